This design comes from an exercise in tuning for small area and a short achievable clock period on the open sky130 flow, not from production work.
Where RTL was checked, it was by simulation tests only, not by an equivalence proof against the original.
The runs stand in the order in which they began. Some may have run side by side, so a run need not build on the results above it, and the first need not be the original design.
Not every run is shown, and edits may drop behaviour that the tests do not exercise.
Only the layout flow was run in runs 3 to 8 and 17 to 19; the RTL was not checked for function there.
The clock port is modelled as an ideal driver, which makes a skipped or thinned clock tree look cheaper than it is; a real chip needs a root buffer or a tree.
Power figures rest on the tool's default switching activity, not on a simulated workload.

$ cat flow/config.mk
export PLATFORM = sky130hd
export DESIGN_NAME = MBF
export DESIGN_NICKNAME = MBF
export VERILOG_FILES = /design/flow/design.v
export SDC_FILE = /design/flow/constraint.sdc
export NUM_CORES = 4
export LEC_CHECK = 0
export CAP_MARGIN = 20
export CORE_MARGIN = 2
export CORE_UTILIZATION = 40
export SLEW_MARGIN = 20
$ cat flow/constraint.sdc
create_clock -name core_clock -period 12.0 [get_ports {clk}]
set_input_delay 2.4000 -clock core_clock [delete_from_list [all_inputs] [get_ports {clk}]]
set_output_delay 2.4000 -clock core_clock [all_outputs]
set_load 0.01 [all_outputs]
$ cat flow/design.v
`timescale 1ns/10ps
module MBF(clk, reset, x_valid, x_in, y_valid, z_valid, y, z);
input          clk;
input          reset;
input          x_valid;
input   [7:0]  x_in;
output         y_valid;
output         z_valid;
output  [7:0]  y;
output  [7:0]  z;
reg  [7:0] d [0:15];    
integer i;
always @(posedge clk) begin
    if (reset) begin
        for (i = 0; i < 16; i = i + 1) d[i] <= 8'd0;
    end else if (x_valid) begin
        d[0] <= x_in;
        for (i = 1; i < 16; i = i + 1) d[i] <= d[i-1];
    end
end
function [16:0] sx;
    input [7:0] v;
    sx = {{9{v[7]}}, v};
endfunction
wire [16:0] e = - sx(d[0])        + (sx(d[2])  << 2) - sx(d[4])*17'd24  + sx(d[6])*17'd80
                + (sx(d[8]) << 8) - sx(d[10])*17'd40 + sx(d[12])*17'd12 - (sx(d[14]) << 1);
wire [16:0] o = - (sx(d[1]) << 1) + sx(d[3])*17'd12  - sx(d[5])*17'd40  + (sx(d[7]) << 8)
                + sx(d[9])*17'd80 - sx(d[11])*17'd24 + (sx(d[13]) << 2) - sx(d[15]);
reg [16:0] e_r, o_r;
reg        v1, v2, v3;
reg  [7:0] y_r, z_r;
wire [16:0] sl = e_r + o_r + 17'd256;
wire [16:0] sh = e_r - o_r + 17'd256;
always @(posedge clk) begin
    e_r <= e;
    o_r <= o;
    y_r <= sl[16:9];
    z_r <= sh[16:9];
    if (reset) begin
        v1 <= 1'b0;
        v2 <= 1'b0;
        v3 <= 1'b0;
    end else begin
        v1 <= x_valid;
        v2 <= v1;
        v3 <= v2;
    end
end
assign y = y_r;
assign z = z_r;
assign y_valid = v3;
assign z_valid = v3;
endmodule
$ cat flow/run.sh
#!/bin/bash
# synth_recipe.tcl (not shown) runs the flow's synth.tcl, then flattens the netlist and writes it again
# the make line also repeats each setting of config.mk as NAME=value (left out here)
make -C /OpenROAD-flow-scripts/flow DESIGN_CONFIG=/design/flow/config.mk WORK_HOME=/design/flow/orfs CLKGATE_MAP_FILE= SYNTH_SCRIPT=/design/flow/synth_recipe.tcl finish
==> results_dict.tcl, run 1 <==
set metrics [dict create \
    drt-wirelength-per-cell_um 16.15 \
    startpoint "d[4][1]$_SDFFE_PP0P_" \
    cp.required_ps 12340 \
    slowest_delay_ps 540 \
    dp_hpwl_mm 24.50 \
    hp-start "d[15][0]$_SDFFE_PP0P_" \
    ios 29 \
    antenna_cells 0 \
    cpMostUsedCell "fa_1" \
    synth_area_um2 14240 \
    final_common_cell "inv_1" \
    report.final.slew_viol_count 0 \
    yosys.cell_types.count 50 \
    finalHoldViolations 0 \
    tns_ps 0 \
    grt_setup_unrepaired "false" \
    post_cts_resized 0 \
    syn_to_final_growth_pct 9.316 \
    clockBufferDepth 2 \
    fmax_mhz 175.4 \
    worst_pin_slew_ps 1026 \
    grt_pass1_vias 9411 \
    dr.pass1.iters 4 \
    path_clk_slew_ps 80 \
    switching_power_uw 818.9 \
    seq_power_share_pct 32.8 \
    p_comb_share_pct 42.3 \
    antenna_found_initial 1 \
    cts_tree "done" \
    ys_warn_count 2 \
    synth_edf_count 0 \
    async_flop_share_pct 0 \
    post-cts-setup-buffers 0 \
    grt_overflow 0 \
    hold_path.class "reg -> reg" \
    drcViolationCount 0 \
    power_density_nw_per_um2 144.7 \
    hold_buffers 0 \
    drv_cap 0 \
    synth_seq_cells 181 \
    max_slew_margin_pct 31.60 \
    final_cell_area_um2 15560 \
    final_cell_mix "inv_1 (226), ha_1 (188), dfxtp_1 (181)" \
    crit_type "reg -> reg" \
    grt_max_degree 92 \
    status "timing/DRC/antenna clean" \
    ys_seq_area_share_pct 25.45 \
    switching_share_pct 36.36 \
    port_buffers 28 \
    syn-instance-count 1395 \
    power.internal_uw 1434 \
    grt_pass1_wl_mm 49.36 \
    drive_above_1_share_pct 3.018 \
    worst_ep_arrival_time_ps 6040 \
    grt_usage_pct 17.45 \
    avgSynthCellArea_um2 10.21 \
    drt-vias-per-instance 4.838 \
    drtIter0Drc 401 \
    die_x_um 192.7 \
    setup_violations 0 \
    core_area_um2 35310 \
    fin_crit_ps 5702 \
    ir_worst_vdd_v 0.0001391 \
    start_kind "flop" \
    wirelength_mm 30.45 \
    rr_startpoint "d[4][1]$_SDFFE_PP0P_" \
    htree_levels 4 \
    cp_max_fo 5 \
    vias 9124 \
    start_util_pct 40.32 \
    fin_crit_sh_pct 47.51 \
    die_h_um 192.7 \
    postRouteAntennaNets 0 \
    leakagePower_uw 0.007706 \
    clock-sinks 181 \
    root_buffer "clkbuf_16" \
    worstSkewPairLatency_ps 460 \
    placed_area_um2 14980 \
    hold_ws_ps 371.1 \
    end_kind "flop" \
    layout.nets 1763 \
    rows 69 \
    cp_cell_sequence "ha_1 > inv_1 > fa_1 > inv_1 > a21oi_1 > o21bai_1 > a21o_1 > a21oi_1 > xnor2_1 > fa_1 > fa_1 > fa_1 > fa_1 > inv_1 > ha_1 > a21o_1 > nand2_1 > o31ai_1 > o41ai_1 > o21ai_1 > xor2_1" \
    finClkSkew_ps 15.75 \
    numCtsBuffers 17 \
    power_frac_clock_pct 25.0 \
    fillCellCount 3393 \
    gp_congestion 0.8157 \
    die_area_um2 37120 \
    slowest_stage "fa_1" \
    ys.flop_type "dfxtp_1" \
]
==> kinds of logic after synthesis <==
kind of cell / after synthesis / share of synthesized area, %
AO/OA/AOI/OAI: 162 / 7.506
XOR/XNOR: 107 / 6.680
adder cells (fa/ha/maj): 340 / 37.90
buffers and inverters: 259 / 6.873
flip-flops: 181 / 25.45
multiplexers: 128 / 9.000
AND/OR/NAND/NOR: 218 / 6.592
==> final timing paths <==
path	slack, ps	to	depth (start not counted)
min reg2reg	370	o_r[0]$_DFF_P_	0
min	370	o_r[0]$_DFF_P_	0
max reg2reg	6300	e_r[16]$_DFF_P_	21
max	6300	e_r[16]$_DFF_P_	21
==> state kept, by name, summed over array words and instances (netlist names) <==
signal and flops:
e_r 17, v1 1, o_r 17, v3 1
d 128, z_r 8, v2 1, y_r 8
==> cells in the mapped netlist (2+ instances only) <==
master,count,area share (%)
o31ai_1,3,0.16
o21ai_0,18,0.63
ha_1,188,17
inv_1,226,6.0
buf_2,2,0.070
nor2_1,152,4.0
nand3_1,3,0.11
a21o_1,25,1.3
o21ai_1,10,0.35
and2_1,2,0.088
o41ai_1,2,0.12
xnor2_1,83,5.1
nor2b_1,20,0.88
o21a_1,12,0.63
clkbuf_1,14,0.37
xor2_1,23,1.4
dfxtp_1,181,25
and3_1,2,0.088
nor3_1,7,0.25
fa_1,152,21
nand2b_1,10,0.44
a21oi_1,52,1.8
a21oi_2,2,0.12
o41ai_2,2,0.23
nand2_1,17,0.45
a211oi_1,3,0.16
o21bai_1,19,1.0
a41o_1,2,0.14
buf_1,15,0.40
mux2i_1,128,9.0
==> per-layer routing <==
layer  track usage, %  vias up  share of wire, %
li1                 -     4537                 -
met1            22.69     4486                47
met2            30.08       74                49
met3            3.019       27               2.2
met4            4.228        0               1.2
met5                0        -                 0
==> area by class of cell <==
cell class                      count  area, um^2  share of cell area (%)
Sequential cell                   181        3623                   23.28
Inverter                          227       852.1                   5.475
Clock inverter                     15       156.4                   1.005
Clock buffer                       17       425.4                   2.734
Multi-Input combinational cell    955        9634                   61.91
Timing Repair Buffer               30       294.0                   1.889
Tap cell                          461       576.8                   3.706
==> stage by stage <==
stage          utilization [%]  worst slack (ps)  cells  total power (uW)
2_1_floorplan                -              6797   1395              1461
3_3_place_gp             42.43              6367   1854              1697
3_5_place_dp             42.43              6323   1854              1711
4_1_cts                  44.07              6296   1886              2289
5_1_grt                  44.07              5959   1886              2429
6_report                 44.07              6298   1886              2252
==> power groups by stage <==
stage	Combinational, uW	Sequential [uW]	Clock [uW]
after global placement	945	752	0
after floorplan	707	754	0
after CTS	969	740	579
final	952	739	562
after detailed placement	957	754	0
after global routing	1080	748	602
==> worst max-delay path, delay by kind of cell, from the launching register on <==
family	cells	cell delay [ps]
buffers and inverters	3	180
AND/OR/NAND/NOR	1	60
AO/OA/AOI/OAI	8	1540
XOR/XNOR	2	390
adder cells (fa/ha/maj)	7	2990
flip-flops	1	420
==> run 2: changes to the inputs <==
==> flow/design.v (replaced) <==
`timescale 1ns/10ps
module MBF(clk, reset, x_valid, x_in, y_valid, z_valid, y, z);
input          clk;
input          reset;
input          x_valid;
input   [7:0]  x_in;
output         y_valid;
output         z_valid;
output  [7:0]  y;
output  [7:0]  z;
reg  [7:0] x0;           
reg        sh, nsh;      
reg        hd, nhd;      
always @(posedge clk) begin
    x0  <= x_in ^ 8'h7f;
    sh  <= x_valid & ~reset;
    nsh <= ~(x_valid & ~reset);
    hd  <= ~x_valid & ~reset;
    nhd <= ~(~x_valid & ~reset);
end
reg  [7:0] d0;
wire [7:0] d0_n;
reg  [7:0] d1;
wire [7:0] d1_n;
reg  [7:0] d2;
wire [7:0] d2_n;
reg  [7:0] d3;
wire [7:0] d3_n;
reg  [7:0] d4;
wire [7:0] d4_n;
reg  [7:0] d5;
wire [7:0] d5_n;
reg  [7:0] d6;
wire [7:0] d6_n;
reg  [7:0] d7;
wire [7:0] d7_n;
reg  [7:0] d8;
wire [7:0] d8_n;
reg  [7:0] d9;
wire [7:0] d9_n;
reg  [7:0] d10;
wire [7:0] d10_n;
reg  [7:0] d11;
wire [7:0] d11_n;
reg  [7:0] d12;
wire [7:0] d12_n;
reg  [7:0] d13;
wire [7:0] d13_n;
reg  [7:0] d14;
wire [7:0] d14_n;
MBF_dl_o22a u_d0_0 (x0[0], d0[0], nsh, nhd, d0_n[0]);
MBF_dl_o22a u_d0_1 (x0[1], d0[1], nsh, nhd, d0_n[1]);
MBF_dl_o22a u_d0_2 (x0[2], d0[2], nsh, nhd, d0_n[2]);
MBF_dl_o22a u_d0_3 (x0[3], d0[3], nsh, nhd, d0_n[3]);
MBF_dl_o22a u_d0_4 (x0[4], d0[4], nsh, nhd, d0_n[4]);
MBF_dl_o22a u_d0_5 (x0[5], d0[5], nsh, nhd, d0_n[5]);
MBF_dl_o22a u_d0_6 (x0[6], d0[6], nsh, nhd, d0_n[6]);
MBF_dl_a22o u_d0_7 (x0[7], d0[7], sh, hd, d0_n[7]);
MBF_dl_a2bb2o u_d1_0 (d0[0], d1[0], nsh, hd, d1_n[0]);
MBF_dl_a2bb2o u_d1_1 (d0[1], d1[1], nsh, hd, d1_n[1]);
MBF_dl_a2bb2o u_d1_2 (d0[2], d1[2], nsh, hd, d1_n[2]);
MBF_dl_a2bb2o u_d1_3 (d0[3], d1[3], nsh, hd, d1_n[3]);
MBF_dl_a2bb2o u_d1_4 (d0[4], d1[4], nsh, hd, d1_n[4]);
MBF_dl_a2bb2o u_d1_5 (d0[5], d1[5], nsh, hd, d1_n[5]);
MBF_dl_a2bb2o u_d1_6 (d0[6], d1[6], nsh, hd, d1_n[6]);
MBF_dl_o2bb2a u_d1_7 (d0[7], d1[7], sh, nhd, d1_n[7]);
MBF_dl_a22o u_d2_0 (d1[0], d2[0], sh, hd, d2_n[0]);
MBF_dl_a22o u_d2_1 (d1[1], d2[1], sh, hd, d2_n[1]);
MBF_dl_a22o u_d2_2 (d1[2], d2[2], sh, hd, d2_n[2]);
MBF_dl_a22o u_d2_3 (d1[3], d2[3], sh, hd, d2_n[3]);
MBF_dl_a22o u_d2_4 (d1[4], d2[4], sh, hd, d2_n[4]);
MBF_dl_a22o u_d2_5 (d1[5], d2[5], sh, hd, d2_n[5]);
MBF_dl_a22o u_d2_6 (d1[6], d2[6], sh, hd, d2_n[6]);
MBF_dl_o22a u_d2_7 (d1[7], d2[7], nsh, nhd, d2_n[7]);
MBF_dl_o2bb2a u_d3_0 (d2[0], d3[0], sh, nhd, d3_n[0]);
MBF_dl_o2bb2a u_d3_1 (d2[1], d3[1], sh, nhd, d3_n[1]);
MBF_dl_o2bb2a u_d3_2 (d2[2], d3[2], sh, nhd, d3_n[2]);
MBF_dl_o2bb2a u_d3_3 (d2[3], d3[3], sh, nhd, d3_n[3]);
MBF_dl_o2bb2a u_d3_4 (d2[4], d3[4], sh, nhd, d3_n[4]);
MBF_dl_o2bb2a u_d3_5 (d2[5], d3[5], sh, nhd, d3_n[5]);
MBF_dl_o2bb2a u_d3_6 (d2[6], d3[6], sh, nhd, d3_n[6]);
MBF_dl_a2bb2o u_d3_7 (d2[7], d3[7], nsh, hd, d3_n[7]);
MBF_dl_o22a u_d4_0 (d3[0], d4[0], nsh, nhd, d4_n[0]);
MBF_dl_o22a u_d4_1 (d3[1], d4[1], nsh, nhd, d4_n[1]);
MBF_dl_o22a u_d4_2 (d3[2], d4[2], nsh, nhd, d4_n[2]);
MBF_dl_o22a u_d4_3 (d3[3], d4[3], nsh, nhd, d4_n[3]);
MBF_dl_o22a u_d4_4 (d3[4], d4[4], nsh, nhd, d4_n[4]);
MBF_dl_o22a u_d4_5 (d3[5], d4[5], nsh, nhd, d4_n[5]);
MBF_dl_o22a u_d4_6 (d3[6], d4[6], nsh, nhd, d4_n[6]);
MBF_dl_a22o u_d4_7 (d3[7], d4[7], sh, hd, d4_n[7]);
MBF_dl_a2bb2o u_d5_0 (d4[0], d5[0], nsh, hd, d5_n[0]);
MBF_dl_a2bb2o u_d5_1 (d4[1], d5[1], nsh, hd, d5_n[1]);
MBF_dl_a2bb2o u_d5_2 (d4[2], d5[2], nsh, hd, d5_n[2]);
MBF_dl_a2bb2o u_d5_3 (d4[3], d5[3], nsh, hd, d5_n[3]);
MBF_dl_a2bb2o u_d5_4 (d4[4], d5[4], nsh, hd, d5_n[4]);
MBF_dl_a2bb2o u_d5_5 (d4[5], d5[5], nsh, hd, d5_n[5]);
MBF_dl_a2bb2o u_d5_6 (d4[6], d5[6], nsh, hd, d5_n[6]);
MBF_dl_o2bb2a u_d5_7 (d4[7], d5[7], sh, nhd, d5_n[7]);
MBF_dl_a22o u_d6_0 (d5[0], d6[0], sh, hd, d6_n[0]);
MBF_dl_a22o u_d6_1 (d5[1], d6[1], sh, hd, d6_n[1]);
MBF_dl_a22o u_d6_2 (d5[2], d6[2], sh, hd, d6_n[2]);
MBF_dl_a22o u_d6_3 (d5[3], d6[3], sh, hd, d6_n[3]);
MBF_dl_a22o u_d6_4 (d5[4], d6[4], sh, hd, d6_n[4]);
MBF_dl_a22o u_d6_5 (d5[5], d6[5], sh, hd, d6_n[5]);
MBF_dl_a22o u_d6_6 (d5[6], d6[6], sh, hd, d6_n[6]);
MBF_dl_o22a u_d6_7 (d5[7], d6[7], nsh, nhd, d6_n[7]);
MBF_dl_a22o u_d7_0 (d6[0], d7[0], sh, hd, d7_n[0]);
MBF_dl_a22o u_d7_1 (d6[1], d7[1], sh, hd, d7_n[1]);
MBF_dl_a22o u_d7_2 (d6[2], d7[2], sh, hd, d7_n[2]);
MBF_dl_a22o u_d7_3 (d6[3], d7[3], sh, hd, d7_n[3]);
MBF_dl_a22o u_d7_4 (d6[4], d7[4], sh, hd, d7_n[4]);
MBF_dl_a22o u_d7_5 (d6[5], d7[5], sh, hd, d7_n[5]);
MBF_dl_a22o u_d7_6 (d6[6], d7[6], sh, hd, d7_n[6]);
MBF_dl_o22a u_d7_7 (d6[7], d7[7], nsh, nhd, d7_n[7]);
MBF_dl_a22o u_d8_0 (d7[0], d8[0], sh, hd, d8_n[0]);
MBF_dl_a22o u_d8_1 (d7[1], d8[1], sh, hd, d8_n[1]);
MBF_dl_a22o u_d8_2 (d7[2], d8[2], sh, hd, d8_n[2]);
MBF_dl_a22o u_d8_3 (d7[3], d8[3], sh, hd, d8_n[3]);
MBF_dl_a22o u_d8_4 (d7[4], d8[4], sh, hd, d8_n[4]);
MBF_dl_a22o u_d8_5 (d7[5], d8[5], sh, hd, d8_n[5]);
MBF_dl_a22o u_d8_6 (d7[6], d8[6], sh, hd, d8_n[6]);
MBF_dl_o22a u_d8_7 (d7[7], d8[7], nsh, nhd, d8_n[7]);
MBF_dl_o2bb2a u_d9_0 (d8[0], d9[0], sh, nhd, d9_n[0]);
MBF_dl_o2bb2a u_d9_1 (d8[1], d9[1], sh, nhd, d9_n[1]);
MBF_dl_o2bb2a u_d9_2 (d8[2], d9[2], sh, nhd, d9_n[2]);
MBF_dl_o2bb2a u_d9_3 (d8[3], d9[3], sh, nhd, d9_n[3]);
MBF_dl_o2bb2a u_d9_4 (d8[4], d9[4], sh, nhd, d9_n[4]);
MBF_dl_o2bb2a u_d9_5 (d8[5], d9[5], sh, nhd, d9_n[5]);
MBF_dl_o2bb2a u_d9_6 (d8[6], d9[6], sh, nhd, d9_n[6]);
MBF_dl_a2bb2o u_d9_7 (d8[7], d9[7], nsh, hd, d9_n[7]);
MBF_dl_o22a u_d10_0 (d9[0], d10[0], nsh, nhd, d10_n[0]);
MBF_dl_o22a u_d10_1 (d9[1], d10[1], nsh, nhd, d10_n[1]);
MBF_dl_o22a u_d10_2 (d9[2], d10[2], nsh, nhd, d10_n[2]);
MBF_dl_o22a u_d10_3 (d9[3], d10[3], nsh, nhd, d10_n[3]);
MBF_dl_o22a u_d10_4 (d9[4], d10[4], nsh, nhd, d10_n[4]);
MBF_dl_o22a u_d10_5 (d9[5], d10[5], nsh, nhd, d10_n[5]);
MBF_dl_o22a u_d10_6 (d9[6], d10[6], nsh, nhd, d10_n[6]);
MBF_dl_a22o u_d10_7 (d9[7], d10[7], sh, hd, d10_n[7]);
MBF_dl_a2bb2o u_d11_0 (d10[0], d11[0], nsh, hd, d11_n[0]);
MBF_dl_a2bb2o u_d11_1 (d10[1], d11[1], nsh, hd, d11_n[1]);
MBF_dl_a2bb2o u_d11_2 (d10[2], d11[2], nsh, hd, d11_n[2]);
MBF_dl_a2bb2o u_d11_3 (d10[3], d11[3], nsh, hd, d11_n[3]);
MBF_dl_a2bb2o u_d11_4 (d10[4], d11[4], nsh, hd, d11_n[4]);
MBF_dl_a2bb2o u_d11_5 (d10[5], d11[5], nsh, hd, d11_n[5]);
MBF_dl_a2bb2o u_d11_6 (d10[6], d11[6], nsh, hd, d11_n[6]);
MBF_dl_o2bb2a u_d11_7 (d10[7], d11[7], sh, nhd, d11_n[7]);
MBF_dl_a22o u_d12_0 (d11[0], d12[0], sh, hd, d12_n[0]);
MBF_dl_a22o u_d12_1 (d11[1], d12[1], sh, hd, d12_n[1]);
MBF_dl_a22o u_d12_2 (d11[2], d12[2], sh, hd, d12_n[2]);
MBF_dl_a22o u_d12_3 (d11[3], d12[3], sh, hd, d12_n[3]);
MBF_dl_a22o u_d12_4 (d11[4], d12[4], sh, hd, d12_n[4]);
MBF_dl_a22o u_d12_5 (d11[5], d12[5], sh, hd, d12_n[5]);
MBF_dl_a22o u_d12_6 (d11[6], d12[6], sh, hd, d12_n[6]);
MBF_dl_o22a u_d12_7 (d11[7], d12[7], nsh, nhd, d12_n[7]);
MBF_dl_o2bb2a u_d13_0 (d12[0], d13[0], sh, nhd, d13_n[0]);
MBF_dl_o2bb2a u_d13_1 (d12[1], d13[1], sh, nhd, d13_n[1]);
MBF_dl_o2bb2a u_d13_2 (d12[2], d13[2], sh, nhd, d13_n[2]);
MBF_dl_o2bb2a u_d13_3 (d12[3], d13[3], sh, nhd, d13_n[3]);
MBF_dl_o2bb2a u_d13_4 (d12[4], d13[4], sh, nhd, d13_n[4]);
MBF_dl_o2bb2a u_d13_5 (d12[5], d13[5], sh, nhd, d13_n[5]);
MBF_dl_o2bb2a u_d13_6 (d12[6], d13[6], sh, nhd, d13_n[6]);
MBF_dl_a2bb2o u_d13_7 (d12[7], d13[7], nsh, hd, d13_n[7]);
MBF_dl_o22a u_d14_0 (d13[0], d14[0], nsh, nhd, d14_n[0]);
MBF_dl_o22a u_d14_1 (d13[1], d14[1], nsh, nhd, d14_n[1]);
MBF_dl_o22a u_d14_2 (d13[2], d14[2], nsh, nhd, d14_n[2]);
MBF_dl_o22a u_d14_3 (d13[3], d14[3], nsh, nhd, d14_n[3]);
MBF_dl_o22a u_d14_4 (d13[4], d14[4], nsh, nhd, d14_n[4]);
MBF_dl_o22a u_d14_5 (d13[5], d14[5], nsh, nhd, d14_n[5]);
MBF_dl_o22a u_d14_6 (d13[6], d14[6], nsh, nhd, d14_n[6]);
MBF_dl_a22o u_d14_7 (d13[7], d14[7], sh, hd, d14_n[7]);
always @(posedge clk) begin
    d0 <= d0_n;
    d1 <= d1_n;
    d2 <= d2_n;
    d3 <= d3_n;
    d4 <= d4_n;
    d5 <= d5_n;
    d6 <= d6_n;
    d7 <= d7_n;
    d8 <= d8_n;
    d9 <= d9_n;
    d10 <= d10_n;
    d11 <= d11_n;
    d12 <= d12_n;
    d13 <= d13_n;
    d14 <= d14_n;
end
reg pe0_0;
reg pe1_0;
reg pe1_1;
reg pe2_0;
reg pe2_1;
reg pe3_0;
reg pe3_1;
reg pe4_0;
reg pe4_1;
reg pe5_0;
reg pe5_1;
reg pe6_0;
reg pe6_1;
reg pe7_0;
reg pe7_1;
reg pe8_0;
reg pe8_1;
reg pe9_0;
reg pe9_1;
reg pe10_0;
reg pe10_1;
reg pe11_0;
reg pe11_1;
reg pe12_0;
reg pe12_1;
reg pe13_0;
reg pe13_1;
reg pe14_0;
reg pe14_1;
reg pe15_0;
reg pe15_1;
reg po0_0;
reg po1_0;
reg po1_1;
reg po2_0;
reg po2_1;
reg po3_0;
reg po3_1;
reg po4_0;
reg po4_1;
reg po5_0;
reg po5_1;
reg po6_0;
reg po6_1;
reg po7_0;
reg po7_1;
reg po8_0;
reg po8_1;
reg po9_0;
reg po9_1;
reg po10_0;
reg po10_1;
reg po11_0;
reg po11_1;
reg po12_0;
reg po12_1;
reg po13_0;
reg po13_1;
reg po14_0;
reg po14_1;
reg po15_0;
reg po15_1;
wire npo0_0 = ~po0_0;
wire npo1_0 = ~po1_0;
wire npo1_1 = ~po1_1;
wire npo2_0 = ~po2_0;
wire npo2_1 = ~po2_1;
wire npo3_0 = ~po3_0;
wire npo3_1 = ~po3_1;
wire npo4_0 = ~po4_0;
wire npo4_1 = ~po4_1;
wire npo5_0 = ~po5_0;
wire npo5_1 = ~po5_1;
wire npo6_0 = ~po6_0;
wire npo6_1 = ~po6_1;
wire npo7_0 = ~po7_0;
wire npo7_1 = ~po7_1;
wire npo8_0 = ~po8_0;
wire npo8_1 = ~po8_1;
wire npo9_0 = ~po9_0;
wire npo9_1 = ~po9_1;
wire npo10_0 = ~po10_0;
wire npo10_1 = ~po10_1;
wire npo11_0 = ~po11_0;
wire npo11_1 = ~po11_1;
wire npo12_0 = ~po12_0;
wire npo12_1 = ~po12_1;
wire npo13_0 = ~po13_0;
wire npo13_1 = ~po13_1;
wire npo14_0 = ~po14_0;
wire npo14_1 = ~po14_1;
wire npo15_0 = ~po15_0;
wire npo15_1 = ~po15_1;
wire es1, ec2;
MBF_ha u_es1 (.a(x0[5]), .b(d1[3]), .s(es1), .co(ec2));
wire es3, ec4;
MBF_fa u_es3 (.a(x0[6]), .b(d1[4]), .c(d3[3]), .s(es3), .co(ec4));
wire es5, ec6;
MBF_ha u_es5 (.a(d3[2]), .b(d5[2]), .s(es5), .co(ec6));
wire es7, ec8;
MBF_fa u_es7 (.a(x0[7]), .b(d1[5]), .c(d3[4]), .s(es7), .co(ec8));
wire es9, ec10;
MBF_fa u_es9 (.a(d3[3]), .b(d5[3]), .c(d5[1]), .s(es9), .co(ec10));
wire es11, ec12;
MBF_fa u_es11 (.a(d1[6]), .b(d3[5]), .c(d3[4]), .s(es11), .co(ec12));
wire es13, ec14;
MBF_fa u_es13 (.a(d5[4]), .b(d5[2]), .c(d7[0]), .s(es13), .co(ec14));
wire es15, ec16;
MBF_fa u_es15 (.a(d1[7]), .b(d3[6]), .c(d3[5]), .s(es15), .co(ec16));
wire es17, ec18;
MBF_ha u_es17 (.a(d5[5]), .b(d5[3]), .s(es17), .co(ec18));
wire es19, ec20;
MBF_ha u_es19 (.a(d3[7]), .b(d3[6]), .s(es19), .co(ec20));
wire es21, ec22;
MBF_ha u_es21 (.a(x0[3]), .b(d1[1]), .s(es21), .co(ec22));
wire es23, ec24;
MBF_fa u_es23 (.a(x0[4]), .b(d1[2]), .c(d3[1]), .s(es23), .co(ec24));
wire es25, ec26;
MBF_fa u_es25 (.a(d3[0]), .b(d5[0]), .c(d9[1]), .s(es25), .co(ec26));
wire es27, ec28;
MBF_fa u_es27 (.a(es1), .b(d3[2]), .c(d3[1]), .s(es27), .co(ec28));
wire es29, ec30;
MBF_fa u_es29 (.a(d5[1]), .b(d9[2]), .c(d9[0]), .s(es29), .co(ec30));
wire es31, ec32;
MBF_ha u_es31 (.a(d11[3]), .b(d11[2]), .s(es31), .co(ec32));
wire es33, ec34;
MBF_fa u_es33 (.a(ec2), .b(es3), .c(es5), .s(es33), .co(ec34));
wire es35, ec36;
MBF_fa u_es35 (.a(d5[0]), .b(d9[3]), .c(d9[1]), .s(es35), .co(ec36));
wire es37, ec38;
MBF_fa u_es37 (.a(d11[4]), .b(d11[3]), .c(d13[5]), .s(es37), .co(ec38));
wire es39, ec40;
MBF_fa u_es39 (.a(ec4), .b(ec6), .c(es7), .s(es39), .co(ec40));
wire es41, ec42;
MBF_fa u_es41 (.a(es9), .b(d9[4]), .c(d9[2]), .s(es41), .co(ec42));
wire es43, ec44;
MBF_fa u_es43 (.a(d11[5]), .b(d11[4]), .c(d13[6]), .s(es43), .co(ec44));
wire es45, ec46;
MBF_fa u_es45 (.a(ec8), .b(ec10), .c(es11), .s(es45), .co(ec46));
wire es47, ec48;
MBF_fa u_es47 (.a(es13), .b(d9[5]), .c(d9[3]), .s(es47), .co(ec48));
wire es49, ec50;
MBF_fa u_es49 (.a(d11[6]), .b(d11[5]), .c(d13[7]), .s(es49), .co(ec50));
wire es51, ec52;
MBF_fa u_es51 (.a(ec12), .b(ec14), .c(es15), .s(es51), .co(ec52));
wire es53, ec54;
MBF_fa u_es53 (.a(es17), .b(d7[1]), .c(d9[6]), .s(es53), .co(ec54));
wire es55, ec56;
MBF_fa u_es55 (.a(d9[4]), .b(d11[7]), .c(d11[6]), .s(es55), .co(ec56));
wire es57, ec58;
MBF_fa u_es57 (.a(ec16), .b(ec18), .c(es19), .s(es57), .co(ec58));
wire es59, ec60;
MBF_fa u_es59 (.a(d5[6]), .b(d5[4]), .c(d7[2]), .s(es59), .co(ec60));
wire es61, ec62;
MBF_fa u_es61 (.a(d9[7]), .b(d9[5]), .c(d11[7]), .s(es61), .co(ec62));
wire es63, ec64;
MBF_fa u_es63 (.a(ec20), .b(d3[7]), .c(d5[7]), .s(es63), .co(ec64));
wire es65, ec66;
MBF_ha u_es65 (.a(d5[5]), .b(d7[3]), .s(es65), .co(ec66));
wire es67, ec68;
MBF_fa u_es67 (.a(es21), .b(d3[0]), .c(d9[0]), .s(es67), .co(ec68));
wire es69, ec70;
MBF_fa u_es69 (.a(ec22), .b(es23), .c(es25), .s(es69), .co(ec70));
wire es71, ec72;
MBF_ha u_es71 (.a(d11[2]), .b(d11[1]), .s(es71), .co(ec72));
wire es73, ec74;
MBF_fa u_es73 (.a(ec24), .b(ec26), .c(es27), .s(es73), .co(ec74));
wire es75, ec76;
MBF_fa u_es75 (.a(es29), .b(es31), .c(d13[4]), .s(es75), .co(ec76));
wire es77, ec78;
MBF_fa u_es77 (.a(ec28), .b(ec30), .c(ec32), .s(es77), .co(ec78));
wire es79, ec80;
MBF_fa u_es79 (.a(es33), .b(es35), .c(es37), .s(es79), .co(ec80));
wire es81, ec82;
MBF_fa u_es81 (.a(ec34), .b(ec36), .c(ec38), .s(es81), .co(ec82));
wire es83, ec84;
MBF_fa u_es83 (.a(es39), .b(es41), .c(es43), .s(es83), .co(ec84));
wire es85, ec86;
MBF_fa u_es85 (.a(ec40), .b(ec42), .c(ec44), .s(es85), .co(ec86));
wire es87, ec88;
MBF_fa u_es87 (.a(es45), .b(es47), .c(es49), .s(es87), .co(ec88));
wire es89, ec90;
MBF_fa u_es89 (.a(ec46), .b(ec48), .c(ec50), .s(es89), .co(ec90));
wire es91, ec92;
MBF_fa u_es91 (.a(es51), .b(es53), .c(es55), .s(es91), .co(ec92));
wire es93, ec94;
MBF_fa u_es93 (.a(ec52), .b(ec54), .c(ec56), .s(es93), .co(ec94));
wire es95, ec96;
MBF_fa u_es95 (.a(es57), .b(es59), .c(es61), .s(es95), .co(ec96));
wire es97, ec98;
MBF_fa u_es97 (.a(ec58), .b(ec60), .c(ec62), .s(es97), .co(ec98));
wire es99, ec100;
MBF_fa u_es99 (.a(es63), .b(es65), .c(d9[6]), .s(es99), .co(ec100));
wire es101, ec102;
MBF_fa u_es101 (.a(ec64), .b(ec66), .c(d5[6]), .s(es101), .co(ec102));
wire es103, ec104;
MBF_ha u_es103 (.a(d7[4]), .b(d9[7]), .s(es103), .co(ec104));
wire es105, ec106;
MBF_ha u_es105 (.a(x0[2]), .b(d1[0]), .s(es105), .co(ec106));
wire es107, ec108;
MBF_fa u_es107 (.a(es67), .b(d11[1]), .c(d11[0]), .s(es107), .co(ec108));
wire es109, ec110;
MBF_fa u_es109 (.a(ec68), .b(es69), .c(es71), .s(es109), .co(ec110));
wire es111, ec112;
MBF_fa u_es111 (.a(ec70), .b(ec72), .c(es73), .s(es111), .co(ec112));
wire es113, ec114;
MBF_fa u_es113 (.a(ec74), .b(ec76), .c(es77), .s(es113), .co(ec114));
wire es115, ec116;
MBF_fa u_es115 (.a(ec78), .b(ec80), .c(es81), .s(es115), .co(ec116));
wire es117, ec118;
MBF_fa u_es117 (.a(ec82), .b(ec84), .c(es85), .s(es117), .co(ec118));
wire es119, ec120;
MBF_fa u_es119 (.a(ec86), .b(ec88), .c(es89), .s(es119), .co(ec120));
wire es121, ec122;
MBF_fa u_es121 (.a(ec90), .b(ec92), .c(es93), .s(es121), .co(ec122));
wire es123, ec124;
MBF_fa u_es123 (.a(ec94), .b(ec96), .c(es97), .s(es123), .co(ec124));
wire es125, ec126;
MBF_fa u_es125 (.a(ec98), .b(ec100), .c(es101), .s(es125), .co(ec126));
wire es127, ec128;
MBF_fa u_es127 (.a(ec102), .b(ec104), .c(d5[7]), .s(es127), .co(ec128));
wire es129, ec130;
MBF_ha u_es129 (.a(es105), .b(d11[0]), .s(es129), .co(ec130));
wire es131, ec132;
MBF_fa u_es131 (.a(ec106), .b(es107), .c(d13[2]), .s(es131), .co(ec132));
wire es133, ec134;
MBF_fa u_es133 (.a(ec108), .b(es109), .c(d13[3]), .s(es133), .co(ec134));
wire es135, ec136;
MBF_fa u_es135 (.a(ec110), .b(es111), .c(es75), .s(es135), .co(ec136));
wire es137, ec138;
MBF_fa u_es137 (.a(ec112), .b(es113), .c(es79), .s(es137), .co(ec138));
wire es139, ec140;
MBF_fa u_es139 (.a(ec114), .b(es115), .c(es83), .s(es139), .co(ec140));
wire es141, ec142;
MBF_fa u_es141 (.a(ec116), .b(es117), .c(es87), .s(es141), .co(ec142));
wire es143, ec144;
MBF_fa u_es143 (.a(ec118), .b(es119), .c(es91), .s(es143), .co(ec144));
wire es145, ec146;
MBF_fa u_es145 (.a(ec120), .b(es121), .c(es95), .s(es145), .co(ec146));
wire es147, ec148;
MBF_fa u_es147 (.a(ec122), .b(es123), .c(es99), .s(es147), .co(ec148));
wire es149, ec150;
MBF_fa u_es149 (.a(ec124), .b(es125), .c(es103), .s(es149), .co(ec150));
wire es151, ec152;
MBF_fa u_es151 (.a(ec126), .b(es127), .c(d7[5]), .s(es151), .co(ec152));
wire es153, ec154;
MBF_ha u_es153 (.a(ec128), .b(d7[6]), .s(es153), .co(ec154));
wire os155, oc156;
MBF_ha u_os155 (.a(d0[4]), .b(d2[3]), .s(os155), .co(oc156));
wire os157, oc158;
MBF_fa u_os157 (.a(d0[5]), .b(d2[4]), .c(d2[3]), .s(os157), .co(oc158));
wire os159, oc160;
MBF_ha u_os159 (.a(d4[3]), .b(d4[1]), .s(os159), .co(oc160));
wire os161, oc162;
MBF_fa u_os161 (.a(d0[6]), .b(d2[5]), .c(d2[4]), .s(os161), .co(oc162));
wire os163, oc164;
MBF_fa u_os163 (.a(d4[4]), .b(d4[2]), .c(d8[3]), .s(os163), .co(oc164));
wire os165, oc166;
MBF_fa u_os165 (.a(d0[7]), .b(d2[6]), .c(d2[5]), .s(os165), .co(oc166));
wire os167, oc168;
MBF_fa u_os167 (.a(d4[5]), .b(d4[3]), .c(d6[0]), .s(os167), .co(oc168));
wire os169, oc170;
MBF_fa u_os169 (.a(d2[7]), .b(d2[6]), .c(d4[6]), .s(os169), .co(oc170));
wire os171, oc172;
MBF_ha u_os171 (.a(d4[4]), .b(d6[1]), .s(os171), .co(oc172));
wire os173, oc174;
MBF_ha u_os173 (.a(d2[7]), .b(d4[7]), .s(os173), .co(oc174));
wire os175, oc176;
MBF_ha u_os175 (.a(d0[2]), .b(d2[1]), .s(os175), .co(oc176));
wire os177, oc178;
MBF_fa u_os177 (.a(d0[3]), .b(d2[2]), .c(d2[1]), .s(os177), .co(oc178));
wire os179, oc180;
MBF_fa u_os179 (.a(d4[1]), .b(d8[0]), .c(d10[1]), .s(os179), .co(oc180));
wire os181, oc182;
MBF_fa u_os181 (.a(os155), .b(d2[2]), .c(d4[2]), .s(os181), .co(oc182));
wire os183, oc184;
MBF_fa u_os183 (.a(d4[0]), .b(d8[1]), .c(d10[2]), .s(os183), .co(oc184));
wire os185, oc186;
MBF_ha u_os185 (.a(d10[1]), .b(d12[3]), .s(os185), .co(oc186));
wire os187, oc188;
MBF_fa u_os187 (.a(oc156), .b(os157), .c(os159), .s(os187), .co(oc188));
wire os189, oc190;
MBF_fa u_os189 (.a(d8[2]), .b(d8[0]), .c(d10[3]), .s(os189), .co(oc190));
wire os191, oc192;
MBF_fa u_os191 (.a(d10[2]), .b(d12[4]), .c(d14[6]), .s(os191), .co(oc192));
wire os193, oc194;
MBF_fa u_os193 (.a(oc158), .b(oc160), .c(os161), .s(os193), .co(oc194));
wire os195, oc196;
MBF_fa u_os195 (.a(os163), .b(d8[1]), .c(d10[4]), .s(os195), .co(oc196));
wire os197, oc198;
MBF_fa u_os197 (.a(d10[3]), .b(d12[5]), .c(d14[7]), .s(os197), .co(oc198));
wire os199, oc200;
MBF_fa u_os199 (.a(oc162), .b(oc164), .c(os165), .s(os199), .co(oc200));
wire os201, oc202;
MBF_fa u_os201 (.a(os167), .b(d8[4]), .c(d8[2]), .s(os201), .co(oc202));
wire os203, oc204;
MBF_fa u_os203 (.a(d10[5]), .b(d10[4]), .c(d12[6]), .s(os203), .co(oc204));
wire os205, oc206;
MBF_fa u_os205 (.a(oc166), .b(oc168), .c(os169), .s(os205), .co(oc206));
wire os207, oc208;
MBF_fa u_os207 (.a(os171), .b(d8[5]), .c(d8[3]), .s(os207), .co(oc208));
wire os209, oc210;
MBF_fa u_os209 (.a(d10[6]), .b(d10[5]), .c(d12[7]), .s(os209), .co(oc210));
wire os211, oc212;
MBF_fa u_os211 (.a(oc170), .b(oc172), .c(os173), .s(os211), .co(oc212));
wire os213, oc214;
MBF_fa u_os213 (.a(d4[5]), .b(d6[2]), .c(d8[6]), .s(os213), .co(oc214));
wire os215, oc216;
MBF_fa u_os215 (.a(d8[4]), .b(d10[7]), .c(d10[6]), .s(os215), .co(oc216));
wire os217, oc218;
MBF_fa u_os217 (.a(oc174), .b(d4[6]), .c(d6[3]), .s(os217), .co(oc218));
wire os219, oc220;
MBF_ha u_os219 (.a(d8[7]), .b(d8[5]), .s(os219), .co(oc220));
wire os221, oc222;
MBF_fa u_os221 (.a(os175), .b(d2[0]), .c(d4[0]), .s(os221), .co(oc222));
wire os223, oc224;
MBF_fa u_os223 (.a(oc176), .b(os177), .c(os179), .s(os223), .co(oc224));
wire os225, oc226;
MBF_ha u_os225 (.a(d10[0]), .b(d12[2]), .s(os225), .co(oc226));
wire os227, oc228;
MBF_fa u_os227 (.a(oc178), .b(oc180), .c(os181), .s(os227), .co(oc228));
wire os229, oc230;
MBF_fa u_os229 (.a(os183), .b(os185), .c(d14[5]), .s(os229), .co(oc230));
wire os231, oc232;
MBF_fa u_os231 (.a(oc182), .b(oc184), .c(oc186), .s(os231), .co(oc232));
wire os233, oc234;
MBF_fa u_os233 (.a(os187), .b(os189), .c(os191), .s(os233), .co(oc234));
wire os235, oc236;
MBF_fa u_os235 (.a(oc188), .b(oc190), .c(oc192), .s(os235), .co(oc236));
wire os237, oc238;
MBF_fa u_os237 (.a(os193), .b(os195), .c(os197), .s(os237), .co(oc238));
wire os239, oc240;
MBF_fa u_os239 (.a(oc194), .b(oc196), .c(oc198), .s(os239), .co(oc240));
wire os241, oc242;
MBF_fa u_os241 (.a(os199), .b(os201), .c(os203), .s(os241), .co(oc242));
wire os243, oc244;
MBF_fa u_os243 (.a(oc200), .b(oc202), .c(oc204), .s(os243), .co(oc244));
wire os245, oc246;
MBF_fa u_os245 (.a(os205), .b(os207), .c(os209), .s(os245), .co(oc246));
wire os247, oc248;
MBF_fa u_os247 (.a(oc206), .b(oc208), .c(oc210), .s(os247), .co(oc248));
wire os249, oc250;
MBF_fa u_os249 (.a(os211), .b(os213), .c(os215), .s(os249), .co(oc250));
wire os251, oc252;
MBF_fa u_os251 (.a(oc212), .b(oc214), .c(oc216), .s(os251), .co(oc252));
wire os253, oc254;
MBF_fa u_os253 (.a(os217), .b(os219), .c(d10[7]), .s(os253), .co(oc254));
wire os255, oc256;
MBF_fa u_os255 (.a(oc218), .b(oc220), .c(d4[7]), .s(os255), .co(oc256));
wire os257, oc258;
MBF_ha u_os257 (.a(d6[4]), .b(d8[6]), .s(os257), .co(oc258));
wire os259, oc260;
MBF_ha u_os259 (.a(d0[1]), .b(d2[0]), .s(os259), .co(oc260));
wire os261, oc262;
MBF_fa u_os261 (.a(os221), .b(d10[0]), .c(d12[1]), .s(os261), .co(oc262));
wire os263, oc264;
MBF_fa u_os263 (.a(oc222), .b(os223), .c(os225), .s(os263), .co(oc264));
wire os265, oc266;
MBF_fa u_os265 (.a(oc224), .b(oc226), .c(os227), .s(os265), .co(oc266));
wire os267, oc268;
MBF_fa u_os267 (.a(oc228), .b(oc230), .c(os231), .s(os267), .co(oc268));
wire os269, oc270;
MBF_fa u_os269 (.a(oc232), .b(oc234), .c(os235), .s(os269), .co(oc270));
wire os271, oc272;
MBF_fa u_os271 (.a(oc236), .b(oc238), .c(os239), .s(os271), .co(oc272));
wire os273, oc274;
MBF_fa u_os273 (.a(oc240), .b(oc242), .c(os243), .s(os273), .co(oc274));
wire os275, oc276;
MBF_fa u_os275 (.a(oc244), .b(oc246), .c(os247), .s(os275), .co(oc276));
wire os277, oc278;
MBF_fa u_os277 (.a(oc248), .b(oc250), .c(os251), .s(os277), .co(oc278));
wire os279, oc280;
MBF_fa u_os279 (.a(oc252), .b(oc254), .c(os255), .s(os279), .co(oc280));
wire os281, oc282;
MBF_fa u_os281 (.a(oc256), .b(oc258), .c(d6[5]), .s(os281), .co(oc282));
wire os283, oc284;
MBF_ha u_os283 (.a(os259), .b(d12[0]), .s(os283), .co(oc284));
wire os285, oc286;
MBF_fa u_os285 (.a(oc260), .b(os261), .c(d14[3]), .s(os285), .co(oc286));
wire os287, oc288;
MBF_fa u_os287 (.a(oc262), .b(os263), .c(d14[4]), .s(os287), .co(oc288));
wire os289, oc290;
MBF_fa u_os289 (.a(oc264), .b(os265), .c(os229), .s(os289), .co(oc290));
wire os291, oc292;
MBF_fa u_os291 (.a(oc266), .b(os267), .c(os233), .s(os291), .co(oc292));
wire os293, oc294;
MBF_fa u_os293 (.a(oc268), .b(os269), .c(os237), .s(os293), .co(oc294));
wire os295, oc296;
MBF_fa u_os295 (.a(oc270), .b(os271), .c(os241), .s(os295), .co(oc296));
wire os297, oc298;
MBF_fa u_os297 (.a(oc272), .b(os273), .c(os245), .s(os297), .co(oc298));
wire os299, oc300;
MBF_fa u_os299 (.a(oc274), .b(os275), .c(os249), .s(os299), .co(oc300));
wire os301, oc302;
MBF_fa u_os301 (.a(oc276), .b(os277), .c(os253), .s(os301), .co(oc302));
wire os303, oc304;
MBF_fa u_os303 (.a(oc278), .b(os279), .c(os257), .s(os303), .co(oc304));
wire os305, oc306;
MBF_fa u_os305 (.a(oc280), .b(os281), .c(d8[7]), .s(os305), .co(oc306));
wire os307, oc308;
MBF_ha u_os307 (.a(oc282), .b(d6[6]), .s(os307), .co(oc308));
wire ls309, lc310;
assign ls309 = pe2_0 ^ pe2_1;
assign lc310 = pe2_0 | pe2_1;
wire ls311, lc312;
MBF_ha u_ls311 (.a(pe3_0), .b(pe3_1), .s(ls311), .co(lc312));
wire ls313, lc314;
MBF_ha u_ls313 (.a(pe4_0), .b(pe4_1), .s(ls313), .co(lc314));
wire ls315, lc316;
MBF_ha u_ls315 (.a(pe5_0), .b(pe5_1), .s(ls315), .co(lc316));
wire ls317, lc318;
MBF_ha u_ls317 (.a(pe6_0), .b(pe6_1), .s(ls317), .co(lc318));
wire ls319, lc320;
assign ls319 = pe7_0 ^ pe7_1;
assign lc320 = pe7_0 | pe7_1;
wire ls321, lc322;
MBF_ha u_ls321 (.a(pe8_0), .b(pe8_1), .s(ls321), .co(lc322));
wire ls323, lc324;
assign ls323 = pe9_0 ^ pe9_1;
assign lc324 = pe9_0 | pe9_1;
wire ls325, lc326;
assign ls325 = pe10_0 ^ pe10_1;
assign lc326 = pe10_0 | pe10_1;
wire ls327, lc328;
assign ls327 = pe11_0 ^ pe11_1;
assign lc328 = pe11_0 | pe11_1;
wire ls329, lc330;
assign ls329 = pe12_0 ^ pe12_1;
assign lc330 = pe12_0 | pe12_1;
wire ls331, lc332;
MBF_ha u_ls331 (.a(pe13_0), .b(pe13_1), .s(ls331), .co(lc332));
wire ls333, lc334;
assign ls333 = pe14_0 ^ pe14_1;
assign lc334 = pe14_0 | pe14_1;
wire ls335, lc336;
MBF_ha u_ls335 (.a(pe15_0), .b(pe15_1), .s(ls335), .co(lc336));
wire ls337, lc338;
MBF_ha u_ls337 (.a(pe1_1), .b(po1_0), .s(ls337), .co(lc338));
wire ls339, lc340;
MBF_fa u_ls339 (.a(pe1_0), .b(po2_0), .c(po2_1), .s(ls339), .co(lc340));
wire ls341, lc342;
MBF_fa u_ls341 (.a(lc310), .b(ls311), .c(po3_0), .s(ls341), .co(lc342));
wire ls343, lc344;
MBF_fa u_ls343 (.a(lc312), .b(ls313), .c(po4_0), .s(ls343), .co(lc344));
wire ls345, lc346;
MBF_fa u_ls345 (.a(lc314), .b(ls315), .c(po5_0), .s(ls345), .co(lc346));
wire ls347, lc348;
MBF_fa u_ls347 (.a(lc316), .b(ls317), .c(po6_0), .s(ls347), .co(lc348));
wire ls349, lc350;
MBF_fa u_ls349 (.a(lc318), .b(po7_0), .c(po7_1), .s(ls349), .co(lc350));
wire ls351, lc352;
MBF_fa u_ls351 (.a(lc320), .b(ls321), .c(po8_0), .s(ls351), .co(lc352));
wire ls353, lc354;
MBF_fa u_ls353 (.a(lc322), .b(po9_0), .c(po9_1), .s(ls353), .co(lc354));
wire ls355, lc356;
MBF_fa u_ls355 (.a(lc324), .b(po10_0), .c(po10_1), .s(ls355), .co(lc356));
wire ls357, lc358;
MBF_fa u_ls357 (.a(lc326), .b(po11_0), .c(po11_1), .s(ls357), .co(lc358));
wire ls359, lc360;
MBF_fa u_ls359 (.a(lc328), .b(po12_0), .c(po12_1), .s(ls359), .co(lc360));
wire ls361, lc362;
MBF_fa u_ls361 (.a(lc330), .b(ls331), .c(po13_0), .s(ls361), .co(lc362));
wire ls363, lc364;
MBF_fa u_ls363 (.a(lc332), .b(po14_0), .c(po14_1), .s(ls363), .co(lc364));
wire ls365, lc366;
MBF_fa u_ls365 (.a(lc334), .b(ls335), .c(po15_0), .s(ls365), .co(lc366));
wire ls367, lc368;
MBF_ha u_ls367 (.a(ls337), .b(po1_1), .s(ls367), .co(lc368));
wire ls369, lc370;
MBF_fa u_ls369 (.a(lc338), .b(ls339), .c(~ls309), .s(ls369), .co(lc370));
wire ls371, lc372;
MBF_fa u_ls371 (.a(lc340), .b(ls341), .c(po3_1), .s(ls371), .co(lc372));
wire ls373, lc374;
MBF_fa u_ls373 (.a(lc342), .b(ls343), .c(po4_1), .s(ls373), .co(lc374));
wire ls375, lc376;
MBF_fa u_ls375 (.a(lc344), .b(ls345), .c(po5_1), .s(ls375), .co(lc376));
wire ls377, lc378;
MBF_fa u_ls377 (.a(lc346), .b(ls347), .c(po6_1), .s(ls377), .co(lc378));
wire ls379, lc380;
MBF_fa u_ls379 (.a(lc348), .b(ls349), .c(~ls319), .s(ls379), .co(lc380));
wire ls381, lc382;
MBF_fa u_ls381 (.a(lc350), .b(ls351), .c(po8_1), .s(ls381), .co(lc382));
wire ls383, lc384;
MBF_fa u_ls383 (.a(lc352), .b(ls353), .c(~ls323), .s(ls383), .co(lc384));
wire ls385, lc386;
MBF_fa u_ls385 (.a(lc354), .b(ls355), .c(~ls325), .s(ls385), .co(lc386));
wire ls387, lc388;
MBF_fa u_ls387 (.a(lc356), .b(ls357), .c(~ls327), .s(ls387), .co(lc388));
wire ls389, lc390;
MBF_fa u_ls389 (.a(lc358), .b(ls359), .c(~ls329), .s(ls389), .co(lc390));
wire ls391, lc392;
MBF_fa u_ls391 (.a(lc360), .b(ls361), .c(po13_1), .s(ls391), .co(lc392));
wire ls393, lc394;
MBF_fa u_ls393 (.a(lc362), .b(ls363), .c(~ls333), .s(ls393), .co(lc394));
wire ls395, lc396;
MBF_fa u_ls395 (.a(lc364), .b(ls365), .c(po15_1), .s(ls395), .co(lc396));
wire ls397, lc398;
MBF_ha u_ls397 (.a(lc366), .b(lc336), .s(ls397), .co(lc398));
wire hs399, hc400;
MBF_ha u_hs399 (.a(pe2_0), .b(pe2_1), .s(hs399), .co(hc400));
wire hs401, hc402;
MBF_ha u_hs401 (.a(pe3_0), .b(pe3_1), .s(hs401), .co(hc402));
wire hs403, hc404;
MBF_ha u_hs403 (.a(pe4_0), .b(pe4_1), .s(hs403), .co(hc404));
wire hs405, hc406;
MBF_ha u_hs405 (.a(pe5_0), .b(pe5_1), .s(hs405), .co(hc406));
wire hs407, hc408;
MBF_ha u_hs407 (.a(pe6_0), .b(pe6_1), .s(hs407), .co(hc408));
wire hs409, hc410;
MBF_ha u_hs409 (.a(pe7_0), .b(pe7_1), .s(hs409), .co(hc410));
wire hs411, hc412;
assign hs411 = pe8_0 ^ pe8_1;
assign hc412 = pe8_0 | pe8_1;
wire hs413, hc414;
MBF_ha u_hs413 (.a(pe9_0), .b(pe9_1), .s(hs413), .co(hc414));
wire hs415, hc416;
MBF_ha u_hs415 (.a(pe10_0), .b(pe10_1), .s(hs415), .co(hc416));
wire hs417, hc418;
MBF_ha u_hs417 (.a(pe11_0), .b(pe11_1), .s(hs417), .co(hc418));
wire hs419, hc420;
MBF_ha u_hs419 (.a(pe12_0), .b(pe12_1), .s(hs419), .co(hc420));
wire hs421, hc422;
MBF_ha u_hs421 (.a(pe13_0), .b(pe13_1), .s(hs421), .co(hc422));
wire hs423, hc424;
MBF_ha u_hs423 (.a(pe14_0), .b(pe14_1), .s(hs423), .co(hc424));
wire hs425, hc426;
MBF_ha u_hs425 (.a(pe15_0), .b(pe15_1), .s(hs425), .co(hc426));
wire hs427, hc428;
MBF_ha u_hs427 (.a(pe1_1), .b(npo1_0), .s(hs427), .co(hc428));
wire hs429, hc430;
MBF_fa u_hs429 (.a(pe1_0), .b(hs399), .c(npo2_0), .s(hs429), .co(hc430));
wire hs431, hc432;
MBF_fa u_hs431 (.a(hc400), .b(hs401), .c(npo3_0), .s(hs431), .co(hc432));
wire hs433, hc434;
MBF_fa u_hs433 (.a(hc402), .b(hs403), .c(npo4_0), .s(hs433), .co(hc434));
wire hs435, hc436;
MBF_fa u_hs435 (.a(hc404), .b(hs405), .c(npo5_0), .s(hs435), .co(hc436));
wire hs437, hc438;
MBF_fa u_hs437 (.a(hc406), .b(hs407), .c(npo6_0), .s(hs437), .co(hc438));
wire hs439, hc440;
MBF_fa u_hs439 (.a(hc408), .b(hs409), .c(npo7_0), .s(hs439), .co(hc440));
wire hs441, hc442;
MBF_fa u_hs441 (.a(hc410), .b(npo8_0), .c(npo8_1), .s(hs441), .co(hc442));
wire hs443, hc444;
MBF_fa u_hs443 (.a(hc412), .b(hs413), .c(npo9_0), .s(hs443), .co(hc444));
wire hs445, hc446;
MBF_fa u_hs445 (.a(hc414), .b(hs415), .c(npo10_0), .s(hs445), .co(hc446));
wire hs447, hc448;
MBF_fa u_hs447 (.a(hc416), .b(hs417), .c(npo11_0), .s(hs447), .co(hc448));
wire hs449, hc450;
MBF_fa u_hs449 (.a(hc418), .b(hs419), .c(npo12_0), .s(hs449), .co(hc450));
wire hs451, hc452;
MBF_fa u_hs451 (.a(hc420), .b(hs421), .c(npo13_0), .s(hs451), .co(hc452));
wire hs453, hc454;
MBF_fa u_hs453 (.a(hc422), .b(hs423), .c(npo14_0), .s(hs453), .co(hc454));
wire hs455, hc456;
MBF_fa u_hs455 (.a(hc424), .b(hs425), .c(npo15_0), .s(hs455), .co(hc456));
wire hs457, hc458;
MBF_fa u_hs457 (.a(hs427), .b(npo1_1), .c(~pe1_0), .s(hs457), .co(hc458));
wire hs459, hc460;
MBF_fa u_hs459 (.a(hc428), .b(hs429), .c(npo2_1), .s(hs459), .co(hc460));
wire hs461, hc462;
MBF_fa u_hs461 (.a(hc430), .b(hs431), .c(npo3_1), .s(hs461), .co(hc462));
wire hs463, hc464;
MBF_fa u_hs463 (.a(hc432), .b(hs433), .c(npo4_1), .s(hs463), .co(hc464));
wire hs465, hc466;
MBF_fa u_hs465 (.a(hc434), .b(hs435), .c(npo5_1), .s(hs465), .co(hc466));
wire hs467, hc468;
MBF_fa u_hs467 (.a(hc436), .b(hs437), .c(npo6_1), .s(hs467), .co(hc468));
wire hs469, hc470;
MBF_fa u_hs469 (.a(hc438), .b(hs439), .c(npo7_1), .s(hs469), .co(hc470));
wire hs471, hc472;
MBF_fa u_hs471 (.a(hc440), .b(hs441), .c(~hs411), .s(hs471), .co(hc472));
wire hs473, hc474;
MBF_fa u_hs473 (.a(hc442), .b(hs443), .c(npo9_1), .s(hs473), .co(hc474));
wire hs475, hc476;
MBF_fa u_hs475 (.a(hc444), .b(hs445), .c(npo10_1), .s(hs475), .co(hc476));
wire hs477, hc478;
MBF_fa u_hs477 (.a(hc446), .b(hs447), .c(npo11_1), .s(hs477), .co(hc478));
wire hs479, hc480;
MBF_fa u_hs479 (.a(hc448), .b(hs449), .c(npo12_1), .s(hs479), .co(hc480));
wire hs481, hc482;
MBF_fa u_hs481 (.a(hc450), .b(hs451), .c(npo13_1), .s(hs481), .co(hc482));
wire hs483, hc484;
MBF_fa u_hs483 (.a(hc452), .b(hs453), .c(npo14_1), .s(hs483), .co(hc484));
wire hs485, hc486;
MBF_fa u_hs485 (.a(hc454), .b(hs455), .c(npo15_1), .s(hs485), .co(hc486));
wire hs487, hc488;
MBF_ha u_hs487 (.a(hc456), .b(hc426), .s(hs487), .co(hc488));
always @(posedge clk) begin
    pe0_0 <= x0[0];
    pe1_0 <= x0[1];
    pe1_1 <= d13[0];
    pe2_0 <= es129;
    pe2_1 <= d13[1];
    pe3_0 <= ec130;
    pe3_1 <= es131;
    pe4_0 <= ec132;
    pe4_1 <= es133;
    pe5_0 <= ec134;
    pe5_1 <= es135;
    pe6_0 <= ec136;
    pe6_1 <= es137;
    pe7_0 <= ec138;
    pe7_1 <= es139;
    pe8_0 <= ec140;
    pe8_1 <= es141;
    pe9_0 <= ec142;
    pe9_1 <= es143;
    pe10_0 <= ec144;
    pe10_1 <= es145;
    pe11_0 <= ec146;
    pe11_1 <= es147;
    pe12_0 <= ec148;
    pe12_1 <= es149;
    pe13_0 <= ec150;
    pe13_1 <= es151;
    pe14_0 <= ec152;
    pe14_1 <= es153;
    pe15_0 <= ec154;
    pe15_1 <= d7[7];
    po0_0 <= d14[0];
    po1_0 <= d0[0];
    po1_1 <= d14[1];
    po2_0 <= os283;
    po2_1 <= d14[2];
    po3_0 <= oc284;
    po3_1 <= os285;
    po4_0 <= oc286;
    po4_1 <= os287;
    po5_0 <= oc288;
    po5_1 <= os289;
    po6_0 <= oc290;
    po6_1 <= os291;
    po7_0 <= oc292;
    po7_1 <= os293;
    po8_0 <= oc294;
    po8_1 <= os295;
    po9_0 <= oc296;
    po9_1 <= os297;
    po10_0 <= oc298;
    po10_1 <= os299;
    po11_0 <= oc300;
    po11_1 <= os301;
    po12_0 <= oc302;
    po12_1 <= os303;
    po13_0 <= oc304;
    po13_1 <= os305;
    po14_0 <= oc306;
    po14_1 <= os307;
    po15_0 <= oc308;
    po15_1 <= d6[7];
end
wire [16:0] sl = {lc396, lc394, lc392, lc390, lc388, lc386, lc384, lc382, lc380, lc378, lc376, lc374, lc372, lc370, lc368, ls367, pe0_0}
                + {ls397, ls395, ls393, ls391, ls389, ls387, ls385, ls383, ls381, ls379, ls377, ls375, ls373, ls371, ls369, ~pe1_0, po0_0};
wire [16:0] sh2 = {hc486, hc484, hc482, hc480, hc478, hc476, hc474, hc472, hc470, hc468, hc466, hc464, hc462, hc460, hc458, pe0_0, ~pe0_0}
                + {hs487, hs485, hs483, hs481, hs479, hs477, hs475, hs473, hs471, hs469, hs467, hs465, hs463, hs461, hs459, hs457, npo0_0};
reg  [7:0] y_r, z_r;
reg        v2, v3;
always @(posedge clk) begin
    y_r <= sl[16:9];
    z_r <= sh2[16:9];
    v2 <= sh & ~reset;
    v3 <= v2 & ~reset;
end
assign y = y_r;
assign z = z_r;
assign y_valid = v3;
assign z_valid = v3;
endmodule
module MBF_fa(a, b, c, s, co);
input  a, b, c;
output s, co;
assign s  = a ^ b ^ c;
assign co = (a & b) | (a & c) | (b & c);
endmodule
module MBF_dl_a22o(p, q, sh, hd, n);
input  p, q, sh, hd;
output n;
assign n = (sh & p) | (hd & q);
endmodule
module MBF_dl_o22a(p, q, nsh, nhd, n);
input  p, q, nsh, nhd;
output n;
assign n = (p | nsh) & (q | nhd);
endmodule
module MBF_dl_a2bb2o(p, q, nsh, hd, n);
input  p, q, nsh, hd;
output n;
assign n = (~nsh & ~p) | (hd & q);
endmodule
module MBF_dl_o2bb2a(p, q, sh, nhd, n);
input  p, q, sh, nhd;
output n;
assign n = (~p | ~sh) & (q | nhd);
endmodule
module MBF_ha(a, b, s, co);
input  a, b;
output s, co;
assign s  = a ^ b;
assign co = a & b;
endmodule
--- a/flow/config.mk
+++ b/flow/config.mk
@@ -9,3 +9,4 @@
 export CORE_MARGIN = 2
 export CORE_UTILIZATION = 40
 export SLEW_MARGIN = 20
+export SYNTH_HIERARCHICAL = 1
==> run 2 against run 1 <==
  * Final area is 16% lower
  * Combinational power is 24% higher
  * Still clean
  * Worst setup slack better by 1900 ps
  * Largest cell class unchanged
  * Largest power group unchanged
==> results_dict.tcl, run 2 <==
set metrics [dict create \
    ys_top_cells_by_count "dfxtp_1 (212), fa_1 (187), ha_1 (87)" \
    layout.nets 1141 \
    numCtsBuffers 25 \
    post-cts-setup-buffers 0 \
    synth_most_common_cell "dfxtp_1" \
    end_kind "output pin" \
    vias 6218 \
    drt-wirelength-per-cell_um 17.87 \
    drtIter0Drc 310 \
    rows 61 \
    slowest_delay_ps 540 \
    ys_seq_area_share_pct 37.00 \
    finalHoldViolations 0 \
    postRouteAntennaNets 0 \
    grt_max_degree 64 \
    gp_congestion 0.7918 \
    clock-sinks 212 \
    root_buffer "clkbuf_16" \
    setup_violations 0 \
    place_ws_ps 8588 \
    start_kind "flop" \
    worst_pin_slew_ps 912.5 \
    r2r_setup_slack_ps 8620 \
    grt_pass1_vias 6885 \
    crit_family "buffers and inverters" \
    antenna_found_initial 0 \
    die_area_um2 30050 \
    dp_hpwl_mm 17.13 \
    layout_setup_ws_ps 8186 \
    ys_warn_count 7 \
    clockBufferDepth 3 \
    dp.cells 1207 \
    status "timing/DRC/antenna clean" \
    syn-instance-count 798 \
    dr.pass1.iters 4 \
    power_density_nw_per_um2 209.5 \
    drv_cap 0 \
    final_cell_mix "dfxtp_1 (208), fa_1 (187), ha_1 (87)" \
    finish.utilization_pct 46.60 \
    cp_cell_sequence "clkdlybuf4s50_1" \
    ir_worst_vdd_v 0.0001212 \
    ios 29 \
    slowest_stage "clkdlybuf4s50_1" \
    hold_buffers 0 \
    synth_seq_cells 212 \
    yosys.cell_types.count 45 \
    wirelength_mm 22.31 \
    path_clk_slew_ps 60 \
    core_area_um2 28010 \
    ys.flop_type "dfxtp_1" \
    drcViolationCount 0 \
    drt-vias-per-instance 4.978 \
    post_cts_resized 0 \
    die_h_um 173.3 \
    worstSkewPairLatency_ps 530 \
    crit_type "reg -> out" \
    fin_cells 1249 \
    cts_tree "done" \
    synth_top_area_cell "dfxtp_1" \
    fin_crit_ps 3814 \
    path_buf_inv 1 \
    htree_levels 1 \
    fmax_mhz 262.2 \
    finClkSkew_ps 22.49 \
    synth_area_um2 11470 \
    start_util_pct 40.95 \
    final_common_cell "dfxtp_1" \
    grt_overflow 0 \
    hold_ws_ps 349.0 \
    die_x_um 173.3 \
    synth_edf_count 0 \
    antenna_cells 0 \
    grt_setup_unrepaired "false" \
    syn_to_final_growth_pct 13.80 \
    synth_area_leaders "dfxtp_1 (37%), fa_1 (33%), ha_1 (9.5%)" \
    fin_crit_sh_pct 31.78 \
    report.final.slew_viol_count 0 \
    grt_usage_pct 15.49 \
    max_slew_margin_pct 39.17 \
    grt_pass1_wl_mm 37.43 \
    hold_path.class "reg -> reg" \
    port_buffers 28 \
    avgSynthCellArea_um2 14.37 \
    tns_ps 0 \
    leakagePower_uw 0.005318 \
    netlist.area_leader.share_pct 37.00 \
    worst_ep_arrival_time_ps 1410 \
    cp_max_fo 1 \
    async_flop_share_pct 0 \
    cp.required_ps 9600 \
    drive_above_1_share_pct 12.06 \
]
==> run 2: routing by layer <==
metal,global-route usage (%),share of wire [%]
met1,22.18,50
met2,24.98,45
met3,2.039,3.2
met4,3.884,2.0
met5,0,0
==> run 2: per-stage QoR <==
step / area [um^2] / total power, uW
3_5_place_dp: 12250 / 2022
6_report: 13050 / 2735
5_1_grt: 13050 / 2978
2_1_floorplan: 11470 / 1713
3_3_place_gp: 12250 / 1989
4_1_cts: 13050 / 2770
==> run 2: final timing paths <==
kind / to / from / cells past startpoint
min reg2reg: pe0_0$_DFF_P_ / x0[0]$_DFF_P_ / 0
max: y[5] / y_r[5]$_DFF_P_ / 1
max reg2reg: y_r[7]$_DFF_P_ / pe4_0$_DFF_P_ / 9
min: pe0_0$_DFF_P_ / x0[0]$_DFF_P_ / 0
==> run 2: cell families after synthesis <==
| kind of cell | Yosys count | synth area share [%] |
|---|---|---|
| flip-flops | 212 | 37.00 |
| adder cells (fa/ha/maj) | 274 | 42.12 |
| AO/OA/AOI/OAI | 177 | 15.09 |
| buffers and inverters | 77 | 2.552 |
| AND/OR/NAND/NOR | 43 | 2.094 |
| XOR/XNOR | 15 | 1.145 |
==> run 2: cell type report <==
cell class	instances	area, um^2
well taps	378	473.0
clock buffers	30	674.4
multi-input cells	509	6934
flip-flops and latches	212	4249
fillers	2525	14960
clock inverters	12	127.6
inverters	76	285.3
repair buffers	32	310.3
==> run 2: Yosys stat by module (local to each module, per instance) <==
module / flip-flops and latches / area (um^2) / copies in the design
MBF_ha: 0 / 12.51 / 49
MBF_dl_a2bb2o: 0 / 15.01 / 24
MBF: 212 / 5763 / 1
MBF_dl_o22a: 0 / 8.758 / 33
MBF_fa: 0 / 20.02 / 187
MBF_dl_a22o: 0 / 8.758 / 39
MBF_dl_o2bb2a: 0 / 15.01 / 24
==> run 2: power by group <==
group          switching [uW]  total (uW)  internal (uW)
sequential               31.8         813            782
combinational             638        1180            546
clock                     296         737            442
==> run 3: changes to the inputs <==
==> flow/design.v (replaced) <==
`timescale 1ns/10ps
module MBF(clk, reset, x_valid, x_in, y_valid, z_valid, y, z);
input          clk;
input          reset;
input          x_valid;
input   [7:0]  x_in;
output         y_valid;
output         z_valid;
output  [7:0]  y;
output  [7:0]  z;
reg  [7:0] x0;           
reg        sh, nsh;      
reg        hd, nhd;      
always @(posedge clk) begin
    x0  <= x_in ^ 8'h7f;
    sh  <= x_valid & ~reset;
    nsh <= ~(x_valid & ~reset);
    hd  <= ~x_valid & ~reset;
    nhd <= ~(~x_valid & ~reset);
end
reg  [7:0] d0;
wire [7:0] d0_n;
reg  [7:0] d1;
wire [7:0] d1_n;
reg  [7:0] d2;
wire [7:0] d2_n;
reg  [7:0] d3;
wire [7:0] d3_n;
reg  [7:0] d4;
wire [7:0] d4_n;
reg  [7:0] d5;
wire [7:0] d5_n;
reg  [7:0] d6;
wire [7:0] d6_n;
reg  [7:0] d7;
wire [7:0] d7_n;
reg  [7:0] d8;
wire [7:0] d8_n;
reg  [7:0] d9;
wire [7:0] d9_n;
reg  [7:0] d10;
wire [7:0] d10_n;
reg  [7:0] d11;
wire [7:0] d11_n;
reg  [7:0] d12;
wire [7:0] d12_n;
reg  [7:0] d13;
wire [7:0] d13_n;
reg  [7:0] d14;
wire [7:0] d14_n;
MBF_dl_o22a u_d0_0 (x0[0], d0[0], nsh, nhd, d0_n[0]);
MBF_dl_o22a u_d0_1 (x0[1], d0[1], nsh, nhd, d0_n[1]);
MBF_dl_o22a u_d0_2 (x0[2], d0[2], nsh, nhd, d0_n[2]);
MBF_dl_o22a u_d0_3 (x0[3], d0[3], nsh, nhd, d0_n[3]);
MBF_dl_o22a u_d0_4 (x0[4], d0[4], nsh, nhd, d0_n[4]);
MBF_dl_o22a u_d0_5 (x0[5], d0[5], nsh, nhd, d0_n[5]);
MBF_dl_o22a u_d0_6 (x0[6], d0[6], nsh, nhd, d0_n[6]);
MBF_dl_a22o u_d0_7 (x0[7], d0[7], sh, hd, d0_n[7]);
MBF_dl_a2bb2o u_d1_0 (d0[0], d1[0], nsh, hd, d1_n[0]);
MBF_dl_a2bb2o u_d1_1 (d0[1], d1[1], nsh, hd, d1_n[1]);
MBF_dl_a2bb2o u_d1_2 (d0[2], d1[2], nsh, hd, d1_n[2]);
MBF_dl_a2bb2o u_d1_3 (d0[3], d1[3], nsh, hd, d1_n[3]);
MBF_dl_a2bb2o u_d1_4 (d0[4], d1[4], nsh, hd, d1_n[4]);
MBF_dl_a2bb2o u_d1_5 (d0[5], d1[5], nsh, hd, d1_n[5]);
MBF_dl_a2bb2o u_d1_6 (d0[6], d1[6], nsh, hd, d1_n[6]);
MBF_dl_o2bb2a u_d1_7 (d0[7], d1[7], sh, nhd, d1_n[7]);
MBF_dl_a22o u_d2_0 (d1[0], d2[0], sh, hd, d2_n[0]);
MBF_dl_a22o u_d2_1 (d1[1], d2[1], sh, hd, d2_n[1]);
MBF_dl_a22o u_d2_2 (d1[2], d2[2], sh, hd, d2_n[2]);
MBF_dl_a22o u_d2_3 (d1[3], d2[3], sh, hd, d2_n[3]);
MBF_dl_a22o u_d2_4 (d1[4], d2[4], sh, hd, d2_n[4]);
MBF_dl_a22o u_d2_5 (d1[5], d2[5], sh, hd, d2_n[5]);
MBF_dl_a22o u_d2_6 (d1[6], d2[6], sh, hd, d2_n[6]);
MBF_dl_o22a u_d2_7 (d1[7], d2[7], nsh, nhd, d2_n[7]);
MBF_dl_o2bb2a u_d3_0 (d2[0], d3[0], sh, nhd, d3_n[0]);
MBF_dl_o2bb2a u_d3_1 (d2[1], d3[1], sh, nhd, d3_n[1]);
MBF_dl_o2bb2a u_d3_2 (d2[2], d3[2], sh, nhd, d3_n[2]);
MBF_dl_o2bb2a u_d3_3 (d2[3], d3[3], sh, nhd, d3_n[3]);
MBF_dl_o2bb2a u_d3_4 (d2[4], d3[4], sh, nhd, d3_n[4]);
MBF_dl_o2bb2a u_d3_5 (d2[5], d3[5], sh, nhd, d3_n[5]);
MBF_dl_o2bb2a u_d3_6 (d2[6], d3[6], sh, nhd, d3_n[6]);
MBF_dl_a2bb2o u_d3_7 (d2[7], d3[7], nsh, hd, d3_n[7]);
MBF_dl_o22a u_d4_0 (d3[0], d4[0], nsh, nhd, d4_n[0]);
MBF_dl_o22a u_d4_1 (d3[1], d4[1], nsh, nhd, d4_n[1]);
MBF_dl_o22a u_d4_2 (d3[2], d4[2], nsh, nhd, d4_n[2]);
MBF_dl_o22a u_d4_3 (d3[3], d4[3], nsh, nhd, d4_n[3]);
MBF_dl_o22a u_d4_4 (d3[4], d4[4], nsh, nhd, d4_n[4]);
MBF_dl_o22a u_d4_5 (d3[5], d4[5], nsh, nhd, d4_n[5]);
MBF_dl_o22a u_d4_6 (d3[6], d4[6], nsh, nhd, d4_n[6]);
MBF_dl_a22o u_d4_7 (d3[7], d4[7], sh, hd, d4_n[7]);
MBF_dl_a2bb2o u_d5_0 (d4[0], d5[0], nsh, hd, d5_n[0]);
MBF_dl_a2bb2o u_d5_1 (d4[1], d5[1], nsh, hd, d5_n[1]);
MBF_dl_a2bb2o u_d5_2 (d4[2], d5[2], nsh, hd, d5_n[2]);
MBF_dl_a2bb2o u_d5_3 (d4[3], d5[3], nsh, hd, d5_n[3]);
MBF_dl_a2bb2o u_d5_4 (d4[4], d5[4], nsh, hd, d5_n[4]);
MBF_dl_a2bb2o u_d5_5 (d4[5], d5[5], nsh, hd, d5_n[5]);
MBF_dl_a2bb2o u_d5_6 (d4[6], d5[6], nsh, hd, d5_n[6]);
MBF_dl_o2bb2a u_d5_7 (d4[7], d5[7], sh, nhd, d5_n[7]);
MBF_dl_a22o u_d6_0 (d5[0], d6[0], sh, hd, d6_n[0]);
MBF_dl_a22o u_d6_1 (d5[1], d6[1], sh, hd, d6_n[1]);
MBF_dl_a22o u_d6_2 (d5[2], d6[2], sh, hd, d6_n[2]);
MBF_dl_a22o u_d6_3 (d5[3], d6[3], sh, hd, d6_n[3]);
MBF_dl_a22o u_d6_4 (d5[4], d6[4], sh, hd, d6_n[4]);
MBF_dl_a22o u_d6_5 (d5[5], d6[5], sh, hd, d6_n[5]);
MBF_dl_a22o u_d6_6 (d5[6], d6[6], sh, hd, d6_n[6]);
MBF_dl_o22a u_d6_7 (d5[7], d6[7], nsh, nhd, d6_n[7]);
MBF_dl_a22o u_d7_0 (d6[0], d7[0], sh, hd, d7_n[0]);
MBF_dl_a22o u_d7_1 (d6[1], d7[1], sh, hd, d7_n[1]);
MBF_dl_a22o u_d7_2 (d6[2], d7[2], sh, hd, d7_n[2]);
MBF_dl_a22o u_d7_3 (d6[3], d7[3], sh, hd, d7_n[3]);
MBF_dl_a22o u_d7_4 (d6[4], d7[4], sh, hd, d7_n[4]);
MBF_dl_a22o u_d7_5 (d6[5], d7[5], sh, hd, d7_n[5]);
MBF_dl_a22o u_d7_6 (d6[6], d7[6], sh, hd, d7_n[6]);
MBF_dl_o22a u_d7_7 (d6[7], d7[7], nsh, nhd, d7_n[7]);
MBF_dl_a22o u_d8_0 (d7[0], d8[0], sh, hd, d8_n[0]);
MBF_dl_a22o u_d8_1 (d7[1], d8[1], sh, hd, d8_n[1]);
MBF_dl_a22o u_d8_2 (d7[2], d8[2], sh, hd, d8_n[2]);
MBF_dl_a22o u_d8_3 (d7[3], d8[3], sh, hd, d8_n[3]);
MBF_dl_a22o u_d8_4 (d7[4], d8[4], sh, hd, d8_n[4]);
MBF_dl_a22o u_d8_5 (d7[5], d8[5], sh, hd, d8_n[5]);
MBF_dl_a22o u_d8_6 (d7[6], d8[6], sh, hd, d8_n[6]);
MBF_dl_o22a u_d8_7 (d7[7], d8[7], nsh, nhd, d8_n[7]);
MBF_dl_o2bb2a u_d9_0 (d8[0], d9[0], sh, nhd, d9_n[0]);
MBF_dl_o2bb2a u_d9_1 (d8[1], d9[1], sh, nhd, d9_n[1]);
MBF_dl_o2bb2a u_d9_2 (d8[2], d9[2], sh, nhd, d9_n[2]);
MBF_dl_o2bb2a u_d9_3 (d8[3], d9[3], sh, nhd, d9_n[3]);
MBF_dl_o2bb2a u_d9_4 (d8[4], d9[4], sh, nhd, d9_n[4]);
MBF_dl_o2bb2a u_d9_5 (d8[5], d9[5], sh, nhd, d9_n[5]);
MBF_dl_o2bb2a u_d9_6 (d8[6], d9[6], sh, nhd, d9_n[6]);
MBF_dl_a2bb2o u_d9_7 (d8[7], d9[7], nsh, hd, d9_n[7]);
MBF_dl_o22a u_d10_0 (d9[0], d10[0], nsh, nhd, d10_n[0]);
MBF_dl_o22a u_d10_1 (d9[1], d10[1], nsh, nhd, d10_n[1]);
MBF_dl_o22a u_d10_2 (d9[2], d10[2], nsh, nhd, d10_n[2]);
MBF_dl_o22a u_d10_3 (d9[3], d10[3], nsh, nhd, d10_n[3]);
MBF_dl_o22a u_d10_4 (d9[4], d10[4], nsh, nhd, d10_n[4]);
MBF_dl_o22a u_d10_5 (d9[5], d10[5], nsh, nhd, d10_n[5]);
MBF_dl_o22a u_d10_6 (d9[6], d10[6], nsh, nhd, d10_n[6]);
MBF_dl_a22o u_d10_7 (d9[7], d10[7], sh, hd, d10_n[7]);
MBF_dl_a2bb2o u_d11_0 (d10[0], d11[0], nsh, hd, d11_n[0]);
MBF_dl_a2bb2o u_d11_1 (d10[1], d11[1], nsh, hd, d11_n[1]);
MBF_dl_a2bb2o u_d11_2 (d10[2], d11[2], nsh, hd, d11_n[2]);
MBF_dl_a2bb2o u_d11_3 (d10[3], d11[3], nsh, hd, d11_n[3]);
MBF_dl_a2bb2o u_d11_4 (d10[4], d11[4], nsh, hd, d11_n[4]);
MBF_dl_a2bb2o u_d11_5 (d10[5], d11[5], nsh, hd, d11_n[5]);
MBF_dl_a2bb2o u_d11_6 (d10[6], d11[6], nsh, hd, d11_n[6]);
MBF_dl_o2bb2a u_d11_7 (d10[7], d11[7], sh, nhd, d11_n[7]);
MBF_dl_a22o u_d12_0 (d11[0], d12[0], sh, hd, d12_n[0]);
MBF_dl_a22o u_d12_1 (d11[1], d12[1], sh, hd, d12_n[1]);
MBF_dl_a22o u_d12_2 (d11[2], d12[2], sh, hd, d12_n[2]);
MBF_dl_a22o u_d12_3 (d11[3], d12[3], sh, hd, d12_n[3]);
MBF_dl_a22o u_d12_4 (d11[4], d12[4], sh, hd, d12_n[4]);
MBF_dl_a22o u_d12_5 (d11[5], d12[5], sh, hd, d12_n[5]);
MBF_dl_a22o u_d12_6 (d11[6], d12[6], sh, hd, d12_n[6]);
MBF_dl_o22a u_d12_7 (d11[7], d12[7], nsh, nhd, d12_n[7]);
MBF_dl_o2bb2a u_d13_0 (d12[0], d13[0], sh, nhd, d13_n[0]);
MBF_dl_o2bb2a u_d13_1 (d12[1], d13[1], sh, nhd, d13_n[1]);
MBF_dl_o2bb2a u_d13_2 (d12[2], d13[2], sh, nhd, d13_n[2]);
MBF_dl_o2bb2a u_d13_3 (d12[3], d13[3], sh, nhd, d13_n[3]);
MBF_dl_o2bb2a u_d13_4 (d12[4], d13[4], sh, nhd, d13_n[4]);
MBF_dl_o2bb2a u_d13_5 (d12[5], d13[5], sh, nhd, d13_n[5]);
MBF_dl_o2bb2a u_d13_6 (d12[6], d13[6], sh, nhd, d13_n[6]);
MBF_dl_a2bb2o u_d13_7 (d12[7], d13[7], nsh, hd, d13_n[7]);
MBF_dl_o22a u_d14_0 (d13[0], d14[0], nsh, nhd, d14_n[0]);
MBF_dl_o22a u_d14_1 (d13[1], d14[1], nsh, nhd, d14_n[1]);
MBF_dl_o22a u_d14_2 (d13[2], d14[2], nsh, nhd, d14_n[2]);
MBF_dl_o22a u_d14_3 (d13[3], d14[3], nsh, nhd, d14_n[3]);
MBF_dl_o22a u_d14_4 (d13[4], d14[4], nsh, nhd, d14_n[4]);
MBF_dl_o22a u_d14_5 (d13[5], d14[5], nsh, nhd, d14_n[5]);
MBF_dl_o22a u_d14_6 (d13[6], d14[6], nsh, nhd, d14_n[6]);
MBF_dl_a22o u_d14_7 (d13[7], d14[7], sh, hd, d14_n[7]);
always @(posedge clk) begin
    d0 <= d0_n;
    d1 <= d1_n;
    d2 <= d2_n;
    d3 <= d3_n;
    d4 <= d4_n;
    d5 <= d5_n;
    d6 <= d6_n;
    d7 <= d7_n;
    d8 <= d8_n;
    d9 <= d9_n;
    d10 <= d10_n;
    d11 <= d11_n;
    d12 <= d12_n;
    d13 <= d13_n;
    d14 <= d14_n;
end
reg pe0_0;
reg pe1_0;
reg pe1_1;
reg pe2_0;
reg pe2_1;
reg pe3_0;
reg pe3_1;
reg pe4_0;
reg pe4_1;
reg pe5_0;
reg pe5_1;
reg pe6_0;
reg pe6_1;
reg pe7_0;
reg pe7_1;
reg pe8_0;
reg pe8_1;
reg pe9_0;
reg pe9_1;
reg pe10_0;
reg pe10_1;
reg pe11_0;
reg pe11_1;
reg pe12_0;
reg pe12_1;
reg pe13_0;
reg pe13_1;
reg pe14_0;
reg pe14_1;
reg pe15_0;
reg pe15_1;
reg po0_0;
reg po1_0;
reg po1_1;
reg po2_0;
reg po2_1;
reg po3_0;
reg po3_1;
reg po4_0;
reg po4_1;
reg po5_0;
reg po5_1;
reg po6_0;
reg po6_1;
reg po7_0;
reg po7_1;
reg po8_0;
reg po8_1;
reg po9_0;
reg po9_1;
reg po10_0;
reg po10_1;
reg po11_0;
reg po11_1;
reg po12_0;
reg po12_1;
reg po13_0;
reg po13_1;
reg po14_0;
reg po14_1;
reg po15_0;
reg po15_1;
wire npo0_0 = ~po0_0;
wire npo1_0 = ~po1_0;
wire npo1_1 = ~po1_1;
wire npo2_0 = ~po2_0;
wire npo2_1 = ~po2_1;
wire npo3_0 = ~po3_0;
wire npo3_1 = ~po3_1;
wire npo4_0 = ~po4_0;
wire npo4_1 = ~po4_1;
wire npo5_0 = ~po5_0;
wire npo5_1 = ~po5_1;
wire npo6_0 = ~po6_0;
wire npo6_1 = ~po6_1;
wire npo7_0 = ~po7_0;
wire npo7_1 = ~po7_1;
wire npo8_0 = ~po8_0;
wire npo8_1 = ~po8_1;
wire npo9_0 = ~po9_0;
wire npo9_1 = ~po9_1;
wire npo10_0 = ~po10_0;
wire npo10_1 = ~po10_1;
wire npo11_0 = ~po11_0;
wire npo11_1 = ~po11_1;
wire npo12_0 = ~po12_0;
wire npo12_1 = ~po12_1;
wire npo13_0 = ~po13_0;
wire npo13_1 = ~po13_1;
wire npo14_0 = ~po14_0;
wire npo14_1 = ~po14_1;
wire npo15_0 = ~po15_0;
wire npo15_1 = ~po15_1;
wire es1, ec2;
MBF_ha u_es1 (.a(x0[5]), .b(d1[3]), .s(es1), .co(ec2));
wire es3, ec4;
assign es3 = x0[6] ^ d1[4];
assign ec4 = x0[6] | d1[4];
wire es5, ec6;
MBF_fa u_es5 (.a(d3[3]), .b(d3[2]), .c(d5[2]), .s(es5), .co(ec6));
wire es7, ec8;
assign es7 = x0[7] ^ d1[5];
assign ec8 = x0[7] | d1[5];
wire es9, ec10;
MBF_fa u_es9 (.a(d3[4]), .b(d3[3]), .c(d5[3]), .s(es9), .co(ec10));
wire es11, ec12;
MBF_ha u_es11 (.a(d5[1]), .b(d9[4]), .s(es11), .co(ec12));
wire es13, ec14;
assign es13 = d1[6] ^ d3[5];
assign ec14 = d1[6] | d3[5];
wire es15, ec16;
MBF_fa u_es15 (.a(d3[4]), .b(d5[4]), .c(d5[2]), .s(es15), .co(ec16));
wire es17, ec18;
MBF_fa u_es17 (.a(d7[0]), .b(d9[5]), .c(d9[3]), .s(es17), .co(ec18));
wire es19, ec20;
assign es19 = d1[7] ^ d3[6];
assign ec20 = d1[7] | d3[6];
wire es21, ec22;
MBF_fa u_es21 (.a(d3[5]), .b(d5[5]), .c(d5[3]), .s(es21), .co(ec22));
wire es23, ec24;
MBF_ha u_es23 (.a(d7[1]), .b(d9[6]), .s(es23), .co(ec24));
wire es25, ec26;
assign es25 = d3[7] ^ d3[6];
assign ec26 = d3[7] | d3[6];
wire es27, ec28;
MBF_ha u_es27 (.a(d5[6]), .b(d5[4]), .s(es27), .co(ec28));
wire es29, ec30;
MBF_ha u_es29 (.a(x0[3]), .b(d1[1]), .s(es29), .co(ec30));
wire es31, ec32;
MBF_fa u_es31 (.a(x0[4]), .b(d1[2]), .c(d3[1]), .s(es31), .co(ec32));
wire es33, ec34;
MBF_fa u_es33 (.a(d3[0]), .b(d5[0]), .c(d9[1]), .s(es33), .co(ec34));
wire es35, ec36;
MBF_fa u_es35 (.a(es1), .b(d3[2]), .c(d3[1]), .s(es35), .co(ec36));
wire es37, ec38;
MBF_fa u_es37 (.a(d5[1]), .b(d9[2]), .c(d9[0]), .s(es37), .co(ec38));
wire es39, ec40;
MBF_ha u_es39 (.a(d11[3]), .b(d11[2]), .s(es39), .co(ec40));
wire es41, ec42;
MBF_fa u_es41 (.a(ec2), .b(es5), .c(d5[0]), .s(es41), .co(ec42));
wire es43, ec44;
MBF_fa u_es43 (.a(d9[3]), .b(d9[1]), .c(d11[4]), .s(es43), .co(ec44));
wire es45, ec46;
MBF_fa u_es45 (.a(d11[3]), .b(d13[5]), .c(~es3), .s(es45), .co(ec46));
wire es47, ec48;
MBF_fa u_es47 (.a(ec4), .b(ec6), .c(es9), .s(es47), .co(ec48));
wire es49, ec50;
MBF_fa u_es49 (.a(es11), .b(d9[2]), .c(d11[5]), .s(es49), .co(ec50));
wire es51, ec52;
MBF_fa u_es51 (.a(d11[4]), .b(d13[6]), .c(~es7), .s(es51), .co(ec52));
wire es53, ec54;
MBF_fa u_es53 (.a(ec8), .b(ec10), .c(ec12), .s(es53), .co(ec54));
wire es55, ec56;
MBF_fa u_es55 (.a(es15), .b(es17), .c(d11[6]), .s(es55), .co(ec56));
wire es57, ec58;
MBF_fa u_es57 (.a(d11[5]), .b(d13[7]), .c(~es13), .s(es57), .co(ec58));
wire es59, ec60;
MBF_fa u_es59 (.a(ec14), .b(ec16), .c(ec18), .s(es59), .co(ec60));
wire es61, ec62;
MBF_fa u_es61 (.a(es21), .b(es23), .c(d9[4]), .s(es61), .co(ec62));
wire es63, ec64;
MBF_fa u_es63 (.a(d11[7]), .b(d11[6]), .c(~es19), .s(es63), .co(ec64));
wire es65, ec66;
MBF_fa u_es65 (.a(ec20), .b(ec22), .c(ec24), .s(es65), .co(ec66));
wire es67, ec68;
MBF_fa u_es67 (.a(es27), .b(d7[2]), .c(d9[7]), .s(es67), .co(ec68));
wire es69, ec70;
MBF_fa u_es69 (.a(d9[5]), .b(d11[7]), .c(~es25), .s(es69), .co(ec70));
wire es71, ec72;
assign es71 = ec26 ^ ec28;
assign ec72 = ec26 | ec28;
wire es73, ec74;
MBF_fa u_es73 (.a(d3[7]), .b(d5[7]), .c(d5[5]), .s(es73), .co(ec74));
wire es75, ec76;
MBF_ha u_es75 (.a(d7[3]), .b(d9[6]), .s(es75), .co(ec76));
wire es77, ec78;
MBF_fa u_es77 (.a(es29), .b(d3[0]), .c(d9[0]), .s(es77), .co(ec78));
wire es79, ec80;
MBF_ha u_es79 (.a(d11[1]), .b(d11[0]), .s(es79), .co(ec80));
wire es81, ec82;
MBF_fa u_es81 (.a(ec30), .b(es31), .c(es33), .s(es81), .co(ec82));
wire es83, ec84;
MBF_fa u_es83 (.a(d11[2]), .b(d11[1]), .c(d13[3]), .s(es83), .co(ec84));
wire es85, ec86;
MBF_fa u_es85 (.a(ec32), .b(ec34), .c(es35), .s(es85), .co(ec86));
wire es87, ec88;
MBF_fa u_es87 (.a(es37), .b(es39), .c(d13[4]), .s(es87), .co(ec88));
wire es89, ec90;
MBF_fa u_es89 (.a(ec36), .b(ec38), .c(ec40), .s(es89), .co(ec90));
wire es91, ec92;
MBF_fa u_es91 (.a(es41), .b(es43), .c(es45), .s(es91), .co(ec92));
wire es93, ec94;
MBF_fa u_es93 (.a(ec42), .b(ec44), .c(ec46), .s(es93), .co(ec94));
wire es95, ec96;
MBF_fa u_es95 (.a(es47), .b(es49), .c(es51), .s(es95), .co(ec96));
wire es97, ec98;
MBF_fa u_es97 (.a(ec48), .b(ec50), .c(ec52), .s(es97), .co(ec98));
wire es99, ec100;
MBF_fa u_es99 (.a(es53), .b(es55), .c(es57), .s(es99), .co(ec100));
wire es101, ec102;
MBF_fa u_es101 (.a(ec54), .b(ec56), .c(ec58), .s(es101), .co(ec102));
wire es103, ec104;
MBF_fa u_es103 (.a(es59), .b(es61), .c(es63), .s(es103), .co(ec104));
wire es105, ec106;
MBF_fa u_es105 (.a(ec60), .b(ec62), .c(ec64), .s(es105), .co(ec106));
wire es107, ec108;
MBF_fa u_es107 (.a(es65), .b(es67), .c(es69), .s(es107), .co(ec108));
wire es109, ec110;
MBF_fa u_es109 (.a(ec66), .b(ec68), .c(ec70), .s(es109), .co(ec110));
wire es111, ec112;
MBF_fa u_es111 (.a(es73), .b(es75), .c(~es71), .s(es111), .co(ec112));
wire es113, ec114;
MBF_fa u_es113 (.a(ec72), .b(ec74), .c(ec76), .s(es113), .co(ec114));
wire es115, ec116;
MBF_fa u_es115 (.a(d5[6]), .b(d7[4]), .c(d9[7]), .s(es115), .co(ec116));
wire es117, ec118;
MBF_ha u_es117 (.a(d1[0]), .b(d11[0]), .s(es117), .co(ec118));
wire es119, ec120;
MBF_fa u_es119 (.a(x0[2]), .b(es77), .c(es79), .s(es119), .co(ec120));
wire es121, ec122;
MBF_fa u_es121 (.a(ec78), .b(ec80), .c(es81), .s(es121), .co(ec122));
wire es123, ec124;
MBF_fa u_es123 (.a(ec82), .b(ec84), .c(es85), .s(es123), .co(ec124));
wire es125, ec126;
MBF_fa u_es125 (.a(ec86), .b(ec88), .c(es89), .s(es125), .co(ec126));
wire es127, ec128;
MBF_fa u_es127 (.a(ec90), .b(ec92), .c(es93), .s(es127), .co(ec128));
wire es129, ec130;
MBF_fa u_es129 (.a(ec94), .b(ec96), .c(es97), .s(es129), .co(ec130));
wire es131, ec132;
MBF_fa u_es131 (.a(ec98), .b(ec100), .c(es101), .s(es131), .co(ec132));
wire es133, ec134;
MBF_fa u_es133 (.a(ec102), .b(ec104), .c(es105), .s(es133), .co(ec134));
wire es135, ec136;
MBF_fa u_es135 (.a(ec106), .b(ec108), .c(es109), .s(es135), .co(ec136));
wire es137, ec138;
MBF_fa u_es137 (.a(ec110), .b(ec112), .c(es113), .s(es137), .co(ec138));
wire es139, ec140;
MBF_fa u_es139 (.a(ec114), .b(ec116), .c(d7[5]), .s(es139), .co(ec140));
wire es141, ec142;
MBF_ha u_es141 (.a(es117), .b(d13[1]), .s(es141), .co(ec142));
wire es143, ec144;
MBF_fa u_es143 (.a(ec118), .b(es119), .c(d13[2]), .s(es143), .co(ec144));
wire es145, ec146;
MBF_fa u_es145 (.a(ec120), .b(es121), .c(es83), .s(es145), .co(ec146));
wire es147, ec148;
MBF_fa u_es147 (.a(ec122), .b(es123), .c(es87), .s(es147), .co(ec148));
wire es149, ec150;
MBF_fa u_es149 (.a(ec124), .b(es125), .c(es91), .s(es149), .co(ec150));
wire es151, ec152;
MBF_fa u_es151 (.a(ec126), .b(es127), .c(es95), .s(es151), .co(ec152));
wire es153, ec154;
MBF_fa u_es153 (.a(ec128), .b(es129), .c(es99), .s(es153), .co(ec154));
wire es155, ec156;
MBF_fa u_es155 (.a(ec130), .b(es131), .c(es103), .s(es155), .co(ec156));
wire es157, ec158;
MBF_fa u_es157 (.a(ec132), .b(es133), .c(es107), .s(es157), .co(ec158));
wire es159, ec160;
MBF_fa u_es159 (.a(ec134), .b(es135), .c(es111), .s(es159), .co(ec160));
wire es161, ec162;
MBF_fa u_es161 (.a(ec136), .b(es137), .c(es115), .s(es161), .co(ec162));
wire es163, ec164;
MBF_fa u_es163 (.a(ec138), .b(es139), .c(~d5[7]), .s(es163), .co(ec164));
wire es165, ec166;
MBF_fa u_es165 (.a(ec140), .b(d5[7]), .c(d7[6]), .s(es165), .co(ec166));
wire os167, oc168;
MBF_ha u_os167 (.a(d0[4]), .b(d2[3]), .s(os167), .co(oc168));
wire os169, oc170;
assign os169 = d0[5] ^ d2[4];
assign oc170 = d0[5] | d2[4];
wire os171, oc172;
MBF_fa u_os171 (.a(d2[3]), .b(d4[3]), .c(d4[1]), .s(os171), .co(oc172));
wire os173, oc174;
assign os173 = d0[6] ^ d2[5];
assign oc174 = d0[6] | d2[5];
wire os175, oc176;
MBF_fa u_os175 (.a(d2[4]), .b(d4[4]), .c(d4[2]), .s(os175), .co(oc176));
wire os177, oc178;
MBF_ha u_os177 (.a(d8[3]), .b(d8[1]), .s(os177), .co(oc178));
wire os179, oc180;
MBF_fa u_os179 (.a(d0[7]), .b(d2[6]), .c(d2[5]), .s(os179), .co(oc180));
wire os181, oc182;
MBF_fa u_os181 (.a(d4[5]), .b(d4[3]), .c(d6[0]), .s(os181), .co(oc182));
wire os183, oc184;
MBF_ha u_os183 (.a(d8[4]), .b(d8[2]), .s(os183), .co(oc184));
wire os185, oc186;
assign os185 = d2[7] ^ d2[6];
assign oc186 = d2[7] | d2[6];
wire os187, oc188;
MBF_fa u_os187 (.a(d4[6]), .b(d4[4]), .c(d6[1]), .s(os187), .co(oc188));
wire os189, oc190;
MBF_ha u_os189 (.a(d8[5]), .b(d8[3]), .s(os189), .co(oc190));
wire os191, oc192;
assign os191 = d2[7] ^ d4[7];
assign oc192 = d2[7] | d4[7];
wire os193, oc194;
MBF_ha u_os193 (.a(d4[5]), .b(d6[2]), .s(os193), .co(oc194));
wire os195, oc196;
MBF_ha u_os195 (.a(d0[2]), .b(d2[1]), .s(os195), .co(oc196));
wire os197, oc198;
MBF_fa u_os197 (.a(d0[3]), .b(d2[2]), .c(d2[1]), .s(os197), .co(oc198));
wire os199, oc200;
MBF_fa u_os199 (.a(d4[1]), .b(d8[0]), .c(d10[1]), .s(os199), .co(oc200));
wire os201, oc202;
MBF_fa u_os201 (.a(os167), .b(d2[2]), .c(d4[2]), .s(os201), .co(oc202));
wire os203, oc204;
MBF_fa u_os203 (.a(d4[0]), .b(d8[1]), .c(d10[2]), .s(os203), .co(oc204));
wire os205, oc206;
MBF_ha u_os205 (.a(d10[1]), .b(d12[3]), .s(os205), .co(oc206));
wire os207, oc208;
MBF_fa u_os207 (.a(oc168), .b(os171), .c(d8[2]), .s(os207), .co(oc208));
wire os209, oc210;
MBF_fa u_os209 (.a(d8[0]), .b(d10[3]), .c(d10[2]), .s(os209), .co(oc210));
wire os211, oc212;
MBF_fa u_os211 (.a(d12[4]), .b(d14[6]), .c(~os169), .s(os211), .co(oc212));
wire os213, oc214;
MBF_fa u_os213 (.a(oc170), .b(oc172), .c(os175), .s(os213), .co(oc214));
wire os215, oc216;
MBF_fa u_os215 (.a(os177), .b(d10[4]), .c(d10[3]), .s(os215), .co(oc216));
wire os217, oc218;
MBF_fa u_os217 (.a(d12[5]), .b(d14[7]), .c(~os173), .s(os217), .co(oc218));
wire os219, oc220;
MBF_fa u_os219 (.a(oc174), .b(oc176), .c(oc178), .s(os219), .co(oc220));
wire os221, oc222;
MBF_fa u_os221 (.a(os179), .b(os181), .c(os183), .s(os221), .co(oc222));
wire os223, oc224;
MBF_fa u_os223 (.a(d10[5]), .b(d10[4]), .c(d12[6]), .s(os223), .co(oc224));
wire os225, oc226;
MBF_fa u_os225 (.a(oc180), .b(oc182), .c(oc184), .s(os225), .co(oc226));
wire os227, oc228;
MBF_fa u_os227 (.a(os187), .b(os189), .c(d10[6]), .s(os227), .co(oc228));
wire os229, oc230;
MBF_fa u_os229 (.a(d10[5]), .b(d12[7]), .c(~os185), .s(os229), .co(oc230));
wire os231, oc232;
MBF_fa u_os231 (.a(oc186), .b(oc188), .c(oc190), .s(os231), .co(oc232));
wire os233, oc234;
MBF_fa u_os233 (.a(os193), .b(d8[6]), .c(d8[4]), .s(os233), .co(oc234));
wire os235, oc236;
MBF_fa u_os235 (.a(d10[7]), .b(d10[6]), .c(~os191), .s(os235), .co(oc236));
wire os237, oc238;
assign os237 = oc192 ^ oc194;
assign oc238 = oc192 | oc194;
wire os239, oc240;
MBF_fa u_os239 (.a(d4[6]), .b(d6[3]), .c(d8[7]), .s(os239), .co(oc240));
wire os241, oc242;
MBF_ha u_os241 (.a(d8[5]), .b(d10[7]), .s(os241), .co(oc242));
wire os243, oc244;
MBF_fa u_os243 (.a(os195), .b(d2[0]), .c(d4[0]), .s(os243), .co(oc244));
wire os245, oc246;
MBF_fa u_os245 (.a(oc196), .b(os197), .c(os199), .s(os245), .co(oc246));
wire os247, oc248;
MBF_ha u_os247 (.a(d10[0]), .b(d12[2]), .s(os247), .co(oc248));
wire os249, oc250;
MBF_fa u_os249 (.a(oc198), .b(oc200), .c(os201), .s(os249), .co(oc250));
wire os251, oc252;
MBF_fa u_os251 (.a(os203), .b(os205), .c(d14[5]), .s(os251), .co(oc252));
wire os253, oc254;
MBF_fa u_os253 (.a(oc202), .b(oc204), .c(oc206), .s(os253), .co(oc254));
wire os255, oc256;
MBF_fa u_os255 (.a(os207), .b(os209), .c(os211), .s(os255), .co(oc256));
wire os257, oc258;
MBF_fa u_os257 (.a(oc208), .b(oc210), .c(oc212), .s(os257), .co(oc258));
wire os259, oc260;
MBF_fa u_os259 (.a(os213), .b(os215), .c(os217), .s(os259), .co(oc260));
wire os261, oc262;
MBF_fa u_os261 (.a(oc214), .b(oc216), .c(oc218), .s(os261), .co(oc262));
wire os263, oc264;
MBF_fa u_os263 (.a(os219), .b(os221), .c(os223), .s(os263), .co(oc264));
wire os265, oc266;
MBF_fa u_os265 (.a(oc220), .b(oc222), .c(oc224), .s(os265), .co(oc266));
wire os267, oc268;
MBF_fa u_os267 (.a(os225), .b(os227), .c(os229), .s(os267), .co(oc268));
wire os269, oc270;
MBF_fa u_os269 (.a(oc226), .b(oc228), .c(oc230), .s(os269), .co(oc270));
wire os271, oc272;
MBF_fa u_os271 (.a(os231), .b(os233), .c(os235), .s(os271), .co(oc272));
wire os273, oc274;
MBF_fa u_os273 (.a(oc232), .b(oc234), .c(oc236), .s(os273), .co(oc274));
wire os275, oc276;
MBF_fa u_os275 (.a(os239), .b(os241), .c(~os237), .s(os275), .co(oc276));
wire os277, oc278;
MBF_fa u_os277 (.a(oc238), .b(oc240), .c(oc242), .s(os277), .co(oc278));
wire os279, oc280;
MBF_fa u_os279 (.a(d4[7]), .b(d6[4]), .c(d8[6]), .s(os279), .co(oc280));
wire os281, oc282;
MBF_ha u_os281 (.a(d0[1]), .b(d2[0]), .s(os281), .co(oc282));
wire os283, oc284;
MBF_fa u_os283 (.a(os243), .b(d10[0]), .c(d12[1]), .s(os283), .co(oc284));
wire os285, oc286;
MBF_fa u_os285 (.a(oc244), .b(os245), .c(os247), .s(os285), .co(oc286));
wire os287, oc288;
MBF_fa u_os287 (.a(oc246), .b(oc248), .c(os249), .s(os287), .co(oc288));
wire os289, oc290;
MBF_fa u_os289 (.a(oc250), .b(oc252), .c(os253), .s(os289), .co(oc290));
wire os291, oc292;
MBF_fa u_os291 (.a(oc254), .b(oc256), .c(os257), .s(os291), .co(oc292));
wire os293, oc294;
MBF_fa u_os293 (.a(oc258), .b(oc260), .c(os261), .s(os293), .co(oc294));
wire os295, oc296;
MBF_fa u_os295 (.a(oc262), .b(oc264), .c(os265), .s(os295), .co(oc296));
wire os297, oc298;
MBF_fa u_os297 (.a(oc266), .b(oc268), .c(os269), .s(os297), .co(oc298));
wire os299, oc300;
MBF_fa u_os299 (.a(oc270), .b(oc272), .c(os273), .s(os299), .co(oc300));
wire os301, oc302;
MBF_fa u_os301 (.a(oc274), .b(oc276), .c(os277), .s(os301), .co(oc302));
wire os303, oc304;
MBF_fa u_os303 (.a(oc278), .b(oc280), .c(d8[7]), .s(os303), .co(oc304));
wire os305, oc306;
MBF_fa u_os305 (.a(os281), .b(d12[0]), .c(d14[2]), .s(os305), .co(oc306));
wire os307, oc308;
MBF_fa u_os307 (.a(oc282), .b(os283), .c(d14[3]), .s(os307), .co(oc308));
wire os309, oc310;
MBF_fa u_os309 (.a(oc284), .b(os285), .c(d14[4]), .s(os309), .co(oc310));
wire os311, oc312;
MBF_fa u_os311 (.a(oc286), .b(os287), .c(os251), .s(os311), .co(oc312));
wire os313, oc314;
MBF_fa u_os313 (.a(oc288), .b(os289), .c(os255), .s(os313), .co(oc314));
wire os315, oc316;
MBF_fa u_os315 (.a(oc290), .b(os291), .c(os259), .s(os315), .co(oc316));
wire os317, oc318;
MBF_fa u_os317 (.a(oc292), .b(os293), .c(os263), .s(os317), .co(oc318));
wire os319, oc320;
MBF_fa u_os319 (.a(oc294), .b(os295), .c(os267), .s(os319), .co(oc320));
wire os321, oc322;
MBF_fa u_os321 (.a(oc296), .b(os297), .c(os271), .s(os321), .co(oc322));
wire os323, oc324;
MBF_fa u_os323 (.a(oc298), .b(os299), .c(os275), .s(os323), .co(oc324));
wire os325, oc326;
MBF_fa u_os325 (.a(oc300), .b(os301), .c(os279), .s(os325), .co(oc326));
wire os327, oc328;
MBF_fa u_os327 (.a(oc302), .b(os303), .c(~d6[5]), .s(os327), .co(oc328));
wire os329, oc330;
MBF_fa u_os329 (.a(oc304), .b(d6[5]), .c(d6[6]), .s(os329), .co(oc330));
wire ls331, lc332;
MBF_ha u_ls331 (.a(pe1_0), .b(pe1_1), .s(ls331), .co(lc332));
wire ls333, lc334;
MBF_fa u_ls333 (.a(pe2_0), .b(po2_0), .c(po2_1), .s(ls333), .co(lc334));
wire ls335, lc336;
MBF_fa u_ls335 (.a(pe3_0), .b(pe3_1), .c(po3_0), .s(ls335), .co(lc336));
wire ls337, lc338;
MBF_fa u_ls337 (.a(pe4_0), .b(pe4_1), .c(po4_0), .s(ls337), .co(lc338));
wire ls339, lc340;
MBF_fa u_ls339 (.a(pe5_0), .b(pe5_1), .c(po5_0), .s(ls339), .co(lc340));
wire ls341, lc342;
MBF_fa u_ls341 (.a(pe6_0), .b(pe6_1), .c(po6_0), .s(ls341), .co(lc342));
wire ls343, lc344;
MBF_fa u_ls343 (.a(pe7_0), .b(pe7_1), .c(po7_0), .s(ls343), .co(lc344));
wire ls345, lc346;
MBF_fa u_ls345 (.a(pe8_0), .b(pe8_1), .c(po8_0), .s(ls345), .co(lc346));
wire ls347, lc348;
MBF_fa u_ls347 (.a(pe9_0), .b(pe9_1), .c(po9_0), .s(ls347), .co(lc348));
wire ls349, lc350;
MBF_fa u_ls349 (.a(pe10_0), .b(pe10_1), .c(po10_0), .s(ls349), .co(lc350));
wire ls351, lc352;
MBF_fa u_ls351 (.a(pe11_0), .b(pe11_1), .c(po11_0), .s(ls351), .co(lc352));
wire ls353, lc354;
MBF_fa u_ls353 (.a(pe12_0), .b(pe12_1), .c(po12_0), .s(ls353), .co(lc354));
wire ls355, lc356;
MBF_fa u_ls355 (.a(pe13_0), .b(pe13_1), .c(po13_0), .s(ls355), .co(lc356));
wire ls357, lc358;
MBF_fa u_ls357 (.a(pe14_0), .b(pe14_1), .c(po14_0), .s(ls357), .co(lc358));
wire ls359, lc360;
MBF_fa u_ls359 (.a(pe15_0), .b(pe15_1), .c(po15_0), .s(ls359), .co(lc360));
wire ls361, lc362;
MBF_ha u_ls361 (.a(ls331), .b(po1_1), .s(ls361), .co(lc362));
wire ls363, lc364;
MBF_fa u_ls363 (.a(lc332), .b(ls333), .c(~pe2_1), .s(ls363), .co(lc364));
wire ls365, lc366;
MBF_fa u_ls365 (.a(lc334), .b(ls335), .c(po3_1), .s(ls365), .co(lc366));
wire ls367, lc368;
MBF_fa u_ls367 (.a(lc336), .b(ls337), .c(po4_1), .s(ls367), .co(lc368));
wire ls369, lc370;
MBF_fa u_ls369 (.a(lc338), .b(ls339), .c(po5_1), .s(ls369), .co(lc370));
wire ls371, lc372;
MBF_fa u_ls371 (.a(lc340), .b(ls341), .c(po6_1), .s(ls371), .co(lc372));
wire ls373, lc374;
MBF_fa u_ls373 (.a(lc342), .b(ls343), .c(po7_1), .s(ls373), .co(lc374));
wire ls375, lc376;
MBF_fa u_ls375 (.a(lc344), .b(ls345), .c(po8_1), .s(ls375), .co(lc376));
wire ls377, lc378;
MBF_fa u_ls377 (.a(lc346), .b(ls347), .c(po9_1), .s(ls377), .co(lc378));
wire ls379, lc380;
MBF_fa u_ls379 (.a(lc348), .b(ls349), .c(po10_1), .s(ls379), .co(lc380));
wire ls381, lc382;
MBF_fa u_ls381 (.a(lc350), .b(ls351), .c(po11_1), .s(ls381), .co(lc382));
wire ls383, lc384;
MBF_fa u_ls383 (.a(lc352), .b(ls353), .c(po12_1), .s(ls383), .co(lc384));
wire ls385, lc386;
MBF_fa u_ls385 (.a(lc354), .b(ls355), .c(po13_1), .s(ls385), .co(lc386));
wire ls387, lc388;
MBF_fa u_ls387 (.a(lc356), .b(ls357), .c(po14_1), .s(ls387), .co(lc388));
wire ls389, lc390;
MBF_fa u_ls389 (.a(lc358), .b(ls359), .c(po15_1), .s(ls389), .co(lc390));
wire hs391, hc392;
MBF_ha u_hs391 (.a(pe1_0), .b(pe1_1), .s(hs391), .co(hc392));
wire hs393, hc394;
MBF_fa u_hs393 (.a(pe2_0), .b(npo2_0), .c(npo2_1), .s(hs393), .co(hc394));
wire hs395, hc396;
MBF_fa u_hs395 (.a(pe3_0), .b(pe3_1), .c(npo3_0), .s(hs395), .co(hc396));
wire hs397, hc398;
MBF_fa u_hs397 (.a(pe4_0), .b(pe4_1), .c(npo4_0), .s(hs397), .co(hc398));
wire hs399, hc400;
MBF_fa u_hs399 (.a(pe5_0), .b(pe5_1), .c(npo5_0), .s(hs399), .co(hc400));
wire hs401, hc402;
MBF_fa u_hs401 (.a(pe6_0), .b(pe6_1), .c(npo6_0), .s(hs401), .co(hc402));
wire hs403, hc404;
MBF_fa u_hs403 (.a(pe7_0), .b(pe7_1), .c(npo7_0), .s(hs403), .co(hc404));
wire hs405, hc406;
MBF_fa u_hs405 (.a(pe8_0), .b(pe8_1), .c(npo8_0), .s(hs405), .co(hc406));
wire hs407, hc408;
MBF_fa u_hs407 (.a(pe9_0), .b(pe9_1), .c(npo9_0), .s(hs407), .co(hc408));
wire hs409, hc410;
MBF_fa u_hs409 (.a(pe10_0), .b(pe10_1), .c(npo10_0), .s(hs409), .co(hc410));
wire hs411, hc412;
MBF_fa u_hs411 (.a(pe11_0), .b(pe11_1), .c(npo11_0), .s(hs411), .co(hc412));
wire hs413, hc414;
MBF_fa u_hs413 (.a(pe12_0), .b(pe12_1), .c(npo12_0), .s(hs413), .co(hc414));
wire hs415, hc416;
MBF_fa u_hs415 (.a(pe13_0), .b(pe13_1), .c(npo13_0), .s(hs415), .co(hc416));
wire hs417, hc418;
MBF_fa u_hs417 (.a(pe14_0), .b(pe14_1), .c(npo14_0), .s(hs417), .co(hc418));
wire hs419, hc420;
MBF_fa u_hs419 (.a(pe15_0), .b(pe15_1), .c(npo15_0), .s(hs419), .co(hc420));
wire hs421, hc422;
MBF_fa u_hs421 (.a(hs391), .b(npo1_1), .c(~npo1_0), .s(hs421), .co(hc422));
wire hs423, hc424;
MBF_fa u_hs423 (.a(hc392), .b(hs393), .c(~pe2_1), .s(hs423), .co(hc424));
wire hs425, hc426;
MBF_fa u_hs425 (.a(hc394), .b(hs395), .c(npo3_1), .s(hs425), .co(hc426));
wire hs427, hc428;
MBF_fa u_hs427 (.a(hc396), .b(hs397), .c(npo4_1), .s(hs427), .co(hc428));
wire hs429, hc430;
MBF_fa u_hs429 (.a(hc398), .b(hs399), .c(npo5_1), .s(hs429), .co(hc430));
wire hs431, hc432;
MBF_fa u_hs431 (.a(hc400), .b(hs401), .c(npo6_1), .s(hs431), .co(hc432));
wire hs433, hc434;
MBF_fa u_hs433 (.a(hc402), .b(hs403), .c(npo7_1), .s(hs433), .co(hc434));
wire hs435, hc436;
MBF_fa u_hs435 (.a(hc404), .b(hs405), .c(npo8_1), .s(hs435), .co(hc436));
wire hs437, hc438;
MBF_fa u_hs437 (.a(hc406), .b(hs407), .c(npo9_1), .s(hs437), .co(hc438));
wire hs439, hc440;
MBF_fa u_hs439 (.a(hc408), .b(hs409), .c(npo10_1), .s(hs439), .co(hc440));
wire hs441, hc442;
MBF_fa u_hs441 (.a(hc410), .b(hs411), .c(npo11_1), .s(hs441), .co(hc442));
wire hs443, hc444;
MBF_fa u_hs443 (.a(hc412), .b(hs413), .c(npo12_1), .s(hs443), .co(hc444));
wire hs445, hc446;
MBF_fa u_hs445 (.a(hc414), .b(hs415), .c(npo13_1), .s(hs445), .co(hc446));
wire hs447, hc448;
MBF_fa u_hs447 (.a(hc416), .b(hs417), .c(npo14_1), .s(hs447), .co(hc448));
wire hs449, hc450;
MBF_fa u_hs449 (.a(hc418), .b(hs419), .c(npo15_1), .s(hs449), .co(hc450));
always @(posedge clk) begin
    pe0_0 <= x0[0];
    pe1_0 <= x0[1];
    pe1_1 <= d13[0];
    pe2_0 <= es141;
    pe2_1 <= x0[2];
    pe3_0 <= ec142;
    pe3_1 <= es143;
    pe4_0 <= ec144;
    pe4_1 <= es145;
    pe5_0 <= ec146;
    pe5_1 <= es147;
    pe6_0 <= ec148;
    pe6_1 <= es149;
    pe7_0 <= ec150;
    pe7_1 <= es151;
    pe8_0 <= ec152;
    pe8_1 <= es153;
    pe9_0 <= ec154;
    pe9_1 <= es155;
    pe10_0 <= ec156;
    pe10_1 <= es157;
    pe11_0 <= ec158;
    pe11_1 <= es159;
    pe12_0 <= ec160;
    pe12_1 <= es161;
    pe13_0 <= ec162;
    pe13_1 <= es163;
    pe14_0 <= ec164;
    pe14_1 <= es165;
    pe15_0 <= ec166;
    pe15_1 <= d7[7];
    po0_0 <= d14[0];
    po1_0 <= d0[0];
    po1_1 <= d14[1];
    po2_0 <= d0[0];
    po2_1 <= os305;
    po3_0 <= oc306;
    po3_1 <= os307;
    po4_0 <= oc308;
    po4_1 <= os309;
    po5_0 <= oc310;
    po5_1 <= os311;
    po6_0 <= oc312;
    po6_1 <= os313;
    po7_0 <= oc314;
    po7_1 <= os315;
    po8_0 <= oc316;
    po8_1 <= os317;
    po9_0 <= oc318;
    po9_1 <= os319;
    po10_0 <= oc320;
    po10_1 <= os321;
    po11_0 <= oc322;
    po11_1 <= os323;
    po12_0 <= oc324;
    po12_1 <= os325;
    po13_0 <= oc326;
    po13_1 <= os327;
    po14_0 <= oc328;
    po14_1 <= os329;
    po15_0 <= oc330;
    po15_1 <= d6[7];
end
wire [16:0] sl = {lc390, lc388, lc386, lc384, lc382, lc380, lc378, lc376, lc374, lc372, lc370, lc368, lc366, lc364, lc362, ls361, pe0_0}
                + {lc360, ls389, ls387, ls385, ls383, ls381, ls379, ls377, ls375, ls373, ls371, ls369, ls367, ls365, ls363, ~po1_0, po0_0};
wire [16:0] sh2 = {hc450, hc448, hc446, hc444, hc442, hc440, hc438, hc436, hc434, hc432, hc430, hc428, hc426, hc424, hc422, pe0_0, ~pe0_0}
                + {hc420, hs449, hs447, hs445, hs443, hs441, hs439, hs437, hs435, hs433, hs431, hs429, hs427, hs425, hs423, hs421, npo0_0};
reg  [7:0] y_r, z_r;
reg        v2, v3;
always @(posedge clk) begin
    y_r <= sl[16:9];
    z_r <= sh2[16:9];
    v2 <= sh & ~reset;
    v3 <= v2 & ~reset;
end
assign y = y_r;
assign z = z_r;
assign y_valid = v3;
assign z_valid = v3;
endmodule
module MBF_fa(a, b, c, s, co);
input  a, b, c;
output s, co;
assign s  = a ^ b ^ c;
assign co = (a & b) | (a & c) | (b & c);
endmodule
module MBF_dl_a22o(p, q, sh, hd, n);
input  p, q, sh, hd;
output n;
assign n = (sh & p) | (hd & q);
endmodule
module MBF_dl_o22a(p, q, nsh, nhd, n);
input  p, q, nsh, nhd;
output n;
assign n = (p | nsh) & (q | nhd);
endmodule
module MBF_dl_a2bb2o(p, q, nsh, hd, n);
input  p, q, nsh, hd;
output n;
assign n = (~nsh & ~p) | (hd & q);
endmodule
module MBF_dl_o2bb2a(p, q, sh, nhd, n);
input  p, q, sh, nhd;
output n;
assign n = (~p | ~sh) & (q | nhd);
endmodule
module MBF_ha(a, b, s, co);
input  a, b;
output s, co;
assign s  = a ^ b;
assign co = a & b;
endmodule
==> flow/flow/run.sh (new file) <==
#!/bin/bash
set -e
export BUFFER_PORTS_ARGS="-buffer_cell sky130_fd_sc_hd__buf_2"
bash standard.sh > standard.log 2>&1
==> flow/standard.sh (new file) <==
#!/bin/bash
# synth_recipe.tcl (not shown) runs the flow's synth.tcl, then flattens the netlist and writes it again
# the make line also repeats each setting of config.mk as NAME=value (left out here)
make -C /OpenROAD-flow-scripts/flow DESIGN_CONFIG=/design/flow/config.mk WORK_HOME=/design/flow/orfs CLKGATE_MAP_FILE= SYNTH_SCRIPT=/design/flow/synth_recipe.tcl "${@:-finish}"
removed: flow/run.sh
==> run 3 against run 2 <==
  * Clock skew down 8.0 ps
  * Largest power group unchanged
  * Final cell count fell by 1.6%
  * Critical path type unchanged
  * Sequential share of layout area is 0.77 points higher
  * Area after synthesis is 1.5% lower
  * Largest cell class unchanged
==> results_dict.tcl, run 3 <==
set metrics [dict create \
    status "timing/DRC/antenna clean" \
    ios 29 \
    hold_path.class "reg -> reg" \
    start_util_pct 40.65 \
    post_cts_resized 0 \
    htree_levels 1 \
    clockBufferDepth 3 \
    ir_worst_vdd_v 0.0001138 \
    placed_area_um2 11920 \
    synth_top_area_cell "dfxtp_1" \
    slowest_delay_ps 320 \
    ys.flop_type "dfxtp_1" \
    postRouteAntennaNets 0 \
    drt-wirelength-per-cell_um 18.50 \
    report.final.slew_viol_count 0 \
    root_buffer "clkbuf_16" \
    worst_pin_slew_ps 911.8 \
    cts_tree "done" \
    finalHoldViolations 0 \
    async_flop_share_pct 0 \
    synth_edf_count 0 \
    clock-sinks 211 \
    drcViolationCount 0 \
    grt_pass1_vias 6956 \
    netlist.area_leader.share_pct 37.40 \
    final_common_cell "dfxtp_1" \
    drv_cap 0 \
    synth_seq_cells 211 \
    cp_max_fo 2 \
    antenna_found_initial 0 \
    syn-instance-count 781 \
    start_kind "flop" \
    ys_seq_area_share_pct 37.40 \
    layout.nets 1101 \
    final_cell_area_um2 12690 \
    post-cts-setup-buffers 0 \
    wirelength_mm 22.73 \
    crit_type "reg -> out" \
    ys_warn_count 7 \
    setup_violations 0 \
    fmax_mhz 297.2 \
    avgSynthCellArea_um2 14.46 \
    cp_cell_sequence "buf_2" \
    grt_usage_pct 16.93 \
    port_buffers 28 \
    numCtsBuffers 23 \
    grt_overflow 0 \
    worstSkewPairLatency_ps 510 \
    end_kind "output pin" \
    final_cell_mix "dfxtp_1 (207), fa_1 (191), inv_1 (84)" \
    synth_area_leaders "dfxtp_1 (37%), fa_1 (34%), ha_1 (7.1%)" \
    hold_buffers 0 \
    grt_setup_unrepaired "false" \
    max_slew_margin_pct 39.22 \
    gp_congestion 0.8499 \
    synth_most_common_cell "dfxtp_1" \
    ys_top_cells_by_count "dfxtp_1 (211), fa_1 (191), inv_1 (84)" \
    finish.utilization_pct 45.69 \
    grt_pass1_wl_mm 38.29 \
    die_x_um 172.0 \
    die_h_um 172.0 \
    path_clk_slew_ps 60 \
    path_buf_inv 1 \
    fin_crit_sh_pct 28.04 \
    drtIter0Drc 301 \
    crit_family "flip-flops" \
    vias 6129 \
    die_area_um2 29600 \
    fin_crit_ps 3365 \
    slowest_stage "dfxtp_1" \
    total_power_uw 2632 \
    core_area_um2 27780 \
    leakagePower_uw 0.005250 \
    cp.required_ps 9600 \
    dr.pass1.iters 4 \
    finClkSkew_ps 14.45 \
    antenna_cells 0 \
    yosys.cell_types.count 50 \
    tns_ps 0 \
    drive_above_1_share_pct 14.57 \
    worst_ep_arrival_time_ps 960 \
    syn_to_final_growth_pct 12.37 \
    power_density_nw_per_um2 207.4 \
    drt-vias-per-instance 4.987 \
    dp_hpwl_mm 17.27 \
    synth_area_um2 11290 \
    rows 61 \
    grt_max_degree 64 \
]
[run 3: changes by cell type in the layout (fill, tap and decap cells not counted), sizes merged, moves of 5 or more]
cell,change
o21a,+6
ha,-23
inv,+8
o21ai,-6
a21o,+5
a21oi,-8
buf,+28
clkdlybuf4s50,-28
[run 3: area by class of cell]
type | instances | area (um^2)
Clock buffer | 33 | 653.1
Clock inverter | 8 | 118.9
Fill cell | 2563 | 15090
Inverter | 84 | 315.3
Multi-Input combinational cell | 483 | 6733
Sequential cell | 211 | 4229
Tap cell | 378 | 473.0
Timing Repair Buffer | 32 | 170.2
[run 3: path summary, 6_finish.rpt]
check / from / endpoint / slack (ps) / cells after the start
worst max register to register: po2_0$_DFF_P_ / z_r[5]$_DFF_P_ / 8860 / 9
worst max-delay path: v3$_DFF_P_ / y_valid / 8640 / 1
worst min-delay path: d14[0]$_DFF_P_ / po0_0$_DFF_P_ / 350 / 0
worst min register to register: d14[0]$_DFF_P_ / po0_0$_DFF_P_ / 350 / 0
[run 3: per-layer routing]
metal | part of all wire, % | GRT usage [%]
met5 | 0 | 0
met4 | 3.2 | 5.005
met3 | 2.4 | 2.060
met2 | 50 | 29.14
met1 | 45 | 22.52
[run 3: logic make-up (layout without fill, tap and decap cells)]
group | after synthesis | after routing | share of synthesized area, %
AND/OR/NAND/NOR | 37 | 37 | 1.916
multiplexers | 1 | 1 | 0.08863
XOR/XNOR | 16 | 16 | 1.241
flip-flops | 211 | 211 | 37.40
buffers and inverters | 87 | 157 | 2.991
AO/OA/AOI/OAI | 174 | 174 | 15.42
adder cells (fa/ha/maj) | 255 | 255 | 40.94
[run 3: modules after synthesis (local to each module, per instance)]
module	area, um^2	cells	copies in the design
MBF	5832	447	1
MBF_dl_a22o	8.758	1	39
MBF_dl_a2bb2o	15.01	1	24
MBF_dl_o22a	8.758	1	33
MBF_dl_o2bb2a	15.01	1	24
MBF_fa	20.02	1	191
MBF_ha	12.51	1	23
[run 3: per-stage QoR]
stage          setup WS [ps]  hold WS (ps)  std cells
3_5_place_dp            8884         345.9       1188
3_3_place_gp            8873         335.3       1188
2_1_floorplan           9115         331.6        781
5_1_grt                 8560         367.6       1229
4_1_cts                 8597         355.9       1229
6_report                8635         352.1       1229
[run 3: power by group]
| part | total [uW] | internal [uW] | switching (uW) |
|---|---|---|---|
| clock network | 720 | 442 | 278 |
| logic | 1090 | 500 | 587 |
| registers | 825 | 781 | 44.2 |
| total | 2630 | 1720 | 909 |
==> run 4: changes to the inputs <==
--- a/flow/config.mk
+++ b/flow/config.mk
@@ -7,6 +7,7 @@
 export LEC_CHECK = 0
 export CAP_MARGIN = 20
 export CORE_MARGIN = 2
-export CORE_UTILIZATION = 40
+export CORE_UTILIZATION = 65
+export CTS_CLUSTER_SIZE = 30
 export SLEW_MARGIN = 20
 export SYNTH_HIERARCHICAL = 1
==> run 4 against run 3 <==
  * Utilization increased by 27 points
  * Critical path depth is the same
  * Non-clock buffer count is the same
==> results_dict.tcl, run 4 <==
set metrics [dict create \
    avgSynthCellArea_um2 14.46 \
    drcViolationCount 0 \
    grt_setup_unrepaired "false" \
    ys_top_cells_by_count "dfxtp_1 (211), fa_1 (191), inv_1 (84)" \
    start_kind "flop" \
    worst_pin_slew_ps 867.4 \
    grt_pass1_wl_mm 37.43 \
    ys_warn_count 7 \
    power_density_nw_per_um2 206.9 \
    grt_overflow 0 \
    layout_setup_ws_ps 8654 \
    setup_violations 0 \
    grt_usage_pct 26.56 \
    antenna_found_initial 0 \
    place_ws_ps 8927 \
    leakagePower_uw 0.005192 \
    clockBufferDepth 3 \
    syn-instance-count 781 \
    die_h_um 135.8 \
    layout.nets 1100 \
    hold_path.class "reg -> reg" \
    syn_to_final_growth_pct 9.837 \
    startpoint "v3$_DFF_P_" \
    report.final.slew_viol_count 0 \
    synth_top_area_cell "dfxtp_1" \
    path_buf_inv 1 \
    htree_levels 1 \
    netlist.area_leader.share_pct 37.40 \
    crit_family "flip-flops" \
    die_x_um 135.8 \
    fin_crit_ps 3346 \
    post_cts_resized 0 \
    worstSkewPairLatency_ps 500 \
    path_clk_slew_ps 60 \
    postRouteAntennaNets 0 \
    final_common_cell "dfxtp_1" \
    crit_type "reg -> out" \
    drtIter0Drc 320 \
    slowest_stage "dfxtp_1" \
    synth_area_um2 11290 \
    placed_area_um2 11730 \
    ys.flop_type "dfxtp_1" \
    ys_seq_area_share_pct 37.40 \
    fin_crit_sh_pct 27.88 \
    rows 48 \
    start_util_pct 65.99 \
    cts_tree "done" \
    cp_cell_sequence "buf_2" \
    drive_above_1_share_pct 14.17 \
    dr.pass1.iters 5 \
    total_power_uw 2567 \
    synth_edf_count 0 \
    die_area_um2 18450 \
    grt_pass1_vias 7085 \
    synth_most_common_cell "dfxtp_1" \
    numCtsBuffers 22 \
    port_buffers 28 \
    post-cts-setup-buffers 0 \
    final_cell_mix "dfxtp_1 (207), fa_1 (191), inv_1 (84)" \
    ir_worst_vdd_v 0.0001763 \
    gp_congestion 0.8830 \
    final_cell_area_um2 12410 \
    drt-vias-per-instance 5.920 \
    core_area_um2 17120 \
    fmax_mhz 298.9 \
    finalHoldViolations 0 \
    finish.utilization_pct 72.48 \
    drv_cap 0 \
    root_buffer "clkbuf_16" \
    ios 29 \
    antenna_cells 0 \
    worst_ep_arrival_time_ps 950 \
    cp.required_ps 9600 \
    grt_max_degree 64 \
    synth_seq_cells 211 \
    finClkSkew_ps 11.20 \
    hold_buffers 0 \
    drt-wirelength-per-cell_um 21.42 \
    vias 6346 \
    clock-sinks 211 \
    hp-start "d14[1]$_DFF_P_" \
    wirelength_mm 22.96 \
    slowest_delay_ps 320 \
    async_flop_share_pct 0 \
    synth_area_leaders "dfxtp_1 (37%), fa_1 (34%), ha_1 (7.1%)" \
    status "timing/DRC/antenna clean" \
    tns_ps 0 \
    end_kind "output pin" \
    yosys.cell_types.count 50 \
    cp_max_fo 2 \
    dp_hpwl_mm 17.51 \
    max_slew_margin_pct 42.17 \
    rr_startpoint "pe9_0$_DFF_P_" \
]
## run 4: cell counts after synthesis
No cell type changed its count.
## run 4: logic make-up after synthesis
family	count (synthesis)	share of synthesized area (%)
adder cells (fa/ha/maj)	255	40.94
flip-flops	211	37.40
AO/OA/AOI/OAI	174	15.42
buffers and inverters	87	2.991
AND/OR/NAND/NOR	37	1.916
XOR/XNOR	16	1.241
multiplexers	1	0.08863
## run 4: where the power goes
| group | internal, uW | switching [uW] | total [uW] |
|---|---|---|---|
| clock network | 369 | 271 | 640 |
| logic | 502 | 602 | 1100 |
| registers | 781 | 41.8 | 823 |
## run 4: layer usage
metal / GRT usage [%] / vias up / share of wire (%)
li1: - / 2816 / -
met1: 37.54 / 3312 / 45
met2: 43.32 / 181 / 47
met3: 4.474 / 37 / 5.5
met4: 7.118 / 0 / 2.1
met5: 0 / - / 0
## run 4: metrics by stage
step                      cells  hold WS (ps)
after global placement     1035         339.0
after floorplan             781         331.6
after global routing       1072         368.7
after CTS                  1072         364.7
after detailed placement   1035         357.3
final                      1072         363.7
## run 4: layout make-up
cell class | instances | area [um^2]
tap | 225 | 281.5
clock inverter | 5 | 37.54
multi-input combinational | 483 | 6733
inverter | 84 | 315.3
fill | 1186 | 4711
timing repair buffer | 32 | 170.2
clock buffer | 32 | 639.4
sequential | 211 | 4229
## run 4: worst paths after layout
check / end / slack [ps] / cells past startpoint
max reg2reg: y_r[6]$_DFF_P_ / 8870 / 8
min reg2reg: po1_1$_DFF_P_ / 360 / 0
min: po1_1$_DFF_P_ / 360 / 0
max: z_valid / 8650 / 1
## run 4: per-module statistics from Yosys, one instance, submodules excluded
module         flip-flops and latches  area (um^2)
MBF                               211         5832
MBF_dl_a22o                         0        8.758
MBF_dl_a2bb2o                       0        15.01
MBF_dl_o22a                         0        8.758
MBF_dl_o2bb2a                       0        15.01
MBF_fa                              0        20.02
MBF_ha                              0        12.51
==> run 5: changes to the inputs <==
--- a/flow/config.mk
+++ b/flow/config.mk
@@ -8,6 +8,7 @@
 export CAP_MARGIN = 20
 export CORE_MARGIN = 2
 export CORE_UTILIZATION = 65
-export CTS_CLUSTER_SIZE = 30
+export CTS_BUF_LIST = sky130_fd_sc_hd__clkbuf_8
+export CTS_CLUSTER_SIZE = 24
 export SLEW_MARGIN = 20
 export SYNTH_HIERARCHICAL = 1
==> run 5 against run 4 <==
  * Utilization rose by 0.066 points
  * Clock skew rose by 14 ps
  * Sequential power barely moved
  * Sequential cell count did not move
  * Routed wire length rose by 0.20%
  * Final area barely moved
  * Area after synthesis did not move
  * Global-route usage rose by 0.34 points
  * Register-to-register slack got worse by 60 ps
  * Combinational power barely moved
  * Power fell by 0.82%
==> results_dict.tcl, run 5 <==
set metrics [dict create \
    start_kind "flop" \
    htree_levels 2 \
    drive_above_1_share_pct 16.03 \
    drt-vias-per-instance 5.819 \
    die_h_um 135.8 \
    numCtsBuffers 35 \
    synth_seq_cells 211 \
    netlist.area_leader.share_pct 37.40 \
    ir_worst_vdd_v 0.0001618 \
    worst_pin_slew_ps 887.0 \
    syn-instance-count 781 \
    total_power_uw 2546 \
    syn_to_final_growth_pct 9.937 \
    placed_area_um2 11730 \
    die_area_um2 18450 \
    route.met2.wl_mm 10.81 \
    die_x_um 135.8 \
    drv_cap 0 \
    synth_top_family_by_area "adder cells" \
    antenna_found_initial 0 \
    vias 6354 \
    gp_congestion 0.8830 \
    drcViolationCount 0 \
    ys.flop_type "dfxtp_1" \
    synth_fa_ha_area_share_pct 40.94 \
    hold_path.class "reg -> reg" \
    synth_top_area_cell "dfxtp_1" \
    top_layer "met4" \
    wl_met1_mm 10.38 \
    grt_max_degree 64 \
    ys_warn_count 7 \
    cts_tree "done" \
    r2r_cells 8 \
    path_clk_slew_ps 60 \
    finClkSkew_ps 25.68 \
    synth_xor_area_share_pct 1.241 \
    final_cell_mix "dfxtp_1 (207), fa_1 (191), inv_1 (91)" \
    final_common_cell "dfxtp_1" \
    drt-wirelength-per-cell_um 21.07 \
    yosys.cell_types.count 50 \
    dr.pass1.iters 4 \
    status "timing/DRC/antenna clean" \
    hold_buffers 0 \
    rows 48 \
    antenna_cells 0 \
    grt_overflow 0 \
    setup_violations 0 \
    ys_seq_area_share_pct 37.40 \
    root_buffer "clkbuf_8" \
    power_density_nw_per_um2 205.1 \
    grt_usage_pct 26.91 \
    end_kind "output pin" \
    cp_cell_sequence "buf_2" \
    crit_type "reg -> out" \
    finish.utilization_pct 72.54 \
    drtIter0Drc 309 \
    core_area_um2 17120 \
    grt_pass1_vias 7115 \
    cp.required_ps 9600 \
    dp_hpwl_mm 17.51 \
    leakagePower_uw 0.005255 \
    start_util_pct 65.99 \
    port_buffers 28 \
    clock-sinks 211 \
    max_slew_margin_pct 40.87 \
    tns_ps 0 \
    synth_most_common_cell "dfxtp_1" \
    cp_max_fo 2 \
    ys_top_cells_by_count "dfxtp_1 (211), fa_1 (191), inv_1 (84)" \
    slowest_stage "dfxtp_1" \
    avgSynthCellArea_um2 14.46 \
    finalHoldViolations 0 \
    synth_mux_area_share_pct 0.08862 \
    synth_area_leaders "dfxtp_1 (37%), fa_1 (34%), ha_1 (7.1%)" \
    layout.nets 1113 \
    post-cts-setup-buffers 0 \
    slowest_delay_ps 320 \
    report.final.slew_viol_count 0 \
    cp.depth 1 \
    fin_crit_sh_pct 28.07 \
    wirelength_mm 23.01 \
    fin_crit_ps 3368 \
    grt_setup_unrepaired "false" \
    grt_pass1_wl_mm 37.63 \
    final_cell_area_um2 12420 \
    synth-simple-area-share_pct 1.916 \
    postRouteAntennaNets 0 \
    clockBufferDepth 3 \
    crit_family "flip-flops" \
    fmax_mhz 296.9 \
    post_cts_resized 0 \
    path_buf_inv 1 \
    synth-compound-area-share_pct 15.42 \
    ios 29 \
    worst_ep_arrival_time_ps 970 \
    worstSkewPairLatency_ps 520 \
    async_flop_share_pct 0 \
    whs_path_depth 0 \
    synth_edf_count 0 \
    synth_area_um2 11290 \
    wl_met3_mm 1.297 \
]
run 5: cell counts after synthesis:
No cell type changed its count.
run 5: worst reg2reg max path: cells and delay by family, from the launching register on:
kind,cells,cell delay (ps)
xor+xnor,1,120
fa+ha+maj,3,1370
flops,1,340
compound gates,4,1230
run 5: through the flow:
step	setup slack (ps)	std cells	hold slack (ps)
global route	8567	1092	368.2
global placement	8964	1035	339.0
detailed placement	8927	1035	357.3
floorplan	9115	781	331.6
finish	8632	1092	362.5
CTS	8600	1092	364.1
run 5: final timing paths:
path                       start        endpoint  slack (ps)
hold / removal    d14[1]$_DFF_P_   po1_1$_DFF_P_         360
setup reg to reg   pe9_0$_DFF_P_  y_r[6]$_DFF_P_        8810
hold reg to reg   d14[1]$_DFF_P_   po1_1$_DFF_P_         360
setup / recovery      v3$_DFF_P_         z_valid        8630
run 5: logic make-up after synthesis:
| group | after synthesis |
|---|---|
| and+or+nand+nor | 37 |
| muxes | 1 |
| DFF | 211 |
| AOI/OAI and AO/OA | 174 |
| adders and majority gates | 255 |
| xor gates and xnor gates | 16 |
| buffers and inverters | 87 |
run 5: layout make-up:
type,instances,area (um^2)
timing repair buffer,32,170.2
tap,225,281.5
sequential,211,4229
clock buffer,47,646.9
multi-input combinational,483,6733
inverter,84,315.3
fill,1189,4700
clock inverter,10,41.29
run 5: metal layers:
layer / global-route usage [%] / vias to the layer above
met1: 37.47 / 3286
li1: - / 2854
met3: 6.115 / 43
met5: 0 / -
met2: 43.21 / 171
met4: 7.407 / 0
run 5: modules after synthesis, one instance, submodules excluded:
module	cells	copies in the design
MBF_dl_a2bb2o	1	24
MBF_dl_o22a	1	33
MBF_fa	1	191
MBF_ha	1	23
MBF_dl_a22o	1	39
MBF_dl_o2bb2a	1	24
MBF	447	1
run 5: report_power, final:
| part | total, uW | switching, uW | internal, uW |
|---|---|---|---|
| sequential | 823 | 41.5 | 781 |
| combinational | 1110 | 605 | 502 |
| clock | 617 | 271 | 346 |
| total | 2550 | 917 | 1630 |
==> run 6: changes to the inputs <==
==> flow/flow/run.sh (replaced) <==
#!/bin/bash
set -e
here=$(cd "$(dirname "$0")" && pwd)
export BUFFER_PORTS_ARGS="-buffer_cell sky130_fd_sc_hd__buf_2"
export POST_SYNTH_TCL="$here/post_synth.tcl"
export CTS_ARGS="-sink_clustering_enable -repair_clock_nets -dont_use_dummy_load"
bash standard.sh > standard.log 2>&1
==> flow/flow/post_synth.tcl (new file) <==
# The delay line's polarity-flipping next-state cells come out of ABC at drive
# strength 2; they drive one flip-flop each and are far from critical.
foreach inst [get_cells *] {
  set m [get_property $inst ref_name]
  if {$m eq "sky130_fd_sc_hd__o2bb2ai_2"} {
    replace_cell $inst sky130_fd_sc_hd__o2bb2ai_1
  } elseif {$m eq "sky130_fd_sc_hd__a2bb2oi_2"} {
    replace_cell $inst sky130_fd_sc_hd__a2bb2oi_1
  }
}
--- a/flow/config.mk
+++ b/flow/config.mk
@@ -8,7 +8,5 @@
 export CAP_MARGIN = 20
 export CORE_MARGIN = 2
 export CORE_UTILIZATION = 65
-export CTS_BUF_LIST = sky130_fd_sc_hd__clkbuf_8
-export CTS_CLUSTER_SIZE = 24
 export SLEW_MARGIN = 20
 export SYNTH_HIERARCHICAL = 1
==> run 6 against run 5 <==
  * Sequential share of layout area grew 1.3 points
  * Die area is 2.6% lower
  * Highest routed layer unchanged
  * Still clean
  * Critical path depth unchanged
  * Largest cell class unchanged
  * Clock-buffer cell count is 25 lower
  * Combinational power is essentially flat
  * Via count decreased by 2.3%
  * Sequential power about the same
  * First-iteration DRC count fell by 17%
  * Area after synthesis down 2.7%
  * Non-clock buffer count unchanged
==> results_dict.tcl, run 6 <==
set metrics [dict create \
    status "timing/DRC/antenna clean" \
    ir_worst_vdd_v 0.0001636 \
    hold_buffers 0 \
    drive_above_1_share_pct 7.572 \
    synth_area_um2 10990 \
    leakagePower_uw 0.005065 \
    drtIter0Drc 255 \
    syn_to_final_growth_pct 8.899 \
    cp.required_ps 9600 \
    path_clk_slew_ps 60 \
    cp_max_fo 2 \
    hold_ws_ps 357.0 \
    dp.cells 1030 \
    syn-instance-count 781 \
    drv_cap 0 \
    fin_crit_ps 3336 \
    post-cts-setup-buffers 0 \
    die_area_um2 17970 \
    ys_warn_count 7 \
    setup_violations 0 \
    fin_cells 1052 \
    vias 6209 \
    fmax_mhz 299.7 \
    clockBufferDepth 3 \
    fin_crit_sh_pct 27.80 \
    grt_pass1_vias 6778 \
    grt_pass1_wl_mm 35.58 \
    crit_type "reg -> out" \
    path_buf_inv 1 \
    drcViolationCount 0 \
    start_util_pct 66.30 \
    slowest_stage "dfxtp_1" \
    worstSkewPairLatency_ps 500 \
    finClkSkew_ps 23.89 \
    rows 47 \
    antenna_found_initial 0 \
    core_area_um2 16580 \
    clock-sinks 211 \
    numCtsBuffers 22 \
    final_cell_mix "dfxtp_1 (207), fa_1 (191), inv_1 (84)" \
    grt_setup_unrepaired "false" \
    post_cts_resized 0 \
    die_h_um 134.1 \
    fillCellCount 1146 \
    end_kind "output pin" \
    grt_usage_pct 25.49 \
    postRouteAntennaNets 0 \
    root_buffer "clkbuf_16" \
    gp_congestion 0.8788 \
    htree_levels 1 \
    dp_hpwl_mm 16.64 \
    cts_tree "done" \
    tns_ps 0 \
    start_kind "flop" \
    wirelength_mm 21.67 \
    worst_pin_slew_ps 737.5 \
    avgSynthCellArea_um2 14.08 \
    die_x_um 134.1 \
    finalHoldViolations 0 \
    grt_overflow 0 \
    hold_path.class "reg -> reg" \
    antenna_cells 0 \
    drt-vias-per-instance 5.902 \
    worst_ep_arrival_time_ps 940 \
    ios 29 \
    port_buffers 28 \
    crit_family "flip-flops" \
    grt_max_degree 64 \
    report.final.slew_viol_count 0 \
    max_slew_margin_pct 50.84 \
    slowest_delay_ps 310 \
    placed_area_um2 11420 \
    dr.pass1.iters 4 \
    final_cell_area_um2 11970 \
    power_density_nw_per_um2 206.1 \
    final_common_cell "dfxtp_1" \
    cp_cell_sequence "buf_2" \
    layout.nets 1100 \
    drt-wirelength-per-cell_um 20.59 \
]
## run 6: where the power goes
group          leakage, uW  switching [uW]  internal (uW)
combinational      0.00307             581            498
clock             0.000271             245            321
sequential         0.00173            40.1            781
total              0.00507             867           1600
## run 6: worst paths after layout
path / endpoint / cells past startpoint / slack, ps / start
min reg2reg: pe1_0$_DFF_P_ / 0 / 360 / x0[1]$_DFF_P_
max reg2reg: po8_1$_DFF_P_ / 5 / 8890 / d4[3]$_DFF_P_
min: pe1_0$_DFF_P_ / 0 / 360 / x0[1]$_DFF_P_
max: z_valid / 1 / 8660 / v3$_DFF_P_
## run 6: final cells by class
type / count / area, um^2 / share of cell area [%]
multi-input combinational: 483 / 6432 / 53.73
sequential: 211 / 4229 / 35.32
clock buffer: 22 / 550.5 / 4.598
inverter: 84 / 315.3 / 2.634
tap: 220 / 275.3 / 2.299
timing repair buffer: 32 / 170.2 / 1.421
## run 6: per-layer routing
layer  vias to the layer above  part of all wire, %  track usage, %
li1                       2803                    -               -
met1                      3219                   46           37.11
met2                       154                   46           39.77
met3                        33                  5.4           5.745
met4                         0                  2.4           6.316
met5                         -                    0               0
## run 6: metrics by stage
stage / utilization (%) / worst slack (ps) / power [uW]
after detailed placement: 68.88 / 8907 / 1908
final: 72.20 / 8664 / 2467
after global placement: 68.88 / 8963 / 1887
after CTS: 72.20 / 8652 / 2483
after floorplan: - / 9115 / 1667
after global routing: 72.20 / 8635 / 2650
==> run 7: changes to the inputs <==
==> flow/flow/run.sh (replaced) <==
#!/bin/bash
set -e
here=$(cd "$(dirname "$0")" && pwd)
export BUFFER_PORTS_ARGS="-buffer_cell sky130_fd_sc_hd__buf_2"
export POST_SYNTH_TCL="$here/post_synth.tcl"
export CTS_ARGS="-sink_clustering_enable -repair_clock_nets -dont_use_dummy_load -sink_clustering_size 24 -sink_clustering_buffer sky130_fd_sc_hd__clkbuf_8"
bash standard.sh > standard.log 2>&1
==> run 7 against run 6 <==
  * Utilization fell by 0.076 points
  * Worst setup slack improved by 47 ps
  * Synthesized cell count did not move
  * Die area did not move
  * Sequential power barely moved
  * Critical path depth did not move
  * Combinational power barely moved
  * Sequential share of layout area barely moved
  * Largest power group unchanged
  * Highest routed layer unchanged
==> results_dict.tcl, run 7 <==
set metrics [dict create \
    status "timing/DRC/antenna clean" \
    r2r_end "z_r[5]$_DFF_P_" \
    drt-wirelength-per-cell_um 20.33 \
    grt_overflow 0 \
    synth_area_um2 10990 \
    drv_cap 0 \
    cp_max_fo 2 \
    cts_tree "done" \
    post_cts_resized 0 \
    finalHoldViolations 0 \
    r2r_cells 9 \
    layout.nets 1113 \
    port_buffers 28 \
    drive_above_1_share_pct 8.994 \
    worst_hold_path.endpoint "pe1_0$_DFF_P_" \
    antenna_cells 0 \
    antenna_found_initial 0 \
    die_area_um2 17970 \
    whs_path_depth 0 \
    grt_max_degree 64 \
    dr.pass1.iters 4 \
    crit_type "reg -> out" \
    avgSynthCellArea_um2 14.08 \
    syn_to_final_growth_pct 8.786 \
    total_power_uw 2450 \
    worstSkewPairLatency_ps 460 \
    drtIter0Drc 323 \
    drt-vias-per-instance 5.914 \
    setup_violations 0 \
    path_buf_inv 1 \
    final_cell_mix "dfxtp_1 (207), fa_1 (191), inv_1 (84)" \
    end_kind "output pin" \
    cp_cell_sequence "buf_2" \
    numCtsBuffers 35 \
    hold_path.class "reg -> reg" \
    rows 47 \
    path_clk_slew_ps 50 \
    drcViolationCount 0 \
    hp-start "x0[1]$_DFF_P_" \
    start_kind "flop" \
    post-cts-setup-buffers 0 \
    die_x_um 134.1 \
    finish.utilization_pct 72.12 \
    slowest_stage "dfxtp_1" \
    grt_pass1_wl_mm 35.76 \
    grt_setup_unrepaired "false" \
    report.final.slew_viol_count 0 \
    hold_buffers 0 \
    worst_ep_arrival_time_ps 890 \
    final_common_cell "dfxtp_1" \
    grt_usage_pct 25.89 \
    vias 6298 \
    root_buffer "clkbuf_16" \
    finClkSkew_ps 31.23 \
    rr_startpoint "po2_0$_DFF_P_" \
    power_density_nw_per_um2 204.9 \
    slowest_delay_ps 310 \
    r2r_setup_slack_ps 8870 \
    fin_crit_sh_pct 27.41 \
    dp_hpwl_mm 16.64 \
    cp.required_ps 9600 \
    postRouteAntennaNets 0 \
    start_util_pct 66.30 \
    crit_family "flip-flops" \
    wirelength_mm 21.65 \
    die_h_um 134.1 \
    ir_worst_vdd_v 0.0001602 \
    fin_crit_ps 3290 \
    gp_congestion 0.8788 \
    tns_ps 0 \
    clock-sinks 211 \
    grt_pass1_vias 6878 \
    max_slew_margin_pct 50.05 \
    htree_levels 2 \
    core_area_um2 16580 \
    ios 29 \
    ys_warn_count 7 \
    syn-instance-count 781 \
    clockBufferDepth 3 \
    worst_pin_slew_ps 749.2 \
    leakagePower_uw 0.005072 \
    fmax_mhz 304.0 \
]
run 7: per-stage QoR:
stage               hold slack (ps)  setup WS [ps]  cell area, um^2  std cells
floorplan                     331.6           9115            10990        781
global placement              338.8           8963            11420       1030
detailed placement            346.7           8907            11420       1030
CTS                           355.2           8688            11960       1065
global route                  359.0           8670            11960       1065
finish                        353.3           8710            11960       1065
run 7: final cells by class:
cell class                 instances  area (um^2)
multi-input combinational        483         6432
fill                            1173         4623
sequential                       211         4229
clock buffer                      35        538.0
inverter                          84        315.3
tap                              220        275.3
timing repair buffer              32        170.2
run 7: worst max path at each step:
stage	start	to	slack (ps)	cells past startpoint
global placement	d4[3]$_DFF_P_	po7_1$_DFF_P_	8960	5
finish	v3$_DFF_P_	z_valid	8710	1
CTS	v3$_DFF_P_	z_valid	8690	1
global route	v3$_DFF_P_	z_valid	8670	1
floorplan	v3$_DFF_P_	z_valid	9110	1
detailed placement	d4[3]$_DFF_P_	po7_1$_DFF_P_	8910	5
run 7: layer usage:
| layer | vias to the layer above | wire [um] | global-route usage [%] |
|---|---|---|---|
| met1 | 3219 | 9962 | 37.51 |
| met4 | 0 | 575 | 8.363 |
| met5 | - | 0 | 0 |
| met3 | 50 | 1246 | 6.274 |
| li1 | 2836 | - | - |
| met2 | 193 | 9866 | 39.32 |
run 7: power by group:
part           leakage [uW]  internal [uW]  switching (uW)
Combinational       0.00307            499             586
Sequential          0.00173            782            40.3
Clock              0.000277            295             248
Total               0.00507           1580             875
==> run 8: changes to the inputs <==
==> flow/flow/run.sh (replaced) <==
#!/bin/bash
set -e
here=$(cd "$(dirname "$0")" && pwd)
export BUFFER_PORTS_ARGS="-buffer_cell sky130_fd_sc_hd__buf_2"
export POST_SYNTH_TCL="$here/post_synth.tcl"
export CTS_ARGS="-sink_clustering_enable -repair_clock_nets -dont_use_dummy_load -sink_clustering_size 32 -sink_clustering_max_diameter 100 -sink_clustering_buffer sky130_fd_sc_hd__clkbuf_16"
bash standard.sh > standard.log 2>&1
==> run 8 against run 7 <==
  * Power decreased by 7.6%
  * Combinational power about the same
  * Via count decreased by 2.3%
  * First-iteration DRC count increased by 0.93%
  * Final cell count decreased by 2.3%
  * Critical path type unchanged
==> results_dict.tcl, run 8 <==
set metrics [dict create \
    hold_ws_ps 361.9 \
    path_clk_slew_ps 110 \
    cp.required_ps 9600 \
    postRouteAntennaNets 0 \
    post_cts_resized 0 \
    final_cell_mix "dfxtp_1 (207), fa_1 (191), inv_1 (84)" \
    die_x_um 134.1 \
    slowest_stage "dfxtp_1" \
    finalHoldViolations 0 \
    start_util_pct 66.30 \
    ios 29 \
    drt-wirelength-per-cell_um 20.29 \
    ir_worst_vdd_v 0.0001597 \
    crit_type "reg -> out" \
    finClkSkew_ps 55.30 \
    status "timing/DRC/antenna clean" \
    hold_buffers 0 \
    drv_cap 0 \
    grt_pass1_wl_mm 34.87 \
    route.met2.wl_mm 9.759 \
    path_buf_inv 1 \
    synth_area_um2 10990 \
    hp-start "x0[1]$_DFF_P_" \
    hold_path.class "reg -> reg" \
    root_buffer "clkbuf_16" \
    die_area_um2 17970 \
    drtIter0Drc 326 \
    wl_met1_mm 9.955 \
    cp_cell_sequence "buf_2" \
    seq_area_um2 4229 \
    slowest_delay_ps 330 \
    syn-instance-count 781 \
    clock-sinks 211 \
    grt_usage_pct 25.01 \
    multiInputGateArea_um2 6432 \
    dr.pass1.iters 7 \
    r2r_setup_slack_ps 8870 \
    rr_startpoint "pe10_0$_DFF_P_" \
    worst_hold_path.endpoint "pe1_0$_DFF_P_" \
    grt_max_degree 64 \
    htree_levels 1 \
    whs_path_depth 0 \
    worst_pin_slew_ps 730.0 \
    antenna_found_initial 0 \
    start_kind "flop" \
    final_common_cell "dfxtp_1" \
    port_buffers 28 \
    numCtsBuffers 10 \
    dp_hpwl_mm 16.64 \
    total_power_uw 2263 \
    r2r_end "y_r[4]$_DFF_P_" \
    wirelength_mm 21.10 \
    ys_warn_count 7 \
    fin_crit_ps 3325 \
    die_h_um 134.1 \
    avgSynthCellArea_um2 14.08 \
    cts_tree "done" \
    tns_ps 0 \
    drt-vias-per-instance 5.916 \
    worstSkewPairLatency_ps 480 \
    worst_ep_arrival_time_ps 930 \
    grt_pass1_vias 6650 \
    drcViolationCount 0 \
    top_layer "met4" \
    grt_setup_unrepaired "false" \
    syn_to_final_growth_pct 6.168 \
    post-cts-setup-buffers 0 \
    wl_met3_um 923 \
    antenna_cells 0 \
    core_area_um2 16580 \
    drive_above_1_share_pct 6.220 \
    max_slew_margin_pct 51.33 \
    cp_max_fo 2 \
    r2r_cells 8 \
    grt_overflow 0 \
    report.final.slew_viol_count 0 \
    power_density_nw_per_um2 193.9 \
    fin_crit_sh_pct 27.71 \
    end_kind "output pin" \
    rows 47 \
    crit_family "flip-flops" \
    gp_congestion 0.8788 \
    setup_violations 0 \
    vias 6153 \
    layout.nets 1088 \
    leakagePower_uw 0.004918 \
    clockBufferDepth 3 \
    fillCellCount 1197 \
    fmax_mhz 300.7 \
]
run 8: cell type report:
cell class | count | area share [%]
Clock buffer | 10 | 2.144
Inverter | 84 | 2.701
Multi-Input combinational cell | 483 | 55.11
Sequential cell | 211 | 36.23
Tap cell | 220 | 2.358
Timing Repair Buffer | 32 | 1.458
run 8: worst max-delay path by stage:
stage	slack (ps)	depth (start not counted)	to	from
2_1_floorplan	9110	1	z_valid	v3$_DFF_P_
3_3_place_gp	8960	5	po7_1$_DFF_P_	d4[3]$_DFF_P_
3_5_place_dp	8910	5	po7_1$_DFF_P_	d4[3]$_DFF_P_
4_1_cts	8660	1	z_valid	v3$_DFF_P_
5_1_grt	8640	1	z_valid	v3$_DFF_P_
6_report	8670	1	z_valid	v3$_DFF_P_
run 8: per-layer routing:
layer  up-vias  track usage (%)
met3        28            4.082
met4         0            5.731
met5         -                0
met2       151            39.12
met1      3189            37.61
li1       2785                -
run 8: metrics by stage:
step / util, % / instances / instance area, um^2 / setup WS (ps)
CTS: 70.39 / 1040 / 11670 / 8656
detailed placement: 68.88 / 1030 / 11420 / 8907
floorplan: - / 781 / 10990 / 9115
finish: 70.39 / 1040 / 11670 / 8675
global placement: 68.88 / 1030 / 11420 / 8963
global route: 70.39 / 1040 / 11670 / 8638
run 8: where the power goes:
| group | total [uW] | internal [uW] | switching [uW] | leakage (uW) |
|---|---|---|---|---|
| clock network | 358 | 151 | 207 | 0.000123 |
| logic | 1090 | 499 | 586 | 0.00307 |
| registers | 820 | 780 | 39.9 | 0.00173 |
| total | 2260 | 1430 | 833 | 0.00492 |
==> run 9: changes to the inputs <==
--- a/flow/design.v
+++ b/flow/design.v
@@ -803,15 +803,181 @@
     po15_0 <= oc330;
     po15_1 <= d6[7];
 end
-wire [16:0] sl = {lc390, lc388, lc386, lc384, lc382, lc380, lc378, lc376, lc374, lc372, lc370, lc368, lc366, lc364, lc362, ls361, pe0_0}
-                + {lc360, ls389, ls387, ls385, ls383, ls381, ls379, ls377, ls375, ls373, ls371, ls369, ls367, ls365, ls363, ~po1_0, po0_0};
-wire [16:0] sh2 = {hc450, hc448, hc446, hc444, hc442, hc440, hc438, hc436, hc434, hc432, hc430, hc428, hc426, hc424, hc422, pe0_0, ~pe0_0}
-                + {hc420, hs449, hs447, hs445, hs443, hs441, hs439, hs437, hs435, hs433, hs431, hs429, hs427, hs425, hs423, hs421, npo0_0};
+wire sl_g0_0 = pe0_0 & po0_0;
+wire sl_p0_0 = pe0_0 | po0_0;
+wire sl_g1_1 = ls361 & ~po1_0;
+wire sl_p1_1 = ls361 | ~po1_0;
+wire sl_g2_2 = lc362 & ls363;
+wire sl_p2_2 = lc362 | ls363;
+wire sl_g3_3 = lc364 & ls365;
+wire sl_p3_3 = lc364 | ls365;
+wire sl_g4_4 = lc366 & ls367;
+wire sl_p4_4 = lc366 | ls367;
+wire sl_g5_5 = lc368 & ls369;
+wire sl_p5_5 = lc368 | ls369;
+wire sl_g6_6 = lc370 & ls371;
+wire sl_p6_6 = lc370 | ls371;
+wire sl_g7_7 = lc372 & ls373;
+wire sl_p7_7 = lc372 | ls373;
+wire sl_g8_8 = lc374 & ls375;
+wire sl_p8_8 = lc374 | ls375;
+wire sl_g9_9 = lc376 & ls377;
+wire sl_p9_9 = lc376 ^ ls377;
+wire sl_g10_10 = lc378 & ls379;
+wire sl_p10_10 = lc378 ^ ls379;
+wire sl_g11_11 = lc380 & ls381;
+wire sl_p11_11 = lc380 ^ ls381;
+wire sl_g12_12 = lc382 & ls383;
+wire sl_p12_12 = lc382 ^ ls383;
+wire sl_g13_13 = lc384 & ls385;
+wire sl_p13_13 = lc384 ^ ls385;
+wire sl_g14_14 = lc386 & ls387;
+wire sl_p14_14 = lc386 ^ ls387;
+wire sl_g15_15 = lc388 & ls389;
+wire sl_p15_15 = lc388 ^ ls389;
+wire sl_g16_16 = lc390 & lc360;
+wire sl_p16_16 = lc390 ^ lc360;
+wire sl_g1_0 = sl_g1_1 | (sl_p1_1 & sl_g0_0);
+wire sl_g3_2 = sl_g3_3 | (sl_p3_3 & sl_g2_2);
+wire sl_p3_2 = sl_p3_3 & sl_p2_2;
+wire sl_g5_4 = sl_g5_5 | (sl_p5_5 & sl_g4_4);
+wire sl_p5_4 = sl_p5_5 & sl_p4_4;
+wire sl_g7_6 = sl_g7_7 | (sl_p7_7 & sl_g6_6);
+wire sl_p7_6 = sl_p7_7 & sl_p6_6;
+wire sl_g9_8 = sl_g9_9 | (sl_p9_9 & sl_g8_8);
+wire sl_p9_8 = sl_p9_9 & sl_p8_8;
+wire sl_g11_10 = sl_g11_11 | (sl_p11_11 & sl_g10_10);
+wire sl_p11_10 = sl_p11_11 & sl_p10_10;
+wire sl_g13_12 = sl_g13_13 | (sl_p13_13 & sl_g12_12);
+wire sl_p13_12 = sl_p13_13 & sl_p12_12;
+wire sl_g15_14 = sl_g15_15 | (sl_p15_15 & sl_g14_14);
+wire sl_p15_14 = sl_p15_15 & sl_p14_14;
+wire sl_g2_0 = sl_g2_2 | (sl_p2_2 & sl_g1_0);
+wire sl_g3_0 = sl_g3_2 | (sl_p3_2 & sl_g1_0);
+wire sl_g6_4 = sl_g6_6 | (sl_p6_6 & sl_g5_4);
+wire sl_p6_4 = sl_p6_6 & sl_p5_4;
+wire sl_g7_4 = sl_g7_6 | (sl_p7_6 & sl_g5_4);
+wire sl_p7_4 = sl_p7_6 & sl_p5_4;
+wire sl_g10_8 = sl_g10_10 | (sl_p10_10 & sl_g9_8);
+wire sl_p10_8 = sl_p10_10 & sl_p9_8;
+wire sl_g11_8 = sl_g11_10 | (sl_p11_10 & sl_g9_8);
+wire sl_p11_8 = sl_p11_10 & sl_p9_8;
+wire sl_g14_12 = sl_g14_14 | (sl_p14_14 & sl_g13_12);
+wire sl_p14_12 = sl_p14_14 & sl_p13_12;
+wire sl_g15_12 = sl_g15_14 | (sl_p15_14 & sl_g13_12);
+wire sl_p15_12 = sl_p15_14 & sl_p13_12;
+wire sl_g4_0 = sl_g4_4 | (sl_p4_4 & sl_g3_0);
+wire sl_g5_0 = sl_g5_4 | (sl_p5_4 & sl_g3_0);
+wire sl_g6_0 = sl_g6_4 | (sl_p6_4 & sl_g3_0);
+wire sl_g7_0 = sl_g7_4 | (sl_p7_4 & sl_g3_0);
+wire sl_g12_8 = sl_g12_12 | (sl_p12_12 & sl_g11_8);
+wire sl_p12_8 = sl_p12_12 & sl_p11_8;
+wire sl_g13_8 = sl_g13_12 | (sl_p13_12 & sl_g11_8);
+wire sl_p13_8 = sl_p13_12 & sl_p11_8;
+wire sl_g14_8 = sl_g14_12 | (sl_p14_12 & sl_g11_8);
+wire sl_p14_8 = sl_p14_12 & sl_p11_8;
+wire sl_g15_8 = sl_g15_12 | (sl_p15_12 & sl_g11_8);
+wire sl_p15_8 = sl_p15_12 & sl_p11_8;
+wire sl_g8_0 = sl_g8_8 | (sl_p8_8 & sl_g7_0);
+wire sl_g9_0 = sl_g9_8 | (sl_p9_8 & sl_g7_0);
+wire sl_g10_0 = sl_g10_8 | (sl_p10_8 & sl_g7_0);
+wire sl_g11_0 = sl_g11_8 | (sl_p11_8 & sl_g7_0);
+wire sl_g12_0 = sl_g12_8 | (sl_p12_8 & sl_g7_0);
+wire sl_g13_0 = sl_g13_8 | (sl_p13_8 & sl_g7_0);
+wire sl_g14_0 = sl_g14_8 | (sl_p14_8 & sl_g7_0);
+wire sl_g15_0 = sl_g15_8 | (sl_p15_8 & sl_g7_0);
+wire sl_g16_0 = sl_g16_16 | (sl_p16_16 & sl_g15_0);
+wire [7:0] sl = {sl_p16_16 ^ sl_g15_0, sl_p15_15 ^ sl_g14_0, sl_p14_14 ^ sl_g13_0, sl_p13_13 ^ sl_g12_0, sl_p12_12 ^ sl_g11_0, sl_p11_11 ^ sl_g10_0, sl_p10_10 ^ sl_g9_0, sl_p9_9 ^ sl_g8_0};
+wire sh2_g0_0 = ~pe0_0 & npo0_0;
+wire sh2_p0_0 = ~pe0_0 | npo0_0;
+wire sh2_g1_1 = pe0_0 & hs421;
+wire sh2_p1_1 = pe0_0 | hs421;
+wire sh2_g2_2 = hc422 & hs423;
+wire sh2_p2_2 = hc422 | hs423;
+wire sh2_g3_3 = hc424 & hs425;
+wire sh2_p3_3 = hc424 | hs425;
+wire sh2_g4_4 = hc426 & hs427;
+wire sh2_p4_4 = hc426 | hs427;
+wire sh2_g5_5 = hc428 & hs429;
+wire sh2_p5_5 = hc428 | hs429;
+wire sh2_g6_6 = hc430 & hs431;
+wire sh2_p6_6 = hc430 | hs431;
+wire sh2_g7_7 = hc432 & hs433;
+wire sh2_p7_7 = hc432 | hs433;
+wire sh2_g8_8 = hc434 & hs435;
+wire sh2_p8_8 = hc434 | hs435;
+wire sh2_g9_9 = hc436 & hs437;
+wire sh2_p9_9 = hc436 ^ hs437;
+wire sh2_g10_10 = hc438 & hs439;
+wire sh2_p10_10 = hc438 ^ hs439;
+wire sh2_g11_11 = hc440 & hs441;
+wire sh2_p11_11 = hc440 ^ hs441;
+wire sh2_g12_12 = hc442 & hs443;
+wire sh2_p12_12 = hc442 ^ hs443;
+wire sh2_g13_13 = hc444 & hs445;
+wire sh2_p13_13 = hc444 ^ hs445;
+wire sh2_g14_14 = hc446 & hs447;
+wire sh2_p14_14 = hc446 ^ hs447;
+wire sh2_g15_15 = hc448 & hs449;
+wire sh2_p15_15 = hc448 ^ hs449;
+wire sh2_g16_16 = hc450 & hc420;
+wire sh2_p16_16 = hc450 ^ hc420;
+wire sh2_g1_0 = sh2_g1_1 | (sh2_p1_1 & sh2_g0_0);
+wire sh2_g3_2 = sh2_g3_3 | (sh2_p3_3 & sh2_g2_2);
+wire sh2_p3_2 = sh2_p3_3 & sh2_p2_2;
+wire sh2_g5_4 = sh2_g5_5 | (sh2_p5_5 & sh2_g4_4);
+wire sh2_p5_4 = sh2_p5_5 & sh2_p4_4;
+wire sh2_g7_6 = sh2_g7_7 | (sh2_p7_7 & sh2_g6_6);
+wire sh2_p7_6 = sh2_p7_7 & sh2_p6_6;
+wire sh2_g9_8 = sh2_g9_9 | (sh2_p9_9 & sh2_g8_8);
+wire sh2_p9_8 = sh2_p9_9 & sh2_p8_8;
+wire sh2_g11_10 = sh2_g11_11 | (sh2_p11_11 & sh2_g10_10);
+wire sh2_p11_10 = sh2_p11_11 & sh2_p10_10;
+wire sh2_g13_12 = sh2_g13_13 | (sh2_p13_13 & sh2_g12_12);
+wire sh2_p13_12 = sh2_p13_13 & sh2_p12_12;
+wire sh2_g15_14 = sh2_g15_15 | (sh2_p15_15 & sh2_g14_14);
+wire sh2_p15_14 = sh2_p15_15 & sh2_p14_14;
+wire sh2_g2_0 = sh2_g2_2 | (sh2_p2_2 & sh2_g1_0);
+wire sh2_g3_0 = sh2_g3_2 | (sh2_p3_2 & sh2_g1_0);
+wire sh2_g6_4 = sh2_g6_6 | (sh2_p6_6 & sh2_g5_4);
+wire sh2_p6_4 = sh2_p6_6 & sh2_p5_4;
+wire sh2_g7_4 = sh2_g7_6 | (sh2_p7_6 & sh2_g5_4);
+wire sh2_p7_4 = sh2_p7_6 & sh2_p5_4;
+wire sh2_g10_8 = sh2_g10_10 | (sh2_p10_10 & sh2_g9_8);
+wire sh2_p10_8 = sh2_p10_10 & sh2_p9_8;
+wire sh2_g11_8 = sh2_g11_10 | (sh2_p11_10 & sh2_g9_8);
+wire sh2_p11_8 = sh2_p11_10 & sh2_p9_8;
+wire sh2_g14_12 = sh2_g14_14 | (sh2_p14_14 & sh2_g13_12);
+wire sh2_p14_12 = sh2_p14_14 & sh2_p13_12;
+wire sh2_g15_12 = sh2_g15_14 | (sh2_p15_14 & sh2_g13_12);
+wire sh2_p15_12 = sh2_p15_14 & sh2_p13_12;
+wire sh2_g4_0 = sh2_g4_4 | (sh2_p4_4 & sh2_g3_0);
+wire sh2_g5_0 = sh2_g5_4 | (sh2_p5_4 & sh2_g3_0);
+wire sh2_g6_0 = sh2_g6_4 | (sh2_p6_4 & sh2_g3_0);
+wire sh2_g7_0 = sh2_g7_4 | (sh2_p7_4 & sh2_g3_0);
+wire sh2_g12_8 = sh2_g12_12 | (sh2_p12_12 & sh2_g11_8);
+wire sh2_p12_8 = sh2_p12_12 & sh2_p11_8;
+wire sh2_g13_8 = sh2_g13_12 | (sh2_p13_12 & sh2_g11_8);
+wire sh2_p13_8 = sh2_p13_12 & sh2_p11_8;
+wire sh2_g14_8 = sh2_g14_12 | (sh2_p14_12 & sh2_g11_8);
+wire sh2_p14_8 = sh2_p14_12 & sh2_p11_8;
+wire sh2_g15_8 = sh2_g15_12 | (sh2_p15_12 & sh2_g11_8);
+wire sh2_p15_8 = sh2_p15_12 & sh2_p11_8;
+wire sh2_g8_0 = sh2_g8_8 | (sh2_p8_8 & sh2_g7_0);
+wire sh2_g9_0 = sh2_g9_8 | (sh2_p9_8 & sh2_g7_0);
+wire sh2_g10_0 = sh2_g10_8 | (sh2_p10_8 & sh2_g7_0);
+wire sh2_g11_0 = sh2_g11_8 | (sh2_p11_8 & sh2_g7_0);
+wire sh2_g12_0 = sh2_g12_8 | (sh2_p12_8 & sh2_g7_0);
+wire sh2_g13_0 = sh2_g13_8 | (sh2_p13_8 & sh2_g7_0);
+wire sh2_g14_0 = sh2_g14_8 | (sh2_p14_8 & sh2_g7_0);
+wire sh2_g15_0 = sh2_g15_8 | (sh2_p15_8 & sh2_g7_0);
+wire sh2_g16_0 = sh2_g16_16 | (sh2_p16_16 & sh2_g15_0);
+wire [7:0] sh2 = {sh2_p16_16 ^ sh2_g15_0, sh2_p15_15 ^ sh2_g14_0, sh2_p14_14 ^ sh2_g13_0, sh2_p13_13 ^ sh2_g12_0, sh2_p12_12 ^ sh2_g11_0, sh2_p11_11 ^ sh2_g10_0, sh2_p10_10 ^ sh2_g9_0, sh2_p9_9 ^ sh2_g8_0};
 reg  [7:0] y_r, z_r;
 reg        v2, v3;
 always @(posedge clk) begin
-    y_r <= sl[16:9];
-    z_r <= sh2[16:9];
+    y_r <= sl;
+    z_r <= sh2;
     v2 <= sh & ~reset;
     v3 <= v2 & ~reset;
 end
==> run 9 against run 8 <==
  * Still clean on timing, DRC and antenna
  * Final area decreased by 2.4%
  * First-iteration DRC count decreased by 5.2%
  * Sequential power about the same
  * Die area decreased by 2.7%
  * Highest routed layer unchanged
==> results_dict.tcl, run 9 <==
set metrics [dict create \
    grt_pass1_vias 6473 \
    slowest_delay_ps 340 \
    switching_power_uw 734.6 \
    drtIter0Drc 309 \
    start_kind "flop" \
    post_cts_resized 0 \
    finalHoldViolations 0 \
    port_buffers 28 \
    power.internal_uw 1354 \
    finClkSkew_ps 60.33 \
    max_slew_margin_pct 51.82 \
    power_frac_clock_pct 18.1 \
    end_kind "output pin" \
    antenna_cells 0 \
    layout.nets 1045 \
    worst_ep_arrival_time_ps 930 \
    crit_family "flip-flops" \
    ys_warn_count 7 \
    clockBufferDepth 3 \
    core_area_um2 16000 \
    ios 29 \
    r2r_end "z_r[7]$_DFF_P_" \
    switching_share_pct 35.17 \
    antenna_found_initial 0 \
    final_common_cell "dfxtp_1" \
    dp_hpwl_mm 15.93 \
    vias 5893 \
    gp_congestion 0.8676 \
    crit_type "reg -> out" \
    worstSkewPairLatency_ps 490 \
    total_power_uw 2089 \
    drcViolationCount 0 \
    fin_crit_ps 3329 \
    die_area_um2 17480 \
    post-cts-setup-buffers 0 \
    htree_levels 1 \
    drt-vias-per-instance 5.840 \
    die_h_um 132.2 \
    r2r_cells 9 \
    report.final.slew_viol_count 0 \
    leakagePower_uw 0.004719 \
    slowest_stage "dfxtp_1" \
    grt_overflow 0 \
    tns_ps 0 \
    clock-sinks 211 \
    fmax_mhz 300.4 \
    hold_buffers 0 \
    r2r_setup_slack_ps 8820 \
    rows 46 \
    avgSynthCellArea_um2 14.21 \
    wirelength_mm 20.47 \
    root_buffer "clkbuf_16" \
    grt_setup_unrepaired "false" \
    postRouteAntennaNets 0 \
    hold_path.class "reg -> reg" \
    power_density_nw_per_um2 183.3 \
    dr.pass1.iters 5 \
    fillCellCount 1143 \
    whs_path_depth 0 \
    cp_cell_sequence "buf_2" \
    grt_usage_pct 24.78 \
    grt_pass1_wl_mm 34.20 \
    fin_crit_sh_pct 27.74 \
    drt-wirelength-per-cell_um 20.29 \
    path_buf_inv 1 \
    worst_pin_slew_ps 722.7 \
    numCtsBuffers 11 \
    grt_max_degree 64 \
    final_cell_mix "dfxtp_1 (207), fa_1 (191), inv_1 (84)" \
    cp_max_fo 1 \
    start_util_pct 66.78 \
    cp.required_ps 9600 \
    ir_worst_vdd_v 0.0001659 \
    setup_violations 0 \
    syn-instance-count 752 \
    cts_tree "done" \
    synth_area_um2 10690 \
    drive_above_1_share_pct 6.810 \
    die_x_um 132.2 \
    rr_startpoint "pe9_0$_DFF_P_" \
    seq_power_share_pct 39.4 \
    p_comb_share_pct 42.4 \
    syn_to_final_growth_pct 6.627 \
    status "timing/DRC/antenna clean" \
    path_clk_slew_ps 110 \
    hp-start "d14[1]$_DFF_P_" \
    worst_hold_path.endpoint "po1_1$_DFF_P_" \
    drv_cap 0 \
]
-- run 9: cell count changes in the layout (fill, tap and decap cells not counted), sizes merged, moves of 4 or more --
cell and delta:
and3 -4, nor2 +5, nand3 -4, a21o -7, ha -16, o21ai +4
-- run 9: area by class of cell --
class	count	area (um^2)	share of cell area, %
clock buffers	11	275.3	2.416
well taps	216	270.3	2.372
multi-input cells	456	6138	53.88
inverters	84	315.3	2.767
repair buffers	31	162.7	1.428
flip-flops and latches	211	4232	37.14
-- run 9: through the flow --
step	instance area, um^2	worst slack, ps	cells	hold WS (ps)	utilization, %
4_1_cts	11390	8655	1009	354.5	71.21
3_3_place_gp	11120	8921	998	343.9	69.47
2_1_floorplan	10690	9035	752	331.6	-
3_5_place_dp	11120	8850	998	340.8	69.49
5_1_grt	11390	8626	1009	374.4	71.21
6_report	11390	8671	1009	355.9	71.21
-- run 9: how the worst max path moves through the flow --
stage | startpoint | end | slack [ps] | cells after the start
finish | y_r[4]$_DFF_P_ | y[4] | 8670 | 1
floorplan | pe9_0$_DFF_P_ | z_r[7]$_DFF_P_ | 9030 | 9
global placement | pe9_0$_DFF_P_ | y_r[7]$_DFF_P_ | 8920 | 9
CTS | y_r[4]$_DFF_P_ | y[4] | 8660 | 1
global route | y_r[3]$_DFF_P_ | y[3] | 8630 | 1
detailed placement | pe9_0$_DFF_P_ | z_r[7]$_DFF_P_ | 8850 | 9
-- run 9: per-layer routing --
| layer | share of wire [%] | GRT usage, % | up-vias | routed length, um |
|---|---|---|---|---|
| met2 | 46 | 39.15 | 141 | 9315 |
| met1 | 48 | 37.89 | 3062 | 9840 |
| li1 | - | - | 2668 | - |
| met3 | 4.7 | 3.076 | 22 | 962 |
| met5 | 0 | 0 | - | 0 |
| met4 | 1.7 | 4.719 | 0 | 352 |
-- run 9: power by group through the flow --
stage | combinational, uW | clock, uW | sequential [uW]
floorplan | 663 | 0 | 851
global placement | 854 | 0 | 837
detailed placement | 884 | 0 | 841
CTS | 888 | 388 | 824
global route | 1000 | 410 | 833
finish | 886 | 379 | 823
==> run 10: changes to the inputs <==
==> flow/flow/run.sh (replaced) <==
#!/bin/bash
set -e
here=$(cd "$(dirname "$0")" && pwd)
export BUFFER_PORTS_ARGS="-buffer_cell sky130_fd_sc_hd__buf_2"
export POST_SYNTH_TCL="$here/post_synth.tcl"
export CTS_ARGS="-sink_clustering_enable -repair_clock_nets -dont_use_dummy_load -sink_clustering_size 32 -sink_clustering_max_diameter 100 -sink_clustering_buffer sky130_fd_sc_hd__clkbuf_16"
export POST_CTS_TCL="$here/post_cts.tcl"
bash standard.sh > standard.log 2>&1
==> flow/flow/post_cts.tcl (new file) <==
set block [ord::get_db_block]
foreach inst [$block getInsts] {
  if {[$inst getName] ne "clkbuf_0_clk"} { continue }
  set in_net [[$inst findITerm A] getNet]
  set out_net [[$inst findITerm X] getNet]
  set loads {}
  foreach it [$out_net getITerms] {
    if {[$it getInst] ne $inst} { lappend loads $it }
  }
  if {[llength $loads] > 4} {
    puts "post_cts: root buffer drives [llength $loads] loads, kept"
    break
  }
  foreach it $loads {
    $it disconnect
    $it connect $in_net
  }
  [$inst findITerm A] disconnect
  [$inst findITerm X] disconnect
  odb::dbInst_destroy $inst
  odb::dbNet_destroy $out_net
  puts "post_cts: removed root buffer, clock port drives [llength $loads] buffers"
}
estimate_parasitics -placement
report_clock_min_period
==> run 10 against run 9 <==
  * Largest power group unchanged
  * Area after synthesis unchanged
  * Global-route usage down 0.13 points
  * Routed wire length is 0.26% higher
  * Worst setup slack gained 130 ps
  * Highest routed layer unchanged
  * Power is 1.0% lower
  * Largest cell class unchanged
  * Clock power down 5.8%
  * Still clean
==> results_dict.tcl, run 10 <==
set metrics [dict create \
    syn_to_final_growth_pct 6.393 \
    drv_cap 0 \
    die_x_um 132.2 \
    finClkSkew_ps 52.83 \
    fmax_mhz 313.0 \
    leakagePower_uw 0.004707 \
    gp_congestion 0.8676 \
    die_area_um2 17480 \
    final_cell_area_um2 11370 \
    report.final.slew_viol_count 0 \
    tns_ps 0 \
    grt_max_degree 64 \
    rows 46 \
    hold_path.class "reg -> reg" \
    drive_above_1_share_pct 6.692 \
    drtIter0Drc 313 \
    core_area_um2 16000 \
    slowest_delay_ps 340 \
    worst_ep_arrival_time_ps 800 \
    final_cell_mix "dfxtp_1 (207), fa_1 (191), inv_1 (84)" \
    power_density_nw_per_um2 181.8 \
    grt_pass1_wl_mm 34.15 \
    grt_overflow 0 \
    antenna_found_initial 0 \
    start_kind "flop" \
    dp_hpwl_mm 15.93 \
    fin_crit_sh_pct 26.63 \
    grt_setup_unrepaired "false" \
    final_common_cell "dfxtp_1" \
    drt-wirelength-per-cell_um 20.36 \
    avgSynthCellArea_um2 14.21 \
    layout.nets 1044 \
    crit_family "flip-flops" \
    cp_cell_sequence "buf_2" \
    cp.required_ps 9600 \
    ios 29 \
    path_clk_slew_ps 110 \
    r2r_setup_slack_ps 8820 \
    finalHoldViolations 0 \
    drt-vias-per-instance 5.855 \
    worst_pin_slew_ps 735.7 \
    vias 5902 \
    setup_violations 0 \
    worstSkewPairLatency_ps 350 \
    postRouteAntennaNets 0 \
    max_slew_margin_pct 50.95 \
    antenna_cells 0 \
    ir_worst_vdd_v 0.0001619 \
    status "timing/DRC/antenna clean" \
    die_h_um 132.2 \
    port_buffers 28 \
    synth_area_um2 10690 \
    clock-sinks 211 \
    placed_area_um2 11120 \
    syn-instance-count 752 \
    wirelength_mm 20.53 \
    cp_max_fo 1 \
    grt_usage_pct 24.66 \
    path_buf_inv 1 \
    grt_pass1_vias 6473 \
    fillCellCount 1146 \
    slowest_stage "dfxtp_1" \
    fin_crit_ps 3195 \
    drcViolationCount 0 \
    dr.pass1.iters 5 \
    end_kind "output pin" \
    ys_warn_count 7 \
    start_util_pct 66.78 \
    crit_type "reg -> out" \
]
-- run 10: metrics by stage --
stage          std cells  util, %  power (uW)  hold slack, ps  worst slack (ps)
3_3_place_gp         998    69.47        1691           343.9              8921
2_1_floorplan        752        -        1513           331.6              9035
3_5_place_dp         998    69.49        1725           340.8              8850
6_report            1008    71.05        2067           354.2              8805
5_1_grt             1008    71.05        2221           374.4              8698
-- run 10: path summary, 6_finish.rpt --
kind | from | to | depth (start not counted)
max | y_r[4]$_DFF_P_ | y[4] | 1
min | d14[1]$_DFF_P_ | po1_1$_DFF_P_ | 0
max reg2reg | pe9_0$_DFF_P_ | z_r[7]$_DFF_P_ | 9
min reg2reg | d14[1]$_DFF_P_ | po1_1$_DFF_P_ | 0
-- run 10: worst register-to-register path: stages (launching register included) --
cell and delay, ps:
dfxtp_1 360, fa_1 560, fa_1 430, ha_1 360, a311oi_1 280, o21ai_0 140, a21oi_2 210, o21ai_2 120
or4_1 470, and3_1 150
-- run 10: area by class of cell --
| cell class | count | area (um^2) | area share (%) |
|---|---|---|---|
| tap | 216 | 270.3 | 2.377 |
| inverter | 84 | 315.3 | 2.773 |
| timing repair buffer | 31 | 162.7 | 1.431 |
| multi-input combinational | 456 | 6138 | 54.00 |
| clock buffer | 10 | 250.2 | 2.201 |
| sequential | 211 | 4232 | 37.22 |
-- run 10: routing by layer --
metal  share of wire, %  vias to the layer above  GRT usage, %
li1                   -                     2666             -
met1                 48                     3066         37.89
met2                 45                      148         39.12
met3                4.8                       22         2.730
met4                1.7                        0         4.421
met5                  0                        -             0
-- run 10: where the power goes --
part	leakage, uW	internal [uW]	switching [uW]	total (uW)
clock	0.000123	151	205	357
combinational	0.00286	410	477	887
sequential	0.00173	779	44.6	823
==> run 11: changes to the inputs <==
==> flow/flow/run.sh (replaced) <==
#!/bin/bash
set -e
here=$(cd "$(dirname "$0")" && pwd)
export BUFFER_PORTS_ARGS="-buffer_cell sky130_fd_sc_hd__buf_2"
export POST_SYNTH_TCL="$here/post_synth.tcl"
export CTS_ARGS="-sink_clustering_enable -repair_clock_nets -dont_use_dummy_load -sink_clustering_size 24 -sink_clustering_max_diameter 80 -sink_clustering_buffer sky130_fd_sc_hd__clkbuf_16"
export POST_CTS_TCL="$here/post_cts.tcl"
bash standard.sh > standard.log 2>&1
==> run 11 against run 10 <==
  * Clock power is 9.2% higher
  * Register-to-register slack worse by 20 ps
  * Clock skew fell by 17 ps
  * Critical path depth increased by 8
  * Sequential cell count stayed put
  * Power grew 1.5%
  * Hold slack better by 1.8 ps
  * Utilization increased by 0.31 points
  * Clock-buffer cell count is 2 higher
  * Die area unchanged
  * Area after synthesis unchanged
==> results_dict.tcl, run 11 <==
set metrics [dict create \
    grt_pass1_wl_mm 34.78 \
    fmax_mhz 312.8 \
    postRouteAntennaNets 0 \
    crit_family "adder cells" \
    rows 46 \
    fillCellCount 1142 \
    wirelength_mm 20.76 \
    cp_cell_sequence "fa_1 > fa_1 > ha_1 > a311oi_1 > o21ai_0 > a21oi_2 > o21ai_2 > or4_1 > and3_1" \
    hold_path.class "reg -> reg" \
    grt_max_degree 64 \
    final_common_cell "dfxtp_1" \
    worst_ep_arrival_time_ps 3400 \
    place_ws_ps 8850 \
    ir_worst_vdd_v 0.0001590 \
    fin_crit_ps 3197 \
    worst_pin_slew_ps 727.5 \
    end_kind "flop" \
    syn_to_final_growth_pct 6.862 \
    finish.utilization_pct 71.36 \
    path_clk_slew_ps 90 \
    layout_setup_ws_ps 8803 \
    drv_cap 0 \
    antenna_cells 0 \
    slowest_stage "fa_1" \
    hold_ws_ps 356.0 \
    core_area_um2 16000 \
    vias 5929 \
    die_area_um2 17480 \
    leakagePower_uw 0.004732 \
    drive_above_1_share_pct 6.927 \
    final_cell_mix "dfxtp_1 (207), fa_1 (191), inv_1 (84)" \
    clock-sinks 211 \
    dr.pass1.iters 5 \
    power_density_nw_per_um2 183.8 \
    grt_setup_unrepaired "false" \
    cpMostUsedCell "fa_1" \
    fin_crit_sh_pct 26.64 \
    finClkSkew_ps 35.76 \
    path_buf_inv 0 \
    report.final.slew_viol_count 0 \
    start_kind "flop" \
    max_slew_margin_pct 51.50 \
    seq_area_um2 4232 \
    ios 29 \
    drtIter0Drc 332 \
    antenna_found_initial 0 \
    setup_violations 0 \
    worstSkewPairLatency_ps 340 \
    gp_congestion 0.8676 \
    finalHoldViolations 0 \
    tns_ps 0 \
    syn-instance-count 752 \
    dp_hpwl_mm 15.93 \
    cp_max_fo 4 \
    layout.nets 1046 \
    crit_type "reg -> reg" \
    cp.required_ps 12200 \
    synth_area_um2 10690 \
    drt-wirelength-per-cell_um 20.56 \
    grt_overflow 0 \
    grt_pass1_vias 6533 \
    avgSynthCellArea_um2 14.21 \
    drt-vias-per-instance 5.870 \
    status "timing/DRC/antenna clean" \
    die_h_um 132.2 \
    slowest_delay_ps 500 \
    ys_warn_count 7 \
    start_util_pct 66.78 \
    port_buffers 28 \
    grt_usage_pct 25.22 \
    multiInputGateArea_um2 6138 \
    die_x_um 132.2 \
    drcViolationCount 0 \
]
-- run 11: per-stage QoR --
| stage | cell area (um^2) | std cells | total power [uW] |
|---|---|---|---|
| finish | 11420 | 1010 | 2099 |
| global route | 11420 | 1010 | 2262 |
| global placement | 11120 | 998 | 1691 |
| detailed placement | 11120 | 998 | 1725 |
| floorplan | 10690 | 752 | 1513 |
-- run 11: per-layer routing --
layer	routed length (um)	track usage (%)	up-vias	share of wire, %
li1	-	-	2665	-
met1	9852	38.68	3083	47
met2	9531	39.84	158	46
met3	988	2.884	23	4.8
met4	390	4.898	0	1.9
met5	0	0	-	0
-- run 11: power breakdown --
| group | switching, uW | internal, uW | total (uW) | leakage (uW) |
|---|---|---|---|---|
| sequential | 44.6 | 779 | 823 | 0.00173 |
| clock | 210 | 180 | 390 | 0.000148 |
| combinational | 476 | 410 | 885 | 0.00286 |
-- run 11: worst paths after layout --
kind                                     start              to  slack, ps  cells after the start
worst max register to register   pe8_0$_DFF_P_  z_r[7]$_DFF_P_       8800                      9
worst min register to register  d14[1]$_DFF_P_   po1_1$_DFF_P_        360                      0
worst max-delay path             pe8_0$_DFF_P_  z_r[7]$_DFF_P_       8800                      9
worst min-delay path            d14[1]$_DFF_P_   po1_1$_DFF_P_        360                      0
-- run 11: worst register-to-register path, delay by kind of cell (launching register included) --
family / cells / cell delay, ps
compound gates: 4 / 750
fa+ha+maj: 3 / 1330
simple gates: 2 / 620
flops: 1 / 360
-- run 11: layout make-up --
cell class	instances	share of cell area, %
clock buffer	12	2.630
inverter	84	2.761
tap	216	2.367
timing repair buffer	31	1.424
multi-input combinational	456	53.76
sequential	211	37.06
==> run 12: changes to the inputs <==
==> flow/flow/run.sh (replaced) <==
#!/bin/bash
set -e
here=$(cd "$(dirname "$0")" && pwd)
export BUFFER_PORTS_ARGS="-buffer_cell sky130_fd_sc_hd__buf_2"
export POST_SYNTH_TCL="$here/post_synth.tcl"
export CTS_ARGS="-sink_clustering_enable -repair_clock_nets -dont_use_dummy_load -sink_clustering_size 32 -sink_clustering_max_diameter 100 -sink_clustering_buffer sky130_fd_sc_hd__clkbuf_16"
export POST_CTS_TCL="$here/post_cts.tcl"
bash standard.sh > standard.log 2>&1
--- a/flow/config.mk
+++ b/flow/config.mk
@@ -7,6 +7,6 @@
 export LEC_CHECK = 0
 export CAP_MARGIN = 20
 export CORE_MARGIN = 2
-export CORE_UTILIZATION = 65
+export CORE_UTILIZATION = 75
 export SLEW_MARGIN = 20
 export SYNTH_HIERARCHICAL = 1
==> run 12 against run 11 <==
  * Still clean
  * Non-clock buffer count shrank 1
  * Die area down 13%
  * Sequential cell count unchanged
  * Clock skew up 24 ps
  * Area after synthesis unchanged
  * Routed wire length fell by 0.33%
  * Sequential share of layout area increased by 0.35 points
  * Hold slack better by 18 ps
  * Highest routed layer unchanged
  * Utilization increased by 10 points
==> results_dict.tcl, run 12 <==
set metrics [dict create \
    grt_overflow 0 \
    syn-instance-count 752 \
    gp_congestion 0.8762 \
    path_clk_slew_ps 110 \
    die_area_um2 15220 \
    crit_family "adder cells" \
    drv_cap 0 \
    setup_violations 0 \
    wirelength_mm 20.70 \
    power.internal_uw 1341 \
    whs_path_depth 0 \
    die_h_um 123.4 \
    antenna_cells 0 \
    start_util_pct 76.98 \
    layout_setup_ws_ps 8801 \
    cp.required_ps 12230 \
    final_cell_mix "dfxtp_1 (207), fa_1 (191), inv_1 (84)" \
    clock-sinks 211 \
    ys_warn_count 7 \
    dp_hpwl_mm 15.69 \
    vias 5973 \
    avgSynthCellArea_um2 14.21 \
    grt_max_degree 64 \
    leakagePower_uw 0.004703 \
    grt_usage_pct 29.19 \
    die_x_um 123.4 \
    postRouteAntennaNets 0 \
    start_kind "flop" \
    max_slew_margin_pct 50.72 \
    worstSkewPairLatency_ps 350 \
    dr.pass1.iters 5 \
    ios 29 \
    fin_crit_sh_pct 26.66 \
    drt-wirelength-per-cell_um 21.31 \
    antenna_found_initial 0 \
    rr_startpoint "pe9_0$_DFF_P_" \
    r2r_end "z_r[7]$_DFF_P_" \
    power_density_nw_per_um2 183.0 \
    rows 43 \
    cpMostUsedCell "fa_1" \
    fillCellCount 792 \
    grt_setup_unrepaired "false" \
    worst_hold_path.endpoint "po1_1$_DFF_P_" \
    fin_crit_ps 3199 \
    fmax_mhz 312.6 \
    grt_pass1_wl_mm 33.56 \
    crit_type "reg -> reg" \
    r2r_cells 9 \
    worst_ep_arrival_time_ps 3430 \
    placed_area_um2 11070 \
    port_buffers 28 \
    cp_max_fo 4 \
    syn_to_final_growth_pct 5.925 \
    switching_share_pct 35.24 \
    drcViolationCount 0 \
    path_buf_inv 0 \
    p_comb_share_pct 43.0 \
    report.final.slew_viol_count 0 \
    hold_path.class "reg -> reg" \
    final_cell_area_um2 11320 \
    r2r_setup_slack_ps 8800 \
    hp-start "d14[1]$_DFF_P_" \
    end_kind "flop" \
    drive_above_1_share_pct 6.574 \
    slowest_stage "fa_1" \
    status "timing/DRC/antenna clean" \
    power_frac_clock_pct 17.2 \
    finClkSkew_ps 60.16 \
    final_common_cell "dfxtp_1" \
    finalHoldViolations 0 \
    switching_power_uw 729.8 \
    worst_pin_slew_ps 739.3 \
    grt_pass1_vias 6409 \
    synth_area_um2 10690 \
    slowest_delay_ps 590 \
    seq_power_share_pct 39.8 \
    drtIter0Drc 561 \
    drt-vias-per-instance 6.151 \
    cp_cell_sequence "fa_1 > fa_1 > ha_1 > a311oi_1 > o21ai_0 > a21oi_2 > o21ai_2 > or4_1 > and3_1" \
    layout.nets 1043 \
    tns_ps 0 \
    place_ws_ps 8801 \
    core_area_um2 13880 \
    ir_worst_vdd_v 0.0001558 \
]
==> run 12: how the worst max path moves through the flow <==
stage,startpoint,end,cells past startpoint,slack (ps)
floorplan,pe9_0$_DFF_P_,z_r[7]$_DFF_P_,9,9030
global placement,pe9_0$_DFF_P_,z_r[7]$_DFF_P_,9,8930
detailed placement,pe9_0$_DFF_P_,z_r[7]$_DFF_P_,9,8800
global route,po9_0$_DFF_P_,z_r[7]$_DFF_P_,10,8560
finish,pe9_0$_DFF_P_,z_r[7]$_DFF_P_,9,8800
==> run 12: final cells by class <==
class / count / area [um^2] / area share (%)
sequential: 211 / 4234 / 37.41
tap: 180 / 225.2 / 1.990
timing repair buffer: 30 / 155.1 / 1.371
clock buffer: 10 / 250.2 / 2.211
multi-input combinational: 456 / 6138 / 54.23
inverter: 84 / 315.3 / 2.786
==> run 12: per-layer routing <==
layer | track usage, % | share of wire [%]
met3 | 3.644 | 5.6
met1 | 43.89 | 45
met4 | 5.682 | 2.0
met2 | 47.01 | 47
met5 | 0 | 0
==> run 12: per-stage QoR <==
step	hold WS (ps)	utilization (%)	total power (uW)	cells
final	373.9	81.54	2071	971
after global placement	343.3	79.70	1682	961
after detailed placement	354.4	79.72	1712	961
after global routing	380.4	81.54	2214	971
after floorplan	331.6	-	1513	752
==> run 12: power by group through the flow <==
stage                     combinational, uW  sequential [uW]  clock [uW]
after floorplan                         663              851           0
after global placement                  842              839           0
after detailed placement                871              841           0
after global routing                    993              836         386
final                                   890              824         357
==> run 13: changes to the inputs <==
--- a/flow/flow/post_cts.tcl
+++ b/flow/flow/post_cts.tcl
@@ -23,3 +23,18 @@
 }
 estimate_parasitics -placement
 report_clock_min_period
+
+# Output-side drive: the flip-flops that drive output ports get drive
+# strength 2 and the output port buffers buf_4.
+foreach inst [$block getInsts] {
+  set name [$inst getName]
+  set m [[$inst getMaster] getName]
+  if {$m eq "sky130_fd_sc_hd__dfxtp_1" && [regexp {^(y_r|z_r|v3)} $name]} {
+    $inst swapMaster [[ord::get_db] findMaster sky130_fd_sc_hd__dfxtp_2]
+  }
+  if {$m eq "sky130_fd_sc_hd__buf_2" && [regexp {^output} $name]} {
+    $inst swapMaster [[ord::get_db] findMaster sky130_fd_sc_hd__buf_4]
+  }
+}
+detailed_placement
+estimate_parasitics -placement
--- a/flow/config.mk
+++ b/flow/config.mk
@@ -7,6 +7,6 @@
 export LEC_CHECK = 0
 export CAP_MARGIN = 20
 export CORE_MARGIN = 2
-export CORE_UTILIZATION = 75
+export CORE_UTILIZATION = 65
 export SLEW_MARGIN = 20
 export SYNTH_HIERARCHICAL = 1
==> run 13 against run 12 <==
  * Critical path depth is 8 lower
  * Worst setup slack gained 1.3 ps
  * Power is 0.75% higher
  * Highest routed layer unchanged
  * Routed wire length is 1.2% lower
==> results_dict.tcl, run 13 <==
set metrics [dict create \
    finalHoldViolations 0 \
    fin_crit_ps 3198 \
    syn-instance-count 752 \
    ir_worst_vdd_v 0.0001633 \
    core_area_um2 16000 \
    wl_met3_um 826 \
    clock-sinks 211 \
    die_area_um2 17480 \
    grt_usage_pct 24.69 \
    slowest_delay_ps 330 \
    finClkSkew_ps 50.73 \
    grt_pass1_wl_mm 34.21 \
    cp_cell_sequence "buf_4" \
    seq_power_share_pct 39.8 \
    switching_power_uw 727.0 \
    power_density_nw_per_um2 182.5 \
    path_clk_slew_ps 110 \
    gp_congestion 0.8676 \
    report.final.slew_viol_count 0 \
    fin_crit_sh_pct 26.65 \
    wl_met1_mm 9.910 \
    switching_share_pct 34.84 \
    drtIter0Drc 303 \
    worst_pin_slew_ps 734.4 \
    drt-vias-per-instance 5.843 \
    drcViolationCount 0 \
    grt_max_degree 64 \
    fmax_mhz 312.7 \
    worstSkewPairLatency_ps 350 \
    synth_area_um2 10690 \
    grt_setup_unrepaired "false" \
    slowest_stage "dfxtp_2" \
    syn_to_final_growth_pct 7.014 \
    antenna_found_initial 0 \
    die_x_um 132.2 \
    crit_type "reg -> out" \
    p_comb_share_pct 43.2 \
    cp.required_ps 9600 \
    end_kind "output pin" \
    route.met2.wl_mm 9.367 \
    postRouteAntennaNets 0 \
    dp_hpwl_mm 15.93 \
    setup_violations 0 \
    path_buf_inv 1 \
    max_slew_margin_pct 51.04 \
    start_kind "flop" \
    start_util_pct 66.78 \
    leakagePower_uw 0.004722 \
    final_cell_mix "fa_1 (191), dfxtp_1 (190), inv_1 (84)" \
    antenna_cells 0 \
    drv_cap 0 \
    worst_ep_arrival_time_ps 800 \
    cp_max_fo 1 \
    hold_path.class "reg -> reg" \
    avgSynthCellArea_um2 14.21 \
    power.internal_uw 1360 \
    drt-wirelength-per-cell_um 20.29 \
    port_buffers 28 \
    tns_ps 0 \
    top_layer "met4" \
    ios 29 \
    status "timing/DRC/antenna clean" \
    die_h_um 132.2 \
    finish.utilization_pct 71.47 \
    power_frac_clock_pct 17.0 \
    grt_overflow 0 \
    ys_warn_count 7 \
    crit_family "flip-flops" \
    dr.pass1.iters 5 \
    grt_pass1_vias 6496 \
    vias 5890 \
    layout.nets 1044 \
    drive_above_1_share_pct 8.838 \
    rows 46 \
    wirelength_mm 20.45 \
    final_common_cell "fa_1" \
]
## run 13: changes by cell type in the layout (fill, tap and decap cells not counted)
cell and change:
dfxtp_2 +18, buf_4 +19, dfxtp_4 -1, dfxtp_1 -17, buf_2 -18
## run 13: power groups by stage
stage                     combinational, uW  clock, uW  sequential [uW]
after global routing                   1020        388              840
after floorplan                         663          0              851
final                                   901        355              831
after global placement                  854          0              837
after detailed placement                884          0              841
## run 13: metal layers
layer	up-vias	track usage [%]
li1	2659	-
met1	3084	37.91
met2	127	39.21
met3	20	2.730
met4	0	4.421
met5	-	0
## run 13: cell type report
cell class / instances / area [um^2]
clock buffers: 10 / 250.2
flip-flops and latches: 211 / 4253
inverters: 84 / 315.3
multi-input cells: 456 / 6138
well taps: 216 / 270.3
repair buffers: 31 / 207.7
fillers: 1138 / 4566
## run 13: worst reg2reg max path, stage by stage (launching register included)
cell	delay [ps]
dfxtp_1	360
fa_1	560
fa_1	430
ha_1	360
a311oi_1	280
o21ai_0	140
a21oi_2	210
o21ai_2	130
or4_1	470
and3_1	150
## run 13: path summary, 6_finish.rpt
kind,slack [ps],startpoint,to,cells after the start
worst max-delay path,8800,y_r[4]$_DFF_P_,y[4],1
worst min-delay path,360,d14[1]$_DFF_P_,po1_1$_DFF_P_,0
worst max register to register,8810,pe9_0$_DFF_P_,z_r[7]$_DFF_P_,9
worst min register to register,360,d14[1]$_DFF_P_,po1_1$_DFF_P_,0
## run 13: stage by stage
step	cell area [um^2]	instances	setup slack [ps]	hold slack [ps]	total power, uW
2_1_floorplan	10690	752	9035	331.6	1513
3_3_place_gp	11120	998	8921	343.9	1691
3_5_place_dp	11120	998	8850	340.8	1725
5_1_grt	11430	1008	8695	374.4	2243
6_report	11430	1008	8802	355.9	2087
==> run 14: changes to the inputs <==
--- a/flow/design.v
+++ b/flow/design.v
@@ -318,138 +318,138 @@
 wire es33, ec34;
 MBF_fa u_es33 (.a(d3[0]), .b(d5[0]), .c(d9[1]), .s(es33), .co(ec34));
 wire es35, ec36;
-MBF_fa u_es35 (.a(es1), .b(d3[2]), .c(d3[1]), .s(es35), .co(ec36));
+MBF_fa u_es35 (.a(d3[2]), .b(d3[1]), .c(d5[1]), .s(es35), .co(ec36));
 wire es37, ec38;
-MBF_fa u_es37 (.a(d5[1]), .b(d9[2]), .c(d9[0]), .s(es37), .co(ec38));
+MBF_fa u_es37 (.a(d9[2]), .b(d9[0]), .c(d11[3]), .s(es37), .co(ec38));
 wire es39, ec40;
-MBF_ha u_es39 (.a(d11[3]), .b(d11[2]), .s(es39), .co(ec40));
+MBF_ha u_es39 (.a(d11[2]), .b(d13[4]), .s(es39), .co(ec40));
 wire es41, ec42;
-MBF_fa u_es41 (.a(ec2), .b(es5), .c(d5[0]), .s(es41), .co(ec42));
+MBF_fa u_es41 (.a(d5[0]), .b(d9[3]), .c(d9[1]), .s(es41), .co(ec42));
 wire es43, ec44;
-MBF_fa u_es43 (.a(d9[3]), .b(d9[1]), .c(d11[4]), .s(es43), .co(ec44));
+MBF_fa u_es43 (.a(d11[4]), .b(d11[3]), .c(d13[5]), .s(es43), .co(ec44));
 wire es45, ec46;
-MBF_fa u_es45 (.a(d11[3]), .b(d13[5]), .c(~es3), .s(es45), .co(ec46));
+MBF_fa u_es45 (.a(ec2), .b(es5), .c(~es3), .s(es45), .co(ec46));
 wire es47, ec48;
-MBF_fa u_es47 (.a(ec4), .b(ec6), .c(es9), .s(es47), .co(ec48));
+MBF_fa u_es47 (.a(d9[2]), .b(d11[5]), .c(d11[4]), .s(es47), .co(ec48));
 wire es49, ec50;
-MBF_fa u_es49 (.a(es11), .b(d9[2]), .c(d11[5]), .s(es49), .co(ec50));
+MBF_fa u_es49 (.a(d13[6]), .b(ec4), .c(es11), .s(es49), .co(ec50));
 wire es51, ec52;
-MBF_fa u_es51 (.a(d11[4]), .b(d13[6]), .c(~es7), .s(es51), .co(ec52));
+MBF_fa u_es51 (.a(ec6), .b(es9), .c(~es7), .s(es51), .co(ec52));
 wire es53, ec54;
-MBF_fa u_es53 (.a(ec8), .b(ec10), .c(ec12), .s(es53), .co(ec54));
+MBF_fa u_es53 (.a(d11[6]), .b(d11[5]), .c(d13[7]), .s(es53), .co(ec54));
 wire es55, ec56;
-MBF_fa u_es55 (.a(es15), .b(es17), .c(d11[6]), .s(es55), .co(ec56));
+MBF_fa u_es55 (.a(ec8), .b(ec12), .c(ec10), .s(es55), .co(ec56));
 wire es57, ec58;
-MBF_fa u_es57 (.a(d11[5]), .b(d13[7]), .c(~es13), .s(es57), .co(ec58));
+MBF_fa u_es57 (.a(es15), .b(es17), .c(~es13), .s(es57), .co(ec58));
 wire es59, ec60;
-MBF_fa u_es59 (.a(ec14), .b(ec16), .c(ec18), .s(es59), .co(ec60));
+MBF_fa u_es59 (.a(d9[4]), .b(d11[7]), .c(d11[6]), .s(es59), .co(ec60));
 wire es61, ec62;
-MBF_fa u_es61 (.a(es21), .b(es23), .c(d9[4]), .s(es61), .co(ec62));
+MBF_fa u_es61 (.a(ec14), .b(es23), .c(ec16), .s(es61), .co(ec62));
 wire es63, ec64;
-MBF_fa u_es63 (.a(d11[7]), .b(d11[6]), .c(~es19), .s(es63), .co(ec64));
+MBF_fa u_es63 (.a(ec18), .b(es21), .c(~es19), .s(es63), .co(ec64));
 wire es65, ec66;
-MBF_fa u_es65 (.a(ec20), .b(ec22), .c(ec24), .s(es65), .co(ec66));
+MBF_fa u_es65 (.a(d7[2]), .b(d9[7]), .c(d9[5]), .s(es65), .co(ec66));
 wire es67, ec68;
-MBF_fa u_es67 (.a(es27), .b(d7[2]), .c(d9[7]), .s(es67), .co(ec68));
+MBF_fa u_es67 (.a(d11[7]), .b(ec20), .c(ec24), .s(es67), .co(ec68));
 wire es69, ec70;
-MBF_fa u_es69 (.a(d9[5]), .b(d11[7]), .c(~es25), .s(es69), .co(ec70));
+MBF_fa u_es69 (.a(es27), .b(ec22), .c(~es25), .s(es69), .co(ec70));
 wire es71, ec72;
-assign es71 = ec26 ^ ec28;
-assign ec72 = ec26 | ec28;
+assign es71 = d3[7] ^ d5[7];
+assign ec72 = d3[7] | d5[7];
 wire es73, ec74;
-MBF_fa u_es73 (.a(d3[7]), .b(d5[7]), .c(d5[5]), .s(es73), .co(ec74));
+MBF_fa u_es73 (.a(d5[5]), .b(d7[3]), .c(d9[6]), .s(es73), .co(ec74));
 wire es75, ec76;
-MBF_ha u_es75 (.a(d7[3]), .b(d9[6]), .s(es75), .co(ec76));
+MBF_ha u_es75 (.a(ec26), .b(ec28), .s(es75), .co(ec76));
 wire es77, ec78;
-MBF_fa u_es77 (.a(es29), .b(d3[0]), .c(d9[0]), .s(es77), .co(ec78));
+MBF_fa u_es77 (.a(d3[0]), .b(d9[0]), .c(d11[1]), .s(es77), .co(ec78));
 wire es79, ec80;
-MBF_ha u_es79 (.a(d11[1]), .b(d11[0]), .s(es79), .co(ec80));
+MBF_ha u_es79 (.a(d11[0]), .b(d13[2]), .s(es79), .co(ec80));
 wire es81, ec82;
-MBF_fa u_es81 (.a(ec30), .b(es31), .c(es33), .s(es81), .co(ec82));
+MBF_fa u_es81 (.a(d11[2]), .b(d11[1]), .c(d13[3]), .s(es81), .co(ec82));
 wire es83, ec84;
-MBF_fa u_es83 (.a(d11[2]), .b(d11[1]), .c(d13[3]), .s(es83), .co(ec84));
+MBF_fa u_es83 (.a(ec30), .b(es31), .c(es33), .s(es83), .co(ec84));
 wire es85, ec86;
-MBF_fa u_es85 (.a(ec32), .b(ec34), .c(es35), .s(es85), .co(ec86));
+MBF_fa u_es85 (.a(es39), .b(es1), .c(ec32), .s(es85), .co(ec86));
 wire es87, ec88;
-MBF_fa u_es87 (.a(es37), .b(es39), .c(d13[4]), .s(es87), .co(ec88));
+MBF_fa u_es87 (.a(ec34), .b(es35), .c(es37), .s(es87), .co(ec88));
 wire es89, ec90;
-MBF_fa u_es89 (.a(ec36), .b(ec38), .c(ec40), .s(es89), .co(ec90));
+MBF_fa u_es89 (.a(ec40), .b(ec36), .c(ec38), .s(es89), .co(ec90));
 wire es91, ec92;
 MBF_fa u_es91 (.a(es41), .b(es43), .c(es45), .s(es91), .co(ec92));
 wire es93, ec94;
-MBF_fa u_es93 (.a(ec42), .b(ec44), .c(ec46), .s(es93), .co(ec94));
+MBF_fa u_es93 (.a(ec42), .b(ec44), .c(es47), .s(es93), .co(ec94));
 wire es95, ec96;
-MBF_fa u_es95 (.a(es47), .b(es49), .c(es51), .s(es95), .co(ec96));
+MBF_fa u_es95 (.a(es49), .b(ec46), .c(es51), .s(es95), .co(ec96));
 wire es97, ec98;
-MBF_fa u_es97 (.a(ec48), .b(ec50), .c(ec52), .s(es97), .co(ec98));
+MBF_fa u_es97 (.a(ec48), .b(es53), .c(ec50), .s(es97), .co(ec98));
 wire es99, ec100;
-MBF_fa u_es99 (.a(es53), .b(es55), .c(es57), .s(es99), .co(ec100));
+MBF_fa u_es99 (.a(ec52), .b(es55), .c(es57), .s(es99), .co(ec100));
 wire es101, ec102;
-MBF_fa u_es101 (.a(ec54), .b(ec56), .c(ec58), .s(es101), .co(ec102));
+MBF_fa u_es101 (.a(ec54), .b(es59), .c(ec56), .s(es101), .co(ec102));
 wire es103, ec104;
-MBF_fa u_es103 (.a(es59), .b(es61), .c(es63), .s(es103), .co(ec104));
+MBF_fa u_es103 (.a(ec58), .b(es61), .c(es63), .s(es103), .co(ec104));
 wire es105, ec106;
-MBF_fa u_es105 (.a(ec60), .b(ec62), .c(ec64), .s(es105), .co(ec106));
+MBF_fa u_es105 (.a(ec60), .b(es65), .c(es67), .s(es105), .co(ec106));
 wire es107, ec108;
-MBF_fa u_es107 (.a(es65), .b(es67), .c(es69), .s(es107), .co(ec108));
+MBF_fa u_es107 (.a(ec62), .b(ec64), .c(es69), .s(es107), .co(ec108));
 wire es109, ec110;
-MBF_fa u_es109 (.a(ec66), .b(ec68), .c(ec70), .s(es109), .co(ec110));
+MBF_fa u_es109 (.a(ec66), .b(es73), .c(es75), .s(es109), .co(ec110));
 wire es111, ec112;
-MBF_fa u_es111 (.a(es73), .b(es75), .c(~es71), .s(es111), .co(ec112));
+MBF_fa u_es111 (.a(ec68), .b(ec70), .c(~es71), .s(es111), .co(ec112));
 wire es113, ec114;
-MBF_fa u_es113 (.a(ec72), .b(ec74), .c(ec76), .s(es113), .co(ec114));
+MBF_fa u_es113 (.a(d5[6]), .b(d7[4]), .c(d9[7]), .s(es113), .co(ec114));
 wire es115, ec116;
-MBF_fa u_es115 (.a(d5[6]), .b(d7[4]), .c(d9[7]), .s(es115), .co(ec116));
+MBF_fa u_es115 (.a(ec72), .b(ec74), .c(ec76), .s(es115), .co(ec116));
 wire es117, ec118;
 MBF_ha u_es117 (.a(d1[0]), .b(d11[0]), .s(es117), .co(ec118));
 wire es119, ec120;
-MBF_fa u_es119 (.a(x0[2]), .b(es77), .c(es79), .s(es119), .co(ec120));
+MBF_fa u_es119 (.a(x0[2]), .b(es79), .c(es29), .s(es119), .co(ec120));
 wire es121, ec122;
-MBF_fa u_es121 (.a(ec78), .b(ec80), .c(es81), .s(es121), .co(ec122));
+MBF_fa u_es121 (.a(ec80), .b(ec78), .c(es81), .s(es121), .co(ec122));
 wire es123, ec124;
 MBF_fa u_es123 (.a(ec82), .b(ec84), .c(es85), .s(es123), .co(ec124));
 wire es125, ec126;
 MBF_fa u_es125 (.a(ec86), .b(ec88), .c(es89), .s(es125), .co(ec126));
 wire es127, ec128;
-MBF_fa u_es127 (.a(ec90), .b(ec92), .c(es93), .s(es127), .co(ec128));
+MBF_fa u_es127 (.a(ec90), .b(es93), .c(ec92), .s(es127), .co(ec128));
 wire es129, ec130;
-MBF_fa u_es129 (.a(ec94), .b(ec96), .c(es97), .s(es129), .co(ec130));
+MBF_fa u_es129 (.a(ec94), .b(es97), .c(ec96), .s(es129), .co(ec130));
 wire es131, ec132;
-MBF_fa u_es131 (.a(ec98), .b(ec100), .c(es101), .s(es131), .co(ec132));
+MBF_fa u_es131 (.a(ec98), .b(es101), .c(ec100), .s(es131), .co(ec132));
 wire es133, ec134;
-MBF_fa u_es133 (.a(ec102), .b(ec104), .c(es105), .s(es133), .co(ec134));
+MBF_fa u_es133 (.a(ec102), .b(es105), .c(ec104), .s(es133), .co(ec134));
 wire es135, ec136;
-MBF_fa u_es135 (.a(ec106), .b(ec108), .c(es109), .s(es135), .co(ec136));
+MBF_fa u_es135 (.a(es109), .b(ec106), .c(ec108), .s(es135), .co(ec136));
 wire es137, ec138;
-MBF_fa u_es137 (.a(ec110), .b(ec112), .c(es113), .s(es137), .co(ec138));
+MBF_fa u_es137 (.a(es113), .b(ec110), .c(es115), .s(es137), .co(ec138));
 wire es139, ec140;
-MBF_fa u_es139 (.a(ec114), .b(ec116), .c(d7[5]), .s(es139), .co(ec140));
+MBF_fa u_es139 (.a(d7[5]), .b(ec114), .c(ec116), .s(es139), .co(ec140));
 wire es141, ec142;
-MBF_ha u_es141 (.a(es117), .b(d13[1]), .s(es141), .co(ec142));
+MBF_ha u_es141 (.a(d13[1]), .b(es117), .s(es141), .co(ec142));
 wire es143, ec144;
-MBF_fa u_es143 (.a(ec118), .b(es119), .c(d13[2]), .s(es143), .co(ec144));
+MBF_fa u_es143 (.a(ec118), .b(es77), .c(es119), .s(es143), .co(ec144));
 wire es145, ec146;
 MBF_fa u_es145 (.a(ec120), .b(es121), .c(es83), .s(es145), .co(ec146));
 wire es147, ec148;
-MBF_fa u_es147 (.a(ec122), .b(es123), .c(es87), .s(es147), .co(ec148));
+MBF_fa u_es147 (.a(ec122), .b(es87), .c(es123), .s(es147), .co(ec148));
 wire es149, ec150;
 MBF_fa u_es149 (.a(ec124), .b(es125), .c(es91), .s(es149), .co(ec150));
 wire es151, ec152;
-MBF_fa u_es151 (.a(ec126), .b(es127), .c(es95), .s(es151), .co(ec152));
+MBF_fa u_es151 (.a(ec126), .b(es95), .c(es127), .s(es151), .co(ec152));
 wire es153, ec154;
-MBF_fa u_es153 (.a(ec128), .b(es129), .c(es99), .s(es153), .co(ec154));
+MBF_fa u_es153 (.a(es99), .b(ec128), .c(es129), .s(es153), .co(ec154));
 wire es155, ec156;
-MBF_fa u_es155 (.a(ec130), .b(es131), .c(es103), .s(es155), .co(ec156));
+MBF_fa u_es155 (.a(es103), .b(ec130), .c(es131), .s(es155), .co(ec156));
 wire es157, ec158;
-MBF_fa u_es157 (.a(ec132), .b(es133), .c(es107), .s(es157), .co(ec158));
+MBF_fa u_es157 (.a(es107), .b(ec132), .c(es133), .s(es157), .co(ec158));
 wire es159, ec160;
-MBF_fa u_es159 (.a(ec134), .b(es135), .c(es111), .s(es159), .co(ec160));
+MBF_fa u_es159 (.a(es111), .b(ec134), .c(es135), .s(es159), .co(ec160));
 wire es161, ec162;
-MBF_fa u_es161 (.a(ec136), .b(es137), .c(es115), .s(es161), .co(ec162));
+MBF_fa u_es161 (.a(ec112), .b(es137), .c(ec136), .s(es161), .co(ec162));
 wire es163, ec164;
 MBF_fa u_es163 (.a(ec138), .b(es139), .c(~d5[7]), .s(es163), .co(ec164));
 wire es165, ec166;
-MBF_fa u_es165 (.a(ec140), .b(d5[7]), .c(d7[6]), .s(es165), .co(ec166));
+MBF_fa u_es165 (.a(d5[7]), .b(d7[6]), .c(ec140), .s(es165), .co(ec166));
 wire os167, oc168;
 MBF_ha u_os167 (.a(d0[4]), .b(d2[3]), .s(os167), .co(oc168));
 wire os169, oc170;
@@ -489,136 +489,136 @@
 wire os199, oc200;
 MBF_fa u_os199 (.a(d4[1]), .b(d8[0]), .c(d10[1]), .s(os199), .co(oc200));
 wire os201, oc202;
-MBF_fa u_os201 (.a(os167), .b(d2[2]), .c(d4[2]), .s(os201), .co(oc202));
+MBF_fa u_os201 (.a(d2[2]), .b(d4[2]), .c(d4[0]), .s(os201), .co(oc202));
 wire os203, oc204;
-MBF_fa u_os203 (.a(d4[0]), .b(d8[1]), .c(d10[2]), .s(os203), .co(oc204));
+MBF_fa u_os203 (.a(d8[1]), .b(d10[2]), .c(d10[1]), .s(os203), .co(oc204));
 wire os205, oc206;
-MBF_ha u_os205 (.a(d10[1]), .b(d12[3]), .s(os205), .co(oc206));
+MBF_ha u_os205 (.a(d12[3]), .b(d14[5]), .s(os205), .co(oc206));
 wire os207, oc208;
-MBF_fa u_os207 (.a(oc168), .b(os171), .c(d8[2]), .s(os207), .co(oc208));
+MBF_fa u_os207 (.a(d8[2]), .b(d8[0]), .c(d10[3]), .s(os207), .co(oc208));
 wire os209, oc210;
-MBF_fa u_os209 (.a(d8[0]), .b(d10[3]), .c(d10[2]), .s(os209), .co(oc210));
+MBF_fa u_os209 (.a(d10[2]), .b(d12[4]), .c(d14[6]), .s(os209), .co(oc210));
 wire os211, oc212;
-MBF_fa u_os211 (.a(d12[4]), .b(d14[6]), .c(~os169), .s(os211), .co(oc212));
+MBF_fa u_os211 (.a(oc168), .b(os171), .c(~os169), .s(os211), .co(oc212));
 wire os213, oc214;
-MBF_fa u_os213 (.a(oc170), .b(oc172), .c(os175), .s(os213), .co(oc214));
+MBF_fa u_os213 (.a(d10[4]), .b(d10[3]), .c(d12[5]), .s(os213), .co(oc214));
 wire os215, oc216;
-MBF_fa u_os215 (.a(os177), .b(d10[4]), .c(d10[3]), .s(os215), .co(oc216));
+MBF_fa u_os215 (.a(d14[7]), .b(oc170), .c(os177), .s(os215), .co(oc216));
 wire os217, oc218;
-MBF_fa u_os217 (.a(d12[5]), .b(d14[7]), .c(~os173), .s(os217), .co(oc218));
+MBF_fa u_os217 (.a(oc172), .b(os175), .c(~os173), .s(os217), .co(oc218));
 wire os219, oc220;
-MBF_fa u_os219 (.a(oc174), .b(oc176), .c(oc178), .s(os219), .co(oc220));
+MBF_fa u_os219 (.a(d10[5]), .b(d10[4]), .c(d12[6]), .s(os219), .co(oc220));
 wire os221, oc222;
-MBF_fa u_os221 (.a(os179), .b(os181), .c(os183), .s(os221), .co(oc222));
+MBF_fa u_os221 (.a(oc174), .b(oc178), .c(os183), .s(os221), .co(oc222));
 wire os223, oc224;
-MBF_fa u_os223 (.a(d10[5]), .b(d10[4]), .c(d12[6]), .s(os223), .co(oc224));
+MBF_fa u_os223 (.a(oc176), .b(os179), .c(os181), .s(os223), .co(oc224));
 wire os225, oc226;
-MBF_fa u_os225 (.a(oc180), .b(oc182), .c(oc184), .s(os225), .co(oc226));
+MBF_fa u_os225 (.a(d10[6]), .b(d10[5]), .c(d12[7]), .s(os225), .co(oc226));
 wire os227, oc228;
-MBF_fa u_os227 (.a(os187), .b(os189), .c(d10[6]), .s(os227), .co(oc228));
+MBF_fa u_os227 (.a(oc184), .b(os189), .c(oc180), .s(os227), .co(oc228));
 wire os229, oc230;
-MBF_fa u_os229 (.a(d10[5]), .b(d12[7]), .c(~os185), .s(os229), .co(oc230));
+MBF_fa u_os229 (.a(oc182), .b(os187), .c(~os185), .s(os229), .co(oc230));
 wire os231, oc232;
-MBF_fa u_os231 (.a(oc186), .b(oc188), .c(oc190), .s(os231), .co(oc232));
+MBF_fa u_os231 (.a(d8[6]), .b(d8[4]), .c(d10[7]), .s(os231), .co(oc232));
 wire os233, oc234;
-MBF_fa u_os233 (.a(os193), .b(d8[6]), .c(d8[4]), .s(os233), .co(oc234));
+MBF_fa u_os233 (.a(d10[6]), .b(oc186), .c(oc190), .s(os233), .co(oc234));
 wire os235, oc236;
-MBF_fa u_os235 (.a(d10[7]), .b(d10[6]), .c(~os191), .s(os235), .co(oc236));
+MBF_fa u_os235 (.a(os193), .b(oc188), .c(~os191), .s(os235), .co(oc236));
 wire os237, oc238;
-assign os237 = oc192 ^ oc194;
-assign oc238 = oc192 | oc194;
+assign os237 = d4[6] ^ d6[3];
+assign oc238 = d4[6] | d6[3];
 wire os239, oc240;
-MBF_fa u_os239 (.a(d4[6]), .b(d6[3]), .c(d8[7]), .s(os239), .co(oc240));
+MBF_fa u_os239 (.a(d8[7]), .b(d8[5]), .c(d10[7]), .s(os239), .co(oc240));
 wire os241, oc242;
-MBF_ha u_os241 (.a(d8[5]), .b(d10[7]), .s(os241), .co(oc242));
+MBF_ha u_os241 (.a(oc192), .b(oc194), .s(os241), .co(oc242));
 wire os243, oc244;
-MBF_fa u_os243 (.a(os195), .b(d2[0]), .c(d4[0]), .s(os243), .co(oc244));
+MBF_fa u_os243 (.a(d2[0]), .b(d4[0]), .c(d10[0]), .s(os243), .co(oc244));
 wire os245, oc246;
-MBF_fa u_os245 (.a(oc196), .b(os197), .c(os199), .s(os245), .co(oc246));
+MBF_fa u_os245 (.a(d10[0]), .b(d12[2]), .c(d14[4]), .s(os245), .co(oc246));
 wire os247, oc248;
-MBF_ha u_os247 (.a(d10[0]), .b(d12[2]), .s(os247), .co(oc248));
+MBF_ha u_os247 (.a(oc196), .b(os197), .s(os247), .co(oc248));
 wire os249, oc250;
-MBF_fa u_os249 (.a(oc198), .b(oc200), .c(os201), .s(os249), .co(oc250));
+MBF_fa u_os249 (.a(os205), .b(os167), .c(oc198), .s(os249), .co(oc250));
 wire os251, oc252;
-MBF_fa u_os251 (.a(os203), .b(os205), .c(d14[5]), .s(os251), .co(oc252));
+MBF_fa u_os251 (.a(oc200), .b(os201), .c(os203), .s(os251), .co(oc252));
 wire os253, oc254;
-MBF_fa u_os253 (.a(oc202), .b(oc204), .c(oc206), .s(os253), .co(oc254));
+MBF_fa u_os253 (.a(oc206), .b(oc202), .c(oc204), .s(os253), .co(oc254));
 wire os255, oc256;
 MBF_fa u_os255 (.a(os207), .b(os209), .c(os211), .s(os255), .co(oc256));
 wire os257, oc258;
-MBF_fa u_os257 (.a(oc208), .b(oc210), .c(oc212), .s(os257), .co(oc258));
+MBF_fa u_os257 (.a(oc208), .b(oc210), .c(os213), .s(os257), .co(oc258));
 wire os259, oc260;
-MBF_fa u_os259 (.a(os213), .b(os215), .c(os217), .s(os259), .co(oc260));
+MBF_fa u_os259 (.a(os215), .b(oc212), .c(os217), .s(os259), .co(oc260));
 wire os261, oc262;
-MBF_fa u_os261 (.a(oc214), .b(oc216), .c(oc218), .s(os261), .co(oc262));
+MBF_fa u_os261 (.a(oc214), .b(os219), .c(oc216), .s(os261), .co(oc262));
 wire os263, oc264;
-MBF_fa u_os263 (.a(os219), .b(os221), .c(os223), .s(os263), .co(oc264));
+MBF_fa u_os263 (.a(os221), .b(oc218), .c(os223), .s(os263), .co(oc264));
 wire os265, oc266;
-MBF_fa u_os265 (.a(oc220), .b(oc222), .c(oc224), .s(os265), .co(oc266));
+MBF_fa u_os265 (.a(oc220), .b(os225), .c(oc222), .s(os265), .co(oc266));
 wire os267, oc268;
-MBF_fa u_os267 (.a(os225), .b(os227), .c(os229), .s(os267), .co(oc268));
+MBF_fa u_os267 (.a(oc224), .b(os227), .c(os229), .s(os267), .co(oc268));
 wire os269, oc270;
-MBF_fa u_os269 (.a(oc226), .b(oc228), .c(oc230), .s(os269), .co(oc270));
+MBF_fa u_os269 (.a(oc226), .b(os231), .c(os233), .s(os269), .co(oc270));
 wire os271, oc272;
-MBF_fa u_os271 (.a(os231), .b(os233), .c(os235), .s(os271), .co(oc272));
+MBF_fa u_os271 (.a(oc228), .b(oc230), .c(os235), .s(os271), .co(oc272));
 wire os273, oc274;
-MBF_fa u_os273 (.a(oc232), .b(oc234), .c(oc236), .s(os273), .co(oc274));
+MBF_fa u_os273 (.a(oc232), .b(os239), .c(os241), .s(os273), .co(oc274));
 wire os275, oc276;
-MBF_fa u_os275 (.a(os239), .b(os241), .c(~os237), .s(os275), .co(oc276));
+MBF_fa u_os275 (.a(oc234), .b(oc236), .c(~os237), .s(os275), .co(oc276));
 wire os277, oc278;
-MBF_fa u_os277 (.a(oc238), .b(oc240), .c(oc242), .s(os277), .co(oc278));
+MBF_fa u_os277 (.a(d4[7]), .b(d6[4]), .c(d8[6]), .s(os277), .co(oc278));
 wire os279, oc280;
-MBF_fa u_os279 (.a(d4[7]), .b(d6[4]), .c(d8[6]), .s(os279), .co(oc280));
+MBF_fa u_os279 (.a(oc238), .b(oc240), .c(oc242), .s(os279), .co(oc280));
 wire os281, oc282;
 MBF_ha u_os281 (.a(d0[1]), .b(d2[0]), .s(os281), .co(oc282));
 wire os283, oc284;
-MBF_fa u_os283 (.a(os243), .b(d10[0]), .c(d12[1]), .s(os283), .co(oc284));
+MBF_fa u_os283 (.a(d12[1]), .b(d14[3]), .c(os195), .s(os283), .co(oc284));
 wire os285, oc286;
-MBF_fa u_os285 (.a(oc244), .b(os245), .c(os247), .s(os285), .co(oc286));
+MBF_fa u_os285 (.a(oc244), .b(os245), .c(os199), .s(os285), .co(oc286));
 wire os287, oc288;
 MBF_fa u_os287 (.a(oc246), .b(oc248), .c(os249), .s(os287), .co(oc288));
 wire os289, oc290;
 MBF_fa u_os289 (.a(oc250), .b(oc252), .c(os253), .s(os289), .co(oc290));
 wire os291, oc292;
-MBF_fa u_os291 (.a(oc254), .b(oc256), .c(os257), .s(os291), .co(oc292));
+MBF_fa u_os291 (.a(oc254), .b(os257), .c(oc256), .s(os291), .co(oc292));
 wire os293, oc294;
-MBF_fa u_os293 (.a(oc258), .b(oc260), .c(os261), .s(os293), .co(oc294));
+MBF_fa u_os293 (.a(oc258), .b(os261), .c(oc260), .s(os293), .co(oc294));
 wire os295, oc296;
-MBF_fa u_os295 (.a(oc262), .b(oc264), .c(os265), .s(os295), .co(oc296));
+MBF_fa u_os295 (.a(oc262), .b(os265), .c(oc264), .s(os295), .co(oc296));
 wire os297, oc298;
-MBF_fa u_os297 (.a(oc266), .b(oc268), .c(os269), .s(os297), .co(oc298));
+MBF_fa u_os297 (.a(oc266), .b(os269), .c(oc268), .s(os297), .co(oc298));
 wire os299, oc300;
-MBF_fa u_os299 (.a(oc270), .b(oc272), .c(os273), .s(os299), .co(oc300));
+MBF_fa u_os299 (.a(os273), .b(oc270), .c(oc272), .s(os299), .co(oc300));
 wire os301, oc302;
-MBF_fa u_os301 (.a(oc274), .b(oc276), .c(os277), .s(os301), .co(oc302));
+MBF_fa u_os301 (.a(os277), .b(oc274), .c(os279), .s(os301), .co(oc302));
 wire os303, oc304;
-MBF_fa u_os303 (.a(oc278), .b(oc280), .c(d8[7]), .s(os303), .co(oc304));
+MBF_fa u_os303 (.a(d8[7]), .b(oc278), .c(oc280), .s(os303), .co(oc304));
 wire os305, oc306;
-MBF_fa u_os305 (.a(os281), .b(d12[0]), .c(d14[2]), .s(os305), .co(oc306));
+MBF_fa u_os305 (.a(d12[0]), .b(d14[2]), .c(os281), .s(os305), .co(oc306));
 wire os307, oc308;
-MBF_fa u_os307 (.a(oc282), .b(os283), .c(d14[3]), .s(os307), .co(oc308));
+MBF_fa u_os307 (.a(oc282), .b(os243), .c(os283), .s(os307), .co(oc308));
 wire os309, oc310;
-MBF_fa u_os309 (.a(oc284), .b(os285), .c(d14[4]), .s(os309), .co(oc310));
+MBF_fa u_os309 (.a(oc284), .b(os247), .c(os285), .s(os309), .co(oc310));
 wire os311, oc312;
-MBF_fa u_os311 (.a(oc286), .b(os287), .c(os251), .s(os311), .co(oc312));
+MBF_fa u_os311 (.a(oc286), .b(os251), .c(os287), .s(os311), .co(oc312));
 wire os313, oc314;
 MBF_fa u_os313 (.a(oc288), .b(os289), .c(os255), .s(os313), .co(oc314));
 wire os315, oc316;
-MBF_fa u_os315 (.a(oc290), .b(os291), .c(os259), .s(os315), .co(oc316));
+MBF_fa u_os315 (.a(oc290), .b(os259), .c(os291), .s(os315), .co(oc316));
 wire os317, oc318;
-MBF_fa u_os317 (.a(oc292), .b(os293), .c(os263), .s(os317), .co(oc318));
+MBF_fa u_os317 (.a(os263), .b(oc292), .c(os293), .s(os317), .co(oc318));
 wire os319, oc320;
-MBF_fa u_os319 (.a(oc294), .b(os295), .c(os267), .s(os319), .co(oc320));
+MBF_fa u_os319 (.a(os267), .b(oc294), .c(os295), .s(os319), .co(oc320));
 wire os321, oc322;
-MBF_fa u_os321 (.a(oc296), .b(os297), .c(os271), .s(os321), .co(oc322));
+MBF_fa u_os321 (.a(os271), .b(oc296), .c(os297), .s(os321), .co(oc322));
 wire os323, oc324;
-MBF_fa u_os323 (.a(oc298), .b(os299), .c(os275), .s(os323), .co(oc324));
+MBF_fa u_os323 (.a(os275), .b(oc298), .c(os299), .s(os323), .co(oc324));
 wire os325, oc326;
-MBF_fa u_os325 (.a(oc300), .b(os301), .c(os279), .s(os325), .co(oc326));
+MBF_fa u_os325 (.a(oc276), .b(os301), .c(oc300), .s(os325), .co(oc326));
 wire os327, oc328;
 MBF_fa u_os327 (.a(oc302), .b(os303), .c(~d6[5]), .s(os327), .co(oc328));
 wire os329, oc330;
-MBF_fa u_os329 (.a(oc304), .b(d6[5]), .c(d6[6]), .s(os329), .co(oc330));
+MBF_fa u_os329 (.a(d6[5]), .b(d6[6]), .c(oc304), .s(os329), .co(oc330));
 wire ls331, lc332;
 MBF_ha u_ls331 (.a(pe1_0), .b(pe1_1), .s(ls331), .co(lc332));
 wire ls333, lc334;
@@ -650,35 +650,35 @@
 wire ls359, lc360;
 MBF_fa u_ls359 (.a(pe15_0), .b(pe15_1), .c(po15_0), .s(ls359), .co(lc360));
 wire ls361, lc362;
-MBF_ha u_ls361 (.a(ls331), .b(po1_1), .s(ls361), .co(lc362));
+MBF_ha u_ls361 (.a(po1_1), .b(ls331), .s(ls361), .co(lc362));
 wire ls363, lc364;
 MBF_fa u_ls363 (.a(lc332), .b(ls333), .c(~pe2_1), .s(ls363), .co(lc364));
 wire ls365, lc366;
-MBF_fa u_ls365 (.a(lc334), .b(ls335), .c(po3_1), .s(ls365), .co(lc366));
+MBF_fa u_ls365 (.a(po3_1), .b(lc334), .c(ls335), .s(ls365), .co(lc366));
 wire ls367, lc368;
-MBF_fa u_ls367 (.a(lc336), .b(ls337), .c(po4_1), .s(ls367), .co(lc368));
+MBF_fa u_ls367 (.a(po4_1), .b(lc336), .c(ls337), .s(ls367), .co(lc368));
 wire ls369, lc370;
-MBF_fa u_ls369 (.a(lc338), .b(ls339), .c(po5_1), .s(ls369), .co(lc370));
+MBF_fa u_ls369 (.a(po5_1), .b(lc338), .c(ls339), .s(ls369), .co(lc370));
 wire ls371, lc372;
-MBF_fa u_ls371 (.a(lc340), .b(ls341), .c(po6_1), .s(ls371), .co(lc372));
+MBF_fa u_ls371 (.a(po6_1), .b(lc340), .c(ls341), .s(ls371), .co(lc372));
 wire ls373, lc374;
-MBF_fa u_ls373 (.a(lc342), .b(ls343), .c(po7_1), .s(ls373), .co(lc374));
+MBF_fa u_ls373 (.a(po7_1), .b(lc342), .c(ls343), .s(ls373), .co(lc374));
 wire ls375, lc376;
-MBF_fa u_ls375 (.a(lc344), .b(ls345), .c(po8_1), .s(ls375), .co(lc376));
+MBF_fa u_ls375 (.a(po8_1), .b(lc344), .c(ls345), .s(ls375), .co(lc376));
 wire ls377, lc378;
-MBF_fa u_ls377 (.a(lc346), .b(ls347), .c(po9_1), .s(ls377), .co(lc378));
+MBF_fa u_ls377 (.a(po9_1), .b(lc346), .c(ls347), .s(ls377), .co(lc378));
 wire ls379, lc380;
-MBF_fa u_ls379 (.a(lc348), .b(ls349), .c(po10_1), .s(ls379), .co(lc380));
+MBF_fa u_ls379 (.a(po10_1), .b(lc348), .c(ls349), .s(ls379), .co(lc380));
 wire ls381, lc382;
-MBF_fa u_ls381 (.a(lc350), .b(ls351), .c(po11_1), .s(ls381), .co(lc382));
+MBF_fa u_ls381 (.a(po11_1), .b(lc350), .c(ls351), .s(ls381), .co(lc382));
 wire ls383, lc384;
-MBF_fa u_ls383 (.a(lc352), .b(ls353), .c(po12_1), .s(ls383), .co(lc384));
+MBF_fa u_ls383 (.a(po12_1), .b(lc352), .c(ls353), .s(ls383), .co(lc384));
 wire ls385, lc386;
-MBF_fa u_ls385 (.a(lc354), .b(ls355), .c(po13_1), .s(ls385), .co(lc386));
+MBF_fa u_ls385 (.a(po13_1), .b(lc354), .c(ls355), .s(ls385), .co(lc386));
 wire ls387, lc388;
-MBF_fa u_ls387 (.a(lc356), .b(ls357), .c(po14_1), .s(ls387), .co(lc388));
+MBF_fa u_ls387 (.a(po14_1), .b(lc356), .c(ls357), .s(ls387), .co(lc388));
 wire ls389, lc390;
-MBF_fa u_ls389 (.a(lc358), .b(ls359), .c(po15_1), .s(ls389), .co(lc390));
+MBF_fa u_ls389 (.a(po15_1), .b(lc358), .c(ls359), .s(ls389), .co(lc390));
 wire hs391, hc392;
 MBF_ha u_hs391 (.a(pe1_0), .b(pe1_1), .s(hs391), .co(hc392));
 wire hs393, hc394;
@@ -710,35 +710,35 @@
 wire hs419, hc420;
 MBF_fa u_hs419 (.a(pe15_0), .b(pe15_1), .c(npo15_0), .s(hs419), .co(hc420));
 wire hs421, hc422;
-MBF_fa u_hs421 (.a(hs391), .b(npo1_1), .c(~npo1_0), .s(hs421), .co(hc422));
+MBF_fa u_hs421 (.a(npo1_1), .b(hs391), .c(~npo1_0), .s(hs421), .co(hc422));
 wire hs423, hc424;
 MBF_fa u_hs423 (.a(hc392), .b(hs393), .c(~pe2_1), .s(hs423), .co(hc424));
 wire hs425, hc426;
-MBF_fa u_hs425 (.a(hc394), .b(hs395), .c(npo3_1), .s(hs425), .co(hc426));
+MBF_fa u_hs425 (.a(npo3_1), .b(hc394), .c(hs395), .s(hs425), .co(hc426));
 wire hs427, hc428;
-MBF_fa u_hs427 (.a(hc396), .b(hs397), .c(npo4_1), .s(hs427), .co(hc428));
+MBF_fa u_hs427 (.a(npo4_1), .b(hc396), .c(hs397), .s(hs427), .co(hc428));
 wire hs429, hc430;
-MBF_fa u_hs429 (.a(hc398), .b(hs399), .c(npo5_1), .s(hs429), .co(hc430));
+MBF_fa u_hs429 (.a(npo5_1), .b(hc398), .c(hs399), .s(hs429), .co(hc430));
 wire hs431, hc432;
-MBF_fa u_hs431 (.a(hc400), .b(hs401), .c(npo6_1), .s(hs431), .co(hc432));
+MBF_fa u_hs431 (.a(npo6_1), .b(hc400), .c(hs401), .s(hs431), .co(hc432));
 wire hs433, hc434;
-MBF_fa u_hs433 (.a(hc402), .b(hs403), .c(npo7_1), .s(hs433), .co(hc434));
+MBF_fa u_hs433 (.a(npo7_1), .b(hc402), .c(hs403), .s(hs433), .co(hc434));
 wire hs435, hc436;
-MBF_fa u_hs435 (.a(hc404), .b(hs405), .c(npo8_1), .s(hs435), .co(hc436));
+MBF_fa u_hs435 (.a(npo8_1), .b(hc404), .c(hs405), .s(hs435), .co(hc436));
 wire hs437, hc438;
-MBF_fa u_hs437 (.a(hc406), .b(hs407), .c(npo9_1), .s(hs437), .co(hc438));
+MBF_fa u_hs437 (.a(npo9_1), .b(hc406), .c(hs407), .s(hs437), .co(hc438));
 wire hs439, hc440;
-MBF_fa u_hs439 (.a(hc408), .b(hs409), .c(npo10_1), .s(hs439), .co(hc440));
+MBF_fa u_hs439 (.a(npo10_1), .b(hc408), .c(hs409), .s(hs439), .co(hc440));
 wire hs441, hc442;
-MBF_fa u_hs441 (.a(hc410), .b(hs411), .c(npo11_1), .s(hs441), .co(hc442));
+MBF_fa u_hs441 (.a(npo11_1), .b(hc410), .c(hs411), .s(hs441), .co(hc442));
 wire hs443, hc444;
-MBF_fa u_hs443 (.a(hc412), .b(hs413), .c(npo12_1), .s(hs443), .co(hc444));
+MBF_fa u_hs443 (.a(npo12_1), .b(hc412), .c(hs413), .s(hs443), .co(hc444));
 wire hs445, hc446;
-MBF_fa u_hs445 (.a(hc414), .b(hs415), .c(npo13_1), .s(hs445), .co(hc446));
+MBF_fa u_hs445 (.a(npo13_1), .b(hc414), .c(hs415), .s(hs445), .co(hc446));
 wire hs447, hc448;
-MBF_fa u_hs447 (.a(hc416), .b(hs417), .c(npo14_1), .s(hs447), .co(hc448));
+MBF_fa u_hs447 (.a(npo14_1), .b(hc416), .c(hs417), .s(hs447), .co(hc448));
 wire hs449, hc450;
-MBF_fa u_hs449 (.a(hc418), .b(hs419), .c(npo15_1), .s(hs449), .co(hc450));
+MBF_fa u_hs449 (.a(npo15_1), .b(hc418), .c(hs419), .s(hs449), .co(hc450));
 always @(posedge clk) begin
     pe0_0 <= x0[0];
     pe1_0 <= x0[1];
--- a/flow/flow/post_cts.tcl
+++ b/flow/flow/post_cts.tcl
@@ -23,18 +23,3 @@
 }
 estimate_parasitics -placement
 report_clock_min_period
-
-# Output-side drive: the flip-flops that drive output ports get drive
-# strength 2 and the output port buffers buf_4.
-foreach inst [$block getInsts] {
-  set name [$inst getName]
-  set m [[$inst getMaster] getName]
-  if {$m eq "sky130_fd_sc_hd__dfxtp_1" && [regexp {^(y_r|z_r|v3)} $name]} {
-    $inst swapMaster [[ord::get_db] findMaster sky130_fd_sc_hd__dfxtp_2]
-  }
-  if {$m eq "sky130_fd_sc_hd__buf_2" && [regexp {^output} $name]} {
-    $inst swapMaster [[ord::get_db] findMaster sky130_fd_sc_hd__buf_4]
-  }
-}
-detailed_placement
-estimate_parasitics -placement
==> run 14 against run 13 <==
  * Synthesized cell count up 1.9%
  * Fmax up 0.52%
  * Worst setup slack better by 16 ps
  * Clock-buffer cell count unchanged
  * Global-route usage up 1.0 points
  * Non-clock buffer count down 1
  * First-iteration DRC count up 5.0%
  * Area after synthesis up 0.55%
  * Power down 7.3%
  * Clock skew down 4.9 ps
  * Combinational power down 15%
  * Sequential cell count unchanged
  * Critical endpoint is now y[7]
  * Highest routed layer unchanged
==> results_dict.tcl, run 14 <==
set metrics [dict create \
    fin_crit_ps 3182 \
    grt_max_degree 64 \
    postRouteAntennaNets 0 \
    drive_above_1_share_pct 6.584 \
    die_h_um 132.6 \
    grt_pass1_vias 6594 \
    start_util_pct 65.72 \
    path_buf_inv 1 \
    finalHoldViolations 0 \
    avgSynthCellArea_um2 14.03 \
    grt_setup_unrepaired "false" \
    path_clk_slew_ps 110 \
    clock-sinks 211 \
    worstSkewPairLatency_ps 340 \
    total_power_uw 1934 \
    antenna_found_initial 0 \
    end_kind "output pin" \
    grt_overflow 0 \
    syn-instance-count 766 \
    drcViolationCount 0 \
    setup_violations 0 \
    dr.pass1.iters 5 \
    drv_cap 0 \
    leakagePower_uw 0.004716 \
    slowest_stage "dfxtp_1" \
    port_buffers 28 \
    layout_setup_ws_ps 8818 \
    ir_worst_vdd_v 0.0001559 \
    tns_ps 0 \
    r2r_setup_slack_ps 8930 \
    layout.nets 1057 \
    place_ws_ps 8935 \
    synth_area_um2 10740 \
    worst_pin_slew_ps 755.1 \
    dp_hpwl_mm 16.64 \
    hold_path.class "reg -> reg" \
    finClkSkew_ps 45.87 \
    core_area_um2 16350 \
    fin_crit_sh_pct 26.51 \
    cp_cell_sequence "buf_2" \
    gp_congestion 0.8950 \
    drt-vias-per-instance 5.866 \
    drtIter0Drc 318 \
    grt_usage_pct 25.72 \
    ys_warn_count 7 \
    die_area_um2 17570 \
    cp_max_fo 1 \
    slowest_delay_ps 330 \
    ios 29 \
    max_slew_margin_pct 49.66 \
    antenna_cells 0 \
    finish.utilization_pct 69.90 \
    drt-wirelength-per-cell_um 20.73 \
    final_cell_mix "dfxtp_1 (207), fa_1 (191), inv_1 (84)" \
    status "timing/DRC/antenna clean" \
    report.final.slew_viol_count 0 \
    worst_ep_arrival_time_ps 780 \
    die_x_um 132.6 \
    start_kind "flop" \
    syn_to_final_growth_pct 6.358 \
    cp.required_ps 9600 \
    crit_type "reg -> out" \
    crit_family "flip-flops" \
    vias 6013 \
    rows 47 \
    final_common_cell "dfxtp_1" \
    wirelength_mm 21.25 \
    power_density_nw_per_um2 169.3 \
    fmax_mhz 314.3 \
    grt_pass1_wl_mm 35.31 \
]
-- run 14: cell types whose count changed in the layout (fill, tap and decap cells not counted), moves of 2 or more --
| cell | before | now |
|---|---|---|
| a21o_1 | 2 | 4 |
| nand3_1 | 0 | 5 |
| dfxtp_2 | 20 | 2 |
| buf_2 | 10 | 28 |
| nor3_1 | 2 | 4 |
| a211oi_1 | 3 | 5 |
| o21ai_1 | 4 | 0 |
| nand2b_1 | 4 | 1 |
| nor2_1 | 11 | 18 |
| xor2_1 | 6 | 11 |
| buf_4 | 21 | 2 |
| or2_2 | 1 | 3 |
| o211ai_1 | 1 | 3 |
| dfxtp_1 | 190 | 207 |
-- run 14: final cells by class --
class	instances	area [um^2]
Multi-Input combinational cell	470	6197
Sequential cell	211	4234
Tap cell	220	275.3
Inverter	84	315.3
Timing Repair Buffer	30	155.1
Fill cell	1224	4921
Clock buffer	10	250.2
-- run 14: worst reg2reg max path, stage by stage (launching register included) --
cell      delay [ps]
dfxtp_1          360
fa_1             560
fa_1             410
ha_1             360
o211ai_1         110
a211oi_1         220
nor2_1            70
nor2_1           210
nand4_1          210
a311oi_2         310
xnor2_1          160
-- run 14: per-layer routing --
layer / GRT usage, % / share of wire [%]
met4: 4.421 / 1.8
met3: 4.215 / 5.0
met2: 41.08 / 47
met5: 0 / 0
met1: 38.46 / 46
-- run 14: path summary, 6_finish.rpt --
| kind | startpoint | end | cells after the start |
|---|---|---|---|
| max | y_r[7]$_DFF_P_ | y[7] | 1 |
| min | x0[1]$_DFF_P_ | pe1_0$_DFF_P_ | 0 |
| min reg2reg | x0[1]$_DFF_P_ | pe1_0$_DFF_P_ | 0 |
| max reg2reg | pe10_0$_DFF_P_ | y_r[7]$_DFF_P_ | 10 |
-- run 14: metrics by stage --
step	hold WS [ps]	area (um^2)	std cells
after floorplan	331.6	10740	766
after global placement	343.4	11170	1015
after detailed placement	353.1	11180	1015
after global routing	332.2	11430	1025
final	328.2	11430	1025
-- run 14: where the power goes --
group / switching [uW] / leakage, uW / internal [uW]
sequential: 40.7 / 0.00173 / 771
combinational: 414 / 0.00287 / 353
clock: 204 / 0.000123 / 151
==> run 15: changes to the inputs <==
==> flow/design.v (replaced) <==
`timescale 1ns/10ps
module MBF(clk, reset, x_valid, x_in, y_valid, z_valid, y, z);
input          clk;
input          reset;
input          x_valid;
input   [7:0]  x_in;
output         y_valid;
output         z_valid;
output  [7:0]  y;
output  [7:0]  z;
reg  [7:0] x0;           
reg        sh, nsh;      
reg        hd, nhd;      
always @(posedge clk) begin
    x0  <= x_in ^ 8'h7f;
    sh  <= x_valid & ~reset;
    nsh <= ~(x_valid & ~reset);
    hd  <= ~x_valid & ~reset;
    nhd <= ~(~x_valid & ~reset);
end
reg  [7:0] d0;
wire [7:0] d0_n;
reg  [7:0] d1;
wire [7:0] d1_n;
reg  [7:0] d2;
wire [7:0] d2_n;
reg  [7:0] d3;
wire [7:0] d3_n;
reg  [7:0] d4;
wire [7:0] d4_n;
reg  [7:0] d5;
wire [7:0] d5_n;
reg  [7:0] d6;
wire [7:0] d6_n;
reg  [7:0] d7;
wire [7:0] d7_n;
reg  [7:0] d8;
wire [7:0] d8_n;
reg  [7:0] d9;
wire [7:0] d9_n;
reg  [7:0] d10;
wire [7:0] d10_n;
reg  [7:0] d11;
wire [7:0] d11_n;
reg  [7:0] d12;
wire [7:0] d12_n;
reg  [7:0] d13;
wire [7:0] d13_n;
reg  [7:0] d14;
wire [7:0] d14_n;
MBF_dl_o22a u_d0_0 (x0[0], d0[0], nsh, nhd, d0_n[0]);
MBF_dl_o22a u_d0_1 (x0[1], d0[1], nsh, nhd, d0_n[1]);
MBF_dl_o22a u_d0_2 (x0[2], d0[2], nsh, nhd, d0_n[2]);
MBF_dl_o22a u_d0_3 (x0[3], d0[3], nsh, nhd, d0_n[3]);
MBF_dl_o22a u_d0_4 (x0[4], d0[4], nsh, nhd, d0_n[4]);
MBF_dl_o22a u_d0_5 (x0[5], d0[5], nsh, nhd, d0_n[5]);
MBF_dl_o22a u_d0_6 (x0[6], d0[6], nsh, nhd, d0_n[6]);
MBF_dl_a22o u_d0_7 (x0[7], d0[7], sh, hd, d0_n[7]);
MBF_dl_a2bb2o u_d1_0 (d0[0], d1[0], nsh, hd, d1_n[0]);
MBF_dl_a2bb2o u_d1_1 (d0[1], d1[1], nsh, hd, d1_n[1]);
MBF_dl_a2bb2o u_d1_2 (d0[2], d1[2], nsh, hd, d1_n[2]);
MBF_dl_a2bb2o u_d1_3 (d0[3], d1[3], nsh, hd, d1_n[3]);
MBF_dl_a2bb2o u_d1_4 (d0[4], d1[4], nsh, hd, d1_n[4]);
MBF_dl_a2bb2o u_d1_5 (d0[5], d1[5], nsh, hd, d1_n[5]);
MBF_dl_a2bb2o u_d1_6 (d0[6], d1[6], nsh, hd, d1_n[6]);
MBF_dl_o2bb2a u_d1_7 (d0[7], d1[7], sh, nhd, d1_n[7]);
MBF_dl_a22o u_d2_0 (d1[0], d2[0], sh, hd, d2_n[0]);
MBF_dl_a22o u_d2_1 (d1[1], d2[1], sh, hd, d2_n[1]);
MBF_dl_a22o u_d2_2 (d1[2], d2[2], sh, hd, d2_n[2]);
MBF_dl_a22o u_d2_3 (d1[3], d2[3], sh, hd, d2_n[3]);
MBF_dl_a22o u_d2_4 (d1[4], d2[4], sh, hd, d2_n[4]);
MBF_dl_a22o u_d2_5 (d1[5], d2[5], sh, hd, d2_n[5]);
MBF_dl_a22o u_d2_6 (d1[6], d2[6], sh, hd, d2_n[6]);
MBF_dl_o22a u_d2_7 (d1[7], d2[7], nsh, nhd, d2_n[7]);
MBF_dl_o2bb2a u_d3_0 (d2[0], d3[0], sh, nhd, d3_n[0]);
MBF_dl_o2bb2a u_d3_1 (d2[1], d3[1], sh, nhd, d3_n[1]);
MBF_dl_o2bb2a u_d3_2 (d2[2], d3[2], sh, nhd, d3_n[2]);
MBF_dl_o2bb2a u_d3_3 (d2[3], d3[3], sh, nhd, d3_n[3]);
MBF_dl_o2bb2a u_d3_4 (d2[4], d3[4], sh, nhd, d3_n[4]);
MBF_dl_o2bb2a u_d3_5 (d2[5], d3[5], sh, nhd, d3_n[5]);
MBF_dl_o2bb2a u_d3_6 (d2[6], d3[6], sh, nhd, d3_n[6]);
MBF_dl_a2bb2o u_d3_7 (d2[7], d3[7], nsh, hd, d3_n[7]);
MBF_dl_o22a u_d4_0 (d3[0], d4[0], nsh, nhd, d4_n[0]);
MBF_dl_o22a u_d4_1 (d3[1], d4[1], nsh, nhd, d4_n[1]);
MBF_dl_o22a u_d4_2 (d3[2], d4[2], nsh, nhd, d4_n[2]);
MBF_dl_o22a u_d4_3 (d3[3], d4[3], nsh, nhd, d4_n[3]);
MBF_dl_o22a u_d4_4 (d3[4], d4[4], nsh, nhd, d4_n[4]);
MBF_dl_o22a u_d4_5 (d3[5], d4[5], nsh, nhd, d4_n[5]);
MBF_dl_o22a u_d4_6 (d3[6], d4[6], nsh, nhd, d4_n[6]);
MBF_dl_a22o u_d4_7 (d3[7], d4[7], sh, hd, d4_n[7]);
MBF_dl_a2bb2o u_d5_0 (d4[0], d5[0], nsh, hd, d5_n[0]);
MBF_dl_a2bb2o u_d5_1 (d4[1], d5[1], nsh, hd, d5_n[1]);
MBF_dl_a2bb2o u_d5_2 (d4[2], d5[2], nsh, hd, d5_n[2]);
MBF_dl_a2bb2o u_d5_3 (d4[3], d5[3], nsh, hd, d5_n[3]);
MBF_dl_a2bb2o u_d5_4 (d4[4], d5[4], nsh, hd, d5_n[4]);
MBF_dl_a2bb2o u_d5_5 (d4[5], d5[5], nsh, hd, d5_n[5]);
MBF_dl_a2bb2o u_d5_6 (d4[6], d5[6], nsh, hd, d5_n[6]);
MBF_dl_o2bb2a u_d5_7 (d4[7], d5[7], sh, nhd, d5_n[7]);
MBF_dl_a22o u_d6_0 (d5[0], d6[0], sh, hd, d6_n[0]);
MBF_dl_a22o u_d6_1 (d5[1], d6[1], sh, hd, d6_n[1]);
MBF_dl_a22o u_d6_2 (d5[2], d6[2], sh, hd, d6_n[2]);
MBF_dl_a22o u_d6_3 (d5[3], d6[3], sh, hd, d6_n[3]);
MBF_dl_a22o u_d6_4 (d5[4], d6[4], sh, hd, d6_n[4]);
MBF_dl_a22o u_d6_5 (d5[5], d6[5], sh, hd, d6_n[5]);
MBF_dl_a22o u_d6_6 (d5[6], d6[6], sh, hd, d6_n[6]);
MBF_dl_o22a u_d6_7 (d5[7], d6[7], nsh, nhd, d6_n[7]);
MBF_dl_a22o u_d7_0 (d6[0], d7[0], sh, hd, d7_n[0]);
MBF_dl_a22o u_d7_1 (d6[1], d7[1], sh, hd, d7_n[1]);
MBF_dl_a22o u_d7_2 (d6[2], d7[2], sh, hd, d7_n[2]);
MBF_dl_a22o u_d7_3 (d6[3], d7[3], sh, hd, d7_n[3]);
MBF_dl_a22o u_d7_4 (d6[4], d7[4], sh, hd, d7_n[4]);
MBF_dl_a22o u_d7_5 (d6[5], d7[5], sh, hd, d7_n[5]);
MBF_dl_a22o u_d7_6 (d6[6], d7[6], sh, hd, d7_n[6]);
MBF_dl_o22a u_d7_7 (d6[7], d7[7], nsh, nhd, d7_n[7]);
MBF_dl_a22o u_d8_0 (d7[0], d8[0], sh, hd, d8_n[0]);
MBF_dl_a22o u_d8_1 (d7[1], d8[1], sh, hd, d8_n[1]);
MBF_dl_a22o u_d8_2 (d7[2], d8[2], sh, hd, d8_n[2]);
MBF_dl_a22o u_d8_3 (d7[3], d8[3], sh, hd, d8_n[3]);
MBF_dl_a22o u_d8_4 (d7[4], d8[4], sh, hd, d8_n[4]);
MBF_dl_a22o u_d8_5 (d7[5], d8[5], sh, hd, d8_n[5]);
MBF_dl_a22o u_d8_6 (d7[6], d8[6], sh, hd, d8_n[6]);
MBF_dl_o22a u_d8_7 (d7[7], d8[7], nsh, nhd, d8_n[7]);
MBF_dl_o2bb2a u_d9_0 (d8[0], d9[0], sh, nhd, d9_n[0]);
MBF_dl_o2bb2a u_d9_1 (d8[1], d9[1], sh, nhd, d9_n[1]);
MBF_dl_o2bb2a u_d9_2 (d8[2], d9[2], sh, nhd, d9_n[2]);
MBF_dl_o2bb2a u_d9_3 (d8[3], d9[3], sh, nhd, d9_n[3]);
MBF_dl_o2bb2a u_d9_4 (d8[4], d9[4], sh, nhd, d9_n[4]);
MBF_dl_o2bb2a u_d9_5 (d8[5], d9[5], sh, nhd, d9_n[5]);
MBF_dl_o2bb2a u_d9_6 (d8[6], d9[6], sh, nhd, d9_n[6]);
MBF_dl_a2bb2o u_d9_7 (d8[7], d9[7], nsh, hd, d9_n[7]);
MBF_dl_o22a u_d10_0 (d9[0], d10[0], nsh, nhd, d10_n[0]);
MBF_dl_o22a u_d10_1 (d9[1], d10[1], nsh, nhd, d10_n[1]);
MBF_dl_o22a u_d10_2 (d9[2], d10[2], nsh, nhd, d10_n[2]);
MBF_dl_o22a u_d10_3 (d9[3], d10[3], nsh, nhd, d10_n[3]);
MBF_dl_o22a u_d10_4 (d9[4], d10[4], nsh, nhd, d10_n[4]);
MBF_dl_o22a u_d10_5 (d9[5], d10[5], nsh, nhd, d10_n[5]);
MBF_dl_o22a u_d10_6 (d9[6], d10[6], nsh, nhd, d10_n[6]);
MBF_dl_a22o u_d10_7 (d9[7], d10[7], sh, hd, d10_n[7]);
MBF_dl_a2bb2o u_d11_0 (d10[0], d11[0], nsh, hd, d11_n[0]);
MBF_dl_a2bb2o u_d11_1 (d10[1], d11[1], nsh, hd, d11_n[1]);
MBF_dl_a2bb2o u_d11_2 (d10[2], d11[2], nsh, hd, d11_n[2]);
MBF_dl_a2bb2o u_d11_3 (d10[3], d11[3], nsh, hd, d11_n[3]);
MBF_dl_a2bb2o u_d11_4 (d10[4], d11[4], nsh, hd, d11_n[4]);
MBF_dl_a2bb2o u_d11_5 (d10[5], d11[5], nsh, hd, d11_n[5]);
MBF_dl_a2bb2o u_d11_6 (d10[6], d11[6], nsh, hd, d11_n[6]);
MBF_dl_o2bb2a u_d11_7 (d10[7], d11[7], sh, nhd, d11_n[7]);
MBF_dl_a22o u_d12_0 (d11[0], d12[0], sh, hd, d12_n[0]);
MBF_dl_a22o u_d12_1 (d11[1], d12[1], sh, hd, d12_n[1]);
MBF_dl_a22o u_d12_2 (d11[2], d12[2], sh, hd, d12_n[2]);
MBF_dl_a22o u_d12_3 (d11[3], d12[3], sh, hd, d12_n[3]);
MBF_dl_a22o u_d12_4 (d11[4], d12[4], sh, hd, d12_n[4]);
MBF_dl_a22o u_d12_5 (d11[5], d12[5], sh, hd, d12_n[5]);
MBF_dl_a22o u_d12_6 (d11[6], d12[6], sh, hd, d12_n[6]);
MBF_dl_o22a u_d12_7 (d11[7], d12[7], nsh, nhd, d12_n[7]);
MBF_dl_o2bb2a u_d13_0 (d12[0], d13[0], sh, nhd, d13_n[0]);
MBF_dl_o2bb2a u_d13_1 (d12[1], d13[1], sh, nhd, d13_n[1]);
MBF_dl_o2bb2a u_d13_2 (d12[2], d13[2], sh, nhd, d13_n[2]);
MBF_dl_o2bb2a u_d13_3 (d12[3], d13[3], sh, nhd, d13_n[3]);
MBF_dl_o2bb2a u_d13_4 (d12[4], d13[4], sh, nhd, d13_n[4]);
MBF_dl_o2bb2a u_d13_5 (d12[5], d13[5], sh, nhd, d13_n[5]);
MBF_dl_o2bb2a u_d13_6 (d12[6], d13[6], sh, nhd, d13_n[6]);
MBF_dl_a2bb2o u_d13_7 (d12[7], d13[7], nsh, hd, d13_n[7]);
MBF_dl_o22a u_d14_0 (d13[0], d14[0], nsh, nhd, d14_n[0]);
MBF_dl_o22a u_d14_1 (d13[1], d14[1], nsh, nhd, d14_n[1]);
MBF_dl_o22a u_d14_2 (d13[2], d14[2], nsh, nhd, d14_n[2]);
MBF_dl_o22a u_d14_3 (d13[3], d14[3], nsh, nhd, d14_n[3]);
MBF_dl_o22a u_d14_4 (d13[4], d14[4], nsh, nhd, d14_n[4]);
MBF_dl_o22a u_d14_5 (d13[5], d14[5], nsh, nhd, d14_n[5]);
MBF_dl_o22a u_d14_6 (d13[6], d14[6], nsh, nhd, d14_n[6]);
MBF_dl_a22o u_d14_7 (d13[7], d14[7], sh, hd, d14_n[7]);
always @(posedge clk) begin
    d0 <= d0_n;
    d1 <= d1_n;
    d2 <= d2_n;
    d3 <= d3_n;
    d4 <= d4_n;
    d5 <= d5_n;
    d6 <= d6_n;
    d7 <= d7_n;
    d8 <= d8_n;
    d9 <= d9_n;
    d10 <= d10_n;
    d11 <= d11_n;
    d12 <= d12_n;
    d13 <= d13_n;
    d14 <= d14_n;
end
reg pe0_0;
reg pe1_0;
reg pe1_1;
reg pe2_0;
reg pe3_0;
reg pe3_1;
reg pe4_0;
reg pe4_1;
reg pe5_0;
reg pe5_1;
reg pe6_0;
reg pe6_1;
reg pe7_0;
reg pe7_1;
reg pe8_0;
reg pe8_1;
reg pe9_0;
reg pe9_1;
reg pe10_0;
reg pe10_1;
reg pe11_0;
reg pe11_1;
reg pe12_0;
reg pe12_1;
reg pe13_0;
reg pe13_1;
reg pe14_0;
reg pe14_1;
reg pe15_0;
reg pe15_1;
reg po0_0;
reg po1_0;
reg po2_0;
reg po2_1;
reg po3_0;
reg po3_1;
reg po4_0;
reg po4_1;
reg po5_0;
reg po5_1;
reg po6_0;
reg po6_1;
reg po7_0;
reg po7_1;
reg po8_0;
reg po8_1;
reg po9_0;
reg po9_1;
reg po10_0;
reg po10_1;
reg po11_0;
reg po11_1;
reg po12_0;
reg po12_1;
reg po13_0;
reg po13_1;
reg po14_0;
reg po14_1;
reg po15_0;
reg po15_1;
wire npo0_0 = ~po0_0;
wire npo1_0 = ~po1_0;
wire npo2_0 = ~po2_0;
wire npo2_1 = ~po2_1;
wire npo3_0 = ~po3_0;
wire npo3_1 = ~po3_1;
wire npo4_0 = ~po4_0;
wire npo4_1 = ~po4_1;
wire npo5_0 = ~po5_0;
wire npo5_1 = ~po5_1;
wire npo6_0 = ~po6_0;
wire npo6_1 = ~po6_1;
wire npo7_0 = ~po7_0;
wire npo7_1 = ~po7_1;
wire npo8_0 = ~po8_0;
wire npo8_1 = ~po8_1;
wire npo9_0 = ~po9_0;
wire npo9_1 = ~po9_1;
wire npo10_0 = ~po10_0;
wire npo10_1 = ~po10_1;
wire npo11_0 = ~po11_0;
wire npo11_1 = ~po11_1;
wire npo12_0 = ~po12_0;
wire npo12_1 = ~po12_1;
wire npo13_0 = ~po13_0;
wire npo13_1 = ~po13_1;
wire npo14_0 = ~po14_0;
wire npo14_1 = ~po14_1;
wire npo15_0 = ~po15_0;
wire npo15_1 = ~po15_1;
wire es1, ec2;
MBF_ha u_es1 (.a(x0[5]), .b(d1[3]), .s(es1), .co(ec2));
wire es3, ec4;
MBF_fa u_es3 (.a(x0[6]), .b(d1[4]), .c(1'b1), .s(es3), .co(ec4));
wire es5, ec6;
MBF_fa u_es5 (.a(d3[3]), .b(d3[2]), .c(d5[2]), .s(es5), .co(ec6));
wire es7, ec8;
MBF_fa u_es7 (.a(x0[7]), .b(d1[5]), .c(1'b1), .s(es7), .co(ec8));
wire es9, ec10;
MBF_fa u_es9 (.a(d3[4]), .b(d3[3]), .c(d5[3]), .s(es9), .co(ec10));
wire es11, ec12;
MBF_ha u_es11 (.a(d5[1]), .b(d9[4]), .s(es11), .co(ec12));
wire es13, ec14;
MBF_fa u_es13 (.a(d1[6]), .b(d3[5]), .c(1'b1), .s(es13), .co(ec14));
wire es15, ec16;
MBF_fa u_es15 (.a(d3[4]), .b(d5[4]), .c(d5[2]), .s(es15), .co(ec16));
wire es17, ec18;
MBF_fa u_es17 (.a(d7[0]), .b(d9[5]), .c(d9[3]), .s(es17), .co(ec18));
wire es19, ec20;
MBF_fa u_es19 (.a(d1[7]), .b(d3[6]), .c(1'b1), .s(es19), .co(ec20));
wire es21, ec22;
MBF_fa u_es21 (.a(d3[5]), .b(d5[5]), .c(d5[3]), .s(es21), .co(ec22));
wire es23, ec24;
MBF_ha u_es23 (.a(d7[1]), .b(d9[6]), .s(es23), .co(ec24));
wire es25, ec26;
MBF_fa u_es25 (.a(d3[7]), .b(d3[6]), .c(1'b1), .s(es25), .co(ec26));
wire es27, ec28;
MBF_ha u_es27 (.a(d5[6]), .b(d5[4]), .s(es27), .co(ec28));
wire es29, ec30;
MBF_ha u_es29 (.a(x0[3]), .b(d1[1]), .s(es29), .co(ec30));
wire es31, ec32;
MBF_fa u_es31 (.a(x0[4]), .b(d1[2]), .c(d3[1]), .s(es31), .co(ec32));
wire es33, ec34;
MBF_fa u_es33 (.a(d3[0]), .b(d5[0]), .c(d9[1]), .s(es33), .co(ec34));
wire es35, ec36;
MBF_fa u_es35 (.a(d3[2]), .b(d3[1]), .c(d5[1]), .s(es35), .co(ec36));
wire es37, ec38;
MBF_fa u_es37 (.a(d9[2]), .b(d9[0]), .c(d11[3]), .s(es37), .co(ec38));
wire es39, ec40;
MBF_ha u_es39 (.a(d11[2]), .b(d13[4]), .s(es39), .co(ec40));
wire es41, ec42;
MBF_fa u_es41 (.a(d5[0]), .b(d9[3]), .c(d9[1]), .s(es41), .co(ec42));
wire es43, ec44;
MBF_fa u_es43 (.a(d11[4]), .b(d11[3]), .c(d13[5]), .s(es43), .co(ec44));
wire es45, ec46;
MBF_fa u_es45 (.a(ec2), .b(es3), .c(es5), .s(es45), .co(ec46));
wire es47, ec48;
MBF_fa u_es47 (.a(d9[2]), .b(d11[5]), .c(d11[4]), .s(es47), .co(ec48));
wire es49, ec50;
MBF_fa u_es49 (.a(d13[6]), .b(ec4), .c(es7), .s(es49), .co(ec50));
wire es51, ec52;
MBF_fa u_es51 (.a(es11), .b(ec6), .c(es9), .s(es51), .co(ec52));
wire es53, ec54;
MBF_fa u_es53 (.a(d11[6]), .b(d11[5]), .c(d13[7]), .s(es53), .co(ec54));
wire es55, ec56;
MBF_fa u_es55 (.a(ec8), .b(ec12), .c(es13), .s(es55), .co(ec56));
wire es57, ec58;
MBF_fa u_es57 (.a(ec10), .b(es15), .c(es17), .s(es57), .co(ec58));
wire es59, ec60;
MBF_fa u_es59 (.a(d9[4]), .b(d11[7]), .c(d11[6]), .s(es59), .co(ec60));
wire es61, ec62;
MBF_fa u_es61 (.a(ec14), .b(es19), .c(es23), .s(es61), .co(ec62));
wire es63, ec64;
MBF_fa u_es63 (.a(ec16), .b(ec18), .c(es21), .s(es63), .co(ec64));
wire es65, ec66;
MBF_fa u_es65 (.a(d7[2]), .b(d9[7]), .c(d9[5]), .s(es65), .co(ec66));
wire es67, ec68;
MBF_fa u_es67 (.a(d11[7]), .b(ec20), .c(ec24), .s(es67), .co(ec68));
wire es69, ec70;
MBF_fa u_es69 (.a(es25), .b(es27), .c(ec22), .s(es69), .co(ec70));
wire es71, ec72;
MBF_fa u_es71 (.a(d3[7]), .b(d5[7]), .c(1'b1), .s(es71), .co(ec72));
wire es73, ec74;
MBF_fa u_es73 (.a(d5[5]), .b(d7[3]), .c(d9[6]), .s(es73), .co(ec74));
wire es75, ec76;
MBF_ha u_es75 (.a(ec26), .b(ec28), .s(es75), .co(ec76));
wire es77, ec78;
MBF_ha u_es77 (.a(x0[2]), .b(d1[0]), .s(es77), .co(ec78));
wire es79, ec80;
MBF_fa u_es79 (.a(d3[0]), .b(d9[0]), .c(d11[1]), .s(es79), .co(ec80));
wire es81, ec82;
MBF_ha u_es81 (.a(d11[0]), .b(d13[2]), .s(es81), .co(ec82));
wire es83, ec84;
MBF_fa u_es83 (.a(d11[2]), .b(d11[1]), .c(d13[3]), .s(es83), .co(ec84));
wire es85, ec86;
MBF_fa u_es85 (.a(ec30), .b(es31), .c(es33), .s(es85), .co(ec86));
wire es87, ec88;
MBF_fa u_es87 (.a(es39), .b(es1), .c(ec32), .s(es87), .co(ec88));
wire es89, ec90;
MBF_fa u_es89 (.a(ec34), .b(es35), .c(es37), .s(es89), .co(ec90));
wire es91, ec92;
MBF_fa u_es91 (.a(ec40), .b(ec36), .c(ec38), .s(es91), .co(ec92));
wire es93, ec94;
MBF_fa u_es93 (.a(es41), .b(es43), .c(es45), .s(es93), .co(ec94));
wire es95, ec96;
MBF_fa u_es95 (.a(ec42), .b(ec44), .c(es47), .s(es95), .co(ec96));
wire es97, ec98;
MBF_fa u_es97 (.a(es49), .b(ec46), .c(es51), .s(es97), .co(ec98));
wire es99, ec100;
MBF_fa u_es99 (.a(ec48), .b(es53), .c(ec50), .s(es99), .co(ec100));
wire es101, ec102;
MBF_fa u_es101 (.a(es55), .b(ec52), .c(es57), .s(es101), .co(ec102));
wire es103, ec104;
MBF_fa u_es103 (.a(ec54), .b(es59), .c(ec56), .s(es103), .co(ec104));
wire es105, ec106;
MBF_fa u_es105 (.a(es61), .b(ec58), .c(es63), .s(es105), .co(ec106));
wire es107, ec108;
MBF_fa u_es107 (.a(ec60), .b(es65), .c(ec62), .s(es107), .co(ec108));
wire es109, ec110;
MBF_fa u_es109 (.a(es67), .b(ec64), .c(es69), .s(es109), .co(ec110));
wire es111, ec112;
MBF_fa u_es111 (.a(es71), .b(ec66), .c(es73), .s(es111), .co(ec112));
wire es113, ec114;
MBF_fa u_es113 (.a(es75), .b(ec68), .c(ec70), .s(es113), .co(ec114));
wire es115, ec116;
MBF_fa u_es115 (.a(d5[6]), .b(d7[4]), .c(d9[7]), .s(es115), .co(ec116));
wire es117, ec118;
MBF_fa u_es117 (.a(ec72), .b(ec74), .c(ec76), .s(es117), .co(ec118));
wire es119, ec120;
MBF_ha u_es119 (.a(d5[7]), .b(d7[5]), .s(es119), .co(ec120));
wire es121, ec122;
MBF_ha u_es121 (.a(d11[0]), .b(d13[1]), .s(es121), .co(ec122));
wire es123, ec124;
MBF_fa u_es123 (.a(ec78), .b(es81), .c(es29), .s(es123), .co(ec124));
wire es125, ec126;
MBF_fa u_es125 (.a(ec82), .b(ec80), .c(es83), .s(es125), .co(ec126));
wire es127, ec128;
MBF_fa u_es127 (.a(ec84), .b(ec86), .c(es87), .s(es127), .co(ec128));
wire es129, ec130;
MBF_fa u_es129 (.a(ec88), .b(ec90), .c(es91), .s(es129), .co(ec130));
wire es131, ec132;
MBF_fa u_es131 (.a(ec92), .b(es95), .c(ec94), .s(es131), .co(ec132));
wire es133, ec134;
MBF_fa u_es133 (.a(ec96), .b(es99), .c(ec98), .s(es133), .co(ec134));
wire es135, ec136;
MBF_fa u_es135 (.a(ec100), .b(es103), .c(ec102), .s(es135), .co(ec136));
wire es137, ec138;
MBF_fa u_es137 (.a(ec104), .b(es107), .c(ec106), .s(es137), .co(ec138));
wire es139, ec140;
MBF_fa u_es139 (.a(es111), .b(ec108), .c(ec110), .s(es139), .co(ec140));
wire es141, ec142;
MBF_fa u_es141 (.a(es115), .b(ec112), .c(es117), .s(es141), .co(ec142));
wire es143, ec144;
MBF_fa u_es143 (.a(es119), .b(ec116), .c(1'b1), .s(es143), .co(ec144));
wire es145, ec146;
MBF_ha u_es145 (.a(es121), .b(es77), .s(es145), .co(ec146));
wire es147, ec148;
MBF_fa u_es147 (.a(ec122), .b(es79), .c(es123), .s(es147), .co(ec148));
wire es149, ec150;
MBF_fa u_es149 (.a(ec124), .b(es125), .c(es85), .s(es149), .co(ec150));
wire es151, ec152;
MBF_fa u_es151 (.a(ec126), .b(es89), .c(es127), .s(es151), .co(ec152));
wire es153, ec154;
MBF_fa u_es153 (.a(ec128), .b(es129), .c(es93), .s(es153), .co(ec154));
wire es155, ec156;
MBF_fa u_es155 (.a(ec130), .b(es97), .c(es131), .s(es155), .co(ec156));
wire es157, ec158;
MBF_fa u_es157 (.a(es101), .b(ec132), .c(es133), .s(es157), .co(ec158));
wire es159, ec160;
MBF_fa u_es159 (.a(es105), .b(ec134), .c(es135), .s(es159), .co(ec160));
wire es161, ec162;
MBF_fa u_es161 (.a(es109), .b(ec136), .c(es137), .s(es161), .co(ec162));
wire es163, ec164;
MBF_fa u_es163 (.a(es113), .b(ec138), .c(es139), .s(es163), .co(ec164));
wire es165, ec166;
MBF_fa u_es165 (.a(ec114), .b(es141), .c(ec140), .s(es165), .co(ec166));
wire es167, ec168;
MBF_fa u_es167 (.a(es143), .b(ec118), .c(ec142), .s(es167), .co(ec168));
wire es169, ec170;
MBF_fa u_es169 (.a(d7[6]), .b(ec120), .c(ec144), .s(es169), .co(ec170));
wire os171, oc172;
MBF_ha u_os171 (.a(d0[4]), .b(d2[3]), .s(os171), .co(oc172));
wire os173, oc174;
MBF_fa u_os173 (.a(d0[5]), .b(d2[4]), .c(1'b1), .s(os173), .co(oc174));
wire os175, oc176;
MBF_fa u_os175 (.a(d2[3]), .b(d4[3]), .c(d4[1]), .s(os175), .co(oc176));
wire os177, oc178;
MBF_fa u_os177 (.a(d0[6]), .b(d2[5]), .c(1'b1), .s(os177), .co(oc178));
wire os179, oc180;
MBF_fa u_os179 (.a(d2[4]), .b(d4[4]), .c(d4[2]), .s(os179), .co(oc180));
wire os181, oc182;
MBF_ha u_os181 (.a(d8[3]), .b(d8[1]), .s(os181), .co(oc182));
wire os183, oc184;
MBF_fa u_os183 (.a(d0[7]), .b(d2[6]), .c(d2[5]), .s(os183), .co(oc184));
wire os185, oc186;
MBF_fa u_os185 (.a(d4[5]), .b(d4[3]), .c(d6[0]), .s(os185), .co(oc186));
wire os187, oc188;
MBF_ha u_os187 (.a(d8[4]), .b(d8[2]), .s(os187), .co(oc188));
wire os189, oc190;
MBF_fa u_os189 (.a(d2[7]), .b(d2[6]), .c(1'b1), .s(os189), .co(oc190));
wire os191, oc192;
MBF_fa u_os191 (.a(d4[6]), .b(d4[4]), .c(d6[1]), .s(os191), .co(oc192));
wire os193, oc194;
MBF_ha u_os193 (.a(d8[5]), .b(d8[3]), .s(os193), .co(oc194));
wire os195, oc196;
MBF_fa u_os195 (.a(d2[7]), .b(d4[7]), .c(1'b1), .s(os195), .co(oc196));
wire os197, oc198;
MBF_ha u_os197 (.a(d4[5]), .b(d6[2]), .s(os197), .co(oc198));
wire os199, oc200;
MBF_ha u_os199 (.a(d0[2]), .b(d2[1]), .s(os199), .co(oc200));
wire os201, oc202;
MBF_fa u_os201 (.a(d0[3]), .b(d2[2]), .c(d2[1]), .s(os201), .co(oc202));
wire os203, oc204;
MBF_fa u_os203 (.a(d4[1]), .b(d8[0]), .c(d10[1]), .s(os203), .co(oc204));
wire os205, oc206;
MBF_fa u_os205 (.a(d2[2]), .b(d4[2]), .c(d4[0]), .s(os205), .co(oc206));
wire os207, oc208;
MBF_fa u_os207 (.a(d8[1]), .b(d10[2]), .c(d10[1]), .s(os207), .co(oc208));
wire os209, oc210;
MBF_ha u_os209 (.a(d12[3]), .b(d14[5]), .s(os209), .co(oc210));
wire os211, oc212;
MBF_fa u_os211 (.a(d8[2]), .b(d8[0]), .c(d10[3]), .s(os211), .co(oc212));
wire os213, oc214;
MBF_fa u_os213 (.a(d10[2]), .b(d12[4]), .c(d14[6]), .s(os213), .co(oc214));
wire os215, oc216;
MBF_fa u_os215 (.a(oc172), .b(os173), .c(os175), .s(os215), .co(oc216));
wire os217, oc218;
MBF_fa u_os217 (.a(d10[4]), .b(d10[3]), .c(d12[5]), .s(os217), .co(oc218));
wire os219, oc220;
MBF_fa u_os219 (.a(d14[7]), .b(oc174), .c(os177), .s(os219), .co(oc220));
wire os221, oc222;
MBF_fa u_os221 (.a(os181), .b(oc176), .c(os179), .s(os221), .co(oc222));
wire os223, oc224;
MBF_fa u_os223 (.a(d10[5]), .b(d10[4]), .c(d12[6]), .s(os223), .co(oc224));
wire os225, oc226;
MBF_fa u_os225 (.a(oc178), .b(oc182), .c(os187), .s(os225), .co(oc226));
wire os227, oc228;
MBF_fa u_os227 (.a(oc180), .b(os183), .c(os185), .s(os227), .co(oc228));
wire os229, oc230;
MBF_fa u_os229 (.a(d10[6]), .b(d10[5]), .c(d12[7]), .s(os229), .co(oc230));
wire os231, oc232;
MBF_fa u_os231 (.a(oc188), .b(os189), .c(os193), .s(os231), .co(oc232));
wire os233, oc234;
MBF_fa u_os233 (.a(oc184), .b(oc186), .c(os191), .s(os233), .co(oc234));
wire os235, oc236;
MBF_fa u_os235 (.a(d8[6]), .b(d8[4]), .c(d10[7]), .s(os235), .co(oc236));
wire os237, oc238;
MBF_fa u_os237 (.a(d10[6]), .b(oc190), .c(oc194), .s(os237), .co(oc238));
wire os239, oc240;
MBF_fa u_os239 (.a(os195), .b(os197), .c(oc192), .s(os239), .co(oc240));
wire os241, oc242;
MBF_fa u_os241 (.a(d4[6]), .b(d6[3]), .c(1'b1), .s(os241), .co(oc242));
wire os243, oc244;
MBF_fa u_os243 (.a(d8[7]), .b(d8[5]), .c(d10[7]), .s(os243), .co(oc244));
wire os245, oc246;
MBF_ha u_os245 (.a(oc196), .b(oc198), .s(os245), .co(oc246));
wire os247, oc248;
MBF_fa u_os247 (.a(d2[0]), .b(d4[0]), .c(d10[0]), .s(os247), .co(oc248));
wire os249, oc250;
MBF_fa u_os249 (.a(d10[0]), .b(d12[2]), .c(d14[4]), .s(os249), .co(oc250));
wire os251, oc252;
MBF_ha u_os251 (.a(oc200), .b(os201), .s(os251), .co(oc252));
wire os253, oc254;
MBF_fa u_os253 (.a(os209), .b(os171), .c(oc202), .s(os253), .co(oc254));
wire os255, oc256;
MBF_fa u_os255 (.a(oc204), .b(os205), .c(os207), .s(os255), .co(oc256));
wire os257, oc258;
MBF_fa u_os257 (.a(oc210), .b(oc206), .c(oc208), .s(os257), .co(oc258));
wire os259, oc260;
MBF_fa u_os259 (.a(os211), .b(os213), .c(os215), .s(os259), .co(oc260));
wire os261, oc262;
MBF_fa u_os261 (.a(oc212), .b(oc214), .c(os217), .s(os261), .co(oc262));
wire os263, oc264;
MBF_fa u_os263 (.a(os219), .b(oc216), .c(os221), .s(os263), .co(oc264));
wire os265, oc266;
MBF_fa u_os265 (.a(oc218), .b(os223), .c(oc220), .s(os265), .co(oc266));
wire os267, oc268;
MBF_fa u_os267 (.a(os225), .b(oc222), .c(os227), .s(os267), .co(oc268));
wire os269, oc270;
MBF_fa u_os269 (.a(oc224), .b(os229), .c(oc226), .s(os269), .co(oc270));
wire os271, oc272;
MBF_fa u_os271 (.a(os231), .b(oc228), .c(os233), .s(os271), .co(oc272));
wire os273, oc274;
MBF_fa u_os273 (.a(oc230), .b(os235), .c(oc232), .s(os273), .co(oc274));
wire os275, oc276;
MBF_fa u_os275 (.a(os237), .b(oc234), .c(os239), .s(os275), .co(oc276));
wire os277, oc278;
MBF_fa u_os277 (.a(os241), .b(oc236), .c(os243), .s(os277), .co(oc278));
wire os279, oc280;
MBF_fa u_os279 (.a(os245), .b(oc238), .c(oc240), .s(os279), .co(oc280));
wire os281, oc282;
MBF_fa u_os281 (.a(d4[7]), .b(d6[4]), .c(d8[6]), .s(os281), .co(oc282));
wire os283, oc284;
MBF_fa u_os283 (.a(oc242), .b(oc244), .c(oc246), .s(os283), .co(oc284));
wire os285, oc286;
MBF_ha u_os285 (.a(d6[5]), .b(d8[7]), .s(os285), .co(oc286));
wire os287, oc288;
MBF_ha u_os287 (.a(d0[1]), .b(d2[0]), .s(os287), .co(oc288));
wire os289, oc290;
MBF_fa u_os289 (.a(d12[1]), .b(d14[3]), .c(os199), .s(os289), .co(oc290));
wire os291, oc292;
MBF_fa u_os291 (.a(oc248), .b(os249), .c(os203), .s(os291), .co(oc292));
wire os293, oc294;
MBF_fa u_os293 (.a(oc250), .b(oc252), .c(os253), .s(os293), .co(oc294));
wire os295, oc296;
MBF_fa u_os295 (.a(oc254), .b(oc256), .c(os257), .s(os295), .co(oc296));
wire os297, oc298;
MBF_fa u_os297 (.a(oc258), .b(os261), .c(oc260), .s(os297), .co(oc298));
wire os299, oc300;
MBF_fa u_os299 (.a(oc262), .b(os265), .c(oc264), .s(os299), .co(oc300));
wire os301, oc302;
MBF_fa u_os301 (.a(oc266), .b(os269), .c(oc268), .s(os301), .co(oc302));
wire os303, oc304;
MBF_fa u_os303 (.a(oc270), .b(os273), .c(oc272), .s(os303), .co(oc304));
wire os305, oc306;
MBF_fa u_os305 (.a(os277), .b(oc274), .c(oc276), .s(os305), .co(oc306));
wire os307, oc308;
MBF_fa u_os307 (.a(os281), .b(oc278), .c(os283), .s(os307), .co(oc308));
wire os309, oc310;
MBF_fa u_os309 (.a(os285), .b(oc282), .c(1'b1), .s(os309), .co(oc310));
wire os311, oc312;
MBF_ha u_os311 (.a(d0[0]), .b(d14[1]), .s(os311), .co(oc312));
wire os313, oc314;
MBF_fa u_os313 (.a(d12[0]), .b(d14[2]), .c(os287), .s(os313), .co(oc314));
wire os315, oc316;
MBF_fa u_os315 (.a(oc288), .b(os247), .c(os289), .s(os315), .co(oc316));
wire os317, oc318;
MBF_fa u_os317 (.a(oc290), .b(os251), .c(os291), .s(os317), .co(oc318));
wire os319, oc320;
MBF_fa u_os319 (.a(oc292), .b(os255), .c(os293), .s(os319), .co(oc320));
wire os321, oc322;
MBF_fa u_os321 (.a(oc294), .b(os295), .c(os259), .s(os321), .co(oc322));
wire os323, oc324;
MBF_fa u_os323 (.a(oc296), .b(os263), .c(os297), .s(os323), .co(oc324));
wire os325, oc326;
MBF_fa u_os325 (.a(os267), .b(oc298), .c(os299), .s(os325), .co(oc326));
wire os327, oc328;
MBF_fa u_os327 (.a(os271), .b(oc300), .c(os301), .s(os327), .co(oc328));
wire os329, oc330;
MBF_fa u_os329 (.a(os275), .b(oc302), .c(os303), .s(os329), .co(oc330));
wire os331, oc332;
MBF_fa u_os331 (.a(os279), .b(oc304), .c(os305), .s(os331), .co(oc332));
wire os333, oc334;
MBF_fa u_os333 (.a(oc280), .b(os307), .c(oc306), .s(os333), .co(oc334));
wire os335, oc336;
MBF_fa u_os335 (.a(os309), .b(oc284), .c(oc308), .s(os335), .co(oc336));
wire os337, oc338;
MBF_fa u_os337 (.a(d6[6]), .b(oc286), .c(oc310), .s(os337), .co(oc338));
wire ls339, lc340;
MBF_ha u_ls339 (.a(pe1_0), .b(pe1_1), .s(ls339), .co(lc340));
wire ls341, lc342;
MBF_fa u_ls341 (.a(pe2_0), .b(po2_0), .c(1'b1), .s(ls341), .co(lc342));
wire ls343, lc344;
MBF_fa u_ls343 (.a(pe3_0), .b(pe3_1), .c(po3_0), .s(ls343), .co(lc344));
wire ls345, lc346;
MBF_fa u_ls345 (.a(pe4_0), .b(pe4_1), .c(po4_0), .s(ls345), .co(lc346));
wire ls347, lc348;
MBF_fa u_ls347 (.a(pe5_0), .b(pe5_1), .c(po5_0), .s(ls347), .co(lc348));
wire ls349, lc350;
MBF_fa u_ls349 (.a(pe6_0), .b(pe6_1), .c(po6_0), .s(ls349), .co(lc350));
wire ls351, lc352;
MBF_fa u_ls351 (.a(pe7_0), .b(pe7_1), .c(po7_0), .s(ls351), .co(lc352));
wire ls353, lc354;
MBF_fa u_ls353 (.a(pe8_0), .b(pe8_1), .c(po8_0), .s(ls353), .co(lc354));
wire ls355, lc356;
MBF_fa u_ls355 (.a(pe9_0), .b(pe9_1), .c(po9_0), .s(ls355), .co(lc356));
wire ls357, lc358;
MBF_fa u_ls357 (.a(pe10_0), .b(pe10_1), .c(po10_0), .s(ls357), .co(lc358));
wire ls359, lc360;
MBF_fa u_ls359 (.a(pe11_0), .b(pe11_1), .c(po11_0), .s(ls359), .co(lc360));
wire ls361, lc362;
MBF_fa u_ls361 (.a(pe12_0), .b(pe12_1), .c(po12_0), .s(ls361), .co(lc362));
wire ls363, lc364;
MBF_fa u_ls363 (.a(pe13_0), .b(pe13_1), .c(po13_0), .s(ls363), .co(lc364));
wire ls365, lc366;
MBF_fa u_ls365 (.a(pe14_0), .b(pe14_1), .c(po14_0), .s(ls365), .co(lc366));
wire ls367, lc368;
MBF_fa u_ls367 (.a(pe15_0), .b(pe15_1), .c(po15_0), .s(ls367), .co(lc368));
wire ls369, lc370;
MBF_ha u_ls369 (.a(po1_0), .b(ls339), .s(ls369), .co(lc370));
wire ls371, lc372;
MBF_fa u_ls371 (.a(po2_1), .b(lc340), .c(ls341), .s(ls371), .co(lc372));
wire ls373, lc374;
MBF_fa u_ls373 (.a(po3_1), .b(lc342), .c(ls343), .s(ls373), .co(lc374));
wire ls375, lc376;
MBF_fa u_ls375 (.a(po4_1), .b(lc344), .c(ls345), .s(ls375), .co(lc376));
wire ls377, lc378;
MBF_fa u_ls377 (.a(po5_1), .b(lc346), .c(ls347), .s(ls377), .co(lc378));
wire ls379, lc380;
MBF_fa u_ls379 (.a(po6_1), .b(lc348), .c(ls349), .s(ls379), .co(lc380));
wire ls381, lc382;
MBF_fa u_ls381 (.a(po7_1), .b(lc350), .c(ls351), .s(ls381), .co(lc382));
wire ls383, lc384;
MBF_fa u_ls383 (.a(po8_1), .b(lc352), .c(ls353), .s(ls383), .co(lc384));
wire ls385, lc386;
MBF_fa u_ls385 (.a(po9_1), .b(lc354), .c(ls355), .s(ls385), .co(lc386));
wire ls387, lc388;
MBF_fa u_ls387 (.a(po10_1), .b(lc356), .c(ls357), .s(ls387), .co(lc388));
wire ls389, lc390;
MBF_fa u_ls389 (.a(po11_1), .b(lc358), .c(ls359), .s(ls389), .co(lc390));
wire ls391, lc392;
MBF_fa u_ls391 (.a(po12_1), .b(lc360), .c(ls361), .s(ls391), .co(lc392));
wire ls393, lc394;
MBF_fa u_ls393 (.a(po13_1), .b(lc362), .c(ls363), .s(ls393), .co(lc394));
wire ls395, lc396;
MBF_fa u_ls395 (.a(po14_1), .b(lc364), .c(ls365), .s(ls395), .co(lc396));
wire ls397, lc398;
MBF_fa u_ls397 (.a(po15_1), .b(lc366), .c(ls367), .s(ls397), .co(lc398));
wire hs399, hc400;
MBF_ha u_hs399 (.a(pe2_0), .b(npo2_0), .s(hs399), .co(hc400));
wire hs401, hc402;
MBF_fa u_hs401 (.a(pe3_0), .b(pe3_1), .c(npo3_0), .s(hs401), .co(hc402));
wire hs403, hc404;
MBF_fa u_hs403 (.a(pe4_0), .b(pe4_1), .c(npo4_0), .s(hs403), .co(hc404));
wire hs405, hc406;
MBF_fa u_hs405 (.a(pe5_0), .b(pe5_1), .c(npo5_0), .s(hs405), .co(hc406));
wire hs407, hc408;
MBF_fa u_hs407 (.a(pe6_0), .b(pe6_1), .c(npo6_0), .s(hs407), .co(hc408));
wire hs409, hc410;
MBF_fa u_hs409 (.a(pe7_0), .b(pe7_1), .c(npo7_0), .s(hs409), .co(hc410));
wire hs411, hc412;
MBF_fa u_hs411 (.a(pe8_0), .b(pe8_1), .c(npo8_0), .s(hs411), .co(hc412));
wire hs413, hc414;
MBF_fa u_hs413 (.a(pe9_0), .b(pe9_1), .c(npo9_0), .s(hs413), .co(hc414));
wire hs415, hc416;
MBF_fa u_hs415 (.a(pe10_0), .b(pe10_1), .c(npo10_0), .s(hs415), .co(hc416));
wire hs417, hc418;
MBF_fa u_hs417 (.a(pe11_0), .b(pe11_1), .c(npo11_0), .s(hs417), .co(hc418));
wire hs419, hc420;
MBF_fa u_hs419 (.a(pe12_0), .b(pe12_1), .c(npo12_0), .s(hs419), .co(hc420));
wire hs421, hc422;
MBF_fa u_hs421 (.a(pe13_0), .b(pe13_1), .c(npo13_0), .s(hs421), .co(hc422));
wire hs423, hc424;
MBF_fa u_hs423 (.a(pe14_0), .b(pe14_1), .c(npo14_0), .s(hs423), .co(hc424));
wire hs425, hc426;
MBF_fa u_hs425 (.a(pe15_0), .b(pe15_1), .c(npo15_0), .s(hs425), .co(hc426));
wire hs427, hc428;
MBF_ha u_hs427 (.a(pe0_0), .b(npo0_0), .s(hs427), .co(hc428));
wire hs429, hc430;
MBF_fa u_hs429 (.a(pe1_0), .b(pe1_1), .c(npo1_0), .s(hs429), .co(hc430));
wire hs431, hc432;
MBF_fa u_hs431 (.a(npo2_1), .b(hs399), .c(1'b1), .s(hs431), .co(hc432));
wire hs433, hc434;
MBF_fa u_hs433 (.a(npo3_1), .b(hc400), .c(hs401), .s(hs433), .co(hc434));
wire hs435, hc436;
MBF_fa u_hs435 (.a(npo4_1), .b(hc402), .c(hs403), .s(hs435), .co(hc436));
wire hs437, hc438;
MBF_fa u_hs437 (.a(npo5_1), .b(hc404), .c(hs405), .s(hs437), .co(hc438));
wire hs439, hc440;
MBF_fa u_hs439 (.a(npo6_1), .b(hc406), .c(hs407), .s(hs439), .co(hc440));
wire hs441, hc442;
MBF_fa u_hs441 (.a(npo7_1), .b(hc408), .c(hs409), .s(hs441), .co(hc442));
wire hs443, hc444;
MBF_fa u_hs443 (.a(npo8_1), .b(hc410), .c(hs411), .s(hs443), .co(hc444));
wire hs445, hc446;
MBF_fa u_hs445 (.a(npo9_1), .b(hc412), .c(hs413), .s(hs445), .co(hc446));
wire hs447, hc448;
MBF_fa u_hs447 (.a(npo10_1), .b(hc414), .c(hs415), .s(hs447), .co(hc448));
wire hs449, hc450;
MBF_fa u_hs449 (.a(npo11_1), .b(hc416), .c(hs417), .s(hs449), .co(hc450));
wire hs451, hc452;
MBF_fa u_hs451 (.a(npo12_1), .b(hc418), .c(hs419), .s(hs451), .co(hc452));
wire hs453, hc454;
MBF_fa u_hs453 (.a(npo13_1), .b(hc420), .c(hs421), .s(hs453), .co(hc454));
wire hs455, hc456;
MBF_fa u_hs455 (.a(npo14_1), .b(hc422), .c(hs423), .s(hs455), .co(hc456));
wire hs457, hc458;
MBF_fa u_hs457 (.a(npo15_1), .b(hc424), .c(hs425), .s(hs457), .co(hc458));
always @(posedge clk) begin
    pe0_0 <= x0[0];
    pe1_0 <= x0[1];
    pe1_1 <= d13[0];
    pe2_0 <= es145;
    pe3_0 <= ec146;
    pe3_1 <= es147;
    pe4_0 <= ec148;
    pe4_1 <= es149;
    pe5_0 <= ec150;
    pe5_1 <= es151;
    pe6_0 <= ec152;
    pe6_1 <= es153;
    pe7_0 <= ec154;
    pe7_1 <= es155;
    pe8_0 <= ec156;
    pe8_1 <= es157;
    pe9_0 <= ec158;
    pe9_1 <= es159;
    pe10_0 <= ec160;
    pe10_1 <= es161;
    pe11_0 <= ec162;
    pe11_1 <= es163;
    pe12_0 <= ec164;
    pe12_1 <= es165;
    pe13_0 <= ec166;
    pe13_1 <= es167;
    pe14_0 <= ec168;
    pe14_1 <= es169;
    pe15_0 <= ec170;
    pe15_1 <= d7[7];
    po0_0 <= d14[0];
    po1_0 <= os311;
    po2_0 <= oc312;
    po2_1 <= os313;
    po3_0 <= oc314;
    po3_1 <= os315;
    po4_0 <= oc316;
    po4_1 <= os317;
    po5_0 <= oc318;
    po5_1 <= os319;
    po6_0 <= oc320;
    po6_1 <= os321;
    po7_0 <= oc322;
    po7_1 <= os323;
    po8_0 <= oc324;
    po8_1 <= os325;
    po9_0 <= oc326;
    po9_1 <= os327;
    po10_0 <= oc328;
    po10_1 <= os329;
    po11_0 <= oc330;
    po11_1 <= os331;
    po12_0 <= oc332;
    po12_1 <= os333;
    po13_0 <= oc334;
    po13_1 <= os335;
    po14_0 <= oc336;
    po14_1 <= os337;
    po15_0 <= oc338;
    po15_1 <= d6[7];
end
wire sl_g0_0 = pe0_0 & po0_0;
wire sl_p0_0 = pe0_0 | po0_0;
wire sl_g1_1 = ls369 & 1'b1;
wire sl_p1_1 = ls369 | 1'b1;
wire sl_g2_2 = lc370 & ls371;
wire sl_p2_2 = lc370 | ls371;
wire sl_g3_3 = lc372 & ls373;
wire sl_p3_3 = lc372 | ls373;
wire sl_g4_4 = lc374 & ls375;
wire sl_p4_4 = lc374 | ls375;
wire sl_g5_5 = lc376 & ls377;
wire sl_p5_5 = lc376 | ls377;
wire sl_g6_6 = lc378 & ls379;
wire sl_p6_6 = lc378 | ls379;
wire sl_g7_7 = lc380 & ls381;
wire sl_p7_7 = lc380 | ls381;
wire sl_g8_8 = lc382 & ls383;
wire sl_p8_8 = lc382 | ls383;
wire sl_g9_9 = lc384 & ls385;
wire sl_p9_9 = lc384 ^ ls385;
wire sl_g10_10 = lc386 & ls387;
wire sl_p10_10 = lc386 ^ ls387;
wire sl_g11_11 = lc388 & ls389;
wire sl_p11_11 = lc388 ^ ls389;
wire sl_g12_12 = lc390 & ls391;
wire sl_p12_12 = lc390 ^ ls391;
wire sl_g13_13 = lc392 & ls393;
wire sl_p13_13 = lc392 ^ ls393;
wire sl_g14_14 = lc394 & ls395;
wire sl_p14_14 = lc394 ^ ls395;
wire sl_g15_15 = lc396 & ls397;
wire sl_p15_15 = lc396 ^ ls397;
wire sl_g16_16 = lc398 & lc368;
wire sl_p16_16 = lc398 ^ lc368;
wire sl_g1_0 = sl_g1_1 | (sl_p1_1 & sl_g0_0);
wire sl_g3_2 = sl_g3_3 | (sl_p3_3 & sl_g2_2);
wire sl_p3_2 = sl_p3_3 & sl_p2_2;
wire sl_g5_4 = sl_g5_5 | (sl_p5_5 & sl_g4_4);
wire sl_p5_4 = sl_p5_5 & sl_p4_4;
wire sl_g7_6 = sl_g7_7 | (sl_p7_7 & sl_g6_6);
wire sl_p7_6 = sl_p7_7 & sl_p6_6;
wire sl_g9_8 = sl_g9_9 | (sl_p9_9 & sl_g8_8);
wire sl_p9_8 = sl_p9_9 & sl_p8_8;
wire sl_g11_10 = sl_g11_11 | (sl_p11_11 & sl_g10_10);
wire sl_p11_10 = sl_p11_11 & sl_p10_10;
wire sl_g13_12 = sl_g13_13 | (sl_p13_13 & sl_g12_12);
wire sl_p13_12 = sl_p13_13 & sl_p12_12;
wire sl_g15_14 = sl_g15_15 | (sl_p15_15 & sl_g14_14);
wire sl_p15_14 = sl_p15_15 & sl_p14_14;
wire sl_g2_0 = sl_g2_2 | (sl_p2_2 & sl_g1_0);
wire sl_g3_0 = sl_g3_2 | (sl_p3_2 & sl_g1_0);
wire sl_g6_4 = sl_g6_6 | (sl_p6_6 & sl_g5_4);
wire sl_p6_4 = sl_p6_6 & sl_p5_4;
wire sl_g7_4 = sl_g7_6 | (sl_p7_6 & sl_g5_4);
wire sl_p7_4 = sl_p7_6 & sl_p5_4;
wire sl_g10_8 = sl_g10_10 | (sl_p10_10 & sl_g9_8);
wire sl_p10_8 = sl_p10_10 & sl_p9_8;
wire sl_g11_8 = sl_g11_10 | (sl_p11_10 & sl_g9_8);
wire sl_p11_8 = sl_p11_10 & sl_p9_8;
wire sl_g14_12 = sl_g14_14 | (sl_p14_14 & sl_g13_12);
wire sl_p14_12 = sl_p14_14 & sl_p13_12;
wire sl_g15_12 = sl_g15_14 | (sl_p15_14 & sl_g13_12);
wire sl_p15_12 = sl_p15_14 & sl_p13_12;
wire sl_g4_0 = sl_g4_4 | (sl_p4_4 & sl_g3_0);
wire sl_g5_0 = sl_g5_4 | (sl_p5_4 & sl_g3_0);
wire sl_g6_0 = sl_g6_4 | (sl_p6_4 & sl_g3_0);
wire sl_g7_0 = sl_g7_4 | (sl_p7_4 & sl_g3_0);
wire sl_g12_8 = sl_g12_12 | (sl_p12_12 & sl_g11_8);
wire sl_p12_8 = sl_p12_12 & sl_p11_8;
wire sl_g13_8 = sl_g13_12 | (sl_p13_12 & sl_g11_8);
wire sl_p13_8 = sl_p13_12 & sl_p11_8;
wire sl_g14_8 = sl_g14_12 | (sl_p14_12 & sl_g11_8);
wire sl_p14_8 = sl_p14_12 & sl_p11_8;
wire sl_g15_8 = sl_g15_12 | (sl_p15_12 & sl_g11_8);
wire sl_p15_8 = sl_p15_12 & sl_p11_8;
wire sl_g8_0 = sl_g8_8 | (sl_p8_8 & sl_g7_0);
wire sl_g9_0 = sl_g9_8 | (sl_p9_8 & sl_g7_0);
wire sl_g10_0 = sl_g10_8 | (sl_p10_8 & sl_g7_0);
wire sl_g11_0 = sl_g11_8 | (sl_p11_8 & sl_g7_0);
wire sl_g12_0 = sl_g12_8 | (sl_p12_8 & sl_g7_0);
wire sl_g13_0 = sl_g13_8 | (sl_p13_8 & sl_g7_0);
wire sl_g14_0 = sl_g14_8 | (sl_p14_8 & sl_g7_0);
wire sl_g15_0 = sl_g15_8 | (sl_p15_8 & sl_g7_0);
wire sl_g16_0 = sl_g16_16 | (sl_p16_16 & sl_g15_0);
wire [7:0] sl = {sl_p16_16 ^ sl_g15_0, sl_p15_15 ^ sl_g14_0, sl_p14_14 ^ sl_g13_0, sl_p13_13 ^ sl_g12_0, sl_p12_12 ^ sl_g11_0, sl_p11_11 ^ sl_g10_0, sl_p10_10 ^ sl_g9_0, sl_p9_9 ^ sl_g8_0};
wire sh2_g0_0 = hs427 & 1'b1;
wire sh2_p0_0 = hs427 | 1'b1;
wire sh2_g1_1 = hc428 & hs429;
wire sh2_p1_1 = hc428 | hs429;
wire sh2_g2_2 = hc430 & hs431;
wire sh2_p2_2 = hc430 | hs431;
wire sh2_g3_3 = hc432 & hs433;
wire sh2_p3_3 = hc432 | hs433;
wire sh2_g4_4 = hc434 & hs435;
wire sh2_p4_4 = hc434 | hs435;
wire sh2_g5_5 = hc436 & hs437;
wire sh2_p5_5 = hc436 | hs437;
wire sh2_g6_6 = hc438 & hs439;
wire sh2_p6_6 = hc438 | hs439;
wire sh2_g7_7 = hc440 & hs441;
wire sh2_p7_7 = hc440 | hs441;
wire sh2_g8_8 = hc442 & hs443;
wire sh2_p8_8 = hc442 | hs443;
wire sh2_g9_9 = hc444 & hs445;
wire sh2_p9_9 = hc444 ^ hs445;
wire sh2_g10_10 = hc446 & hs447;
wire sh2_p10_10 = hc446 ^ hs447;
wire sh2_g11_11 = hc448 & hs449;
wire sh2_p11_11 = hc448 ^ hs449;
wire sh2_g12_12 = hc450 & hs451;
wire sh2_p12_12 = hc450 ^ hs451;
wire sh2_g13_13 = hc452 & hs453;
wire sh2_p13_13 = hc452 ^ hs453;
wire sh2_g14_14 = hc454 & hs455;
wire sh2_p14_14 = hc454 ^ hs455;
wire sh2_g15_15 = hc456 & hs457;
wire sh2_p15_15 = hc456 ^ hs457;
wire sh2_g16_16 = hc458 & hc426;
wire sh2_p16_16 = hc458 ^ hc426;
wire sh2_g1_0 = sh2_g1_1 | (sh2_p1_1 & sh2_g0_0);
wire sh2_g3_2 = sh2_g3_3 | (sh2_p3_3 & sh2_g2_2);
wire sh2_p3_2 = sh2_p3_3 & sh2_p2_2;
wire sh2_g5_4 = sh2_g5_5 | (sh2_p5_5 & sh2_g4_4);
wire sh2_p5_4 = sh2_p5_5 & sh2_p4_4;
wire sh2_g7_6 = sh2_g7_7 | (sh2_p7_7 & sh2_g6_6);
wire sh2_p7_6 = sh2_p7_7 & sh2_p6_6;
wire sh2_g9_8 = sh2_g9_9 | (sh2_p9_9 & sh2_g8_8);
wire sh2_p9_8 = sh2_p9_9 & sh2_p8_8;
wire sh2_g11_10 = sh2_g11_11 | (sh2_p11_11 & sh2_g10_10);
wire sh2_p11_10 = sh2_p11_11 & sh2_p10_10;
wire sh2_g13_12 = sh2_g13_13 | (sh2_p13_13 & sh2_g12_12);
wire sh2_p13_12 = sh2_p13_13 & sh2_p12_12;
wire sh2_g15_14 = sh2_g15_15 | (sh2_p15_15 & sh2_g14_14);
wire sh2_p15_14 = sh2_p15_15 & sh2_p14_14;
wire sh2_g2_0 = sh2_g2_2 | (sh2_p2_2 & sh2_g1_0);
wire sh2_g3_0 = sh2_g3_2 | (sh2_p3_2 & sh2_g1_0);
wire sh2_g6_4 = sh2_g6_6 | (sh2_p6_6 & sh2_g5_4);
wire sh2_p6_4 = sh2_p6_6 & sh2_p5_4;
wire sh2_g7_4 = sh2_g7_6 | (sh2_p7_6 & sh2_g5_4);
wire sh2_p7_4 = sh2_p7_6 & sh2_p5_4;
wire sh2_g10_8 = sh2_g10_10 | (sh2_p10_10 & sh2_g9_8);
wire sh2_p10_8 = sh2_p10_10 & sh2_p9_8;
wire sh2_g11_8 = sh2_g11_10 | (sh2_p11_10 & sh2_g9_8);
wire sh2_p11_8 = sh2_p11_10 & sh2_p9_8;
wire sh2_g14_12 = sh2_g14_14 | (sh2_p14_14 & sh2_g13_12);
wire sh2_p14_12 = sh2_p14_14 & sh2_p13_12;
wire sh2_g15_12 = sh2_g15_14 | (sh2_p15_14 & sh2_g13_12);
wire sh2_p15_12 = sh2_p15_14 & sh2_p13_12;
wire sh2_g4_0 = sh2_g4_4 | (sh2_p4_4 & sh2_g3_0);
wire sh2_g5_0 = sh2_g5_4 | (sh2_p5_4 & sh2_g3_0);
wire sh2_g6_0 = sh2_g6_4 | (sh2_p6_4 & sh2_g3_0);
wire sh2_g7_0 = sh2_g7_4 | (sh2_p7_4 & sh2_g3_0);
wire sh2_g12_8 = sh2_g12_12 | (sh2_p12_12 & sh2_g11_8);
wire sh2_p12_8 = sh2_p12_12 & sh2_p11_8;
wire sh2_g13_8 = sh2_g13_12 | (sh2_p13_12 & sh2_g11_8);
wire sh2_p13_8 = sh2_p13_12 & sh2_p11_8;
wire sh2_g14_8 = sh2_g14_12 | (sh2_p14_12 & sh2_g11_8);
wire sh2_p14_8 = sh2_p14_12 & sh2_p11_8;
wire sh2_g15_8 = sh2_g15_12 | (sh2_p15_12 & sh2_g11_8);
wire sh2_p15_8 = sh2_p15_12 & sh2_p11_8;
wire sh2_g8_0 = sh2_g8_8 | (sh2_p8_8 & sh2_g7_0);
wire sh2_g9_0 = sh2_g9_8 | (sh2_p9_8 & sh2_g7_0);
wire sh2_g10_0 = sh2_g10_8 | (sh2_p10_8 & sh2_g7_0);
wire sh2_g11_0 = sh2_g11_8 | (sh2_p11_8 & sh2_g7_0);
wire sh2_g12_0 = sh2_g12_8 | (sh2_p12_8 & sh2_g7_0);
wire sh2_g13_0 = sh2_g13_8 | (sh2_p13_8 & sh2_g7_0);
wire sh2_g14_0 = sh2_g14_8 | (sh2_p14_8 & sh2_g7_0);
wire sh2_g15_0 = sh2_g15_8 | (sh2_p15_8 & sh2_g7_0);
wire sh2_g16_0 = sh2_g16_16 | (sh2_p16_16 & sh2_g15_0);
wire [7:0] sh2 = {sh2_p16_16 ^ sh2_g15_0, sh2_p15_15 ^ sh2_g14_0, sh2_p14_14 ^ sh2_g13_0, sh2_p13_13 ^ sh2_g12_0, sh2_p12_12 ^ sh2_g11_0, sh2_p11_11 ^ sh2_g10_0, sh2_p10_10 ^ sh2_g9_0, sh2_p9_9 ^ sh2_g8_0};
reg  [7:0] y_r, z_r;
reg        v2, v3;
always @(posedge clk) begin
    y_r <= sl;
    z_r <= sh2;
    v2 <= sh & ~reset;
    v3 <= v2 & ~reset;
end
assign y = y_r;
assign z = z_r;
assign y_valid = v3;
assign z_valid = v3;
endmodule
module MBF_fa(a, b, c, s, co);
input  a, b, c;
output s, co;
assign s  = a ^ b ^ c;
assign co = (a & b) | (a & c) | (b & c);
endmodule
module MBF_dl_a22o(p, q, sh, hd, n);
input  p, q, sh, hd;
output n;
assign n = (sh & p) | (hd & q);
endmodule
module MBF_dl_o22a(p, q, nsh, nhd, n);
input  p, q, nsh, nhd;
output n;
assign n = (p | nsh) & (q | nhd);
endmodule
module MBF_dl_a2bb2o(p, q, nsh, hd, n);
input  p, q, nsh, hd;
output n;
assign n = (~nsh & ~p) | (hd & q);
endmodule
module MBF_dl_o2bb2a(p, q, sh, nhd, n);
input  p, q, sh, nhd;
output n;
assign n = (~p | ~sh) & (q | nhd);
endmodule
module MBF_ha(a, b, s, co);
input  a, b;
output s, co;
assign s  = a ^ b;
assign co = a & b;
endmodule
==> run 15 against run 14 <==
  * Largest cell class unchanged
  * Final area down 0.28%
  * Fmax about the same
  * Critical path depth unchanged
  * Still clean on timing, DRC and antenna
  * Via count down 3.2%
  * Sequential share of layout area down 0.092 points
==> results_dict.tcl, run 15 <==
set metrics [dict create \
    status "timing/DRC/antenna clean" \
    finalHoldViolations 0 \
    grt_pass1_wl_mm 34.58 \
    synth_area_um2 10660 \
    ir_worst_vdd_v 0.0001733 \
    antenna_cells 0 \
    dp.cells 976 \
    path_buf_inv 1 \
    r2r_cells 8 \
    drv_cap 0 \
    start_util_pct 66.86 \
    clock-sinks 210 \
    fillCellCount 1127 \
    fin_crit_sh_pct 26.50 \
    cp_cell_sequence "buf_2" \
    report.final.slew_viol_count 0 \
    vias 5821 \
    drtIter0Drc 437 \
    power_density_nw_per_um2 206.1 \
    wirelength_mm 21.21 \
    fin_crit_ps 3180 \
    grt_overflow 0 \
    drcViolationCount 0 \
    grt_util_met2_pct 40.34 \
    grt_setup_unrepaired "false" \
    grt_usage_pct 25.57 \
    slowest_stage "dfxtp_1" \
    hold_path.class "reg -> reg" \
    worst_ep_arrival_time_ps 780 \
    core_area_um2 15940 \
    avgSynthCellArea_um2 14.89 \
    crit_family "flip-flops" \
    dp_hpwl_mm 16.69 \
    cp_max_fo 2 \
    end_kind "output pin" \
    grtUsageMet3_pct 3.422 \
    max_slew_margin_pct 52.10 \
    drt-wirelength-per-cell_um 21.51 \
    hp-start "d14[0]$_DFF_P_" \
    worst_hold_path.endpoint "po0_0$_DFF_P_" \
    multiInputGateArea_um2 6339 \
    cp.depth 1 \
    ios 29 \
    dr.pass1.iters 4 \
    drive_above_1_share_pct 7.662 \
    path_clk_slew_ps 70 \
    gp_congestion 0.8654 \
    die_area_um2 17440 \
    final_common_cell "dfxtp_1" \
    worstSkewPairLatency_ps 340 \
    slowest_delay_ps 340 \
    syn-instance-count 716 \
    grt_max_degree 64 \
    worst_pin_slew_ps 718.5 \
    syn_to_final_growth_pct 6.902 \
    use_met1_pct 39.02 \
    ys_warn_count 7 \
    r2r_setup_slack_ps 8940 \
    final_cell_mix "dfxtp_1 (206), fa_1 (201), inv_1 (43)" \
    crit_type "reg -> out" \
    leakagePower_uw 0.004627 \
    rows 46 \
    grt.busiest_layer "met2" \
    postRouteAntennaNets 0 \
    seq_area_um2 4212 \
    r2r_end "z_r[5]$_DFF_P_" \
    fmax_mhz 314.5 \
    die_h_um 132.1 \
    antenna_found_initial 0 \
    port_buffers 28 \
    setup_violations 0 \
    cp.required_ps 9600 \
    whs_path_depth 0 \
    die_x_um 132.1 \
    start_kind "flop" \
    grt_pass1_vias 6376 \
    layout.nets 1026 \
    finClkSkew_ps 42.13 \
    tns_ps 0 \
    drt-vias-per-instance 5.904 \
    fin_cells 986 \
    rr_startpoint "pe9_1$_DFF_P_" \
]
run 15: area by class of cell:
class                           instances  area share [%]
Sequential cell                       210           36.96
Multi-Input combinational cell        476           55.63
Inverter                               43           1.416
Clock buffer                           10           2.196
Tap cell                              216           2.372
Timing Repair Buffer                   31           1.427
run 15: routing by layer:
layer	wire [um]	share of wire, %
met1	9885	47
met2	9846	46
met3	1108	5.2
met4	367	1.7
met5	0	0
run 15: worst max path at each step:
stage                                end           from
after floorplan                  z_valid     v3$_DFF_P_
after global placement    po10_1$_DFF_P_  d2[6]$_DFF_P_
final                            y_valid     v3$_DFF_P_
after detailed placement  po10_1$_DFF_P_  d2[6]$_DFF_P_
after global routing             y_valid     v3$_DFF_P_
run 15: per-stage QoR:
step           total power [uW]  worst slack, ps  area, um^2  hold slack [ps]  util [%]
2_1_floorplan              1733             9115       10710            331.6         -
3_3_place_gp               1951             9075       11140            342.2     69.89
3_5_place_dp               2005             9014       11140            343.3     69.90
5_1_grt                    2524             8785       11390            369.9     71.47
6_report                   2349             8820       11390            355.1     71.47
run 15: power by group:
group | internal (uW) | total (uW) | switching [uW]
sequential | 792 | 849 | 56.9
combinational | 534 | 1150 | 612
clock | 151 | 354 | 202
total | 1480 | 2350 | 872
==> run 16: changes to the inputs <==
==> flow/flow/run.sh (replaced) <==
#!/bin/bash
set -e
here=$(cd "$(dirname "$0")" && pwd)
export BUFFER_PORTS_ARGS="-buffer_cell sky130_fd_sc_hd__buf_2"
export POST_SYNTH_TCL="$here/post_synth.tcl"
export CTS_ARGS="-sink_clustering_enable -repair_clock_nets -dont_use_dummy_load -sink_clustering_size 28 -sink_clustering_max_diameter 100 -sink_clustering_buffer sky130_fd_sc_hd__clkbuf_16"
export POST_CTS_TCL="$here/post_cts.tcl"
bash standard.sh > standard.log 2>&1
==> run 16 against run 15 <==
  * Worst setup slack got worse by 14 ps
  * Largest power group unchanged
  * Combinational power about the same
  * Clock power about the same
  * Fmax decreased by 0.43%
  * Utilization unchanged
  * Sequential cell count unchanged
==> results_dict.tcl, run 16 <==
set metrics [dict create \
    dp_hpwl_mm 16.69 \
    drive_above_1_share_pct 7.662 \
    crit_family "flip-flops" \
    startpoint "v3$_DFF_P_" \
    fillCellCount 1111 \
    drtIter0Drc 383 \
    ys_warn_count 7 \
    rows 46 \
    die_area_um2 17440 \
    worst_pin_slew_ps 735.6 \
    layout.nets 1026 \
    clock-sinks 210 \
    multiInputGateArea_um2 6339 \
    start_kind "flop" \
    fmax_mhz 313.1 \
    cp.required_ps 9600 \
    rr_startpoint "pe9_1$_DFF_P_" \
    hp-start "d14[0]$_DFF_P_" \
    tns_ps 0 \
    final_cell_mix "dfxtp_1 (206), fa_1 (201), inv_1 (43)" \
    report.final.slew_viol_count 0 \
    antenna_found_initial 0 \
    path_clk_slew_ps 90 \
    die_h_um 132.1 \
    p_comb_share_pct 48.8 \
    worstSkewPairLatency_ps 340 \
    worst_hold_path.endpoint "po0_0$_DFF_P_" \
    dp.cells 976 \
    slowest_stage "dfxtp_1" \
    r2r_setup_slack_ps 8990 \
    power_frac_clock_pct 15.1 \
    ir_worst_vdd_v 0.0001766 \
    gp_congestion 0.8654 \
    die_x_um 132.1 \
    fin_crit_ps 3194 \
    hold_path.class "reg -> reg" \
    finClkSkew_ps 28.51 \
    power_density_nw_per_um2 206.4 \
    fin_crit_sh_pct 26.61 \
    grt_setup_unrepaired "false" \
    final_common_cell "dfxtp_1" \
    whs_path_depth 0 \
    vias 5906 \
    switching_share_pct 37.20 \
    setup_violations 0 \
    avgSynthCellArea_um2 14.89 \
    r2r_cells 8 \
    start_util_pct 66.86 \
    grt_pass1_vias 6375 \
    grt_overflow 0 \
    cp_cell_sequence "buf_2" \
    drcViolationCount 0 \
    antenna_cells 0 \
    slowest_delay_ps 340 \
    dr.pass1.iters 5 \
    worst_ep_arrival_time_ps 790 \
    finalHoldViolations 0 \
    end_kind "output pin" \
    seq_power_share_pct 36.1 \
    grt_usage_pct 25.58 \
    drt-vias-per-instance 5.990 \
    crit_type "reg -> out" \
    ios 29 \
    path_buf_inv 1 \
    status "timing/DRC/antenna clean" \
    seq_area_um2 4212 \
    syn-instance-count 716 \
    drv_cap 0 \
    grt_pass1_wl_mm 34.58 \
    synth_area_um2 10660 \
    postRouteAntennaNets 0 \
    placed_area_um2 11140 \
    r2r_end "z_r[5]$_DFF_P_" \
    syn_to_final_growth_pct 6.902 \
    switching_power_uw 874.9 \
    wirelength_mm 21.37 \
    core_area_um2 15940 \
    power.internal_uw 1477 \
    port_buffers 28 \
    leakagePower_uw 0.004627 \
    max_slew_margin_pct 50.96 \
    fin_cells 986 \
    final_cell_area_um2 11390 \
    grt_max_degree 64 \
    drt-wirelength-per-cell_um 21.67 \
    cp_max_fo 2 \
]
-- run 16: power by group through the flow --
stage / Combinational (uW) / Sequential, uW / Clock (uW)
final: 1150 / 849 / 355
after global routing: 1280 / 860 / 389
after detailed placement: 1140 / 867 / 0
after global placement: 1090 / 864 / 0
after floorplan: 860 / 873 / 0
-- run 16: cell type report --
| type | instances | area share (%) |
|---|---|---|
| Sequential cell | 210 | 36.96 |
| Multi-Input combinational cell | 476 | 55.63 |
| Tap cell | 216 | 2.372 |
| Timing Repair Buffer | 31 | 1.427 |
| Inverter | 43 | 1.416 |
| Clock buffer | 10 | 2.196 |
-- run 16: metal layers --
metal  track usage, %  share of wire (%)  vias to the layer above
li1                 -                  -                     2594
met1            38.22                 45                     3106
met2            40.05                 46                      184
met3            5.113                6.9                       22
met4            4.710                1.5                        0
met5                0                  0                        -
-- run 16: worst max path at each step --
stage / to / slack [ps] / depth (start not counted)
detailed placement: po10_1$_DFF_P_ / 9010 / 5
floorplan: z_valid / 9110 / 1
global route: y_valid / 8750 / 1
finish: y_valid / 8810 / 1
global placement: po10_1$_DFF_P_ / 9080 / 5
-- run 16: per-stage QoR --
step / hold slack (ps) / worst slack [ps] / utilization [%] / power, uW
after floorplan: 331.6 / 9115 / - / 1733
after global placement: 342.2 / 9075 / 69.89 / 1951
after detailed placement: 343.3 / 9014 / 69.90 / 2005
after global routing: 369.7 / 8751 / 71.47 / 2525
final: 355.4 / 8806 / 71.47 / 2352
==> run 17: changes to the inputs <==
--- a/flow/design.v
+++ b/flow/design.v
@@ -9,14 +9,14 @@
 output  [7:0]  y;
 output  [7:0]  z;
 reg  [7:0] x0;           
-reg        sh, nsh;      
-reg        hd, nhd;      
+reg        sh;           
+reg        hd;           
+wire       nsh = ~sh;
+wire       nhd = ~hd;
 always @(posedge clk) begin
     x0  <= x_in ^ 8'h7f;
     sh  <= x_valid & ~reset;
-    nsh <= ~(x_valid & ~reset);
     hd  <= ~x_valid & ~reset;
-    nhd <= ~(~x_valid & ~reset);
 end
 reg  [7:0] d0;
 wire [7:0] d0_n;
==> flow/flow/run.sh (replaced) <==
#!/bin/bash
set -e
here=$(cd "$(dirname "$0")" && pwd)
export BUFFER_PORTS_ARGS="-buffer_cell sky130_fd_sc_hd__buf_2"
export POST_SYNTH_TCL="$here/post_synth.tcl"
export CTS_ARGS="-sink_clustering_enable -repair_clock_nets -dont_use_dummy_load -sink_clustering_size 32 -sink_clustering_max_diameter 100 -sink_clustering_buffer sky130_fd_sc_hd__clkbuf_16"
export POST_CTS_TCL="$here/post_cts.tcl"
bash standard.sh > standard.log 2>&1
==> run 17 against run 16 <==
  * Still clean
  * Final cell count down 0.20%
  * Final area decreased by 0.43%
  * Fmax fell by 0.17%
  * Clock skew is 28 ps higher
  * Critical path depth unchanged
  * Combinational power is essentially flat
  * Area after synthesis decreased by 0.42%
  * Synthesized cell count fell by 0.28%
  * Sequential cell count is 2 lower
  * Critical endpoint is now z[0]
  * Highest routed layer unchanged
==> results_dict.tcl, run 17 <==
set metrics [dict create \
    status "timing/DRC/antenna clean" \
    cp_cell_sequence "buf_2" \
    switching_power_uw 872.3 \
    die_h_um 131.8 \
    slowest_delay_ps 350 \
    start_kind "flop" \
    drtIter0Drc 196 \
    ir_worst_vdd_v 0.0001330 \
    switching_share_pct 37.28 \
    placed_area_um2 11090 \
    grt_setup_unrepaired "false" \
    path_clk_slew_ps 100 \
    r2r_cells 5 \
    start_util_pct 66.58 \
    clock-sinks 208 \
    die_x_um 131.8 \
    synth_area_um2 10610 \
    hold_path.class "reg -> reg" \
    port_buffers 28 \
    grt_overflow 0 \
    final_cell_mix "dfxtp_1 (206), fa_1 (201), ha_1 (42)" \
    worst_ep_arrival_time_ps 800 \
    fillCellCount 1128 \
    postRouteAntennaNets 0 \
    hp-start "d14[0]$_DFF_P_" \
    power.internal_uw 1468 \
    cp.required_ps 9600 \
    drcViolationCount 0 \
    grtUsageMet3_pct 2.653 \
    seq_area_um2 4167 \
    grt_util_met2_pct 47.59 \
    worst_pin_slew_ps 956.8 \
    crit_family "flip-flops" \
    grt_usage_pct 26.32 \
    fmax_mhz 312.6 \
    drive_above_1_share_pct 7.422 \
    whs_path_depth 0 \
    fin_crit_sh_pct 26.66 \
    power_density_nw_per_um2 206.2 \
    cp_max_fo 1 \
    syn-instance-count 714 \
    slowest_stage "dfxtp_1" \
    antenna_cells 0 \
    gp_congestion 0.8449 \
    p_comb_share_pct 48.8 \
    layout.nets 1024 \
    antenna_found_initial 0 \
    rr_startpoint "d3[6]$_DFF_P_" \
    r2r_end "pe11_1$_DFF_P_" \
    tns_ps 0 \
    avgSynthCellArea_um2 14.87 \
    final_common_cell "dfxtp_1" \
    fin_crit_ps 3199 \
    seq_power_share_pct 35.9 \
    ys_warn_count 7 \
    grt_pass1_vias 6586 \
    wirelength_mm 21.49 \
    multiInputGateArea_um2 6334 \
    rows 46 \
    report.final.slew_viol_count 0 \
    setup_violations 0 \
    dp_hpwl_mm 16.39 \
    startpoint "z_r[0]$_DFF_P_" \
    max_slew_margin_pct 36.21 \
    worstSkewPairLatency_ps 350 \
    drv_cap 0 \
    r2r_setup_slack_ps 8990 \
    core_area_um2 15940 \
    vias 5820 \
    syn_to_final_growth_pct 6.896 \
    crit_type "reg -> out" \
    finalHoldViolations 0 \
    dr.pass1.iters 4 \
    worst_hold_path.endpoint "po0_0$_DFF_P_" \
    die_area_um2 17370 \
    end_kind "output pin" \
    final_cell_area_um2 11350 \
    grt_max_degree 65 \
    grt_pass1_wl_mm 35.28 \
    finClkSkew_ps 56.62 \
    drt-vias-per-instance 5.915 \
    use_met1_pct 33.99 \
    leakagePower_uw 0.004597 \
    ios 29 \
    drt-wirelength-per-cell_um 21.83 \
    path_buf_inv 1 \
    power_frac_clock_pct 15.3 \
    grt.busiest_layer "met2" \
]
## run 17: area by class of cell
| class | count | share of cell area, % |
|---|---|---|
| well taps | 216 | 2.382 |
| flip-flops and latches | 208 | 36.72 |
| repair buffers | 31 | 1.434 |
| multi-input cells | 476 | 55.82 |
| inverters | 43 | 1.434 |
| clock buffers | 10 | 2.206 |
## run 17: worst reg2reg max path, cell delays in order (launching register included)
cell and delay, ps:
dfxtp_1 450, fa_1 480, fa_1 510, fa_1 460
fa_1 430, fa_1 520
## run 17: power by group through the flow
stage               clock network, uW  logic [uW]  registers [uW]
detailed placement                  0        1140             858
global placement                    0        1100             855
floorplan                           0         864             862
global route                      383        1270             850
finish                            357        1140             841
## run 17: metrics by stage
stage	cells	setup slack, ps	power (uW)	hold slack, ps	util, %
2_1_floorplan	728	9115	1726	331.6	-
3_3_place_gp	974	9077	1954	338.4	69.59
3_5_place_dp	974	9051	1994	341.7	69.59
5_1_grt	984	8767	2506	360.7	71.17
6_report	984	8801	2340	360.7	71.17
## run 17: per-layer routing
metal	vias up	routed length (um)
li1	2587	-
met1	3051	8773
met2	138	11350
met3	44	693
met4	0	665
met5	-	0
## run 17: how the worst max path moves through the flow
| stage | to | cells past startpoint | slack (ps) |
|---|---|---|---|
| 3_5_place_dp | po10_1$_DFF_P_ | 5 | 9050 |
| 3_3_place_gp | po10_1$_DFF_P_ | 5 | 9080 |
| 5_1_grt | z[0] | 1 | 8770 |
| 6_report | z[0] | 1 | 8800 |
| 2_1_floorplan | z_valid | 1 | 9110 |
==> run 18: changes to the inputs <==
--- a/flow/config.mk
+++ b/flow/config.mk
@@ -7,6 +7,6 @@
 export LEC_CHECK = 0
 export CAP_MARGIN = 20
 export CORE_MARGIN = 2
-export CORE_UTILIZATION = 65
+export CORE_UTILIZATION = 72
 export SLEW_MARGIN = 20
 export SYNTH_HIERARCHICAL = 1
==> run 18 against run 17 <==
  * Largest power group unchanged
  * Fmax barely moved
  * Combinational power about the same
  * Largest cell class unchanged
  * Critical endpoint is now y[1]
  * Still clean
  * Clock skew is 23 ps lower
  * Worst setup slack got worse by 0.77 ps
==> results_dict.tcl, run 18 <==
set metrics [dict create \
    status "timing/DRC/antenna clean" \
    syn_to_final_growth_pct 6.283 \
    crit_type "reg -> out" \
    worst_pin_slew_ps 978.8 \
    setup_violations 0 \
    final_cell_mix "dfxtp_1 (206), fa_1 (201), inv_1 (42), ha_1 (42), a22o_1 (40)" \
    start_kind "flop" \
    drcViolationCount 0 \
    rows 44 \
    antenna_found_initial 0 \
    crit_family "flip-flops" \
    fin_crit_sh_pct 26.67 \
    layout_setup_ws_ps 8800 \
    rr_startpoint "pe9_0$_DFF_P_" \
    r2r_setup_slack_ps 8980 \
    grt_setup_unrepaired "false" \
    grt_overflow 0 \
    ir_worst_vdd_v 0.0001325 \
    grt_pass1_wl_mm 35.02 \
    max_slew_margin_pct 34.75 \
    drv_cap 0 \
    r2r_cells 8 \
    antenna_cells 0 \
    gp_congestion 0.8828 \
    end_kind "output pin" \
    place_ws_ps 9020 \
    ys_warn_count 7 \
    synth_area_um2 10610 \
    clock-sinks 208 \
    worst_hold_path.endpoint "pe1_0$_DFF_P_" \
    die_x_um 125.4 \
    cp.required_ps 9600 \
    path_buf_inv 1 \
    power_density_nw_per_um2 205.0 \
    wirelength_mm 21.12 \
    cp_cell_sequence "buf_2" \
    r2r_end "z_r[5]$_DFF_P_" \
    fin_crit_ps 3200 \
    port_buffers 28 \
    die_h_um 125.4 \
    finClkSkew_ps 33.15 \
    layout.nets 1023 \
    postRouteAntennaNets 0 \
    fillCellCount 881 \
    core_area_um2 14480 \
    syn-instance-count 714 \
    drt-wirelength-per-cell_um 22.20 \
    finalHoldViolations 0 \
    slowest_stage "dfxtp_1" \
    grt_pass1_vias 6617 \
    path_clk_slew_ps 110 \
    dp_hpwl_mm 16.20 \
    grt_max_degree 65 \
    report.final.slew_viol_count 0 \
    fmax_mhz 312.5 \
    die_area_um2 15730 \
    start_util_pct 73.31 \
    avgSynthCellArea_um2 14.87 \
    drtIter0Drc 392 \
    hp-start "x0[1]$_DFF_P_" \
    drt-vias-per-instance 6.123 \
    ios 29 \
    cp_max_fo 1 \
    whs_path_depth 0 \
    total_power_uw 2313 \
    worstSkewPairLatency_ps 340 \
    leakagePower_uw 0.004587 \
    tns_ps 0 \
    worst_ep_arrival_time_ps 800 \
    final_common_cell "dfxtp_1" \
    vias 5823 \
    drive_above_1_share_pct 7.301 \
    hold_path.class "reg -> reg" \
    grt_usage_pct 28.70 \
    dr.pass1.iters 7 \
    slowest_delay_ps 350 \
]
==> run 18: cell type report <==
type	count	area (um^2)	share of cell area (%)
Multi-Input combinational cell	476	6334	56.14
Sequential cell	208	4167	36.93
Tap cell	184	230.2	2.041
Clock buffer	9	225.2	1.996
Timing Repair Buffer	31	162.7	1.442
Inverter	43	162.7	1.442
==> run 18: power breakdown <==
group          switching, uW  leakage [uW]  internal [uW]
registers               53.2       0.00171            785
logic                    612       0.00277            531
clock network            194      0.000111            137
total                    860       0.00459           1450
==> run 18: how the worst max path moves through the flow <==
stage	from	to	slack [ps]	cells after the start
2_1_floorplan	v3$_DFF_P_	z_valid	9110	1
3_3_place_gp	d2[6]$_DFF_P_	po10_1$_DFF_P_	9060	5
3_5_place_dp	pe9_0$_DFF_P_	z_r[5]$_DFF_P_	9020	8
5_1_grt	y_r[2]$_DFF_P_	y[2]	8770	1
6_report	y_r[1]$_DFF_P_	y[1]	8800	1
==> run 18: through the flow <==
step / hold WS [ps] / cells / instance area (um^2) / utilization, %
global placement: 337.6 / 942 / 11050 / 76.35
floorplan: 331.6 / 728 / 10670 / -
detailed placement: 342.5 / 942 / 11050 / 76.35
finish: 361.6 / 951 / 11280 / 77.91
global route: 369.1 / 951 / 11280 / 77.91
==> run 18: layer usage <==
metal  vias to the layer above  part of all wire [%]  wire (um)  track usage, %
met5                         -                     0          0               0
met1                      3041                    41       8733           38.66
met3                        37                   4.5        947           3.851
met4                         0                   2.6        544           7.320
li1                       2584                     -          -               -
met2                       161                    52      10890           50.29
==> run 19: changes to the inputs <==
--- a/flow/config.mk
+++ b/flow/config.mk
@@ -7,6 +7,6 @@
 export LEC_CHECK = 0
 export CAP_MARGIN = 20
 export CORE_MARGIN = 2
-export CORE_UTILIZATION = 72
+export CORE_UTILIZATION = 55
 export SLEW_MARGIN = 20
 export SYNTH_HIERARCHICAL = 1
==> run 19 against run 18 <==
  * Hold slack worse by 4.3 ps
  * Still clean on timing, DRC and antenna
  * Sequential power about the same
  * Synthesized cell count stayed put
  * First-iteration DRC count decreased by 41%
  * Sequential cell count unchanged
  * Largest power group unchanged
==> results_dict.tcl, run 19 <==
set metrics [dict create \
    status "timing/DRC/antenna clean" \
    fin_crit_sh_pct 26.83 \
    layout.nets 1025 \
    avgSynthCellArea_um2 14.87 \
    drcViolationCount 0 \
    start_kind "flop" \
    rows 50 \
    crit_type "reg -> out" \
    grt_usage_pct 23.39 \
    cp.required_ps 9600 \
    dp_hpwl_mm 16.91 \
    cp_max_fo 1 \
    syn_to_final_growth_pct 7.497 \
    layout_setup_ws_ps 8780 \
    slowest_stage "dfxtp_1" \
    drt-wirelength-per-cell_um 21.24 \
    report.final.slew_viol_count 0 \
    setup_violations 0 \
    drtIter0Drc 231 \
    die_x_um 142.9 \
    postRouteAntennaNets 0 \
    die_area_um2 20420 \
    grt_overflow 0 \
    r2r_cells 5 \
    place_ws_ps 9010 \
    gp_congestion 0.8388 \
    drv_cap 0 \
    fmax_mhz 310.6 \
    grt_pass1_wl_mm 36.00 \
    hold_ws_ps 357.3 \
    synth_area_um2 10610 \
    dr.pass1.iters 4 \
    fin_crit_ps 3220 \
    rr_startpoint "d2[6]$_DFF_P_" \
    hp-start "x0[0]$_DFF_P_" \
    startpoint "y_r[1]$_DFF_P_" \
    end_kind "output pin" \
    clock-sinks 208 \
    drive_above_1_share_pct 7.542 \
    wirelength_mm 21.85 \
    ir_worst_vdd_v 0.0001631 \
    finalHoldViolations 0 \
    total_power_uw 2326 \
    path_clk_slew_ps 100 \
    tns_ps 0 \
    core_area_um2 18830 \
    whs_path_depth 0 \
    grt_max_degree 65 \
    cp_cell_sequence "buf_2" \
    port_buffers 28 \
    fillCellCount 1520 \
    syn-instance-count 714 \
    fin_cells 1029 \
    worst_ep_arrival_time_ps 820 \
    grt_pass1_vias 6470 \
    antenna_found_initial 0 \
    ios 29 \
    final_cell_mix "dfxtp_1 (206), fa_1 (201), ha_1 (42)" \
    ys_warn_count 7 \
    die_h_um 142.9 \
    leakagePower_uw 0.004603 \
    start_util_pct 56.37 \
    worstSkewPairLatency_ps 350 \
    drt-vias-per-instance 5.579 \
    vias 5741 \
    slowest_delay_ps 360 \
    path_buf_inv 1 \
    antenna_cells 0 \
    cp.depth 1 \
    power_density_nw_per_um2 203.8 \
    worst_pin_slew_ps 823.3 \
    dp.cells 1019 \
    crit_family "flip-flops" \
    max_slew_margin_pct 45.11 \
    finClkSkew_ps 67.80 \
    grt_setup_unrepaired "false" \
    hold_path.class "reg -> reg" \
    final_common_cell "dfxtp_1" \
]
-- run 19: path summary, 6_finish.rpt --
kind                   end  slack (ps)
max                   y[1]        8780
min reg2reg  pe0_0$_DFF_P_         360
min          pe0_0$_DFF_P_         360
max reg2reg  po9_1$_DFF_P_        8960
-- run 19: where the power goes --
part / switching, uW / internal, uW
Combinational: 601 / 529
Clock: 204 / 151
Sequential: 55.6 / 785
-- run 19: per-stage QoR --
step,area (um^2),utilization (%)
after floorplan,10670,-
after global placement,11160,59.25
after detailed placement,11160,59.26
after global routing,11410,60.59
final,11410,60.59
-- run 19: per-layer routing --
layer  up-vias  GRT usage (%)  wire [um]
li1       2593              -          -
met1      2997          30.63       8995
met2       108          41.78      11590
met3        43          2.146        564
met4         0          6.670        700
met5         -              0          0
-- run 19: area by class of cell --
type	instances	area, um^2	share of cell area [%]
tap	260	325.3	2.851
clock buffer	10	250.2	2.193
inverter	43	163.9	1.437
timing repair buffer	32	170.2	1.491
sequential	208	4167	36.52
multi-input combinational	476	6334	55.51

==> what the ideal ports hide <==
In the flow no input, the clock included, has a driving cell. The finished layouts below were timed again as built, in two steps. Step 1 (the two cells are an assumption about what drives the block):
set clk [get_ports {clk}]
set_driving_cell -lib_cell sky130_fd_sc_hd__clkbuf_16 $clk
set_driving_cell -lib_cell sky130_fd_sc_hd__buf_2 [delete_from_list [all_inputs] $clk]
Step 2 also shifts input and output timing later by t, the mid clock arrival at the registers, as if the neighbouring blocks saw the same clock. Slacks: no drivers / after step 1 / after step 2; pairs: no drivers / after step 1.
run	t (ns)	setup slack, ns	worst data-port slew with drivers (ns)
run 1	0.508	6.298 / 6.298 / 6.298	0.04
run 2	0.568	8.186 / 8.140 / 8.625	0.03
run 3	0.553	8.635 / 8.589 / 8.864	0.03
run 4	0.546	8.654 / 8.607 / 8.868	0.03
run 5	0.550	8.632 / 8.592 / 8.809	0.03
run 6	0.530	8.664 / 8.618 / 8.894	0.03
run 7	0.492	8.710 / 8.665 / 8.866	0.03
run 8	0.499	8.675 / 8.627 / 8.871	0.03
run 9	0.500	8.671 / 8.627 / 8.819	0.03
run 10	0.380	8.805 / 8.746 / 8.819	0.03
run 11	0.379	8.803 / 8.753 / 8.803	0.03
run 12	0.372	8.801 / 8.771 / 8.801	0.03
run 13	0.379	8.802 / 8.743 / 8.813	0.03
run 14	0.380	8.818 / 8.759 / 8.929	0.03
run 15	0.381	8.820 / 8.763 / 8.940	0.03
run 16	0.382	8.806 / 8.747 / 8.989	0.03
run 17	0.378	8.801 / 8.743 / 8.995	0.03
run 18	0.383	8.800 / 8.743 / 8.983	0.03
run 19	0.375	8.780 / 8.722 / 8.960	0.03
After both steps setup and hold are still met in every run listed.
